What follows belongs to an exercise in optimizing a design on an open flow for small area, a short achievable clock period and few clock cycles; a production flow would make more cautious choices.
The RTL was checked by simulation tests, not by an equivalence proof against the original design.
Runs are listed by start time; runs that overlapped did not see each other's results, and the first one shown may already differ from the original design.
Some runs may be left out. An edit can pass the tests and still lose a function that they never use.

<file path="design/flow/config.mk">
export PLATFORM = sky130hd
export DESIGN_NAME = escape_time_mdbrot
export DESIGN_NICKNAME = escape_time_mdbrot
export VERILOG_FILES = /design/flow/design.v
export SDC_FILE = /design/flow/constraint.sdc
export NUM_CORES = 4
export LEC_CHECK = 0
export CAP_MARGIN = 20
export CORE_MARGIN = 2
export CORE_UTILIZATION = 40
export PLACE_DENSITY = 0.6
export SLEW_MARGIN = 20
</file>
<file path="design/flow/constraint.sdc">
create_clock -name core_clock -period 20.0 [get_ports {clk}]
set_input_delay 4.0000 -clock core_clock [delete_from_list [all_inputs] [get_ports {clk}]]
set_output_delay 4.0000 -clock core_clock [all_outputs]
set_load 0.01 [all_outputs]
</file>
<file path="design/flow/design.v">
`timescale 1ns / 1ps
module qadd #(
	parameter Q = 15,
	parameter N = 32
	)
	(
    input [N-1:0] a,
    input [N-1:0] b,
    output [N-1:0] c
    );
reg [N-1:0] res;
assign c = res;
always @* begin
	if(a[N-1] == b[N-1]) begin						 
		res[N-2:0] = a[N-2:0] + b[N-2:0];		 
		res[N-1] = a[N-1];							 
		end												 
	else if(a[N-1] == 0 && b[N-1] == 1) begin		 
		if( a[N-2:0] > b[N-2:0] ) begin					 
			res[N-2:0] = a[N-2:0] - b[N-2:0];			 
			res[N-1] = 0;										 
			end
		else begin												 
			res[N-2:0] = b[N-2:0] - a[N-2:0];			 
			if (res[N-2:0] == 0)
				res[N-1] = 0;										 
			else
				res[N-1] = 1;										 
			end
		end
	else begin												 
		if( a[N-2:0] > b[N-2:0] ) begin					 
			res[N-2:0] = a[N-2:0] - b[N-2:0];			 
			if (res[N-2:0] == 0)
				res[N-1] = 0;										 
			else
				res[N-1] = 1;										 
			end
		else begin												 
			res[N-2:0] = b[N-2:0] - a[N-2:0];			 
			res[N-1] = 0;										 
			end
		end
	end
endmodule
`timescale 1ns / 1ps
module qmult #(
	parameter Q = 15,
	parameter N = 32
	)
	(
	 input			[N-1:0]	i_multiplicand,
	 input			[N-1:0]	i_multiplier,
	 output			[N-1:0]	o_result
	 );
	reg [2*N-1:0]	r_result;		 
	reg [N-1:0]		r_RetVal;
	assign o_result = r_RetVal;	 
	always @*	begin						 
		r_result = i_multiplicand[N-2:0] * i_multiplier[N-2:0];	 
		end
	always @* begin													 
		r_RetVal[N-1] = i_multiplicand[N-1] ^ i_multiplier[N-1];	 
		r_RetVal[N-2:0] = r_result[N-2+Q:Q];								 
		end
endmodule
module escape_time_mdbrot(input logic clk, input logic rst, input logic start,
                          input logic [12:0] max_iter, input logic [31:0] xmin, input logic [31:0] xmax, input logic [31:0] ymin, input logic [31:0] ymax, input logic [31:0] Xscale, input logic [31:0] Yscale,
                          output logic [7:0] vga_x, output logic [6:0] vga_y, output logic [2:0] vga_colour, output logic vga_plot,
                          output logic ready);
localparam MAXBITS = 32;
localparam FPBITS = 20;
localparam [1:0] S_START     = 2'd0;
localparam [1:0] S_PIXEL_ON  = 2'd1;
localparam [1:0] S_CALC_LOOP = 2'd2;
localparam [1:0] S_WAITSTATE = 2'd3;
localparam logic signed [MAXBITS - 1:0] four = 32'b0000_0000_0100_0000_0000_0000_0000_0000;
logic signed [MAXBITS - 1:0] x;
logic signed [MAXBITS - 1:0] y;
logic [1:0] pstate;
logic [14:0] iter;
logic signed [MAXBITS - 1:0] xm;
logic signed [MAXBITS - 1:0] ym;
logic signed [MAXBITS - 1:0] x_fp, y_fp;
assign x_fp = x << FPBITS;
assign y_fp = y << FPBITS;
logic signed [MAXBITS - 1:0] x_scaled1, y_scaled1, x_scaled, y_scaled;
qmult #(FPBITS, MAXBITS) x_mult_xscale_mod(x_fp, Xscale, x_scaled1);
qmult #(FPBITS, MAXBITS) y_mult_yscale_mod(y_fp, Yscale, y_scaled1);
qadd #(FPBITS, MAXBITS) xscaled_mod(x_scaled1, xmin, x_scaled);
qadd #(FPBITS, MAXBITS) yscaled_mod(y_scaled1, ymin, y_scaled);
logic signed [MAXBITS - 1:0] xm2, ym2, xm2_plus_ym2, zero_check;
qmult #(FPBITS, MAXBITS) xm2_mod(xm, xm, xm2);
qmult #(FPBITS, MAXBITS) ym2_mod(ym, ym, ym2);
qadd #(FPBITS, MAXBITS) xm2_plus_m2_mod(xm2, ym2, xm2_plus_ym2);
qadd #(FPBITS, MAXBITS) sub_comp_mod(xm2_plus_ym2, {1'b1, four[30:0]}, zero_check);
logic signed [MAXBITS - 1:0] xtemp1, xtemp;
qadd #(FPBITS, MAXBITS) xm2_sub_ym2_mod(xm2, {1'b1, ym2[30:0]}, xtemp1);  
qadd #(FPBITS, MAXBITS) xtemp_mod(xtemp1, x_scaled, xtemp);
logic signed [MAXBITS - 1:0] xm_mult_ym, _2_xm_ym_plus_yscaled;
qmult #(FPBITS, MAXBITS) xm_mult_ym_mod(xm, ym, xm_mult_ym);
logic signed [31:0] _2_xm_ym;
assign _2_xm_ym = {xm_mult_ym[31], xm_mult_ym[29:0], 1'b0};  
qadd #(FPBITS, MAXBITS) _2_xm_ym_plus_yscaled_mod(_2_xm_ym, y_scaled, _2_xm_ym_plus_yscaled);
always @(posedge clk) begin
     if (!rst)
          pstate <= S_START;
     else
          case (pstate)
               S_START: begin
                    x <= 32'd0;
                    y <= 32'd0;
                    xm <= {32{1'b0}};
                    ym <= {32{1'b0}};
                    iter <= 15'd0;
                    pstate <= start ? S_WAITSTATE : S_START;
               end
               S_PIXEL_ON: begin
                    if (y < 32'd119)
                         y <= y + 32'd1;
                    else begin
                         y <= 32'd0;
                         x <= x + 32'd1;
                    end
                    xm <= {32{1'b0}};
                    ym <= {32{1'b0}};
                    iter <= 15'd0;
                    pstate <= (x == 32'd159 && y == 32'd119) ? S_START : S_WAITSTATE;
               end
               S_WAITSTATE: pstate <= S_CALC_LOOP;
               S_CALC_LOOP: begin
                    if ((zero_check[31] == 1'b1) && iter < {2'b00, max_iter}) begin
                         ym <= _2_xm_ym_plus_yscaled;
                         xm <= xtemp;
                         iter <= iter + 15'd1;
                         pstate <= S_CALC_LOOP;
                    end else begin
                         pstate <= S_PIXEL_ON;
                    end
               end
               default: pstate <= S_START;
          endcase
end
assign ready = (pstate == S_START);
always_comb begin
          case(pstate)
               S_PIXEL_ON: begin
                    vga_x = x[7:0];
                    vga_y = y[6:0];
                    vga_colour = iter == {2'b00, max_iter} ? 3'd0 : iter[2:0];  
                    vga_plot = 1'd1;
               end
               default: begin
                    vga_x = 8'd0;
                    vga_y = 7'd0;
                    vga_colour = 3'd0;
                    vga_plot = 1'd0;
               end
          endcase
     end
endmodule
</file>
<file path="design/flow/run.sh">
#!/bin/bash
# synth_recipe.tcl (not shown) runs the flow's synth.tcl, then flattens the netlist and writes it again
# the make line also repeats each setting of config.mk as NAME=value (left out here)
make -C /OpenROAD-flow-scripts/flow DESIGN_CONFIG=/design/flow/config.mk WORK_HOME=/design/flow/orfs CLKGATE_MAP_FILE= SYNTH_SCRIPT=/design/flow/synth_recipe.tcl finish
</file>
==> impl_results.html, run 1 <==
<table>
<tr><th>Metric</th><th>Value</th></tr>
<tr><th colspan="2">Die</th></tr>
<tr><td>IO Count</td><td>approximately 230</td></tr>
<tr><td>Initial core utilization</td><td>approximately two fifths</td></tr>
<tr><td>Site Rows</td><td>a little over 200</td></tr>
<tr><td>Vertical die dimension</td><td>approximately 560 um</td></tr>
<tr><td>Core region area</td><td>just over 300000 sq um</td></tr>
<tr><td>Die ar.</td><td>between 300000 and 400000 sq um</td></tr>
<tr><td>Die width</td><td>~560 um</td></tr>
<tr><th colspan="2">Route</th></tr>
<tr><td>First-pass iteration count of the detailed router</td><td>6</td></tr>
<tr><td>Vias per std cell</td><td>about 5.2</td></tr>
<tr><td>Routed via count</td><td>95581</td></tr>
<tr><td>Residual antenna-violating net count after detailed routing</td><td>0</td></tr>
<tr><td>DRC marker count from the first detailed-route iteration</td><td>6841</td></tr>
<tr><td>Number of design rule violations left after detail routing</td><td>0</td></tr>
<tr><td>Wirelength per Cell</td><td>20.0 um</td></tr>
<tr><td>Post-detailed-routing wire length</td><td>365 mm</td></tr>
<tr><th colspan="2">Setup path</th></tr>
<tr><td>Launch point of the critical path</td><td>Xscale[7]</td></tr>
<tr><td>Startpoint class of the critical path</td><td>input pin</td></tr>
<tr><td>Crit path top cell by count</td><td>fa_1</td></tr>
<tr><td>Arrival time reported for the critical path endpoint</td><td>roughly 18000 ps</td></tr>
<tr><td>CP max-delay cell</td><td>a2111oi_0</td></tr>
<tr><td>Critical path required time</td><td>20260 ps</td></tr>
<tr><td>Nature of the critical path endpoint</td><td>flip-flop</td></tr>
<tr><td>Worst Reg-to-Reg Cells</td><td>46</td></tr>
<tr><td>Classification of the worst setup path</td><td>input pin to flip-flop</td></tr>
<tr><td>Max FO, Critical Path</td><td>18</td></tr>
<tr><td>Buffer and inverter count on the worst path</td><td>5</td></tr>
<tr><td>Crit Reg-Reg Endpoint</td><td>xm[28]$_SDFFCE_PN0P_</td></tr>
<tr><td>Top cell family by delay on the critical path</td><td>compound AO/OA/AOI/OAI gates</td></tr>
<tr><td>Register-to-register setup slack</td><td>between 1500 and 2000 ps</td></tr>
<tr><td>Reg2Reg Launch Point</td><td>xm[15]$_SDFFCE_PN0P_</td></tr>
<tr><td>Crit path largest cell delay</td><td>~900 ps</td></tr>
<tr><td>Depth of the critical timing path with buffers and inverters included</td><td>48</td></tr>
<tr><td>Last element of the critical path</td><td>xm[28]$_SDFFCE_PN0P_</td></tr>
<tr><th colspan="2">Flow run</th></tr>
<tr><td>Max-cap violations</td><td>0</td></tr>
<tr><th colspan="2">Yosys</th></tr>
<tr><td>Gate count of the mapped netlist</td><td>14404</td></tr>
<tr><td>Register area share after synthesis</td><td>under 10%</td></tr>
<tr><td>Number of flops mapped to enable cells by yosys</td><td>~140</td></tr>
<tr><td>Synth Area per Inst</td><td>about 8.5 sq um</td></tr>
<tr><td>Ys Warns</td><td>3</td></tr>
<tr><td>Commonest register cell after synthesis</td><td>edfxtp_1</td></tr>
<tr><td>Netlist area before placement</td><td>about 120000 sq um</td></tr>
<tr><td>Async SR Flop Fraction</td><td>0%</td></tr>
<tr><td>Unique masters post-synth</td><td>110</td></tr>
<tr><td>Yosys reg bits</td><td>145</td></tr>
<tr><th colspan="2">Timing</th></tr>
<tr><td>Worst max-slew margin expressed relative to the limit</td><td>between 8 and 9%</td></tr>
<tr><td>Setup TNS Final</td><td>0 ps</td></tr>
<tr><td>Final-layout worst hold slack</td><td>~600 ps</td></tr>
<tr><td>Number of failing setup endpoints in the final timing report</td><td>0</td></tr>
<tr><td>Maximum clock rate</td><td>55.0 MHz</td></tr>
<tr><td>Worst-case clock skew</td><td>between 40 and 50 ps</td></tr>
<tr><td>Unrepaired setup endpoints after global routing</td><td>no</td></tr>
<tr><td>Slew of the pin with the lowest slew margin</td><td>between 1000 and 1500 ps</td></tr>
<tr><td>Final Critical Period</td><td>about 18000 ps</td></tr>
<tr><td>Number of failing hold endpoints at the final stage</td><td>0</td></tr>
<tr><td>Least setup slack across all paths after layout</td><td>1810 ps</td></tr>
<tr><td>Final worst path period share</td><td>approximately nine tenths</td></tr>
<tr><td>Final slew viol count</td><td>0</td></tr>
<tr><th colspan="2">CTS</th></tr>
<tr><td>Maximum level of the CTS H-tree</td><td>4</td></tr>
<tr><td>Buffer cell driving the clock tree root</td><td>clkbuf_16</td></tr>
<tr><td>Number of buffers inserted for hold repair after clock tree synthesis</td><td>0</td></tr>
<tr><td>Resized Gates After CTS</td><td>0</td></tr>
<tr><td>Number of CTS-inserted buffers</td><td>17</td></tr>
<tr><td>Largest buffer count on any clock path</td><td>2</td></tr>
<tr><td>Num Clock Sinks</td><td>145</td></tr>
<tr><td>CTS tree</td><td>yes</td></tr>
<tr><td>Clock Latency Late Sink</td><td>roughly 540 ps</td></tr>
<tr><td>Buffer count from post-CTS setup fixing</td><td>0</td></tr>
<tr><td>Clock-pin slew reported for the worst setup and hold paths after clock tree synthesis</td><td>roughly 80 ps</td></tr>
<tr><th colspan="2">Global route</th></tr>
<tr><td>Total grt overflow</td><td>0</td></tr>
<tr><td>GR Util All Layers</td><td>a little under a quarter</td></tr>
<tr><td>Wire length of the first global-routing pass</td><td>approximately 580 mm</td></tr>
<tr><td>Maximum number of pins on one net before global-route repair</td><td>between 60 and 70</td></tr>
<tr><td>Antenna violations before repair</td><td>15</td></tr>
<tr><td>Via count of the first global-routing pass</td><td>roughly 100k</td></tr>
<tr><th colspan="2">Placed design</th></tr>
<tr><td># port buffers</td><td>roughly 160</td></tr>
<tr><td>Final GP Congestion</td><td>around 0.97</td></tr>
<tr><td>Post-Place Setup Slack</td><td>approximately 1500 ps</td></tr>
<tr><td>DPL Wire Length</td><td>~300 mm</td></tr>
<tr><th colspan="2">Final layout</th></tr>
<tr><td>Footprint of the multi-input gates</td><td>just over 100000 sq um</td></tr>
<tr><td>Sequential standard cell area</td><td>about 4300 sq um</td></tr>
<tr><td>Final #Nets</td><td>approximately 18000</td></tr>
<tr><td>Total of fill cells in the finished design</td><td>between 30000 and 40000</td></tr>
<tr><td>Final standard cell utilization of the core</td><td>between 40% and 50%</td></tr>
<tr><td>Area Growth Syn to Fin</td><td>5.18%</td></tr>
<tr><td>Ratio of cells with drive above 1 in the final layout</td><td>between 2 and 3%</td></tr>
<tr><th colspan="2">Worst hold path</th></tr>
<tr><td>Worst min-delay path category</td><td>flip-flop to flip-flop</td></tr>
<tr><td>Hold path cells</td><td>1</td></tr>
<tr><th colspan="2">Outcome</th></tr>
<tr><td>Result of the run</td><td>finished clean</td></tr>
</table>
==> registers in the layout, summed over array words and instances, names as in the netlist <==
register	count
iter	15
pstate	2
x	32
xm	32
y	32
ym	32
==> cells by family after synthesis <==
| logic type | after synthesis | synth area share [%] |
|---|---|---|
| buf+inv | 3938 | 12.1 |
| simple gates | 3999 | 15.0 |
| xor+xnor | 656 | 4.67 |
| fa+ha+maj | 3769 | 54.4 |
| flops | 145 | 3.52 |
| mux | 94 | 0.789 |
| other cells | 1 | 0.00305 |
| compound gates | 1802 | 9.54 |
==> Yosys cell counts (138+ instances only) <==
cell / count / area, sq um
ha_1: 1143 / 14300
nor3_1: 153 / 766
and2_1: 716 / 4480
clkbuf_1: 624 / 2340
nand2_1: 1923 / 7220
edfxtp_1: 143 / 4290
xnor2_1: 492 / 4310
nor2_1: 638 / 2390
inv_1: 3183 / 11900
o21ai_0: 303 / 1520
a21oi_1: 577 / 2890
a21o_1: 138 / 1040
xor2_1: 164 / 1440
fa_1: 2626 / 52600
==> routing by layer <==
layer | routed length [um] | track usage, % | up-vias
met1 | 161000 | 33.5 | 48733
met4 | 9670 | 5.90 | 10
met2 | 171000 | 39.5 | 3071
met3 | 22700 | 2.72 | 454
li1 | - | - | 43313
met5 | 64 | 0 | -
==> area by class of cell <==
| class | count | share of cell area (%) |
|---|---|---|
| timing repair buffer | 357 | 2.45 |
| sequential | 145 | 3.35 |
| clock inverter | 15 | 0.158 |
| antenna | 13 | 0.0251 |
| multi-input combinational | 10345 | 80.3 |
| inverter | 3233 | 9.39 |
| tap | 4100 | 3.96 |
| clock buffer | 17 | 0.329 |
==> cells in the final DEF (no fill, tap or decap), types with 163 or more instances in the layout <==
| cell | count |
|---|---|
| a21oi_1 | 576 |
| and2_1 | 715 |
| buf_4 | 186 |
| clkdlybuf4s50_1 | 163 |
| fa_1 | 2626 |
| ha_1 | 1143 |
| inv_1 | 3183 |
| nand2_1 | 1923 |
| nor2_1 | 636 |
| o21ai_0 | 303 |
| xnor2_1 | 491 |
| xor2_1 | 164 |
==> per-stage QoR <==
step                instances  area, sq um
floorplan               14428       123000
global placement        18177       129000
detailed placement      18178       129000
CTS                     18210       129000
global route            18212       129000
finish                  18225       129000
==> worst min path at each step <==
stage	slack (ps)	endpoint	start
2_1_floorplan	520	pstate[0]$_SDFF_PN0_	pstate[1]$_SDFF_PN0_
3_3_place_gp	580	iter[0]$_SDFFCE_PN0P_	iter[0]$_SDFFCE_PN0P_
3_5_place_dp	590	iter[0]$_SDFFCE_PN0P_	iter[0]$_SDFFCE_PN0P_
4_1_cts	600	iter[0]$_SDFFCE_PN0P_	iter[0]$_SDFFCE_PN0P_
5_1_grt	620	iter[0]$_SDFFCE_PN0P_	iter[0]$_SDFFCE_PN0P_
6_report	600	iter[0]$_SDFFCE_PN0P_	iter[0]$_SDFFCE_PN0P_
Testbench counts, summed over its fixed seeds: cycles 3,216,759.
Power of run 1 is left out: the tool's default activity adds up to more than one toggle a clock period on the data nets, which glitch-free logic cannot reach.
==> run 2: changes to the inputs <==
==> design/flow/design.v (replaced) <==
`timescale 1ns / 1ps
module qadd #(
	parameter Q = 15,
	parameter N = 32
	)
	(
    input [N-1:0] a,
    input [N-1:0] b,
    output [N-1:0] c
    );
reg [N-1:0] res;
assign c = res;
always @* begin
	if(a[N-1] == b[N-1]) begin						 
		res[N-2:0] = a[N-2:0] + b[N-2:0];		 
		res[N-1] = a[N-1];							 
		end												 
	else if(a[N-1] == 0 && b[N-1] == 1) begin		 
		if( a[N-2:0] > b[N-2:0] ) begin					 
			res[N-2:0] = a[N-2:0] - b[N-2:0];			 
			res[N-1] = 0;										 
			end
		else begin												 
			res[N-2:0] = b[N-2:0] - a[N-2:0];			 
			if (res[N-2:0] == 0)
				res[N-1] = 0;										 
			else
				res[N-1] = 1;										 
			end
		end
	else begin												 
		if( a[N-2:0] > b[N-2:0] ) begin					 
			res[N-2:0] = a[N-2:0] - b[N-2:0];			 
			if (res[N-2:0] == 0)
				res[N-1] = 0;										 
			else
				res[N-1] = 1;										 
			end
		else begin												 
			res[N-2:0] = b[N-2:0] - a[N-2:0];			 
			res[N-1] = 0;										 
			end
		end
	end
endmodule
`timescale 1ns / 1ps
module qmult #(
	parameter Q = 15,
	parameter N = 32
	)
	(
	 input			[N-1:0]	i_multiplicand,
	 input			[N-1:0]	i_multiplier,
	 output			[N-1:0]	o_result
	 );
	reg [2*N-1:0]	r_result;		 
	reg [N-1:0]		r_RetVal;
	assign o_result = r_RetVal;	 
	always @*	begin						 
		r_result = i_multiplicand[N-2:0] * i_multiplier[N-2:0];	 
		end
	always @* begin													 
		r_RetVal[N-1] = i_multiplicand[N-1] ^ i_multiplier[N-1];	 
		r_RetVal[N-2:0] = r_result[N-2+Q:Q];								 
		end
endmodule
module escape_time_mdbrot(input logic clk, input logic rst, input logic start,
                          input logic [12:0] max_iter, input logic [31:0] xmin, input logic [31:0] xmax, input logic [31:0] ymin, input logic [31:0] ymax, input logic [31:0] Xscale, input logic [31:0] Yscale,
                          output logic [7:0] vga_x, output logic [6:0] vga_y, output logic [2:0] vga_colour, output logic vga_plot,
                          output logic ready);
localparam [1:0] S_IDLE = 2'd0;
localparam [1:0] S_INIT = 2'd1;
localparam [1:0] S_RUN  = 2'd2;
logic [1:0] state;
logic        xs_s, ys_s;           
logic [15:0] xs_m, ys_m;           
logic [12:0] mi_r;                 
logic        mi0, mi1;             
logic [24:0] gcx, gcy;             
logic [7:0]  gx;
logic [6:0]  gy;
logic        gdir;                 
logic        gval;                 
logic        v1, fin1;
logic [21:0] x1, y1;
logic [12:0] rem1;                 
logic [24:0] cx1, cy1;
logic [7:0]  px1;
logic [6:0]  py1;
logic        v2, fin2, sxy2;
logic [22:0] xx2, yy2;             
logic [21:0] xy2;                  
logic [12:0] rem2;
logic [24:0] cx2, cy2;
logic [7:0]  px2;
logic [6:0]  py2;
function automatic logic big25(input logic [24:0] v);
     big25 = (v[24:21] != 4'b0000) && (v[24:21] != 4'b1111);
endfunction
function automatic logic [42:0] square(input logic [20:0] a, input logic s);
     logic [42:0] acc;
     acc = {21'd0, a, s} & {43{s}};
     for (int i = 0; i < 21; i++) begin
          acc = acc + ((43'(a[i]) << (2 * i)) |
                       ((43'(a >> (i + 1)) & {43{a[i]}}) << (2 * i + 2)));
     end
     square = acc;
endfunction
logic        sx1, sy1;
logic [20:0] xa1, ya1;
logic [42:0] xxf, yyf;
logic [42:0] xyf;
assign sx1 = x1[21];
assign sy1 = y1[21];
assign xa1 = x1[20:0] ^ {21{sx1}};
assign ya1 = y1[20:0] ^ {21{sy1}};
assign xxf = square(xa1, sx1);
assign yyf = square(ya1, sy1);
assign xyf = 43'(xa1) * 43'(ya1) + (43'(xa1) & {43{sy1}}) + (43'(ya1) & {43{sx1}}) + 43'(sx1 & sy1);
always_ff @(posedge clk) begin
     xx2  <= xxf[42:20];
     yy2  <= yyf[42:20];
     xy2  <= xyf[41:20];
     sxy2 <= sx1 ^ sy1;
     fin2 <= fin1;
     rem2 <= rem1;
     cx2  <= cx1;
     cy2  <= cy1;
     px2  <= px1;
     py2  <= py1;
end
logic [23:0] mag2;
logic        esc, stop_now, fin_next, finish, take;
logic [24:0] xn, yn, xy2x;
assign mag2 = {1'b0, xx2} + {1'b0, yy2};
assign esc = mag2[23] | mag2[22];                     
assign stop_now = fin2 | esc;
assign xn = {2'b00, xx2} - {2'b00, yy2} + cx2;
assign xy2x = {2'b00, xy2, 1'b0};
assign yn = sxy2 ? cy2 - xy2x : cy2 + xy2x;
assign fin_next = (rem2 == 13'd1) | big25(xn) | big25(yn);
assign finish = v2 & (stop_now | fin_next);
assign take = gval & (state == S_RUN) & (~v2 | finish);
logic [2:0] dcol, col;
logic       maxed;
assign dcol = mi_r[2:0] - rem2[2:0];
assign col = dcol + (stop_now ? 3'd1 : 3'd2);
assign maxed = stop_now ? (rem2 == 13'd0) : (rem2 == 13'd1);
always_ff @(posedge clk) begin
     if (take) begin
          x1   <= gcx[21:0];
          y1   <= gcy[21:0];
          cx1  <= gcx;
          cy1  <= gcy;
          px1  <= gx;
          py1  <= gy;
          rem1 <= mi0 ? 13'd0 : mi_r;
          fin1 <= mi0 | mi1 | big25(gcx) | big25(gcy);
     end else begin
          x1   <= xn[21:0];
          y1   <= yn[21:0];
          cx1  <= cx2;
          cy1  <= cy2;
          px1  <= px2;
          py1  <= py2;
          rem1 <= rem2 - 13'd1;
          fin1 <= 1'b0;
     end
     vga_x      <= px2;
     vga_y      <= py2;
     vga_colour <= maxed ? 3'd0 : col;
end
always_ff @(posedge clk) begin
     if (!rst) begin
          v1       <= 1'b0;
          v2       <= 1'b0;
          vga_plot <= 1'b0;
     end else begin
          v1       <= take | (v2 & ~finish);
          v2       <= v1;
          vga_plot <= finish;
     end
end
logic        gwrap;
logic [24:0] gcx_a, gcy_a;
logic [23:0] gcx_b, gcy_b;
logic        gcx_s, gcy_s;
assign gwrap = gdir ? (gy == 7'd0) : (gy == 7'd119);
assign gcx_a = (state == S_INIT) ? 25'd0 : gcx;
assign gcx_b = (state == S_INIT) ? gcx[23:0] : {8'd0, xs_m};
assign gcx_s = (state == S_INIT) ? gcx[24] : xs_s;
assign gcy_a = (state == S_INIT) ? 25'd0 : gcy;
assign gcy_b = (state == S_INIT) ? gcy[23:0] : {8'd0, ys_m};
assign gcy_s = (state == S_INIT) ? gcy[24] : (ys_s ^ gdir);
logic [24:0] gcx_sum, gcy_sum;
assign gcx_sum = gcx_a + {gcx_s, gcx_b ^ {24{gcx_s}}} + 25'(gcx_s);
assign gcy_sum = gcy_a + {gcy_s, gcy_b ^ {24{gcy_s}}} + 25'(gcy_s);
always_ff @(posedge clk) begin
     if (!rst) begin
          state <= S_IDLE;
          ready <= 1'b1;
          gval  <= 1'b0;
     end else begin
          case (state)
               S_IDLE: begin
                    gval <= 1'b0;
                    if (start) begin
                         state <= S_INIT;
                         ready <= 1'b0;
                    end
               end
               S_INIT: begin
                    gval  <= 1'b1;
                    state <= S_RUN;
               end
               default: begin
                    if (take && gwrap && gx == 8'd159) gval <= 1'b0;
                    if (!gval && !v1 && !v2) begin
                         state <= S_IDLE;
                         ready <= 1'b1;
                    end
               end
          endcase
     end
end
always_ff @(posedge clk) begin
     case (state)
          S_IDLE: begin
               xs_s <= Xscale[31];
               xs_m <= Xscale[15:0];
               ys_s <= Yscale[31];
               ys_m <= Yscale[15:0];
               mi_r <= max_iter;
               gcx  <= {xmin[31], 1'b0, xmin[22:0]};
               gcy  <= {ymin[31], 1'b0, ymin[22:0]};
               gx   <= 8'd0;
               gy   <= 7'd0;
               gdir <= 1'b0;
          end
          S_INIT: begin
               mi0  <= (mi_r == 13'd0);
               mi1  <= (mi_r == 13'd1);
               mi_r <= mi_r - 13'd1;
               gcx  <= gcx_sum;
               gcy  <= gcy_sum;
          end
          default: begin
               if (take) begin
                    if (gwrap) begin
                         gx   <= gx + 8'd1;
                         gdir <= ~gdir;
                         gcx  <= gcx_sum;
                    end else begin
                         gy   <= gdir ? gy - 7'd1 : gy + 7'd1;
                         gcy  <= gcy_sum;
                    end
               end
          end
     endcase
end
endmodule
==> run 2 against run 1 <==
First-iteration DRC count fell by 73%. Sequential share of layout area up 13 points. Clock-buffer cell count rose by 38. Non-clock buffer count down 170. Final cell count down 61%. Cell area fell by 57%. Global-route usage shrank 4.4 points. Area after synthesis is 58% lower. Clock skew rose by 23 ps. Wire length decreased by 66%. Critical path depth decreased by 20. Worst setup slack improved by 7400 ps.
==> impl_results.html, run 2 <==
<table>
<tr><th>Metric</th><th>Value</th></tr>
<tr><th colspan="2">Final layout</th></tr>
<tr><td>Area Growth Syn to Fin</td><td>8.67%</td></tr>
<tr><td>Sequential standard cell area</td><td>around 9400 sq um</td></tr>
<tr><td>Highest-count cells in the layout ignoring fill and taps</td><td>inv_1 (911), fa_1 (751), nor2_1 (604)</td></tr>
<tr><td>Final #Nets</td><td>between 6000 and 7000</td></tr>
<tr><td>Footprint of the multi-input gates</td><td>between 30000 and 40000 sq um</td></tr>
<tr><td>Commonest non-fill, non-tap cell in the layout</td><td>inv_1</td></tr>
<tr><td>Total of fill cells in the finished design</td><td>12394</td></tr>
<tr><td>Ratio of cells with drive above 1 in the final layout</td><td>13.0%</td></tr>
<tr><th colspan="2">Die</th></tr>
<tr><td>IO Count</td><td>228</td></tr>
<tr><td>Die width</td><td>around 360 um</td></tr>
<tr><td>Site Rows</td><td>131</td></tr>
<tr><td>Die ar.</td><td>approximately 130000 sq um</td></tr>
<tr><td>Core region area</td><td>between 100000 and 150000 sq um</td></tr>
<tr><td>Vertical die dimension</td><td>362 um</td></tr>
<tr><td>Initial core utilization</td><td>between 40% and 50%</td></tr>
<tr><th colspan="2">Yosys</th></tr>
<tr><td>Fraction of the mapped netlist area in simple logic gates</td><td>14.8%</td></tr>
<tr><td>Largest area contributor in the netlist</td><td>fa_1</td></tr>
<tr><td>Cell with the most instances after synthesis</td><td>inv_1</td></tr>
<tr><td>Commonest register cell after synthesis</td><td>dfxtp_1</td></tr>
<tr><td>Number of flops mapped to enable cells by yosys</td><td>between 100 and 150</td></tr>
<tr><td>Ys Warns</td><td>1</td></tr>
<tr><td>Portion of synthesized cell area occupied by the leading cell type</td><td>~29%</td></tr>
<tr><td>Most used standard cells in the synthesized netlist</td><td>inv_1 (911), fa_1 (751), nor2_1 (605)</td></tr>
<tr><td>Unique masters post-synth</td><td>between 70 and 80</td></tr>
<tr><td>Biggest area contributors in the synthesized netlist</td><td>fa_1 (29%), ha_1 (15%), dfxtp_1 (12%)</td></tr>
<tr><td>XOR/XNOR Fraction of Synth Area</td><td>between 4 and 5%</td></tr>
<tr><td>Gate count of the mapped netlist</td><td>5345</td></tr>
<tr><td>Yosys reg bits</td><td>between 400 and 500</td></tr>
<tr><td>Register area share after synthesis</td><td>18.3%</td></tr>
<tr><td>Synth Area per Inst</td><td>roughly 9.6 sq um</td></tr>
<tr><td>Async SR Flop Fraction</td><td>0%</td></tr>
<tr><td>Combinational family with the most area after synthesis</td><td>adder cells</td></tr>
<tr><td>Compound-gate portion of the synthesized area</td><td>6.54%</td></tr>
<tr><td>Synthesized-area fraction occupied by adder cells</td><td>44.0%</td></tr>
<tr><td>Netlist area before placement</td><td>between 50000 and 60000 sq um</td></tr>
<tr><td>Multiplexer share of the synthesized area</td><td>under 10%</td></tr>
<tr><th colspan="2">Route</th></tr>
<tr><td>Residual antenna-violating net count after detailed routing</td><td>0</td></tr>
<tr><td>Routed via count</td><td>around 36000</td></tr>
<tr><td>Number of design rule violations left after detail routing</td><td>0</td></tr>
<tr><td>First-pass iteration count of the detailed router</td><td>5</td></tr>
<tr><td>Vias per std cell</td><td>5.03</td></tr>
<tr><td>DRC marker count from the first detailed-route iteration</td><td>between 1500 and 2000</td></tr>
<tr><td>Wirelength per Cell</td><td>around 18 um</td></tr>
<tr><td>Post-detailed-routing wire length</td><td>about 120 mm</td></tr>
<tr><th colspan="2">Timing</th></tr>
<tr><td>Setup TNS Final</td><td>0 ps</td></tr>
<tr><td>Final Critical Period</td><td>~11000 ps</td></tr>
<tr><td>Worst max-slew margin expressed relative to the limit</td><td>28.4%</td></tr>
<tr><td>Number of failing setup endpoints in the final timing report</td><td>0</td></tr>
<tr><td>Final worst path period share</td><td>54.1%</td></tr>
<tr><td>Maximum clock rate</td><td>92.5 MHz</td></tr>
<tr><td>Unrepaired setup endpoints after global routing</td><td>no</td></tr>
<tr><td>Number of failing hold endpoints at the final stage</td><td>0</td></tr>
<tr><td>Slew of the pin with the lowest slew margin</td><td>approximately 1100 ps</td></tr>
<tr><td>Final slew viol count</td><td>0</td></tr>
<tr><td>Worst-case clock skew</td><td>64.8 ps</td></tr>
<tr><th colspan="2">CTS</th></tr>
<tr><td>Num Clock Sinks</td><td>~400</td></tr>
<tr><td>CTS tree</td><td>yes</td></tr>
<tr><td>Number of buffers inserted for hold repair after clock tree synthesis</td><td>0</td></tr>
<tr><td>Clock-pin slew reported for the worst setup and hold paths after clock tree synthesis</td><td>around 70 ps</td></tr>
<tr><td>Buffer count from post-CTS setup fixing</td><td>0</td></tr>
<tr><td>Buffer cell driving the clock tree root</td><td>clkbuf_16</td></tr>
<tr><td>Largest buffer count on any clock path</td><td>3</td></tr>
<tr><td>Resized Gates After CTS</td><td>0</td></tr>
<tr><td>Maximum level of the CTS H-tree</td><td>2</td></tr>
<tr><td>Clock Latency Late Sink</td><td>between 600 and 700 ps</td></tr>
<tr><td>Number of CTS-inserted buffers</td><td>44</td></tr>
<tr><th colspan="2">Worst hold path</th></tr>
<tr><td>Worst min-delay path category</td><td>flip-flop to flip-flop</td></tr>
<tr><th colspan="2">Placed design</th></tr>
<tr><td># port buffers</td><td>~120</td></tr>
<tr><td>Final GP Congestion</td><td>0.843</td></tr>
<tr><td>DPL Wire Length</td><td>just over 90 mm</td></tr>
<tr><th colspan="2">Setup path</th></tr>
<tr><td>Arrival time reported for the critical path endpoint</td><td>11290 ps</td></tr>
<tr><td>Register-to-register setup slack</td><td>about 9200 ps</td></tr>
<tr><td>Critical path required time</td><td>a little over 20000 ps</td></tr>
<tr><td>Nature of the critical path endpoint</td><td>flip-flop</td></tr>
<tr><td>Classification of the worst setup path</td><td>flip-flop to flip-flop</td></tr>
<tr><td>Crit path largest cell delay</td><td>1020 ps</td></tr>
<tr><td>Startpoint class of the critical path</td><td>flip-flop</td></tr>
<tr><td>Crit path top cell by count</td><td>fa_1</td></tr>
<tr><td>Max FO, Critical Path</td><td>39</td></tr>
<tr><td>CP max-delay cell</td><td>dfxtp_2</td></tr>
<tr><th colspan="2">Global route</th></tr>
<tr><td>Wire length of the first global-routing pass</td><td>204 mm</td></tr>
<tr><td>Total grt overflow</td><td>0</td></tr>
<tr><td>Via count of the first global-routing pass</td><td>roughly 37000</td></tr>
<tr><td>Maximum number of pins on one net before global-route repair</td><td>76</td></tr>
<tr><td>GR Util All Layers</td><td>approximately a fifth</td></tr>
<tr><td>Antenna violations before repair</td><td>5</td></tr>
<tr><th colspan="2">Outcome</th></tr>
<tr><td>Result of the run</td><td>finished clean</td></tr>
<tr><th colspan="2">Flow run</th></tr>
<tr><td>Max-cap violations</td><td>0</td></tr>
</table>
run 2: changes by cell type after synthesis, sizes merged, moves of 100 or more:
cell and delta:
or2 +410, o21ai -218, and2 -660, clkbuf -421, nand2 -1801, inv -2286
fa -1875, a21oi -445, dfxtp +293, xnor2 -340, ha -546, nor3 -104
o21bai -100
run 2: final timing paths:
check / from / end / depth (start not counted)
worst max register to register: x1[21]$_DFF_P_ / xy2[21]$_DFF_P_ / 28
worst min register to register: cx1[6]$_DFF_P_ / cx2[6]$_DFF_P_ / 0
worst min-delay path: cx1[6]$_DFF_P_ / cx2[6]$_DFF_P_ / 0
worst max-delay path: x1[21]$_DFF_P_ / xy2[21]$_DFF_P_ / 28
run 2: per-layer routing:
metal / GRT usage (%) / part of all wire, %
met1: 27.1 / 46
met2: 32.8 / 47
met3: 2.29 / 4.8
met4: 3.91 / 2.0
met5: 0 / 0.020
run 2: cell families (layout without fill, tap and decap cells):
group,after synthesis,count (layout)
AO/OA/AOI/OAI,521,521
XOR/XNOR,261,261
adder cells (fa/ha/maj),1348,1348
buffers and inverters,1134,1180
flip-flops,410,410
multiplexers,159,159
other,0,1
AND/OR/NAND/NOR,1512,1512
run 2: cell type report:
| cell class | instances | share of cell area, % |
|---|---|---|
| well taps | 1662 | 3.74 |
| flip-flops and latches | 410 | 16.8 |
| clock buffers | 55 | 2.24 |
| repair buffers | 187 | 3.09 |
| multi-input cells | 3801 | 67.5 |
| inverters | 911 | 6.15 |
| diodes | 1 | 0.00450 |
| clock inverters | 27 | 0.499 |
run 2: worst max-delay path, delay by kind of cell (launching register included):
kind            cells  cell delay (ps)
simple gates        3              950
buf+inv             6              710
compound gates     10             3900
fa+ha+maj           9             4070
flops               1             1020
run 2: per-stage QoR:
step | cells | setup slack [ps] | utilization (%) | hold WS (ps) | cell area (sq um)
6_report | 7054 | 9180 | 43.7 | 320 | 55600
3_5_place_dp | 6970 | 9120 | 42.5 | 312 | 54100
4_1_cts | 7052 | 9080 | 43.7 | 322 | 55600
3_3_place_gp | 6970 | 9220 | 42.5 | 310 | 54100
5_1_grt | 7053 | 8650 | 43.7 | 330 | 55600
2_1_floorplan | 5345 | 11640 | - | 310 | 51200
Testbench counts for the RTL of run 2, summed over its fixed seeds: cycles 2,630,833.
Power of run 2 is left out for the same reason.
--- run 3: outline of the changes from run 2 ---
design/flow/design.v: 261 -> 1502 lines; modules unchanged: 1
  mfa: new, 4 lines
  mha: new, 4 lines
  sq22: new, 386 lines
  mul22: new, 885 lines, shown in part
  escape_time_mdbrot: edited, 195 -> 178 lines
  removed: qmult
  code outside the modules changed too, not shown
==> module mfa as of run 3 <==
module mfa(input a, input b, input c, output s, output co);
assign s = a ^ b ^ c;
assign co = (a & b) | (a & c) | (b & c);
endmodule
==> module mha as of run 3 <==
module mha(input a, input b, output s, output co);
assign s = a ^ b;
assign co = a & b;
endmodule
==> module sq22 as of run 3 <==
module sq22(input [21:0] x, output [23:0] q);
wire sq22_s0, sq22_c0;
mha sq22_u1(.a((x[0] & x[17])), .b((x[1] & x[16])), .s(sq22_s0), .co(sq22_c0));
wire sq22_s1, sq22_c1;
mha sq22_u2(.a((x[0] & x[18])), .b((x[1] & x[17])), .s(sq22_s1), .co(sq22_c1));
wire sq22_s2, sq22_c2;
mfa sq22_u3(.a((x[0] & x[19])), .b((x[1] & x[18])), .c((x[2] & x[17])), .s(sq22_s2), .co(sq22_c2));
wire sq22_s3, sq22_c3;
mha sq22_u4(.a((x[3] & x[16])), .b((x[4] & x[15])), .s(sq22_s3), .co(sq22_c3));
wire sq22_s4, sq22_c4;
mfa sq22_u5(.a((x[0] & x[20])), .b((x[1] & x[19])), .c((x[2] & x[18])), .s(sq22_s4), .co(sq22_c4));
wire sq22_s5, sq22_c5;
mha sq22_u6(.a((x[3] & x[17])), .b((x[4] & x[16])), .s(sq22_s5), .co(sq22_c5));
wire sq22_s6, sq22_c6;
mfa sq22_u7(.a(~(x[0] & x[21])), .b((x[1] & x[20])), .c((x[2] & x[19])), .s(sq22_s6), .co(sq22_c6));
wire sq22_s7, sq22_c7;
mfa sq22_u8(.a((x[3] & x[18])), .b((x[4] & x[17])), .c((x[5] & x[16])), .s(sq22_s7), .co(sq22_c7));
wire sq22_s8, sq22_c8;
mfa sq22_u9(.a((x[6] & x[15])), .b((x[7] & x[14])), .c((x[8] & x[13])), .s(sq22_s8), .co(sq22_c8));
wire sq22_s9, sq22_c9;
mfa sq22_u10(.a(~(x[1] & x[21])), .b((x[2] & x[20])), .c((x[3] & x[19])), .s(sq22_s9), .co(sq22_c9));
wire sq22_s10, sq22_c10;
mfa sq22_u11(.a((x[4] & x[18])), .b((x[5] & x[17])), .c((x[6] & x[16])), .s(sq22_s10), .co(sq22_c10));
wire sq22_s11, sq22_c11;
mfa sq22_u12(.a(~(x[2] & x[21])), .b((x[3] & x[20])), .c((x[4] & x[19])), .s(sq22_s11), .co(sq22_c11));
wire sq22_s12, sq22_c12;
mfa sq22_u13(.a((x[5] & x[18])), .b((x[6] & x[17])), .c((x[7] & x[16])), .s(sq22_s12), .co(sq22_c12));
wire sq22_s13, sq22_c13;
mfa sq22_u14(.a(~(x[3] & x[21])), .b((x[4] & x[20])), .c((x[5] & x[19])), .s(sq22_s13), .co(sq22_c13));
wire sq22_s14, sq22_c14;
mfa sq22_u15(.a(~(x[4] & x[21])), .b((x[5] & x[20])), .c((x[6] & x[19])), .s(sq22_s14), .co(sq22_c14));
wire sq22_s15, sq22_c15;
mha sq22_u16(.a((x[0] & x[11])), .b((x[1] & x[10])), .s(sq22_s15), .co(sq22_c15));
wire sq22_s16, sq22_c16;
mha sq22_u17(.a((x[0] & x[12])), .b((x[1] & x[11])), .s(sq22_s16), .co(sq22_c16));
wire sq22_s17, sq22_c17;
mfa sq22_u18(.a((x[0] & x[13])), .b((x[1] & x[12])), .c((x[2] & x[11])), .s(sq22_s17), .co(sq22_c17));
wire sq22_s18, sq22_c18;
mha sq22_u19(.a((x[3] & x[10])), .b((x[4] & x[9])), .s(sq22_s18), .co(sq22_c18));
wire sq22_s19, sq22_c19;
mfa sq22_u20(.a((x[0] & x[14])), .b((x[1] & x[13])), .c((x[2] & x[12])), .s(sq22_s19), .co(sq22_c19));
wire sq22_s20, sq22_c20;
mha sq22_u21(.a((x[3] & x[11])), .b((x[4] & x[10])), .s(sq22_s20), .co(sq22_c20));
wire sq22_s21, sq22_c21;
mfa sq22_u22(.a((x[0] & x[15])), .b((x[1] & x[14])), .c((x[2] & x[13])), .s(sq22_s21), .co(sq22_c21));
wire sq22_s22, sq22_c22;
mfa sq22_u23(.a((x[3] & x[12])), .b((x[4] & x[11])), .c((x[5] & x[10])), .s(sq22_s22), .co(sq22_c22));
wire sq22_s23, sq22_c23;
mha sq22_u24(.a((x[6] & x[9])), .b((x[7] & x[8])), .s(sq22_s23), .co(sq22_c23));
wire sq22_s24, sq22_c24;
mfa sq22_u25(.a((x[0] & x[16])), .b((x[1] & x[15])), .c((x[2] & x[14])), .s(sq22_s24), .co(sq22_c24));
wire sq22_s25, sq22_c25;
mfa sq22_u26(.a((x[3] & x[13])), .b((x[4] & x[12])), .c((x[5] & x[11])), .s(sq22_s25), .co(sq22_c25));
wire sq22_s26, sq22_c26;
mha sq22_u27(.a((x[6] & x[10])), .b((x[7] & x[9])), .s(sq22_s26), .co(sq22_c26));
wire sq22_s27, sq22_c27;
mfa sq22_u28(.a(sq22_s0), .b((x[2] & x[15])), .c((x[3] & x[14])), .s(sq22_s27), .co(sq22_c27));
wire sq22_s28, sq22_c28;
mfa sq22_u29(.a((x[4] & x[13])), .b((x[5] & x[12])), .c((x[6] & x[11])), .s(sq22_s28), .co(sq22_c28));
wire sq22_s29, sq22_c29;
mfa sq22_u30(.a((x[7] & x[10])), .b((x[8] & x[9])), .c(x[9]), .s(sq22_s29), .co(sq22_c29));
wire sq22_s30, sq22_c30;
mfa sq22_u31(.a(sq22_s1), .b((x[2] & x[16])), .c((x[3] & x[15])), .s(sq22_s30), .co(sq22_c30));
wire sq22_s31, sq22_c31;
mfa sq22_u32(.a((x[4] & x[14])), .b((x[5] & x[13])), .c((x[6] & x[12])), .s(sq22_s31), .co(sq22_c31));
wire sq22_s32, sq22_c32;
mfa sq22_u33(.a((x[7] & x[11])), .b((x[8] & x[10])), .c(sq22_c0), .s(sq22_s32), .co(sq22_c32));
wire sq22_s33, sq22_c33;
mfa sq22_u34(.a(sq22_s2), .b(sq22_s3), .c((x[5] & x[14])), .s(sq22_s33), .co(sq22_c33));
wire sq22_s34, sq22_c34;
mfa sq22_u35(.a((x[6] & x[13])), .b((x[7] & x[12])), .c((x[8] & x[11])), .s(sq22_s34), .co(sq22_c34));
wire sq22_s35, sq22_c35;
mfa sq22_u36(.a((x[9] & x[10])), .b(x[10]), .c(sq22_c1), .s(sq22_s35), .co(sq22_c35));
wire sq22_s36, sq22_c36;
mfa sq22_u37(.a(sq22_s4), .b(sq22_s5), .c((x[5] & x[15])), .s(sq22_s36), .co(sq22_c36));
wire sq22_s37, sq22_c37;
mfa sq22_u38(.a((x[6] & x[14])), .b((x[7] & x[13])), .c((x[8] & x[12])), .s(sq22_s37), .co(sq22_c37));
wire sq22_s38, sq22_c38;
mfa sq22_u39(.a((x[9] & x[11])), .b(sq22_c2), .c(sq22_c3), .s(sq22_s38), .co(sq22_c38));
wire sq22_s39, sq22_c39;
mfa sq22_u40(.a(sq22_s6), .b(sq22_s7), .c(sq22_s8), .s(sq22_s39), .co(sq22_c39));
wire sq22_s40, sq22_c40;
mfa sq22_u41(.a((x[9] & x[12])), .b((x[10] & x[11])), .c(x[11]), .s(sq22_s40), .co(sq22_c40));
wire sq22_s41, sq22_c41;
mfa sq22_u42(.a(1'b1), .b(sq22_c4), .c(sq22_c5), .s(sq22_s41), .co(sq22_c41));
wire sq22_s42, sq22_c42;
mfa sq22_u43(.a(sq22_s9), .b(sq22_s10), .c((x[7] & x[15])), .s(sq22_s42), .co(sq22_c42));
wire sq22_s43, sq22_c43;
mfa sq22_u44(.a((x[8] & x[14])), .b((x[9] & x[13])), .c((x[10] & x[12])), .s(sq22_s43), .co(sq22_c43));
wire sq22_s44, sq22_c44;
mfa sq22_u45(.a(sq22_c6), .b(sq22_c7), .c(sq22_c8), .s(sq22_s44), .co(sq22_c44));
wire sq22_s45, sq22_c45;
mfa sq22_u46(.a(sq22_s11), .b(sq22_s12), .c((x[8] & x[15])), .s(sq22_s45), .co(sq22_c45));
wire sq22_s46, sq22_c46;
mfa sq22_u47(.a((x[9] & x[14])), .b((x[10] & x[13])), .c((x[11] & x[12])), .s(sq22_s46), .co(sq22_c46));
wire sq22_s47, sq22_c47;
mfa sq22_u48(.a(x[12]), .b(sq22_c9), .c(sq22_c10), .s(sq22_s47), .co(sq22_c47));
wire sq22_s48, sq22_c48;
mfa sq22_u49(.a(sq22_s13), .b((x[6] & x[18])), .c((x[7] & x[17])), .s(sq22_s48), .co(sq22_c48));
wire sq22_s49, sq22_c49;
mfa sq22_u50(.a((x[8] & x[16])), .b((x[9] & x[15])), .c((x[10] & x[14])), .s(sq22_s49), .co(sq22_c49));
wire sq22_s50, sq22_c50;
mfa sq22_u51(.a((x[11] & x[13])), .b(sq22_c11), .c(sq22_c12), .s(sq22_s50), .co(sq22_c50));
wire sq22_s51, sq22_c51;
mfa sq22_u52(.a(sq22_s14), .b((x[7] & x[18])), .c((x[8] & x[17])), .s(sq22_s51), .co(sq22_c51));
wire sq22_s52, sq22_c52;
mfa sq22_u53(.a((x[9] & x[16])), .b((x[10] & x[15])), .c((x[11] & x[14])), .s(sq22_s52), .co(sq22_c52));
wire sq22_s53, sq22_c53;
mfa sq22_u54(.a((x[12] & x[13])), .b(x[13]), .c(sq22_c13), .s(sq22_s53), .co(sq22_c53));
wire sq22_s54, sq22_c54;
mfa sq22_u55(.a(~(x[5] & x[21])), .b((x[6] & x[20])), .c((x[7] & x[19])), .s(sq22_s54), .co(sq22_c54));
wire sq22_s55, sq22_c55;
mfa sq22_u56(.a((x[8] & x[18])), .b((x[9] & x[17])), .c((x[10] & x[16])), .s(sq22_s55), .co(sq22_c55));
wire sq22_s56, sq22_c56;
mfa sq22_u57(.a((x[11] & x[15])), .b((x[12] & x[14])), .c(sq22_c14), .s(sq22_s56), .co(sq22_c56));
wire sq22_s57, sq22_c57;
mfa sq22_u58(.a(~(x[6] & x[21])), .b((x[7] & x[20])), .c((x[8] & x[19])), .s(sq22_s57), .co(sq22_c57));
wire sq22_s58, sq22_c58;
mfa sq22_u59(.a((x[9] & x[18])), .b((x[10] & x[17])), .c((x[11] & x[16])), .s(sq22_s58), .co(sq22_c58));
wire sq22_s59, sq22_c59;
mfa sq22_u60(.a((x[12] & x[15])), .b((x[13] & x[14])), .c(x[14]), .s(sq22_s59), .co(sq22_c59));
wire sq22_s60, sq22_c60;
mfa sq22_u61(.a(~(x[7] & x[21])), .b((x[8] & x[20])), .c((x[9] & x[19])), .s(sq22_s60), .co(sq22_c60));
wire sq22_s61, sq22_c61;
mfa sq22_u62(.a((x[10] & x[18])), .b((x[11] & x[17])), .c((x[12] & x[16])), .s(sq22_s61), .co(sq22_c61));
wire sq22_s62, sq22_c62;
mfa sq22_u63(.a(~(x[8] & x[21])), .b((x[9] & x[20])), .c((x[10] & x[19])), .s(sq22_s62), .co(sq22_c62));
wire sq22_s63, sq22_c63;
mfa sq22_u64(.a((x[11] & x[18])), .b((x[12] & x[17])), .c((x[13] & x[16])), .s(sq22_s63), .co(sq22_c63));
wire sq22_s64, sq22_c64;
mfa sq22_u65(.a(~(x[9] & x[21])), .b((x[10] & x[20])), .c((x[11] & x[19])), .s(sq22_s64), .co(sq22_c64));
wire sq22_s65, sq22_c65;
mfa sq22_u66(.a(~(x[10] & x[21])), .b((x[11] & x[20])), .c((x[12] & x[19])), .s(sq22_s65), .co(sq22_c65));
wire sq22_s66, sq22_c66;
mha sq22_u67(.a((x[0] & x[7])), .b((x[1] & x[6])), .s(sq22_s66), .co(sq22_c66));
wire sq22_s67, sq22_c67;
mha sq22_u68(.a((x[0] & x[8])), .b((x[1] & x[7])), .s(sq22_s67), .co(sq22_c67));
wire sq22_s68, sq22_c68;
mfa sq22_u69(.a((x[0] & x[9])), .b((x[1] & x[8])), .c((x[2] & x[7])), .s(sq22_s68), .co(sq22_c68));
wire sq22_s69, sq22_c69;
mha sq22_u70(.a((x[3] & x[6])), .b((x[4] & x[5])), .s(sq22_s69), .co(sq22_c69));
wire sq22_s70, sq22_c70;
mfa sq22_u71(.a((x[0] & x[10])), .b((x[1] & x[9])), .c((x[2] & x[8])), .s(sq22_s70), .co(sq22_c70));
wire sq22_s71, sq22_c71;
mha sq22_u72(.a((x[3] & x[7])), .b((x[4] & x[6])), .s(sq22_s71), .co(sq22_c71));
wire sq22_s72, sq22_c72;
mfa sq22_u73(.a(sq22_s15), .b((x[2] & x[9])), .c((x[3] & x[8])), .s(sq22_s72), .co(sq22_c72));
wire sq22_s73, sq22_c73;
mfa sq22_u74(.a((x[4] & x[7])), .b((x[5] & x[6])), .c(x[6]), .s(sq22_s73), .co(sq22_c73));
wire sq22_s74, sq22_c74;
mfa sq22_u75(.a(sq22_s16), .b((x[2] & x[10])), .c((x[3] & x[9])), .s(sq22_s74), .co(sq22_c74));
wire sq22_s75, sq22_c75;
mfa sq22_u76(.a((x[4] & x[8])), .b((x[5] & x[7])), .c(sq22_c15), .s(sq22_s75), .co(sq22_c75));
wire sq22_s76, sq22_c76;
mfa sq22_u77(.a(sq22_s17), .b(sq22_s18), .c((x[5] & x[8])), .s(sq22_s76), .co(sq22_c76));
wire sq22_s77, sq22_c77;
mfa sq22_u78(.a((x[6] & x[7])), .b(x[7]), .c(sq22_c16), .s(sq22_s77), .co(sq22_c77));
wire sq22_s78, sq22_c78;
mfa sq22_u79(.a(sq22_s19), .b(sq22_s20), .c((x[5] & x[9])), .s(sq22_s78), .co(sq22_c78));
wire sq22_s79, sq22_c79;
mfa sq22_u80(.a((x[6] & x[8])), .b(sq22_c17), .c(sq22_c18), .s(sq22_s79), .co(sq22_c79));
wire sq22_s80, sq22_c80;
mfa sq22_u81(.a(sq22_s21), .b(sq22_s22), .c(sq22_s23), .s(sq22_s80), .co(sq22_c80));
wire sq22_s81, sq22_c81;
mfa sq22_u82(.a(x[8]), .b(sq22_c19), .c(sq22_c20), .s(sq22_s81), .co(sq22_c81));
wire sq22_s82, sq22_c82;
mfa sq22_u83(.a(sq22_s24), .b(sq22_s25), .c(sq22_s26), .s(sq22_s82), .co(sq22_c82));
wire sq22_s83, sq22_c83;
mfa sq22_u84(.a(sq22_c21), .b(sq22_c22), .c(sq22_c23), .s(sq22_s83), .co(sq22_c83));
wire sq22_s84, sq22_c84;
mfa sq22_u85(.a(sq22_s27), .b(sq22_s28), .c(sq22_s29), .s(sq22_s84), .co(sq22_c84));
wire sq22_s85, sq22_c85;
mfa sq22_u86(.a(sq22_c24), .b(sq22_c25), .c(sq22_c26), .s(sq22_s85), .co(sq22_c85));
wire sq22_s86, sq22_c86;
mfa sq22_u87(.a(sq22_s30), .b(sq22_s31), .c(sq22_s32), .s(sq22_s86), .co(sq22_c86));
wire sq22_s87, sq22_c87;
mfa sq22_u88(.a(sq22_c27), .b(sq22_c28), .c(sq22_c29), .s(sq22_s87), .co(sq22_c87));
wire sq22_s88, sq22_c88;
mfa sq22_u89(.a(sq22_s33), .b(sq22_s34), .c(sq22_s35), .s(sq22_s88), .co(sq22_c88));
wire sq22_s89, sq22_c89;
mfa sq22_u90(.a(sq22_c30), .b(sq22_c31), .c(sq22_c32), .s(sq22_s89), .co(sq22_c89));
wire sq22_s90, sq22_c90;
mfa sq22_u91(.a(sq22_s36), .b(sq22_s37), .c(sq22_s38), .s(sq22_s90), .co(sq22_c90));
wire sq22_s91, sq22_c91;
mfa sq22_u92(.a(sq22_c33), .b(sq22_c34), .c(sq22_c35), .s(sq22_s91), .co(sq22_c91));
wire sq22_s92, sq22_c92;
mfa sq22_u93(.a(sq22_s39), .b(sq22_s40), .c(sq22_s41), .s(sq22_s92), .co(sq22_c92));
wire sq22_s93, sq22_c93;
mfa sq22_u94(.a(sq22_c36), .b(sq22_c37), .c(sq22_c38), .s(sq22_s93), .co(sq22_c93));
wire sq22_s94, sq22_c94;
mfa sq22_u95(.a(sq22_s42), .b(sq22_s43), .c(sq22_s44), .s(sq22_s94), .co(sq22_c94));
wire sq22_s95, sq22_c95;
mfa sq22_u96(.a(sq22_c39), .b(sq22_c40), .c(sq22_c41), .s(sq22_s95), .co(sq22_c95));
wire sq22_s96, sq22_c96;
mfa sq22_u97(.a(sq22_s45), .b(sq22_s46), .c(sq22_s47), .s(sq22_s96), .co(sq22_c96));
wire sq22_s97, sq22_c97;
mfa sq22_u98(.a(sq22_c42), .b(sq22_c43), .c(sq22_c44), .s(sq22_s97), .co(sq22_c97));
wire sq22_s98, sq22_c98;
mfa sq22_u99(.a(sq22_s48), .b(sq22_s49), .c(sq22_s50), .s(sq22_s98), .co(sq22_c98));
wire sq22_s99, sq22_c99;
mfa sq22_u100(.a(sq22_c45), .b(sq22_c46), .c(sq22_c47), .s(sq22_s99), .co(sq22_c99));
wire sq22_s100, sq22_c100;
mfa sq22_u101(.a(sq22_s51), .b(sq22_s52), .c(sq22_s53), .s(sq22_s100), .co(sq22_c100));
wire sq22_s101, sq22_c101;
mfa sq22_u102(.a(sq22_c48), .b(sq22_c49), .c(sq22_c50), .s(sq22_s101), .co(sq22_c101));
wire sq22_s102, sq22_c102;
mfa sq22_u103(.a(sq22_s54), .b(sq22_s55), .c(sq22_s56), .s(sq22_s102), .co(sq22_c102));
wire sq22_s103, sq22_c103;
mfa sq22_u104(.a(sq22_c51), .b(sq22_c52), .c(sq22_c53), .s(sq22_s103), .co(sq22_c103));
wire sq22_s104, sq22_c104;
mfa sq22_u105(.a(sq22_s57), .b(sq22_s58), .c(sq22_s59), .s(sq22_s104), .co(sq22_c104));
wire sq22_s105, sq22_c105;
mfa sq22_u106(.a(sq22_c54), .b(sq22_c55), .c(sq22_c56), .s(sq22_s105), .co(sq22_c105));
wire sq22_s106, sq22_c106;
mfa sq22_u107(.a(sq22_s60), .b(sq22_s61), .c((x[13] & x[15])), .s(sq22_s106), .co(sq22_c106));
wire sq22_s107, sq22_c107;
mfa sq22_u108(.a(sq22_c57), .b(sq22_c58), .c(sq22_c59), .s(sq22_s107), .co(sq22_c107));
wire sq22_s108, sq22_c108;
mfa sq22_u109(.a(sq22_s62), .b(sq22_s63), .c((x[14] & x[15])), .s(sq22_s108), .co(sq22_c108));
wire sq22_s109, sq22_c109;
mfa sq22_u110(.a(x[15]), .b(sq22_c60), .c(sq22_c61), .s(sq22_s109), .co(sq22_c109));
wire sq22_s110, sq22_c110;
mfa sq22_u111(.a(sq22_s64), .b((x[12] & x[18])), .c((x[13] & x[17])), .s(sq22_s110), .co(sq22_c110));
wire sq22_s111, sq22_c111;
mfa sq22_u112(.a((x[14] & x[16])), .b(sq22_c62), .c(sq22_c63), .s(sq22_s111), .co(sq22_c111));
wire sq22_s112, sq22_c112;
mfa sq22_u113(.a(sq22_s65), .b((x[13] & x[18])), .c((x[14] & x[17])), .s(sq22_s112), .co(sq22_c112));
wire sq22_s113, sq22_c113;
mfa sq22_u114(.a((x[15] & x[16])), .b(x[16]), .c(sq22_c64), .s(sq22_s113), .co(sq22_c113));
wire sq22_s114, sq22_c114;
mfa sq22_u115(.a(~(x[11] & x[21])), .b((x[12] & x[20])), .c((x[13] & x[19])), .s(sq22_s114), .co(sq22_c114));
wire sq22_s115, sq22_c115;
mfa sq22_u116(.a((x[14] & x[18])), .b((x[15] & x[17])), .c(sq22_c65), .s(sq22_s115), .co(sq22_c115));
wire sq22_s116, sq22_c116;
mfa sq22_u117(.a(~(x[12] & x[21])), .b((x[13] & x[20])), .c((x[14] & x[19])), .s(sq22_s116), .co(sq22_c116));
wire sq22_s117, sq22_c117;
mfa sq22_u118(.a((x[15] & x[18])), .b((x[16] & x[17])), .c(x[17]), .s(sq22_s117), .co(sq22_c117));
wire sq22_s118, sq22_c118;
mfa sq22_u119(.a(~(x[13] & x[21])), .b((x[14] & x[20])), .c((x[15] & x[19])), .s(sq22_s118), .co(sq22_c118));
wire sq22_s119, sq22_c119;
mfa sq22_u120(.a(~(x[14] & x[21])), .b((x[15] & x[20])), .c((x[16] & x[19])), .s(sq22_s119), .co(sq22_c119));
wire sq22_s120, sq22_c120;
mha sq22_u121(.a((x[0] & x[5])), .b((x[1] & x[4])), .s(sq22_s120), .co(sq22_c120));
wire sq22_s121, sq22_c121;
mha sq22_u122(.a((x[0] & x[6])), .b((x[1] & x[5])), .s(sq22_s121), .co(sq22_c121));
wire sq22_s122, sq22_c122;
mfa sq22_u123(.a(sq22_s66), .b((x[2] & x[5])), .c((x[3] & x[4])), .s(sq22_s122), .co(sq22_c122));
wire sq22_s123, sq22_c123;
mfa sq22_u124(.a(sq22_s67), .b((x[2] & x[6])), .c((x[3] & x[5])), .s(sq22_s123), .co(sq22_c123));
wire sq22_s124, sq22_c124;
mfa sq22_u125(.a(sq22_s68), .b(sq22_s69), .c(x[5]), .s(sq22_s124), .co(sq22_c124));
wire sq22_s125, sq22_c125;
mfa sq22_u126(.a(sq22_s70), .b(sq22_s71), .c(sq22_c68), .s(sq22_s125), .co(sq22_c125));
wire sq22_s126, sq22_c126;
mfa sq22_u127(.a(sq22_s72), .b(sq22_s73), .c(sq22_c70), .s(sq22_s126), .co(sq22_c126));
wire sq22_s127, sq22_c127;
mfa sq22_u128(.a(sq22_s74), .b(sq22_s75), .c(sq22_c72), .s(sq22_s127), .co(sq22_c127));
wire sq22_s128, sq22_c128;
mfa sq22_u129(.a(sq22_s76), .b(sq22_s77), .c(sq22_c74), .s(sq22_s128), .co(sq22_c128));
wire sq22_s129, sq22_c129;
mfa sq22_u130(.a(sq22_s78), .b(sq22_s79), .c(sq22_c76), .s(sq22_s129), .co(sq22_c129));
wire sq22_s130, sq22_c130;
mfa sq22_u131(.a(sq22_s80), .b(sq22_s81), .c(sq22_c78), .s(sq22_s130), .co(sq22_c130));
wire sq22_s131, sq22_c131;
mfa sq22_u132(.a(sq22_s82), .b(sq22_s83), .c(sq22_c80), .s(sq22_s131), .co(sq22_c131));
wire sq22_s132, sq22_c132;
mfa sq22_u133(.a(sq22_s84), .b(sq22_s85), .c(sq22_c82), .s(sq22_s132), .co(sq22_c132));
wire sq22_s133, sq22_c133;
mfa sq22_u134(.a(sq22_s86), .b(sq22_s87), .c(sq22_c84), .s(sq22_s133), .co(sq22_c133));
wire sq22_s134, sq22_c134;
mfa sq22_u135(.a(sq22_s88), .b(sq22_s89), .c(sq22_c86), .s(sq22_s134), .co(sq22_c134));
wire sq22_s135, sq22_c135;
mfa sq22_u136(.a(sq22_s90), .b(sq22_s91), .c(sq22_c88), .s(sq22_s135), .co(sq22_c135));
wire sq22_s136, sq22_c136;
mfa sq22_u137(.a(sq22_s92), .b(sq22_s93), .c(sq22_c90), .s(sq22_s136), .co(sq22_c136));
wire sq22_s137, sq22_c137;
mfa sq22_u138(.a(sq22_s94), .b(sq22_s95), .c(sq22_c92), .s(sq22_s137), .co(sq22_c137));
wire sq22_s138, sq22_c138;
mfa sq22_u139(.a(sq22_s96), .b(sq22_s97), .c(sq22_c94), .s(sq22_s138), .co(sq22_c138));
wire sq22_s139, sq22_c139;
mfa sq22_u140(.a(sq22_s98), .b(sq22_s99), .c(sq22_c96), .s(sq22_s139), .co(sq22_c139));
wire sq22_s140, sq22_c140;
mfa sq22_u141(.a(sq22_s100), .b(sq22_s101), .c(sq22_c98), .s(sq22_s140), .co(sq22_c140));
wire sq22_s141, sq22_c141;
mfa sq22_u142(.a(sq22_s102), .b(sq22_s103), .c(sq22_c100), .s(sq22_s141), .co(sq22_c141));
wire sq22_s142, sq22_c142;
mfa sq22_u143(.a(sq22_s104), .b(sq22_s105), .c(sq22_c102), .s(sq22_s142), .co(sq22_c142));
wire sq22_s143, sq22_c143;
mfa sq22_u144(.a(sq22_s106), .b(sq22_s107), .c(sq22_c104), .s(sq22_s143), .co(sq22_c143));
wire sq22_s144, sq22_c144;
mfa sq22_u145(.a(sq22_s108), .b(sq22_s109), .c(sq22_c106), .s(sq22_s144), .co(sq22_c144));
wire sq22_s145, sq22_c145;
mfa sq22_u146(.a(sq22_s110), .b(sq22_s111), .c(sq22_c108), .s(sq22_s145), .co(sq22_c145));
wire sq22_s146, sq22_c146;
mfa sq22_u147(.a(sq22_s112), .b(sq22_s113), .c(sq22_c110), .s(sq22_s146), .co(sq22_c146));
wire sq22_s147, sq22_c147;
mfa sq22_u148(.a(sq22_s114), .b(sq22_s115), .c(sq22_c112), .s(sq22_s147), .co(sq22_c147));
wire sq22_s148, sq22_c148;
mfa sq22_u149(.a(sq22_s116), .b(sq22_s117), .c(sq22_c114), .s(sq22_s148), .co(sq22_c148));
wire sq22_s149, sq22_c149;
mfa sq22_u150(.a(sq22_s118), .b((x[16] & x[18])), .c(sq22_c116), .s(sq22_s149), .co(sq22_c149));
wire sq22_s150, sq22_c150;
mfa sq22_u151(.a(sq22_s119), .b((x[17] & x[18])), .c(x[18]), .s(sq22_s150), .co(sq22_c150));
wire sq22_s151, sq22_c151;
mfa sq22_u152(.a(~(x[15] & x[21])), .b((x[16] & x[20])), .c((x[17] & x[19])), .s(sq22_s151), .co(sq22_c151));
wire sq22_s152, sq22_c152;
mfa sq22_u153(.a(~(x[16] & x[21])), .b((x[17] & x[20])), .c((x[18] & x[19])), .s(sq22_s152), .co(sq22_c152));
wire sq22_s153, sq22_c153;
mha sq22_u154(.a((x[0] & x[3])), .b((x[1] & x[2])), .s(sq22_s153), .co(sq22_c153));
wire sq22_s154, sq22_c154;
mha sq22_u155(.a((x[0] & x[4])), .b((x[1] & x[3])), .s(sq22_s154), .co(sq22_c154));
wire sq22_s155, sq22_c155;
mfa sq22_u156(.a(sq22_s120), .b((x[2] & x[3])), .c(x[3]), .s(sq22_s155), .co(sq22_c155));
wire sq22_s156, sq22_c156;
mfa sq22_u157(.a(sq22_s121), .b((x[2] & x[4])), .c(sq22_c120), .s(sq22_s156), .co(sq22_c156));
wire sq22_s157, sq22_c157;
mfa sq22_u158(.a(sq22_s122), .b(x[4]), .c(sq22_c121), .s(sq22_s157), .co(sq22_c157));
wire sq22_s158, sq22_c158;
mfa sq22_u159(.a(sq22_s123), .b(sq22_c66), .c(sq22_c122), .s(sq22_s158), .co(sq22_c158));
wire sq22_s159, sq22_c159;
mfa sq22_u160(.a(sq22_s124), .b(sq22_c67), .c(sq22_c123), .s(sq22_s159), .co(sq22_c159));
wire sq22_s160, sq22_c160;
mfa sq22_u161(.a(sq22_s125), .b(sq22_c69), .c(sq22_c124), .s(sq22_s160), .co(sq22_c160));
wire sq22_s161, sq22_c161;
mfa sq22_u162(.a(sq22_s126), .b(sq22_c71), .c(sq22_c125), .s(sq22_s161), .co(sq22_c161));
wire sq22_s162, sq22_c162;
mfa sq22_u163(.a(sq22_s127), .b(sq22_c73), .c(sq22_c126), .s(sq22_s162), .co(sq22_c162));
wire sq22_s163, sq22_c163;
mfa sq22_u164(.a(sq22_s128), .b(sq22_c75), .c(sq22_c127), .s(sq22_s163), .co(sq22_c163));
wire sq22_s164, sq22_c164;
mfa sq22_u165(.a(sq22_s129), .b(sq22_c77), .c(sq22_c128), .s(sq22_s164), .co(sq22_c164));
wire sq22_s165, sq22_c165;
mfa sq22_u166(.a(sq22_s130), .b(sq22_c79), .c(sq22_c129), .s(sq22_s165), .co(sq22_c165));
wire sq22_s166, sq22_c166;
mfa sq22_u167(.a(sq22_s131), .b(sq22_c81), .c(sq22_c130), .s(sq22_s166), .co(sq22_c166));
wire sq22_s167, sq22_c167;
mfa sq22_u168(.a(sq22_s132), .b(sq22_c83), .c(sq22_c131), .s(sq22_s167), .co(sq22_c167));
wire sq22_s168, sq22_c168;
mfa sq22_u169(.a(sq22_s133), .b(sq22_c85), .c(sq22_c132), .s(sq22_s168), .co(sq22_c168));
wire sq22_s169, sq22_c169;
mfa sq22_u170(.a(sq22_s134), .b(sq22_c87), .c(sq22_c133), .s(sq22_s169), .co(sq22_c169));
wire sq22_s170, sq22_c170;
mfa sq22_u171(.a(sq22_s135), .b(sq22_c89), .c(sq22_c134), .s(sq22_s170), .co(sq22_c170));
wire sq22_s171, sq22_c171;
mfa sq22_u172(.a(sq22_s136), .b(sq22_c91), .c(sq22_c135), .s(sq22_s171), .co(sq22_c171));
wire sq22_s172, sq22_c172;
mfa sq22_u173(.a(sq22_s137), .b(sq22_c93), .c(sq22_c136), .s(sq22_s172), .co(sq22_c172));
wire sq22_s173, sq22_c173;
mfa sq22_u174(.a(sq22_s138), .b(sq22_c95), .c(sq22_c137), .s(sq22_s173), .co(sq22_c173));
wire sq22_s174, sq22_c174;
mfa sq22_u175(.a(sq22_s139), .b(sq22_c97), .c(sq22_c138), .s(sq22_s174), .co(sq22_c174));
wire sq22_s175, sq22_c175;
mfa sq22_u176(.a(sq22_s140), .b(sq22_c99), .c(sq22_c139), .s(sq22_s175), .co(sq22_c175));
wire sq22_s176, sq22_c176;
mfa sq22_u177(.a(sq22_s141), .b(sq22_c101), .c(sq22_c140), .s(sq22_s176), .co(sq22_c176));
wire sq22_s177, sq22_c177;
mfa sq22_u178(.a(sq22_s142), .b(sq22_c103), .c(sq22_c141), .s(sq22_s177), .co(sq22_c177));
wire sq22_s178, sq22_c178;
mfa sq22_u179(.a(sq22_s143), .b(sq22_c105), .c(sq22_c142), .s(sq22_s178), .co(sq22_c178));
wire sq22_s179, sq22_c179;
mfa sq22_u180(.a(sq22_s144), .b(sq22_c107), .c(sq22_c143), .s(sq22_s179), .co(sq22_c179));
wire sq22_s180, sq22_c180;
mfa sq22_u181(.a(sq22_s145), .b(sq22_c109), .c(sq22_c144), .s(sq22_s180), .co(sq22_c180));
wire sq22_s181, sq22_c181;
mfa sq22_u182(.a(sq22_s146), .b(sq22_c111), .c(sq22_c145), .s(sq22_s181), .co(sq22_c181));
wire sq22_s182, sq22_c182;
mfa sq22_u183(.a(sq22_s147), .b(sq22_c113), .c(sq22_c146), .s(sq22_s182), .co(sq22_c182));
wire sq22_s183, sq22_c183;
mfa sq22_u184(.a(sq22_s148), .b(sq22_c115), .c(sq22_c147), .s(sq22_s183), .co(sq22_c183));
wire sq22_s184, sq22_c184;
mfa sq22_u185(.a(sq22_s149), .b(sq22_c117), .c(sq22_c148), .s(sq22_s184), .co(sq22_c184));
wire sq22_s185, sq22_c185;
mfa sq22_u186(.a(sq22_s150), .b(sq22_c118), .c(sq22_c149), .s(sq22_s185), .co(sq22_c185));
wire sq22_s186, sq22_c186;
mfa sq22_u187(.a(sq22_s151), .b(sq22_c119), .c(sq22_c150), .s(sq22_s186), .co(sq22_c186));
wire sq22_s187, sq22_c187;
mfa sq22_u188(.a(sq22_s152), .b(x[19]), .c(sq22_c151), .s(sq22_s187), .co(sq22_c187));
wire sq22_s188, sq22_c188;
mfa sq22_u189(.a(~(x[17] & x[21])), .b((x[18] & x[20])), .c(sq22_c152), .s(sq22_s188), .co(sq22_c188));
wire sq22_s189, sq22_c189;
mfa sq22_u190(.a(~(x[18] & x[21])), .b((x[19] & x[20])), .c(x[20]), .s(sq22_s189), .co(sq22_c189));
wire [43:0] sq22_ra = {1'b1, ~(x[20] & x[21]), ~(x[19] & x[21]), sq22_s189, sq22_s188, sq22_s187, sq22_s186, sq22_s185, sq22_s184, sq22_s183, sq22_s182, sq22_s181, sq22_s180, sq22_s179, sq22_s178, sq22_s177, sq22_s176, sq22_s175, sq22_s174, sq22_s173, sq22_s172, sq22_s171, sq22_s170, sq22_s169, sq22_s168, sq22_s167, sq22_s166, sq22_s165, sq22_s164, sq22_s163, sq22_s162, sq22_s161, sq22_s160, sq22_s159, sq22_s158, sq22_s157, sq22_s156, sq22_s155, sq22_s154, sq22_s153, (x[0] & x[2]), (x[0] & x[1]), 1'b0, x[0]};
wire [43:0] sq22_rb = {1'b0, x[21], sq22_c189, sq22_c188, sq22_c187, sq22_c186, sq22_c185, sq22_c184, sq22_c183, sq22_c182, sq22_c181, sq22_c180, sq22_c179, sq22_c178, sq22_c177, sq22_c176, sq22_c175, sq22_c174, sq22_c173, sq22_c172, sq22_c171, sq22_c170, sq22_c169, sq22_c168, sq22_c167, sq22_c166, sq22_c165, sq22_c164, sq22_c163, sq22_c162, sq22_c161, sq22_c160, sq22_c159, sq22_c158, sq22_c157, sq22_c156, sq22_c155, sq22_c154, sq22_c153, x[2], 1'b0, x[1], 1'b0, 1'b0};
wire [43:0] sq22_s = sq22_ra + sq22_rb;
assign q = sq22_s[43:20];
endmodule
==> module mul22 as of run 3, first 29 of 885 lines <==
module mul22(input [21:0] x, input [21:0] y, output [23:0] q);
wire neg = x[21] ^ y[21];
wire mul22_s0, mul22_c0;
mha mul22_u1(.a((x[0] & y[18])), .b((x[1] & y[17])), .s(mul22_s0), .co(mul22_c0));
wire mul22_s1, mul22_c1;
mfa mul22_u2(.a((x[0] & y[19])), .b((x[1] & y[18])), .c((x[2] & y[17])), .s(mul22_s1), .co(mul22_c1));
wire mul22_s2, mul22_c2;
mha mul22_u3(.a((x[3] & y[16])), .b((x[4] & y[15])), .s(mul22_s2), .co(mul22_c2));
wire mul22_s3, mul22_c3;
mfa mul22_u4(.a((x[0] & y[20])), .b((x[1] & y[19])), .c((x[2] & y[18])), .s(mul22_s3), .co(mul22_c3));
wire mul22_s4, mul22_c4;
mfa mul22_u5(.a((x[3] & y[17])), .b((x[4] & y[16])), .c((x[5] & y[15])), .s(mul22_s4), .co(mul22_c4));
wire mul22_s5, mul22_c5;
mfa mul22_u6(.a(~(x[0] & y[21])), .b((x[1] & y[20])), .c((x[2] & y[19])), .s(mul22_s5), .co(mul22_c5));
wire mul22_s6, mul22_c6;
mfa mul22_u7(.a((x[3] & y[18])), .b((x[4] & y[17])), .c((x[5] & y[16])), .s(mul22_s6), .co(mul22_c6));
wire mul22_s7, mul22_c7;
mha mul22_u8(.a((x[6] & y[15])), .b((x[7] & y[14])), .s(mul22_s7), .co(mul22_c7));
wire mul22_s8, mul22_c8;
mfa mul22_u9(.a(~(x[1] & y[21])), .b((x[2] & y[20])), .c((x[3] & y[19])), .s(mul22_s8), .co(mul22_c8));
wire mul22_s9, mul22_c9;
mfa mul22_u10(.a((x[4] & y[18])), .b((x[5] & y[17])), .c((x[6] & y[16])), .s(mul22_s9), .co(mul22_c9));
wire mul22_s10, mul22_c10;
mfa mul22_u11(.a((x[7] & y[15])), .b((x[8] & y[14])), .c((x[9] & y[13])), .s(mul22_s10), .co(mul22_c10));
wire mul22_s11, mul22_c11;
mfa mul22_u12(.a(~(x[2] & y[21])), .b((x[3] & y[20])), .c((x[4] & y[19])), .s(mul22_s11), .co(mul22_c11));
wire mul22_s12, mul22_c12;
mfa mul22_u13(.a((x[5] & y[18])), .b((x[6] & y[17])), .c((x[7] & y[16])), .s(mul22_s12), .co(mul22_c12));
wire mul22_s13, mul22_c13;
==> module escape_time_mdbrot, changes in run 3 <==
@@ -23,5 +23,5 @@
 logic [6:0]  py1;
-logic        v2, fin2, sxy2;
+logic        v2, fin2;
 logic [22:0] xx2, yy2;             
-logic [21:0] xy2;                  
+logic [23:0] xy2;                  
 logic [12:0] rem2;
@@ -33,27 +33,10 @@
 endfunction
-function automatic logic [42:0] square(input logic [20:0] a, input logic s);
-     logic [42:0] acc;
-     acc = {21'd0, a, s} & {43{s}};
-     for (int i = 0; i < 21; i++) begin
-          acc = acc + ((43'(a[i]) << (2 * i)) |
-                       ((43'(a >> (i + 1)) & {43{a[i]}}) << (2 * i + 2)));
-     end
-     square = acc;
-endfunction
-logic        sx1, sy1;
-logic [20:0] xa1, ya1;
-logic [42:0] xxf, yyf;
-logic [42:0] xyf;
-assign sx1 = x1[21];
-assign sy1 = y1[21];
-assign xa1 = x1[20:0] ^ {21{sx1}};
-assign ya1 = y1[20:0] ^ {21{sy1}};
-assign xxf = square(xa1, sx1);
-assign yyf = square(ya1, sy1);
-assign xyf = 43'(xa1) * 43'(ya1) + (43'(xa1) & {43{sy1}}) + (43'(ya1) & {43{sx1}}) + 43'(sx1 & sy1);
+logic [23:0] xxf, yyf, xyf;
+sq22  sq_x (.x(x1), .q(xxf));
+sq22  sq_y (.x(y1), .q(yyf));
+mul22 mul_xy (.x(x1), .y(y1), .q(xyf));
 always_ff @(posedge clk) begin
-     xx2  <= xxf[42:20];
-     yy2  <= yyf[42:20];
-     xy2  <= xyf[41:20];
-     sxy2 <= sx1 ^ sy1;
+     xx2  <= xxf[22:0];
+     yy2  <= yyf[22:0];
+     xy2  <= xyf;
      fin2 <= fin1;
@@ -72,4 +55,4 @@
 assign xn = {2'b00, xx2} - {2'b00, yy2} + cx2;
-assign xy2x = {2'b00, xy2, 1'b0};
-assign yn = sxy2 ? cy2 - xy2x : cy2 + xy2x;
+assign xy2x = {xy2, 1'b0};
+assign yn = cy2 + xy2x;
 assign fin_next = (rem2 == 13'd1) | big25(xn) | big25(yn);
--- a/design/flow/config.mk
+++ b/design/flow/config.mk
@@ -12 +12,2 @@
 export SLEW_MARGIN = 20
+export SYNTH_HIERARCHICAL = 1
==> run 3 against run 2 <==
Sequential share of layout area rose by 1.1 points. Highest routed layer unchanged. Clock-buffer cell count up 3. Flip-flop and latch count up 1. Register-to-register slack better by 3100 ps. Final cell count down 11%.
==> impl_results.html, run 3 <==
<table>
<tr><th>Metric</th><th>Value</th></tr>
<tr><th colspan="2">Die</th></tr>
<tr><td>Core region area</td><td>about 120000 sq um</td></tr>
<tr><td>Die ar.</td><td>about 120000 sq um</td></tr>
<tr><td>Die width</td><td>350 um</td></tr>
<tr><td>Initial core utilization</td><td>40.2%</td></tr>
<tr><td>Vertical die dimension</td><td>approximately 350 um</td></tr>
<tr><td>Site Rows</td><td>between 100 and 150</td></tr>
<tr><td>IO Count</td><td>228</td></tr>
<tr><th colspan="2">Worst hold path</th></tr>
<tr><td>Worst min-delay path startpoint</td><td>cx1[18]$_DFF_P_</td></tr>
<tr><td>Worst min-delay path category</td><td>flip-flop to flip-flop</td></tr>
<tr><th colspan="2">Outcome</th></tr>
<tr><td>Result of the run</td><td>finished clean</td></tr>
<tr><th colspan="2">CTS</th></tr>
<tr><td>Buffer count from post-CTS setup fixing</td><td>0</td></tr>
<tr><td>Clock Latency Late Sink</td><td>600 ps</td></tr>
<tr><td>Clock-pin slew reported for the worst setup and hold paths after clock tree synthesis</td><td>roughly 60 ps</td></tr>
<tr><td>CTS tree</td><td>yes</td></tr>
<tr><td>Number of CTS-inserted buffers</td><td>44</td></tr>
<tr><td>Maximum level of the CTS H-tree</td><td>2</td></tr>
<tr><td>Buffer cell driving the clock tree root</td><td>clkbuf_16</td></tr>
<tr><td>Num Clock Sinks</td><td>slightly above 400</td></tr>
<tr><td>Largest buffer count on any clock path</td><td>3</td></tr>
<tr><td>Resized Gates After CTS</td><td>0</td></tr>
<tr><td>Number of buffers inserted for hold repair after clock tree synthesis</td><td>0</td></tr>
<tr><th colspan="2">Timing</th></tr>
<tr><td>Slew of the pin with the lowest slew margin</td><td>between 1000 and 1500 ps</td></tr>
<tr><td>Final slew viol count</td><td>0</td></tr>
<tr><td>Maximum clock rate</td><td>approximately 130 MHz</td></tr>
<tr><td>Unrepaired setup endpoints after global routing</td><td>no</td></tr>
<tr><td>Final Critical Period</td><td>roughly 7700 ps</td></tr>
<tr><td>Number of failing hold endpoints at the final stage</td><td>0</td></tr>
<tr><td>Worst-case clock skew</td><td>41.0 ps</td></tr>
<tr><td>Final worst path period share</td><td>38.4%</td></tr>
<tr><td>Number of failing setup endpoints in the final timing report</td><td>0</td></tr>
<tr><td>Setup TNS Final</td><td>0 ps</td></tr>
<tr><td>Worst max-slew margin expressed relative to the limit</td><td>between 20% and 30%</td></tr>
<tr><th colspan="2">Setup path</th></tr>
<tr><td>Launch point of the critical path</td><td>yy2[2]$_DFF_P_</td></tr>
<tr><td>Critical path required time</td><td>20230 ps</td></tr>
<tr><td>Reg2Reg Launch Point</td><td>yy2[2]$_DFF_P_</td></tr>
<tr><td>Arrival time reported for the critical path endpoint</td><td>7910 ps</td></tr>
<tr><td>Startpoint class of the critical path</td><td>flip-flop</td></tr>
<tr><td>Nature of the critical path endpoint</td><td>flip-flop</td></tr>
<tr><td>Classification of the worst setup path</td><td>flip-flop to flip-flop</td></tr>
<tr><td>Register-to-register setup slack</td><td>12320 ps</td></tr>
<tr><td>Max FO, Critical Path</td><td>50</td></tr>
<tr><th colspan="2">Route</th></tr>
<tr><td>Routed via count</td><td>34108</td></tr>
<tr><td>First-pass iteration count of the detailed router</td><td>5</td></tr>
<tr><td>Wirelength per Cell</td><td>21.2 um</td></tr>
<tr><td>Residual antenna-violating net count after detailed routing</td><td>0</td></tr>
<tr><td>Number of design rule violations left after detail routing</td><td>0</td></tr>
<tr><td>Post-detailed-routing wire length</td><td>~130 mm</td></tr>
<tr><td>DRC marker count from the first detailed-route iteration</td><td>around 2100</td></tr>
<tr><td>Vias per std cell</td><td>5.45</td></tr>
<tr><th colspan="2">Yosys</th></tr>
<tr><td>Synth Area per Inst</td><td>approximately 10 sq um</td></tr>
<tr><td>Gate count of the mapped netlist</td><td>4632</td></tr>
<tr><td>Ys Warns</td><td>7</td></tr>
<tr><td>Netlist area before placement</td><td>48000 sq um</td></tr>
<tr><th colspan="2">Final layout</th></tr>
<tr><td>Commonest non-fill, non-tap cell in the layout</td><td>and2_1</td></tr>
<tr><td>Footprint of the multi-input gates</td><td>between 30000 and 40000 sq um</td></tr>
<tr><td>Ratio of cells with drive above 1 in the final layout</td><td>approximately 6.6%</td></tr>
<tr><td>Sequential standard cell area</td><td>roughly 9400 sq um</td></tr>
<tr><td>Total of fill cells in the finished design</td><td>roughly 11000</td></tr>
<tr><td>Final #Nets</td><td>5912</td></tr>
<tr><td>Area Growth Syn to Fin</td><td>8.83%</td></tr>
<tr><td>Highest-count cells in the layout ignoring fill and taps</td><td>and2_1 (909), fa_1 (771), ha_1 (327)</td></tr>
<tr><th colspan="2">Global route</th></tr>
<tr><td>Antenna violations before repair</td><td>8</td></tr>
<tr><td>GR Util All Layers</td><td>about 22%</td></tr>
<tr><td>Wire length of the first global-routing pass</td><td>212 mm</td></tr>
<tr><td>Via count of the first global-routing pass</td><td>roughly 37000</td></tr>
<tr><td>Maximum number of pins on one net before global-route repair</td><td>76</td></tr>
<tr><td>Total grt overflow</td><td>0</td></tr>
<tr><th colspan="2">Placed design</th></tr>
<tr><td># port buffers</td><td>approximately 120</td></tr>
<tr><td>DPL Wire Length</td><td>approximately 92 mm</td></tr>
<tr><td>Final GP Congestion</td><td>0.881</td></tr>
<tr><th colspan="2">Flow run</th></tr>
<tr><td>Max-cap violations</td><td>0</td></tr>
</table>
[run 3: cell count changes in the layout (fill, tap and decap cells not counted), sizes merged, moves of 32 or more]
cell	before	now
or2	444	7
and2	57	909
a21oi	144	245
o22ai	2	34
mux2	107	70
nor2	605	177
inv	915	95
o21ai	122	163
nand2	125	284
ha	597	327
[run 3: path summary, 6_finish.rpt]
path,end,cells after the start
max,gy[0]$_SDFFCE_PP0P_,25
max reg2reg,gy[0]$_SDFFCE_PP0P_,25
min reg2reg,cx2[18]$_DFF_P_,0
min,cx2[18]$_DFF_P_,0
[run 3: area by class of cell]
type,count,area share [%]
well taps,1612,3.86
multi-input cells,3871,71.3
clock buffers,58,2.42
inverters,92,0.663
repair buffers,186,3.23
clock inverters,22,0.486
diodes,7,0.0335
flip-flops and latches,411,18.0
[run 3: metal layers]
metal  routed length (um)  vias to the layer above  global-route usage (%)
li1                     -                    15461                       -
met1                59500                    17530                    30.7
met2                62600                      930                    36.6
met3                 7310                      185                    2.93
met4                 3120                        2                    5.30
met5                   13                        -                       0
[run 3: critical path, stage by stage, from the launching register on]
cell,delay (ps)
dfxtp_1,350
inv_1,50
ha_1,340
nor2b_1,160
o21a_1,170
o21ai_0,230
a21oi_1,170
a311o_1,400
a2111oi_0,420
a21oi_1,90
a211oi_1,270
nor3_1,110
ha_1,340
nand2_1,100
a21oi_1,50
a221o_1,370
a21oi_1,130
a21oi_1,120
o22a_1,200
xnor2_1,150
or4_4,550
a211oi_4,210
buf_4,570
nand2b_4,630
buf_4,680
o21ai_1,420
[run 3: stage by stage]
stage	cell area (sq um)	instances	utilization, %	setup WS, ps	hold WS, ps
after floorplan	48000	4632	-	13180	310
after global placement	50700	6172	42.4	12210	310
final	52200	6259	43.7	12320	304
after CTS	52200	6252	43.7	12100	294
after global routing	52200	6256	43.7	11680	295
after detailed placement	50700	6172	42.4	12190	312
Testbench counts for the RTL of run 3, summed over its fixed seeds: cycles 2,630,833.
Power of run 3 is left out for the same reason.
## Run 4: large edit since run 3, in outline
design/flow/design.v: 1502 -> 2087 lines; modules unchanged: 3
  mbenc: new, 5 lines
  mbpp: new, 3 lines
  sqcs: new, 428 lines, not shown
  mulcs: new, 1017 lines, shown in part
  xnew: new, 191 lines
  ynew: new, 52 lines
  escape: new, 144 lines
  escape_time_mdbrot: edited, 178 -> 194 lines
  removed: sq22, mul22
==> module mbenc as of run 4 <==
module mbenc(input y1, input y0, input ym, output one, output two, output neg);
assign one = y0 ^ ym;
assign two = (y1 & ~y0 & ~ym) | (~y1 & y0 & ym);
assign neg = y1;
endmodule
==> module mbpp as of run 4 <==
module mbpp(input one, input two, input neg, input a, input b, output p);
assign p = ((one & a) | (two & b)) ^ neg;
endmodule
==> module mulcs as of run 4, first 37 of 1017 lines <==
module mulcs(input [21:0] x, input [21:0] y, output [23:0] ha, output [23:0] hb, output c);
wire neg = x[21] ^ y[21];
wire bo0, bt0, bn0;
mbenc u_benc0(.y1(y[1]), .y0(y[0]), .ym(1'b0), .one(bo0), .two(bt0), .neg(bn0));
wire bp0_0;
mbpp u_bpp0_0(.one(bo0), .two(bt0), .neg(bn0), .a(x[0]), .b(1'b0), .p(bp0_0));
wire bp0_1;
mbpp u_bpp0_1(.one(bo0), .two(bt0), .neg(bn0), .a(x[1]), .b(x[0]), .p(bp0_1));
wire bp0_2;
mbpp u_bpp0_2(.one(bo0), .two(bt0), .neg(bn0), .a(x[2]), .b(x[1]), .p(bp0_2));
wire bp0_3;
mbpp u_bpp0_3(.one(bo0), .two(bt0), .neg(bn0), .a(x[3]), .b(x[2]), .p(bp0_3));
wire bp0_4;
mbpp u_bpp0_4(.one(bo0), .two(bt0), .neg(bn0), .a(x[4]), .b(x[3]), .p(bp0_4));
wire bp0_5;
mbpp u_bpp0_5(.one(bo0), .two(bt0), .neg(bn0), .a(x[5]), .b(x[4]), .p(bp0_5));
wire bp0_6;
mbpp u_bpp0_6(.one(bo0), .two(bt0), .neg(bn0), .a(x[6]), .b(x[5]), .p(bp0_6));
wire bp0_7;
mbpp u_bpp0_7(.one(bo0), .two(bt0), .neg(bn0), .a(x[7]), .b(x[6]), .p(bp0_7));
wire bp0_8;
mbpp u_bpp0_8(.one(bo0), .two(bt0), .neg(bn0), .a(x[8]), .b(x[7]), .p(bp0_8));
wire bp0_9;
mbpp u_bpp0_9(.one(bo0), .two(bt0), .neg(bn0), .a(x[9]), .b(x[8]), .p(bp0_9));
wire bp0_10;
mbpp u_bpp0_10(.one(bo0), .two(bt0), .neg(bn0), .a(x[10]), .b(x[9]), .p(bp0_10));
wire bp0_11;
mbpp u_bpp0_11(.one(bo0), .two(bt0), .neg(bn0), .a(x[11]), .b(x[10]), .p(bp0_11));
wire bp0_12;
mbpp u_bpp0_12(.one(bo0), .two(bt0), .neg(bn0), .a(x[12]), .b(x[11]), .p(bp0_12));
wire bp0_13;
mbpp u_bpp0_13(.one(bo0), .two(bt0), .neg(bn0), .a(x[13]), .b(x[12]), .p(bp0_13));
wire bp0_14;
mbpp u_bpp0_14(.one(bo0), .two(bt0), .neg(bn0), .a(x[14]), .b(x[13]), .p(bp0_14));
wire bp0_15;
mbpp u_bpp0_15(.one(bo0), .two(bt0), .neg(bn0), .a(x[15]), .b(x[14]), .p(bp0_15));
wire bp0_16;
==> module xnew as of run 4 <==
module xnew(input [22:0] xa, input [22:0] xb, input xc, input [22:0] ya, input [22:0] yb, input yc, input [24:0] cx, output [24:0] q);
wire xn_s0, xn_c0;
mfa u_xn_1(.a(xa[0]), .b(xb[0]), .c(~ya[0]), .s(xn_s0), .co(xn_c0));
wire xn_s1, xn_c1;
mfa u_xn_2(.a(xa[1]), .b(xb[1]), .c(~ya[1]), .s(xn_s1), .co(xn_c1));
wire xn_s2, xn_c2;
mha u_xn_3(.a(~yb[1]), .b(cx[1]), .s(xn_s2), .co(xn_c2));
wire xn_s3, xn_c3;
mfa u_xn_4(.a(xa[2]), .b(xb[2]), .c(~ya[2]), .s(xn_s3), .co(xn_c3));
wire xn_s4, xn_c4;
mha u_xn_5(.a(~yb[2]), .b(cx[2]), .s(xn_s4), .co(xn_c4));
wire xn_s5, xn_c5;
mfa u_xn_6(.a(xa[3]), .b(xb[3]), .c(~ya[3]), .s(xn_s5), .co(xn_c5));
wire xn_s6, xn_c6;
mha u_xn_7(.a(~yb[3]), .b(cx[3]), .s(xn_s6), .co(xn_c6));
wire xn_s7, xn_c7;
mfa u_xn_8(.a(xa[4]), .b(xb[4]), .c(~ya[4]), .s(xn_s7), .co(xn_c7));
wire xn_s8, xn_c8;
mha u_xn_9(.a(~yb[4]), .b(cx[4]), .s(xn_s8), .co(xn_c8));
wire xn_s9, xn_c9;
mfa u_xn_10(.a(xa[5]), .b(xb[5]), .c(~ya[5]), .s(xn_s9), .co(xn_c9));
wire xn_s10, xn_c10;
mha u_xn_11(.a(~yb[5]), .b(cx[5]), .s(xn_s10), .co(xn_c10));
wire xn_s11, xn_c11;
mfa u_xn_12(.a(xa[6]), .b(xb[6]), .c(~ya[6]), .s(xn_s11), .co(xn_c11));
wire xn_s12, xn_c12;
mha u_xn_13(.a(~yb[6]), .b(cx[6]), .s(xn_s12), .co(xn_c12));
wire xn_s13, xn_c13;
mfa u_xn_14(.a(xa[7]), .b(xb[7]), .c(~ya[7]), .s(xn_s13), .co(xn_c13));
wire xn_s14, xn_c14;
mha u_xn_15(.a(~yb[7]), .b(cx[7]), .s(xn_s14), .co(xn_c14));
wire xn_s15, xn_c15;
mfa u_xn_16(.a(xa[8]), .b(xb[8]), .c(~ya[8]), .s(xn_s15), .co(xn_c15));
wire xn_s16, xn_c16;
mha u_xn_17(.a(~yb[8]), .b(cx[8]), .s(xn_s16), .co(xn_c16));
wire xn_s17, xn_c17;
mfa u_xn_18(.a(xa[9]), .b(xb[9]), .c(~ya[9]), .s(xn_s17), .co(xn_c17));
wire xn_s18, xn_c18;
mha u_xn_19(.a(~yb[9]), .b(cx[9]), .s(xn_s18), .co(xn_c18));
wire xn_s19, xn_c19;
mfa u_xn_20(.a(xa[10]), .b(xb[10]), .c(~ya[10]), .s(xn_s19), .co(xn_c19));
wire xn_s20, xn_c20;
mha u_xn_21(.a(~yb[10]), .b(cx[10]), .s(xn_s20), .co(xn_c20));
wire xn_s21, xn_c21;
mfa u_xn_22(.a(xa[11]), .b(xb[11]), .c(~ya[11]), .s(xn_s21), .co(xn_c21));
wire xn_s22, xn_c22;
mha u_xn_23(.a(~yb[11]), .b(cx[11]), .s(xn_s22), .co(xn_c22));
wire xn_s23, xn_c23;
mfa u_xn_24(.a(xa[12]), .b(xb[12]), .c(~ya[12]), .s(xn_s23), .co(xn_c23));
wire xn_s24, xn_c24;
mha u_xn_25(.a(~yb[12]), .b(cx[12]), .s(xn_s24), .co(xn_c24));
wire xn_s25, xn_c25;
mfa u_xn_26(.a(xa[13]), .b(xb[13]), .c(~ya[13]), .s(xn_s25), .co(xn_c25));
wire xn_s26, xn_c26;
mha u_xn_27(.a(~yb[13]), .b(cx[13]), .s(xn_s26), .co(xn_c26));
wire xn_s27, xn_c27;
mfa u_xn_28(.a(xa[14]), .b(xb[14]), .c(~ya[14]), .s(xn_s27), .co(xn_c27));
wire xn_s28, xn_c28;
mha u_xn_29(.a(~yb[14]), .b(cx[14]), .s(xn_s28), .co(xn_c28));
wire xn_s29, xn_c29;
mfa u_xn_30(.a(xa[15]), .b(xb[15]), .c(~ya[15]), .s(xn_s29), .co(xn_c29));
wire xn_s30, xn_c30;
mha u_xn_31(.a(~yb[15]), .b(cx[15]), .s(xn_s30), .co(xn_c30));
wire xn_s31, xn_c31;
mfa u_xn_32(.a(xa[16]), .b(xb[16]), .c(~ya[16]), .s(xn_s31), .co(xn_c31));
wire xn_s32, xn_c32;
mha u_xn_33(.a(~yb[16]), .b(cx[16]), .s(xn_s32), .co(xn_c32));
wire xn_s33, xn_c33;
mfa u_xn_34(.a(xa[17]), .b(xb[17]), .c(~ya[17]), .s(xn_s33), .co(xn_c33));
wire xn_s34, xn_c34;
mha u_xn_35(.a(~yb[17]), .b(cx[17]), .s(xn_s34), .co(xn_c34));
wire xn_s35, xn_c35;
mfa u_xn_36(.a(xa[18]), .b(xb[18]), .c(~ya[18]), .s(xn_s35), .co(xn_c35));
wire xn_s36, xn_c36;
mha u_xn_37(.a(~yb[18]), .b(cx[18]), .s(xn_s36), .co(xn_c36));
wire xn_s37, xn_c37;
mfa u_xn_38(.a(xa[19]), .b(xb[19]), .c(~ya[19]), .s(xn_s37), .co(xn_c37));
wire xn_s38, xn_c38;
mha u_xn_39(.a(~yb[19]), .b(cx[19]), .s(xn_s38), .co(xn_c38));
wire xn_s39, xn_c39;
mfa u_xn_40(.a(xa[20]), .b(xb[20]), .c(~ya[20]), .s(xn_s39), .co(xn_c39));
wire xn_s40, xn_c40;
mha u_xn_41(.a(~yb[20]), .b(cx[20]), .s(xn_s40), .co(xn_c40));
wire xn_s41, xn_c41;
mfa u_xn_42(.a(xa[21]), .b(xb[21]), .c(~ya[21]), .s(xn_s41), .co(xn_c41));
wire xn_s42, xn_c42;
mha u_xn_43(.a(~yb[21]), .b(cx[21]), .s(xn_s42), .co(xn_c42));
wire xn_s43, xn_c43;
mfa u_xn_44(.a(xa[22]), .b(xb[22]), .c(~ya[22]), .s(xn_s43), .co(xn_c43));
wire xn_s44, xn_c44;
mha u_xn_45(.a(~yb[22]), .b(cx[22]), .s(xn_s44), .co(xn_c44));
wire xn_s45, xn_c45;
mha u_xn_46(.a(xn_s0), .b(~yb[0]), .s(xn_s45), .co(xn_c45));
wire xn_s46, xn_c46;
mfa u_xn_47(.a(xn_s1), .b(xn_s2), .c(~yc), .s(xn_s46), .co(xn_c46));
wire xn_s47, xn_c47;
mfa u_xn_48(.a(xn_s3), .b(xn_s4), .c(xn_c1), .s(xn_s47), .co(xn_c47));
wire xn_s48, xn_c48;
mfa u_xn_49(.a(xn_s5), .b(xn_s6), .c(xn_c3), .s(xn_s48), .co(xn_c48));
wire xn_s49, xn_c49;
mfa u_xn_50(.a(xn_s7), .b(xn_s8), .c(xn_c5), .s(xn_s49), .co(xn_c49));
wire xn_s50, xn_c50;
mfa u_xn_51(.a(xn_s9), .b(xn_s10), .c(xn_c7), .s(xn_s50), .co(xn_c50));
wire xn_s51, xn_c51;
mfa u_xn_52(.a(xn_s11), .b(xn_s12), .c(xn_c9), .s(xn_s51), .co(xn_c51));
wire xn_s52, xn_c52;
mfa u_xn_53(.a(xn_s13), .b(xn_s14), .c(xn_c11), .s(xn_s52), .co(xn_c52));
wire xn_s53, xn_c53;
mfa u_xn_54(.a(xn_s15), .b(xn_s16), .c(xn_c13), .s(xn_s53), .co(xn_c53));
wire xn_s54, xn_c54;
mfa u_xn_55(.a(xn_s17), .b(xn_s18), .c(xn_c15), .s(xn_s54), .co(xn_c54));
wire xn_s55, xn_c55;
mfa u_xn_56(.a(xn_s19), .b(xn_s20), .c(xn_c17), .s(xn_s55), .co(xn_c55));
wire xn_s56, xn_c56;
mfa u_xn_57(.a(xn_s21), .b(xn_s22), .c(xn_c19), .s(xn_s56), .co(xn_c56));
wire xn_s57, xn_c57;
mfa u_xn_58(.a(xn_s23), .b(xn_s24), .c(xn_c21), .s(xn_s57), .co(xn_c57));
wire xn_s58, xn_c58;
mfa u_xn_59(.a(xn_s25), .b(xn_s26), .c(xn_c23), .s(xn_s58), .co(xn_c58));
wire xn_s59, xn_c59;
mfa u_xn_60(.a(xn_s27), .b(xn_s28), .c(xn_c25), .s(xn_s59), .co(xn_c59));
wire xn_s60, xn_c60;
mfa u_xn_61(.a(xn_s29), .b(xn_s30), .c(xn_c27), .s(xn_s60), .co(xn_c60));
wire xn_s61, xn_c61;
mfa u_xn_62(.a(xn_s31), .b(xn_s32), .c(xn_c29), .s(xn_s61), .co(xn_c61));
wire xn_s62, xn_c62;
mfa u_xn_63(.a(xn_s33), .b(xn_s34), .c(xn_c31), .s(xn_s62), .co(xn_c62));
wire xn_s63, xn_c63;
mfa u_xn_64(.a(xn_s35), .b(xn_s36), .c(xn_c33), .s(xn_s63), .co(xn_c63));
wire xn_s64, xn_c64;
mfa u_xn_65(.a(xn_s37), .b(xn_s38), .c(xn_c35), .s(xn_s64), .co(xn_c64));
wire xn_s65, xn_c65;
mfa u_xn_66(.a(xn_s39), .b(xn_s40), .c(xn_c37), .s(xn_s65), .co(xn_c65));
wire xn_s66, xn_c66;
mfa u_xn_67(.a(xn_s41), .b(xn_s42), .c(xn_c39), .s(xn_s66), .co(xn_c66));
wire xn_s67, xn_c67;
mfa u_xn_68(.a(xn_s43), .b(xn_s44), .c(xn_c41), .s(xn_s67), .co(xn_c67));
wire xn_s68, xn_c68;
mha u_xn_69(.a(cx[23]), .b(xn_c43), .s(xn_s68), .co(xn_c68));
wire xn_s69, xn_c69;
mha u_xn_70(.a(xn_s45), .b(cx[0]), .s(xn_s69), .co(xn_c69));
wire xn_s70, xn_c70;
mfa u_xn_71(.a(xn_s46), .b(xn_c0), .c(xn_c45), .s(xn_s70), .co(xn_c70));
wire xn_s71, xn_c71;
mfa u_xn_72(.a(xn_s47), .b(xn_c2), .c(xn_c46), .s(xn_s71), .co(xn_c71));
wire xn_s72, xn_c72;
mfa u_xn_73(.a(xn_s48), .b(xn_c4), .c(xn_c47), .s(xn_s72), .co(xn_c72));
wire xn_s73, xn_c73;
mfa u_xn_74(.a(xn_s49), .b(xn_c6), .c(xn_c48), .s(xn_s73), .co(xn_c73));
wire xn_s74, xn_c74;
mfa u_xn_75(.a(xn_s50), .b(xn_c8), .c(xn_c49), .s(xn_s74), .co(xn_c74));
wire xn_s75, xn_c75;
mfa u_xn_76(.a(xn_s51), .b(xn_c10), .c(xn_c50), .s(xn_s75), .co(xn_c75));
wire xn_s76, xn_c76;
mfa u_xn_77(.a(xn_s52), .b(xn_c12), .c(xn_c51), .s(xn_s76), .co(xn_c76));
wire xn_s77, xn_c77;
mfa u_xn_78(.a(xn_s53), .b(xn_c14), .c(xn_c52), .s(xn_s77), .co(xn_c77));
wire xn_s78, xn_c78;
mfa u_xn_79(.a(xn_s54), .b(xn_c16), .c(xn_c53), .s(xn_s78), .co(xn_c78));
wire xn_s79, xn_c79;
mfa u_xn_80(.a(xn_s55), .b(xn_c18), .c(xn_c54), .s(xn_s79), .co(xn_c79));
wire xn_s80, xn_c80;
mfa u_xn_81(.a(xn_s56), .b(xn_c20), .c(xn_c55), .s(xn_s80), .co(xn_c80));
wire xn_s81, xn_c81;
mfa u_xn_82(.a(xn_s57), .b(xn_c22), .c(xn_c56), .s(xn_s81), .co(xn_c81));
wire xn_s82, xn_c82;
mfa u_xn_83(.a(xn_s58), .b(xn_c24), .c(xn_c57), .s(xn_s82), .co(xn_c82));
wire xn_s83, xn_c83;
mfa u_xn_84(.a(xn_s59), .b(xn_c26), .c(xn_c58), .s(xn_s83), .co(xn_c83));
wire xn_s84, xn_c84;
mfa u_xn_85(.a(xn_s60), .b(xn_c28), .c(xn_c59), .s(xn_s84), .co(xn_c84));
wire xn_s85, xn_c85;
mfa u_xn_86(.a(xn_s61), .b(xn_c30), .c(xn_c60), .s(xn_s85), .co(xn_c85));
wire xn_s86, xn_c86;
mfa u_xn_87(.a(xn_s62), .b(xn_c32), .c(xn_c61), .s(xn_s86), .co(xn_c86));
wire xn_s87, xn_c87;
mfa u_xn_88(.a(xn_s63), .b(xn_c34), .c(xn_c62), .s(xn_s87), .co(xn_c87));
wire xn_s88, xn_c88;
mfa u_xn_89(.a(xn_s64), .b(xn_c36), .c(xn_c63), .s(xn_s88), .co(xn_c88));
wire xn_s89, xn_c89;
mfa u_xn_90(.a(xn_s65), .b(xn_c38), .c(xn_c64), .s(xn_s89), .co(xn_c89));
wire xn_s90, xn_c90;
mfa u_xn_91(.a(xn_s66), .b(xn_c40), .c(xn_c65), .s(xn_s90), .co(xn_c90));
wire xn_s91, xn_c91;
mfa u_xn_92(.a(xn_s67), .b(xn_c42), .c(xn_c66), .s(xn_s91), .co(xn_c91));
wire xn_s92, xn_c92;
mfa u_xn_93(.a(xn_s68), .b(xn_c44), .c(xn_c67), .s(xn_s92), .co(xn_c92));
wire xn_s93, xn_c93;
mfa u_xn_94(.a(cx[24]), .b(1'b1), .c(xn_c68), .s(xn_s93), .co(xn_c93));
assign q = {xn_s93, xn_s92, xn_s91, xn_s90, xn_s89, xn_s88, xn_s87, xn_s86, xn_s85, xn_s84, xn_s83, xn_s82, xn_s81, xn_s80, xn_s79, xn_s78, xn_s77, xn_s76, xn_s75, xn_s74, xn_s73, xn_s72, xn_s71, xn_s70, xn_s69} + {xn_c92, xn_c91, xn_c90, xn_c89, xn_c88, xn_c87, xn_c86, xn_c85, xn_c84, xn_c83, xn_c82, xn_c81, xn_c80, xn_c79, xn_c78, xn_c77, xn_c76, xn_c75, xn_c74, xn_c73, xn_c72, xn_c71, xn_c70, xn_c69, yc} + {24'd0, xc};
endmodule
==> module ynew as of run 4 <==
module ynew(input [24:0] cy, input [23:0] pa, input [23:0] pb, input pc, output [24:0] q);
wire [23:0] cyh = cy[24:1];
wire yn_s0, yn_c0;
mha u_yn_1(.a(cyh[0]), .b(pa[0]), .s(yn_s0), .co(yn_c0));
wire yn_s1, yn_c1;
mfa u_yn_2(.a(cyh[1]), .b(pa[1]), .c(pb[1]), .s(yn_s1), .co(yn_c1));
wire yn_s2, yn_c2;
mfa u_yn_3(.a(cyh[2]), .b(pa[2]), .c(pb[2]), .s(yn_s2), .co(yn_c2));
wire yn_s3, yn_c3;
mfa u_yn_4(.a(cyh[3]), .b(pa[3]), .c(pb[3]), .s(yn_s3), .co(yn_c3));
wire yn_s4, yn_c4;
mfa u_yn_5(.a(cyh[4]), .b(pa[4]), .c(pb[4]), .s(yn_s4), .co(yn_c4));
wire yn_s5, yn_c5;
mfa u_yn_6(.a(cyh[5]), .b(pa[5]), .c(pb[5]), .s(yn_s5), .co(yn_c5));
wire yn_s6, yn_c6;
mfa u_yn_7(.a(cyh[6]), .b(pa[6]), .c(pb[6]), .s(yn_s6), .co(yn_c6));
wire yn_s7, yn_c7;
mfa u_yn_8(.a(cyh[7]), .b(pa[7]), .c(pb[7]), .s(yn_s7), .co(yn_c7));
wire yn_s8, yn_c8;
mfa u_yn_9(.a(cyh[8]), .b(pa[8]), .c(pb[8]), .s(yn_s8), .co(yn_c8));
wire yn_s9, yn_c9;
mfa u_yn_10(.a(cyh[9]), .b(pa[9]), .c(pb[9]), .s(yn_s9), .co(yn_c9));
wire yn_s10, yn_c10;
mfa u_yn_11(.a(cyh[10]), .b(pa[10]), .c(pb[10]), .s(yn_s10), .co(yn_c10));
wire yn_s11, yn_c11;
mfa u_yn_12(.a(cyh[11]), .b(pa[11]), .c(pb[11]), .s(yn_s11), .co(yn_c11));
wire yn_s12, yn_c12;
mfa u_yn_13(.a(cyh[12]), .b(pa[12]), .c(pb[12]), .s(yn_s12), .co(yn_c12));
wire yn_s13, yn_c13;
mfa u_yn_14(.a(cyh[13]), .b(pa[13]), .c(pb[13]), .s(yn_s13), .co(yn_c13));
wire yn_s14, yn_c14;
mfa u_yn_15(.a(cyh[14]), .b(pa[14]), .c(pb[14]), .s(yn_s14), .co(yn_c14));
wire yn_s15, yn_c15;
mfa u_yn_16(.a(cyh[15]), .b(pa[15]), .c(pb[15]), .s(yn_s15), .co(yn_c15));
wire yn_s16, yn_c16;
mfa u_yn_17(.a(cyh[16]), .b(pa[16]), .c(pb[16]), .s(yn_s16), .co(yn_c16));
wire yn_s17, yn_c17;
mfa u_yn_18(.a(cyh[17]), .b(pa[17]), .c(pb[17]), .s(yn_s17), .co(yn_c17));
wire yn_s18, yn_c18;
mfa u_yn_19(.a(cyh[18]), .b(pa[18]), .c(pb[18]), .s(yn_s18), .co(yn_c18));
wire yn_s19, yn_c19;
mfa u_yn_20(.a(cyh[19]), .b(pa[19]), .c(pb[19]), .s(yn_s19), .co(yn_c19));
wire yn_s20, yn_c20;
mfa u_yn_21(.a(cyh[20]), .b(pa[20]), .c(pb[20]), .s(yn_s20), .co(yn_c20));
wire yn_s21, yn_c21;
mfa u_yn_22(.a(cyh[21]), .b(pa[21]), .c(pb[21]), .s(yn_s21), .co(yn_c21));
wire yn_s22, yn_c22;
mfa u_yn_23(.a(cyh[22]), .b(pa[22]), .c(pb[22]), .s(yn_s22), .co(yn_c22));
wire yn_s23, yn_c23;
mfa u_yn_24(.a(cyh[23]), .b(pa[23]), .c(pb[23]), .s(yn_s23), .co(yn_c23));
assign q = {{yn_s23, yn_s22, yn_s21, yn_s20, yn_s19, yn_s18, yn_s17, yn_s16, yn_s15, yn_s14, yn_s13, yn_s12, yn_s11, yn_s10, yn_s9, yn_s8, yn_s7, yn_s6, yn_s5, yn_s4, yn_s3, yn_s2, yn_s1, yn_s0} + {yn_c22, yn_c21, yn_c20, yn_c19, yn_c18, yn_c17, yn_c16, yn_c15, yn_c14, yn_c13, yn_c12, yn_c11, yn_c10, yn_c9, yn_c8, yn_c7, yn_c6, yn_c5, yn_c4, yn_c3, yn_c2, yn_c1, yn_c0, pb[0]} + {23'd0, pc}, cy[0]};
endmodule
==> module escape as of run 4 <==
module escape(input [22:0] xa, input [22:0] xb, input xc, input [22:0] ya, input [22:0] yb, input yc, output esc);
wire es_s0, es_c0;
mfa u_es_1(.a(xa[0]), .b(xb[0]), .c(ya[0]), .s(es_s0), .co(es_c0));
wire es_s1, es_c1;
mha u_es_2(.a(xa[1]), .b(xb[1]), .s(es_s1), .co(es_c1));
wire es_s2, es_c2;
mha u_es_3(.a(xa[2]), .b(xb[2]), .s(es_s2), .co(es_c2));
wire es_s3, es_c3;
mha u_es_4(.a(xa[3]), .b(xb[3]), .s(es_s3), .co(es_c3));
wire es_s4, es_c4;
mha u_es_5(.a(xa[4]), .b(xb[4]), .s(es_s4), .co(es_c4));
wire es_s5, es_c5;
mha u_es_6(.a(xa[5]), .b(xb[5]), .s(es_s5), .co(es_c5));
wire es_s6, es_c6;
mha u_es_7(.a(xa[6]), .b(xb[6]), .s(es_s6), .co(es_c6));
wire es_s7, es_c7;
mha u_es_8(.a(xa[7]), .b(xb[7]), .s(es_s7), .co(es_c7));
wire es_s8, es_c8;
mha u_es_9(.a(xa[8]), .b(xb[8]), .s(es_s8), .co(es_c8));
wire es_s9, es_c9;
mha u_es_10(.a(xa[9]), .b(xb[9]), .s(es_s9), .co(es_c9));
wire es_s10, es_c10;
mha u_es_11(.a(xa[10]), .b(xb[10]), .s(es_s10), .co(es_c10));
wire es_s11, es_c11;
mha u_es_12(.a(xa[11]), .b(xb[11]), .s(es_s11), .co(es_c11));
wire es_s12, es_c12;
mha u_es_13(.a(xa[12]), .b(xb[12]), .s(es_s12), .co(es_c12));
wire es_s13, es_c13;
mha u_es_14(.a(xa[13]), .b(xb[13]), .s(es_s13), .co(es_c13));
wire es_s14, es_c14;
mha u_es_15(.a(xa[14]), .b(xb[14]), .s(es_s14), .co(es_c14));
wire es_s15, es_c15;
mha u_es_16(.a(xa[15]), .b(xb[15]), .s(es_s15), .co(es_c15));
wire es_s16, es_c16;
mha u_es_17(.a(xa[16]), .b(xb[16]), .s(es_s16), .co(es_c16));
wire es_s17, es_c17;
mha u_es_18(.a(xa[17]), .b(xb[17]), .s(es_s17), .co(es_c17));
wire es_s18, es_c18;
mha u_es_19(.a(xa[18]), .b(xb[18]), .s(es_s18), .co(es_c18));
wire es_s19, es_c19;
mha u_es_20(.a(xa[19]), .b(xb[19]), .s(es_s19), .co(es_c19));
wire es_s20, es_c20;
mha u_es_21(.a(xa[20]), .b(xb[20]), .s(es_s20), .co(es_c20));
wire es_s21, es_c21;
mha u_es_22(.a(xa[21]), .b(xb[21]), .s(es_s21), .co(es_c21));
wire es_s22, es_c22;
mha u_es_23(.a(xa[22]), .b(xb[22]), .s(es_s22), .co(es_c22));
wire es_s23, es_c23;
mha u_es_24(.a(es_s0), .b(yb[0]), .s(es_s23), .co(es_c23));
wire es_s24, es_c24;
mfa u_es_25(.a(es_s1), .b(ya[1]), .c(yb[1]), .s(es_s24), .co(es_c24));
wire es_s25, es_c25;
mfa u_es_26(.a(es_s2), .b(ya[2]), .c(yb[2]), .s(es_s25), .co(es_c25));
wire es_s26, es_c26;
mfa u_es_27(.a(es_s3), .b(ya[3]), .c(yb[3]), .s(es_s26), .co(es_c26));
wire es_s27, es_c27;
mfa u_es_28(.a(es_s4), .b(ya[4]), .c(yb[4]), .s(es_s27), .co(es_c27));
wire es_s28, es_c28;
mfa u_es_29(.a(es_s5), .b(ya[5]), .c(yb[5]), .s(es_s28), .co(es_c28));
wire es_s29, es_c29;
mfa u_es_30(.a(es_s6), .b(ya[6]), .c(yb[6]), .s(es_s29), .co(es_c29));
wire es_s30, es_c30;
mfa u_es_31(.a(es_s7), .b(ya[7]), .c(yb[7]), .s(es_s30), .co(es_c30));
wire es_s31, es_c31;
mfa u_es_32(.a(es_s8), .b(ya[8]), .c(yb[8]), .s(es_s31), .co(es_c31));
wire es_s32, es_c32;
mfa u_es_33(.a(es_s9), .b(ya[9]), .c(yb[9]), .s(es_s32), .co(es_c32));
wire es_s33, es_c33;
mfa u_es_34(.a(es_s10), .b(ya[10]), .c(yb[10]), .s(es_s33), .co(es_c33));
wire es_s34, es_c34;
mfa u_es_35(.a(es_s11), .b(ya[11]), .c(yb[11]), .s(es_s34), .co(es_c34));
wire es_s35, es_c35;
mfa u_es_36(.a(es_s12), .b(ya[12]), .c(yb[12]), .s(es_s35), .co(es_c35));
wire es_s36, es_c36;
mfa u_es_37(.a(es_s13), .b(ya[13]), .c(yb[13]), .s(es_s36), .co(es_c36));
wire es_s37, es_c37;
mfa u_es_38(.a(es_s14), .b(ya[14]), .c(yb[14]), .s(es_s37), .co(es_c37));
wire es_s38, es_c38;
mfa u_es_39(.a(es_s15), .b(ya[15]), .c(yb[15]), .s(es_s38), .co(es_c38));
wire es_s39, es_c39;
mfa u_es_40(.a(es_s16), .b(ya[16]), .c(yb[16]), .s(es_s39), .co(es_c39));
wire es_s40, es_c40;
mfa u_es_41(.a(es_s17), .b(ya[17]), .c(yb[17]), .s(es_s40), .co(es_c40));
wire es_s41, es_c41;
mfa u_es_42(.a(es_s18), .b(ya[18]), .c(yb[18]), .s(es_s41), .co(es_c41));
wire es_s42, es_c42;
mfa u_es_43(.a(es_s19), .b(ya[19]), .c(yb[19]), .s(es_s42), .co(es_c42));
wire es_s43, es_c43;
mfa u_es_44(.a(es_s20), .b(ya[20]), .c(yb[20]), .s(es_s43), .co(es_c43));
wire es_s44, es_c44;
mfa u_es_45(.a(es_s21), .b(ya[21]), .c(yb[21]), .s(es_s44), .co(es_c44));
wire es_s45, es_c45;
mfa u_es_46(.a(es_s22), .b(ya[22]), .c(yb[22]), .s(es_s45), .co(es_c45));
wire es_s46, es_c46;
mha u_es_47(.a(es_s23), .b(xc), .s(es_s46), .co(es_c46));
wire es_s47, es_c47;
mfa u_es_48(.a(es_s24), .b(es_c0), .c(es_c23), .s(es_s47), .co(es_c47));
wire es_s48, es_c48;
mfa u_es_49(.a(es_s25), .b(es_c1), .c(es_c24), .s(es_s48), .co(es_c48));
wire es_s49, es_c49;
mfa u_es_50(.a(es_s26), .b(es_c2), .c(es_c25), .s(es_s49), .co(es_c49));
wire es_s50, es_c50;
mfa u_es_51(.a(es_s27), .b(es_c3), .c(es_c26), .s(es_s50), .co(es_c50));
wire es_s51, es_c51;
mfa u_es_52(.a(es_s28), .b(es_c4), .c(es_c27), .s(es_s51), .co(es_c51));
wire es_s52, es_c52;
mfa u_es_53(.a(es_s29), .b(es_c5), .c(es_c28), .s(es_s52), .co(es_c52));
wire es_s53, es_c53;
mfa u_es_54(.a(es_s30), .b(es_c6), .c(es_c29), .s(es_s53), .co(es_c53));
wire es_s54, es_c54;
mfa u_es_55(.a(es_s31), .b(es_c7), .c(es_c30), .s(es_s54), .co(es_c54));
wire es_s55, es_c55;
mfa u_es_56(.a(es_s32), .b(es_c8), .c(es_c31), .s(es_s55), .co(es_c55));
wire es_s56, es_c56;
mfa u_es_57(.a(es_s33), .b(es_c9), .c(es_c32), .s(es_s56), .co(es_c56));
wire es_s57, es_c57;
mfa u_es_58(.a(es_s34), .b(es_c10), .c(es_c33), .s(es_s57), .co(es_c57));
wire es_s58, es_c58;
mfa u_es_59(.a(es_s35), .b(es_c11), .c(es_c34), .s(es_s58), .co(es_c58));
wire es_s59, es_c59;
mfa u_es_60(.a(es_s36), .b(es_c12), .c(es_c35), .s(es_s59), .co(es_c59));
wire es_s60, es_c60;
mfa u_es_61(.a(es_s37), .b(es_c13), .c(es_c36), .s(es_s60), .co(es_c60));
wire es_s61, es_c61;
mfa u_es_62(.a(es_s38), .b(es_c14), .c(es_c37), .s(es_s61), .co(es_c61));
wire es_s62, es_c62;
mfa u_es_63(.a(es_s39), .b(es_c15), .c(es_c38), .s(es_s62), .co(es_c62));
wire es_s63, es_c63;
mfa u_es_64(.a(es_s40), .b(es_c16), .c(es_c39), .s(es_s63), .co(es_c63));
wire es_s64, es_c64;
mfa u_es_65(.a(es_s41), .b(es_c17), .c(es_c40), .s(es_s64), .co(es_c64));
wire es_s65, es_c65;
mfa u_es_66(.a(es_s42), .b(es_c18), .c(es_c41), .s(es_s65), .co(es_c65));
wire es_s66, es_c66;
mfa u_es_67(.a(es_s43), .b(es_c19), .c(es_c42), .s(es_s66), .co(es_c66));
wire es_s67, es_c67;
mfa u_es_68(.a(es_s44), .b(es_c20), .c(es_c43), .s(es_s67), .co(es_c67));
wire es_s68, es_c68;
mfa u_es_69(.a(es_s45), .b(es_c21), .c(es_c44), .s(es_s68), .co(es_c68));
wire es_s69, es_c69;
mha u_es_70(.a(es_c22), .b(es_c45), .s(es_s69), .co(es_c69));
wire [24:0] sum = {es_c69, es_s69, es_s68, es_s67, es_s66, es_s65, es_s64, es_s63, es_s62, es_s61, es_s60, es_s59, es_s58, es_s57, es_s56, es_s55, es_s54, es_s53, es_s52, es_s51, es_s50, es_s49, es_s48, es_s47, es_s46} + {1'b0, es_c68, es_c67, es_c66, es_c65, es_c64, es_c63, es_c62, es_c61, es_c60, es_c59, es_c58, es_c57, es_c56, es_c55, es_c54, es_c53, es_c52, es_c51, es_c50, es_c49, es_c48, es_c47, es_c46, yc};
assign esc = |sum[24:22];
endmodule
==> module escape_time_mdbrot as of run 4 <==
module escape_time_mdbrot(input logic clk, input logic rst, input logic start,
                          input logic [12:0] max_iter, input logic [31:0] xmin, input logic [31:0] xmax, input logic [31:0] ymin, input logic [31:0] ymax, input logic [31:0] Xscale, input logic [31:0] Yscale,
                          output logic [7:0] vga_x, output logic [6:0] vga_y, output logic [2:0] vga_colour, output logic vga_plot,
                          output logic ready);
localparam [1:0] S_IDLE = 2'd0;
localparam [1:0] S_INIT = 2'd1;
localparam [1:0] S_RUN  = 2'd2;
logic [1:0] state;
logic        xs_s, ys_s;           
logic [15:0] xs_m, ys_m;           
logic [12:0] mi_r;                 
logic        mi0, mi1, mi2;        
logic [24:0] gcx, gcy;             
logic [7:0]  gx;
logic [6:0]  gy;
logic        gdir;                 
logic        gval;                 
logic        v1, fin1, last1;
logic [21:0] x1, y1;
logic        sx1, sy1;
logic [20:0] ax1, ay1;
logic [12:0] rem1;                 
logic [24:0] cx1, cy1;
logic [7:0]  px1;
logic [6:0]  py1;
logic        v2, fin2, last2;
logic [22:0] xxa2, xxb2, yya2, yyb2;    
logic        xxc2, yyc2;
logic [23:0] xya2, xyb2;                
logic        xyc2;
logic [12:0] rem2;
logic [24:0] cx2, cy2;
logic [7:0]  px2;
logic [6:0]  py2;
function automatic logic big25(input logic [24:0] v);
     big25 = (v[24:21] != 4'b0000) && (v[24:21] != 4'b1111);
endfunction
logic [22:0] xxa, xxb, yya, yyb;
logic        xxc, yyc, xyc;
logic [23:0] xya, xyb;
sqcs  sq_x   (.a(ax1), .s(sx1), .ha(xxa), .hb(xxb), .c(xxc));
sqcs  sq_y   (.a(ay1), .s(sy1), .ha(yya), .hb(yyb), .c(yyc));
mulcs mul_xy (.x(x1), .y(y1), .ha(xya), .hb(xyb), .c(xyc));
always_ff @(posedge clk) begin
     xxa2  <= xxa;
     xxb2  <= xxb;
     xxc2  <= xxc;
     yya2  <= yya;
     yyb2  <= yyb;
     yyc2  <= yyc;
     xya2  <= xya;
     xyb2  <= xyb;
     xyc2  <= xyc;
     fin2  <= fin1;
     last2 <= last1;
     rem2  <= rem1;
     cx2   <= cx1;
     cy2   <= cy1;
     px2   <= px1;
     py2   <= py1;
end
logic        esc, stop, take;
logic [24:0] xn, yn;
escape esc_t (.xa(xxa2), .xb(xxb2), .xc(xxc2), .ya(yya2), .yb(yyb2), .yc(yyc2), .esc(esc));
xnew   xn_a  (.xa(xxa2), .xb(xxb2), .xc(xxc2), .ya(yya2), .yb(yyb2), .yc(yyc2), .cx(cx2), .q(xn));
ynew   yn_a  (.cy(cy2), .pa(xya2), .pb(xyb2), .pc(xyc2), .q(yn));
assign stop = v2 & (fin2 | esc | last2);
assign take = gval & (state == S_RUN) & (~v2 | stop);
logic [2:0] col;
assign col = mi_r[2:0] + 3'd1 - rem2[2:0];
always_ff @(posedge clk) begin
     if (take) begin
          x1    <= gcx[21:0];
          y1    <= gcy[21:0];
          sx1   <= gcx[21];
          sy1   <= gcy[21];
          ax1   <= gcx[20:0] ^ {21{gcx[21]}};
          ay1   <= gcy[20:0] ^ {21{gcy[21]}};
          cx1   <= gcx;
          cy1   <= gcy;
          px1   <= gx;
          py1   <= gy;
          rem1  <= mi0 ? 13'd0 : mi_r;
          fin1  <= mi0 | mi1 | big25(gcx) | big25(gcy);
          last1 <= mi2;
     end else begin
          x1    <= xn[21:0];
          y1    <= yn[21:0];
          sx1   <= xn[21];
          sy1   <= yn[21];
          ax1   <= xn[20:0] ^ {21{xn[21]}};
          ay1   <= yn[20:0] ^ {21{yn[21]}};
          cx1   <= cx2;
          cy1   <= cy2;
          px1   <= px2;
          py1   <= py2;
          rem1  <= rem2 - 13'd1;
          fin1  <= big25(xn) | big25(yn);
          last1 <= (rem2 == 13'd2);
     end
     vga_x      <= px2;
     vga_y      <= py2;
     vga_colour <= ((~fin2 & ~esc) | rem2 == 13'd0) ? 3'd0 : col;
end
always_ff @(posedge clk) begin
     if (!rst) begin
          v1       <= 1'b0;
          v2       <= 1'b0;
          vga_plot <= 1'b0;
     end else begin
          v1       <= take | (v2 & ~stop);
          v2       <= v1;
          vga_plot <= stop;
     end
end
logic        gwrap;
logic [24:0] gcx_a, gcy_a;
logic [23:0] gcx_b, gcy_b;
logic        gcx_s, gcy_s;
assign gwrap = gdir ? (gy == 7'd0) : (gy == 7'd119);
assign gcx_a = (state == S_INIT) ? 25'd0 : gcx;
assign gcx_b = (state == S_INIT) ? gcx[23:0] : {8'd0, xs_m};
assign gcx_s = (state == S_INIT) ? gcx[24] : xs_s;
assign gcy_a = (state == S_INIT) ? 25'd0 : gcy;
assign gcy_b = (state == S_INIT) ? gcy[23:0] : {8'd0, ys_m};
assign gcy_s = (state == S_INIT) ? gcy[24] : (ys_s ^ gdir);
logic [24:0] gcx_sum, gcy_sum;
assign gcx_sum = gcx_a + {gcx_s, gcx_b ^ {24{gcx_s}}} + 25'(gcx_s);
assign gcy_sum = gcy_a + {gcy_s, gcy_b ^ {24{gcy_s}}} + 25'(gcy_s);
always_ff @(posedge clk) begin
     if (!rst) begin
          state <= S_IDLE;
          ready <= 1'b1;
          gval  <= 1'b0;
     end else begin
          case (state)
               S_IDLE: begin
                    gval <= 1'b0;
                    if (start) begin
                         state <= S_INIT;
                         ready <= 1'b0;
                    end
               end
               S_INIT: begin
                    gval  <= 1'b1;
                    state <= S_RUN;
               end
               default: begin
                    if (take && gwrap && gx == 8'd159) gval <= 1'b0;
                    if (!gval && !v1 && !v2) begin
                         state <= S_IDLE;
                         ready <= 1'b1;
                    end
               end
          endcase
     end
end
always_ff @(posedge clk) begin
     case (state)
          S_IDLE: begin
               xs_s <= Xscale[31];
               xs_m <= Xscale[15:0];
               ys_s <= Yscale[31];
               ys_m <= Yscale[15:0];
               mi_r <= max_iter;
               gcx  <= {xmin[31], 1'b0, xmin[22:0]};
               gcy  <= {ymin[31], 1'b0, ymin[22:0]};
               gx   <= 8'd0;
               gy   <= 7'd0;
               gdir <= 1'b0;
          end
          S_INIT: begin
               mi0  <= (mi_r == 13'd0);
               mi1  <= (mi_r == 13'd1);
               mi2  <= (mi_r == 13'd2);
               mi_r <= mi_r - 13'd1;
               gcx  <= gcx_sum;
               gcy  <= gcy_sum;
          end
          default: begin
               if (take) begin
                    if (gwrap) begin
                         gx   <= gx + 8'd1;
                         gdir <= ~gdir;
                         gcx  <= gcx_sum;
                    end else begin
                         gy   <= gdir ? gy - 7'd1 : gy + 7'd1;
                         gcy  <= gcy_sum;
                    end
               end
          end
     endcase
end
endmodule
==> run 4 against run 3 <==
Critical endpoint is now ay1[3]$_DFF_P_. Clock-buffer cell count is 25 higher. Synthesized cell count is 0.43% lower. Cell area is 4.6% higher. Still clean. Clock skew is 6.0 ps higher. Largest cell class unchanged. Final cell count is 0.21% higher. Global-route usage is 1.4 points lower. First-iteration DRC count is 13% lower. Wire length is 1.9% lower. Critical path type unchanged. Utilization hardly changed.
==> impl_results.html, run 4 <==
<table>
<tr><th>Metric</th><th>Value</th></tr>
<tr><th colspan="2">Yosys</th></tr>
<tr><td>Biggest area contributors in the synthesized netlist</td><td>fa_1 (28%), dfxtp_1 (16%), ha_1 (8.5%)</td></tr>
<tr><td>Portion of synthesized cell area occupied by the leading cell type</td><td>27.7%</td></tr>
<tr><td>Largest area contributor in the netlist</td><td>fa_1</td></tr>
<tr><td>Yosys reg bits</td><td>530</td></tr>
<tr><td>Synth Area per Inst</td><td>between 10 and 15 sq um</td></tr>
<tr><td>Gate count of the mapped netlist</td><td>roughly 4600</td></tr>
<tr><td>Ys Warns</td><td>7</td></tr>
<tr><td>Register area share after synthesis</td><td>approximately a quarter</td></tr>
<tr><td>Async SR Flop Fraction</td><td>0%</td></tr>
<tr><td>Unique masters post-synth</td><td>roughly 100</td></tr>
<tr><td>Number of flops mapped to enable cells by yosys</td><td>between 100 and 150</td></tr>
<tr><td>Most used standard cells in the synthesized netlist</td><td>fa_1 (695), and2_1 (479), nand2_1 (457)</td></tr>
<tr><td>Netlist area before placement</td><td>50200 sq um</td></tr>
<tr><td>Commonest register cell after synthesis</td><td>dfxtp_1</td></tr>
<tr><td>Cell with the most instances after synthesis</td><td>fa_1</td></tr>
<tr><th colspan="2">Route</th></tr>
<tr><td>Wirelength per Cell</td><td>20.7 um</td></tr>
<tr><td>Residual antenna-violating net count after detailed routing</td><td>0</td></tr>
<tr><td>Post-detailed-routing wire length</td><td>130 mm</td></tr>
<tr><td>DRC marker count from the first detailed-route iteration</td><td>~1800</td></tr>
<tr><td>First-pass iteration count of the detailed router</td><td>5</td></tr>
<tr><td>Number of design rule violations left after detail routing</td><td>0</td></tr>
<tr><td>Vias per std cell</td><td>around 5.3</td></tr>
<tr><td>Routed via count</td><td>about 33000</td></tr>
<tr><th colspan="2">Setup path</th></tr>
<tr><td>CP max-delay cell</td><td>buf_4</td></tr>
<tr><td>Worst Reg-to-Reg Cells</td><td>15</td></tr>
<tr><td>Crit-path cells</td><td>ha_1 -&gt; fa_1 -&gt; fa_1 -&gt; ha_1 -&gt; nand4_1 -&gt; or2_0 -&gt; or4_1 -&gt; a2111oi_1 -&gt; nor3_1 -&gt; o22ai_2 -&gt; nor3_1 -&gt; a21oi_4 -&gt; buf_4 -&gt; buf_4 -&gt; o21ai_0</td></tr>
<tr><td>Crit path largest cell delay</td><td>between 700 and 800 ps</td></tr>
<tr><td>Classification of the worst setup path</td><td>flip-flop to flip-flop</td></tr>
<tr><td>Reg2Reg Launch Point</td><td>xxa2[13]$_DFF_P_</td></tr>
<tr><td>Register-to-register setup slack</td><td>approximately 13000 ps</td></tr>
<tr><td>Arrival time reported for the critical path endpoint</td><td>around 6900 ps</td></tr>
<tr><td>Critical path required time</td><td>just over 20000 ps</td></tr>
<tr><td>Max FO, Critical Path</td><td>between 90 and 100</td></tr>
<tr><td>Startpoint class of the critical path</td><td>flip-flop</td></tr>
<tr><td>Nature of the critical path endpoint</td><td>flip-flop</td></tr>
<tr><td>Crit Reg-Reg Endpoint</td><td>ay1[3]$_DFF_P_</td></tr>
<tr><th colspan="2">Global route</th></tr>
<tr><td>Maximum number of pins on one net before global-route repair</td><td>95</td></tr>
<tr><td>Total grt overflow</td><td>0</td></tr>
<tr><td>Via count of the first global-routing pass</td><td>about 36000</td></tr>
<tr><td>GR Util All Layers</td><td>slightly above 20%</td></tr>
<tr><td>Antenna violations before repair</td><td>4</td></tr>
<tr><td>Wire length of the first global-routing pass</td><td>~210 mm</td></tr>
<tr><th colspan="2">Placed design</th></tr>
<tr><td>Post-Place Setup Slack</td><td>approximately 14000 ps</td></tr>
<tr><td># port buffers</td><td>roughly 120</td></tr>
<tr><td>DPL Wire Length</td><td>about 94 mm</td></tr>
<tr><td>Final GP Congestion</td><td>a little under 0.9</td></tr>
<tr><th colspan="2">Timing</th></tr>
<tr><td>Final Critical Period</td><td>between 6000 and 7000 ps</td></tr>
<tr><td>Number of failing hold endpoints at the final stage</td><td>0</td></tr>
<tr><td>Slew of the pin with the lowest slew margin</td><td>about 1100 ps</td></tr>
<tr><td>Maximum clock rate</td><td>between 150 and 200 MHz</td></tr>
<tr><td>Setup TNS Final</td><td>0 ps</td></tr>
<tr><td>Number of failing setup endpoints in the final timing report</td><td>0</td></tr>
<tr><td>Unrepaired setup endpoints after global routing</td><td>no</td></tr>
<tr><td>Final worst path period share</td><td>32.5%</td></tr>
<tr><td>Least setup slack across all paths after layout</td><td>13490 ps</td></tr>
<tr><td>Final slew viol count</td><td>0</td></tr>
<tr><td>Worst max-slew margin expressed relative to the limit</td><td>about a quarter</td></tr>
<tr><td>Worst-case clock skew</td><td>around 47 ps</td></tr>
<tr><th colspan="2">Outcome</th></tr>
<tr><td>Result of the run</td><td>finished clean</td></tr>
<tr><th colspan="2">Die</th></tr>
<tr><td>IO Count</td><td>~230</td></tr>
<tr><td>Site Rows</td><td>130</td></tr>
<tr><td>Die width</td><td>358 um</td></tr>
<tr><td>Die ar.</td><td>roughly 130000 sq um</td></tr>
<tr><td>Initial core utilization</td><td>40.2%</td></tr>
<tr><td>Core region area</td><td>roughly 130000 sq um</td></tr>
<tr><td>Vertical die dimension</td><td>between 300 and 400 um</td></tr>
<tr><th colspan="2">Worst hold path</th></tr>
<tr><td>Worst min-delay path category</td><td>flip-flop to flip-flop</td></tr>
<tr><td>Worst Hold Endpoint</td><td>cy2[19]$_DFF_P_</td></tr>
<tr><td>Worst min-delay path startpoint</td><td>cy1[19]$_DFF_P_</td></tr>
<tr><td>Hold path cells</td><td>0</td></tr>
<tr><th colspan="2">CTS</th></tr>
<tr><td>Clock Latency Late Sink</td><td>670 ps</td></tr>
<tr><td>Num Clock Sinks</td><td>530</td></tr>
<tr><td>Resized Gates After CTS</td><td>0</td></tr>
<tr><td>Clock-pin slew reported for the worst setup and hold paths after clock tree synthesis</td><td>~60 ps</td></tr>
<tr><td>Buffer count from post-CTS setup fixing</td><td>0</td></tr>
<tr><td>Largest buffer count on any clock path</td><td>3</td></tr>
<tr><td>CTS tree</td><td>yes</td></tr>
<tr><td>Buffer cell driving the clock tree root</td><td>clkbuf_16</td></tr>
<tr><td>Maximum level of the CTS H-tree</td><td>2</td></tr>
<tr><td>Number of buffers inserted for hold repair after clock tree synthesis</td><td>0</td></tr>
<tr><td>Number of CTS-inserted buffers</td><td>60</td></tr>
<tr><th colspan="2">Final layout</th></tr>
<tr><td>Highest-count cells in the layout ignoring fill and taps</td><td>fa_1 (695), and2_1 (479), nand2_1 (457)</td></tr>
<tr><td>Final #Nets</td><td>slightly below 6000</td></tr>
<tr><td>Area Growth Syn to Fin</td><td>8.79%</td></tr>
<tr><td>Commonest non-fill, non-tap cell in the layout</td><td>fa_1</td></tr>
<tr><td>Ratio of cells with drive above 1 in the final layout</td><td>approximately 12%</td></tr>
<tr><td>Final standard cell utilization of the core</td><td>a little over two fifths</td></tr>
<tr><th colspan="2">Flow run</th></tr>
<tr><td>Max-cap violations</td><td>0</td></tr>
</table>
-- run 4: worst max-delay path by stage --
stage               slack (ps)             endpoint              from  depth (start not counted)
detailed placement       13540       ay1[3]$_DFF_P_   xxa2[2]$_DFF_P_                         15
floorplan                13660  gy[0]$_SDFFCE_PP0P_  xxa2[14]$_DFF_P_                         16
global placement         13600       ay1[3]$_DFF_P_   xxa2[2]$_DFF_P_                         15
global route             13090       ay1[3]$_DFF_P_  xxa2[14]$_DFF_P_                         15
CTS                      13540       ay1[3]$_DFF_P_   xxa2[2]$_DFF_P_                         15
finish                   13490       ay1[3]$_DFF_P_  xxa2[13]$_DFF_P_                         15
-- run 4: per-stage QoR --
| stage | instance area (sq um) | cells | hold WS, ps |
|---|---|---|---|
| floorplan | 50300 | 4641 | 310 |
| global placement | 52600 | 6159 | 310 |
| detailed placement | 52600 | 6159 | 312 |
| CTS | 54600 | 6271 | 324 |
| global route | 54600 | 6271 | 326 |
| finish | 54700 | 6272 | 315 |
-- run 4: metal layers --
layer	up-vias	GRT usage, %	wire length, um
li1	15309	-	-
met1	17031	28.9	59100
met2	845	34.0	60900
met5	-	0	0
met3	154	3.48	7490
met4	0	4.44	2510
-- run 4: kinds of logic (layout without fill, tap and decap cells) --
group | Yosys count | after routing | synth area share [%]
mux | 37 | 37 | 0.740
other cells | 5 | 35 | 0.0374
buf+inv | 432 | 412 | 4.40
fa+ha+maj | 1038 | 1038 | 36.2
compound gates | 753 | 753 | 12.8
simple gates | 1305 | 1305 | 13.4
xor+xnor | 512 | 512 | 8.93
flops | 530 | 530 | 23.4
-- run 4: final cells by class --
cell class / count / area, sq um
Antenna cell: 1 / 2.50
Clock buffer: 83 / 1780
Clock inverter: 29 / 310
Fill cell: 11734 / 70400
Inverter: 90 / 344
Multi-Input combinational cell: 3679 / 36500
Sequential cell: 530 / 11800
Tap cell: 1650 / 2060
Timing Repair Buffer: 210 / 1870
-- run 4: worst max-delay path, delay by kind of cell, from the launching register on --
kind                     cells  cell delay (ps)
buffers and inverters        2             1460
adder cells (fa/ha/maj)      4             1640
AND/OR/NAND/NOR              5             1130
flip-flops                   1              430
AO/OA/AOI/OAI                4             1510
-- run 4: Yosys stat by module (local to each module, per instance), a selection --
module,copies in the design,flops+latches,area [sq um],cells
escape,1,0,613,75
xnew,1,0,1470,230
ynew,1,0,1230,169
sqcs,2,0,2330,366
mulcs,1,0,816,106
escape_time_mdbrot,1,530,19900,1891
Testbench counts for the RTL of run 4, summed over its fixed seeds: cycles 2,717,180.
Power of run 4 is left out for the same reason.
==> run 5: changes to the inputs <==
--- a/design/flow/design.v
+++ b/design/flow/design.v
@@ -489,4 +489,3 @@
 endmodule
-module mulcs(input [21:0] x, input [21:0] y, output [23:0] ha, output [23:0] hb, output c);
-wire neg = x[21] ^ y[21];
+module mulcs(input [21:0] x, input [21:0] y, input neg, output [23:0] ha, output [23:0] hb, output c);
 wire bo0, bt0, bn0;
@@ -1910,6 +1909,4 @@
 logic        gval;                 
-logic        v1, fin1, last1;
+logic        v1, fresh1, fin1, last1, neg1;
 logic [21:0] x1, y1;
-logic        sx1, sy1;
-logic [20:0] ax1, ay1;
 logic [12:0] rem1;                 
@@ -1930,2 +1927,22 @@
 endfunction
+logic        gwrap, glast;
+logic [24:0] gcx_a, gcy_a;
+logic [23:0] gcx_b, gcy_b;
+logic        gcx_s, gcy_s;
+logic [24:0] gcx_sum, gcy_sum, gcx_nx, gcy_nx;
+assign gwrap = gdir ? (gy == 7'd0) : (gy == 7'd119);
+assign glast = gwrap & (gx == 8'd159);
+assign gcx_a = (state == S_INIT) ? 25'd0 : gcx;
+assign gcx_b = (state == S_INIT) ? gcx[23:0] : {8'd0, xs_m};
+assign gcx_s = (state == S_INIT) ? gcx[24] : xs_s;
+assign gcy_a = (state == S_INIT) ? 25'd0 : gcy;
+assign gcy_b = (state == S_INIT) ? gcy[23:0] : {8'd0, ys_m};
+assign gcy_s = (state == S_INIT) ? gcy[24] : (ys_s ^ gdir);
+assign gcx_sum = gcx_a + {gcx_s, gcx_b ^ {24{gcx_s}}} + 25'(gcx_s);
+assign gcy_sum = gcy_a + {gcy_s, gcy_b ^ {24{gcy_s}}} + 25'(gcy_s);
+assign gcx_nx = gwrap ? gcx_sum : gcx;
+assign gcy_nx = gwrap ? gcy : gcy_sum;
+logic [20:0] ax1, ay1;
+assign ax1 = x1[20:0] ^ {21{x1[21]}};
+assign ay1 = y1[20:0] ^ {21{y1[21]}};
 logic [22:0] xxa, xxb, yya, yyb;
@@ -1933,5 +1950,5 @@
 logic [23:0] xya, xyb;
-sqcs  sq_x   (.a(ax1), .s(sx1), .ha(xxa), .hb(xxb), .c(xxc));
-sqcs  sq_y   (.a(ay1), .s(sy1), .ha(yya), .hb(yyb), .c(yyc));
-mulcs mul_xy (.x(x1), .y(y1), .ha(xya), .hb(xyb), .c(xyc));
+sqcs  sq_x   (.a(ax1), .s(x1[21]), .ha(xxa), .hb(xxb), .c(xxc));
+sqcs  sq_y   (.a(ay1), .s(y1[21]), .ha(yya), .hb(yyb), .c(yyc));
+mulcs mul_xy (.x(x1), .y(y1), .neg(neg1), .ha(xya), .hb(xyb), .c(xyc));
 always_ff @(posedge clk) begin
@@ -1946,11 +1963,21 @@
      xyc2  <= xyc;
-     fin2  <= fin1;
-     last2 <= last1;
-     rem2  <= rem1;
-     cx2   <= cx1;
-     cy2   <= cy1;
-     px2   <= px1;
-     py2   <= py1;
+     if (fresh1) begin
+          fin2  <= mi0 | mi1 | big25(gcx) | big25(gcy);
+          last2 <= mi2;
+          rem2  <= mi0 ? 13'd0 : mi_r;
+          cx2   <= gcx;
+          cy2   <= gcy;
+          px2   <= gx;
+          py2   <= gy;
+     end else begin
+          fin2  <= fin1;
+          last2 <= last1;
+          rem2  <= rem1;
+          cx2   <= cx1;
+          cy2   <= cy1;
+          px2   <= px1;
+          py2   <= py1;
+     end
 end
-logic        esc, stop, take;
+logic        esc, stop, avail, take;
 logic [24:0] xn, yn;
@@ -1960,3 +1987,4 @@
 assign stop = v2 & (fin2 | esc | last2);
-assign take = gval & (state == S_RUN) & (~v2 | stop);
+assign avail = (state == S_RUN) & gval & ~(fresh1 & glast);
+assign take = avail & (~v2 | stop);
 logic [2:0] col;
@@ -1965,30 +1993,17 @@
      if (take) begin
-          x1    <= gcx[21:0];
-          y1    <= gcy[21:0];
-          sx1   <= gcx[21];
-          sy1   <= gcy[21];
-          ax1   <= gcx[20:0] ^ {21{gcx[21]}};
-          ay1   <= gcy[20:0] ^ {21{gcy[21]}};
-          cx1   <= gcx;
-          cy1   <= gcy;
-          px1   <= gx;
-          py1   <= gy;
-          rem1  <= mi0 ? 13'd0 : mi_r;
-          fin1  <= mi0 | mi1 | big25(gcx) | big25(gcy);
-          last1 <= mi2;
+          x1   <= fresh1 ? gcx_nx[21:0] : gcx[21:0];
+          y1   <= fresh1 ? gcy_nx[21:0] : gcy[21:0];
+          neg1 <= fresh1 ? (gcx_nx[21] ^ gcy_nx[21]) : (gcx[21] ^ gcy[21]);
      end else begin
-          x1    <= xn[21:0];
-          y1    <= yn[21:0];
-          sx1   <= xn[21];
-          sy1   <= yn[21];
-          ax1   <= xn[20:0] ^ {21{xn[21]}};
-          ay1   <= yn[20:0] ^ {21{yn[21]}};
-          cx1   <= cx2;
-          cy1   <= cy2;
-          px1   <= px2;
-          py1   <= py2;
-          rem1  <= rem2 - 13'd1;
-          fin1  <= big25(xn) | big25(yn);
-          last1 <= (rem2 == 13'd2);
+          x1   <= xn[21:0];
+          y1   <= yn[21:0];
+          neg1 <= xn[21] ^ yn[21];
      end
+     rem1       <= rem2 - 13'd1;
+     fin1       <= big25(xn) | big25(yn);
+     last1      <= (rem2 == 13'd2);
+     cx1        <= cx2;
+     cy1        <= cy2;
+     px1        <= px2;
+     py1        <= py2;
      vga_x      <= px2;
@@ -2001,2 +2016,3 @@
           v2       <= 1'b0;
+          fresh1   <= 1'b0;
           vga_plot <= 1'b0;
@@ -2005,2 +2021,3 @@
           v2       <= v1;
+          fresh1   <= take;
           vga_plot <= stop;
@@ -2008,16 +2025,2 @@
 end
-logic        gwrap;
-logic [24:0] gcx_a, gcy_a;
-logic [23:0] gcx_b, gcy_b;
-logic        gcx_s, gcy_s;
-assign gwrap = gdir ? (gy == 7'd0) : (gy == 7'd119);
-assign gcx_a = (state == S_INIT) ? 25'd0 : gcx;
-assign gcx_b = (state == S_INIT) ? gcx[23:0] : {8'd0, xs_m};
-assign gcx_s = (state == S_INIT) ? gcx[24] : xs_s;
-assign gcy_a = (state == S_INIT) ? 25'd0 : gcy;
-assign gcy_b = (state == S_INIT) ? gcy[23:0] : {8'd0, ys_m};
-assign gcy_s = (state == S_INIT) ? gcy[24] : (ys_s ^ gdir);
-logic [24:0] gcx_sum, gcy_sum;
-assign gcx_sum = gcx_a + {gcx_s, gcx_b ^ {24{gcx_s}}} + 25'(gcx_s);
-assign gcy_sum = gcy_a + {gcy_s, gcy_b ^ {24{gcy_s}}} + 25'(gcy_s);
 always_ff @(posedge clk) begin
@@ -2041,3 +2044,3 @@
                default: begin
-                    if (take && gwrap && gx == 8'd159) gval <= 1'b0;
+                    if (fresh1 && glast) gval <= 1'b0;
                     if (!gval && !v1 && !v2) begin
@@ -2073,3 +2076,5 @@
           default: begin
-               if (take) begin
+               if (fresh1) begin
+                    gcx <= gcx_nx;
+                    gcy <= gcy_nx;
                     if (gwrap) begin
@@ -2077,6 +2082,4 @@
                          gdir <= ~gdir;
-                         gcx  <= gcx_sum;
                     end else begin
                          gy   <= gdir ? gy - 7'd1 : gy + 7'd1;
-                         gcy  <= gcy_sum;
                     end
==> run 5 against run 4 <==
Synthesized cell count down 2.4%. Area after synthesis down 1.2%. Clock skew down 18 ps. Flip-flop and latch count down 55. Die area down 1.2%. Still clean on timing, DRC and antenna. Largest cell class unchanged. Register-to-register slack better by 310 ps. Clock-buffer cell count down 7. Hold slack better by 11 ps. Utilization down 0.068 points. Critical path depth down 1.
==> impl_results.html, run 5 <==
<table>
<tr><th>Metric</th><th>Value</th></tr>
<tr><th colspan="2">Outcome</th></tr>
<tr><td>Result of the run</td><td>finished clean</td></tr>
<tr><th colspan="2">Final layout</th></tr>
<tr><td>Area Growth Syn to Fin</td><td>8.53%</td></tr>
<tr><td>Footprint of the multi-input gates</td><td>between 30000 and 40000 sq um</td></tr>
<tr><td>Commonest non-fill, non-tap cell in the layout</td><td>fa_1</td></tr>
<tr><td>Final #Nets</td><td>~5700</td></tr>
<tr><td>Ratio of cells with drive above 1 in the final layout</td><td>about an eighth</td></tr>
<tr><td>Sequential standard cell area</td><td>10700 sq um</td></tr>
<tr><td>Total of fill cells in the finished design</td><td>about 12000</td></tr>
<tr><td>Highest-count cells in the layout ignoring fill and taps</td><td>fa_1 (695), and2_1 (521), xnor2_1 (347)</td></tr>
<tr><th colspan="2">Yosys</th></tr>
<tr><td>Fraction of the mapped netlist area in simple logic gates</td><td>approximately an eighth</td></tr>
<tr><td>Most used standard cells in the synthesized netlist</td><td>fa_1 (695), and2_1 (521), dfxtp_1 (359)</td></tr>
<tr><td>Netlist area before placement</td><td>between 40000 and 50000 sq um</td></tr>
<tr><td>Ys Warns</td><td>7</td></tr>
<tr><td>Compound-gate portion of the synthesized area</td><td>between 10% and 20%</td></tr>
<tr><td>Register area share after synthesis</td><td>~22%</td></tr>
<tr><td>Async SR Flop Fraction</td><td>0%</td></tr>
<tr><td>Cell with the most instances after synthesis</td><td>fa_1</td></tr>
<tr><td>Largest area contributor in the netlist</td><td>fa_1</td></tr>
<tr><td>XOR/XNOR Fraction of Synth Area</td><td>8.49%</td></tr>
<tr><td>Combinational family with the most area after synthesis</td><td>adder cells</td></tr>
<tr><td>Unique masters post-synth</td><td>between 90 and 100</td></tr>
<tr><td>Portion of synthesized cell area occupied by the leading cell type</td><td>between 20% and 30%</td></tr>
<tr><td>Biggest area contributors in the synthesized netlist</td><td>fa_1 (28%), dfxtp_1 (14%), ha_1 (8.6%)</td></tr>
<tr><td>Synthesized-area fraction occupied by adder cells</td><td>a little under two fifths</td></tr>
<tr><td>Number of flops mapped to enable cells by yosys</td><td>roughly 120</td></tr>
<tr><td>Synth Area per Inst</td><td>about 11 sq um</td></tr>
<tr><td>Yosys reg bits</td><td>475</td></tr>
<tr><td>Commonest register cell after synthesis</td><td>dfxtp_1</td></tr>
<tr><td>Multiplexer share of the synthesized area</td><td>under 10%</td></tr>
<tr><td>Gate count of the mapped netlist</td><td>approximately 4500</td></tr>
<tr><th colspan="2">Worst hold path</th></tr>
<tr><td>Worst min-delay path startpoint</td><td>py2[1]$_DFF_P_</td></tr>
<tr><td>Worst min-delay path category</td><td>flip-flop to flip-flop</td></tr>
<tr><th colspan="2">Timing</th></tr>
<tr><td>Final worst path period share</td><td>a little under a third</td></tr>
<tr><td>Number of failing setup endpoints in the final timing report</td><td>0</td></tr>
<tr><td>Worst-case clock skew</td><td>28.9 ps</td></tr>
<tr><td>Final-layout worst hold slack</td><td>between 300 and 400 ps</td></tr>
<tr><td>Maximum clock rate</td><td>roughly 160 MHz</td></tr>
<tr><td>Final Critical Period</td><td>between 6000 and 7000 ps</td></tr>
<tr><td>Number of failing hold endpoints at the final stage</td><td>0</td></tr>
<tr><td>Unrepaired setup endpoints after global routing</td><td>no</td></tr>
<tr><td>Slew of the pin with the lowest slew margin</td><td>about 1200 ps</td></tr>
<tr><td>Worst max-slew margin expressed relative to the limit</td><td>21.1%</td></tr>
<tr><td>Final slew viol count</td><td>0</td></tr>
<tr><td>Setup TNS Final</td><td>0 ps</td></tr>
<tr><th colspan="2">Placed design</th></tr>
<tr><td>DPL Wire Length</td><td>between 90 and 100 mm</td></tr>
<tr><td># port buffers</td><td>between 100 and 150</td></tr>
<tr><td>Final GP Congestion</td><td>approximately 0.85</td></tr>
<tr><th colspan="2">Die</th></tr>
<tr><td>IO Count</td><td>between 200 and 250</td></tr>
<tr><td>Die ar.</td><td>127000 sq um</td></tr>
<tr><td>Initial core utilization</td><td>40.2%</td></tr>
<tr><td>Die width</td><td>roughly 360 um</td></tr>
<tr><td>Core region area</td><td>about 120000 sq um</td></tr>
<tr><td>Vertical die dimension</td><td>356 um</td></tr>
<tr><td>Site Rows</td><td>about 130</td></tr>
<tr><th colspan="2">CTS</th></tr>
<tr><td>Largest buffer count on any clock path</td><td>3</td></tr>
<tr><td>Maximum level of the CTS H-tree</td><td>2</td></tr>
<tr><td>Buffer cell driving the clock tree root</td><td>clkbuf_16</td></tr>
<tr><td>Clock-pin slew reported for the worst setup and hold paths after clock tree synthesis</td><td>about 70 ps</td></tr>
<tr><td>Number of buffers inserted for hold repair after clock tree synthesis</td><td>0</td></tr>
<tr><td>Resized Gates After CTS</td><td>0</td></tr>
<tr><td>CTS tree</td><td>yes</td></tr>
<tr><td>Clock Latency Late Sink</td><td>slightly above 600 ps</td></tr>
<tr><td>Num Clock Sinks</td><td>475</td></tr>
<tr><td>Buffer count from post-CTS setup fixing</td><td>0</td></tr>
<tr><td>Number of CTS-inserted buffers</td><td>52</td></tr>
<tr><th colspan="2">Setup path</th></tr>
<tr><td>Classification of the worst setup path</td><td>flip-flop to flip-flop</td></tr>
<tr><td>CP max-delay cell</td><td>dfxtp_4</td></tr>
<tr><td>Crit-path cells</td><td>buf_4 -&gt; xor2_1 -&gt; buf_4 -&gt; and2_1 -&gt; fa_1 -&gt; fa_1 -&gt; fa_1 -&gt; fa_1 -&gt; fa_1 -&gt; ha_1 -&gt; nand4_1 -&gt; nor4_1 -&gt; o21ai_1 -&gt; o211ai_1</td></tr>
<tr><td>Buffer and inverter count on the worst path</td><td>2</td></tr>
<tr><td>Crit path top cell by count</td><td>fa_1</td></tr>
<tr><td>Startpoint class of the critical path</td><td>flip-flop</td></tr>
<tr><td>Reg2Reg Launch Point</td><td>y1[21]$_DFF_P_</td></tr>
<tr><td>Arrival time reported for the critical path endpoint</td><td>between 6000 and 7000 ps</td></tr>
<tr><td>Nature of the critical path endpoint</td><td>flip-flop</td></tr>
<tr><td>Launch point of the critical path</td><td>y1[21]$_DFF_P_</td></tr>
<tr><td>Crit path largest cell delay</td><td>720 ps</td></tr>
<tr><td>Top cell family by delay on the critical path</td><td>adder cells</td></tr>
<tr><td>Max FO, Critical Path</td><td>40</td></tr>
<tr><td>Critical path required time</td><td>about 20000 ps</td></tr>
<tr><th colspan="2">Route</th></tr>
<tr><td>First-pass iteration count of the detailed router</td><td>5</td></tr>
<tr><td>Routed via count</td><td>between 30000 and 40000</td></tr>
<tr><td>Vias per std cell</td><td>5.39</td></tr>
<tr><td>Wirelength per Cell</td><td>between 20 and 25 um</td></tr>
<tr><td>Number of design rule violations left after detail routing</td><td>0</td></tr>
<tr><td>Residual antenna-violating net count after detailed routing</td><td>0</td></tr>
<tr><td>DRC marker count from the first detailed-route iteration</td><td>2129</td></tr>
<tr><td>Post-detailed-routing wire length</td><td>between 100 and 150 mm</td></tr>
<tr><th colspan="2">Global route</th></tr>
<tr><td>Antenna violations before repair</td><td>1</td></tr>
<tr><td>Wire length of the first global-routing pass</td><td>between 200 and 250 mm</td></tr>
<tr><td>Maximum number of pins on one net before global-route repair</td><td>roughly 80</td></tr>
<tr><td>Met2 track demand over resource in global routing</td><td>33.4%</td></tr>
<tr><td>Via count of the first global-routing pass</td><td>around 35000</td></tr>
<tr><td>Layer with the highest usage</td><td>met2</td></tr>
<tr><td>Met3 track utilization from global routing</td><td>3.24%</td></tr>
<tr><td>GR Util All Layers</td><td>a little over a fifth</td></tr>
<tr><td>Total grt overflow</td><td>0</td></tr>
<tr><td>Routing usage on met1</td><td>30.1%</td></tr>
<tr><th colspan="2">Flow run</th></tr>
<tr><td>Max-cap violations</td><td>0</td></tr>
</table>
[run 5: changes by cell type after synthesis, moves of 21 or more]
cell and delta:
nand2_1 -206, dfxtp_1 -55, a211oi_1 +27, mux2_2 +66, mux2i_1 +29, inv_1 +21
a31oi_1 +29, xnor2_1 -39, and2_1 +42
[run 5: layer usage]
| layer | share of wire [%] | vias to the layer above | wire length, um |
|---|---|---|---|
| li1 | - | 15158 | - |
| met1 | 47 | 16946 | 61800 |
| met2 | 45 | 901 | 59500 |
| met3 | 6.0 | 159 | 7930 |
| met4 | 2.0 | 2 | 2620 |
| met5 | 0.0099 | - | 13 |
[run 5: cells by family after synthesis]
logic type,after synthesis
compound gates,820
xor+xnor,480
fa+ha+maj,1038
buf+inv,448
flops,475
mux,132
other cells,5
simple gates,1104
[run 5: path summary, 6_finish.rpt]
kind / end / slack [ps] / depth (start not counted)
worst max-delay path: yyc2$_DFF_P_ / 13810 / 14
worst min-delay path: py1[1]$_DFF_P_ / 330 / 0
worst max register to register: yyc2$_DFF_P_ / 13810 / 14
worst min register to register: py1[1]$_DFF_P_ / 330 / 0
[run 5: per-stage QoR]
step           worst slack, ps  std cells  instance area [sq um]  util (%)
3_3_place_gp             13820       6054                  52100      42.2
6_report                 13810       6148                  53900      43.6
5_1_grt                  13440       6147                  53900      43.6
3_5_place_dp             13820       6054                  52100      42.2
2_1_floorplan            14010       4531                  49700         -
4_1_cts                  13730       6147                  53800      43.6
[run 5: Yosys stat by module, one instance, submodules excluded, a selection]
module / cells inside / copies in the design
escape_time_mdbrot: 1778 / 1
xnew: 230 / 1
mha: 1 / 160
escape: 75 / 1
mfa: 1 / 688
sqcs: 366 / 2
mbpp: 2 / 253
mulcs: 109 / 1
[run 5: layout make-up]
| cell class | count | area share, % |
|---|---|---|
| Timing Repair Buffer | 223 | 3.65 |
| Clock buffer | 76 | 2.83 |
| Sequential cell | 475 | 19.9 |
| Multi-Input combinational cell | 3608 | 68.7 |
| Clock inverter | 17 | 0.365 |
| Inverter | 111 | 0.774 |
| Tap cell | 1637 | 3.80 |
| Antenna cell | 1 | 0.00465 |
Testbench counts for the RTL of run 5, summed over its fixed seeds: cycles 2,717,180.
Power of run 5 is left out for the same reason.
==> run 6: changes to the inputs <==
--- a/design/flow/design.v
+++ b/design/flow/design.v
@@ -1911,2 +1911,3 @@
 logic [21:0] x1, y1;
+logic [21:0] xs1, ys1;             
 logic [12:0] rem1;                 
@@ -1915,3 +1916,4 @@
 logic [6:0]  py1;
-logic        v2, fin2, last2;
+logic        v2, fin2, last2, per2;
+logic [21:0] xs2, ys2;
 logic [22:0] xxa2, xxb2, yya2, yyb2;    
@@ -1953,3 +1955,9 @@
 mulcs mul_xy (.x(x1), .y(y1), .neg(neg1), .ha(xya), .hb(xyb), .c(xyc));
+logic match, save;
+assign match = ~fresh1 & (x1 == xs1) & (y1 == ys1);
+assign save = fresh1 | (rem1[1:0] == 2'd0);
 always_ff @(posedge clk) begin
+     per2  <= match;
+     xs2   <= save ? x1 : xs1;
+     ys2   <= save ? y1 : ys1;
      xxa2  <= xxa;
@@ -1986,3 +1994,3 @@
 ynew   yn_a  (.cy(cy2), .pa(xya2), .pb(xyb2), .pc(xyc2), .q(yn));
-assign stop = v2 & (fin2 | esc | last2);
+assign stop = v2 & (fin2 | esc | last2 | per2);
 assign avail = (state == S_RUN) & gval & ~(fresh1 & glast);
@@ -2004,2 +2012,4 @@
      last1      <= (rem2 == 13'd2);
+     xs1        <= xs2;
+     ys1        <= ys2;
      cx1        <= cx2;
==> run 6 against run 5 <==
Still clean. Die area is 5.4% higher. Fmax is 0.15% lower. First-iteration DRC count is 18% higher. Clock-buffer cell count is 8 higher. Flip-flop and latch count is 89 higher. Worst setup slack worse by 9.2 ps. Critical endpoint is now y1[21]$_DFF_P_. Highest routed layer unchanged.
==> impl_results.html, run 6 <==
<table>
<tr><th>Metric</th><th>Value</th></tr>
<tr><th colspan="2">Yosys</th></tr>
<tr><td>Cell with the most instances after synthesis</td><td>fa_1</td></tr>
<tr><td>Synth Area per Inst</td><td>between 10 and 15 sq um</td></tr>
<tr><td>Gate count of the mapped netlist</td><td>4722</td></tr>
<tr><td>Unique masters post-synth</td><td>between 100 and 150</td></tr>
<tr><td>Yosys reg bits</td><td>approximately 560</td></tr>
<tr><td>Largest area contributor in the netlist</td><td>fa_1</td></tr>
<tr><td>Register area share after synthesis</td><td>between 20% and 30%</td></tr>
<tr><td>Biggest area contributors in the synthesized netlist</td><td>fa_1 (27%), dfxtp_1 (17%), ha_1 (8.2%)</td></tr>
<tr><td>Number of flops mapped to enable cells by yosys</td><td>116</td></tr>
<tr><td>Netlist area before placement</td><td>52400 sq um</td></tr>
<tr><td>Most used standard cells in the synthesized netlist</td><td>fa_1 (695), and2_1 (521), dfxtp_1 (448)</td></tr>
<tr><td>Async SR Flop Fraction</td><td>0%</td></tr>
<tr><td>Commonest register cell after synthesis</td><td>dfxtp_1</td></tr>
<tr><td>Ys Warns</td><td>7</td></tr>
<tr><td>Portion of synthesized cell area occupied by the leading cell type</td><td>a little over a quarter</td></tr>
<tr><th colspan="2">Setup path</th></tr>
<tr><td>Crit-path cells</td><td>nand2b_4 -&gt; buf_4 -&gt; and2_1 -&gt; o21bai_2 -&gt; xor2_1 -&gt; ha_1 -&gt; a21o_1 -&gt; a221o_1 -&gt; a221oi_1 -&gt; o21ai_1 -&gt; a211oi_1 -&gt; o21bai_1 -&gt; xor2_1 -&gt; nand2_1 -&gt; a31oi_1</td></tr>
<tr><td>Max FO, Critical Path</td><td>71</td></tr>
<tr><td>Crit Reg-Reg Endpoint</td><td>y1[21]$_DFF_P_</td></tr>
<tr><td>CP max-delay cell</td><td>dfxtp_2</td></tr>
<tr><td>Register-to-register setup slack</td><td>about 14000 ps</td></tr>
<tr><td>Crit path top cell by count</td><td>xor2_1</td></tr>
<tr><td>Buffer and inverter count on the worst path</td><td>1</td></tr>
<tr><td>Critical path required time</td><td>~20000 ps</td></tr>
<tr><td>Arrival time reported for the critical path endpoint</td><td>between 6000 and 7000 ps</td></tr>
<tr><td>Crit path largest cell delay</td><td>between 800 and 900 ps</td></tr>
<tr><td>Nature of the critical path endpoint</td><td>flip-flop</td></tr>
<tr><td>Last element of the critical path</td><td>y1[21]$_DFF_P_</td></tr>
<tr><td>Classification of the worst setup path</td><td>flip-flop to flip-flop</td></tr>
<tr><td>Top cell family by delay on the critical path</td><td>compound AO/OA/AOI/OAI gates</td></tr>
<tr><td>Worst Reg-to-Reg Cells</td><td>15</td></tr>
<tr><td>Depth of the critical timing path with buffers and inverters included</td><td>15</td></tr>
<tr><td>Startpoint class of the critical path</td><td>flip-flop</td></tr>
<tr><td>Reg2Reg Launch Point</td><td>state[1]$_SDFFE_PN0P_</td></tr>
<tr><td>Launch point of the critical path</td><td>state[1]$_SDFFE_PN0P_</td></tr>
<tr><th colspan="2">CTS</th></tr>
<tr><td>Clock-pin slew reported for the worst setup and hold paths after clock tree synthesis</td><td>~60 ps</td></tr>
<tr><td>Largest buffer count on any clock path</td><td>3</td></tr>
<tr><td>Num Clock Sinks</td><td>between 500 and 600</td></tr>
<tr><td>Number of buffers inserted for hold repair after clock tree synthesis</td><td>0</td></tr>
<tr><td>Number of CTS-inserted buffers</td><td>59</td></tr>
<tr><td>Resized Gates After CTS</td><td>0</td></tr>
<tr><td>Clock Latency Late Sink</td><td>roughly 670 ps</td></tr>
<tr><td>CTS tree</td><td>yes</td></tr>
<tr><td>Buffer count from post-CTS setup fixing</td><td>0</td></tr>
<tr><td>Maximum level of the CTS H-tree</td><td>2</td></tr>
<tr><td>Buffer cell driving the clock tree root</td><td>clkbuf_16</td></tr>
<tr><th colspan="2">Final layout</th></tr>
<tr><td>Highest-count cells in the layout ignoring fill and taps</td><td>fa_1 (695), and2_1 (520), dfxtp_1 (433)</td></tr>
<tr><td>Ratio of cells with drive above 1 in the final layout</td><td>14.3%</td></tr>
<tr><td>Final #Nets</td><td>5948</td></tr>
<tr><td>Commonest non-fill, non-tap cell in the layout</td><td>fa_1</td></tr>
<tr><td>Count of placed standard cells in the final layout, fillers left out</td><td>approximately 6500</td></tr>
<tr><td>Total of fill cells in the finished design</td><td>12017</td></tr>
<tr><td>Sequential standard cell area</td><td>between 10000 and 15000 sq um</td></tr>
<tr><td>Area Growth Syn to Fin</td><td>9.18%</td></tr>
<tr><td>Footprint of the multi-input gates</td><td>between 30000 and 40000 sq um</td></tr>
<tr><th colspan="2">Placed design</th></tr>
<tr><td>DPL Wire Length</td><td>approximately 100 mm</td></tr>
<tr><td># port buffers</td><td>117</td></tr>
<tr><td>Final GP Congestion</td><td>roughly 0.86</td></tr>
<tr><td>Placed cell count</td><td>roughly 6400</td></tr>
<tr><th colspan="2">Route</th></tr>
<tr><td>First-pass iteration count of the detailed router</td><td>7</td></tr>
<tr><td>Residual antenna-violating net count after detailed routing</td><td>0</td></tr>
<tr><td>Routed via count</td><td>~35000</td></tr>
<tr><td>Met1 Wirelength</td><td>~67 mm</td></tr>
<tr><td>Met2 Routed Length</td><td>~64 mm</td></tr>
<tr><td>Top sig layer</td><td>met5</td></tr>
<tr><td>DRC marker count from the first detailed-route iteration</td><td>roughly 2500</td></tr>
<tr><td>Wirelength per Cell</td><td>between 20 and 25 um</td></tr>
<tr><td>DR WL met3</td><td>slightly below 8 mm</td></tr>
<tr><td>Vias per std cell</td><td>around 5.4</td></tr>
<tr><td>Number of design rule violations left after detail routing</td><td>0</td></tr>
<tr><td>Post-detailed-routing wire length</td><td>141 mm</td></tr>
<tr><th colspan="2">Global route</th></tr>
<tr><td>GR Util All Layers</td><td>21.2%</td></tr>
<tr><td>Wire length of the first global-routing pass</td><td>224 mm</td></tr>
<tr><td>Antenna violations before repair</td><td>2</td></tr>
<tr><td>Maximum number of pins on one net before global-route repair</td><td>72</td></tr>
<tr><td>Via count of the first global-routing pass</td><td>37275</td></tr>
<tr><td>Total grt overflow</td><td>0</td></tr>
<tr><th colspan="2">Worst hold path</th></tr>
<tr><td>Worst min-delay path category</td><td>flip-flop to flip-flop</td></tr>
<tr><td>Hold path cells</td><td>0</td></tr>
<tr><th colspan="2">Die</th></tr>
<tr><td>Vertical die dimension</td><td>around 370 um</td></tr>
<tr><td>Site Rows</td><td>132</td></tr>
<tr><td>Die ar.</td><td>134000 sq um</td></tr>
<tr><td>Die width</td><td>between 300 and 400 um</td></tr>
<tr><td>IO Count</td><td>about 230</td></tr>
<tr><td>Initial core utilization</td><td>about two fifths</td></tr>
<tr><td>Core region area</td><td>130000 sq um</td></tr>
<tr><th colspan="2">Timing</th></tr>
<tr><td>Slew of the pin with the lowest slew margin</td><td>1060 ps</td></tr>
<tr><td>Final slew viol count</td><td>0</td></tr>
<tr><td>Setup TNS Final</td><td>0 ps</td></tr>
<tr><td>Number of failing hold endpoints at the final stage</td><td>0</td></tr>
<tr><td>Unrepaired setup endpoints after global routing</td><td>no</td></tr>
<tr><td>Final-layout worst hold slack</td><td>between 300 and 400 ps</td></tr>
<tr><td>Worst-case clock skew</td><td>44.1 ps</td></tr>
<tr><td>Worst max-slew margin expressed relative to the limit</td><td>between 20% and 30%</td></tr>
<tr><td>Maximum clock rate</td><td>between 150 and 200 MHz</td></tr>
<tr><td>Number of failing setup endpoints in the final timing report</td><td>0</td></tr>
<tr><td>Final worst path period share</td><td>between 30% and 40%</td></tr>
<tr><td>Final Critical Period</td><td>6200 ps</td></tr>
<tr><th colspan="2">Flow run</th></tr>
<tr><td>Max-cap violations</td><td>0</td></tr>
<tr><th colspan="2">Outcome</th></tr>
<tr><td>Result of the run</td><td>finished clean</td></tr>
</table>
[run 6: changes by cell type after synthesis, moves of 11 or more]
cell     before  now
o21a_1       21   10
o21ai_0     124   90
mux2_2       67  110
xor2_1      132  169
mux2i_1      65   44
a21oi_1     167  186
nor2_1       97  134
a31oi_1      44   58
dfxtp_1     359  448
[run 6: cell families (layout without fill, tap and decap cells)]
group	Yosys count	count (layout)	share of synthesized area [%]
mux	154	154	3.21
simple gates	1174	1174	12.2
other cells	5	35	0.0359
buf+inv	454	456	4.38
xor+xnor	517	517	8.66
flops	564	564	23.8
fa+ha+maj	1038	1038	34.8
compound gates	816	816	13.0
[run 6: modules after synthesis (local to each module, per instance), a selection]
module              cells inside  times used  flip-flops and latches  cell area, sq um
ynew                         169           1                       0              1230
mfa                            1         688                       0              20.0
escape_time_mdbrot          1998           1                     564             22000
mulcs                        109           1                       0               816
mbpp                           2         253                       0              21.3
escape                        75           1                       0               613
xnew                         230           1                       0              1470
mbenc                          5          11                       0              38.8
sqcs                         366           2                       0              2330
[run 6: worst min path at each step]
stage	end	slack, ps	startpoint
floorplan	px1[0]$_DFF_P_	310	px2[0]$_DFF_P_
global placement	px1[5]$_DFF_P_	310	px2[5]$_DFF_P_
detailed placement	py1[5]$_DFF_P_	310	py2[5]$_DFF_P_
CTS	xs1[10]$_DFF_P_	330	xs2[10]$_DFF_P_
global route	py1[2]$_DFF_P_	320	py2[2]$_DFF_P_
finish	py1[2]$_DFF_P_	320	py2[2]$_DFF_P_
[run 6: stage by stage]
| stage | worst slack, ps | instance area [sq um] | util, % |
|---|---|---|---|
| finish | 13800 | 57200 | 44.1 |
| global route | 13350 | 57200 | 44.1 |
| CTS | 13750 | 57100 | 44.1 |
| detailed placement | 13780 | 55000 | 42.5 |
| global placement | 13820 | 55000 | 42.5 |
| floorplan | 13960 | 52500 | - |
[run 6: final cells by class]
class / count / share of cell area [%]
multi-input combinational: 3733 / 66.4
clock buffer: 84 / 3.24
tap: 1742 / 3.81
sequential: 564 / 21.8
timing repair buffer: 233 / 3.57
clock inverter: 28 / 0.460
antenna: 1 / 0.00438
inverter: 111 / 0.729
[run 6: layer usage]
| layer | track usage [%] | up-vias |
|---|---|---|
| met4 | 5.17 | 2 |
| met5 | 0 | - |
| li1 | - | 15921 |
| met1 | 30.5 | 17933 |
| met2 | 33.6 | 1037 |
| met3 | 2.72 | 213 |
Testbench counts for the RTL of run 6, summed over its fixed seeds: cycles 2,352,101.
Power of run 6 is left out for the same reason.
## Run 7: large edit since run 6, in outline
design/flow/design.v: 2100 -> 2582 lines; modules unchanged: 5
  mbsel: new, 3 lines
  mxor: new, 3 lines
  sqcs: edited, 428 -> 388 lines, not shown
  mulcs: edited, 1016 -> 1522 lines, shown in part
  xnew: edited, 191 -> 197 lines
  escape: edited, 144 -> 150 lines
  escape_time_mdbrot: edited, 208 -> 209 lines
  removed: mbpp
==> module mbsel as of run 7 <==
module mbsel(input one, input two, input a, input b, output p);
assign p = (one & a) | (two & b);
endmodule
==> module mxor as of run 7 <==
module mxor(input a, input b, output p);
assign p = a ^ b;
endmodule
==> module mulcs, changes in run 7, first 40 of 1287 lines <==
@@ -4,47 +4,93 @@
 wire bp0_0;
-mbpp u_bpp0_0(.one(bo0), .two(bt0), .neg(bn0), .a(x[0]), .b(1'b0), .p(bp0_0));
+wire bp0_0s;
+mbsel u_bsel0_0(.one(bo0), .two(bt0), .a(x[0]), .b(1'b0), .p(bp0_0s));
+mxor u_bxor0_0(.a(bp0_0s), .b(bn0), .p(bp0_0));
 wire bp0_1;
-mbpp u_bpp0_1(.one(bo0), .two(bt0), .neg(bn0), .a(x[1]), .b(x[0]), .p(bp0_1));
+wire bp0_1s;
+mbsel u_bsel0_1(.one(bo0), .two(bt0), .a(x[1]), .b(x[0]), .p(bp0_1s));
+mxor u_bxor0_1(.a(bp0_1s), .b(bn0), .p(bp0_1));
 wire bp0_2;
-mbpp u_bpp0_2(.one(bo0), .two(bt0), .neg(bn0), .a(x[2]), .b(x[1]), .p(bp0_2));
+wire bp0_2s;
+mbsel u_bsel0_2(.one(bo0), .two(bt0), .a(x[2]), .b(x[1]), .p(bp0_2s));
+mxor u_bxor0_2(.a(bp0_2s), .b(bn0), .p(bp0_2));
 wire bp0_3;
-mbpp u_bpp0_3(.one(bo0), .two(bt0), .neg(bn0), .a(x[3]), .b(x[2]), .p(bp0_3));
+wire bp0_3s;
+mbsel u_bsel0_3(.one(bo0), .two(bt0), .a(x[3]), .b(x[2]), .p(bp0_3s));
+mxor u_bxor0_3(.a(bp0_3s), .b(bn0), .p(bp0_3));
 wire bp0_4;
-mbpp u_bpp0_4(.one(bo0), .two(bt0), .neg(bn0), .a(x[4]), .b(x[3]), .p(bp0_4));
+wire bp0_4s;
+mbsel u_bsel0_4(.one(bo0), .two(bt0), .a(x[4]), .b(x[3]), .p(bp0_4s));
+mxor u_bxor0_4(.a(bp0_4s), .b(bn0), .p(bp0_4));
 wire bp0_5;
-mbpp u_bpp0_5(.one(bo0), .two(bt0), .neg(bn0), .a(x[5]), .b(x[4]), .p(bp0_5));
+wire bp0_5s;
+mbsel u_bsel0_5(.one(bo0), .two(bt0), .a(x[5]), .b(x[4]), .p(bp0_5s));
+mxor u_bxor0_5(.a(bp0_5s), .b(bn0), .p(bp0_5));
 wire bp0_6;
-mbpp u_bpp0_6(.one(bo0), .two(bt0), .neg(bn0), .a(x[6]), .b(x[5]), .p(bp0_6));
+wire bp0_6s;
+mbsel u_bsel0_6(.one(bo0), .two(bt0), .a(x[6]), .b(x[5]), .p(bp0_6s));
+mxor u_bxor0_6(.a(bp0_6s), .b(bn0), .p(bp0_6));
 wire bp0_7;
-mbpp u_bpp0_7(.one(bo0), .two(bt0), .neg(bn0), .a(x[7]), .b(x[6]), .p(bp0_7));
+wire bp0_7s;
+mbsel u_bsel0_7(.one(bo0), .two(bt0), .a(x[7]), .b(x[6]), .p(bp0_7s));
==> module xnew as of run 7 <==
module xnew(input [23:0] xa, input [23:0] xb, input xc, input [23:0] ya, input [23:0] yb, input yc, input [24:0] cx, output [24:0] q);
wire xn_s0, xn_c0;
mfa u_xn_1(.a(xa[0]), .b(xb[0]), .c(~ya[0]), .s(xn_s0), .co(xn_c0));
wire xn_s1, xn_c1;
mfa u_xn_2(.a(xa[1]), .b(xb[1]), .c(~ya[1]), .s(xn_s1), .co(xn_c1));
wire xn_s2, xn_c2;
mha u_xn_3(.a(~yb[1]), .b(cx[1]), .s(xn_s2), .co(xn_c2));
wire xn_s3, xn_c3;
mfa u_xn_4(.a(xa[2]), .b(xb[2]), .c(~ya[2]), .s(xn_s3), .co(xn_c3));
wire xn_s4, xn_c4;
mha u_xn_5(.a(~yb[2]), .b(cx[2]), .s(xn_s4), .co(xn_c4));
wire xn_s5, xn_c5;
mfa u_xn_6(.a(xa[3]), .b(xb[3]), .c(~ya[3]), .s(xn_s5), .co(xn_c5));
wire xn_s6, xn_c6;
mha u_xn_7(.a(~yb[3]), .b(cx[3]), .s(xn_s6), .co(xn_c6));
wire xn_s7, xn_c7;
mfa u_xn_8(.a(xa[4]), .b(xb[4]), .c(~ya[4]), .s(xn_s7), .co(xn_c7));
wire xn_s8, xn_c8;
mha u_xn_9(.a(~yb[4]), .b(cx[4]), .s(xn_s8), .co(xn_c8));
wire xn_s9, xn_c9;
mfa u_xn_10(.a(xa[5]), .b(xb[5]), .c(~ya[5]), .s(xn_s9), .co(xn_c9));
wire xn_s10, xn_c10;
mha u_xn_11(.a(~yb[5]), .b(cx[5]), .s(xn_s10), .co(xn_c10));
wire xn_s11, xn_c11;
mfa u_xn_12(.a(xa[6]), .b(xb[6]), .c(~ya[6]), .s(xn_s11), .co(xn_c11));
wire xn_s12, xn_c12;
mha u_xn_13(.a(~yb[6]), .b(cx[6]), .s(xn_s12), .co(xn_c12));
wire xn_s13, xn_c13;
mfa u_xn_14(.a(xa[7]), .b(xb[7]), .c(~ya[7]), .s(xn_s13), .co(xn_c13));
wire xn_s14, xn_c14;
mha u_xn_15(.a(~yb[7]), .b(cx[7]), .s(xn_s14), .co(xn_c14));
wire xn_s15, xn_c15;
mfa u_xn_16(.a(xa[8]), .b(xb[8]), .c(~ya[8]), .s(xn_s15), .co(xn_c15));
wire xn_s16, xn_c16;
mha u_xn_17(.a(~yb[8]), .b(cx[8]), .s(xn_s16), .co(xn_c16));
wire xn_s17, xn_c17;
mfa u_xn_18(.a(xa[9]), .b(xb[9]), .c(~ya[9]), .s(xn_s17), .co(xn_c17));
wire xn_s18, xn_c18;
mha u_xn_19(.a(~yb[9]), .b(cx[9]), .s(xn_s18), .co(xn_c18));
wire xn_s19, xn_c19;
mfa u_xn_20(.a(xa[10]), .b(xb[10]), .c(~ya[10]), .s(xn_s19), .co(xn_c19));
wire xn_s20, xn_c20;
mha u_xn_21(.a(~yb[10]), .b(cx[10]), .s(xn_s20), .co(xn_c20));
wire xn_s21, xn_c21;
mfa u_xn_22(.a(xa[11]), .b(xb[11]), .c(~ya[11]), .s(xn_s21), .co(xn_c21));
wire xn_s22, xn_c22;
mha u_xn_23(.a(~yb[11]), .b(cx[11]), .s(xn_s22), .co(xn_c22));
wire xn_s23, xn_c23;
mfa u_xn_24(.a(xa[12]), .b(xb[12]), .c(~ya[12]), .s(xn_s23), .co(xn_c23));
wire xn_s24, xn_c24;
mha u_xn_25(.a(~yb[12]), .b(cx[12]), .s(xn_s24), .co(xn_c24));
wire xn_s25, xn_c25;
mfa u_xn_26(.a(xa[13]), .b(xb[13]), .c(~ya[13]), .s(xn_s25), .co(xn_c25));
wire xn_s26, xn_c26;
mha u_xn_27(.a(~yb[13]), .b(cx[13]), .s(xn_s26), .co(xn_c26));
wire xn_s27, xn_c27;
mfa u_xn_28(.a(xa[14]), .b(xb[14]), .c(~ya[14]), .s(xn_s27), .co(xn_c27));
wire xn_s28, xn_c28;
mha u_xn_29(.a(~yb[14]), .b(cx[14]), .s(xn_s28), .co(xn_c28));
wire xn_s29, xn_c29;
mfa u_xn_30(.a(xa[15]), .b(xb[15]), .c(~ya[15]), .s(xn_s29), .co(xn_c29));
wire xn_s30, xn_c30;
mha u_xn_31(.a(~yb[15]), .b(cx[15]), .s(xn_s30), .co(xn_c30));
wire xn_s31, xn_c31;
mfa u_xn_32(.a(xa[16]), .b(xb[16]), .c(~ya[16]), .s(xn_s31), .co(xn_c31));
wire xn_s32, xn_c32;
mha u_xn_33(.a(~yb[16]), .b(cx[16]), .s(xn_s32), .co(xn_c32));
wire xn_s33, xn_c33;
mfa u_xn_34(.a(xa[17]), .b(xb[17]), .c(~ya[17]), .s(xn_s33), .co(xn_c33));
wire xn_s34, xn_c34;
mha u_xn_35(.a(~yb[17]), .b(cx[17]), .s(xn_s34), .co(xn_c34));
wire xn_s35, xn_c35;
mfa u_xn_36(.a(xa[18]), .b(xb[18]), .c(~ya[18]), .s(xn_s35), .co(xn_c35));
wire xn_s36, xn_c36;
mha u_xn_37(.a(~yb[18]), .b(cx[18]), .s(xn_s36), .co(xn_c36));
wire xn_s37, xn_c37;
mfa u_xn_38(.a(xa[19]), .b(xb[19]), .c(~ya[19]), .s(xn_s37), .co(xn_c37));
wire xn_s38, xn_c38;
mha u_xn_39(.a(~yb[19]), .b(cx[19]), .s(xn_s38), .co(xn_c38));
wire xn_s39, xn_c39;
mfa u_xn_40(.a(xa[20]), .b(xb[20]), .c(~ya[20]), .s(xn_s39), .co(xn_c39));
wire xn_s40, xn_c40;
mha u_xn_41(.a(~yb[20]), .b(cx[20]), .s(xn_s40), .co(xn_c40));
wire xn_s41, xn_c41;
mfa u_xn_42(.a(xa[21]), .b(xb[21]), .c(~ya[21]), .s(xn_s41), .co(xn_c41));
wire xn_s42, xn_c42;
mha u_xn_43(.a(~yb[21]), .b(cx[21]), .s(xn_s42), .co(xn_c42));
wire xn_s43, xn_c43;
mfa u_xn_44(.a(xa[22]), .b(xb[22]), .c(~ya[22]), .s(xn_s43), .co(xn_c43));
wire xn_s44, xn_c44;
mha u_xn_45(.a(~yb[22]), .b(cx[22]), .s(xn_s44), .co(xn_c44));
wire xn_s45, xn_c45;
mfa u_xn_46(.a(xa[23]), .b(xb[23]), .c(~ya[23]), .s(xn_s45), .co(xn_c45));
wire xn_s46, xn_c46;
mha u_xn_47(.a(~yb[23]), .b(cx[23]), .s(xn_s46), .co(xn_c46));
wire xn_s47, xn_c47;
mha u_xn_48(.a(xn_s0), .b(~yb[0]), .s(xn_s47), .co(xn_c47));
wire xn_s48, xn_c48;
mfa u_xn_49(.a(xn_s1), .b(xn_s2), .c(~yc), .s(xn_s48), .co(xn_c48));
wire xn_s49, xn_c49;
mfa u_xn_50(.a(xn_s3), .b(xn_s4), .c(xn_c1), .s(xn_s49), .co(xn_c49));
wire xn_s50, xn_c50;
mfa u_xn_51(.a(xn_s5), .b(xn_s6), .c(xn_c3), .s(xn_s50), .co(xn_c50));
wire xn_s51, xn_c51;
mfa u_xn_52(.a(xn_s7), .b(xn_s8), .c(xn_c5), .s(xn_s51), .co(xn_c51));
wire xn_s52, xn_c52;
mfa u_xn_53(.a(xn_s9), .b(xn_s10), .c(xn_c7), .s(xn_s52), .co(xn_c52));
wire xn_s53, xn_c53;
mfa u_xn_54(.a(xn_s11), .b(xn_s12), .c(xn_c9), .s(xn_s53), .co(xn_c53));
wire xn_s54, xn_c54;
mfa u_xn_55(.a(xn_s13), .b(xn_s14), .c(xn_c11), .s(xn_s54), .co(xn_c54));
wire xn_s55, xn_c55;
mfa u_xn_56(.a(xn_s15), .b(xn_s16), .c(xn_c13), .s(xn_s55), .co(xn_c55));
wire xn_s56, xn_c56;
mfa u_xn_57(.a(xn_s17), .b(xn_s18), .c(xn_c15), .s(xn_s56), .co(xn_c56));
wire xn_s57, xn_c57;
mfa u_xn_58(.a(xn_s19), .b(xn_s20), .c(xn_c17), .s(xn_s57), .co(xn_c57));
wire xn_s58, xn_c58;
mfa u_xn_59(.a(xn_s21), .b(xn_s22), .c(xn_c19), .s(xn_s58), .co(xn_c58));
wire xn_s59, xn_c59;
mfa u_xn_60(.a(xn_s23), .b(xn_s24), .c(xn_c21), .s(xn_s59), .co(xn_c59));
wire xn_s60, xn_c60;
mfa u_xn_61(.a(xn_s25), .b(xn_s26), .c(xn_c23), .s(xn_s60), .co(xn_c60));
wire xn_s61, xn_c61;
mfa u_xn_62(.a(xn_s27), .b(xn_s28), .c(xn_c25), .s(xn_s61), .co(xn_c61));
wire xn_s62, xn_c62;
mfa u_xn_63(.a(xn_s29), .b(xn_s30), .c(xn_c27), .s(xn_s62), .co(xn_c62));
wire xn_s63, xn_c63;
mfa u_xn_64(.a(xn_s31), .b(xn_s32), .c(xn_c29), .s(xn_s63), .co(xn_c63));
wire xn_s64, xn_c64;
mfa u_xn_65(.a(xn_s33), .b(xn_s34), .c(xn_c31), .s(xn_s64), .co(xn_c64));
wire xn_s65, xn_c65;
mfa u_xn_66(.a(xn_s35), .b(xn_s36), .c(xn_c33), .s(xn_s65), .co(xn_c65));
wire xn_s66, xn_c66;
mfa u_xn_67(.a(xn_s37), .b(xn_s38), .c(xn_c35), .s(xn_s66), .co(xn_c66));
wire xn_s67, xn_c67;
mfa u_xn_68(.a(xn_s39), .b(xn_s40), .c(xn_c37), .s(xn_s67), .co(xn_c67));
wire xn_s68, xn_c68;
mfa u_xn_69(.a(xn_s41), .b(xn_s42), .c(xn_c39), .s(xn_s68), .co(xn_c68));
wire xn_s69, xn_c69;
mfa u_xn_70(.a(xn_s43), .b(xn_s44), .c(xn_c41), .s(xn_s69), .co(xn_c69));
wire xn_s70, xn_c70;
mfa u_xn_71(.a(xn_s45), .b(xn_s46), .c(xn_c43), .s(xn_s70), .co(xn_c70));
wire xn_s71, xn_c71;
mha u_xn_72(.a(cx[24]), .b(xn_c45), .s(xn_s71), .co(xn_c71));
wire xn_s72, xn_c72;
mha u_xn_73(.a(xn_s47), .b(cx[0]), .s(xn_s72), .co(xn_c72));
wire xn_s73, xn_c73;
mfa u_xn_74(.a(xn_s48), .b(xn_c0), .c(xn_c47), .s(xn_s73), .co(xn_c73));
wire xn_s74, xn_c74;
mfa u_xn_75(.a(xn_s49), .b(xn_c2), .c(xn_c48), .s(xn_s74), .co(xn_c74));
wire xn_s75, xn_c75;
mfa u_xn_76(.a(xn_s50), .b(xn_c4), .c(xn_c49), .s(xn_s75), .co(xn_c75));
wire xn_s76, xn_c76;
mfa u_xn_77(.a(xn_s51), .b(xn_c6), .c(xn_c50), .s(xn_s76), .co(xn_c76));
wire xn_s77, xn_c77;
mfa u_xn_78(.a(xn_s52), .b(xn_c8), .c(xn_c51), .s(xn_s77), .co(xn_c77));
wire xn_s78, xn_c78;
mfa u_xn_79(.a(xn_s53), .b(xn_c10), .c(xn_c52), .s(xn_s78), .co(xn_c78));
wire xn_s79, xn_c79;
mfa u_xn_80(.a(xn_s54), .b(xn_c12), .c(xn_c53), .s(xn_s79), .co(xn_c79));
wire xn_s80, xn_c80;
mfa u_xn_81(.a(xn_s55), .b(xn_c14), .c(xn_c54), .s(xn_s80), .co(xn_c80));
wire xn_s81, xn_c81;
mfa u_xn_82(.a(xn_s56), .b(xn_c16), .c(xn_c55), .s(xn_s81), .co(xn_c81));
wire xn_s82, xn_c82;
mfa u_xn_83(.a(xn_s57), .b(xn_c18), .c(xn_c56), .s(xn_s82), .co(xn_c82));
wire xn_s83, xn_c83;
mfa u_xn_84(.a(xn_s58), .b(xn_c20), .c(xn_c57), .s(xn_s83), .co(xn_c83));
wire xn_s84, xn_c84;
mfa u_xn_85(.a(xn_s59), .b(xn_c22), .c(xn_c58), .s(xn_s84), .co(xn_c84));
wire xn_s85, xn_c85;
mfa u_xn_86(.a(xn_s60), .b(xn_c24), .c(xn_c59), .s(xn_s85), .co(xn_c85));
wire xn_s86, xn_c86;
mfa u_xn_87(.a(xn_s61), .b(xn_c26), .c(xn_c60), .s(xn_s86), .co(xn_c86));
wire xn_s87, xn_c87;
mfa u_xn_88(.a(xn_s62), .b(xn_c28), .c(xn_c61), .s(xn_s87), .co(xn_c87));
wire xn_s88, xn_c88;
mfa u_xn_89(.a(xn_s63), .b(xn_c30), .c(xn_c62), .s(xn_s88), .co(xn_c88));
wire xn_s89, xn_c89;
mfa u_xn_90(.a(xn_s64), .b(xn_c32), .c(xn_c63), .s(xn_s89), .co(xn_c89));
wire xn_s90, xn_c90;
mfa u_xn_91(.a(xn_s65), .b(xn_c34), .c(xn_c64), .s(xn_s90), .co(xn_c90));
wire xn_s91, xn_c91;
mfa u_xn_92(.a(xn_s66), .b(xn_c36), .c(xn_c65), .s(xn_s91), .co(xn_c91));
wire xn_s92, xn_c92;
mfa u_xn_93(.a(xn_s67), .b(xn_c38), .c(xn_c66), .s(xn_s92), .co(xn_c92));
wire xn_s93, xn_c93;
mfa u_xn_94(.a(xn_s68), .b(xn_c40), .c(xn_c67), .s(xn_s93), .co(xn_c93));
wire xn_s94, xn_c94;
mfa u_xn_95(.a(xn_s69), .b(xn_c42), .c(xn_c68), .s(xn_s94), .co(xn_c94));
wire xn_s95, xn_c95;
mfa u_xn_96(.a(xn_s70), .b(xn_c44), .c(xn_c69), .s(xn_s95), .co(xn_c95));
wire xn_s96, xn_c96;
mfa u_xn_97(.a(xn_s71), .b(xn_c46), .c(xn_c70), .s(xn_s96), .co(xn_c96));
assign q = {xn_s96, xn_s95, xn_s94, xn_s93, xn_s92, xn_s91, xn_s90, xn_s89, xn_s88, xn_s87, xn_s86, xn_s85, xn_s84, xn_s83, xn_s82, xn_s81, xn_s80, xn_s79, xn_s78, xn_s77, xn_s76, xn_s75, xn_s74, xn_s73, xn_s72} + {xn_c95, xn_c94, xn_c93, xn_c92, xn_c91, xn_c90, xn_c89, xn_c88, xn_c87, xn_c86, xn_c85, xn_c84, xn_c83, xn_c82, xn_c81, xn_c80, xn_c79, xn_c78, xn_c77, xn_c76, xn_c75, xn_c74, xn_c73, xn_c72, yc} + {24'd0, xc};
endmodule
==> module escape as of run 7 <==
module escape(input [23:0] xa, input [23:0] xb, input xc, input [23:0] ya, input [23:0] yb, input yc, output esc);
wire es_s0, es_c0;
mfa u_es_1(.a(xa[0]), .b(xb[0]), .c(ya[0]), .s(es_s0), .co(es_c0));
wire es_s1, es_c1;
mha u_es_2(.a(xa[1]), .b(xb[1]), .s(es_s1), .co(es_c1));
wire es_s2, es_c2;
mha u_es_3(.a(xa[2]), .b(xb[2]), .s(es_s2), .co(es_c2));
wire es_s3, es_c3;
mfa u_es_4(.a(xa[3]), .b(xb[3]), .c(ya[3]), .s(es_s3), .co(es_c3));
wire es_s4, es_c4;
mha u_es_5(.a(xa[4]), .b(xb[4]), .s(es_s4), .co(es_c4));
wire es_s5, es_c5;
mha u_es_6(.a(xa[5]), .b(xb[5]), .s(es_s5), .co(es_c5));
wire es_s6, es_c6;
mha u_es_7(.a(xa[6]), .b(xb[6]), .s(es_s6), .co(es_c6));
wire es_s7, es_c7;
mha u_es_8(.a(xa[7]), .b(xb[7]), .s(es_s7), .co(es_c7));
wire es_s8, es_c8;
mha u_es_9(.a(xa[8]), .b(xb[8]), .s(es_s8), .co(es_c8));
wire es_s9, es_c9;
mha u_es_10(.a(xa[9]), .b(xb[9]), .s(es_s9), .co(es_c9));
wire es_s10, es_c10;
mha u_es_11(.a(xa[10]), .b(xb[10]), .s(es_s10), .co(es_c10));
wire es_s11, es_c11;
mha u_es_12(.a(xa[11]), .b(xb[11]), .s(es_s11), .co(es_c11));
wire es_s12, es_c12;
mha u_es_13(.a(xa[12]), .b(xb[12]), .s(es_s12), .co(es_c12));
wire es_s13, es_c13;
mha u_es_14(.a(xa[13]), .b(xb[13]), .s(es_s13), .co(es_c13));
wire es_s14, es_c14;
mha u_es_15(.a(xa[14]), .b(xb[14]), .s(es_s14), .co(es_c14));
wire es_s15, es_c15;
mha u_es_16(.a(xa[15]), .b(xb[15]), .s(es_s15), .co(es_c15));
wire es_s16, es_c16;
mha u_es_17(.a(xa[16]), .b(xb[16]), .s(es_s16), .co(es_c16));
wire es_s17, es_c17;
mha u_es_18(.a(xa[17]), .b(xb[17]), .s(es_s17), .co(es_c17));
wire es_s18, es_c18;
mha u_es_19(.a(xa[18]), .b(xb[18]), .s(es_s18), .co(es_c18));
wire es_s19, es_c19;
mha u_es_20(.a(xa[19]), .b(xb[19]), .s(es_s19), .co(es_c19));
wire es_s20, es_c20;
mha u_es_21(.a(xa[20]), .b(xb[20]), .s(es_s20), .co(es_c20));
wire es_s21, es_c21;
mha u_es_22(.a(xa[21]), .b(xb[21]), .s(es_s21), .co(es_c21));
wire es_s22, es_c22;
mha u_es_23(.a(xa[22]), .b(xb[22]), .s(es_s22), .co(es_c22));
wire es_s23, es_c23;
mha u_es_24(.a(xa[23]), .b(xb[23]), .s(es_s23), .co(es_c23));
wire es_s24, es_c24;
mha u_es_25(.a(es_s0), .b(yb[0]), .s(es_s24), .co(es_c24));
wire es_s25, es_c25;
mfa u_es_26(.a(es_s1), .b(ya[1]), .c(yb[1]), .s(es_s25), .co(es_c25));
wire es_s26, es_c26;
mfa u_es_27(.a(es_s2), .b(ya[2]), .c(yb[2]), .s(es_s26), .co(es_c26));
wire es_s27, es_c27;
mfa u_es_28(.a(es_s3), .b(yb[3]), .c(1'b1), .s(es_s27), .co(es_c27));
wire es_s28, es_c28;
mfa u_es_29(.a(es_s4), .b(ya[4]), .c(yb[4]), .s(es_s28), .co(es_c28));
wire es_s29, es_c29;
mfa u_es_30(.a(es_s5), .b(ya[5]), .c(yb[5]), .s(es_s29), .co(es_c29));
wire es_s30, es_c30;
mfa u_es_31(.a(es_s6), .b(ya[6]), .c(yb[6]), .s(es_s30), .co(es_c30));
wire es_s31, es_c31;
mfa u_es_32(.a(es_s7), .b(ya[7]), .c(yb[7]), .s(es_s31), .co(es_c31));
wire es_s32, es_c32;
mfa u_es_33(.a(es_s8), .b(ya[8]), .c(yb[8]), .s(es_s32), .co(es_c32));
wire es_s33, es_c33;
mfa u_es_34(.a(es_s9), .b(ya[9]), .c(yb[9]), .s(es_s33), .co(es_c33));
wire es_s34, es_c34;
mfa u_es_35(.a(es_s10), .b(ya[10]), .c(yb[10]), .s(es_s34), .co(es_c34));
wire es_s35, es_c35;
mfa u_es_36(.a(es_s11), .b(ya[11]), .c(yb[11]), .s(es_s35), .co(es_c35));
wire es_s36, es_c36;
mfa u_es_37(.a(es_s12), .b(ya[12]), .c(yb[12]), .s(es_s36), .co(es_c36));
wire es_s37, es_c37;
mfa u_es_38(.a(es_s13), .b(ya[13]), .c(yb[13]), .s(es_s37), .co(es_c37));
wire es_s38, es_c38;
mfa u_es_39(.a(es_s14), .b(ya[14]), .c(yb[14]), .s(es_s38), .co(es_c38));
wire es_s39, es_c39;
mfa u_es_40(.a(es_s15), .b(ya[15]), .c(yb[15]), .s(es_s39), .co(es_c39));
wire es_s40, es_c40;
mfa u_es_41(.a(es_s16), .b(ya[16]), .c(yb[16]), .s(es_s40), .co(es_c40));
wire es_s41, es_c41;
mfa u_es_42(.a(es_s17), .b(ya[17]), .c(yb[17]), .s(es_s41), .co(es_c41));
wire es_s42, es_c42;
mfa u_es_43(.a(es_s18), .b(ya[18]), .c(yb[18]), .s(es_s42), .co(es_c42));
wire es_s43, es_c43;
mfa u_es_44(.a(es_s19), .b(ya[19]), .c(yb[19]), .s(es_s43), .co(es_c43));
wire es_s44, es_c44;
mfa u_es_45(.a(es_s20), .b(ya[20]), .c(yb[20]), .s(es_s44), .co(es_c44));
wire es_s45, es_c45;
mfa u_es_46(.a(es_s21), .b(ya[21]), .c(yb[21]), .s(es_s45), .co(es_c45));
wire es_s46, es_c46;
mfa u_es_47(.a(es_s22), .b(ya[22]), .c(yb[22]), .s(es_s46), .co(es_c46));
wire es_s47, es_c47;
mfa u_es_48(.a(es_s23), .b(ya[23]), .c(yb[23]), .s(es_s47), .co(es_c47));
wire es_s48, es_c48;
mha u_es_49(.a(es_s24), .b(xc), .s(es_s48), .co(es_c48));
wire es_s49, es_c49;
mfa u_es_50(.a(es_s25), .b(es_c0), .c(es_c24), .s(es_s49), .co(es_c49));
wire es_s50, es_c50;
mfa u_es_51(.a(es_s26), .b(es_c1), .c(es_c25), .s(es_s50), .co(es_c50));
wire es_s51, es_c51;
mfa u_es_52(.a(es_s27), .b(es_c2), .c(es_c26), .s(es_s51), .co(es_c51));
wire es_s52, es_c52;
mfa u_es_53(.a(es_s28), .b(es_c3), .c(es_c27), .s(es_s52), .co(es_c52));
wire es_s53, es_c53;
mfa u_es_54(.a(es_s29), .b(es_c4), .c(es_c28), .s(es_s53), .co(es_c53));
wire es_s54, es_c54;
mfa u_es_55(.a(es_s30), .b(es_c5), .c(es_c29), .s(es_s54), .co(es_c54));
wire es_s55, es_c55;
mfa u_es_56(.a(es_s31), .b(es_c6), .c(es_c30), .s(es_s55), .co(es_c55));
wire es_s56, es_c56;
mfa u_es_57(.a(es_s32), .b(es_c7), .c(es_c31), .s(es_s56), .co(es_c56));
wire es_s57, es_c57;
mfa u_es_58(.a(es_s33), .b(es_c8), .c(es_c32), .s(es_s57), .co(es_c57));
wire es_s58, es_c58;
mfa u_es_59(.a(es_s34), .b(es_c9), .c(es_c33), .s(es_s58), .co(es_c58));
wire es_s59, es_c59;
mfa u_es_60(.a(es_s35), .b(es_c10), .c(es_c34), .s(es_s59), .co(es_c59));
wire es_s60, es_c60;
mfa u_es_61(.a(es_s36), .b(es_c11), .c(es_c35), .s(es_s60), .co(es_c60));
wire es_s61, es_c61;
mfa u_es_62(.a(es_s37), .b(es_c12), .c(es_c36), .s(es_s61), .co(es_c61));
wire es_s62, es_c62;
mfa u_es_63(.a(es_s38), .b(es_c13), .c(es_c37), .s(es_s62), .co(es_c62));
wire es_s63, es_c63;
mfa u_es_64(.a(es_s39), .b(es_c14), .c(es_c38), .s(es_s63), .co(es_c63));
wire es_s64, es_c64;
mfa u_es_65(.a(es_s40), .b(es_c15), .c(es_c39), .s(es_s64), .co(es_c64));
wire es_s65, es_c65;
mfa u_es_66(.a(es_s41), .b(es_c16), .c(es_c40), .s(es_s65), .co(es_c65));
wire es_s66, es_c66;
mfa u_es_67(.a(es_s42), .b(es_c17), .c(es_c41), .s(es_s66), .co(es_c66));
wire es_s67, es_c67;
mfa u_es_68(.a(es_s43), .b(es_c18), .c(es_c42), .s(es_s67), .co(es_c67));
wire es_s68, es_c68;
mfa u_es_69(.a(es_s44), .b(es_c19), .c(es_c43), .s(es_s68), .co(es_c68));
wire es_s69, es_c69;
mfa u_es_70(.a(es_s45), .b(es_c20), .c(es_c44), .s(es_s69), .co(es_c69));
wire es_s70, es_c70;
mfa u_es_71(.a(es_s46), .b(es_c21), .c(es_c45), .s(es_s70), .co(es_c70));
wire es_s71, es_c71;
mfa u_es_72(.a(es_s47), .b(es_c22), .c(es_c46), .s(es_s71), .co(es_c71));
wire es_s72, es_c72;
mfa u_es_73(.a(1'b1), .b(es_c23), .c(es_c47), .s(es_s72), .co(es_c72));
wire [24:0] sum = {es_s72, es_s71, es_s70, es_s69, es_s68, es_s67, es_s66, es_s65, es_s64, es_s63, es_s62, es_s61, es_s60, es_s59, es_s58, es_s57, es_s56, es_s55, es_s54, es_s53, es_s52, es_s51, es_s50, es_s49, es_s48} + {es_c71, es_c70, es_c69, es_c68, es_c67, es_c66, es_c65, es_c64, es_c63, es_c62, es_c61, es_c60, es_c59, es_c58, es_c57, es_c56, es_c55, es_c54, es_c53, es_c52, es_c51, es_c50, es_c49, es_c48, yc};
assign esc = |sum[24:22];
endmodule
==> module escape_time_mdbrot, changes in run 7 <==
@@ -8,2 +8,3 @@
 logic [1:0] state;
+logic       init;                  
 logic        xs_s, ys_s;           
@@ -26,3 +27,3 @@
 logic [21:0] xs2, ys2;
-logic [22:0] xxa2, xxb2, yya2, yyb2;    
+logic [23:0] xxa2, xxb2, yya2, yyb2;    
 logic        xxc2, yyc2;
@@ -44,8 +45,8 @@
 assign glast = gwrap & (gx == 8'd159);
-assign gcx_a = (state == S_INIT) ? 25'd0 : gcx;
-assign gcx_b = (state == S_INIT) ? gcx[23:0] : {8'd0, xs_m};
-assign gcx_s = (state == S_INIT) ? gcx[24] : xs_s;
-assign gcy_a = (state == S_INIT) ? 25'd0 : gcy;
-assign gcy_b = (state == S_INIT) ? gcy[23:0] : {8'd0, ys_m};
-assign gcy_s = (state == S_INIT) ? gcy[24] : (ys_s ^ gdir);
+assign gcx_a = init ? 25'd0 : gcx;
+assign gcx_b = init ? gcx[23:0] : {8'd0, xs_m};
+assign gcx_s = init ? gcx[24] : xs_s;
+assign gcy_a = init ? 25'd0 : gcy;
+assign gcy_b = init ? gcy[23:0] : {8'd0, ys_m};
+assign gcy_s = init ? gcy[24] : (ys_s ^ gdir);
 assign gcx_sum = gcx_a + {gcx_s, gcx_b ^ {24{gcx_s}}} + 25'(gcx_s);
@@ -54,10 +55,7 @@
 assign gcy_nx = gwrap ? gcy : gcy_sum;
-logic [20:0] ax1, ay1;
-assign ax1 = x1[20:0] ^ {21{x1[21]}};
-assign ay1 = y1[20:0] ^ {21{y1[21]}};
-logic [22:0] xxa, xxb, yya, yyb;
+logic [23:0] xxa, xxb, yya, yyb;
 logic        xxc, yyc, xyc;
 logic [23:0] xya, xyb;
-sqcs  sq_x   (.a(ax1), .s(x1[21]), .ha(xxa), .hb(xxb), .c(xxc));
-sqcs  sq_y   (.a(ay1), .s(y1[21]), .ha(yya), .hb(yyb), .c(yyc));
+sqcs  sq_x   (.x(x1), .ha(xxa), .hb(xxb), .c(xxc));
+sqcs  sq_y   (.x(y1), .ha(yya), .hb(yyb), .c(yyc));
 mulcs mul_xy (.x(x1), .y(y1), .neg(neg1), .ha(xya), .hb(xyb), .c(xyc));
@@ -126,4 +124,2 @@
      py1        <= py2;
-     vga_x      <= px2;
-     vga_y      <= py2;
      vga_colour <= ((~fin2 & ~esc) | rem2 == 13'd0) ? 3'd0 : col;
@@ -143,2 +139,4 @@
 end
+assign vga_x = px1;
+assign vga_y = py1;
 always_ff @(posedge clk) begin
@@ -146,2 +144,3 @@
           state <= S_IDLE;
+          init  <= 1'b0;
           ready <= 1'b1;
@@ -154,2 +153,3 @@
                          state <= S_INIT;
+                         init  <= 1'b1;
                          ready <= 1'b0;
@@ -158,2 +158,3 @@
                S_INIT: begin
+                    init  <= 1'b0;
                     gval  <= 1'b1;
==> run 7 against run 6 <==
Hold slack got worse by 9.1 ps. Wire length increased by 1.3%. Critical endpoint is now xyc2$_DFF_P_. Clock-buffer cell count decreased by 5. Cell area decreased by 3.0%. Clock skew about the same. Largest cell class unchanged. Critical path depth unchanged. Sequential share of layout area increased by 0.88 points. Utilization decreased by 0.055 points. Final cell count decreased by 2.2%. Still clean on timing, DRC and antenna.
==> impl_results.html, run 7 <==
<table>
<tr><th>Metric</th><th>Value</th></tr>
<tr><th colspan="2">Setup path</th></tr>
<tr><td>Crit path top cell by count</td><td>fa_1</td></tr>
<tr><td>Arrival time reported for the critical path endpoint</td><td>about 6800 ps</td></tr>
<tr><td>CP max-delay cell</td><td>buf_4</td></tr>
<tr><td>Startpoint class of the critical path</td><td>flip-flop</td></tr>
<tr><td>Max FO, Critical Path</td><td>53</td></tr>
<tr><td>Crit Reg-Reg Endpoint</td><td>xyc2$_DFF_P_</td></tr>
<tr><td>Nature of the critical path endpoint</td><td>flip-flop</td></tr>
<tr><td>Classification of the worst setup path</td><td>flip-flop to flip-flop</td></tr>
<tr><td>Crit-path cells</td><td>buf_4 -&gt; xor2_1 -&gt; buf_4 -&gt; a22o_1 -&gt; xor2_1 -&gt; fa_1 -&gt; fa_1 -&gt; fa_1 -&gt; fa_1 -&gt; fa_1 -&gt; ha_1 -&gt; nand4_2 -&gt; nor4_2 -&gt; nand3_1 -&gt; nand4_1</td></tr>
<tr><td>Critical path required time</td><td>~20000 ps</td></tr>
<tr><td>Worst Reg-to-Reg Cells</td><td>15</td></tr>
<tr><td>Reg2Reg Launch Point</td><td>y1[5]$_DFF_P_</td></tr>
<tr><td>Register-to-register setup slack</td><td>about 14000 ps</td></tr>
<tr><td>Crit path largest cell delay</td><td>690 ps</td></tr>
<tr><th colspan="2">Yosys</th></tr>
<tr><td>Gate count of the mapped netlist</td><td>4676</td></tr>
<tr><td>Register area share after synthesis</td><td>24.7%</td></tr>
<tr><td>Cell with the most instances after synthesis</td><td>fa_1</td></tr>
<tr><td>Synth Area per Inst</td><td>around 11 sq um</td></tr>
<tr><td>Unique masters post-synth</td><td>106</td></tr>
<tr><td>Biggest area contributors in the synthesized netlist</td><td>fa_1 (28%), dfxtp_1 (18%), ha_1 (7.3%)</td></tr>
<tr><td>Async SR Flop Fraction</td><td>0%</td></tr>
<tr><td>Commonest register cell after synthesis</td><td>dfxtp_1</td></tr>
<tr><td>Ys Warns</td><td>7</td></tr>
<tr><td>Largest area contributor in the netlist</td><td>fa_1</td></tr>
<tr><td>Most used standard cells in the synthesized netlist</td><td>fa_1 (701), dfxtp_1 (453), and2_1 (427)</td></tr>
<tr><td>Netlist area before placement</td><td>about 51000 sq um</td></tr>
<tr><td>Number of flops mapped to enable cells by yosys</td><td>approximately 120</td></tr>
<tr><td>Portion of synthesized cell area occupied by the leading cell type</td><td>27.6%</td></tr>
<tr><td>Yosys reg bits</td><td>~570</td></tr>
<tr><th colspan="2">Global route</th></tr>
<tr><td>Antenna violations before repair</td><td>3</td></tr>
<tr><td>Met2 track demand over resource in global routing</td><td>between 30% and 40%</td></tr>
<tr><td>Total grt overflow</td><td>0</td></tr>
<tr><td>Wire length of the first global-routing pass</td><td>between 200 and 250 mm</td></tr>
<tr><td>Met3 track utilization from global routing</td><td>under 10%</td></tr>
<tr><td>Routing usage on met1</td><td>30.6%</td></tr>
<tr><td>Layer with the highest usage</td><td>met2</td></tr>
<tr><td>GR Util All Layers</td><td>22.1%</td></tr>
<tr><td>Via count of the first global-routing pass</td><td>about 37000</td></tr>
<tr><td>Maximum number of pins on one net before global-route repair</td><td>75</td></tr>
<tr><th colspan="2">Worst hold path</th></tr>
<tr><td>Worst min-delay path category</td><td>flip-flop to flip-flop</td></tr>
<tr><td>Hold path cells</td><td>0</td></tr>
<tr><td>Worst Hold Endpoint</td><td>xs1[14]$_DFF_P_</td></tr>
<tr><td>Worst min-delay path startpoint</td><td>xs2[14]$_DFF_P_</td></tr>
<tr><th colspan="2">Final layout</th></tr>
<tr><td>Final design area excluding fillers</td><td>~55000 sq um</td></tr>
<tr><td>Sequential standard cell area</td><td>approximately 13000 sq um</td></tr>
<tr><td>Final #Nets</td><td>a little under 6000</td></tr>
<tr><td>Total of fill cells in the finished design</td><td>around 12000</td></tr>
<tr><td>Area Growth Syn to Fin</td><td>8.92%</td></tr>
<tr><td>Ratio of cells with drive above 1 in the final layout</td><td>8.65%</td></tr>
<tr><td>Commonest non-fill, non-tap cell in the layout</td><td>fa_1</td></tr>
<tr><td>Highest-count cells in the layout ignoring fill and taps</td><td>fa_1 (701), dfxtp_1 (429), and2_1 (426)</td></tr>
<tr><td>Footprint of the multi-input gates</td><td>about 36000 sq um</td></tr>
<tr><td>Diodes inserted</td><td>0</td></tr>
<tr><th colspan="2">Route</th></tr>
<tr><td>Wirelength per Cell</td><td>between 20 and 25 um</td></tr>
<tr><td>Number of design rule violations left after detail routing</td><td>0</td></tr>
<tr><td>DRC marker count from the first detailed-route iteration</td><td>2603</td></tr>
<tr><td>Residual antenna-violating net count after detailed routing</td><td>0</td></tr>
<tr><td>Post-detailed-routing wire length</td><td>143 mm</td></tr>
<tr><td>First-pass iteration count of the detailed router</td><td>7</td></tr>
<tr><td>Vias per std cell</td><td>5.52</td></tr>
<tr><td>Routed via count</td><td>35076</td></tr>
<tr><th colspan="2">Die</th></tr>
<tr><td>Core region area</td><td>126000 sq um</td></tr>
<tr><td>Site Rows</td><td>130</td></tr>
<tr><td>Vertical die dimension</td><td>approximately 360 um</td></tr>
<tr><td>Initial core utilization</td><td>between 40% and 50%</td></tr>
<tr><td>Die ar.</td><td>between 100000 and 150000 sq um</td></tr>
<tr><td>IO Count</td><td>roughly 230</td></tr>
<tr><td>Die width</td><td>between 300 and 400 um</td></tr>
<tr><th colspan="2">Placed design</th></tr>
<tr><td>Post-placement cell area</td><td>approximately 53000 sq um</td></tr>
<tr><td># port buffers</td><td>between 100 and 150</td></tr>
<tr><td>DPL Wire Length</td><td>roughly 99 mm</td></tr>
<tr><td>Final GP Congestion</td><td>around 0.86</td></tr>
<tr><th colspan="2">Timing</th></tr>
<tr><td>Setup TNS Final</td><td>0 ps</td></tr>
<tr><td>Final worst path period share</td><td>30.8%</td></tr>
<tr><td>Final Critical Period</td><td>6150 ps</td></tr>
<tr><td>Worst max-slew margin expressed relative to the limit</td><td>between 20% and 30%</td></tr>
<tr><td>Number of failing setup endpoints in the final timing report</td><td>0</td></tr>
<tr><td>Number of failing hold endpoints at the final stage</td><td>0</td></tr>
<tr><td>Maximum clock rate</td><td>roughly 160 MHz</td></tr>
<tr><td>Unrepaired setup endpoints after global routing</td><td>no</td></tr>
<tr><td>Final slew viol count</td><td>0</td></tr>
<tr><td>Worst-case clock skew</td><td>approximately 44 ps</td></tr>
<tr><td>Slew of the pin with the lowest slew margin</td><td>1110 ps</td></tr>
<tr><th colspan="2">Outcome</th></tr>
<tr><td>Result of the run</td><td>finished clean</td></tr>
<tr><th colspan="2">CTS</th></tr>
<tr><td>Maximum level of the CTS H-tree</td><td>3</td></tr>
<tr><td>Num Clock Sinks</td><td>about 570</td></tr>
<tr><td>Clock Latency Late Sink</td><td>about 700 ps</td></tr>
<tr><td>Number of CTS-inserted buffers</td><td>between 60 and 70</td></tr>
<tr><td>Resized Gates After CTS</td><td>0</td></tr>
<tr><td>Buffer count from post-CTS setup fixing</td><td>0</td></tr>
<tr><td>Buffer cell driving the clock tree root</td><td>clkbuf_16</td></tr>
<tr><td>Largest buffer count on any clock path</td><td>3</td></tr>
<tr><td>Number of buffers inserted for hold repair after clock tree synthesis</td><td>0</td></tr>
<tr><td>Clock-pin slew reported for the worst setup and hold paths after clock tree synthesis</td><td>70 ps</td></tr>
<tr><td>CTS tree</td><td>yes</td></tr>
<tr><th colspan="2">Flow run</th></tr>
<tr><td>Max-cap violations</td><td>0</td></tr>
</table>
[run 7: cell types whose count changed after synthesis, sizes merged, moves of 44 or more]
cell / change
nand2: +55
a22oi: -248
a22o: +252
ha: -44
nor2b: +48
xor2: +209
xnor2: -256
and2: -95
[run 7: metal layers]
metal	routed length [um]	share of wire (%)
met3	8210	5.7
met2	65900	46
met4	3860	2.7
met5	0	0
met1	65400	46
[run 7: through the flow]
| step | setup WS [ps] | hold WS, ps | std cells | util [%] |
|---|---|---|---|---|
| 2_1_floorplan | 14640 | 310 | 4704 | - |
| 3_3_place_gp | 13890 | 310 | 6235 | 42.2 |
| 3_5_place_dp | 13870 | 312 | 6235 | 42.2 |
| 4_1_cts | 13820 | 318 | 6354 | 44.0 |
| 5_1_grt | 13470 | 329 | 6354 | 44.0 |
| 6_report | 13850 | 314 | 6354 | 44.0 |
[run 7: critical path, delay by kind of cell (launching register included)]
kind,cells,cell delay [ps]
buffers and inverters,2,1060
flip-flops,1,310
AND/OR/NAND/NOR,4,650
AO/OA/AOI/OAI,1,200
XOR/XNOR,2,880
adder cells (fa/ha/maj),6,2930
[run 7: how the worst max path moves through the flow]
stage	startpoint	end	slack, ps	depth (start not counted)
floorplan	y1[1]$_DFF_P_	xyc2$_DFF_P_	14640	13
global placement	y1[5]$_DFF_P_	xyc2$_DFF_P_	13890	15
detailed placement	y1[5]$_DFF_P_	xyc2$_DFF_P_	13870	15
CTS	y1[5]$_DFF_P_	xyc2$_DFF_P_	13820	15
global route	y1[1]$_DFF_P_	xyc2$_DFF_P_	13470	15
finish	y1[5]$_DFF_P_	xyc2$_DFF_P_	13850	15
[run 7: layout make-up]
type                    instances  share of cell area, %
inverters                     122                  0.826
clock buffers                  79                   3.20
well taps                    1650                   3.72
clock inverters                40                  0.950
multi-input cells            3680                   65.2
repair buffers                214                   3.43
flip-flops and latches        569                   22.7
[run 7: logic make-up (layout without fill, tap and decap cells)]
group	count (synthesis)	count (layout)	synth area share [%]
buffers and inverters	455	455	4.63
adder cells (fa/ha/maj)	1000	1000	34.9
AO/OA/AOI/OAI	863	863	12.4
other	5	33	0.0369
AND/OR/NAND/NOR	1177	1177	12.3
XOR/XNOR	470	470	8.12
multiplexers	137	137	2.95
flip-flops	569	569	24.7
[run 7: per-module statistics from Yosys, one instance, submodules excluded, a selection]
| module | cells inside | flip-flops and latches | area, sq um | times used |
|---|---|---|---|---|
| mbsel | 1 | 0 | 8.76 | 253 |
| mha | 1 | 0 | 12.5 | 120 |
| xnew | 214 | 0 | 1430 | 1 |
| sqcs | 357 | 0 | 2240 | 2 |
| mxor | 1 | 0 | 8.76 | 253 |
| escape_time_mdbrot | 2002 | 569 | 22000 | 1 |
| mbenc | 5 | 0 | 38.8 | 11 |
Testbench counts for the RTL of run 7, summed over its fixed seeds: cycles 2,352,101.
Power of run 7 is left out for the same reason.
==> run 8: changes to the inputs <==
--- a/design/flow/design.v
+++ b/design/flow/design.v
@@ -452,3 +452,3 @@
 endmodule
-module mulcs(input [21:0] x, input [21:0] y, input neg, output [23:0] ha, output [23:0] hb, output c);
+module mulcs(input [21:0] x, input [21:0] y, input neg, output [23:0] ha, output [23:0] hb, output [19:0] la, output [19:0] lb);
 wire bo0, bt0, bn0;
@@ -1967,6 +1967,4 @@
 mha u_mul_240(.a(bp10_21), .b(1'b1), .s(mul_s239), .co(mul_c239));
-wire [19:0] lo_a = {mul_s217, mul_s216, mul_s215, mul_s214, mul_s213, mul_s212, mul_s211, mul_s210, mul_s209, mul_s208, mul_s207, mul_s206, mul_s205, mul_s204, mul_s203, mul_s202, mul_s201, mul_s200, mul_s199, mul_s198};
-wire [19:0] lo_b = {mul_c216, mul_c215, mul_c214, mul_c213, mul_c212, mul_c211, mul_c210, mul_c209, mul_c208, mul_c207, mul_c206, mul_c205, mul_c204, mul_c203, mul_c202, mul_c201, mul_c200, mul_c199, mul_c198, neg};
-wire [20:0] lo = {1'b0, lo_a} + {1'b0, lo_b};
-assign c = lo[20];
+assign la = {mul_s217, mul_s216, mul_s215, mul_s214, mul_s213, mul_s212, mul_s211, mul_s210, mul_s209, mul_s208, mul_s207, mul_s206, mul_s205, mul_s204, mul_s203, mul_s202, mul_s201, mul_s200, mul_s199, mul_s198};
+assign lb = {mul_c216, mul_c215, mul_c214, mul_c213, mul_c212, mul_c211, mul_c210, mul_c209, mul_c208, mul_c207, mul_c206, mul_c205, mul_c204, mul_c203, mul_c202, mul_c201, mul_c200, mul_c199, mul_c198, neg};
 assign ha = {1'b1, ~bp10_22, mul_s239, mul_s238, mul_s237, mul_s236, mul_s235, mul_s234, mul_s233, mul_s232, mul_s231, mul_s230, mul_s229, mul_s228, mul_s227, mul_s226, mul_s225, mul_s224, mul_s223, mul_s222, mul_s221, mul_s220, mul_s219, mul_s218};
@@ -2171,4 +2169,6 @@
 endmodule
-module ynew(input [24:0] cy, input [23:0] pa, input [23:0] pb, input pc, output [24:0] q);
+module ynew(input [24:0] cy, input [23:0] pa, input [23:0] pb, input [19:0] la, input [19:0] lb, output [24:0] q);
 wire [23:0] cyh = cy[24:1];
+wire [20:0] lo = {1'b0, la} + {1'b0, lb};
+wire pc = lo[20];
 wire yn_s0, yn_c0;
@@ -2403,3 +2403,3 @@
 logic [23:0] xya2, xyb2;                
-logic        xyc2;
+logic [19:0] xyla2, xylb2;              
 logic [12:0] rem2;
@@ -2429,7 +2429,8 @@
 logic [23:0] xxa, xxb, yya, yyb;
-logic        xxc, yyc, xyc;
+logic        xxc, yyc;
 logic [23:0] xya, xyb;
+logic [19:0] xyla, xylb;
 sqcs  sq_x   (.x(x1), .ha(xxa), .hb(xxb), .c(xxc));
 sqcs  sq_y   (.x(y1), .ha(yya), .hb(yyb), .c(yyc));
-mulcs mul_xy (.x(x1), .y(y1), .neg(neg1), .ha(xya), .hb(xyb), .c(xyc));
+mulcs mul_xy (.x(x1), .y(y1), .neg(neg1), .ha(xya), .hb(xyb), .la(xyla), .lb(xylb));
 logic match, save;
@@ -2449,3 +2450,4 @@
      xyb2  <= xyb;
-     xyc2  <= xyc;
+     xyla2 <= xyla;
+     xylb2 <= xylb;
      if (fresh1) begin
@@ -2472,3 +2474,3 @@
 xnew   xn_a  (.xa(xxa2), .xb(xxb2), .xc(xxc2), .ya(yya2), .yb(yyb2), .yc(yyc2), .cx(cx2), .q(xn));
-ynew   yn_a  (.cy(cy2), .pa(xya2), .pb(xyb2), .pc(xyc2), .q(yn));
+ynew   yn_a  (.cy(cy2), .pa(xya2), .pb(xyb2), .la(xyla2), .lb(xylb2), .q(yn));
 assign stop = v2 & (fin2 | esc | last2 | per2);
==> run 8 against run 7 <==
Utilization is 0.30 points lower. Final cell count is 2.5% higher. Die area is 2.4% higher. Non-clock buffer count is 8 lower. Synthesized cell count is 2.1% higher. Sequential share of layout area is 0.92 points higher. Worst setup slack better by 82 ps. Hold slack worse by 26 ps. Flip-flop and latch count is 39 higher. Critical endpoint is now y1[2]$_DFF_P_. Still clean on timing, DRC and antenna. First-iteration DRC count is 1.8% higher. Register-to-register slack better by 80 ps.
==> impl_results.html, run 8 <==
<table>
<tr><th>Metric</th><th>Value</th></tr>
<tr><th colspan="2">Yosys</th></tr>
<tr><td>Gate count of the mapped netlist</td><td>between 4000 and 5000</td></tr>
<tr><td>Largest area contributor in the netlist</td><td>fa_1</td></tr>
<tr><td>Biggest area contributors in the synthesized netlist</td><td>fa_1 (27%), dfxtp_1 (19%), ha_1 (7.2%)</td></tr>
<tr><td>Combinational family with the most area after synthesis</td><td>adder cells</td></tr>
<tr><td>Ys Warns</td><td>7</td></tr>
<tr><td>Register area share after synthesis</td><td>between 20% and 30%</td></tr>
<tr><td>Commonest register cell after synthesis</td><td>dfxtp_1</td></tr>
<tr><td>Synth Area per Inst</td><td>between 10 and 15 sq um</td></tr>
<tr><td>Cell with the most instances after synthesis</td><td>fa_1</td></tr>
<tr><td>Compound-gate portion of the synthesized area</td><td>between 10% and 20%</td></tr>
<tr><td>Unique masters post-synth</td><td>about 110</td></tr>
<tr><td>Portion of synthesized cell area occupied by the leading cell type</td><td>between 20% and 30%</td></tr>
<tr><td>Netlist area before placement</td><td>between 50000 and 60000 sq um</td></tr>
<tr><td>Most used standard cells in the synthesized netlist</td><td>fa_1 (701), dfxtp_1 (492), and2_1 (427)</td></tr>
<tr><td>Number of flops mapped to enable cells by yosys</td><td>approximately 120</td></tr>
<tr><td>Yosys reg bits</td><td>between 600 and 700</td></tr>
<tr><td>Multiplexer share of the synthesized area</td><td>between 2 and 3%</td></tr>
<tr><td>Synthesized-area fraction occupied by adder cells</td><td>about a third</td></tr>
<tr><td>Async SR Flop Fraction</td><td>0%</td></tr>
<tr><td>Fraction of the mapped netlist area in simple logic gates</td><td>12.0%</td></tr>
<tr><td>XOR/XNOR Fraction of Synth Area</td><td>7.89%</td></tr>
<tr><th colspan="2">Setup path</th></tr>
<tr><td>Classification of the worst setup path</td><td>flip-flop to flip-flop</td></tr>
<tr><td>Crit path largest cell delay</td><td>640 ps</td></tr>
<tr><td>Arrival time reported for the critical path endpoint</td><td>6560 ps</td></tr>
<tr><td>Top cell family by delay on the critical path</td><td>adder cells</td></tr>
<tr><td>Crit Reg-Reg Endpoint</td><td>y1[2]$_DFF_P_</td></tr>
<tr><td>Register-to-register setup slack</td><td>roughly 14000 ps</td></tr>
<tr><td>Reg2Reg Launch Point</td><td>xxa2[3]$_DFF_P_</td></tr>
<tr><td>CP max-delay cell</td><td>nor4_1</td></tr>
<tr><td>Max FO, Critical Path</td><td>39</td></tr>
<tr><td>Startpoint class of the critical path</td><td>flip-flop</td></tr>
<tr><td>Launch point of the critical path</td><td>xxa2[3]$_DFF_P_</td></tr>
<tr><td>Critical path required time</td><td>just over 20000 ps</td></tr>
<tr><td>Nature of the critical path endpoint</td><td>flip-flop</td></tr>
<tr><td>Crit-path cells</td><td>fa_1 -&gt; fa_1 -&gt; fa_1 -&gt; ha_1 -&gt; a21o_1 -&gt; a21oi_1 -&gt; o21ai_2 -&gt; a41o_1 -&gt; a21oi_2 -&gt; xor2_1 -&gt; nand3_1 -&gt; nor4_1 -&gt; nand2_1 -&gt; and2_2 -&gt; buf_4 -&gt; a31oi_1</td></tr>
<tr><td>Crit path top cell by count</td><td>fa_1</td></tr>
<tr><td>Depth of the critical timing path with buffers and inverters included</td><td>16</td></tr>
<tr><td>Last element of the critical path</td><td>y1[2]$_DFF_P_</td></tr>
<tr><td>Worst Reg-to-Reg Cells</td><td>16</td></tr>
<tr><td>Buffer and inverter count on the worst path</td><td>1</td></tr>
<tr><th colspan="2">CTS</th></tr>
<tr><td>Maximum level of the CTS H-tree</td><td>3</td></tr>
<tr><td>Buffer cell driving the clock tree root</td><td>clkbuf_16</td></tr>
<tr><td>Resized Gates After CTS</td><td>0</td></tr>
<tr><td>CTS tree</td><td>yes</td></tr>
<tr><td>Buffer count from post-CTS setup fixing</td><td>0</td></tr>
<tr><td>Clock Latency Late Sink</td><td>approximately 690 ps</td></tr>
<tr><td>Number of CTS-inserted buffers</td><td>73</td></tr>
<tr><td>Clock-pin slew reported for the worst setup and hold paths after clock tree synthesis</td><td>around 60 ps</td></tr>
<tr><td>Number of buffers inserted for hold repair after clock tree synthesis</td><td>0</td></tr>
<tr><td>Num Clock Sinks</td><td>just over 600</td></tr>
<tr><td>Largest buffer count on any clock path</td><td>3</td></tr>
<tr><th colspan="2">Global route</th></tr>
<tr><td>Wire length of the first global-routing pass</td><td>~220 mm</td></tr>
<tr><td>Via count of the first global-routing pass</td><td>~37000</td></tr>
<tr><td>Antenna violations before repair</td><td>6</td></tr>
<tr><td>GR Util All Layers</td><td>21.7%</td></tr>
<tr><td>Total grt overflow</td><td>0</td></tr>
<tr><td>Maximum number of pins on one net before global-route repair</td><td>between 60 and 70</td></tr>
<tr><th colspan="2">Final layout</th></tr>
<tr><td>Highest-count cells in the layout ignoring fill and taps</td><td>fa_1 (701), dfxtp_1 (457), and2_1 (426)</td></tr>
<tr><td>Final #Nets</td><td>5914</td></tr>
<tr><td>Sequential standard cell area</td><td>~13000 sq um</td></tr>
<tr><td>Area Growth Syn to Fin</td><td>8.65%</td></tr>
<tr><td>Final design area excluding fillers</td><td>between 50000 and 60000 sq um</td></tr>
<tr><td>Commonest non-fill, non-tap cell in the layout</td><td>fa_1</td></tr>
<tr><td>Ratio of cells with drive above 1 in the final layout</td><td>just under 9%</td></tr>
<tr><td>Total of fill cells in the finished design</td><td>12241</td></tr>
<tr><td>Footprint of the multi-input gates</td><td>36200 sq um</td></tr>
<tr><th colspan="2">Timing</th></tr>
<tr><td>Number of failing setup endpoints in the final timing report</td><td>0</td></tr>
<tr><td>Maximum clock rate</td><td>approximately 160 MHz</td></tr>
<tr><td>Final worst path period share</td><td>30.3%</td></tr>
<tr><td>Setup TNS Final</td><td>0 ps</td></tr>
<tr><td>Worst-case clock skew</td><td>around 60 ps</td></tr>
<tr><td>Final Critical Period</td><td>~6100 ps</td></tr>
<tr><td>Slew of the pin with the lowest slew margin</td><td>1040 ps</td></tr>
<tr><td>Unrepaired setup endpoints after global routing</td><td>no</td></tr>
<tr><td>Final slew viol count</td><td>0</td></tr>
<tr><td>Worst max-slew margin expressed relative to the limit</td><td>30.4%</td></tr>
<tr><td>Number of failing hold endpoints at the final stage</td><td>0</td></tr>
<tr><td>Least setup slack across all paths after layout</td><td>about 14000 ps</td></tr>
<tr><th colspan="2">Die</th></tr>
<tr><td>Die ar.</td><td>133000 sq um</td></tr>
<tr><td>Core region area</td><td>between 100000 and 150000 sq um</td></tr>
<tr><td>IO Count</td><td>approximately 230</td></tr>
<tr><td>Die width</td><td>between 300 and 400 um</td></tr>
<tr><td>Initial core utilization</td><td>between 40% and 50%</td></tr>
<tr><td>Vertical die dimension</td><td>about 360 um</td></tr>
<tr><td>Site Rows</td><td>approximately 130</td></tr>
<tr><th colspan="2">Route</th></tr>
<tr><td>Number of design rule violations left after detail routing</td><td>0</td></tr>
<tr><td>Post-detailed-routing wire length</td><td>between 100 and 150 mm</td></tr>
<tr><td>Wirelength per Cell</td><td>22.1 um</td></tr>
<tr><td>Residual antenna-violating net count after detailed routing</td><td>0</td></tr>
<tr><td>DRC marker count from the first detailed-route iteration</td><td>around 2600</td></tr>
<tr><td>Routed via count</td><td>around 36000</td></tr>
<tr><td>First-pass iteration count of the detailed router</td><td>7</td></tr>
<tr><td>Vias per std cell</td><td>approximately 5.5</td></tr>
<tr><th colspan="2">Worst hold path</th></tr>
<tr><td>Worst min-delay path category</td><td>flip-flop to flip-flop</td></tr>
<tr><th colspan="2">Placed design</th></tr>
<tr><td>DPL Wire Length</td><td>slightly below 100 mm</td></tr>
<tr><td>Post-placement cell area</td><td>roughly 54000 sq um</td></tr>
<tr><td>Final GP Congestion</td><td>roughly 0.9</td></tr>
<tr><td># port buffers</td><td>117</td></tr>
<tr><td>Post-Place Setup Slack</td><td>between 10000 and 15000 ps</td></tr>
<tr><th colspan="2">Outcome</th></tr>
<tr><td>Result of the run</td><td>finished clean</td></tr>
<tr><th colspan="2">Flow run</th></tr>
<tr><td>Max-cap violations</td><td>0</td></tr>
</table>
[run 8: changes by cell type after synthesis, moves of 4 or more]
cell / delta
a21oi_1: -7
dfxtp_1: +39
inv_1: +4
o21ai_1: +4
o21a_1: +4
o21ai_0: -4
nand4_1: +6
a21o_1: +12
a211o_1: +4
buf_4: +39
nand3_1: -4
nor3_1: +4
[run 8: final cells by class]
type	instances	share of cell area [%]
well taps	1742	3.85
clock inverters	29	0.705
repair buffers	206	3.24
inverters	126	0.835
flip-flops and latches	608	23.6
diodes	3	0.0133
clock buffers	107	3.72
multi-input cells	3691	64.0
[run 8: cell families after synthesis]
family | Yosys count
compound gates | 876
xor+xnor | 468
fa+ha+maj | 1000
buf+inv | 501
flops | 608
mux | 138
other cells | 5
simple gates | 1176
[run 8: worst min path at each step]
stage | to | slack (ps) | cells after the start | startpoint
floorplan | px1[0]$_DFF_P_ | 310 | 0 | px2[0]$_DFF_P_
CTS | ys1[11]$_DFF_P_ | 300 | 0 | ys2[11]$_DFF_P_
global placement | ys1[19]$_DFF_P_ | 310 | 0 | ys2[19]$_DFF_P_
detailed placement | ys1[15]$_DFF_P_ | 310 | 0 | ys2[15]$_DFF_P_
finish | ys1[11]$_DFF_P_ | 290 | 0 | ys2[11]$_DFF_P_
global route | xs1[2]$_DFF_P_ | 310 | 0 | xs2[2]$_DFF_P_
[run 8: per-layer routing]
layer	up-vias	share of wire (%)	track usage, %	wire length, um
met5	-	0	0	0
met4	0	3.2	7.53	4660
met3	236	6.8	3.81	9770
met2	1144	46	35.5	66700
met1	18251	44	29.0	62600
li1	16028	-	-	-
[run 8: metrics by stage]
step                      std cells  utilization (%)  hold slack, ps
after floorplan                4800                -             310
after global placement         6372             41.8             311
after detailed placement       6373             41.8             312
after CTS                      6509             43.7             298
after global routing           6509             43.7             306
final                          6512             43.7             288
[run 8: Yosys stat by module (local to each module, per instance), a selection]
module | cells inside | flip-flops and latches | copies in the design | area, sq um
mulcs | 100 | 0 | 1 | 702
mbenc | 5 | 0 | 11 | 38.8
ynew | 235 | 0 | 1 | 1790
escape_time_mdbrot | 2041 | 608 | 1 | 22700
mha | 1 | 0 | 120 | 12.5
xnew | 214 | 0 | 1 | 1430
mfa | 1 | 0 | 694 | 20.0
mxor | 1 | 0 | 253 | 8.76
sqcs | 357 | 0 | 2 | 2240
[run 8: worst reg2reg max path, delay by kind of cell (launching register included)]
kind	cells	cell delay (ps)
buffers and inverters	1	380
xor gates and xnor gates	1	150
adders and majority gates	4	1780
AOI/OAI and AO/OA	6	1680
and+or+nand+nor	4	1540
DFF	1	340
Testbench counts for the RTL of run 8, summed over its fixed seeds: cycles 2,352,101.
Power of run 8 is left out for the same reason.
==> run 9: changes to the inputs <==
--- a/design/flow/config.mk
+++ b/design/flow/config.mk
@@ -9,4 +9,4 @@
 export CORE_MARGIN = 2
-export CORE_UTILIZATION = 40
-export PLACE_DENSITY = 0.6
+export CORE_UTILIZATION = 65
+export PLACE_DENSITY = 0.75
 export SLEW_MARGIN = 20
==> run 9 against run 8 <==
Still clean. Hold slack improved by 33 ps. Clock skew down 22 ps. Die area fell by 38%. Fmax increased by 4.4%. Cell area is 1.7% lower. Sequential share of layout area up 0.36 points. First-iteration DRC count increased by 8.1%. Non-clock buffer count decreased by 8. Final cell count shrank 11%. Synthesized cell count stayed put. Register-to-register slack improved by 260 ps. Largest cell class unchanged.
==> impl_results.html, run 9 <==
<table>
<tr><th>Metric</th><th>Value</th></tr>
<tr><th colspan="2">Yosys</th></tr>
<tr><td>Most used standard cells in the synthesized netlist</td><td>fa_1 (701), dfxtp_1 (492), and2_1 (427)</td></tr>
<tr><td>Synth Area per Inst</td><td>about 11 sq um</td></tr>
<tr><td>Number of flops mapped to enable cells by yosys</td><td>roughly 120</td></tr>
<tr><td>Compound-gate portion of the synthesized area</td><td>about an eighth</td></tr>
<tr><td>Yosys reg bits</td><td>608</td></tr>
<tr><td>Async SR Flop Fraction</td><td>0%</td></tr>
<tr><td>Combinational family with the most area after synthesis</td><td>adder cells</td></tr>
<tr><td>Gate count of the mapped netlist</td><td>between 4000 and 5000</td></tr>
<tr><td>Multiplexer share of the synthesized area</td><td>around 2.9%</td></tr>
<tr><td>Largest area contributor in the netlist</td><td>fa_1</td></tr>
<tr><td>Unique masters post-synth</td><td>108</td></tr>
<tr><td>Register area share after synthesis</td><td>25.6%</td></tr>
<tr><td>Netlist area before placement</td><td>~52000 sq um</td></tr>
<tr><td>Ys Warns</td><td>7</td></tr>
<tr><td>Fraction of the mapped netlist area in simple logic gates</td><td>around an eighth</td></tr>
<tr><td>Commonest register cell after synthesis</td><td>dfxtp_1</td></tr>
<tr><td>XOR/XNOR Fraction of Synth Area</td><td>under 10%</td></tr>
<tr><td>Portion of synthesized cell area occupied by the leading cell type</td><td>~27%</td></tr>
<tr><td>Cell with the most instances after synthesis</td><td>fa_1</td></tr>
<tr><td>Synthesized-area fraction occupied by adder cells</td><td>roughly a third</td></tr>
<tr><td>Biggest area contributors in the synthesized netlist</td><td>fa_1 (27%), dfxtp_1 (19%), ha_1 (7.2%)</td></tr>
<tr><th colspan="2">Timing</th></tr>
<tr><td>Unrepaired setup endpoints after global routing</td><td>no</td></tr>
<tr><td>Final slew viol count</td><td>0</td></tr>
<tr><td>Maximum clock rate</td><td>172 MHz</td></tr>
<tr><td>Setup TNS Final</td><td>0 ps</td></tr>
<tr><td>Final Critical Period</td><td>5810 ps</td></tr>
<tr><td>Final worst path period share</td><td>29.1%</td></tr>
<tr><td>Number of failing hold endpoints at the final stage</td><td>0</td></tr>
<tr><td>Worst max-slew margin expressed relative to the limit</td><td>25.4%</td></tr>
<tr><td>Number of failing setup endpoints in the final timing report</td><td>0</td></tr>
<tr><td>Slew of the pin with the lowest slew margin</td><td>about 1100 ps</td></tr>
<tr><td>Least setup slack across all paths after layout</td><td>between 10000 and 15000 ps</td></tr>
<tr><td>Worst-case clock skew</td><td>38.0 ps</td></tr>
<tr><th colspan="2">CTS</th></tr>
<tr><td>Clock-pin slew reported for the worst setup and hold paths after clock tree synthesis</td><td>60 ps</td></tr>
<tr><td>Num Clock Sinks</td><td>approximately 610</td></tr>
<tr><td>Clock Latency Late Sink</td><td>about 650 ps</td></tr>
<tr><td>Buffer count from post-CTS setup fixing</td><td>0</td></tr>
<tr><td>Maximum level of the CTS H-tree</td><td>3</td></tr>
<tr><td>Buffer cell driving the clock tree root</td><td>clkbuf_16</td></tr>
<tr><td>Largest buffer count on any clock path</td><td>3</td></tr>
<tr><td>CTS tree</td><td>yes</td></tr>
<tr><td>Number of buffers inserted for hold repair after clock tree synthesis</td><td>0</td></tr>
<tr><td>Number of CTS-inserted buffers</td><td>a little under 70</td></tr>
<tr><td>Resized Gates After CTS</td><td>0</td></tr>
<tr><th colspan="2">Worst hold path</th></tr>
<tr><td>Worst min-delay path startpoint</td><td>xs2[0]$_DFF_P_</td></tr>
<tr><td>Worst Hold Endpoint</td><td>xs1[0]$_DFF_P_</td></tr>
<tr><td>Hold path cells</td><td>0</td></tr>
<tr><td>Worst min-delay path category</td><td>flip-flop to flip-flop</td></tr>
<tr><th colspan="2">Global route</th></tr>
<tr><td>Maximum number of pins on one net before global-route repair</td><td>74</td></tr>
<tr><td>GR Util All Layers</td><td>33.2%</td></tr>
<tr><td>Antenna violations before repair</td><td>3</td></tr>
<tr><td>Via count of the first global-routing pass</td><td>37816</td></tr>
<tr><td>Total grt overflow</td><td>0</td></tr>
<tr><td>Wire length of the first global-routing pass</td><td>about 210 mm</td></tr>
<tr><th colspan="2">Final layout</th></tr>
<tr><td>Final #Nets</td><td>between 5000 and 6000</td></tr>
<tr><td>Highest-count cells in the layout ignoring fill and taps</td><td>fa_1 (701), dfxtp_1 (472), and2_1 (426)</td></tr>
<tr><td>Ratio of cells with drive above 1 in the final layout</td><td>approximately 8.2%</td></tr>
<tr><td>Area Growth Syn to Fin</td><td>6.86%</td></tr>
<tr><td>Commonest non-fill, non-tap cell in the layout</td><td>fa_1</td></tr>
<tr><th colspan="2">Route</th></tr>
<tr><td>Number of design rule violations left after detail routing</td><td>0</td></tr>
<tr><td>Post-detailed-routing wire length</td><td>around 130 mm</td></tr>
<tr><td>DRC marker count from the first detailed-route iteration</td><td>around 2900</td></tr>
<tr><td>First-pass iteration count of the detailed router</td><td>6</td></tr>
<tr><td>Routed via count</td><td>~36000</td></tr>
<tr><td>Vias per std cell</td><td>between 6 and 7</td></tr>
<tr><td>Residual antenna-violating net count after detailed routing</td><td>0</td></tr>
<tr><td>Wirelength per Cell</td><td>about 23 um</td></tr>
<tr><th colspan="2">Outcome</th></tr>
<tr><td>Result of the run</td><td>finished clean</td></tr>
<tr><th colspan="2">Setup path</th></tr>
<tr><td>Crit Reg-Reg Endpoint</td><td>neg1$_DFF_P_</td></tr>
<tr><td>Max FO, Critical Path</td><td>73</td></tr>
<tr><td>Critical path required time</td><td>20460 ps</td></tr>
<tr><td>Startpoint class of the critical path</td><td>flip-flop</td></tr>
<tr><td>Classification of the worst setup path</td><td>flip-flop to flip-flop</td></tr>
<tr><td>Reg2Reg Launch Point</td><td>xxa2[3]$_DFF_P_</td></tr>
<tr><td>Worst Reg-to-Reg Cells</td><td>16</td></tr>
<tr><td>Nature of the critical path endpoint</td><td>flip-flop</td></tr>
<tr><td>Register-to-register setup slack</td><td>~14000 ps</td></tr>
<tr><td>Arrival time reported for the critical path endpoint</td><td>6270 ps</td></tr>
<tr><th colspan="2">Die</th></tr>
<tr><td>Die ar.</td><td>82500 sq um</td></tr>
<tr><td>Site Rows</td><td>roughly 100</td></tr>
<tr><td>IO Count</td><td>~230</td></tr>
<tr><td>Die width</td><td>about 290 um</td></tr>
<tr><td>Vertical die dimension</td><td>between 200 and 300 um</td></tr>
<tr><td>Initial core utilization</td><td>between 60% and 70%</td></tr>
<tr><td>Core region area</td><td>79100 sq um</td></tr>
<tr><th colspan="2">Flow run</th></tr>
<tr><td>Max-cap violations</td><td>0</td></tr>
<tr><th colspan="2">Placed design</th></tr>
<tr><td># port buffers</td><td>approximately 120</td></tr>
<tr><td>Post-Place Setup Slack</td><td>14260 ps</td></tr>
<tr><td>DPL Wire Length</td><td>between 90 and 100 mm</td></tr>
<tr><td>Final GP Congestion</td><td>around 0.94</td></tr>
</table>
-- run 9: cell count changes in the layout (fill, tap and decap cells not counted), moves of 2 or more --
cell       before  now
bufinv_16       3    7
dfxtp_2        33   18
clkinv_8        0    2
buf_4          88   80
clkbuf_1       20    9
clkbuf_8       13    9
dfxtp_1       457  472
-- run 9: logic make-up after synthesis --
| family | after synthesis |
|---|---|
| xor gates and xnor gates | 468 |
| buffers and inverters | 501 |
| muxes | 138 |
| other | 5 |
| and+or+nand+nor | 1176 |
| AOI/OAI and AO/OA | 876 |
| adders and majority gates | 1000 |
| DFF | 608 |
-- run 9: metal layers --
layer	GRT usage, %	vias up	routed length, um
met3	5.47	319	9580
met2	55.2	1392	64800
met4	13.0	2	5350
li1	-	15998	-
met1	43.5	18211	55100
met5	0	-	13
-- run 9: metrics by stage --
step / cells / area (sq um) / hold WS, ps / util (%)
after floorplan: 4800 / 52200 / 310 / -
after global placement: 5672 / 53200 / 310 / 67.2
after detailed placement: 5672 / 53200 / 312 / 67.2
after CTS: 5797 / 55700 / 319 / 70.4
after global routing: 5799 / 55700 / 326 / 70.4
final: 5800 / 55700 / 321 / 70.4
-- run 9: worst max-delay path, stage by stage, from the launching register on --
cell     delay [ps]
dfxtp_1         340
fa_1            510
fa_1            520
fa_1            440
ha_1            330
a21o_1          190
a21oi_1         310
o21ai_2         140
a41o_1          270
a21oi_2         150
xor2_1          150
nand3_1         300
nor4_1          740
nand2_1         160
and2_2          200
buf_4           350
o22ai_1         530
-- run 9: per-module statistics from Yosys, one instance, submodules excluded --
module	cells inside	area (sq um)	copies in the design
escape_time_mdbrot	2041	22700	1
sqcs	357	2240	2
ynew	235	1790	1
xnew	214	1430	1
escape	93	716	1
mulcs	100	702	1
mbenc	5	38.8	11
mfa	1	20.0	694
mha	1	12.5	120
mbsel	1	8.76	253
mxor	1	8.76	253
-- run 9: final cells by class --
type	instances	area (sq um)
Multi-Input combinational cell	3691	36300
Fill cell	5897	23400
Sequential cell	608	13400
Clock buffer	92	2010
Timing Repair Buffer	198	1790
Tap cell	1050	1310
Clock inverter	33	497
Inverter	126	473
Antenna cell	2	5.00
-- run 9: worst max path at each step --
stage,start,cells after the start,endpoint
after detailed placement,xxa2[3]$_DFF_P_,17,y1[20]$_DFF_P_
final,xxa2[3]$_DFF_P_,16,neg1$_DFF_P_
after global routing,xxa2[3]$_DFF_P_,18,x1[12]$_DFF_P_
after CTS,xxa2[3]$_DFF_P_,15,y1[5]$_DFF_P_
after floorplan,xmin[12],3,gcx[12]$_DFFE_PP_
after global placement,xxa2[3]$_DFF_P_,15,y1[5]$_DFF_P_
Power of run 9 is left out for the same reason.
==> run 10: changes to the inputs <==
--- a/design/flow/design.v
+++ b/design/flow/design.v
@@ -2386,2 +2386,3 @@
 logic        mi0, mi1, mi2;        
+logic [12:0] mim1;                 
 logic [24:0] gcx, gcy;             
@@ -2455,3 +2456,3 @@
           last2 <= mi2;
-          rem2  <= mi0 ? 13'd0 : mi_r;
+          rem2  <= mi0 ? 13'd0 : mim1;
           cx2   <= gcx;
@@ -2475,3 +2476,3 @@
 ynew   yn_a  (.cy(cy2), .pa(xya2), .pb(xyb2), .la(xyla2), .lb(xylb2), .q(yn));
-assign stop = v2 & (fin2 | esc | last2 | per2);
+assign stop = v2 & (fin2 | last2 | per2);
 assign avail = (state == S_RUN) & gval & ~(fresh1 & glast);
@@ -2479,3 +2480,3 @@
 logic [2:0] col;
-assign col = mi_r[2:0] + 3'd1 - rem2[2:0];
+assign col = mi_r[2:0] - rem2[2:0];
 always_ff @(posedge clk) begin
@@ -2490,4 +2491,4 @@
      end
-     rem1       <= rem2 - 13'd1;
-     fin1       <= big25(xn) | big25(yn);
+     rem1       <= esc ? rem2 : rem2 - 13'd1;
+     fin1       <= esc | big25(xn) | big25(yn);
      last1      <= (rem2 == 13'd2);
@@ -2499,3 +2500,3 @@
      py1        <= py2;
-     vga_colour <= ((~fin2 & ~esc) | rem2 == 13'd0) ? 3'd0 : col;
+     vga_colour <= ((fin2 | esc) & rem2 != 13'd0) ? col : 3'd0;
 end
@@ -2547,2 +2548,13 @@
 end
+assign mim1 = mi_r - 13'd1;
+assign mi0 = (mi_r == 13'd0);
+assign mi1 = (mi_r == 13'd1);
+assign mi2 = (mi_r == 13'd2);
+always_ff @(posedge clk) begin
+     xs_s <= Xscale[31];
+     xs_m <= Xscale[15:0];
+     ys_s <= Yscale[31];
+     ys_m <= Yscale[15:0];
+     mi_r <= max_iter;
+end
 always_ff @(posedge clk) begin
@@ -2550,7 +2562,2 @@
           S_IDLE: begin
-               xs_s <= Xscale[31];
-               xs_m <= Xscale[15:0];
-               ys_s <= Yscale[31];
-               ys_m <= Yscale[15:0];
-               mi_r <= max_iter;
                gcx  <= {xmin[31], 1'b0, xmin[22:0]};
@@ -2562,6 +2569,2 @@
           S_INIT: begin
-               mi0  <= (mi_r == 13'd0);
-               mi1  <= (mi_r == 13'd1);
-               mi2  <= (mi_r == 13'd2);
-               mi_r <= mi_r - 13'd1;
                gcx  <= gcx_sum;
--- a/design/flow/config.mk
+++ b/design/flow/config.mk
@@ -9,4 +9,4 @@
 export CORE_MARGIN = 2
-export CORE_UTILIZATION = 65
-export PLACE_DENSITY = 0.75
+export CORE_UTILIZATION = 40
+export PLACE_DENSITY = 0.6
 export SLEW_MARGIN = 20
==> run 10 against run 9 <==
Wire length is 4.0% higher. Final cell count is 10% higher. Via count is 2.9% lower. Area after synthesis is 1.1% lower. Sequential share of layout area is 1.1 points lower. Utilization is 27 points lower.
==> impl_results.html, run 10 <==
<table>
<tr><th>Metric</th><th>Value</th></tr>
<tr><th colspan="2">Outcome</th></tr>
<tr><td>Result of the run</td><td>finished clean</td></tr>
<tr><th colspan="2">CTS</th></tr>
<tr><td>Buffer cell driving the clock tree root</td><td>clkbuf_16</td></tr>
<tr><td>Num Clock Sinks</td><td>~600</td></tr>
<tr><td>Buffer count from post-CTS setup fixing</td><td>0</td></tr>
<tr><td>Clock-pin slew reported for the worst setup and hold paths after clock tree synthesis</td><td>~70 ps</td></tr>
<tr><td>Number of CTS-inserted buffers</td><td>between 60 and 70</td></tr>
<tr><td>CTS tree</td><td>yes</td></tr>
<tr><td>Number of buffers inserted for hold repair after clock tree synthesis</td><td>0</td></tr>
<tr><td>Resized Gates After CTS</td><td>0</td></tr>
<tr><td>Maximum level of the CTS H-tree</td><td>3</td></tr>
<tr><td>Clock Latency Late Sink</td><td>between 600 and 700 ps</td></tr>
<tr><td>Largest buffer count on any clock path</td><td>3</td></tr>
<tr><th colspan="2">Global route</th></tr>
<tr><td>Met3 track utilization from global routing</td><td>roughly 3%</td></tr>
<tr><td>Via count of the first global-routing pass</td><td>about 37000</td></tr>
<tr><td>Total grt overflow</td><td>0</td></tr>
<tr><td>Met2 track demand over resource in global routing</td><td>a little over a third</td></tr>
<tr><td>Maximum number of pins on one net before global-route repair</td><td>65</td></tr>
<tr><td>Layer with the highest usage</td><td>met2</td></tr>
<tr><td>Wire length of the first global-routing pass</td><td>221 mm</td></tr>
<tr><td>GR Util All Layers</td><td>between 20% and 30%</td></tr>
<tr><td>Antenna violations before repair</td><td>4</td></tr>
<tr><td>Routing usage on met1</td><td>30.0%</td></tr>
<tr><th colspan="2">Die</th></tr>
<tr><td>Site Rows</td><td>~130</td></tr>
<tr><td>IO Count</td><td>roughly 230</td></tr>
<tr><td>Vertical die dimension</td><td>approximately 360 um</td></tr>
<tr><td>Initial core utilization</td><td>between 40% and 50%</td></tr>
<tr><td>Core region area</td><td>between 100000 and 150000 sq um</td></tr>
<tr><td>Die ar.</td><td>~130000 sq um</td></tr>
<tr><td>Die width</td><td>363 um</td></tr>
<tr><th colspan="2">Final layout</th></tr>
<tr><td>Final standard cell utilization of the core</td><td>43.8%</td></tr>
<tr><td>Highest-count cells in the layout ignoring fill and taps</td><td>fa_1 (702), dfxtp_1 (510), and2_1 (427)</td></tr>
<tr><td>Area Growth Syn to Fin</td><td>8.37%</td></tr>
<tr><td>Final #Nets</td><td>slightly below 6000</td></tr>
<tr><td>Total of fill cells in the finished design</td><td>12031</td></tr>
<tr><td>Commonest non-fill, non-tap cell in the layout</td><td>fa_1</td></tr>
<tr><td>Ratio of cells with drive above 1 in the final layout</td><td>under 10%</td></tr>
<tr><th colspan="2">Yosys</th></tr>
<tr><td>Fraction of the mapped netlist area in simple logic gates</td><td>~12%</td></tr>
<tr><td>XOR/XNOR Fraction of Synth Area</td><td>8.00%</td></tr>
<tr><td>Gate count of the mapped netlist</td><td>~4700</td></tr>
<tr><td>Largest area contributor in the netlist</td><td>fa_1</td></tr>
<tr><td>Commonest register cell after synthesis</td><td>dfxtp_1</td></tr>
<tr><td>Biggest area contributors in the synthesized netlist</td><td>fa_1 (27%), dfxtp_1 (21%), ha_1 (7.2%)</td></tr>
<tr><td>Register area share after synthesis</td><td>between 20% and 30%</td></tr>
<tr><td>Synth Area per Inst</td><td>approximately 11 sq um</td></tr>
<tr><td>Multiplexer share of the synthesized area</td><td>3.10%</td></tr>
<tr><td>Cell with the most instances after synthesis</td><td>fa_1</td></tr>
<tr><td>Ys Warns</td><td>7</td></tr>
<tr><td>Synthesized-area fraction occupied by adder cells</td><td>34.5%</td></tr>
<tr><td>Yosys reg bits</td><td>605</td></tr>
<tr><td>Number of flops mapped to enable cells by yosys</td><td>66</td></tr>
<tr><td>Portion of synthesized cell area occupied by the leading cell type</td><td>27.3%</td></tr>
<tr><td>Netlist area before placement</td><td>~52000 sq um</td></tr>
<tr><td>Combinational family with the most area after synthesis</td><td>adder cells</td></tr>
<tr><td>Unique masters post-synth</td><td>107</td></tr>
<tr><td>Async SR Flop Fraction</td><td>0%</td></tr>
<tr><td>Compound-gate portion of the synthesized area</td><td>12.6%</td></tr>
<tr><td>Most used standard cells in the synthesized netlist</td><td>fa_1 (702), dfxtp_1 (539), and2_1 (427)</td></tr>
<tr><th colspan="2">Route</th></tr>
<tr><td>Post-detailed-routing wire length</td><td>between 100 and 150 mm</td></tr>
<tr><td>Residual antenna-violating net count after detailed routing</td><td>0</td></tr>
<tr><td>First-pass iteration count of the detailed router</td><td>6</td></tr>
<tr><td>Vias per std cell</td><td>5.46</td></tr>
<tr><td>Number of design rule violations left after detail routing</td><td>0</td></tr>
<tr><td>Routed via count</td><td>34886</td></tr>
<tr><td>Wirelength per Cell</td><td>21.9 um</td></tr>
<tr><td>DRC marker count from the first detailed-route iteration</td><td>2482</td></tr>
<tr><th colspan="2">Timing</th></tr>
<tr><td>Worst-case clock skew</td><td>slightly above 30 ps</td></tr>
<tr><td>Final-layout worst hold slack</td><td>around 310 ps</td></tr>
<tr><td>Unrepaired setup endpoints after global routing</td><td>no</td></tr>
<tr><td>Final Critical Period</td><td>around 5600 ps</td></tr>
<tr><td>Number of failing setup endpoints in the final timing report</td><td>0</td></tr>
<tr><td>Slew of the pin with the lowest slew margin</td><td>around 1200 ps</td></tr>
<tr><td>Worst max-slew margin expressed relative to the limit</td><td>~22%</td></tr>
<tr><td>Number of failing hold endpoints at the final stage</td><td>0</td></tr>
<tr><td>Final slew viol count</td><td>0</td></tr>
<tr><td>Maximum clock rate</td><td>about 180 MHz</td></tr>
<tr><td>Least setup slack across all paths after layout</td><td>14350 ps</td></tr>
<tr><td>Final worst path period share</td><td>about 28%</td></tr>
<tr><td>Setup TNS Final</td><td>0 ps</td></tr>
<tr><th colspan="2">Setup path</th></tr>
<tr><td>CP max-delay cell</td><td>xor2_1</td></tr>
<tr><td>Startpoint class of the critical path</td><td>flip-flop</td></tr>
<tr><td>Arrival time reported for the critical path endpoint</td><td>around 6200 ps</td></tr>
<tr><td>Critical path required time</td><td>approximately 21000 ps</td></tr>
<tr><td>Classification of the worst setup path</td><td>flip-flop to flip-flop</td></tr>
<tr><td>Nature of the critical path endpoint</td><td>flip-flop</td></tr>
<tr><td>Crit path largest cell delay</td><td>about 960 ps</td></tr>
<tr><td>Max FO, Critical Path</td><td>around 40</td></tr>
<tr><td>Crit path top cell by count</td><td>fa_1</td></tr>
<tr><td>Crit-path cells</td><td>buf_4 -&gt; xor2_1 -&gt; buf_4 -&gt; a22o_1 -&gt; xor2_1 -&gt; fa_1 -&gt; fa_1 -&gt; fa_1 -&gt; fa_1 -&gt; fa_1</td></tr>
<tr><th colspan="2">Placed design</th></tr>
<tr><td>DPL Wire Length</td><td>roughly 96 mm</td></tr>
<tr><td>Post-Place Setup Slack</td><td>14450 ps</td></tr>
<tr><td>Final GP Congestion</td><td>0.876</td></tr>
<tr><td># port buffers</td><td>roughly 120</td></tr>
<tr><th colspan="2">Flow run</th></tr>
<tr><td>Max-cap violations</td><td>0</td></tr>
<tr><th colspan="2">Worst hold path</th></tr>
<tr><td>Worst min-delay path category</td><td>flip-flop to flip-flop</td></tr>
</table>
==> run 10: path summary, 6_finish.rpt <==
| kind | from | to | slack, ps | cells after the start |
|---|---|---|---|---|
| max | y1[7]$_DFF_P_ | xyla2[18]$_DFF_P_ | 14350 | 10 |
| min | ys2[12]$_DFF_P_ | ys1[12]$_DFF_P_ | 310 | 0 |
| max reg2reg | y1[7]$_DFF_P_ | xyla2[18]$_DFF_P_ | 14350 | 10 |
| min reg2reg | ys2[12]$_DFF_P_ | ys1[12]$_DFF_P_ | 310 | 0 |
==> run 10: final cells by class <==
cell class / instances / area (sq um) / area share, %
antenna: 4 / 10.0 / 0.0179
clock buffer: 88 / 1850 / 3.31
multi-input combinational: 3678 / 36400 / 65.1
sequential: 605 / 12800 / 22.9
inverter: 105 / 394 / 0.705
clock inverter: 34 / 480 / 0.860
tap: 1662 / 2080 / 3.72
timing repair buffer: 211 / 1880 / 3.36
==> run 10: worst max-delay path, delay by kind of cell (launching register included) <==
kind                     cells  cell delay, ps
XOR/XNOR                     2            1150
adder cells (fa/ha/maj)      5            2550
flip-flops                   1             630
AO/OA/AOI/OAI                1             180
buffers and inverters        2            1000
==> run 10: kinds of logic (layout without fill, tap and decap cells) <==
kind of cell / after synthesis / count (layout)
adder cells (fa/ha/maj): 999 / 999
buffers and inverters: 482 / 438
other: 5 / 37
AO/OA/AOI/OAI: 874 / 874
XOR/XNOR: 471 / 471
AND/OR/NAND/NOR: 1155 / 1155
multiplexers: 146 / 146
flip-flops: 605 / 605
==> run 10: metrics by stage <==
stage | std cells | instance area [sq um]
after floorplan | 4765 | 51700
after global placement | 6261 | 53500
after detailed placement | 6261 | 53500
after CTS | 6383 | 55900
after global routing | 6383 | 55900
final | 6387 | 55900
==> run 10: layer usage <==
layer	wire length (um)	part of all wire [%]
met1	64000	46
met3	8590	6.1
met5	0	0
met4	2850	2.0
met2	64700	46
==> run 10: per-module statistics from Yosys (local to each module, per instance) <==
module	times used	flops+latches	cells inside	cell area (sq um)
escape	1	0	93	716
escape_time_mdbrot	1	605	2006	22200
mbenc	11	0	5	38.8
mbsel	253	0	1	8.76
mfa	694	0	1	20.0
mha	120	0	1	12.5
mulcs	1	0	100	702
mxor	253	0	1	8.76
sqcs	2	0	357	2240
xnew	1	0	214	1430
ynew	1	0	235	1790
Testbench counts for the RTL of run 10, summed over its fixed seeds: cycles 2,373,874.
Power of run 10 is left out for the same reason.
==> run 11: changes to the inputs <==
==> design/flow/flow/run.sh (new file) <==
#!/bin/bash
# The standard layout, with the port buffers that buffer_ports inserts made
# plain buf_2 cells instead of the library's default pick (a delay buffer).
set -euo pipefail
export BUFFER_PORTS_ARGS="-buffer_cell sky130_fd_sc_hd__buf_2"
bash standard.sh > standard.log 2>&1
==> design/flow/standard.sh (new file) <==
#!/bin/bash
# synth_recipe.tcl (not shown) runs the flow's synth.tcl, then flattens the netlist and writes it again
# the make line also repeats each setting of config.mk as NAME=value (left out here)
make -C /OpenROAD-flow-scripts/flow DESIGN_CONFIG=/design/flow/config.mk WORK_HOME=/design/flow/orfs CLKGATE_MAP_FILE= SYNTH_SCRIPT=/design/flow/synth_recipe.tcl "${@:-finish}"
--- a/design/flow/config.mk
+++ b/design/flow/config.mk
@@ -9,4 +9,4 @@
 export CORE_MARGIN = 2
-export CORE_UTILIZATION = 40
-export PLACE_DENSITY = 0.6
+export CORE_UTILIZATION = 65
+export PLACE_DENSITY = 0.75
 export SLEW_MARGIN = 20
removed: design/flow/run.sh
==> run 11 against run 10 <==
Cell area decreased by 2.2%. Via count up 3.2%. Hold slack gained 6.5 ps. Worst setup slack better by 450 ps. Register-to-register slack improved by 450 ps. Final cell count decreased by 9.5%. Utilization grew 26 points.
==> impl_results.html, run 11 <==
<table>
<tr><th>Metric</th><th>Value</th></tr>
<tr><th colspan="2">Yosys</th></tr>
<tr><td>Unique masters post-synth</td><td>107</td></tr>
<tr><td>Number of flops mapped to enable cells by yosys</td><td>66</td></tr>
<tr><td>Ys Warns</td><td>7</td></tr>
<tr><td>Async SR Flop Fraction</td><td>0%</td></tr>
<tr><td>Synth Area per Inst</td><td>10.9 sq um</td></tr>
<tr><td>Yosys reg bits</td><td>~600</td></tr>
<tr><td>Cell with the most instances after synthesis</td><td>fa_1</td></tr>
<tr><td>Portion of synthesized cell area occupied by the leading cell type</td><td>between 20% and 30%</td></tr>
<tr><td>Netlist area before placement</td><td>between 50000 and 60000 sq um</td></tr>
<tr><td>Commonest register cell after synthesis</td><td>dfxtp_1</td></tr>
<tr><td>Most used standard cells in the synthesized netlist</td><td>fa_1 (702), dfxtp_1 (539), and2_1 (427)</td></tr>
<tr><td>Biggest area contributors in the synthesized netlist</td><td>fa_1 (27%), dfxtp_1 (21%), ha_1 (7.2%)</td></tr>
<tr><td>Largest area contributor in the netlist</td><td>fa_1</td></tr>
<tr><td>Register area share after synthesis</td><td>about 25%</td></tr>
<tr><td>Gate count of the mapped netlist</td><td>4737</td></tr>
<tr><th colspan="2">Timing</th></tr>
<tr><td>Number of failing hold endpoints at the final stage</td><td>0</td></tr>
<tr><td>Final Critical Period</td><td>approximately 5200 ps</td></tr>
<tr><td>Worst-case clock skew</td><td>60.1 ps</td></tr>
<tr><td>Final slew viol count</td><td>0</td></tr>
<tr><td>Worst max-slew margin expressed relative to the limit</td><td>about 40%</td></tr>
<tr><td>Setup TNS Final</td><td>0 ps</td></tr>
<tr><td>Maximum clock rate</td><td>just under 200 MHz</td></tr>
<tr><td>Final worst path period share</td><td>roughly 26%</td></tr>
<tr><td>Unrepaired setup endpoints after global routing</td><td>no</td></tr>
<tr><td>Number of failing setup endpoints in the final timing report</td><td>0</td></tr>
<tr><td>Slew of the pin with the lowest slew margin</td><td>approximately 900 ps</td></tr>
<tr><th colspan="2">CTS</th></tr>
<tr><td>Num Clock Sinks</td><td>~600</td></tr>
<tr><td>Resized Gates After CTS</td><td>0</td></tr>
<tr><td>Buffer count from post-CTS setup fixing</td><td>0</td></tr>
<tr><td>CTS tree</td><td>yes</td></tr>
<tr><td>Clock-pin slew reported for the worst setup and hold paths after clock tree synthesis</td><td>~70 ps</td></tr>
<tr><td>Largest buffer count on any clock path</td><td>3</td></tr>
<tr><td>Number of CTS-inserted buffers</td><td>between 60 and 70</td></tr>
<tr><td>Buffer cell driving the clock tree root</td><td>clkbuf_16</td></tr>
<tr><td>Clock Latency Late Sink</td><td>about 650 ps</td></tr>
<tr><td>Number of buffers inserted for hold repair after clock tree synthesis</td><td>0</td></tr>
<tr><td>Maximum level of the CTS H-tree</td><td>3</td></tr>
<tr><th colspan="2">Global route</th></tr>
<tr><td>Maximum number of pins on one net before global-route repair</td><td>between 60 and 70</td></tr>
<tr><td>GR Util All Layers</td><td>33.1%</td></tr>
<tr><td>Total grt overflow</td><td>0</td></tr>
<tr><td>Via count of the first global-routing pass</td><td>roughly 37000</td></tr>
<tr><td>Wire length of the first global-routing pass</td><td>around 210 mm</td></tr>
<tr><td>Antenna violations before repair</td><td>3</td></tr>
<tr><th colspan="2">Final layout</th></tr>
<tr><td>Sequential standard cell area</td><td>between 10000 and 15000 sq um</td></tr>
<tr><td>Final #Nets</td><td>between 5000 and 6000</td></tr>
<tr><td>Highest-count cells in the layout ignoring fill and taps</td><td>fa_1 (702), dfxtp_1 (522), and2_1 (427)</td></tr>
<tr><td>Ratio of cells with drive above 1 in the final layout</td><td>between 10% and 20%</td></tr>
<tr><td>Commonest non-fill, non-tap cell in the layout</td><td>fa_1</td></tr>
<tr><td>Diodes inserted</td><td>0</td></tr>
<tr><td>Footprint of the multi-input gates</td><td>between 30000 and 40000 sq um</td></tr>
<tr><td>Total of fill cells in the finished design</td><td>5856</td></tr>
<tr><td>Area Growth Syn to Fin</td><td>6.00%</td></tr>
<tr><th colspan="2">Route</th></tr>
<tr><td>First-pass iteration count of the detailed router</td><td>5</td></tr>
<tr><td>Routed via count</td><td>between 30000 and 40000</td></tr>
<tr><td>Post-detailed-routing wire length</td><td>between 100 and 150 mm</td></tr>
<tr><td>Residual antenna-violating net count after detailed routing</td><td>0</td></tr>
<tr><td>Vias per std cell</td><td>slightly above 6</td></tr>
<tr><td>Number of design rule violations left after detail routing</td><td>0</td></tr>
<tr><td>Wirelength per Cell</td><td>22.9 um</td></tr>
<tr><td>DRC marker count from the first detailed-route iteration</td><td>3000</td></tr>
<tr><th colspan="2">Outcome</th></tr>
<tr><td>Result of the run</td><td>finished clean</td></tr>
<tr><th colspan="2">Placed design</th></tr>
<tr><td># port buffers</td><td>approximately 120</td></tr>
<tr><td>DPL Wire Length</td><td>roughly 90 mm</td></tr>
<tr><td>Final GP Congestion</td><td>0.924</td></tr>
<tr><th colspan="2">Setup path</th></tr>
<tr><td>Crit Reg-Reg Endpoint</td><td>xyla2[19]$_DFF_P_</td></tr>
<tr><td>Max FO, Critical Path</td><td>33</td></tr>
<tr><td>Nature of the critical path endpoint</td><td>flip-flop</td></tr>
<tr><td>Critical path required time</td><td>between 20000 and 25000 ps</td></tr>
<tr><td>Startpoint class of the critical path</td><td>flip-flop</td></tr>
<tr><td>Arrival time reported for the critical path endpoint</td><td>~5700 ps</td></tr>
<tr><td>Reg2Reg Launch Point</td><td>y1[9]$_DFF_P_</td></tr>
<tr><td>Register-to-register setup slack</td><td>around 15000 ps</td></tr>
<tr><td>Classification of the worst setup path</td><td>flip-flop to flip-flop</td></tr>
<tr><td>Worst Reg-to-Reg Cells</td><td>12</td></tr>
<tr><th colspan="2">Worst hold path</th></tr>
<tr><td>Worst min-delay path startpoint</td><td>xs2[17]$_DFF_P_</td></tr>
<tr><td>Worst min-delay path category</td><td>flip-flop to flip-flop</td></tr>
<tr><td>Worst Hold Endpoint</td><td>xs1[17]$_DFF_P_</td></tr>
<tr><td>Hold path cells</td><td>0</td></tr>
<tr><th colspan="2">Die</th></tr>
<tr><td>Die ar.</td><td>approximately 80000 sq um</td></tr>
<tr><td>Site Rows</td><td>roughly 100</td></tr>
<tr><td>Die width</td><td>around 290 um</td></tr>
<tr><td>IO Count</td><td>~230</td></tr>
<tr><td>Vertical die dimension</td><td>about 290 um</td></tr>
<tr><td>Initial core utilization</td><td>about two thirds</td></tr>
<tr><td>Core region area</td><td>around 79000 sq um</td></tr>
<tr><th colspan="2">Flow run</th></tr>
<tr><td>Max-cap violations</td><td>0</td></tr>
</table>
==> run 11: layout make-up <==
type                    instances  area share [%]
multi-input cells            3678            66.5
inverters                     105           0.721
clock buffers                  86            3.43
well taps                    1050            2.40
clock inverters                41            1.07
repair buffers                215            2.42
flip-flops and latches        605            23.4
==> run 11: modules after synthesis, one instance, submodules excluded <==
module | area, sq um | copies in the design
escape_time_mdbrot | 22200 | 1
sqcs | 2240 | 2
ynew | 1790 | 1
xnew | 1430 | 1
escape | 716 | 1
mulcs | 702 | 1
mbenc | 38.8 | 11
mfa | 20.0 | 694
mha | 12.5 | 120
mbsel | 8.76 | 253
mxor | 8.76 | 253
==> run 11: kinds of logic (layout without fill, tap and decap cells) <==
kind of cell             Yosys count  count (layout)  share of synthesized area, %
AND/OR/NAND/NOR                 1155            1155                          12.1
XOR/XNOR                         471             471                          8.00
multiplexers                     146             146                          3.10
other                              5              33                        0.0364
flip-flops                       605             605                          24.8
AO/OA/AOI/OAI                    874             874                          12.6
buffers and inverters            482             447                          4.96
adder cells (fa/ha/maj)          999             999                          34.5
==> run 11: worst max-delay path: stages, from the launching register on <==
cell,delay [ps]
dfxtp_2,310
buf_4,460
buf_4,490
nand2b_1,120
o22ai_2,320
buf_4,350
a22o_1,190
xor2_1,230
fa_1,480
fa_1,500
fa_1,530
fa_1,550
fa_1,500
==> run 11: worst max path at each step <==
stage | end | start | slack, ps
floorplan | xya2[6]$_DFF_P_ | y1[3]$_DFF_P_ | 15330
global placement | xya2[2]$_DFF_P_ | y1[1]$_DFF_P_ | 14940
detailed placement | xya2[2]$_DFF_P_ | y1[1]$_DFF_P_ | 14910
CTS | vga_y[1] | py1[1]$_DFF_P_ | 14830
global route | xya2[4]$_DFF_P_ | y1[9]$_DFF_P_ | 14680
finish | xyla2[19]$_DFF_P_ | y1[9]$_DFF_P_ | 14800
==> run 11: through the flow <==
stage               area (sq um)  setup slack (ps)  hold slack [ps]  instances  utilization (%)
floorplan                  51700             15330              310       4765                -
global placement           52200             14940              310       5653             66.3
detailed placement         52200             14910              312       5653             66.3
CTS                        54600             14830              314       5780             69.4
global route               54600             14680              327       5780             69.4
finish                     54600             14800              312       5780             69.4
==> run 11: metal layers <==
layer,vias up,share of wire (%),global-route usage [%]
li1,15944,-,-
met5,-,0.0098,0
met1,18002,42,46.8
met2,1816,45,51.0
met3,255,10,7.55
met4,2,2.7,10.2
Power of run 11 is left out for the same reason.
==> run 12: changes to the inputs <==
--- a/design/flow/design.v
+++ b/design/flow/design.v
@@ -53,7 +53,2 @@
 endmodule
-module mbenc(input y1, input y0, input ym, output one, output two, output neg);
-assign one = y0 ^ ym;
-assign two = (y1 & ~y0 & ~ym) | (~y1 & y0 & ym);
-assign neg = y1;
-endmodule
 module mbsel(input one, input two, input a, input b, output p);
@@ -452,5 +447,6 @@
 endmodule
-module mulcs(input [21:0] x, input [21:0] y, input neg, output [23:0] ha, output [23:0] hb, output [19:0] la, output [19:0] lb);
-wire bo0, bt0, bn0;
-mbenc u_benc0(.y1(y[1]), .y0(y[0]), .ym(1'b0), .one(bo0), .two(bt0), .neg(bn0));
+module mulcs(input [21:0] x, input [21:0] y, input [10:0] one, input [10:0] two, input neg, output [23:0] ha, output [23:0] hb, output [19:0] la, output [19:0] lb);
+wire bo0 = one[0];
+wire bt0 = two[0];
+wire bn0 = y[1];
 wire bp0_0;
@@ -547,4 +543,5 @@
 mxor u_bxor0_22(.a(bp0_22s), .b(bn0), .p(bp0_22));
-wire bo1, bt1, bn1;
-mbenc u_benc1(.y1(y[3]), .y0(y[2]), .ym(y[1]), .one(bo1), .two(bt1), .neg(bn1));
+wire bo1 = one[1];
+wire bt1 = two[1];
+wire bn1 = y[3];
 wire bp1_0;
@@ -641,4 +638,5 @@
 mxor u_bxor1_22(.a(bp1_22s), .b(bn1), .p(bp1_22));
-wire bo2, bt2, bn2;
-mbenc u_benc2(.y1(y[5]), .y0(y[4]), .ym(y[3]), .one(bo2), .two(bt2), .neg(bn2));
+wire bo2 = one[2];
+wire bt2 = two[2];
+wire bn2 = y[5];
 wire bp2_0;
@@ -735,4 +733,5 @@
 mxor u_bxor2_22(.a(bp2_22s), .b(bn2), .p(bp2_22));
-wire bo3, bt3, bn3;
-mbenc u_benc3(.y1(y[7]), .y0(y[6]), .ym(y[5]), .one(bo3), .two(bt3), .neg(bn3));
+wire bo3 = one[3];
+wire bt3 = two[3];
+wire bn3 = y[7];
 wire bp3_0;
@@ -829,4 +828,5 @@
 mxor u_bxor3_22(.a(bp3_22s), .b(bn3), .p(bp3_22));
-wire bo4, bt4, bn4;
-mbenc u_benc4(.y1(y[9]), .y0(y[8]), .ym(y[7]), .one(bo4), .two(bt4), .neg(bn4));
+wire bo4 = one[4];
+wire bt4 = two[4];
+wire bn4 = y[9];
 wire bp4_0;
@@ -923,4 +923,5 @@
 mxor u_bxor4_22(.a(bp4_22s), .b(bn4), .p(bp4_22));
-wire bo5, bt5, bn5;
-mbenc u_benc5(.y1(y[11]), .y0(y[10]), .ym(y[9]), .one(bo5), .two(bt5), .neg(bn5));
+wire bo5 = one[5];
+wire bt5 = two[5];
+wire bn5 = y[11];
 wire bp5_0;
@@ -1017,4 +1018,5 @@
 mxor u_bxor5_22(.a(bp5_22s), .b(bn5), .p(bp5_22));
-wire bo6, bt6, bn6;
-mbenc u_benc6(.y1(y[13]), .y0(y[12]), .ym(y[11]), .one(bo6), .two(bt6), .neg(bn6));
+wire bo6 = one[6];
+wire bt6 = two[6];
+wire bn6 = y[13];
 wire bp6_0;
@@ -1111,4 +1113,5 @@
 mxor u_bxor6_22(.a(bp6_22s), .b(bn6), .p(bp6_22));
-wire bo7, bt7, bn7;
-mbenc u_benc7(.y1(y[15]), .y0(y[14]), .ym(y[13]), .one(bo7), .two(bt7), .neg(bn7));
+wire bo7 = one[7];
+wire bt7 = two[7];
+wire bn7 = y[15];
 wire bp7_0;
@@ -1205,4 +1208,5 @@
 mxor u_bxor7_22(.a(bp7_22s), .b(bn7), .p(bp7_22));
-wire bo8, bt8, bn8;
-mbenc u_benc8(.y1(y[17]), .y0(y[16]), .ym(y[15]), .one(bo8), .two(bt8), .neg(bn8));
+wire bo8 = one[8];
+wire bt8 = two[8];
+wire bn8 = y[17];
 wire bp8_0;
@@ -1299,4 +1303,5 @@
 mxor u_bxor8_22(.a(bp8_22s), .b(bn8), .p(bp8_22));
-wire bo9, bt9, bn9;
-mbenc u_benc9(.y1(y[19]), .y0(y[18]), .ym(y[17]), .one(bo9), .two(bt9), .neg(bn9));
+wire bo9 = one[9];
+wire bt9 = two[9];
+wire bn9 = y[19];
 wire bp9_0;
@@ -1393,4 +1398,5 @@
 mxor u_bxor9_22(.a(bp9_22s), .b(bn9), .p(bp9_22));
-wire bo10, bt10, bn10;
-mbenc u_benc10(.y1(y[21]), .y0(y[20]), .ym(y[19]), .one(bo10), .two(bt10), .neg(bn10));
+wire bo10 = one[10];
+wire bt10 = two[10];
+wire bn10 = y[21];
 wire bp10_0;
@@ -2394,2 +2400,3 @@
 logic [21:0] x1, y1;
+logic [10:0] one1, two1;           
 logic [21:0] xs1, ys1;             
@@ -2435,3 +2442,3 @@
 sqcs  sq_y   (.x(y1), .ha(yya), .hb(yyb), .c(yyc));
-mulcs mul_xy (.x(x1), .y(y1), .neg(neg1), .ha(xya), .hb(xyb), .la(xyla), .lb(xylb));
+mulcs mul_xy (.x(x1), .y(y1), .one(one1), .two(two1), .neg(neg1), .ha(xya), .hb(xyb), .la(xyla), .lb(xylb));
 logic match, save;
@@ -2481,11 +2488,14 @@
 assign col = mi_r[2:0] - rem2[2:0];
+logic [21:0] x1d, y1d;
+logic [22:0] yb;
+assign x1d = take ? (fresh1 ? gcx_nx[21:0] : gcx[21:0]) : xn[21:0];
+assign y1d = take ? (fresh1 ? gcy_nx[21:0] : gcy[21:0]) : yn[21:0];
+assign yb = {y1d, 1'b0};
 always_ff @(posedge clk) begin
-     if (take) begin
-          x1   <= fresh1 ? gcx_nx[21:0] : gcx[21:0];
-          y1   <= fresh1 ? gcy_nx[21:0] : gcy[21:0];
-          neg1 <= fresh1 ? (gcx_nx[21] ^ gcy_nx[21]) : (gcx[21] ^ gcy[21]);
-     end else begin
-          x1   <= xn[21:0];
-          y1   <= yn[21:0];
-          neg1 <= xn[21] ^ yn[21];
+     x1   <= x1d;
+     y1   <= y1d;
+     neg1 <= x1d[21] ^ y1d[21];
+     for (int k = 0; k < 11; k++) begin
+          one1[k] <= yb[2*k+1] ^ yb[2*k];
+          two1[k] <= (yb[2*k+2] & ~yb[2*k+1] & ~yb[2*k]) | (~yb[2*k+2] & yb[2*k+1] & yb[2*k]);
      end
==> run 12 against run 11 <==
Worst setup slack lost 25 ps. Final cell count down 0.81%. Wire length increased by 1.4%. Register-to-register slack lost 20 ps. First-iteration DRC count down 8.0%. Die area is 0.38% higher. Global-route usage rose by 0.44 points. Critical path type unchanged. Largest cell class unchanged. Highest routed layer is now met4.
==> impl_results.html, run 12 <==
<table>
<tr><th>Metric</th><th>Value</th></tr>
<tr><th colspan="2">Route</th></tr>
<tr><td>Wirelength per Cell</td><td>roughly 23 um</td></tr>
<tr><td>Routed via count</td><td>between 30000 and 40000</td></tr>
<tr><td>Residual antenna-violating net count after detailed routing</td><td>0</td></tr>
<tr><td>DRC marker count from the first detailed-route iteration</td><td>around 2800</td></tr>
<tr><td>Post-detailed-routing wire length</td><td>135 mm</td></tr>
<tr><td>First-pass iteration count of the detailed router</td><td>7</td></tr>
<tr><td>Number of design rule violations left after detail routing</td><td>0</td></tr>
<tr><td>Vias per std cell</td><td>roughly 6.2</td></tr>
<tr><th colspan="2">Final layout</th></tr>
<tr><td>Final design area excluding fillers</td><td>roughly 55000 sq um</td></tr>
<tr><td>Area Growth Syn to Fin</td><td>5.89%</td></tr>
<tr><td>Sequential standard cell area</td><td>around 13000 sq um</td></tr>
<tr><td>Commonest non-fill, non-tap cell in the layout</td><td>fa_1</td></tr>
<tr><td>Final #Nets</td><td>approximately 6000</td></tr>
<tr><td>Total of fill cells in the finished design</td><td>~6000</td></tr>
<tr><td>Highest-count cells in the layout ignoring fill and taps</td><td>fa_1 (702), dfxtp_1 (530), and2_1 (429)</td></tr>
<tr><td>Ratio of cells with drive above 1 in the final layout</td><td>between 10 and 15%</td></tr>
<tr><td>Footprint of the multi-input gates</td><td>between 30000 and 40000 sq um</td></tr>
<tr><th colspan="2">Placed design</th></tr>
<tr><td>Final GP Congestion</td><td>~0.93</td></tr>
<tr><td>Post-placement cell area</td><td>around 52000 sq um</td></tr>
<tr><td># port buffers</td><td>between 100 and 150</td></tr>
<tr><td>DPL Wire Length</td><td>between 80 and 90 mm</td></tr>
<tr><th colspan="2">Global route</th></tr>
<tr><td>Via count of the first global-routing pass</td><td>~38000</td></tr>
<tr><td>Total grt overflow</td><td>0</td></tr>
<tr><td>Maximum number of pins on one net before global-route repair</td><td>between 70 and 80</td></tr>
<tr><td>GR Util All Layers</td><td>between 30% and 40%</td></tr>
<tr><td>Antenna violations before repair</td><td>6</td></tr>
<tr><td>Wire length of the first global-routing pass</td><td>approximately 210 mm</td></tr>
<tr><th colspan="2">Yosys</th></tr>
<tr><td>Gate count of the mapped netlist</td><td>roughly 4700</td></tr>
<tr><td>Netlist area before placement</td><td>between 50000 and 60000 sq um</td></tr>
<tr><td>Register area share after synthesis</td><td>25.5%</td></tr>
<tr><td>Biggest area contributors in the synthesized netlist</td><td>fa_1 (27%), dfxtp_1 (22%), ha_1 (7.2%)</td></tr>
<tr><td>Number of flops mapped to enable cells by yosys</td><td>66</td></tr>
<tr><td>Portion of synthesized cell area occupied by the leading cell type</td><td>a little over a quarter</td></tr>
<tr><td>Cell with the most instances after synthesis</td><td>fa_1</td></tr>
<tr><td>Ys Warns</td><td>7</td></tr>
<tr><td>Commonest register cell after synthesis</td><td>dfxtp_1</td></tr>
<tr><td>Most used standard cells in the synthesized netlist</td><td>fa_1 (702), dfxtp_1 (560), and2_1 (429)</td></tr>
<tr><td>Largest area contributor in the netlist</td><td>fa_1</td></tr>
<tr><td>Synth Area per Inst</td><td>~11 sq um</td></tr>
<tr><td>Unique masters post-synth</td><td>approximately 110</td></tr>
<tr><td>Async SR Flop Fraction</td><td>0%</td></tr>
<tr><td>Yosys reg bits</td><td>between 600 and 700</td></tr>
<tr><th colspan="2">Flow run</th></tr>
<tr><td>Max-cap violations</td><td>0</td></tr>
<tr><th colspan="2">Setup path</th></tr>
<tr><td>Arrival time reported for the critical path endpoint</td><td>slightly below 6000 ps</td></tr>
<tr><td>Launch point of the critical path</td><td>xxa2[3]$_DFF_P_</td></tr>
<tr><td>Nature of the critical path endpoint</td><td>flip-flop</td></tr>
<tr><td>Critical path required time</td><td>20580 ps</td></tr>
<tr><td>Classification of the worst setup path</td><td>flip-flop to flip-flop</td></tr>
<tr><td>Crit Reg-Reg Endpoint</td><td>rem1[11]$_DFF_P_</td></tr>
<tr><td>Reg2Reg Launch Point</td><td>xxa2[3]$_DFF_P_</td></tr>
<tr><td>Startpoint class of the critical path</td><td>flip-flop</td></tr>
<tr><td>Register-to-register setup slack</td><td>around 15000 ps</td></tr>
<tr><td>Worst Reg-to-Reg Cells</td><td>15</td></tr>
<tr><td>Max FO, Critical Path</td><td>8</td></tr>
<tr><th colspan="2">Timing</th></tr>
<tr><td>Unrepaired setup endpoints after global routing</td><td>no</td></tr>
<tr><td>Maximum clock rate</td><td>191 MHz</td></tr>
<tr><td>Final Critical Period</td><td>between 5000 and 6000 ps</td></tr>
<tr><td>Worst-case clock skew</td><td>roughly 44 ps</td></tr>
<tr><td>Number of failing hold endpoints at the final stage</td><td>0</td></tr>
<tr><td>Final slew viol count</td><td>0</td></tr>
<tr><td>Number of failing setup endpoints in the final timing report</td><td>0</td></tr>
<tr><td>Final worst path period share</td><td>26.1%</td></tr>
<tr><td>Worst max-slew margin expressed relative to the limit</td><td>roughly a quarter</td></tr>
<tr><td>Setup TNS Final</td><td>0 ps</td></tr>
<tr><td>Slew of the pin with the lowest slew margin</td><td>approximately 1100 ps</td></tr>
<tr><th colspan="2">CTS</th></tr>
<tr><td>Buffer cell driving the clock tree root</td><td>clkbuf_16</td></tr>
<tr><td>Maximum level of the CTS H-tree</td><td>3</td></tr>
<tr><td>Clock-pin slew reported for the worst setup and hold paths after clock tree synthesis</td><td>roughly 60 ps</td></tr>
<tr><td>Number of buffers inserted for hold repair after clock tree synthesis</td><td>0</td></tr>
<tr><td>Clock Latency Late Sink</td><td>between 600 and 700 ps</td></tr>
<tr><td>Buffer count from post-CTS setup fixing</td><td>0</td></tr>
<tr><td>Largest buffer count on any clock path</td><td>3</td></tr>
<tr><td>Num Clock Sinks</td><td>between 600 and 700</td></tr>
<tr><td>Number of CTS-inserted buffers</td><td>between 70 and 80</td></tr>
<tr><td>CTS tree</td><td>yes</td></tr>
<tr><td>Resized Gates After CTS</td><td>0</td></tr>
<tr><th colspan="2">Worst hold path</th></tr>
<tr><td>Worst min-delay path category</td><td>flip-flop to flip-flop</td></tr>
<tr><td>Worst min-delay path startpoint</td><td>ys2[4]$_DFF_P_</td></tr>
<tr><td>Hold path cells</td><td>0</td></tr>
<tr><td>Worst Hold Endpoint</td><td>ys1[4]$_DFF_P_</td></tr>
<tr><th colspan="2">Die</th></tr>
<tr><td>Die width</td><td>~290 um</td></tr>
<tr><td>IO Count</td><td>~230</td></tr>
<tr><td>Initial core utilization</td><td>about two thirds</td></tr>
<tr><td>Core region area</td><td>approximately 80000 sq um</td></tr>
<tr><td>Die ar.</td><td>approximately 82000 sq um</td></tr>
<tr><td>Vertical die dimension</td><td>286 um</td></tr>
<tr><td>Site Rows</td><td>103</td></tr>
<tr><th colspan="2">Outcome</th></tr>
<tr><td>Result of the run</td><td>finished clean</td></tr>
</table>
run 12: cell types whose count changed after synthesis, sizes merged, moves of 12 or more:
cell   delta
a21oi    -22
inv      +13
a21o     +12
mux2i    +22
nor2     -24
dfxtp    +21
run 12: worst max-delay path, cell delays in order, from the launching register on:
cell,delay (ps)
dfxtp_1,350
fa_1,530
fa_1,530
fa_1,430
ha_1,320
a21o_1,180
a21oi_1,310
o21ai_2,120
a41o_1,250
a21oi_2,140
xor2_1,150
nand3_1,450
nor4b_1,740
nand2_1,200
nor4_1,280
xor2_1,160
run 12: kinds of logic after synthesis:
| family | after synthesis | share of synthesized area (%) |
|---|---|---|
| buf+inv | 483 | 4.89 |
| xor+xnor | 475 | 8.05 |
| mux | 169 | 3.54 |
| simple gates | 1099 | 11.6 |
| flops | 626 | 25.5 |
| compound gates | 845 | 12.1 |
| other cells | 5 | 0.0363 |
| fa+ha+maj | 999 | 34.3 |
run 12: area by class of cell:
class                   instances  area share, %
multi-input cells            3617           66.0
flip-flops and latches        626           24.2
clock buffers                  96           3.67
well taps                    1050           2.40
repair buffers                193           2.11
clock inverters                32          0.856
inverters                     116          0.795
diodes                          3         0.0137
run 12: per-module statistics from Yosys (local to each module, per instance):
module / cells / area [sq um] / flops+latches
ynew: 235 / 1790 / 0
xnew: 214 / 1430 / 0
sqcs: 357 / 2240 / 0
mulcs: 100 / 702 / 0
escape_time_mdbrot: 2025 / 22800 / 626
escape: 93 / 716 / 0
mfa: 1 / 20.0 / 0
mxor: 1 / 8.76 / 0
mbsel: 1 / 8.76 / 0
mha: 1 / 12.5 / 0
run 12: worst max path at each step:
stage                             to  slack, ps  cells after the start
floorplan               yyc2$_DFF_P_      15280                     11
global placement    rem1[11]$_DFF_P_      14890                     15
detailed placement  rem1[11]$_DFF_P_      14810                     15
CTS                            ready      14800                      1
global route        rem1[11]$_DFF_P_      14540                     15
finish              rem1[11]$_DFF_P_      14780                     15
run 12: stage by stage:
stage               cells  hold WS [ps]  utilization [%]  setup WS, ps
floorplan            4726           310                -         15280
global placement     5602           310             66.3         14890
detailed placement   5602           312             66.3         14810
CTS                  5730           302             69.5         14800
global route         5732           309             69.5         14540
finish               5733           300             69.5         14780
run 12: routing by layer:
metal / global-route usage, % / part of all wire (%) / up-vias
li1: - / - / 15737
met3: 6.76 / 9.7 / 309
met2: 52.8 / 46 / 1757
met5: 0 / 0 / -
met1: 46.3 / 41 / 17933
met4: 12.1 / 3.4 / 0
Testbench counts for the RTL of run 12, summed over its fixed seeds: cycles 2,373,874.
Power of run 12 is left out for the same reason.
==> run 13: changes to the inputs <==
--- a/design/flow/config.mk
+++ b/design/flow/config.mk
@@ -10,2 +10,4 @@
 export CORE_UTILIZATION = 65
+export CTS_CLUSTER_DIAMETER = 100
+export CTS_CLUSTER_SIZE = 22
 export PLACE_DENSITY = 0.75
==> run 13 against run 12 <==
Still clean on timing, DRC and antenna. Via count shrank 1.3%. Clock-buffer cell count fell by 46. Critical path depth unchanged. Worst setup slack worse by 97 ps. Sequential share of layout area increased by 0.61 points. Critical endpoint unchanged. Largest cell class unchanged. Highest routed layer is now met5.
==> impl_results.html, run 13 <==
<table>
<tr><th>Metric</th><th>Value</th></tr>
<tr><th colspan="2">Outcome</th></tr>
<tr><td>Result of the run</td><td>finished clean</td></tr>
<tr><th colspan="2">Route</th></tr>
<tr><td>DR WL met3</td><td>between 10 and 15 mm</td></tr>
<tr><td>Top sig layer</td><td>met5</td></tr>
<tr><td>First-pass iteration count of the detailed router</td><td>5</td></tr>
<tr><td>DRC marker count from the first detailed-route iteration</td><td>just under 3000</td></tr>
<tr><td>Routed via count</td><td>35269</td></tr>
<tr><td>Residual antenna-violating net count after detailed routing</td><td>0</td></tr>
<tr><td>Met2 Routed Length</td><td>about 61 mm</td></tr>
<tr><td>Vias per std cell</td><td>6.22</td></tr>
<tr><td>Post-detailed-routing wire length</td><td>133 mm</td></tr>
<tr><td>Number of design rule violations left after detail routing</td><td>0</td></tr>
<tr><td>Wirelength per Cell</td><td>roughly 23 um</td></tr>
<tr><td>Met1 Wirelength</td><td>about 56 mm</td></tr>
<tr><th colspan="2">Timing</th></tr>
<tr><td>Unrepaired setup endpoints after global routing</td><td>no</td></tr>
<tr><td>Number of failing hold endpoints at the final stage</td><td>0</td></tr>
<tr><td>Maximum clock rate</td><td>188 MHz</td></tr>
<tr><td>Worst-case clock skew</td><td>slightly below 50 ps</td></tr>
<tr><td>Slew of the pin with the lowest slew margin</td><td>between 1000 and 1500 ps</td></tr>
<tr><td>Final-layout worst hold slack</td><td>313 ps</td></tr>
<tr><td>Setup TNS Final</td><td>0 ps</td></tr>
<tr><td>Final worst path period share</td><td>between 20% and 30%</td></tr>
<tr><td>Number of failing setup endpoints in the final timing report</td><td>0</td></tr>
<tr><td>Final slew viol count</td><td>0</td></tr>
<tr><td>Worst max-slew margin expressed relative to the limit</td><td>23.3%</td></tr>
<tr><td>Final Critical Period</td><td>about 5300 ps</td></tr>
<tr><th colspan="2">Yosys</th></tr>
<tr><td>Register area share after synthesis</td><td>around a quarter</td></tr>
<tr><td>Ys Warns</td><td>7</td></tr>
<tr><td>Async SR Flop Fraction</td><td>0%</td></tr>
<tr><td>Biggest area contributors in the synthesized netlist</td><td>fa_1 (27%), dfxtp_1 (22%), ha_1 (7.2%)</td></tr>
<tr><td>Commonest register cell after synthesis</td><td>dfxtp_1</td></tr>
<tr><td>Cell with the most instances after synthesis</td><td>fa_1</td></tr>
<tr><td>Largest area contributor in the netlist</td><td>fa_1</td></tr>
<tr><td>Netlist area before placement</td><td>around 52000 sq um</td></tr>
<tr><td>Number of flops mapped to enable cells by yosys</td><td>between 60 and 70</td></tr>
<tr><td>Gate count of the mapped netlist</td><td>4701</td></tr>
<tr><td>Portion of synthesized cell area occupied by the leading cell type</td><td>27.2%</td></tr>
<tr><td>Unique masters post-synth</td><td>about 110</td></tr>
<tr><td>Most used standard cells in the synthesized netlist</td><td>fa_1 (702), dfxtp_1 (560), and2_1 (429)</td></tr>
<tr><td>Yosys reg bits</td><td>around 630</td></tr>
<tr><td>Synth Area per Inst</td><td>about 11 sq um</td></tr>
<tr><th colspan="2">Setup path</th></tr>
<tr><td>Nature of the critical path endpoint</td><td>flip-flop</td></tr>
<tr><td>Startpoint class of the critical path</td><td>flip-flop</td></tr>
<tr><td>Crit-path cells</td><td>fa_1 -&gt; fa_1 -&gt; fa_1 -&gt; ha_1 -&gt; a21o_1 -&gt; a21oi_1 -&gt; o21ai_2 -&gt; a21oi_1 -&gt; o211ai_2 -&gt; xnor2_1 -&gt; nand3_1 -&gt; nor4b_1 -&gt; nand2_1 -&gt; nor4_1 -&gt; xor2_1</td></tr>
<tr><td>Max FO, Critical Path</td><td>8</td></tr>
<tr><td>CP max-delay cell</td><td>nor4b_1</td></tr>
<tr><td>Crit path top cell by count</td><td>fa_1</td></tr>
<tr><td>Buffer and inverter count on the worst path</td><td>0</td></tr>
<tr><td>Critical path required time</td><td>approximately 20000 ps</td></tr>
<tr><td>Register-to-register setup slack</td><td>14680 ps</td></tr>
<tr><td>Arrival time reported for the critical path endpoint</td><td>around 5900 ps</td></tr>
<tr><td>Crit path largest cell delay</td><td>between 700 and 800 ps</td></tr>
<tr><td>Classification of the worst setup path</td><td>flip-flop to flip-flop</td></tr>
<tr><td>Top cell family by delay on the critical path</td><td>adder cells</td></tr>
<tr><th colspan="2">Final layout</th></tr>
<tr><td>Sequential standard cell area</td><td>around 13000 sq um</td></tr>
<tr><td>Highest-count cells in the layout ignoring fill and taps</td><td>fa_1 (702), dfxtp_1 (530), and2_1 (429)</td></tr>
<tr><td>Ratio of cells with drive above 1 in the final layout</td><td>9.80%</td></tr>
<tr><td>Area Growth Syn to Fin</td><td>3.30%</td></tr>
<tr><td>Total of fill cells in the finished design</td><td>around 6100</td></tr>
<tr><td>Footprint of the multi-input gates</td><td>36200 sq um</td></tr>
<tr><td>Commonest non-fill, non-tap cell in the layout</td><td>fa_1</td></tr>
<tr><td>Final #Nets</td><td>between 5000 and 6000</td></tr>
<tr><td>Count of placed standard cells in the final layout, fillers left out</td><td>~5700</td></tr>
<tr><th colspan="2">CTS</th></tr>
<tr><td>Number of buffers inserted for hold repair after clock tree synthesis</td><td>0</td></tr>
<tr><td>Buffer cell driving the clock tree root</td><td>clkbuf_16</td></tr>
<tr><td>Maximum level of the CTS H-tree</td><td>2</td></tr>
<tr><td>Number of CTS-inserted buffers</td><td>36</td></tr>
<tr><td>Largest buffer count on any clock path</td><td>3</td></tr>
<tr><td>Clock-pin slew reported for the worst setup and hold paths after clock tree synthesis</td><td>90 ps</td></tr>
<tr><td>Clock Latency Late Sink</td><td>~630 ps</td></tr>
<tr><td>Resized Gates After CTS</td><td>0</td></tr>
<tr><td>Buffer count from post-CTS setup fixing</td><td>0</td></tr>
<tr><td>CTS tree</td><td>yes</td></tr>
<tr><td>Num Clock Sinks</td><td>approximately 630</td></tr>
<tr><th colspan="2">Worst hold path</th></tr>
<tr><td>Worst min-delay path category</td><td>flip-flop to flip-flop</td></tr>
<tr><th colspan="2">Placed design</th></tr>
<tr><td>DPL Wire Length</td><td>a little under 90 mm</td></tr>
<tr><td>Final GP Congestion</td><td>0.927</td></tr>
<tr><td># port buffers</td><td>between 100 and 150</td></tr>
<tr><td>Placed cell count</td><td>around 5600</td></tr>
<tr><th colspan="2">Global route</th></tr>
<tr><td>Antenna violations before repair</td><td>9</td></tr>
<tr><td>GR Util All Layers</td><td>32.9%</td></tr>
<tr><td>Maximum number of pins on one net before global-route repair</td><td>slightly above 70</td></tr>
<tr><td>Wire length of the first global-routing pass</td><td>approximately 210 mm</td></tr>
<tr><td>Total grt overflow</td><td>0</td></tr>
<tr><td>Via count of the first global-routing pass</td><td>about 37000</td></tr>
<tr><th colspan="2">Die</th></tr>
<tr><td>Die width</td><td>~290 um</td></tr>
<tr><td>Core region area</td><td>78900 sq um</td></tr>
<tr><td>IO Count</td><td>around 230</td></tr>
<tr><td>Site Rows</td><td>slightly above 100</td></tr>
<tr><td>Die ar.</td><td>~82000 sq um</td></tr>
<tr><td>Vertical die dimension</td><td>286 um</td></tr>
<tr><td>Initial core utilization</td><td>65.6%</td></tr>
<tr><th colspan="2">Flow run</th></tr>
<tr><td>Max-cap violations</td><td>0</td></tr>
</table>
## run 13: stage by stage
step / cell area (sq um) / util, % / setup WS (ps)
after floorplan: 51800 / - / 15280
after global placement: 52300 / 66.3 / 14890
after detailed placement: 52300 / 66.3 / 14810
after CTS: 53400 / 67.8 / 14780
after global routing: 53500 / 67.8 / 14510
final: 53500 / 67.8 / 14680
## run 13: modules after synthesis (local to each module, per instance)
module,flops+latches,cells inside,area (sq um),copies in the design
mbsel,0,1,8.76,253
mha,0,1,12.5,120
mulcs,0,100,702,1
escape_time_mdbrot,626,2025,22800,1
ynew,0,235,1790,1
xnew,0,214,1430,1
mxor,0,1,8.76,253
sqcs,0,357,2240,2
mfa,0,1,20.0,694
escape,0,93,716,1
## run 13: metal layers
metal | up-vias | track usage [%]
met2 | 1685 | 51.9
met3 | 283 | 6.26
li1 | 15619 | -
met5 | - | 0.174
met4 | 2 | 10.7
met1 | 17680 | 46.2
## run 13: layout make-up
cell class / instances / share of cell area [%]
multi-input combinational: 3617 / 67.7
sequential: 626 / 24.8
tap: 1050 / 2.46
timing repair buffer: 193 / 2.16
clock buffer: 50 / 1.82
inverter: 116 / 0.814
clock inverter: 10 / 0.302
antenna: 4 / 0.0187
## run 13: worst paths after layout
path,from,endpoint,cells past startpoint
worst max-delay path,xxa2[3]$_DFF_P_,rem1[11]$_DFF_P_,15
worst max register to register,xxa2[3]$_DFF_P_,rem1[11]$_DFF_P_,15
worst min-delay path,xs2[11]$_DFF_P_,xs1[11]$_DFF_P_,0
worst min register to register,xs2[11]$_DFF_P_,xs1[11]$_DFF_P_,0
## run 13: kinds of logic (layout without fill, tap and decap cells)
group	after synthesis	in the layout	share of synthesized area [%]
and+or+nand+nor	1099	1099	11.6
adders and majority gates	999	999	34.3
AOI/OAI and AO/OA	845	845	12.1
DFF	626	626	25.5
buffers and inverters	483	369	4.89
xor gates and xnor gates	475	475	8.05
muxes	169	169	3.54
other	5	34	0.0363
Power of run 13 is left out for the same reason.
==> run 14: changes to the inputs <==
--- a/design/flow/design.v
+++ b/design/flow/design.v
@@ -77,3 +77,3 @@
 wire sq_s8, sq_c8;
-mha u_sq_9(.a((x[6] & x[15])), .b((x[7] & x[14])), .s(sq_s8), .co(sq_c8));
+mfa u_sq_9(.a((x[6] & x[15])), .b((x[7] & x[14])), .c((x[8] & x[13])), .s(sq_s8), .co(sq_c8));
 wire sq_s9, sq_c9;
@@ -141,5 +141,5 @@
 wire sq_s40, sq_c40;
-mfa u_sq_41(.a((x[8] & x[13])), .b((x[9] & x[12])), .c((x[10] & x[11])), .s(sq_s40), .co(sq_c40));
+mfa u_sq_41(.a((x[9] & x[12])), .b((x[10] & x[11])), .c(x[11]), .s(sq_s40), .co(sq_c40));
 wire sq_s41, sq_c41;
-mfa u_sq_42(.a(x[11]), .b(sq_c4), .c(sq_c5), .s(sq_s41), .co(sq_c41));
+mfa u_sq_42(.a(1'b1), .b(sq_c4), .c(sq_c5), .s(sq_s41), .co(sq_c41));
 wire sq_s42, sq_c42;
@@ -447,3 +447,3 @@
 endmodule
-module mulcs(input [21:0] x, input [21:0] y, input [10:0] one, input [10:0] two, input neg, output [23:0] ha, output [23:0] hb, output [19:0] la, output [19:0] lb);
+module mulcs(input [21:0] x, input [21:0] y, input [10:0] one, input [10:0] two, input neg, output [23:0] ha, output [23:0] hb, output c);
 wire bo0 = one[0];
@@ -1890,3 +1890,3 @@
 wire mul_s198, mul_c198;
-mha u_mul_199(.a(bp0_0), .b(bn0), .s(mul_s198), .co(mul_c198));
+mfa u_mul_199(.a(bp0_0), .b(bn0), .c(neg), .s(mul_s198), .co(mul_c198));
 wire mul_s199, mul_c199;
@@ -1973,4 +1973,6 @@
 mha u_mul_240(.a(bp10_21), .b(1'b1), .s(mul_s239), .co(mul_c239));
-assign la = {mul_s217, mul_s216, mul_s215, mul_s214, mul_s213, mul_s212, mul_s211, mul_s210, mul_s209, mul_s208, mul_s207, mul_s206, mul_s205, mul_s204, mul_s203, mul_s202, mul_s201, mul_s200, mul_s199, mul_s198};
-assign lb = {mul_c216, mul_c215, mul_c214, mul_c213, mul_c212, mul_c211, mul_c210, mul_c209, mul_c208, mul_c207, mul_c206, mul_c205, mul_c204, mul_c203, mul_c202, mul_c201, mul_c200, mul_c199, mul_c198, neg};
+wire [19:0] lo_a = {mul_s217, mul_s216, mul_s215, mul_s214, mul_s213, mul_s212, mul_s211, mul_s210, mul_s209, mul_s208, mul_s207, mul_s206, mul_s205, mul_s204, mul_s203, mul_s202, mul_s201, mul_s200, mul_s199, mul_s198};
+wire [19:0] lo_b = {mul_c216, mul_c215, mul_c214, mul_c213, mul_c212, mul_c211, mul_c210, mul_c209, mul_c208, mul_c207, mul_c206, mul_c205, mul_c204, mul_c203, mul_c202, mul_c201, mul_c200, mul_c199, mul_c198, 1'b0};
+wire [20:0] lo = {1'b0, lo_a} + {1'b0, lo_b};
+assign c = lo[20];
 assign ha = {1'b1, ~bp10_22, mul_s239, mul_s238, mul_s237, mul_s236, mul_s235, mul_s234, mul_s233, mul_s232, mul_s231, mul_s230, mul_s229, mul_s228, mul_s227, mul_s226, mul_s225, mul_s224, mul_s223, mul_s222, mul_s221, mul_s220, mul_s219, mul_s218};
@@ -2124,3 +2126,3 @@
 wire xn_s72, xn_c72;
-mha u_xn_73(.a(xn_s47), .b(cx[0]), .s(xn_s72), .co(xn_c72));
+mfa u_xn_73(.a(xn_s47), .b(cx[0]), .c(yc), .s(xn_s72), .co(xn_c72));
 wire xn_s73, xn_c73;
@@ -2173,10 +2175,8 @@
 mfa u_xn_97(.a(xn_s71), .b(xn_c46), .c(xn_c70), .s(xn_s96), .co(xn_c96));
-assign q = {xn_s96, xn_s95, xn_s94, xn_s93, xn_s92, xn_s91, xn_s90, xn_s89, xn_s88, xn_s87, xn_s86, xn_s85, xn_s84, xn_s83, xn_s82, xn_s81, xn_s80, xn_s79, xn_s78, xn_s77, xn_s76, xn_s75, xn_s74, xn_s73, xn_s72} + {xn_c95, xn_c94, xn_c93, xn_c92, xn_c91, xn_c90, xn_c89, xn_c88, xn_c87, xn_c86, xn_c85, xn_c84, xn_c83, xn_c82, xn_c81, xn_c80, xn_c79, xn_c78, xn_c77, xn_c76, xn_c75, xn_c74, xn_c73, xn_c72, yc} + {24'd0, xc};
+assign q = {xn_s96, xn_s95, xn_s94, xn_s93, xn_s92, xn_s91, xn_s90, xn_s89, xn_s88, xn_s87, xn_s86, xn_s85, xn_s84, xn_s83, xn_s82, xn_s81, xn_s80, xn_s79, xn_s78, xn_s77, xn_s76, xn_s75, xn_s74, xn_s73, xn_s72} + {xn_c95, xn_c94, xn_c93, xn_c92, xn_c91, xn_c90, xn_c89, xn_c88, xn_c87, xn_c86, xn_c85, xn_c84, xn_c83, xn_c82, xn_c81, xn_c80, xn_c79, xn_c78, xn_c77, xn_c76, xn_c75, xn_c74, xn_c73, xn_c72, 1'b0} + {24'd0, xc};
 endmodule
-module ynew(input [24:0] cy, input [23:0] pa, input [23:0] pb, input [19:0] la, input [19:0] lb, output [24:0] q);
+module ynew(input [24:0] cy, input [23:0] pa, input [23:0] pb, input pc, output [24:0] q);
 wire [23:0] cyh = cy[24:1];
-wire [20:0] lo = {1'b0, la} + {1'b0, lb};
-wire pc = lo[20];
 wire yn_s0, yn_c0;
-mha u_yn_1(.a(cyh[0]), .b(pa[0]), .s(yn_s0), .co(yn_c0));
+mfa u_yn_1(.a(cyh[0]), .b(pa[0]), .c(pb[0]), .s(yn_s0), .co(yn_c0));
 wire yn_s1, yn_c1;
@@ -2227,3 +2227,3 @@
 mfa u_yn_24(.a(cyh[23]), .b(pa[23]), .c(pb[23]), .s(yn_s23), .co(yn_c23));
-assign q = {{yn_s23, yn_s22, yn_s21, yn_s20, yn_s19, yn_s18, yn_s17, yn_s16, yn_s15, yn_s14, yn_s13, yn_s12, yn_s11, yn_s10, yn_s9, yn_s8, yn_s7, yn_s6, yn_s5, yn_s4, yn_s3, yn_s2, yn_s1, yn_s0} + {yn_c22, yn_c21, yn_c20, yn_c19, yn_c18, yn_c17, yn_c16, yn_c15, yn_c14, yn_c13, yn_c12, yn_c11, yn_c10, yn_c9, yn_c8, yn_c7, yn_c6, yn_c5, yn_c4, yn_c3, yn_c2, yn_c1, yn_c0, pb[0]} + {23'd0, pc}, cy[0]};
+assign q = {{yn_s23, yn_s22, yn_s21, yn_s20, yn_s19, yn_s18, yn_s17, yn_s16, yn_s15, yn_s14, yn_s13, yn_s12, yn_s11, yn_s10, yn_s9, yn_s8, yn_s7, yn_s6, yn_s5, yn_s4, yn_s3, yn_s2, yn_s1, yn_s0} + {yn_c22, yn_c21, yn_c20, yn_c19, yn_c18, yn_c17, yn_c16, yn_c15, yn_c14, yn_c13, yn_c12, yn_c11, yn_c10, yn_c9, yn_c8, yn_c7, yn_c6, yn_c5, yn_c4, yn_c3, yn_c2, yn_c1, yn_c0, 1'b0} + {23'd0, pc}, cy[0]};
 endmodule
@@ -2231,7 +2231,7 @@
 wire es_s0, es_c0;
-mfa u_es_1(.a(xa[0]), .b(xb[0]), .c(ya[0]), .s(es_s0), .co(es_c0));
+mha u_es_1(.a(xa[0]), .b(xb[0]), .s(es_s0), .co(es_c0));
 wire es_s1, es_c1;
-mha u_es_2(.a(xa[1]), .b(xb[1]), .s(es_s1), .co(es_c1));
+mfa u_es_2(.a(xa[1]), .b(xb[1]), .c(ya[1]), .s(es_s1), .co(es_c1));
 wire es_s2, es_c2;
-mha u_es_3(.a(xa[2]), .b(xb[2]), .s(es_s2), .co(es_c2));
+mfa u_es_3(.a(xa[2]), .b(xb[2]), .c(ya[2]), .s(es_s2), .co(es_c2));
 wire es_s3, es_c3;
@@ -2239,141 +2239,91 @@
 wire es_s4, es_c4;
-mha u_es_5(.a(xa[4]), .b(xb[4]), .s(es_s4), .co(es_c4));
+mfa u_es_5(.a(xa[4]), .b(xb[4]), .c(ya[4]), .s(es_s4), .co(es_c4));
 wire es_s5, es_c5;
-mha u_es_6(.a(xa[5]), .b(xb[5]), .s(es_s5), .co(es_c5));
+mfa u_es_6(.a(xa[5]), .b(xb[5]), .c(ya[5]), .s(es_s5), .co(es_c5));
 wire es_s6, es_c6;
-mha u_es_7(.a(xa[6]), .b(xb[6]), .s(es_s6), .co(es_c6));
+mfa u_es_7(.a(xa[6]), .b(xb[6]), .c(ya[6]), .s(es_s6), .co(es_c6));
 wire es_s7, es_c7;
-mha u_es_8(.a(xa[7]), .b(xb[7]), .s(es_s7), .co(es_c7));
+mfa u_es_8(.a(xa[7]), .b(xb[7]), .c(ya[7]), .s(es_s7), .co(es_c7));
 wire es_s8, es_c8;
-mha u_es_9(.a(xa[8]), .b(xb[8]), .s(es_s8), .co(es_c8));
+mfa u_es_9(.a(xa[8]), .b(xb[8]), .c(ya[8]), .s(es_s8), .co(es_c8));
 wire es_s9, es_c9;
-mha u_es_10(.a(xa[9]), .b(xb[9]), .s(es_s9), .co(es_c9));
+mfa u_es_10(.a(xa[9]), .b(xb[9]), .c(ya[9]), .s(es_s9), .co(es_c9));
 wire es_s10, es_c10;
-mha u_es_11(.a(xa[10]), .b(xb[10]), .s(es_s10), .co(es_c10));
+mfa u_es_11(.a(xa[10]), .b(xb[10]), .c(ya[10]), .s(es_s10), .co(es_c10));
 wire es_s11, es_c11;
-mha u_es_12(.a(xa[11]), .b(xb[11]), .s(es_s11), .co(es_c11));
+mfa u_es_12(.a(xa[11]), .b(xb[11]), .c(ya[11]), .s(es_s11), .co(es_c11));
 wire es_s12, es_c12;
-mha u_es_13(.a(xa[12]), .b(xb[12]), .s(es_s12), .co(es_c12));
+mfa u_es_13(.a(xa[12]), .b(xb[12]), .c(ya[12]), .s(es_s12), .co(es_c12));
 wire es_s13, es_c13;
-mha u_es_14(.a(xa[13]), .b(xb[13]), .s(es_s13), .co(es_c13));
+mfa u_es_14(.a(xa[13]), .b(xb[13]), .c(ya[13]), .s(es_s13), .co(es_c13));
 wire es_s14, es_c14;
-mha u_es_15(.a(xa[14]), .b(xb[14]), .s(es_s14), .co(es_c14));
+mfa u_es_15(.a(xa[14]), .b(xb[14]), .c(ya[14]), .s(es_s14), .co(es_c14));
 wire es_s15, es_c15;
-mha u_es_16(.a(xa[15]), .b(xb[15]), .s(es_s15), .co(es_c15));
+mfa u_es_16(.a(xa[15]), .b(xb[15]), .c(ya[15]), .s(es_s15), .co(es_c15));
 wire es_s16, es_c16;
-mha u_es_17(.a(xa[16]), .b(xb[16]), .s(es_s16), .co(es_c16));
+mfa u_es_17(.a(xa[16]), .b(xb[16]), .c(ya[16]), .s(es_s16), .co(es_c16));
 wire es_s17, es_c17;
-mha u_es_18(.a(xa[17]), .b(xb[17]), .s(es_s17), .co(es_c17));
+mfa u_es_18(.a(xa[17]), .b(xb[17]), .c(ya[17]), .s(es_s17), .co(es_c17));
 wire es_s18, es_c18;
-mha u_es_19(.a(xa[18]), .b(xb[18]), .s(es_s18), .co(es_c18));
+mfa u_es_19(.a(xa[18]), .b(xb[18]), .c(ya[18]), .s(es_s18), .co(es_c18));
 wire es_s19, es_c19;
-mha u_es_20(.a(xa[19]), .b(xb[19]), .s(es_s19), .co(es_c19));
+mfa u_es_20(.a(xa[19]), .b(xb[19]), .c(ya[19]), .s(es_s19), .co(es_c19));
 wire es_s20, es_c20;
-mha u_es_21(.a(xa[20]), .b(xb[20]), .s(es_s20), .co(es_c20));
+mfa u_es_21(.a(xa[20]), .b(xb[20]), .c(ya[20]), .s(es_s20), .co(es_c20));
 wire es_s21, es_c21;
-mha u_es_22(.a(xa[21]), .b(xb[21]), .s(es_s21), .co(es_c21));
+mfa u_es_22(.a(xa[21]), .b(xb[21]), .c(ya[21]), .s(es_s21), .co(es_c21));
 wire es_s22, es_c22;
-mha u_es_23(.a(xa[22]), .b(xb[22]), .s(es_s22), .co(es_c22));
+mfa u_es_23(.a(xa[22]), .b(xb[22]), .c(ya[22]), .s(es_s22), .co(es_c22));
 wire es_s23, es_c23;
-mha u_es_24(.a(xa[23]), .b(xb[23]), .s(es_s23), .co(es_c23));
+mfa u_es_24(.a(xa[23]), .b(xb[23]), .c(ya[23]), .s(es_s23), .co(es_c23));
 wire es_s24, es_c24;
-mha u_es_25(.a(es_s0), .b(yb[0]), .s(es_s24), .co(es_c24));
+mfa u_es_25(.a(es_s0), .b(ya[0]), .c(yb[0]), .s(es_s24), .co(es_c24));
 wire es_s25, es_c25;
-mfa u_es_26(.a(es_s1), .b(ya[1]), .c(yb[1]), .s(es_s25), .co(es_c25));
+mfa u_es_26(.a(es_s1), .b(yb[1]), .c(es_c0), .s(es_s25), .co(es_c25));
 wire es_s26, es_c26;
-mfa u_es_27(.a(es_s2), .b(ya[2]), .c(yb[2]), .s(es_s26), .co(es_c26));
+mfa u_es_27(.a(es_s2), .b(yb[2]), .c(es_c1), .s(es_s26), .co(es_c26));
 wire es_s27, es_c27;
-mfa u_es_28(.a(es_s3), .b(yb[3]), .c(1'b1), .s(es_s27), .co(es_c27));
+mfa u_es_28(.a(es_s3), .b(yb[3]), .c(es_c2), .s(es_s27), .co(es_c27));
 wire es_s28, es_c28;
-mfa u_es_29(.a(es_s4), .b(ya[4]), .c(yb[4]), .s(es_s28), .co(es_c28));
+mfa u_es_29(.a(es_s4), .b(yb[4]), .c(es_c3), .s(es_s28), .co(es_c28));
 wire es_s29, es_c29;
-mfa u_es_30(.a(es_s5), .b(ya[5]), .c(yb[5]), .s(es_s29), .co(es_c29));
+mfa u_es_30(.a(es_s5), .b(yb[5]), .c(es_c4), .s(es_s29), .co(es_c29));
 wire es_s30, es_c30;
-mfa u_es_31(.a(es_s6), .b(ya[6]), .c(yb[6]), .s(es_s30), .co(es_c30));
+mfa u_es_31(.a(es_s6), .b(yb[6]), .c(es_c5), .s(es_s30), .co(es_c30));
 wire es_s31, es_c31;
-mfa u_es_32(.a(es_s7), .b(ya[7]), .c(yb[7]), .s(es_s31), .co(es_c31));
+mfa u_es_32(.a(es_s7), .b(yb[7]), .c(es_c6), .s(es_s31), .co(es_c31));
 wire es_s32, es_c32;
-mfa u_es_33(.a(es_s8), .b(ya[8]), .c(yb[8]), .s(es_s32), .co(es_c32));
+mfa u_es_33(.a(es_s8), .b(yb[8]), .c(es_c7), .s(es_s32), .co(es_c32));
 wire es_s33, es_c33;
-mfa u_es_34(.a(es_s9), .b(ya[9]), .c(yb[9]), .s(es_s33), .co(es_c33));
+mfa u_es_34(.a(es_s9), .b(yb[9]), .c(es_c8), .s(es_s33), .co(es_c33));
 wire es_s34, es_c34;
-mfa u_es_35(.a(es_s10), .b(ya[10]), .c(yb[10]), .s(es_s34), .co(es_c34));
+mfa u_es_35(.a(es_s10), .b(yb[10]), .c(es_c9), .s(es_s34), .co(es_c34));
 wire es_s35, es_c35;
-mfa u_es_36(.a(es_s11), .b(ya[11]), .c(yb[11]), .s(es_s35), .co(es_c35));
+mfa u_es_36(.a(es_s11), .b(yb[11]), .c(es_c10), .s(es_s35), .co(es_c35));
 wire es_s36, es_c36;
-mfa u_es_37(.a(es_s12), .b(ya[12]), .c(yb[12]), .s(es_s36), .co(es_c36));
+mfa u_es_37(.a(es_s12), .b(yb[12]), .c(es_c11), .s(es_s36), .co(es_c36));
 wire es_s37, es_c37;
-mfa u_es_38(.a(es_s13), .b(ya[13]), .c(yb[13]), .s(es_s37), .co(es_c37));
+mfa u_es_38(.a(es_s13), .b(yb[13]), .c(es_c12), .s(es_s37), .co(es_c37));
 wire es_s38, es_c38;
-mfa u_es_39(.a(es_s14), .b(ya[14]), .c(yb[14]), .s(es_s38), .co(es_c38));
+mfa u_es_39(.a(es_s14), .b(yb[14]), .c(es_c13), .s(es_s38), .co(es_c38));
 wire es_s39, es_c39;
-mfa u_es_40(.a(es_s15), .b(ya[15]), .c(yb[15]), .s(es_s39), .co(es_c39));
+mfa u_es_40(.a(es_s15), .b(yb[15]), .c(es_c14), .s(es_s39), .co(es_c39));
 wire es_s40, es_c40;
-mfa u_es_41(.a(es_s16), .b(ya[16]), .c(yb[16]), .s(es_s40), .co(es_c40));
+mfa u_es_41(.a(es_s16), .b(yb[16]), .c(es_c15), .s(es_s40), .co(es_c40));
 wire es_s41, es_c41;
-mfa u_es_42(.a(es_s17), .b(ya[17]), .c(yb[17]), .s(es_s41), .co(es_c41));
+mfa u_es_42(.a(es_s17), .b(yb[17]), .c(es_c16), .s(es_s41), .co(es_c41));
 wire es_s42, es_c42;
-mfa u_es_43(.a(es_s18), .b(ya[18]), .c(yb[18]), .s(es_s42), .co(es_c42));
+mfa u_es_43(.a(es_s18), .b(yb[18]), .c(es_c17), .s(es_s42), .co(es_c42));
 wire es_s43, es_c43;
-mfa u_es_44(.a(es_s19), .b(ya[19]), .c(yb[19]), .s(es_s43), .co(es_c43));
+mfa u_es_44(.a(es_s19), .b(yb[19]), .c(es_c18), .s(es_s43), .co(es_c43));
 wire es_s44, es_c44;
-mfa u_es_45(.a(es_s20), .b(ya[20]), .c(yb[20]), .s(es_s44), .co(es_c44));
+mfa u_es_45(.a(es_s20), .b(yb[20]), .c(es_c19), .s(es_s44), .co(es_c44));
 wire es_s45, es_c45;
-mfa u_es_46(.a(es_s21), .b(ya[21]), .c(yb[21]), .s(es_s45), .co(es_c45));
+mfa u_es_46(.a(es_s21), .b(yb[21]), .c(es_c20), .s(es_s45), .co(es_c45));
 wire es_s46, es_c46;
-mfa u_es_47(.a(es_s22), .b(ya[22]), .c(yb[22]), .s(es_s46), .co(es_c46));
+mfa u_es_47(.a(es_s22), .b(yb[22]), .c(es_c21), .s(es_s46), .co(es_c46));
 wire es_s47, es_c47;
-mfa u_es_48(.a(es_s23), .b(ya[23]), .c(yb[23]), .s(es_s47), .co(es_c47));
-wire es_s48, es_c48;
-mha u_es_49(.a(es_s24), .b(xc), .s(es_s48), .co(es_c48));
-wire es_s49, es_c49;
-mfa u_es_50(.a(es_s25), .b(es_c0), .c(es_c24), .s(es_s49), .co(es_c49));
-wire es_s50, es_c50;
-mfa u_es_51(.a(es_s26), .b(es_c1), .c(es_c25), .s(es_s50), .co(es_c50));
-wire es_s51, es_c51;
-mfa u_es_52(.a(es_s27), .b(es_c2), .c(es_c26), .s(es_s51), .co(es_c51));
-wire es_s52, es_c52;
-mfa u_es_53(.a(es_s28), .b(es_c3), .c(es_c27), .s(es_s52), .co(es_c52));
-wire es_s53, es_c53;
-mfa u_es_54(.a(es_s29), .b(es_c4), .c(es_c28), .s(es_s53), .co(es_c53));
-wire es_s54, es_c54;
-mfa u_es_55(.a(es_s30), .b(es_c5), .c(es_c29), .s(es_s54), .co(es_c54));
-wire es_s55, es_c55;
-mfa u_es_56(.a(es_s31), .b(es_c6), .c(es_c30), .s(es_s55), .co(es_c55));
-wire es_s56, es_c56;
-mfa u_es_57(.a(es_s32), .b(es_c7), .c(es_c31), .s(es_s56), .co(es_c56));
-wire es_s57, es_c57;
-mfa u_es_58(.a(es_s33), .b(es_c8), .c(es_c32), .s(es_s57), .co(es_c57));
-wire es_s58, es_c58;
-mfa u_es_59(.a(es_s34), .b(es_c9), .c(es_c33), .s(es_s58), .co(es_c58));
-wire es_s59, es_c59;
-mfa u_es_60(.a(es_s35), .b(es_c10), .c(es_c34), .s(es_s59), .co(es_c59));
-wire es_s60, es_c60;
-mfa u_es_61(.a(es_s36), .b(es_c11), .c(es_c35), .s(es_s60), .co(es_c60));
-wire es_s61, es_c61;
-mfa u_es_62(.a(es_s37), .b(es_c12), .c(es_c36), .s(es_s61), .co(es_c61));
-wire es_s62, es_c62;
-mfa u_es_63(.a(es_s38), .b(es_c13), .c(es_c37), .s(es_s62), .co(es_c62));
-wire es_s63, es_c63;
-mfa u_es_64(.a(es_s39), .b(es_c14), .c(es_c38), .s(es_s63), .co(es_c63));
-wire es_s64, es_c64;
-mfa u_es_65(.a(es_s40), .b(es_c15), .c(es_c39), .s(es_s64), .co(es_c64));
-wire es_s65, es_c65;
-mfa u_es_66(.a(es_s41), .b(es_c16), .c(es_c40), .s(es_s65), .co(es_c65));
-wire es_s66, es_c66;
-mfa u_es_67(.a(es_s42), .b(es_c17), .c(es_c41), .s(es_s66), .co(es_c66));
-wire es_s67, es_c67;
-mfa u_es_68(.a(es_s43), .b(es_c18), .c(es_c42), .s(es_s67), .co(es_c67));
-wire es_s68, es_c68;
-mfa u_es_69(.a(es_s44), .b(es_c19), .c(es_c43), .s(es_s68), .co(es_c68));
-wire es_s69, es_c69;
-mfa u_es_70(.a(es_s45), .b(es_c20), .c(es_c44), .s(es_s69), .co(es_c69));
-wire es_s70, es_c70;
-mfa u_es_71(.a(es_s46), .b(es_c21), .c(es_c45), .s(es_s70), .co(es_c70));
-wire es_s71, es_c71;
-mfa u_es_72(.a(es_s47), .b(es_c22), .c(es_c46), .s(es_s71), .co(es_c71));
-wire es_s72, es_c72;
-mfa u_es_73(.a(1'b1), .b(es_c23), .c(es_c47), .s(es_s72), .co(es_c72));
-wire [24:0] sum = {es_s72, es_s71, es_s70, es_s69, es_s68, es_s67, es_s66, es_s65, es_s64, es_s63, es_s62, es_s61, es_s60, es_s59, es_s58, es_s57, es_s56, es_s55, es_s54, es_s53, es_s52, es_s51, es_s50, es_s49, es_s48} + {es_c71, es_c70, es_c69, es_c68, es_c67, es_c66, es_c65, es_c64, es_c63, es_c62, es_c61, es_c60, es_c59, es_c58, es_c57, es_c56, es_c55, es_c54, es_c53, es_c52, es_c51, es_c50, es_c49, es_c48, yc};
-assign esc = |sum[24:22];
+mfa u_es_48(.a(es_s23), .b(yb[23]), .c(es_c22), .s(es_s47), .co(es_c47));
+wire [23:0] sum = {es_s47, es_s46, es_s45, es_s44, es_s43, es_s42, es_s41, es_s40, es_s39, es_s38, es_s37, es_s36, es_s35, es_s34, es_s33, es_s32, es_s31, es_s30, es_s29, es_s28, es_s27, es_s26, es_s25, es_s24} + {es_c46, es_c45, es_c44, es_c43, es_c42, es_c41, es_c40, es_c39, es_c38, es_c37, es_c36, es_c35, es_c34, es_c33, es_c32, es_c31, es_c30, es_c29, es_c28, es_c27, es_c26, es_c25, es_c24, yc} + {23'd0, xc};
+assign esc = sum[23] | sum[22];
 endmodule
@@ -2399,2 +2349,3 @@
 logic        v1, fresh1, fin1, last1, neg1;
+logic        esc1;                 
 logic [21:0] x1, y1;
@@ -2407,2 +2358,3 @@
 logic        v2, fin2, last2, per2;
+logic        escd2;                
 logic [21:0] xs2, ys2;
@@ -2411,3 +2363,3 @@
 logic [23:0] xya2, xyb2;                
-logic [19:0] xyla2, xylb2;              
+logic        xyc2;
 logic [12:0] rem2;
@@ -2439,6 +2391,6 @@
 logic [23:0] xya, xyb;
-logic [19:0] xyla, xylb;
+logic        xyc;
 sqcs  sq_x   (.x(x1), .ha(xxa), .hb(xxb), .c(xxc));
 sqcs  sq_y   (.x(y1), .ha(yya), .hb(yyb), .c(yyc));
-mulcs mul_xy (.x(x1), .y(y1), .one(one1), .two(two1), .neg(neg1), .ha(xya), .hb(xyb), .la(xyla), .lb(xylb));
+mulcs mul_xy (.x(x1), .y(y1), .one(one1), .two(two1), .neg(neg1), .ha(xya), .hb(xyb), .c(xyc));
 logic match, save;
@@ -2458,6 +2410,6 @@
      xyb2  <= xyb;
-     xyla2 <= xyla;
-     xylb2 <= xylb;
+     xyc2  <= xyc;
      if (fresh1) begin
           fin2  <= mi0 | mi1 | big25(gcx) | big25(gcy);
+          escd2 <= 1'b0;
           last2 <= mi2;
@@ -2469,3 +2421,4 @@
      end else begin
-          fin2  <= fin1;
+          fin2  <= fin1 | esc1;
+          escd2 <= esc1;
           last2 <= last1;
@@ -2482,3 +2435,3 @@
 xnew   xn_a  (.xa(xxa2), .xb(xxb2), .xc(xxc2), .ya(yya2), .yb(yyb2), .yc(yyc2), .cx(cx2), .q(xn));
-ynew   yn_a  (.cy(cy2), .pa(xya2), .pb(xyb2), .la(xyla2), .lb(xylb2), .q(yn));
+ynew   yn_a  (.cy(cy2), .pa(xya2), .pb(xyb2), .pc(xyc2), .q(yn));
 assign stop = v2 & (fin2 | last2 | per2);
@@ -2487,3 +2440,3 @@
 logic [2:0] col;
-assign col = mi_r[2:0] - rem2[2:0];
+assign col = mi_r[2:0] - rem2[2:0] - {2'b00, escd2};
 logic [21:0] x1d, y1d;
@@ -2501,4 +2454,5 @@
      end
-     rem1       <= esc ? rem2 : rem2 - 13'd1;
-     fin1       <= esc | big25(xn) | big25(yn);
+     rem1       <= rem2 - 13'd1;
+     esc1       <= esc;
+     fin1       <= big25(xn) | big25(yn);
      last1      <= (rem2 == 13'd2);
@@ -2510,3 +2464,3 @@
      py1        <= py2;
-     vga_colour <= ((fin2 | esc) & rem2 != 13'd0) ? col : 3'd0;
+     vga_colour <= (escd2 | (fin2 & rem2 != 13'd0) | (~fin2 & esc)) ? col : 3'd0;
 end
--- a/design/flow/config.mk
+++ b/design/flow/config.mk
@@ -10,4 +10,2 @@
 export CORE_UTILIZATION = 65
-export CTS_CLUSTER_DIAMETER = 100
-export CTS_CLUSTER_SIZE = 22
 export PLACE_DENSITY = 0.75
==> run 14 against run 13 <==
Fmax down 6.3%. Register-to-register slack worse by 360 ps. Clock skew down 15 ps. Still clean on timing, DRC and antenna. Highest routed layer unchanged. Worst setup slack worse by 360 ps. Utilization up 1.6 points.
==> impl_results.html, run 14 <==
<table>
<tr><th>Metric</th><th>Value</th></tr>
<tr><th colspan="2">Yosys</th></tr>
<tr><td>Commonest register cell after synthesis</td><td>dfxtp_1</td></tr>
<tr><td>Cell with the most instances after synthesis</td><td>fa_1</td></tr>
<tr><td>Number of flops mapped to enable cells by yosys</td><td>66</td></tr>
<tr><td>Biggest area contributors in the synthesized netlist</td><td>fa_1 (28%), dfxtp_1 (21%), ha_1 (6.7%)</td></tr>
<tr><td>Async SR Flop Fraction</td><td>0%</td></tr>
<tr><td>Register area share after synthesis</td><td>roughly 25%</td></tr>
<tr><td>Unique masters post-synth</td><td>~110</td></tr>
<tr><td>Most used standard cells in the synthesized netlist</td><td>fa_1 (704), dfxtp_1 (523), and2_1 (428)</td></tr>
<tr><td>Synth Area per Inst</td><td>between 10 and 15 sq um</td></tr>
<tr><td>Yosys reg bits</td><td>roughly 600</td></tr>
<tr><td>Ys Warns</td><td>7</td></tr>
<tr><td>Portion of synthesized cell area occupied by the leading cell type</td><td>between 20% and 30%</td></tr>
<tr><td>Largest area contributor in the netlist</td><td>fa_1</td></tr>
<tr><td>Gate count of the mapped netlist</td><td>around 4600</td></tr>
<tr><td>Netlist area before placement</td><td>50500 sq um</td></tr>
<tr><th colspan="2">Die</th></tr>
<tr><td>Initial core utilization</td><td>roughly two thirds</td></tr>
<tr><td>Die width</td><td>between 200 and 300 um</td></tr>
<tr><td>Vertical die dimension</td><td>roughly 280 um</td></tr>
<tr><td>Site Rows</td><td>102</td></tr>
<tr><td>Die ar.</td><td>80000 sq um</td></tr>
<tr><td>IO Count</td><td>between 200 and 250</td></tr>
<tr><td>Core region area</td><td>about 77000 sq um</td></tr>
<tr><th colspan="2">Timing</th></tr>
<tr><td>Number of failing setup endpoints in the final timing report</td><td>0</td></tr>
<tr><td>Least setup slack across all paths after layout</td><td>14320 ps</td></tr>
<tr><td>Worst-case clock skew</td><td>approximately 35 ps</td></tr>
<tr><td>Slew of the pin with the lowest slew margin</td><td>~1200 ps</td></tr>
<tr><td>Unrepaired setup endpoints after global routing</td><td>no</td></tr>
<tr><td>Maximum clock rate</td><td>176 MHz</td></tr>
<tr><td>Setup TNS Final</td><td>0 ps</td></tr>
<tr><td>Final-layout worst hold slack</td><td>approximately 320 ps</td></tr>
<tr><td>Worst max-slew margin expressed relative to the limit</td><td>17.1%</td></tr>
<tr><td>Final worst path period share</td><td>about 28%</td></tr>
<tr><td>Final slew viol count</td><td>0</td></tr>
<tr><td>Number of failing hold endpoints at the final stage</td><td>0</td></tr>
<tr><td>Final Critical Period</td><td>5680 ps</td></tr>
<tr><th colspan="2">Route</th></tr>
<tr><td>First-pass iteration count of the detailed router</td><td>5</td></tr>
<tr><td>DRC marker count from the first detailed-route iteration</td><td>2863</td></tr>
<tr><td>Routed via count</td><td>approximately 35000</td></tr>
<tr><td>Residual antenna-violating net count after detailed routing</td><td>0</td></tr>
<tr><td>Wirelength per Cell</td><td>roughly 23 um</td></tr>
<tr><td>Number of design rule violations left after detail routing</td><td>0</td></tr>
<tr><td>Vias per std cell</td><td>just over 6</td></tr>
<tr><td>Post-detailed-routing wire length</td><td>~130 mm</td></tr>
<tr><th colspan="2">Global route</th></tr>
<tr><td>Total grt overflow</td><td>0</td></tr>
<tr><td>Maximum number of pins on one net before global-route repair</td><td>68</td></tr>
<tr><td>GR Util All Layers</td><td>between 30% and 40%</td></tr>
<tr><td>Antenna violations before repair</td><td>3</td></tr>
<tr><td>Wire length of the first global-routing pass</td><td>around 210 mm</td></tr>
<tr><td>Via count of the first global-routing pass</td><td>36537</td></tr>
<tr><th colspan="2">Final layout</th></tr>
<tr><td>Area Growth Syn to Fin</td><td>6.09%</td></tr>
<tr><td>Highest-count cells in the layout ignoring fill and taps</td><td>fa_1 (704), dfxtp_1 (504), and2_1 (428)</td></tr>
<tr><td>Final #Nets</td><td>between 5000 and 6000</td></tr>
<tr><td>Ratio of cells with drive above 1 in the final layout</td><td>about 11%</td></tr>
<tr><td>Final design area excluding fillers</td><td>about 54000 sq um</td></tr>
<tr><td>Commonest non-fill, non-tap cell in the layout</td><td>fa_1</td></tr>
<tr><th colspan="2">Flow run</th></tr>
<tr><td>Max-cap violations</td><td>0</td></tr>
<tr><th colspan="2">CTS</th></tr>
<tr><td>Largest buffer count on any clock path</td><td>3</td></tr>
<tr><td>Number of buffers inserted for hold repair after clock tree synthesis</td><td>0</td></tr>
<tr><td>Buffer count from post-CTS setup fixing</td><td>0</td></tr>
<tr><td>CTS tree</td><td>yes</td></tr>
<tr><td>Num Clock Sinks</td><td>roughly 590</td></tr>
<tr><td>Number of CTS-inserted buffers</td><td>67</td></tr>
<tr><td>Maximum level of the CTS H-tree</td><td>3</td></tr>
<tr><td>Clock Latency Late Sink</td><td>around 630 ps</td></tr>
<tr><td>Buffer cell driving the clock tree root</td><td>clkbuf_16</td></tr>
<tr><td>Resized Gates After CTS</td><td>0</td></tr>
<tr><td>Clock-pin slew reported for the worst setup and hold paths after clock tree synthesis</td><td>~60 ps</td></tr>
<tr><th colspan="2">Setup path</th></tr>
<tr><td>Crit-path cells</td><td>buf_4 -&gt; nor2b_1 -&gt; a21o_1 -&gt; xor2_1 -&gt; ha_1 -&gt; a21oi_1 -&gt; o21ai_1 -&gt; a311oi_1 -&gt; nand2_1 -&gt; a31oi_1 -&gt; o2111ai_1 -&gt; nand3_1 -&gt; xor2_1</td></tr>
<tr><td>CP max-delay cell</td><td>dfxtp_4</td></tr>
<tr><td>Arrival time reported for the critical path endpoint</td><td>about 6200 ps</td></tr>
<tr><td>Top cell family by delay on the critical path</td><td>compound AO/OA/AOI/OAI gates</td></tr>
<tr><td>Max FO, Critical Path</td><td>between 50 and 60</td></tr>
<tr><td>Crit path top cell by count</td><td>xor2_1</td></tr>
<tr><td>Classification of the worst setup path</td><td>flip-flop to flip-flop</td></tr>
<tr><td>Critical path required time</td><td>~21000 ps</td></tr>
<tr><td>Crit path largest cell delay</td><td>between 700 and 800 ps</td></tr>
<tr><td>Buffer and inverter count on the worst path</td><td>1</td></tr>
<tr><td>Startpoint class of the critical path</td><td>flip-flop</td></tr>
<tr><td>Nature of the critical path endpoint</td><td>flip-flop</td></tr>
<tr><th colspan="2">Outcome</th></tr>
<tr><td>Result of the run</td><td>finished clean</td></tr>
<tr><th colspan="2">Worst hold path</th></tr>
<tr><td>Worst min-delay path category</td><td>flip-flop to flip-flop</td></tr>
<tr><th colspan="2">Placed design</th></tr>
<tr><td>DPL Wire Length</td><td>between 90 and 100 mm</td></tr>
<tr><td># port buffers</td><td>around 120</td></tr>
<tr><td>Final GP Congestion</td><td>0.929</td></tr>
<tr><td>Post-Place Setup Slack</td><td>~15000 ps</td></tr>
<tr><td>Post-placement cell area</td><td>~51000 sq um</td></tr>
</table>
run 14: cell types whose count changed in the layout (fill, tap and decap cells not counted), moves of 13 or more:
cell,change
nand3_1,+13
a31oi_1,-14
dfxtp_1,-26
a21oi_1,+37
clkbuf_16,+35
a21o_1,-32
xnor2_1,-25
ha_1,-26
xor2_1,+21
clkinv_2,+13
nand2_1,+20
run 14: cells by family (layout without fill, tap and decap cells):
family | after synthesis | count (layout) | share of synthesized area (%)
AOI/OAI and AO/OA | 843 | 843 | 12.1
xor gates and xnor gates | 471 | 471 | 8.18
adders and majority gates | 975 | 975 | 34.6
buffers and inverters | 435 | 426 | 4.43
DFF | 589 | 589 | 24.6
muxes | 164 | 164 | 3.52
other | 6 | 31 | 0.0446
and+or+nand+nor | 1159 | 1159 | 12.4
run 14: final timing paths:
path,from,endpoint,slack [ps],depth (start not counted)
hold reg to reg,xs2[5]$_DFF_P_,xs1[5]$_DFF_P_,320,0
setup reg to reg,init$_SDFFE_PN0P_,neg1$_DFF_P_,14320,13
hold / removal,xs2[5]$_DFF_P_,xs1[5]$_DFF_P_,320,0
setup / recovery,init$_SDFFE_PN0P_,neg1$_DFF_P_,14320,13
run 14: worst register-to-register path, stage by stage, from the launching register on:
cell and delay, ps:
dfxtp_4 780, buf_4 670, nor2b_1 370, a21o_1 550, xor2_1 300, ha_1 410, a21oi_1 420, o21ai_1 200
a311oi_1 620, nand2_1 150, a31oi_1 280, o2111ai_1 160, nand3_1 300, xor2_1 330
run 14: layer usage:
layer	GRT usage, %	routed length [um]
met3	7.57	12400
met2	52.1	58700
met5	1.10	132
met1	46.4	55800
met4	12.3	4710
run 14: per-stage QoR:
stage	std cells	utilization, %
floorplan	4666	-
global placement	5575	66.5
detailed placement	5576	66.5
CTS	5697	69.4
global route	5698	69.4
finish	5698	69.4
run 14: cell type report:
type	instances	area (sq um)
antenna	1	2.50
clock buffer	87	1920
clock inverter	34	340
fill	5754	23600
inverter	110	413
multi-input combinational	3642	36000
sequential	589	12500
tap	1040	1300
timing repair buffer	195	1170
run 14: per-module statistics from Yosys, one instance, submodules excluded, a selection:
module,copies in the design,flops+latches,area [sq um]
mulcs,1,0,777
sqcs,2,0,2250
mha,92,0,12.5
escape,1,0,667
ynew,1,0,1230
mxor,253,0,8.76
xnew,1,0,1530
Testbench counts for the RTL of run 14, summed over its fixed seeds: cycles 2,373,874.
Power of run 14 is left out for the same reason.
==> run 15: changes to the inputs <==
--- a/design/flow/config.mk
+++ b/design/flow/config.mk
@@ -10,2 +10,4 @@
 export CORE_UTILIZATION = 65
+export CTS_CLUSTER_DIAMETER = 100
+export CTS_CLUSTER_SIZE = 22
 export PLACE_DENSITY = 0.75
==> run 15 against run 14 <==
Still clean on timing, DRC and antenna. Register-to-register slack about the same. Clock-buffer cell count down 38. Synthesized cell count stayed put. Clock skew grew 4.9 ps. Die area unchanged. Sequential share of layout area up 0.51 points. Fmax about the same. Global-route usage shrank 0.53 points. Non-clock buffer count stayed put. Flip-flop and latch count unchanged. Cell area down 2.1%. First-iteration DRC count is 7.2% lower. Highest routed layer unchanged.
==> impl_results.html, run 15 <==
<table>
<tr><th>Metric</th><th>Value</th></tr>
<tr><th colspan="2">Die</th></tr>
<tr><td>Site Rows</td><td>approximately 100</td></tr>
<tr><td>IO Count</td><td>~230</td></tr>
<tr><td>Initial core utilization</td><td>between 60% and 70%</td></tr>
<tr><td>Core region area</td><td>approximately 77000 sq um</td></tr>
<tr><td>Die ar.</td><td>80000 sq um</td></tr>
<tr><td>Die width</td><td>between 200 and 300 um</td></tr>
<tr><td>Vertical die dimension</td><td>283 um</td></tr>
<tr><th colspan="2">CTS</th></tr>
<tr><td>Num Clock Sinks</td><td>a little under 600</td></tr>
<tr><td>Buffer count from post-CTS setup fixing</td><td>0</td></tr>
<tr><td>Number of CTS-inserted buffers</td><td>35</td></tr>
<tr><td>CTS tree</td><td>yes</td></tr>
<tr><td>Clock Latency Late Sink</td><td>600 ps</td></tr>
<tr><td>Clock-pin slew reported for the worst setup and hold paths after clock tree synthesis</td><td>90 ps</td></tr>
<tr><td>Largest buffer count on any clock path</td><td>3</td></tr>
<tr><td>Buffer cell driving the clock tree root</td><td>clkbuf_16</td></tr>
<tr><td>Resized Gates After CTS</td><td>0</td></tr>
<tr><td>Maximum level of the CTS H-tree</td><td>2</td></tr>
<tr><td>Number of buffers inserted for hold repair after clock tree synthesis</td><td>0</td></tr>
<tr><th colspan="2">Setup path</th></tr>
<tr><td>Crit-path cells</td><td>buf_4 -&gt; nor2b_1 -&gt; a21o_1 -&gt; xor2_1 -&gt; ha_1 -&gt; a21oi_1 -&gt; o21ai_1 -&gt; a311oi_1 -&gt; nand2_1 -&gt; a31oi_1 -&gt; o2111ai_1 -&gt; nand3_1 -&gt; xor2_1</td></tr>
<tr><td>Critical path required time</td><td>between 20000 and 25000 ps</td></tr>
<tr><td>Arrival time reported for the critical path endpoint</td><td>6150 ps</td></tr>
<tr><td>Depth of the critical timing path with buffers and inverters included</td><td>13</td></tr>
<tr><td>Worst Reg-to-Reg Cells</td><td>13</td></tr>
<tr><td>Max FO, Critical Path</td><td>54</td></tr>
<tr><td>Nature of the critical path endpoint</td><td>flip-flop</td></tr>
<tr><td>Buffer and inverter count on the worst path</td><td>1</td></tr>
<tr><td>Startpoint class of the critical path</td><td>flip-flop</td></tr>
<tr><td>CP max-delay cell</td><td>dfxtp_4</td></tr>
<tr><td>Classification of the worst setup path</td><td>flip-flop to flip-flop</td></tr>
<tr><td>Crit path largest cell delay</td><td>790 ps</td></tr>
<tr><td>Crit path top cell by count</td><td>xor2_1</td></tr>
<tr><td>Top cell family by delay on the critical path</td><td>compound AO/OA/AOI/OAI gates</td></tr>
<tr><th colspan="2">Final layout</th></tr>
<tr><td>Highest-count cells in the layout ignoring fill and taps</td><td>fa_1 (704), dfxtp_1 (504), and2_1 (428)</td></tr>
<tr><td>Sequential standard cell area</td><td>around 12000 sq um</td></tr>
<tr><td>Commonest non-fill, non-tap cell in the layout</td><td>fa_1</td></tr>
<tr><td>Ratio of cells with drive above 1 in the final layout</td><td>under 10%</td></tr>
<tr><td>Total of fill cells in the finished design</td><td>between 5000 and 6000</td></tr>
<tr><td>Footprint of the multi-input gates</td><td>36000 sq um</td></tr>
<tr><td>Area Growth Syn to Fin</td><td>3.83%</td></tr>
<tr><td>Final #Nets</td><td>between 5000 and 6000</td></tr>
<tr><th colspan="2">Timing</th></tr>
<tr><td>Setup TNS Final</td><td>0 ps</td></tr>
<tr><td>Worst max-slew margin expressed relative to the limit</td><td>between 10% and 20%</td></tr>
<tr><td>Final Critical Period</td><td>5680 ps</td></tr>
<tr><td>Maximum clock rate</td><td>about 180 MHz</td></tr>
<tr><td>Slew of the pin with the lowest slew margin</td><td>around 1200 ps</td></tr>
<tr><td>Worst-case clock skew</td><td>39.6 ps</td></tr>
<tr><td>Number of failing hold endpoints at the final stage</td><td>0</td></tr>
<tr><td>Number of failing setup endpoints in the final timing report</td><td>0</td></tr>
<tr><td>Final slew viol count</td><td>0</td></tr>
<tr><td>Final worst path period share</td><td>between 20% and 30%</td></tr>
<tr><td>Unrepaired setup endpoints after global routing</td><td>no</td></tr>
<tr><th colspan="2">Flow run</th></tr>
<tr><td>Max-cap violations</td><td>0</td></tr>
<tr><th colspan="2">Worst hold path</th></tr>
<tr><td>Hold path cells</td><td>0</td></tr>
<tr><td>Worst min-delay path category</td><td>flip-flop to flip-flop</td></tr>
<tr><th colspan="2">Yosys</th></tr>
<tr><td>Async SR Flop Fraction</td><td>0%</td></tr>
<tr><td>Yosys reg bits</td><td>between 500 and 600</td></tr>
<tr><td>Portion of synthesized cell area occupied by the leading cell type</td><td>between 20% and 30%</td></tr>
<tr><td>Commonest register cell after synthesis</td><td>dfxtp_1</td></tr>
<tr><td>Ys Warns</td><td>7</td></tr>
<tr><td>Unique masters post-synth</td><td>about 110</td></tr>
<tr><td>Register area share after synthesis</td><td>roughly a quarter</td></tr>
<tr><td>Most used standard cells in the synthesized netlist</td><td>fa_1 (704), dfxtp_1 (523), and2_1 (428)</td></tr>
<tr><td>Cell with the most instances after synthesis</td><td>fa_1</td></tr>
<tr><td>Gate count of the mapped netlist</td><td>about 4600</td></tr>
<tr><td>Netlist area before placement</td><td>between 50000 and 60000 sq um</td></tr>
<tr><td>Largest area contributor in the netlist</td><td>fa_1</td></tr>
<tr><td>Biggest area contributors in the synthesized netlist</td><td>fa_1 (28%), dfxtp_1 (21%), ha_1 (6.7%)</td></tr>
<tr><td>Number of flops mapped to enable cells by yosys</td><td>66</td></tr>
<tr><td>Synth Area per Inst</td><td>between 10 and 15 sq um</td></tr>
<tr><th colspan="2">Global route</th></tr>
<tr><td>Maximum number of pins on one net before global-route repair</td><td>between 60 and 70</td></tr>
<tr><td>Antenna violations before repair</td><td>2</td></tr>
<tr><td>Wire length of the first global-routing pass</td><td>204 mm</td></tr>
<tr><td>Total grt overflow</td><td>0</td></tr>
<tr><td>GR Util All Layers</td><td>33.1%</td></tr>
<tr><td>Via count of the first global-routing pass</td><td>35961</td></tr>
<tr><th colspan="2">Route</th></tr>
<tr><td>Wirelength per Cell</td><td>23.0 um</td></tr>
<tr><td>Residual antenna-violating net count after detailed routing</td><td>0</td></tr>
<tr><td>Number of design rule violations left after detail routing</td><td>0</td></tr>
<tr><td>Post-detailed-routing wire length</td><td>~130 mm</td></tr>
<tr><td>Vias per std cell</td><td>slightly above 6</td></tr>
<tr><td>First-pass iteration count of the detailed router</td><td>5</td></tr>
<tr><td>Routed via count</td><td>approximately 35000</td></tr>
<tr><td>DRC marker count from the first detailed-route iteration</td><td>2658</td></tr>
<tr><th colspan="2">Placed design</th></tr>
<tr><td># port buffers</td><td>117</td></tr>
<tr><td>DPL Wire Length</td><td>a little over 90 mm</td></tr>
<tr><td>Final GP Congestion</td><td>slightly above 0.9</td></tr>
<tr><th colspan="2">Outcome</th></tr>
<tr><td>Result of the run</td><td>finished clean</td></tr>
</table>
## run 15: path summary, 6_finish.rpt
check / startpoint / to / slack (ps)
min reg2reg: ys2[10]$_DFF_P_ / ys1[10]$_DFF_P_ / 310
max reg2reg: init$_SDFFE_PN0P_ / neg1$_DFF_P_ / 14320
max: init$_SDFFE_PN0P_ / neg1$_DFF_P_ / 14320
min: ys2[10]$_DFF_P_ / ys1[10]$_DFF_P_ / 310
## run 15: area by class of cell
| class | instances | share of cell area (%) |
|---|---|---|
| Inverter | 110 | 0.787 |
| Multi-Input combinational cell | 3642 | 68.6 |
| Tap cell | 1040 | 2.48 |
| Sequential cell | 589 | 23.8 |
| Timing Repair Buffer | 195 | 2.23 |
| Clock buffer | 49 | 1.85 |
| Antenna cell | 1 | 0.00477 |
| Clock inverter | 8 | 0.286 |
## run 15: per-layer routing
metal,GRT usage (%),part of all wire [%],up-vias
met1,46.5,43,17607
li1,-,-,15557
met4,10.1,3.0,4
met2,51.9,45,1602
met5,0,0.021,-
met3,6.69,9.1,245
## run 15: stage by stage
step           setup WS (ps)  instances  hold WS, ps  cell area (sq um)  util (%)
6_report               14320       5634          310              52500      67.9
5_1_grt                14050       5633          322              52500      67.9
4_1_cts                14470       5633          310              52500      67.9
3_5_place_dp           14550       5576          312              51300      66.5
3_3_place_gp           14620       5575          310              51300      66.5
2_1_floorplan          15230       4666          310              50600         -
## run 15: kinds of logic after synthesis
logic type,count (synthesis),synth area share (%)
AO/OA/AOI/OAI,843,12.1
XOR/XNOR,471,8.18
adder cells (fa/ha/maj),975,34.6
buffers and inverters,435,4.43
flip-flops,589,24.6
multiplexers,164,3.52
other,6,0.0446
AND/OR/NAND/NOR,1159,12.4
## run 15: modules after synthesis (local to each module, per instance)
module              cells  flops+latches  area [sq um]  copies in the design
ynew                  172              0          1230                     1
mha                     1              0          12.5                    92
mulcs                 105              0           777                     1
mbsel                   1              0          8.76                   253
mxor                    1              0          8.76                   253
escape                 90              0           667                     1
sqcs                  358              0          2250                     2
xnew                  231              0          1530                     1
mfa                     1              0          20.0                   697
escape_time_mdbrot   2033            589         22300                     1
Power of run 15 is left out for the same reason.
==> run 16: changes to the inputs <==
--- a/design/flow/design.v
+++ b/design/flow/design.v
@@ -1980,3 +1980,4 @@
 endmodule
-module xnew(input [23:0] xa, input [23:0] xb, input xc, input [23:0] ya, input [23:0] yb, input yc, input [24:0] cx, output [24:0] q);
+module xnew(input [23:0] xa, input [23:0] xb, input xc, input [23:0] ya, input [23:0] yb, input yc, input [21:0] cx, output [23:0] q);
+wire [23:0] cxe = {{2{cx[21]}}, cx};
 wire xn_s0, xn_c0;
@@ -1986,3 +1987,3 @@
 wire xn_s2, xn_c2;
-mha u_xn_3(.a(~yb[1]), .b(cx[1]), .s(xn_s2), .co(xn_c2));
+mha u_xn_3(.a(~yb[1]), .b(cxe[1]), .s(xn_s2), .co(xn_c2));
 wire xn_s3, xn_c3;
@@ -1990,3 +1991,3 @@
 wire xn_s4, xn_c4;
-mha u_xn_5(.a(~yb[2]), .b(cx[2]), .s(xn_s4), .co(xn_c4));
+mha u_xn_5(.a(~yb[2]), .b(cxe[2]), .s(xn_s4), .co(xn_c4));
 wire xn_s5, xn_c5;
@@ -1994,3 +1995,3 @@
 wire xn_s6, xn_c6;
-mha u_xn_7(.a(~yb[3]), .b(cx[3]), .s(xn_s6), .co(xn_c6));
+mha u_xn_7(.a(~yb[3]), .b(cxe[3]), .s(xn_s6), .co(xn_c6));
 wire xn_s7, xn_c7;
@@ -1998,3 +1999,3 @@
 wire xn_s8, xn_c8;
-mha u_xn_9(.a(~yb[4]), .b(cx[4]), .s(xn_s8), .co(xn_c8));
+mha u_xn_9(.a(~yb[4]), .b(cxe[4]), .s(xn_s8), .co(xn_c8));
 wire xn_s9, xn_c9;
@@ -2002,3 +2003,3 @@
 wire xn_s10, xn_c10;
-mha u_xn_11(.a(~yb[5]), .b(cx[5]), .s(xn_s10), .co(xn_c10));
+mha u_xn_11(.a(~yb[5]), .b(cxe[5]), .s(xn_s10), .co(xn_c10));
 wire xn_s11, xn_c11;
@@ -2006,3 +2007,3 @@
 wire xn_s12, xn_c12;
-mha u_xn_13(.a(~yb[6]), .b(cx[6]), .s(xn_s12), .co(xn_c12));
+mha u_xn_13(.a(~yb[6]), .b(cxe[6]), .s(xn_s12), .co(xn_c12));
 wire xn_s13, xn_c13;
@@ -2010,3 +2011,3 @@
 wire xn_s14, xn_c14;
-mha u_xn_15(.a(~yb[7]), .b(cx[7]), .s(xn_s14), .co(xn_c14));
+mha u_xn_15(.a(~yb[7]), .b(cxe[7]), .s(xn_s14), .co(xn_c14));
 wire xn_s15, xn_c15;
@@ -2014,3 +2015,3 @@
 wire xn_s16, xn_c16;
-mha u_xn_17(.a(~yb[8]), .b(cx[8]), .s(xn_s16), .co(xn_c16));
+mha u_xn_17(.a(~yb[8]), .b(cxe[8]), .s(xn_s16), .co(xn_c16));
 wire xn_s17, xn_c17;
@@ -2018,3 +2019,3 @@
 wire xn_s18, xn_c18;
-mha u_xn_19(.a(~yb[9]), .b(cx[9]), .s(xn_s18), .co(xn_c18));
+mha u_xn_19(.a(~yb[9]), .b(cxe[9]), .s(xn_s18), .co(xn_c18));
 wire xn_s19, xn_c19;
@@ -2022,3 +2023,3 @@
 wire xn_s20, xn_c20;
-mha u_xn_21(.a(~yb[10]), .b(cx[10]), .s(xn_s20), .co(xn_c20));
+mha u_xn_21(.a(~yb[10]), .b(cxe[10]), .s(xn_s20), .co(xn_c20));
 wire xn_s21, xn_c21;
@@ -2026,3 +2027,3 @@
 wire xn_s22, xn_c22;
-mha u_xn_23(.a(~yb[11]), .b(cx[11]), .s(xn_s22), .co(xn_c22));
+mha u_xn_23(.a(~yb[11]), .b(cxe[11]), .s(xn_s22), .co(xn_c22));
 wire xn_s23, xn_c23;
@@ -2030,3 +2031,3 @@
 wire xn_s24, xn_c24;
-mha u_xn_25(.a(~yb[12]), .b(cx[12]), .s(xn_s24), .co(xn_c24));
+mha u_xn_25(.a(~yb[12]), .b(cxe[12]), .s(xn_s24), .co(xn_c24));
 wire xn_s25, xn_c25;
@@ -2034,3 +2035,3 @@
 wire xn_s26, xn_c26;
-mha u_xn_27(.a(~yb[13]), .b(cx[13]), .s(xn_s26), .co(xn_c26));
+mha u_xn_27(.a(~yb[13]), .b(cxe[13]), .s(xn_s26), .co(xn_c26));
 wire xn_s27, xn_c27;
@@ -2038,3 +2039,3 @@
 wire xn_s28, xn_c28;
-mha u_xn_29(.a(~yb[14]), .b(cx[14]), .s(xn_s28), .co(xn_c28));
+mha u_xn_29(.a(~yb[14]), .b(cxe[14]), .s(xn_s28), .co(xn_c28));
 wire xn_s29, xn_c29;
@@ -2042,3 +2043,3 @@
 wire xn_s30, xn_c30;
-mha u_xn_31(.a(~yb[15]), .b(cx[15]), .s(xn_s30), .co(xn_c30));
+mha u_xn_31(.a(~yb[15]), .b(cxe[15]), .s(xn_s30), .co(xn_c30));
 wire xn_s31, xn_c31;
@@ -2046,3 +2047,3 @@
 wire xn_s32, xn_c32;
-mha u_xn_33(.a(~yb[16]), .b(cx[16]), .s(xn_s32), .co(xn_c32));
+mha u_xn_33(.a(~yb[16]), .b(cxe[16]), .s(xn_s32), .co(xn_c32));
 wire xn_s33, xn_c33;
@@ -2050,3 +2051,3 @@
 wire xn_s34, xn_c34;
-mha u_xn_35(.a(~yb[17]), .b(cx[17]), .s(xn_s34), .co(xn_c34));
+mha u_xn_35(.a(~yb[17]), .b(cxe[17]), .s(xn_s34), .co(xn_c34));
 wire xn_s35, xn_c35;
@@ -2054,3 +2055,3 @@
 wire xn_s36, xn_c36;
-mha u_xn_37(.a(~yb[18]), .b(cx[18]), .s(xn_s36), .co(xn_c36));
+mha u_xn_37(.a(~yb[18]), .b(cxe[18]), .s(xn_s36), .co(xn_c36));
 wire xn_s37, xn_c37;
@@ -2058,3 +2059,3 @@
 wire xn_s38, xn_c38;
-mha u_xn_39(.a(~yb[19]), .b(cx[19]), .s(xn_s38), .co(xn_c38));
+mha u_xn_39(.a(~yb[19]), .b(cxe[19]), .s(xn_s38), .co(xn_c38));
 wire xn_s39, xn_c39;
@@ -2062,3 +2063,3 @@
 wire xn_s40, xn_c40;
-mha u_xn_41(.a(~yb[20]), .b(cx[20]), .s(xn_s40), .co(xn_c40));
+mha u_xn_41(.a(~yb[20]), .b(cxe[20]), .s(xn_s40), .co(xn_c40));
 wire xn_s41, xn_c41;
@@ -2066,3 +2067,3 @@
 wire xn_s42, xn_c42;
-mha u_xn_43(.a(~yb[21]), .b(cx[21]), .s(xn_s42), .co(xn_c42));
+mha u_xn_43(.a(~yb[21]), .b(cxe[21]), .s(xn_s42), .co(xn_c42));
 wire xn_s43, xn_c43;
@@ -2070,3 +2071,3 @@
 wire xn_s44, xn_c44;
-mha u_xn_45(.a(~yb[22]), .b(cx[22]), .s(xn_s44), .co(xn_c44));
+mha u_xn_45(.a(~yb[22]), .b(cxe[22]), .s(xn_s44), .co(xn_c44));
 wire xn_s45, xn_c45;
@@ -2074,3 +2075,3 @@
 wire xn_s46, xn_c46;
-mha u_xn_47(.a(~yb[23]), .b(cx[23]), .s(xn_s46), .co(xn_c46));
+mha u_xn_47(.a(~yb[23]), .b(cxe[23]), .s(xn_s46), .co(xn_c46));
 wire xn_s47, xn_c47;
@@ -2124,57 +2125,53 @@
 wire xn_s71, xn_c71;
-mha u_xn_72(.a(cx[24]), .b(xn_c45), .s(xn_s71), .co(xn_c71));
+mfa u_xn_72(.a(xn_s47), .b(cxe[0]), .c(yc), .s(xn_s71), .co(xn_c71));
 wire xn_s72, xn_c72;
-mfa u_xn_73(.a(xn_s47), .b(cx[0]), .c(yc), .s(xn_s72), .co(xn_c72));
+mfa u_xn_73(.a(xn_s48), .b(xn_c0), .c(xn_c47), .s(xn_s72), .co(xn_c72));
 wire xn_s73, xn_c73;
-mfa u_xn_74(.a(xn_s48), .b(xn_c0), .c(xn_c47), .s(xn_s73), .co(xn_c73));
+mfa u_xn_74(.a(xn_s49), .b(xn_c2), .c(xn_c48), .s(xn_s73), .co(xn_c73));
 wire xn_s74, xn_c74;
-mfa u_xn_75(.a(xn_s49), .b(xn_c2), .c(xn_c48), .s(xn_s74), .co(xn_c74));
+mfa u_xn_75(.a(xn_s50), .b(xn_c4), .c(xn_c49), .s(xn_s74), .co(xn_c74));
 wire xn_s75, xn_c75;
-mfa u_xn_76(.a(xn_s50), .b(xn_c4), .c(xn_c49), .s(xn_s75), .co(xn_c75));
+mfa u_xn_76(.a(xn_s51), .b(xn_c6), .c(xn_c50), .s(xn_s75), .co(xn_c75));
 wire xn_s76, xn_c76;
-mfa u_xn_77(.a(xn_s51), .b(xn_c6), .c(xn_c50), .s(xn_s76), .co(xn_c76));
+mfa u_xn_77(.a(xn_s52), .b(xn_c8), .c(xn_c51), .s(xn_s76), .co(xn_c76));
 wire xn_s77, xn_c77;
-mfa u_xn_78(.a(xn_s52), .b(xn_c8), .c(xn_c51), .s(xn_s77), .co(xn_c77));
+mfa u_xn_78(.a(xn_s53), .b(xn_c10), .c(xn_c52), .s(xn_s77), .co(xn_c77));
 wire xn_s78, xn_c78;
-mfa u_xn_79(.a(xn_s53), .b(xn_c10), .c(xn_c52), .s(xn_s78), .co(xn_c78));
+mfa u_xn_79(.a(xn_s54), .b(xn_c12), .c(xn_c53), .s(xn_s78), .co(xn_c78));
 wire xn_s79, xn_c79;
-mfa u_xn_80(.a(xn_s54), .b(xn_c12), .c(xn_c53), .s(xn_s79), .co(xn_c79));
+mfa u_xn_80(.a(xn_s55), .b(xn_c14), .c(xn_c54), .s(xn_s79), .co(xn_c79));
 wire xn_s80, xn_c80;
-mfa u_xn_81(.a(xn_s55), .b(xn_c14), .c(xn_c54), .s(xn_s80), .co(xn_c80));
+mfa u_xn_81(.a(xn_s56), .b(xn_c16), .c(xn_c55), .s(xn_s80), .co(xn_c80));
 wire xn_s81, xn_c81;
-mfa u_xn_82(.a(xn_s56), .b(xn_c16), .c(xn_c55), .s(xn_s81), .co(xn_c81));
+mfa u_xn_82(.a(xn_s57), .b(xn_c18), .c(xn_c56), .s(xn_s81), .co(xn_c81));
 wire xn_s82, xn_c82;
-mfa u_xn_83(.a(xn_s57), .b(xn_c18), .c(xn_c56), .s(xn_s82), .co(xn_c82));
+mfa u_xn_83(.a(xn_s58), .b(xn_c20), .c(xn_c57), .s(xn_s82), .co(xn_c82));
 wire xn_s83, xn_c83;
-mfa u_xn_84(.a(xn_s58), .b(xn_c20), .c(xn_c57), .s(xn_s83), .co(xn_c83));
+mfa u_xn_84(.a(xn_s59), .b(xn_c22), .c(xn_c58), .s(xn_s83), .co(xn_c83));
 wire xn_s84, xn_c84;
-mfa u_xn_85(.a(xn_s59), .b(xn_c22), .c(xn_c58), .s(xn_s84), .co(xn_c84));
+mfa u_xn_85(.a(xn_s60), .b(xn_c24), .c(xn_c59), .s(xn_s84), .co(xn_c84));
 wire xn_s85, xn_c85;
-mfa u_xn_86(.a(xn_s60), .b(xn_c24), .c(xn_c59), .s(xn_s85), .co(xn_c85));
+mfa u_xn_86(.a(xn_s61), .b(xn_c26), .c(xn_c60), .s(xn_s85), .co(xn_c85));
 wire xn_s86, xn_c86;
-mfa u_xn_87(.a(xn_s61), .b(xn_c26), .c(xn_c60), .s(xn_s86), .co(xn_c86));
+mfa u_xn_87(.a(xn_s62), .b(xn_c28), .c(xn_c61), .s(xn_s86), .co(xn_c86));
 wire xn_s87, xn_c87;
-mfa u_xn_88(.a(xn_s62), .b(xn_c28), .c(xn_c61), .s(xn_s87), .co(xn_c87));
+mfa u_xn_88(.a(xn_s63), .b(xn_c30), .c(xn_c62), .s(xn_s87), .co(xn_c87));
 wire xn_s88, xn_c88;
-mfa u_xn_89(.a(xn_s63), .b(xn_c30), .c(xn_c62), .s(xn_s88), .co(xn_c88));
+mfa u_xn_89(.a(xn_s64), .b(xn_c32), .c(xn_c63), .s(xn_s88), .co(xn_c88));
 wire xn_s89, xn_c89;
-mfa u_xn_90(.a(xn_s64), .b(xn_c32), .c(xn_c63), .s(xn_s89), .co(xn_c89));
+mfa u_xn_90(.a(xn_s65), .b(xn_c34), .c(xn_c64), .s(xn_s89), .co(xn_c89));
 wire xn_s90, xn_c90;
-mfa u_xn_91(.a(xn_s65), .b(xn_c34), .c(xn_c64), .s(xn_s90), .co(xn_c90));
+mfa u_xn_91(.a(xn_s66), .b(xn_c36), .c(xn_c65), .s(xn_s90), .co(xn_c90));
 wire xn_s91, xn_c91;
-mfa u_xn_92(.a(xn_s66), .b(xn_c36), .c(xn_c65), .s(xn_s91), .co(xn_c91));
+mfa u_xn_92(.a(xn_s67), .b(xn_c38), .c(xn_c66), .s(xn_s91), .co(xn_c91));
 wire xn_s92, xn_c92;
-mfa u_xn_93(.a(xn_s67), .b(xn_c38), .c(xn_c66), .s(xn_s92), .co(xn_c92));
+mfa u_xn_93(.a(xn_s68), .b(xn_c40), .c(xn_c67), .s(xn_s92), .co(xn_c92));
 wire xn_s93, xn_c93;
-mfa u_xn_94(.a(xn_s68), .b(xn_c40), .c(xn_c67), .s(xn_s93), .co(xn_c93));
+mfa u_xn_94(.a(xn_s69), .b(xn_c42), .c(xn_c68), .s(xn_s93), .co(xn_c93));
 wire xn_s94, xn_c94;
-mfa u_xn_95(.a(xn_s69), .b(xn_c42), .c(xn_c68), .s(xn_s94), .co(xn_c94));
-wire xn_s95, xn_c95;
-mfa u_xn_96(.a(xn_s70), .b(xn_c44), .c(xn_c69), .s(xn_s95), .co(xn_c95));
-wire xn_s96, xn_c96;
-mfa u_xn_97(.a(xn_s71), .b(xn_c46), .c(xn_c70), .s(xn_s96), .co(xn_c96));
-assign q = {xn_s96, xn_s95, xn_s94, xn_s93, xn_s92, xn_s91, xn_s90, xn_s89, xn_s88, xn_s87, xn_s86, xn_s85, xn_s84, xn_s83, xn_s82, xn_s81, xn_s80, xn_s79, xn_s78, xn_s77, xn_s76, xn_s75, xn_s74, xn_s73, xn_s72} + {xn_c95, xn_c94, xn_c93, xn_c92, xn_c91, xn_c90, xn_c89, xn_c88, xn_c87, xn_c86, xn_c85, xn_c84, xn_c83, xn_c82, xn_c81, xn_c80, xn_c79, xn_c78, xn_c77, xn_c76, xn_c75, xn_c74, xn_c73, xn_c72, 1'b0} + {24'd0, xc};
+mfa u_xn_95(.a(xn_s70), .b(xn_c44), .c(xn_c69), .s(xn_s94), .co(xn_c94));
+assign q = {xn_s94, xn_s93, xn_s92, xn_s91, xn_s90, xn_s89, xn_s88, xn_s87, xn_s86, xn_s85, xn_s84, xn_s83, xn_s82, xn_s81, xn_s80, xn_s79, xn_s78, xn_s77, xn_s76, xn_s75, xn_s74, xn_s73, xn_s72, xn_s71} + {xn_c93, xn_c92, xn_c91, xn_c90, xn_c89, xn_c88, xn_c87, xn_c86, xn_c85, xn_c84, xn_c83, xn_c82, xn_c81, xn_c80, xn_c79, xn_c78, xn_c77, xn_c76, xn_c75, xn_c74, xn_c73, xn_c72, xn_c71, 1'b0} + {23'd0, xc};
 endmodule
-module ynew(input [24:0] cy, input [23:0] pa, input [23:0] pb, input pc, output [24:0] q);
-wire [23:0] cyh = cy[24:1];
+module ynew(input [21:0] cy, input [23:0] pa, input [23:0] pb, input pc, output [23:0] q);
+wire [22:0] cyh = {{2{cy[21]}}, cy[21:1]};
 wire yn_s0, yn_c0;
@@ -2225,5 +2222,3 @@
 mfa u_yn_23(.a(cyh[22]), .b(pa[22]), .c(pb[22]), .s(yn_s22), .co(yn_c22));
-wire yn_s23, yn_c23;
-mfa u_yn_24(.a(cyh[23]), .b(pa[23]), .c(pb[23]), .s(yn_s23), .co(yn_c23));
-assign q = {{yn_s23, yn_s22, yn_s21, yn_s20, yn_s19, yn_s18, yn_s17, yn_s16, yn_s15, yn_s14, yn_s13, yn_s12, yn_s11, yn_s10, yn_s9, yn_s8, yn_s7, yn_s6, yn_s5, yn_s4, yn_s3, yn_s2, yn_s1, yn_s0} + {yn_c22, yn_c21, yn_c20, yn_c19, yn_c18, yn_c17, yn_c16, yn_c15, yn_c14, yn_c13, yn_c12, yn_c11, yn_c10, yn_c9, yn_c8, yn_c7, yn_c6, yn_c5, yn_c4, yn_c3, yn_c2, yn_c1, yn_c0, 1'b0} + {23'd0, pc}, cy[0]};
+assign q = {{yn_s22, yn_s21, yn_s20, yn_s19, yn_s18, yn_s17, yn_s16, yn_s15, yn_s14, yn_s13, yn_s12, yn_s11, yn_s10, yn_s9, yn_s8, yn_s7, yn_s6, yn_s5, yn_s4, yn_s3, yn_s2, yn_s1, yn_s0} + {yn_c21, yn_c20, yn_c19, yn_c18, yn_c17, yn_c16, yn_c15, yn_c14, yn_c13, yn_c12, yn_c11, yn_c10, yn_c9, yn_c8, yn_c7, yn_c6, yn_c5, yn_c4, yn_c3, yn_c2, yn_c1, yn_c0, 1'b0} + {22'd0, pc}, cy[0]};
 endmodule
@@ -2354,3 +2349,3 @@
 logic [12:0] rem1;                 
-logic [24:0] cx1, cy1;
+logic [21:0] cx1, cy1;             
 logic [7:0]  px1;
@@ -2365,3 +2360,3 @@
 logic [12:0] rem2;
-logic [24:0] cx2, cy2;
+logic [21:0] cx2, cy2;
 logic [7:0]  px2;
@@ -2371,19 +2366,16 @@
 endfunction
-logic        gwrap, glast;
-logic [24:0] gcx_a, gcy_a;
-logic [23:0] gcx_b, gcy_b;
-logic        gcx_s, gcy_s;
-logic [24:0] gcx_sum, gcy_sum, gcx_nx, gcy_nx;
+function automatic logic big24(input logic [23:0] v);
+     big24 = (v[23:21] != 3'b000) && (v[23:21] != 3'b111);
+endfunction
+logic        gwrap, glast, gys;
+logic [24:0] gcx_sum, gcy_sum, gcx_nx, gcy_nx, gcx_cv, gcy_cv;
 assign gwrap = gdir ? (gy == 7'd0) : (gy == 7'd119);
 assign glast = gwrap & (gx == 8'd159);
-assign gcx_a = init ? 25'd0 : gcx;
-assign gcx_b = init ? gcx[23:0] : {8'd0, xs_m};
-assign gcx_s = init ? gcx[24] : xs_s;
-assign gcy_a = init ? 25'd0 : gcy;
-assign gcy_b = init ? gcy[23:0] : {8'd0, ys_m};
-assign gcy_s = init ? gcy[24] : (ys_s ^ gdir);
-assign gcx_sum = gcx_a + {gcx_s, gcx_b ^ {24{gcx_s}}} + 25'(gcx_s);
-assign gcy_sum = gcy_a + {gcy_s, gcy_b ^ {24{gcy_s}}} + 25'(gcy_s);
+assign gys = ys_s ^ gdir;
+assign gcx_sum = gcx + ({25{xs_s}} ^ {9'd0, xs_m}) + 25'(xs_s);
+assign gcy_sum = gcy + ({25{gys}} ^ {9'd0, ys_m}) + 25'(gys);
 assign gcx_nx = gwrap ? gcx_sum : gcx;
 assign gcy_nx = gwrap ? gcy : gcy_sum;
+assign gcx_cv = ({25{gcx[24]}} ^ {2'd0, gcx[22:0]}) + 25'(gcx[24]);
+assign gcy_cv = ({25{gcy[24]}} ^ {2'd0, gcy[22:0]}) + 25'(gcy[24]);
 logic [23:0] xxa, xxb, yya, yyb;
@@ -2416,4 +2408,4 @@
           rem2  <= mi0 ? 13'd0 : mim1;
-          cx2   <= gcx;
-          cy2   <= gcy;
+          cx2   <= gcx[21:0];
+          cy2   <= gcy[21:0];
           px2   <= gx;
@@ -2432,3 +2424,3 @@
 logic        esc, stop, avail, take;
-logic [24:0] xn, yn;
+logic [23:0] xn, yn;
 escape esc_t (.xa(xxa2), .xb(xxb2), .xc(xxc2), .ya(yya2), .yb(yyb2), .yc(yyc2), .esc(esc));
@@ -2456,3 +2448,3 @@
      esc1       <= esc;
-     fin1       <= big25(xn) | big25(yn);
+     fin1       <= big24(xn) | big24(yn);
      last1      <= (rem2 == 13'd2);
@@ -2533,4 +2525,4 @@
           S_INIT: begin
-               gcx  <= gcx_sum;
-               gcy  <= gcy_sum;
+               gcx  <= gcx_cv;
+               gcy  <= gcy_cv;
           end
==> run 16 against run 15 <==
Via count up 0.40%. Sequential share of layout area decreased by 0.47 points. Critical path depth decreased by 2. Hold slack improved by 16 ps. Wire length is 1.0% lower. Flip-flop and latch count fell by 15. Cell area shrank 0.36%. First-iteration DRC count rose by 0.98%.
==> impl_results.html, run 16 <==
<table>
<tr><th>Metric</th><th>Value</th></tr>
<tr><th colspan="2">Setup path</th></tr>
<tr><td>Launch point of the critical path</td><td>one1[1]$_DFF_P_</td></tr>
<tr><td>Crit path largest cell delay</td><td>~1100 ps</td></tr>
<tr><td>Startpoint class of the critical path</td><td>flip-flop</td></tr>
<tr><td>Crit path top cell by count</td><td>fa_1</td></tr>
<tr><td>Crit-path cells</td><td>a22o_1 -&gt; xor2_1 -&gt; fa_1 -&gt; fa_1 -&gt; fa_1 -&gt; fa_1 -&gt; fa_1 -&gt; ha_1 -&gt; and4_1 -&gt; a221oi_1 -&gt; o21ai_1</td></tr>
<tr><td>Critical path required time</td><td>roughly 20000 ps</td></tr>
<tr><td>Top cell family by delay on the critical path</td><td>adder cells</td></tr>
<tr><td>Max FO, Critical Path</td><td>23</td></tr>
<tr><td>CP max-delay cell</td><td>dfxtp_1</td></tr>
<tr><td>Buffer and inverter count on the worst path</td><td>0</td></tr>
<tr><td>Nature of the critical path endpoint</td><td>flip-flop</td></tr>
<tr><td>Arrival time reported for the critical path endpoint</td><td>around 5800 ps</td></tr>
<tr><td>Classification of the worst setup path</td><td>flip-flop to flip-flop</td></tr>
<tr><td>Reg2Reg Launch Point</td><td>one1[1]$_DFF_P_</td></tr>
<tr><th colspan="2">CTS</th></tr>
<tr><td>Largest buffer count on any clock path</td><td>3</td></tr>
<tr><td>Buffer cell driving the clock tree root</td><td>clkbuf_16</td></tr>
<tr><td>Clock Latency Late Sink</td><td>600 ps</td></tr>
<tr><td>Maximum level of the CTS H-tree</td><td>2</td></tr>
<tr><td>Resized Gates After CTS</td><td>0</td></tr>
<tr><td>Buffer count from post-CTS setup fixing</td><td>0</td></tr>
<tr><td>Number of CTS-inserted buffers</td><td>34</td></tr>
<tr><td>Num Clock Sinks</td><td>574</td></tr>
<tr><td>CTS tree</td><td>yes</td></tr>
<tr><td>Clock-pin slew reported for the worst setup and hold paths after clock tree synthesis</td><td>around 90 ps</td></tr>
<tr><td>Number of buffers inserted for hold repair after clock tree synthesis</td><td>0</td></tr>
<tr><th colspan="2">Yosys</th></tr>
<tr><td>Netlist area before placement</td><td>a little over 50000 sq um</td></tr>
<tr><td>Gate count of the mapped netlist</td><td>4674</td></tr>
<tr><td>Ys Warns</td><td>7</td></tr>
<tr><td>Synth Area per Inst</td><td>about 11 sq um</td></tr>
<tr><th colspan="2">Final layout</th></tr>
<tr><td>Final #Nets</td><td>roughly 5800</td></tr>
<tr><td>Area Growth Syn to Fin</td><td>3.77%</td></tr>
<tr><td>Total of fill cells in the finished design</td><td>slightly below 6000</td></tr>
<tr><td>Sequential standard cell area</td><td>between 10000 and 15000 sq um</td></tr>
<tr><td>Registers with the most flip-flops</td><td>gcx (25), gcy (25)</td></tr>
<tr><td>Highest-count cells in the layout ignoring fill and taps</td><td>fa_1 (702), dfxtp_1 (481), and2_1 (422)</td></tr>
<tr><td>Footprint of the multi-input gates</td><td>approximately 36000 sq um</td></tr>
<tr><td>Final standard cell utilization of the core</td><td>67.8%</td></tr>
<tr><td>Commonest non-fill, non-tap cell in the layout</td><td>fa_1</td></tr>
<tr><td>Ratio of cells with drive above 1 in the final layout</td><td>under 10%</td></tr>
<tr><th colspan="2">Timing</th></tr>
<tr><td>Number of failing setup endpoints in the final timing report</td><td>0</td></tr>
<tr><td>Maximum clock rate</td><td>189 MHz</td></tr>
<tr><td>Final worst path period share</td><td>between 20% and 30%</td></tr>
<tr><td>Unrepaired setup endpoints after global routing</td><td>no</td></tr>
<tr><td>Least setup slack across all paths after layout</td><td>14720 ps</td></tr>
<tr><td>Setup TNS Final</td><td>0 ps</td></tr>
<tr><td>Final slew viol count</td><td>0</td></tr>
<tr><td>Worst max-slew margin expressed relative to the limit</td><td>19.0%</td></tr>
<tr><td>Final Critical Period</td><td>between 5000 and 6000 ps</td></tr>
<tr><td>Worst-case clock skew</td><td>36.0 ps</td></tr>
<tr><td>Number of failing hold endpoints at the final stage</td><td>0</td></tr>
<tr><td>Slew of the pin with the lowest slew margin</td><td>about 1200 ps</td></tr>
<tr><th colspan="2">Global route</th></tr>
<tr><td>Antenna violations before repair</td><td>5</td></tr>
<tr><td>Maximum number of pins on one net before global-route repair</td><td>100</td></tr>
<tr><td>Wire length of the first global-routing pass</td><td>201 mm</td></tr>
<tr><td>Total grt overflow</td><td>0</td></tr>
<tr><td>Via count of the first global-routing pass</td><td>about 36000</td></tr>
<tr><td>GR Util All Layers</td><td>between 30 and 40%</td></tr>
<tr><th colspan="2">Worst hold path</th></tr>
<tr><td>Worst min-delay path startpoint</td><td>xs2[8]$_DFF_P_</td></tr>
<tr><td>Worst min-delay path category</td><td>flip-flop to flip-flop</td></tr>
<tr><th colspan="2">Placed design</th></tr>
<tr><td>Final GP Congestion</td><td>0.894</td></tr>
<tr><td>DPL Wire Length</td><td>just under 90 mm</td></tr>
<tr><td>Post-Place Setup Slack</td><td>around 15000 ps</td></tr>
<tr><td># port buffers</td><td>117</td></tr>
<tr><th colspan="2">Route</th></tr>
<tr><td>Vias per std cell</td><td>around 6.2</td></tr>
<tr><td>First-pass iteration count of the detailed router</td><td>5</td></tr>
<tr><td>Number of design rule violations left after detail routing</td><td>0</td></tr>
<tr><td>Post-detailed-routing wire length</td><td>between 100 and 150 mm</td></tr>
<tr><td>Wirelength per Cell</td><td>~23 um</td></tr>
<tr><td>Routed via count</td><td>35156</td></tr>
<tr><td>Residual antenna-violating net count after detailed routing</td><td>0</td></tr>
<tr><td>DRC marker count from the first detailed-route iteration</td><td>about 2700</td></tr>
<tr><th colspan="2">Flow run</th></tr>
<tr><td>Max-cap violations</td><td>0</td></tr>
<tr><th colspan="2">Die</th></tr>
<tr><td>Site Rows</td><td>just over 100</td></tr>
<tr><td>Die width</td><td>around 280 um</td></tr>
<tr><td>IO Count</td><td>228</td></tr>
<tr><td>Die ar.</td><td>roughly 80000 sq um</td></tr>
<tr><td>Core region area</td><td>77100 sq um</td></tr>
<tr><td>Initial core utilization</td><td>between 60 and 70%</td></tr>
<tr><td>Vertical die dimension</td><td>roughly 280 um</td></tr>
<tr><th colspan="2">Outcome</th></tr>
<tr><td>Result of the run</td><td>finished clean</td></tr>
</table>
run 16: layout make-up:
type	count	share of cell area (%)
clock inverters	11	0.347
repair buffers	193	2.21
well taps	1040	2.49
diodes	3	0.0144
flip-flops and latches	574	23.3
inverters	136	0.977
multi-input cells	3648	68.9
clock buffers	44	1.76
run 16: path summary, 6_finish.rpt:
| path | end | slack (ps) | cells after the start |
|---|---|---|---|
| max | xyc2$_DFF_P_ | 14720 | 11 |
| min | xs1[8]$_DFF_P_ | 330 | 0 |
| max reg2reg | xyc2$_DFF_P_ | 14720 | 11 |
| min reg2reg | xs1[8]$_DFF_P_ | 330 | 0 |
run 16: metrics by stage:
stage          hold WS (ps)  std cells  cell area, sq um
6_report                326       5649             52300
5_1_grt                 331       5647             52300
4_1_cts                 328       5646             52300
3_5_place_dp            312       5591             51200
3_3_place_gp            310       5591             51200
2_1_floorplan           310       4696             50500
run 16: layer usage:
metal  track usage, %  routed length (um)  vias to the layer above  part of all wire (%)
met4             12.2                5060                        4                   3.9
met5                0                  23                        -                 0.018
met3             6.62               11600                      303                   9.0
met1             45.1               54200                    17674                    42
li1                 -                   -                    15655                     -
met2             51.3               57600                     1520                    45
run 16: worst register-to-register path, cell delays in order (launching register included):
cell and delay [ps]:
dfxtp_1 1050, a22o_1 290, xor2_1 200, fa_1 520, fa_1 540, fa_1 560, fa_1 570, fa_1 540
ha_1 320, and4_1 220, a221oi_1 250, o21ai_1 100
Testbench counts for the RTL of run 16, summed over its fixed seeds: cycles 2,373,874.
Power of run 16 is left out for the same reason.
==> run 17: changes to the inputs <==
--- a/design/flow/config.mk
+++ b/design/flow/config.mk
@@ -9,6 +9,6 @@
 export CORE_MARGIN = 2
-export CORE_UTILIZATION = 65
+export CORE_UTILIZATION = 75
 export CTS_CLUSTER_DIAMETER = 100
 export CTS_CLUSTER_SIZE = 22
-export PLACE_DENSITY = 0.75
+export PLACE_DENSITY = 0.85
 export SLEW_MARGIN = 20
==> run 17 against run 16 <==
Synthesized cell count is the same. First-iteration DRC count up 47%. Flip-flop and latch count unchanged. Area after synthesis is the same. Sequential share of layout area grew 0.066 points. Highest routed layer unchanged. Register-to-register slack improved by 20 ps. Critical endpoint unchanged.
==> impl_results.html, run 17 <==
<table>
<tr><th>Metric</th><th>Value</th></tr>
<tr><th colspan="2">Outcome</th></tr>
<tr><td>Result of the run</td><td>finished clean</td></tr>
<tr><th colspan="2">Route</th></tr>
<tr><td>Number of design rule violations left after detail routing</td><td>0</td></tr>
<tr><td>Vias per std cell</td><td>between 6 and 7</td></tr>
<tr><td>Routed via count</td><td>~36000</td></tr>
<tr><td>First-pass iteration count of the detailed router</td><td>9</td></tr>
<tr><td>Residual antenna-violating net count after detailed routing</td><td>0</td></tr>
<tr><td>DRC marker count from the first detailed-route iteration</td><td>a little under 4000</td></tr>
<tr><td>Post-detailed-routing wire length</td><td>around 130 mm</td></tr>
<tr><td>Wirelength per Cell</td><td>roughly 24 um</td></tr>
<tr><th colspan="2">Final layout</th></tr>
<tr><td>Total of fill cells in the finished design</td><td>between 4000 and 5000</td></tr>
<tr><td>Highest-count cells in the layout ignoring fill and taps</td><td>fa_1 (702), dfxtp_1 (488), and2_1 (422)</td></tr>
<tr><td>Count of placed standard cells in the final layout, fillers left out</td><td>5486</td></tr>
<tr><td>Ratio of cells with drive above 1 in the final layout</td><td>a little under a tenth</td></tr>
<tr><td>Diodes inserted</td><td>0</td></tr>
<tr><td>Final standard cell utilization of the core</td><td>between 70% and 80%</td></tr>
<tr><td>Area Growth Syn to Fin</td><td>3.40%</td></tr>
<tr><td>Registers with the most flip-flops</td><td>gcx (25), gcy (25)</td></tr>
<tr><td>Final #Nets</td><td>roughly 5800</td></tr>
<tr><td>Commonest non-fill, non-tap cell in the layout</td><td>fa_1</td></tr>
<tr><th colspan="2">Worst hold path</th></tr>
<tr><td>Worst min-delay path category</td><td>flip-flop to flip-flop</td></tr>
<tr><th colspan="2">CTS</th></tr>
<tr><td>Resized Gates After CTS</td><td>0</td></tr>
<tr><td>CTS tree</td><td>yes</td></tr>
<tr><td>Maximum level of the CTS H-tree</td><td>2</td></tr>
<tr><td>Clock-pin slew reported for the worst setup and hold paths after clock tree synthesis</td><td>~90 ps</td></tr>
<tr><td>Buffer count from post-CTS setup fixing</td><td>0</td></tr>
<tr><td>Clock Latency Late Sink</td><td>roughly 610 ps</td></tr>
<tr><td>Buffer cell driving the clock tree root</td><td>clkbuf_16</td></tr>
<tr><td>Num Clock Sinks</td><td>574</td></tr>
<tr><td>Number of CTS-inserted buffers</td><td>35</td></tr>
<tr><td>Largest buffer count on any clock path</td><td>3</td></tr>
<tr><td>Number of buffers inserted for hold repair after clock tree synthesis</td><td>0</td></tr>
<tr><th colspan="2">Yosys</th></tr>
<tr><td>Ys Warns</td><td>7</td></tr>
<tr><td>Gate count of the mapped netlist</td><td>~4700</td></tr>
<tr><td>Netlist area before placement</td><td>approximately 50000 sq um</td></tr>
<tr><td>Synth Area per Inst</td><td>10.8 sq um</td></tr>
<tr><th colspan="2">Setup path</th></tr>
<tr><td>Startpoint class of the critical path</td><td>flip-flop</td></tr>
<tr><td>Register-to-register setup slack</td><td>around 15000 ps</td></tr>
<tr><td>Nature of the critical path endpoint</td><td>flip-flop</td></tr>
<tr><td>Arrival time reported for the critical path endpoint</td><td>approximately 5700 ps</td></tr>
<tr><td>Classification of the worst setup path</td><td>flip-flop to flip-flop</td></tr>
<tr><td>Max FO, Critical Path</td><td>25</td></tr>
<tr><td>Critical path required time</td><td>between 20000 and 25000 ps</td></tr>
<tr><th colspan="2">Placed design</th></tr>
<tr><td># port buffers</td><td>about 120</td></tr>
<tr><td>Final GP Congestion</td><td>roughly 0.96</td></tr>
<tr><td>DPL Wire Length</td><td>slightly below 90 mm</td></tr>
<tr><td>Placed cell count</td><td>5427</td></tr>
<tr><th colspan="2">Timing</th></tr>
<tr><td>Slew of the pin with the lowest slew margin</td><td>1200 ps</td></tr>
<tr><td>Final slew viol count</td><td>0</td></tr>
<tr><td>Setup TNS Final</td><td>0 ps</td></tr>
<tr><td>Maximum clock rate</td><td>~190 MHz</td></tr>
<tr><td>Worst max-slew margin expressed relative to the limit</td><td>between 20% and 30%</td></tr>
<tr><td>Final worst path period share</td><td>about a quarter</td></tr>
<tr><td>Worst-case clock skew</td><td>around 30 ps</td></tr>
<tr><td>Number of failing hold endpoints at the final stage</td><td>0</td></tr>
<tr><td>Number of failing setup endpoints in the final timing report</td><td>0</td></tr>
<tr><td>Final Critical Period</td><td>roughly 5300 ps</td></tr>
<tr><td>Unrepaired setup endpoints after global routing</td><td>no</td></tr>
<tr><th colspan="2">Global route</th></tr>
<tr><td>Wire length of the first global-routing pass</td><td>about 210 mm</td></tr>
<tr><td>Antenna violations before repair</td><td>4</td></tr>
<tr><td>Via count of the first global-routing pass</td><td>37308</td></tr>
<tr><td>Maximum number of pins on one net before global-route repair</td><td>between 90 and 100</td></tr>
<tr><td>Total grt overflow</td><td>0</td></tr>
<tr><td>GR Util All Layers</td><td>38.1%</td></tr>
<tr><th colspan="2">Die</th></tr>
<tr><td>Core region area</td><td>around 67000 sq um</td></tr>
<tr><td>Die ar.</td><td>between 60000 and 70000 sq um</td></tr>
<tr><td>Initial core utilization</td><td>around 75%</td></tr>
<tr><td>Die width</td><td>roughly 260 um</td></tr>
<tr><td>Vertical die dimension</td><td>between 200 and 300 um</td></tr>
<tr><td>IO Count</td><td>around 230</td></tr>
<tr><td>Site Rows</td><td>95</td></tr>
<tr><th colspan="2">Flow run</th></tr>
<tr><td>Max-cap violations</td><td>0</td></tr>
</table>
==> run 17: critical path, cell delays in order (launching register included) <==
cell and delay (ps):
dfxtp_1 330, buf_4 340, buf_4 380, a22o_1 200, xor2_1 220, fa_1 510, fa_1 530, fa_1 540
fa_1 570, fa_1 620, ha_1 260, and4_1 230, a221oi_1 270, o21ai_1 100
==> run 17: routing by layer <==
metal	part of all wire [%]	vias up	GRT usage (%)
met3	11	398	8.59
met1	39	17990	51.6
li1	-	15667	-
met2	46	1996	60.1
met4	4.3	4	15.5
met5	0.019	-	0
==> run 17: cell type report <==
cell class	count	area [sq um]	share of cell area, %
multi-input cells	3648	36000	69.1
flip-flops and latches	574	12200	23.4
repair buffers	196	1180	2.26
well taps	873	1090	2.10
clock buffers	47	973	1.87
inverters	136	510	0.980
clock inverters	12	149	0.286
==> run 17: through the flow <==
stage                     setup WS (ps)  instance area, sq um  hold slack [ps]
after CTS                         14770                 52100              326
after detailed placement          14840                 51000              312
after floorplan                   15150                 50500              310
after global placement            14880                 51000              310
after global routing              14540                 52100              331
final                             14740                 52100              322
==> run 17: path summary, 6_finish.rpt <==
kind / start / end / cells after the start
max: x1[16]$_DFF_P_ / xyc2$_DFF_P_ / 13
min: ys2[0]$_DFF_P_ / ys1[0]$_DFF_P_ / 0
max reg2reg: x1[16]$_DFF_P_ / xyc2$_DFF_P_ / 13
min reg2reg: ys2[0]$_DFF_P_ / ys1[0]$_DFF_P_ / 0
Power of run 17 is left out for the same reason.
==> run 18: changes to the inputs <==
--- a/design/flow/design.v
+++ b/design/flow/design.v
@@ -447,3 +447,3 @@
 endmodule
-module mulcs(input [21:0] x, input [21:0] y, input [10:0] one, input [10:0] two, input neg, output [23:0] ha, output [23:0] hb, output c);
+module mulcs(input [21:0] x, input [21:0] y, input [10:0] one, input [10:0] two, input neg, output [23:0] ha, output [23:0] hb, output [3:0] g, output [2:0] p);
 wire bo0 = one[0];
@@ -1975,4 +1975,13 @@
 wire [19:0] lo_b = {mul_c216, mul_c215, mul_c214, mul_c213, mul_c212, mul_c211, mul_c210, mul_c209, mul_c208, mul_c207, mul_c206, mul_c205, mul_c204, mul_c203, mul_c202, mul_c201, mul_c200, mul_c199, mul_c198, 1'b0};
-wire [20:0] lo = {1'b0, lo_a} + {1'b0, lo_b};
-assign c = lo[20];
+wire [5:0] lo0 = {1'b0, lo_a[4:0]} + {1'b0, lo_b[4:0]};
+assign g[0] = lo0[5];
+wire [5:0] lo1 = {1'b0, lo_a[9:5]} + {1'b0, lo_b[9:5]};
+assign g[1] = lo1[5];
+assign p[0] = &(lo_a[9:5] ^ lo_b[9:5]);
+wire [5:0] lo2 = {1'b0, lo_a[14:10]} + {1'b0, lo_b[14:10]};
+assign g[2] = lo2[5];
+assign p[1] = &(lo_a[14:10] ^ lo_b[14:10]);
+wire [5:0] lo3 = {1'b0, lo_a[19:15]} + {1'b0, lo_b[19:15]};
+assign g[3] = lo3[5];
+assign p[2] = &(lo_a[19:15] ^ lo_b[19:15]);
 assign ha = {1'b1, ~bp10_22, mul_s239, mul_s238, mul_s237, mul_s236, mul_s235, mul_s234, mul_s233, mul_s232, mul_s231, mul_s230, mul_s229, mul_s228, mul_s227, mul_s226, mul_s225, mul_s224, mul_s223, mul_s222, mul_s221, mul_s220, mul_s219, mul_s218};
@@ -2332,3 +2341,2 @@
 logic [1:0] state;
-logic       init;                  
 logic        xs_s, ys_s;           
@@ -2358,3 +2366,4 @@
 logic [23:0] xya2, xyb2;                
-logic        xyc2;
+logic [3:0]  xyg2;                      
+logic [2:0]  xyp2;                      
 logic [12:0] rem2;
@@ -2383,6 +2392,7 @@
 logic [23:0] xya, xyb;
-logic        xyc;
+logic [3:0]  xyg;
+logic [2:0]  xyp;
 sqcs  sq_x   (.x(x1), .ha(xxa), .hb(xxb), .c(xxc));
 sqcs  sq_y   (.x(y1), .ha(yya), .hb(yyb), .c(yyc));
-mulcs mul_xy (.x(x1), .y(y1), .one(one1), .two(two1), .neg(neg1), .ha(xya), .hb(xyb), .c(xyc));
+mulcs mul_xy (.x(x1), .y(y1), .one(one1), .two(two1), .neg(neg1), .ha(xya), .hb(xyb), .g(xyg), .p(xyp));
 logic match, save;
@@ -2402,3 +2412,4 @@
      xyb2  <= xyb;
-     xyc2  <= xyc;
+     xyg2  <= xyg;
+     xyp2  <= xyp;
      if (fresh1) begin
@@ -2427,2 +2438,4 @@
 xnew   xn_a  (.xa(xxa2), .xb(xxb2), .xc(xxc2), .ya(yya2), .yb(yyb2), .yc(yyc2), .cx(cx2), .q(xn));
+logic xyc2;
+assign xyc2 = xyg2[3] | (xyp2[2] & (xyg2[2] | (xyp2[1] & (xyg2[1] | (xyp2[0] & xyg2[0])))));
 ynew   yn_a  (.cy(cy2), .pa(xya2), .pb(xyb2), .pc(xyc2), .q(yn));
@@ -2476,3 +2489,2 @@
           state <= S_IDLE;
-          init  <= 1'b0;
           ready <= 1'b1;
@@ -2485,3 +2497,2 @@
                          state <= S_INIT;
-                         init  <= 1'b1;
                          ready <= 1'b0;
@@ -2490,3 +2501,2 @@
                S_INIT: begin
-                    init  <= 1'b0;
                     gval  <= 1'b1;
--- a/design/flow/config.mk
+++ b/design/flow/config.mk
@@ -9,6 +9,6 @@
 export CORE_MARGIN = 2
-export CORE_UTILIZATION = 75
+export CORE_UTILIZATION = 65
 export CTS_CLUSTER_DIAMETER = 100
 export CTS_CLUSTER_SIZE = 22
-export PLACE_DENSITY = 0.85
+export PLACE_DENSITY = 0.75
 export SLEW_MARGIN = 20
==> run 18 against run 17 <==
Synthesized cell count increased by 1.0%. Clock skew rose by 7.3 ps. Critical path depth down 12. Still clean. Cell area grew 0.98%. Non-clock buffer count did not move. Critical endpoint is now vga_y[3]. Final cell count is 3.9% higher. Wire length grew 2.0%. Critical path type is now flip-flop to output pin. Flip-flop and latch count is 6 higher.
==> impl_results.html, run 18 <==
<table>
<tr><th>Metric</th><th>Value</th></tr>
<tr><th colspan="2">CTS</th></tr>
<tr><td>Buffer cell driving the clock tree root</td><td>clkbuf_16</td></tr>
<tr><td>Buffer count from post-CTS setup fixing</td><td>0</td></tr>
<tr><td>Clock-pin slew reported for the worst setup and hold paths after clock tree synthesis</td><td>90 ps</td></tr>
<tr><td>Number of CTS-inserted buffers</td><td>36</td></tr>
<tr><td>CTS tree</td><td>yes</td></tr>
<tr><td>Largest buffer count on any clock path</td><td>3</td></tr>
<tr><td>Clock Latency Late Sink</td><td>610 ps</td></tr>
<tr><td>Num Clock Sinks</td><td>580</td></tr>
<tr><td>Resized Gates After CTS</td><td>0</td></tr>
<tr><td>Maximum level of the CTS H-tree</td><td>2</td></tr>
<tr><td>Number of buffers inserted for hold repair after clock tree synthesis</td><td>0</td></tr>
<tr><th colspan="2">Timing</th></tr>
<tr><td>Final Critical Period</td><td>5100 ps</td></tr>
<tr><td>Number of failing hold endpoints at the final stage</td><td>0</td></tr>
<tr><td>Slew of the pin with the lowest slew margin</td><td>approximately 1200 ps</td></tr>
<tr><td>Final worst path period share</td><td>approximately a quarter</td></tr>
<tr><td>Setup TNS Final</td><td>0 ps</td></tr>
<tr><td>Worst max-slew margin expressed relative to the limit</td><td>between 10% and 20%</td></tr>
<tr><td>Least setup slack across all paths after layout</td><td>14900 ps</td></tr>
<tr><td>Worst-case clock skew</td><td>around 38 ps</td></tr>
<tr><td>Final slew viol count</td><td>0</td></tr>
<tr><td>Unrepaired setup endpoints after global routing</td><td>no</td></tr>
<tr><td>Maximum clock rate</td><td>196 MHz</td></tr>
<tr><td>Number of failing setup endpoints in the final timing report</td><td>0</td></tr>
<tr><th colspan="2">Placed design</th></tr>
<tr><td>Post-Place Setup Slack</td><td>between 15000 and 20000 ps</td></tr>
<tr><td>DPL Wire Length</td><td>between 90 and 100 mm</td></tr>
<tr><td>Post-placement cell area</td><td>51500 sq um</td></tr>
<tr><td>Final GP Congestion</td><td>around 0.95</td></tr>
<tr><td>Placed cell count</td><td>roughly 5600</td></tr>
<tr><td># port buffers</td><td>about 120</td></tr>
<tr><th colspan="2">Route</th></tr>
<tr><td>Post-detailed-routing wire length</td><td>roughly 130 mm</td></tr>
<tr><td>First-pass iteration count of the detailed router</td><td>5</td></tr>
<tr><td>DRC marker count from the first detailed-route iteration</td><td>approximately 2900</td></tr>
<tr><td>Residual antenna-violating net count after detailed routing</td><td>0</td></tr>
<tr><td>Wirelength per Cell</td><td>about 23 um</td></tr>
<tr><td>Routed via count</td><td>35724</td></tr>
<tr><td>Number of design rule violations left after detail routing</td><td>0</td></tr>
<tr><td>Vias per std cell</td><td>between 6 and 7</td></tr>
<tr><th colspan="2">Global route</th></tr>
<tr><td>GR Util All Layers</td><td>between 30% and 40%</td></tr>
<tr><td>Total grt overflow</td><td>0</td></tr>
<tr><td>Via count of the first global-routing pass</td><td>37211</td></tr>
<tr><td>Antenna violations before repair</td><td>3</td></tr>
<tr><td>Wire length of the first global-routing pass</td><td>211 mm</td></tr>
<tr><td>Maximum number of pins on one net before global-route repair</td><td>76</td></tr>
<tr><th colspan="2">Setup path</th></tr>
<tr><td>Depth of the critical timing path with buffers and inverters included</td><td>1</td></tr>
<tr><td>Startpoint class of the critical path</td><td>flip-flop</td></tr>
<tr><td>Worst Reg-to-Reg Cells</td><td>14</td></tr>
<tr><td>Critical path required time</td><td>16000 ps</td></tr>
<tr><td>Crit-path cells</td><td>buf_2</td></tr>
<tr><td>Top cell family by delay on the critical path</td><td>flip-flops</td></tr>
<tr><td>CP max-delay cell</td><td>dfxtp_1</td></tr>
<tr><td>Register-to-register setup slack</td><td>between 10000 and 15000 ps</td></tr>
<tr><td>Nature of the critical path endpoint</td><td>output pin</td></tr>
<tr><td>Classification of the worst setup path</td><td>flip-flop to output pin</td></tr>
<tr><td>Arrival time reported for the critical path endpoint</td><td>about 1100 ps</td></tr>
<tr><td>Max FO, Critical Path</td><td>2</td></tr>
<tr><td>Crit path largest cell delay</td><td>approximately 360 ps</td></tr>
<tr><td>Buffer and inverter count on the worst path</td><td>1</td></tr>
<tr><th colspan="2">Final layout</th></tr>
<tr><td>Final design area excluding fillers</td><td>about 53000 sq um</td></tr>
<tr><td>Footprint of the multi-input gates</td><td>between 30000 and 40000 sq um</td></tr>
<tr><td>Highest-count cells in the layout ignoring fill and taps</td><td>fa_1 (702), dfxtp_1 (498), and2_1 (425)</td></tr>
<tr><td>Area Growth Syn to Fin</td><td>3.75%</td></tr>
<tr><td>Registers with the most flip-flops</td><td>gcx (25), gcy (25)</td></tr>
<tr><td>Sequential standard cell area</td><td>between 10000 and 15000 sq um</td></tr>
<tr><td>Commonest non-fill, non-tap cell in the layout</td><td>fa_1</td></tr>
<tr><td>Count of placed standard cells in the final layout, fillers left out</td><td>about 5700</td></tr>
<tr><td>Total of fill cells in the finished design</td><td>~6000</td></tr>
<tr><td>Ratio of cells with drive above 1 in the final layout</td><td>9.00%</td></tr>
<tr><td>Final #Nets</td><td>between 5000 and 6000</td></tr>
<tr><th colspan="2">Die</th></tr>
<tr><td>Die ar.</td><td>between 80000 and 90000 sq um</td></tr>
<tr><td>Core region area</td><td>roughly 77000 sq um</td></tr>
<tr><td>Site Rows</td><td>around 100</td></tr>
<tr><td>Vertical die dimension</td><td>283 um</td></tr>
<tr><td>IO Count</td><td>228</td></tr>
<tr><td>Die width</td><td>around 280 um</td></tr>
<tr><td>Initial core utilization</td><td>about 66%</td></tr>
<tr><th colspan="2">Worst hold path</th></tr>
<tr><td>Hold path cells</td><td>0</td></tr>
<tr><td>Worst min-delay path category</td><td>flip-flop to flip-flop</td></tr>
<tr><th colspan="2">Yosys</th></tr>
<tr><td>Ys Warns</td><td>7</td></tr>
<tr><td>Netlist area before placement</td><td>between 50000 and 60000 sq um</td></tr>
<tr><td>Gate count of the mapped netlist</td><td>4721</td></tr>
<tr><td>Synth Area per Inst</td><td>between 10 and 15 sq um</td></tr>
<tr><th colspan="2">Outcome</th></tr>
<tr><td>Result of the run</td><td>finished clean</td></tr>
<tr><th colspan="2">Flow run</th></tr>
<tr><td>Max-cap violations</td><td>0</td></tr>
</table>
==> run 18: cell type report <==
class,count,share of cell area (%)
Multi-Input combinational cell,3686,68.8
Sequential cell,580,23.4
Tap cell,1040,2.47
Timing Repair Buffer,196,2.24
Clock buffer,46,1.82
Inverter,133,0.949
Clock inverter,14,0.314
Antenna cell,4,0.0190
==> run 18: routing by layer <==
layer	part of all wire (%)	GRT usage (%)	wire length, um	vias to the layer above
met3	9.1	6.59	12100	325
met5	0.011	0	15	-
met4	3.6	11.9	4810	2
met1	42	46.4	56000	17834
met2	45	52.6	60100	1708
li1	-	-	-	15855
==> run 18: per-stage QoR <==
step / util (%) / hold WS (ps)
after floorplan: - / 310
after global placement: 66.5 / 310
after detailed placement: 66.5 / 312
after CTS: 68.0 / 325
after global routing: 68.0 / 328
final: 68.0 / 321
==> run 18: final timing paths <==
| check | from | endpoint |
|---|---|---|
| setup / recovery | py1[3]$_DFF_P_ | vga_y[3] |
| hold / removal | ys2[20]$_DFF_P_ | ys1[20]$_DFF_P_ |
| setup reg to reg | yya2[16]$_DFF_P_ | neg1$_DFF_P_ |
| hold reg to reg | ys2[20]$_DFF_P_ | ys1[20]$_DFF_P_ |
Testbench counts for the RTL of run 18, summed over its fixed seeds: cycles 2,373,874.
Power of run 18 is left out for the same reason.
==> run 19: changes to the inputs <==
--- a/design/flow/design.v
+++ b/design/flow/design.v
@@ -2351,3 +2351,3 @@
 logic        gval;                 
-logic        v1, fresh1, fin1, last1, neg1;
+logic        v1, fresh1, fin1, last1, neg1;    
 logic        esc1;                 
@@ -2379,3 +2379,3 @@
 logic        gwrap, glast, gys;
-logic [24:0] gcx_sum, gcy_sum, gcx_nx, gcy_nx, gcx_cv, gcy_cv;
+logic [24:0] gcx_sum, gcy_sum, gcx_cv, gcy_cv;
 assign gwrap = gdir ? (gy == 7'd0) : (gy == 7'd119);
@@ -2385,4 +2385,2 @@
 assign gcy_sum = gcy + ({25{gys}} ^ {9'd0, ys_m}) + 25'(gys);
-assign gcx_nx = gwrap ? gcx_sum : gcx;
-assign gcy_nx = gwrap ? gcy : gcy_sum;
 assign gcx_cv = ({25{gcx[24]}} ^ {2'd0, gcx[22:0]}) + 25'(gcx[24]);
@@ -2414,21 +2412,10 @@
      xyp2  <= xyp;
-     if (fresh1) begin
-          fin2  <= mi0 | mi1 | big25(gcx) | big25(gcy);
-          escd2 <= 1'b0;
-          last2 <= mi2;
-          rem2  <= mi0 ? 13'd0 : mim1;
-          cx2   <= gcx[21:0];
-          cy2   <= gcy[21:0];
-          px2   <= gx;
-          py2   <= gy;
-     end else begin
-          fin2  <= fin1 | esc1;
-          escd2 <= esc1;
-          last2 <= last1;
-          rem2  <= rem1;
-          cx2   <= cx1;
-          cy2   <= cy1;
-          px2   <= px1;
-          py2   <= py1;
-     end
+     fin2  <= fin1 | esc1;
+     escd2 <= esc1;
+     last2 <= last1;
+     rem2  <= rem1;
+     cx2   <= cx1;
+     cy2   <= cy1;
+     px2   <= px1;
+     py2   <= py1;
 end
@@ -2442,3 +2429,3 @@
 assign stop = v2 & (fin2 | last2 | per2);
-assign avail = (state == S_RUN) & gval & ~(fresh1 & glast);
+assign avail = (state == S_RUN) & gval;
 assign take = avail & (~v2 | stop);
@@ -2448,4 +2435,4 @@
 logic [22:0] yb;
-assign x1d = take ? (fresh1 ? gcx_nx[21:0] : gcx[21:0]) : xn[21:0];
-assign y1d = take ? (fresh1 ? gcy_nx[21:0] : gcy[21:0]) : yn[21:0];
+assign x1d = take ? gcx[21:0] : xn[21:0];
+assign y1d = take ? gcy[21:0] : yn[21:0];
 assign yb = {y1d, 1'b0};
@@ -2459,12 +2446,25 @@
      end
-     rem1       <= rem2 - 13'd1;
-     esc1       <= esc;
-     fin1       <= big24(xn) | big24(yn);
-     last1      <= (rem2 == 13'd2);
+     if (take) begin
+          rem1  <= mi0 ? 13'd0 : mim1;
+          esc1  <= 1'b0;
+          fin1  <= mi0 | mi1 | big25(gcx) | big25(gcy);
+          last1 <= mi2;
+          cx1   <= gcx[21:0];
+          cy1   <= gcy[21:0];
+          px1   <= gx;
+          py1   <= gy;
+     end else begin
+          rem1  <= rem2 - 13'd1;
+          esc1  <= esc;
+          fin1  <= big24(xn) | big24(yn);
+          last1 <= (rem2 == 13'd2);
+          cx1   <= cx2;
+          cy1   <= cy2;
+          px1   <= px2;
+          py1   <= py2;
+     end
      xs1        <= xs2;
      ys1        <= ys2;
-     cx1        <= cx2;
-     cy1        <= cy2;
-     px1        <= px2;
-     py1        <= py2;
+     vga_x      <= px2;
+     vga_y      <= py2;
      vga_colour <= (escd2 | (fin2 & rem2 != 13'd0) | (~fin2 & esc)) ? col : 3'd0;
@@ -2484,4 +2484,2 @@
 end
-assign vga_x = px1;
-assign vga_y = py1;
 always_ff @(posedge clk) begin
@@ -2505,3 +2503,3 @@
                default: begin
-                    if (fresh1 && glast) gval <= 1'b0;
+                    if (take && glast) gval <= 1'b0;
                     if (!gval && !v1 && !v2) begin
@@ -2539,5 +2537,3 @@
           default: begin
-               if (fresh1) begin
-                    gcx <= gcx_nx;
-                    gcy <= gcy_nx;
+               if (take) begin
                     if (gwrap) begin
@@ -2545,4 +2541,6 @@
                          gdir <= ~gdir;
+                         gcx  <= gcx_sum;
                     end else begin
                          gy   <= gdir ? gy - 7'd1 : gy + 7'd1;
+                         gcy  <= gcy_sum;
                     end
==> run 19 against run 18 <==
Still clean. Via count down 2.2%. Final cell count decreased by 0.32%. Cell area down 1.1%. Clock skew increased by 13 ps. Wire length is 4.0% lower. Area after synthesis fell by 1.2%. Sequential share of layout area is 0.82 points higher. Non-clock buffer count grew 4. Largest cell class unchanged.
==> impl_results.html, run 19 <==
<table>
<tr><th>Metric</th><th>Value</th></tr>
<tr><th colspan="2">CTS</th></tr>
<tr><td>Number of buffers inserted for hold repair after clock tree synthesis</td><td>0</td></tr>
<tr><td>Resized Gates After CTS</td><td>0</td></tr>
<tr><td>Clock-pin slew reported for the worst setup and hold paths after clock tree synthesis</td><td>90 ps</td></tr>
<tr><td>Buffer cell driving the clock tree root</td><td>clkbuf_16</td></tr>
<tr><td>Buffer count from post-CTS setup fixing</td><td>0</td></tr>
<tr><td>Clock Latency Late Sink</td><td>620 ps</td></tr>
<tr><td>Maximum level of the CTS H-tree</td><td>2</td></tr>
<tr><td>Number of CTS-inserted buffers</td><td>35</td></tr>
<tr><td>CTS tree</td><td>yes</td></tr>
<tr><td>Largest buffer count on any clock path</td><td>3</td></tr>
<tr><td>Num Clock Sinks</td><td>between 500 and 600</td></tr>
<tr><th colspan="2">Setup path</th></tr>
<tr><td>CP max-delay cell</td><td>a221oi_1</td></tr>
<tr><td>Register-to-register setup slack</td><td>14690 ps</td></tr>
<tr><td>Buffer and inverter count on the worst path</td><td>1</td></tr>
<tr><td>Startpoint class of the critical path</td><td>flip-flop</td></tr>
<tr><td>Reg2Reg Launch Point</td><td>yya2[6]$_DFF_P_</td></tr>
<tr><td>Crit Reg-Reg Endpoint</td><td>fin1$_DFF_P_</td></tr>
<tr><td>Classification of the worst setup path</td><td>flip-flop to flip-flop</td></tr>
<tr><td>Max FO, Critical Path</td><td>6</td></tr>
<tr><td>Crit-path cells</td><td>inv_1 -&gt; fa_1 -&gt; fa_1 -&gt; fa_1 -&gt; ha_1 -&gt; a21oi_1 -&gt; o21ai_1 -&gt; a2111oi_2 -&gt; a211oi_1 -&gt; nor4_1 -&gt; a211oi_1 -&gt; or3_1 -&gt; a221oi_1 -&gt; a21oi_1</td></tr>
<tr><td>Critical path required time</td><td>20460 ps</td></tr>
<tr><td>Nature of the critical path endpoint</td><td>flip-flop</td></tr>
<tr><td>Worst Reg-to-Reg Cells</td><td>14</td></tr>
<tr><td>Crit path top cell by count</td><td>fa_1</td></tr>
<tr><td>Crit path largest cell delay</td><td>770 ps</td></tr>
<tr><td>Arrival time reported for the critical path endpoint</td><td>5770 ps</td></tr>
<tr><td>Top cell family by delay on the critical path</td><td>compound AO/OA/AOI/OAI gates</td></tr>
<tr><th colspan="2">Yosys</th></tr>
<tr><td>Gate count of the mapped netlist</td><td>between 4000 and 5000</td></tr>
<tr><td>Netlist area before placement</td><td>50100 sq um</td></tr>
<tr><td>Synth Area per Inst</td><td>roughly 11 sq um</td></tr>
<tr><td>Ys Warns</td><td>7</td></tr>
<tr><th colspan="2">Final layout</th></tr>
<tr><td>Registers with the most flip-flops</td><td>gcx (25), gcy (25)</td></tr>
<tr><td>Commonest non-fill, non-tap cell in the layout</td><td>fa_1</td></tr>
<tr><td>Final #Nets</td><td>around 5800</td></tr>
<tr><td>Highest-count cells in the layout ignoring fill and taps</td><td>fa_1 (702), dfxtp_1 (512), and2_1 (426)</td></tr>
<tr><td>Diodes inserted</td><td>0</td></tr>
<tr><td>Area Growth Syn to Fin</td><td>3.91%</td></tr>
<tr><td>Final standard cell utilization of the core</td><td>between 60% and 70%</td></tr>
<tr><td>Ratio of cells with drive above 1 in the final layout</td><td>7.76%</td></tr>
<tr><td>Final design area excluding fillers</td><td>~52000 sq um</td></tr>
<tr><th colspan="2">Global route</th></tr>
<tr><td>Met3 track utilization from global routing</td><td>under 10%</td></tr>
<tr><td>Maximum number of pins on one net before global-route repair</td><td>69</td></tr>
<tr><td>Wire length of the first global-routing pass</td><td>between 200 and 250 mm</td></tr>
<tr><td>Layer with the highest usage</td><td>met2</td></tr>
<tr><td>Antenna violations before repair</td><td>1</td></tr>
<tr><td>GR Util All Layers</td><td>33.1%</td></tr>
<tr><td>Via count of the first global-routing pass</td><td>between 30000 and 40000</td></tr>
<tr><td>Routing usage on met1</td><td>between 40% and 50%</td></tr>
<tr><td>Total grt overflow</td><td>0</td></tr>
<tr><td>Met2 track demand over resource in global routing</td><td>roughly 54%</td></tr>
<tr><th colspan="2">Placed design</th></tr>
<tr><td># port buffers</td><td>around 120</td></tr>
<tr><td>Post-placement cell area</td><td>51000 sq um</td></tr>
<tr><td>DPL Wire Length</td><td>87.8 mm</td></tr>
<tr><td>Final GP Congestion</td><td>roughly 0.9</td></tr>
<tr><th colspan="2">Die</th></tr>
<tr><td>Core region area</td><td>approximately 76000 sq um</td></tr>
<tr><td>Vertical die dimension</td><td>~280 um</td></tr>
<tr><td>IO Count</td><td>228</td></tr>
<tr><td>Initial core utilization</td><td>between 60 and 70%</td></tr>
<tr><td>Die ar.</td><td>79300 sq um</td></tr>
<tr><td>Die width</td><td>roughly 280 um</td></tr>
<tr><td>Site Rows</td><td>between 100 and 150</td></tr>
<tr><th colspan="2">Route</th></tr>
<tr><td>Number of design rule violations left after detail routing</td><td>0</td></tr>
<tr><td>Vias per std cell</td><td>6.15</td></tr>
<tr><td>First-pass iteration count of the detailed router</td><td>8</td></tr>
<tr><td>Post-detailed-routing wire length</td><td>about 130 mm</td></tr>
<tr><td>DRC marker count from the first detailed-route iteration</td><td>between 2000 and 3000</td></tr>
<tr><td>Routed via count</td><td>about 35000</td></tr>
<tr><td>Residual antenna-violating net count after detailed routing</td><td>0</td></tr>
<tr><td>Wirelength per Cell</td><td>roughly 22 um</td></tr>
<tr><th colspan="2">Timing</th></tr>
<tr><td>Slew of the pin with the lowest slew margin</td><td>1090 ps</td></tr>
<tr><td>Unrepaired setup endpoints after global routing</td><td>no</td></tr>
<tr><td>Setup TNS Final</td><td>0 ps</td></tr>
<tr><td>Maximum clock rate</td><td>roughly 190 MHz</td></tr>
<tr><td>Final Critical Period</td><td>5310 ps</td></tr>
<tr><td>Number of failing setup endpoints in the final timing report</td><td>0</td></tr>
<tr><td>Number of failing hold endpoints at the final stage</td><td>0</td></tr>
<tr><td>Worst max-slew margin expressed relative to the limit</td><td>between 20% and 30%</td></tr>
<tr><td>Final slew viol count</td><td>0</td></tr>
<tr><td>Final worst path period share</td><td>a little over a quarter</td></tr>
<tr><td>Worst-case clock skew</td><td>between 50 and 60 ps</td></tr>
<tr><th colspan="2">Worst hold path</th></tr>
<tr><td>Worst min-delay path startpoint</td><td>cx1[16]$_DFF_P_</td></tr>
<tr><td>Hold path cells</td><td>0</td></tr>
<tr><td>Worst min-delay path category</td><td>flip-flop to flip-flop</td></tr>
<tr><td>Worst Hold Endpoint</td><td>cx2[16]$_DFF_P_</td></tr>
<tr><th colspan="2">Outcome</th></tr>
<tr><td>Result of the run</td><td>finished clean</td></tr>
<tr><th colspan="2">Flow run</th></tr>
<tr><td>Max-cap violations</td><td>0</td></tr>
</table>
==> run 19: stage by stage <==
| stage | hold slack, ps | std cells | worst slack (ps) |
|---|---|---|---|
| 3_3_place_gp | 309 | 5624 | 14860 |
| 3_5_place_dp | 312 | 5624 | 14800 |
| 4_1_cts | 317 | 5681 | 14830 |
| 6_report | 309 | 5681 | 14690 |
| 2_1_floorplan | 310 | 4716 | 15270 |
| 5_1_grt | 329 | 5681 | 14610 |
==> run 19: worst max path at each step <==
stage | startpoint | endpoint | slack [ps] | cells after the start
finish | yya2[6]$_DFF_P_ | fin1$_DFF_P_ | 14690 | 14
global placement | xxa2[6]$_DFF_P_ | fin1$_DFF_P_ | 14860 | 13
floorplan | y1[17]$_DFF_P_ | yyc2$_DFF_P_ | 15270 | 11
global route | yya2[16]$_DFF_P_ | fin1$_DFF_P_ | 14610 | 14
CTS | vga_x[4]$_DFF_P_ | vga_x[4] | 14830 | 1
detailed placement | yya2[6]$_DFF_P_ | fin1$_DFF_P_ | 14800 | 14
==> run 19: routing by layer <==
metal | vias to the layer above | share of wire [%]
li1 | 15674 | -
met1 | 17506 | 41
met2 | 1494 | 47
met3 | 273 | 8.6
met4 | 0 | 4.0
met5 | - | 0
==> run 19: area by class of cell <==
type	count	area [sq um]
fill	5909	24100
clock inverter	11	141
multi-input combinational	3668	35400
timing repair buffer	200	1210
inverter	131	492
sequential	595	12600
clock buffer	46	927
tap	1030	1290
Testbench counts for the RTL of run 19, summed over its fixed seeds: cycles 2,373,874.
Power of run 19 is left out for the same reason.
==> run 20: changes to the inputs <==
--- a/design/flow/design.v
+++ b/design/flow/design.v
@@ -2345,3 +2345,2 @@
 logic        mi0, mi1, mi2;        
-logic [12:0] mim1;                 
 logic [24:0] gcx, gcy;             
@@ -2397,3 +2396,3 @@
 assign match = ~fresh1 & (x1 == xs1) & (y1 == ys1);
-assign save = fresh1 | (rem1[1:0] == 2'd0);
+assign save = fresh1 | (rem1[1:0] == 2'd1);
 always_ff @(posedge clk) begin
@@ -2432,3 +2431,3 @@
 logic [2:0] col;
-assign col = mi_r[2:0] - rem2[2:0] - {2'b00, escd2};
+assign col = mi_r[2:0] - rem2[2:0] + {2'b00, ~escd2};
 logic [21:0] x1d, y1d;
@@ -2447,3 +2446,3 @@
      if (take) begin
-          rem1  <= mi0 ? 13'd0 : mim1;
+          rem1  <= mi0 ? 13'd1 : mi_r;
           esc1  <= 1'b0;
@@ -2459,3 +2458,3 @@
           fin1  <= big24(xn) | big24(yn);
-          last1 <= (rem2 == 13'd2);
+          last1 <= (rem2 == 13'd3);
           cx1   <= cx2;
@@ -2469,3 +2468,3 @@
      vga_y      <= py2;
-     vga_colour <= (escd2 | (fin2 & rem2 != 13'd0) | (~fin2 & esc)) ? col : 3'd0;
+     vga_colour <= (escd2 | (fin2 & rem2 != 13'd1) | (~fin2 & esc)) ? col : 3'd0;
 end
@@ -2512,3 +2511,2 @@
 end
-assign mim1 = mi_r - 13'd1;
 assign mi0 = (mi_r == 13'd0);
==> run 20 against run 19 <==
Die area fell by 0.44%. Still clean. Flip-flop and latch count did not move. Sequential share of layout area rose by 0.16 points. First-iteration DRC count fell by 6.0%. Fmax rose by 3.7%. Hold slack improved by 5.6 ps. Clock-buffer cell count fell by 2. Clock skew fell by 2.3 ps.
==> impl_results.html, run 20 <==
<table>
<tr><th>Metric</th><th>Value</th></tr>
<tr><th colspan="2">Outcome</th></tr>
<tr><td>Result of the run</td><td>finished clean</td></tr>
<tr><th colspan="2">CTS</th></tr>
<tr><td>Num Clock Sinks</td><td>about 600</td></tr>
<tr><td>Clock-pin slew reported for the worst setup and hold paths after clock tree synthesis</td><td>around 100 ps</td></tr>
<tr><td>CTS tree</td><td>yes</td></tr>
<tr><td>Number of buffers inserted for hold repair after clock tree synthesis</td><td>0</td></tr>
<tr><td>Resized Gates After CTS</td><td>0</td></tr>
<tr><td>Buffer count from post-CTS setup fixing</td><td>0</td></tr>
<tr><td>Maximum level of the CTS H-tree</td><td>2</td></tr>
<tr><td>Largest buffer count on any clock path</td><td>3</td></tr>
<tr><td>Clock Latency Late Sink</td><td>620 ps</td></tr>
<tr><td>Buffer cell driving the clock tree root</td><td>clkbuf_16</td></tr>
<tr><td>Number of CTS-inserted buffers</td><td>35</td></tr>
<tr><th colspan="2">Final layout</th></tr>
<tr><td>Ratio of cells with drive above 1 in the final layout</td><td>7.51%</td></tr>
<tr><td>Registers with the most flip-flops</td><td>gcx (25), gcy (25)</td></tr>
<tr><td>Area Growth Syn to Fin</td><td>3.69%</td></tr>
<tr><td>Commonest non-fill, non-tap cell in the layout</td><td>fa_1</td></tr>
<tr><td>Final #Nets</td><td>5761</td></tr>
<tr><td>Total of fill cells in the finished design</td><td>about 6000</td></tr>
<tr><td>Highest-count cells in the layout ignoring fill and taps</td><td>fa_1 (701), dfxtp_1 (514), and2_1 (428)</td></tr>
<tr><th colspan="2">Global route</th></tr>
<tr><td>Maximum number of pins on one net before global-route repair</td><td>~80</td></tr>
<tr><td>Via count of the first global-routing pass</td><td>between 30000 and 40000</td></tr>
<tr><td>Antenna violations before repair</td><td>4</td></tr>
<tr><td>Wire length of the first global-routing pass</td><td>202 mm</td></tr>
<tr><td>GR Util All Layers</td><td>about a third</td></tr>
<tr><td>Total grt overflow</td><td>0</td></tr>
<tr><th colspan="2">Setup path</th></tr>
<tr><td>Arrival time reported for the critical path endpoint</td><td>1130 ps</td></tr>
<tr><td>Top cell family by delay on the critical path</td><td>flip-flops</td></tr>
<tr><td>Nature of the critical path endpoint</td><td>output pin</td></tr>
<tr><td>Max FO, Critical Path</td><td>3</td></tr>
<tr><td>Critical path required time</td><td>between 15000 and 20000 ps</td></tr>
<tr><td>Buffer and inverter count on the worst path</td><td>1</td></tr>
<tr><td>Crit path largest cell delay</td><td>about 360 ps</td></tr>
<tr><td>CP max-delay cell</td><td>dfxtp_1</td></tr>
<tr><td>Startpoint class of the critical path</td><td>flip-flop</td></tr>
<tr><td>Crit-path cells</td><td>buf_2</td></tr>
<tr><td>Classification of the worst setup path</td><td>flip-flop to output pin</td></tr>
<tr><th colspan="2">Die</th></tr>
<tr><td>Core region area</td><td>approximately 76000 sq um</td></tr>
<tr><td>Vertical die dimension</td><td>between 200 and 300 um</td></tr>
<tr><td>IO Count</td><td>around 230</td></tr>
<tr><td>Die width</td><td>281 um</td></tr>
<tr><td>Initial core utilization</td><td>about two thirds</td></tr>
<tr><td>Die ar.</td><td>just under 80000 sq um</td></tr>
<tr><td>Site Rows</td><td>roughly 100</td></tr>
<tr><th colspan="2">Route</th></tr>
<tr><td>First-pass iteration count of the detailed router</td><td>5</td></tr>
<tr><td>Wirelength per Cell</td><td>about 22 um</td></tr>
<tr><td>Number of design rule violations left after detail routing</td><td>0</td></tr>
<tr><td>Routed via count</td><td>about 35000</td></tr>
<tr><td>Post-detailed-routing wire length</td><td>~130 mm</td></tr>
<tr><td>Vias per std cell</td><td>6.16</td></tr>
<tr><td>Residual antenna-violating net count after detailed routing</td><td>0</td></tr>
<tr><td>DRC marker count from the first detailed-route iteration</td><td>2760</td></tr>
<tr><th colspan="2">Worst hold path</th></tr>
<tr><td>Worst min-delay path category</td><td>flip-flop to flip-flop</td></tr>
<tr><th colspan="2">Yosys</th></tr>
<tr><td>Gate count of the mapped netlist</td><td>about 4600</td></tr>
<tr><td>Synth Area per Inst</td><td>10.7 sq um</td></tr>
<tr><td>Ys Warns</td><td>7</td></tr>
<tr><td>Netlist area before placement</td><td>roughly 50000 sq um</td></tr>
<tr><th colspan="2">Timing</th></tr>
<tr><td>Slew of the pin with the lowest slew margin</td><td>approximately 1200 ps</td></tr>
<tr><td>Number of failing setup endpoints in the final timing report</td><td>0</td></tr>
<tr><td>Number of failing hold endpoints at the final stage</td><td>0</td></tr>
<tr><td>Final worst path period share</td><td>roughly a quarter</td></tr>
<tr><td>Final slew viol count</td><td>0</td></tr>
<tr><td>Setup TNS Final</td><td>0 ps</td></tr>
<tr><td>Maximum clock rate</td><td>195 MHz</td></tr>
<tr><td>Worst-case clock skew</td><td>roughly 49 ps</td></tr>
<tr><td>Final Critical Period</td><td>between 5000 and 6000 ps</td></tr>
<tr><td>Unrepaired setup endpoints after global routing</td><td>no</td></tr>
<tr><td>Worst max-slew margin expressed relative to the limit</td><td>a little under 20%</td></tr>
<tr><th colspan="2">Flow run</th></tr>
<tr><td>Max-cap violations</td><td>0</td></tr>
<tr><th colspan="2">Placed design</th></tr>
<tr><td># port buffers</td><td>roughly 120</td></tr>
<tr><td>Final GP Congestion</td><td>0.942</td></tr>
<tr><td>DPL Wire Length</td><td>~87 mm</td></tr>
</table>
## run 20: layout make-up
cell class / instances / area [sq um] / area share (%)
Antenna cell: 2 / 5.00 / 0.00968
Clock buffer: 44 / 910 / 1.76
Clock inverter: 8 / 108 / 0.208
Inverter: 135 / 507 / 0.981
Multi-Input combinational cell: 3621 / 35100 / 68.0
Sequential cell: 595 / 12600 / 24.4
Tap cell: 1030 / 1290 / 2.49
Timing Repair Buffer: 191 / 1140 / 2.21
## run 20: routing by layer
layer | track usage [%] | routed length [um] | vias to the layer above | part of all wire, %
met5 | 0 | 11 | - | 0.0087
met4 | 12.3 | 4820 | 2 | 3.8
met3 | 5.00 | 9860 | 302 | 7.8
met2 | 53.8 | 59400 | 1451 | 47
met1 | 44.6 | 51800 | 17462 | 41
li1 | - | - | 15453 | -
## run 20: path summary, 6_finish.rpt
check             cells past startpoint               to               start  slack [ps]
hold reg to reg                       0   cy2[2]$_DFF_P_      cy1[2]$_DFF_P_         310
hold / removal                        0   cy2[2]$_DFF_P_      cy1[2]$_DFF_P_         310
setup reg to reg                     11  xyg2[3]$_DFF_P_      x1[18]$_DFF_P_       14920
setup / recovery                      1            ready  ready$_SDFFE_PN1P_       14870
## run 20: metrics by stage
| stage | hold WS, ps | utilization, % | cells | worst slack [ps] | instance area, sq um |
|---|---|---|---|---|---|
| 2_1_floorplan | 310 | - | 4670 | 15280 | 49900 |
| 6_report | 315 | 68.0 | 5626 | 14870 | 51700 |
| 3_5_place_dp | 312 | 66.7 | 5572 | 14990 | 50700 |
| 5_1_grt | 322 | 68.0 | 5626 | 14760 | 51700 |
| 4_1_cts | 321 | 68.0 | 5624 | 14850 | 51700 |
| 3_3_place_gp | 310 | 66.7 | 5572 | 15040 | 50700 |
Testbench counts for the RTL of run 20, summed over its fixed seeds: cycles 2,373,874.
Power of run 20 is left out for the same reason.
==> run 21: changes to the inputs <==
--- a/design/flow/design.v
+++ b/design/flow/design.v
@@ -2352,2 +2352,3 @@
 logic        esc1;                 
+logic        finl1;                
 logic [21:0] x1, y1;
@@ -2411,3 +2412,3 @@
      xyp2  <= xyp;
-     fin2  <= fin1 | esc1;
+     fin2  <= (fin1 & ~fresh1) | finl1 | esc1;
      escd2 <= esc1;
@@ -2445,6 +2446,7 @@
      end
+     fin1       <= big24(xn) | big24(yn);
+     esc1       <= esc & ~take;
+     finl1      <= take & (mi0 | mi1 | big25(gcx) | big25(gcy));
      if (take) begin
           rem1  <= mi0 ? 13'd1 : mi_r;
-          esc1  <= 1'b0;
-          fin1  <= mi0 | mi1 | big25(gcx) | big25(gcy);
           last1 <= mi2;
@@ -2456,4 +2458,2 @@
           rem1  <= rem2 - 13'd1;
-          esc1  <= esc;
-          fin1  <= big24(xn) | big24(yn);
           last1 <= (rem2 == 13'd3);
==> run 21 against run 20 <==
Still clean on timing, DRC and antenna. Clock-buffer cell count increased by 2. Register-to-register slack improved by 150 ps. Critical path depth unchanged. Utilization increased by 0.23 points. Critical endpoint unchanged.
==> impl_results.html, run 21 <==
<table>
<tr><th>Metric</th><th>Value</th></tr>
<tr><th colspan="2">Outcome</th></tr>
<tr><td>Result of the run</td><td>finished clean</td></tr>
<tr><th colspan="2">Timing</th></tr>
<tr><td>Final slew viol count</td><td>0</td></tr>
<tr><td>Setup TNS Final</td><td>0 ps</td></tr>
<tr><td>Final-layout worst hold slack</td><td>317 ps</td></tr>
<tr><td>Number of failing hold endpoints at the final stage</td><td>0</td></tr>
<tr><td>Worst max-slew margin expressed relative to the limit</td><td>22.8%</td></tr>
<tr><td>Final Critical Period</td><td>5090 ps</td></tr>
<tr><td>Number of failing setup endpoints in the final timing report</td><td>0</td></tr>
<tr><td>Maximum clock rate</td><td>~200 MHz</td></tr>
<tr><td>Worst-case clock skew</td><td>about 27 ps</td></tr>
<tr><td>Unrepaired setup endpoints after global routing</td><td>no</td></tr>
<tr><td>Final worst path period share</td><td>between 20% and 30%</td></tr>
<tr><td>Slew of the pin with the lowest slew margin</td><td>approximately 1200 ps</td></tr>
<tr><th colspan="2">Final layout</th></tr>
<tr><td>Final #Nets</td><td>5803</td></tr>
<tr><td>Area Growth Syn to Fin</td><td>3.84%</td></tr>
<tr><td>Ratio of cells with drive above 1 in the final layout</td><td>about 7.5%</td></tr>
<tr><td>Registers with the most flip-flops</td><td>gcx (25), gcy (25)</td></tr>
<tr><td>Highest-count cells in the layout ignoring fill and taps</td><td>fa_1 (701), dfxtp_1 (515), and2_1 (435)</td></tr>
<tr><td>Total of fill cells in the finished design</td><td>roughly 6000</td></tr>
<tr><td>Count of placed standard cells in the final layout, fillers left out</td><td>approximately 5700</td></tr>
<tr><td>Commonest non-fill, non-tap cell in the layout</td><td>fa_1</td></tr>
<tr><td>Footprint of the multi-input gates</td><td>roughly 35000 sq um</td></tr>
<tr><td>Sequential standard cell area</td><td>12600 sq um</td></tr>
<tr><th colspan="2">Route</th></tr>
<tr><td>Number of design rule violations left after detail routing</td><td>0</td></tr>
<tr><td>DRC marker count from the first detailed-route iteration</td><td>between 3000 and 4000</td></tr>
<tr><td>Post-detailed-routing wire length</td><td>around 130 mm</td></tr>
<tr><td>Routed via count</td><td>roughly 35000</td></tr>
<tr><td>Vias per std cell</td><td>between 6 and 7</td></tr>
<tr><td>First-pass iteration count of the detailed router</td><td>5</td></tr>
<tr><td>Wirelength per Cell</td><td>around 22 um</td></tr>
<tr><td>Residual antenna-violating net count after detailed routing</td><td>0</td></tr>
<tr><th colspan="2">Setup path</th></tr>
<tr><td>Reg2Reg Launch Point</td><td>xxb2[6]$_DFF_P_</td></tr>
<tr><td>CP max-delay cell</td><td>dfxtp_1</td></tr>
<tr><td>Crit Reg-Reg Endpoint</td><td>neg1$_DFF_P_</td></tr>
<tr><td>Critical path required time</td><td>between 15000 and 20000 ps</td></tr>
<tr><td>Startpoint class of the critical path</td><td>flip-flop</td></tr>
<tr><td>Classification of the worst setup path</td><td>flip-flop to output pin</td></tr>
<tr><td>Worst Reg-to-Reg Cells</td><td>13</td></tr>
<tr><td>Crit-path cells</td><td>buf_2</td></tr>
<tr><td>Crit path largest cell delay</td><td>350 ps</td></tr>
<tr><td>Arrival time reported for the critical path endpoint</td><td>1090 ps</td></tr>
<tr><td>Register-to-register setup slack</td><td>about 15000 ps</td></tr>
<tr><td>Buffer and inverter count on the worst path</td><td>1</td></tr>
<tr><td>Top cell family by delay on the critical path</td><td>flip-flops</td></tr>
<tr><td>Nature of the critical path endpoint</td><td>output pin</td></tr>
<tr><td>Max FO, Critical Path</td><td>3</td></tr>
<tr><th colspan="2">Die</th></tr>
<tr><td>Site Rows</td><td>101</td></tr>
<tr><td>Initial core utilization</td><td>65.7%</td></tr>
<tr><td>Die width</td><td>281 um</td></tr>
<tr><td>Core region area</td><td>around 76000 sq um</td></tr>
<tr><td>Die ar.</td><td>~79000 sq um</td></tr>
<tr><td>IO Count</td><td>around 230</td></tr>
<tr><td>Vertical die dimension</td><td>between 200 and 300 um</td></tr>
<tr><th colspan="2">Global route</th></tr>
<tr><td>Maximum number of pins on one net before global-route repair</td><td>74</td></tr>
<tr><td>Via count of the first global-routing pass</td><td>36612</td></tr>
<tr><td>Total grt overflow</td><td>0</td></tr>
<tr><td>GR Util All Layers</td><td>about 33%</td></tr>
<tr><td>Wire length of the first global-routing pass</td><td>202 mm</td></tr>
<tr><td>Antenna violations before repair</td><td>0</td></tr>
<tr><th colspan="2">Worst hold path</th></tr>
<tr><td>Worst min-delay path category</td><td>flip-flop to flip-flop</td></tr>
<tr><td>Hold path cells</td><td>0</td></tr>
<tr><td>Worst Hold Endpoint</td><td>rem2[3]$_DFF_P_</td></tr>
<tr><td>Worst min-delay path startpoint</td><td>rem1[3]$_DFF_P_</td></tr>
<tr><th colspan="2">CTS</th></tr>
<tr><td>Clock Latency Late Sink</td><td>610 ps</td></tr>
<tr><td>Buffer count from post-CTS setup fixing</td><td>0</td></tr>
<tr><td>Num Clock Sinks</td><td>596</td></tr>
<tr><td>Clock-pin slew reported for the worst setup and hold paths after clock tree synthesis</td><td>90 ps</td></tr>
<tr><td>CTS tree</td><td>yes</td></tr>
<tr><td>Number of CTS-inserted buffers</td><td>35</td></tr>
<tr><td>Largest buffer count on any clock path</td><td>3</td></tr>
<tr><td>Buffer cell driving the clock tree root</td><td>clkbuf_16</td></tr>
<tr><td>Maximum level of the CTS H-tree</td><td>2</td></tr>
<tr><td>Number of buffers inserted for hold repair after clock tree synthesis</td><td>0</td></tr>
<tr><td>Resized Gates After CTS</td><td>0</td></tr>
<tr><th colspan="2">Placed design</th></tr>
<tr><td>Final GP Congestion</td><td>0.897</td></tr>
<tr><td>Placed cell count</td><td>around 5600</td></tr>
<tr><td># port buffers</td><td>117</td></tr>
<tr><td>DPL Wire Length</td><td>about 89 mm</td></tr>
<tr><th colspan="2">Yosys</th></tr>
<tr><td>Netlist area before placement</td><td>50000 sq um</td></tr>
<tr><td>Ys Warns</td><td>7</td></tr>
<tr><td>Gate count of the mapped netlist</td><td>around 4700</td></tr>
<tr><td>Synth Area per Inst</td><td>10.7 sq um</td></tr>
<tr><th colspan="2">Flow run</th></tr>
<tr><td>Max-cap violations</td><td>0</td></tr>
</table>
run 21: cell count changes in the layout (fill, tap and decap cells not counted), sizes merged, moves of 7 or more:
cell,before,now
o211ai,11,19
a21oi,147,154
xnor2,139,121
o21ai,130,113
or3,20,10
xor2,352,361
o22ai,10,24
and2,430,437
nor3,42,49
nand3,48,72
run 21: cell type report:
type	instances	share of cell area, %
clock inverters	9	0.255
clock buffers	46	1.77
multi-input cells	3657	68.0
repair buffers	196	2.27
diodes	1	0.00482
flip-flops and latches	596	24.3
well taps	1030	2.48
inverters	135	0.976
run 21: routing by layer:
metal  up-vias  share of wire, %  global-route usage, %
li1      15646                 -                      -
met1     17532                41                   44.4
met2      1549                47                   53.6
met3       286               7.5                   4.96
met4         0               4.3                   13.4
met5         -                 0                      0
run 21: worst max-delay path by stage:
stage | from | end | slack [ps] | cells past startpoint
global route | ready$_SDFFE_PN1P_ | ready | 14860 | 1
detailed placement | ymin[31] | gcy[24]$_DFFE_PP_ | 15000 | 5
finish | ready$_SDFFE_PN1P_ | ready | 14910 | 1
CTS | ready$_SDFFE_PN1P_ | ready | 14880 | 1
global placement | ymin[31] | gcy[24]$_DFFE_PP_ | 14980 | 5
floorplan | ymin[31] | gcy[24]$_DFFE_PP_ | 15220 | 4
run 21: per-stage QoR:
step                utilization, %  instance area (sq um)  worst slack [ps]
floorplan                        -                  50100             15220
global placement              66.9                  50900             14980
detailed placement            66.9                  50900             15000
CTS                           68.3                  51900             14880
global route                  68.3                  51900             14860
finish                        68.3                  51900             14910
Testbench counts for the RTL of run 21, summed over its fixed seeds: cycles 2,373,874.
Power of run 21 is left out for the same reason.

-- static timing again, ports no longer ideal --
In the flow no input, the clock included, has a driving cell. The finished layouts below were timed again as built, in two steps.
Step 1, drivers: a clkbuf_16 drives clk and a buf_2 each remaining input, both assumed.
Step 2 adds t to the input delays and takes it off the output delays; t is the mean of the earliest and latest rising clock arrival at the registers after step 1. Input paths then give back, and output paths get back, about the clock's delay inside the block.
Slacks: no drivers / after step 1 / after step 2; pairs: no drivers / after step 1.
| run | shift t [ns] | setup slack, ns | worst slew at a driven data input, ns |
|---|---|---|---|
| run 1 | 0.585 | 1.812 / 1.860 / 1.275 | 0.13 |
| run 2 | 0.645 | 9.185 / 9.185 / 9.185 | 0.07 |
| run 3 | 0.643 | 12.317 / 12.317 / 12.317 | 0.08 |
| run 4 | 0.728 | 13.495 / 13.495 / 13.495 | 0.11 |
| run 5 | 0.673 | 13.806 / 13.806 / 13.806 | 0.10 |
| run 6 | 0.717 | 13.796 / 13.796 / 13.796 | 0.09 |
| run 7 | 0.736 | 13.849 / 13.849 / 13.849 | 0.11 |
| run 8 | 0.738 | 13.931 / 13.931 / 13.931 | 0.10 |
| run 9 | 0.696 | 14.189 / 14.189 / 14.189 | 0.10 |
| run 10 | 0.730 | 14.355 / 14.306 / 14.355 | 0.11 |
| run 11 | 0.696 | 14.802 / 14.797 / 14.802 | 0.05 |
| run 12 | 0.694 | 14.777 / 14.747 / 14.777 | 0.12 |
| run 13 | 0.671 | 14.681 / 14.681 / 14.681 | 0.11 |
| run 14 | 0.670 | 14.322 / 14.322 / 14.322 | 0.05 |
| run 15 | 0.639 | 14.319 / 14.319 / 14.319 | 0.06 |
| run 16 | 0.649 | 14.717 / 14.717 / 14.717 | 0.07 |
| run 17 | 0.654 | 14.742 / 14.742 / 14.742 | 0.06 |
| run 18 | 0.663 | 14.896 / 14.824 / 14.975 | 0.07 |
| run 19 | 0.659 | 14.686 / 14.686 / 14.686 | 0.07 |
| run 20 | 0.662 | 14.873 / 14.805 / 14.919 | 0.09 |
| run 21 | 0.661 | 14.913 / 14.845 / 14.982 | 0.08 |
After both steps every run listed still meets setup and hold. For run 1, which loses most, drivers alone change the setup slack by +0.048 ns; drivers and shift together by -0.537 ns.
